Background: an optimization exercise with open tools, aiming at small area and few clock cycles. Do not read the settings as production practice.
At most, simulation tests tie the RTL to the original design; equivalence was not proved.
Runs are listed by start time; runs that overlapped did not see each other's results, and the first one shown may already differ from the original design.
Some runs may be left out. An edit can pass the tests and still lose a function that they never use.
Only the layout flow was run in runs 2 to 4, 6, 8, 12, 19, 23 to 25, 27 to 31, 33, 34, 40 and 41; the RTL was not checked for function there.
Power figures rest on the tool's default switching activity, not on a simulated workload.

**config.mk**
```make
export PLATFORM = sky130hd
export DESIGN_NAME = F
export DESIGN_NICKNAME = F
export VERILOG_FILES = /design/flow/design.v
export SDC_FILE = /design/flow/constraint.sdc
export NUM_CORES = 4
export LEC_CHECK = 0
export CAP_MARGIN = 20
export CORE_MARGIN = 2
export CORE_UTILIZATION = 40
export SLEW_MARGIN = 20
```
**run.sh**
```bash
#!/bin/bash
# synth_recipe.tcl (not shown) runs the flow's synth.tcl, then flattens the netlist and writes it again
# the make line also repeats each setting of config.mk as NAME=value (left out here)
make -C /OpenROAD-flow-scripts/flow DESIGN_CONFIG=/design/flow/config.mk WORK_HOME=/design/flow/orfs CLKGATE_MAP_FILE= SYNTH_SCRIPT=/design/flow/synth_recipe.tcl finish
```
**constraint.sdc**
```tcl
create_clock -name core_clock -period 8.0 [get_ports {clk}]
set_input_delay 1.6000 -clock core_clock [delete_from_list [all_inputs] [get_ports {clk}]]
set_output_delay 1.6000 -clock core_clock [all_outputs]
set_load 0.01 [all_outputs]
```
**design.v**
```verilog
module BUFFER(input [DATA_WIDTH-1:0] data_in,
					input clk,
					input ce,
					input rst,
					output [DATA_WIDTH-1:0] data_out
);
parameter DATA_DEPTH = 4;
parameter DATA_WIDTH = 32;
reg [DATA_DEPTH-1:0] shift_reg [DATA_WIDTH-1:0];
genvar i;
generate
	for (i=0; i < DATA_WIDTH; i=i+1) begin: buffer
		always @(posedge clk) begin
			if (rst==1'b1) begin
				shift_reg[i] <= 0;
			end else begin
				if (ce) begin
					if (DATA_DEPTH<2) begin
						shift_reg[i] <= data_in[i];
					end else begin
						shift_reg[i] <= {shift_reg[i][DATA_DEPTH-2:0], data_in[i]};
					end
				end
			end
		end
		assign data_out[i] = shift_reg[i][DATA_DEPTH-1:DATA_DEPTH-1];
	end
endgenerate
endmodule
`timescale 1ns / 1ps
module F(
    input empty,
    input [15:0] iu,
    input [15:0] iv,
    input [15:0] offset,
    input [PRECISION-1:0] indatar,
    input [PRECISION-1:0] indatai,
    output read,
    output valid,
    output [15:0] gind,
    output [15:0] cind,
    output [PRECISION-1:0] outdatar,
    output [PRECISION-1:0] outdatai,
    input clk,
    input rst
    );
	parameter PRECISION = 32;
	parameter GSIZE = 32;
	parameter SUPPORT = 7;
	parameter SSIZE = 2*SUPPORT+1;
	reg [3:0] k;	 
	wire last = (k == SSIZE - 1);
	always @(posedge clk)
		if (rst)
			k <= 0;
		else if (!empty)
			k <= last ? 4'd0 : k + 4'd1;
	wire [34:0] prod = offset * 35'h8889;
	assign valid = !empty;
	assign read = !empty && last;
	assign gind = GSIZE * (iv + k) + iu - SUPPORT;
	assign cind = prod[34:19] + k;
	assign outdatar = indatar;
	assign outdatai = indatai;
endmodule
```
==> reports/qor.txt, run 1 <==
Worst EP arrival: 6520 ps
vias: 4,193
Area growth, synth to finish: 37.1%
Max VDD drop: 178 uV
Clock power frac: 5.1%
first-pass GRT wire length: 18,100 microns
DR iter-0 viols: 109
Req. time, crit path: 6400 ps
Setup-failing EPs final: 2
Pwr Density: 248 nW/um^2
Post-synth EDFFs: 0
Cell Int Power: 0.000874 W
Max Cap Viol: 0
GRT Util Overall: 17.2%
core area: 11,400 sq um
fraction of registers with async set/reset: 0%
die width: 112 microns
run status: complete, but fails checks
Unique masters post-synth: 57
pre-CTS worst setup slack: -1200 ps
grt ovf: 0
Tmin final: 8120 ps
CP Max Fanout: 6
critical path type: in2out
SO Faults: setup timing
clock sinks: 4
Fin. Hold Viols: 0
ant diodes: 0
Gate power share: 93.5%
clk slew on worst S/H paths: 30 ps
via-per-instance ratio: 5.15
Clock Skews: 4.11 ps
clock insertion delay at the later pin of the skew report: 230 ps
cell mode on critical path: ha_4
layout cells sized above 1: 29.7%
register bit total from synthesis: 4
Max Slew Vio Count: 0
Mapped Cells: 564
post-layout utilization of the core: 56.0%
H-tree depth: 1
largest net degree at the start of global routing: 10
Switching Fraction: 44.8%
post-synthesis sequential area ratio: 1.72%
Tcrit/Tclk final: 101%
yosys warns: 1
die span in y: 112 microns
Post-DP HPWL: 9520 microns
critical path endpoint category: output pin
Total Wirelength: 11,300 microns
CP delay by family, top: adder cells
Initial Utilization: 40.9%
slowest cell delay on critical path: 520 ps
Hold-fix buffers, CTS: 0
Final nets: 938
synthesized area: 4650 sq um
net load switching power: 0.000708 W
worst-case clock buffer depth: 2
top-level I/O count: 213
number of global-route vias before repair: 4,093
first-pass detailed-route iteration total: 4
post-synthesis area per instance: 8.24 sq um
Final ANT Viol Nets: 0
CP max-delay cell: fa_1
Worst Path Buf+Inv: 6
static leakage: 3.20 nW
root buffer cell: clkbuf_16
Achievable Freq: 123 MHz
max reg flops: 4
Seq pwr share: 1.5%
DRC Markers: 0
Synth Flop Type: dfxtp_1
Biggest register: k
die area: 12,500 sq um
CP Launch Type: input pin
Routed WL per cell: 13.9 microns
Cell Rows: 39
Fill cells: 1,013
CTS Buf Count: 3
RD Place Congestion: 0.837
RSZ-0062 raised after global routing: yes
TritonCTS clock tree: built
worst setup margin: -115 ps
PortBufs: 77
initial antenna violation count: 0
HP Class: reg2reg
-- worst register-to-register path, cell delays in order (launching register included) --
cell and delay [ps]:
dfxtp_1 460, inv_1 90, nor2_1 250, a31oi_1 130
a311oi_1 260
-- cell type report --
cell class,count,area (sq um),share of cell area (%)
Clock buffer,3,75.1,1.18
Timing Repair Buffer,175,1500,23.5
Tap cell,143,179,2.81
Inverter,84,315,4.95
Multi-Input combinational cell,405,4230,66.3
Sequential cell,4,80.1,1.26
-- placed cells by master, fill, tap and decap left out, types with 5 or more instances in the layout --
cell type / instances
ha_1: 102
xnor2_1: 22
a21oi_1: 28
nor3_2: 7
nand2_1: 14
fa_1: 20
inv_1: 77
buf_2: 8
a21oi_2: 6
nand3_1: 12
xor2_1: 18
inv_2: 7
clkdlybuf4s50_1: 54
nor3_1: 10
buf_4: 94
buf_6: 10
a21o_1: 12
ha_4: 25
nand4_1: 5
nor2_1: 24
o21ai_0: 19
-- cell families after synthesis --
kind of cell | count (synthesis) | synth area share, %
XOR/XNOR | 42 | 7.92
buffers and inverters | 156 | 18.1
other | 1 | 0.0807
AO/OA/AOI/OAI | 96 | 13.8
multiplexers | 5 | 1.10
AND/OR/NAND/NOR | 110 | 13.5
adder cells (fa/ha/maj) | 150 | 43.8
flip-flops | 4 | 1.72
-- through the flow --
stage	area [sq um]	setup TNS, ps	total power, W	hold slack, ps	instances
floorplan	4810	0	0.000833	538	565
global placement	5840	-9400	0.00130	584	793
detailed placement	5840	-10250	0.00133	603	793
CTS	6210	-221	0.00152	640	809
global route	6370	-1490	0.00172	675	814
finish	6370	-156	0.00158	641	814
-- final timing paths --
path | cells past startpoint | slack, ps | startpoint | to
hold reg to reg | 2 | 640 | k[0] | k[1]
setup / recovery | 26 | -120 | offset[1] | cind[9]
hold / removal | 2 | 640 | k[0] | k[1]
setup reg to reg | 4 | 6700 | k[1] | k[3]
-- Yosys cell counts, types with 3 or more instances --
library cell	count	area, sq um
buf_4	66	495
and3_1	4	25.0
buf_2	3	15.0
dfxtp_1	4	80.1
nand4_1	5	31.3
fa_1	21	420
nor3_1	17	85.1
a21o_1	12	90.1
mux2i_1	4	40.0
o21bai_1	4	30.0
nand2_1	15	56.3
inv_1	84	315
xnor2_1	22	193
a21oi_1	33	165
nand3_1	16	80.1
nor2b_1	5	31.3
nor4_1	3	18.8
xor2_1	20	175
a211oi_1	5	37.5
ha_1	129	1610
nor2_1	26	97.6
o21ai_0	22	110
-- layer usage --
layer | up-vias | wire length (microns) | part of all wire (%) | global-route usage (%)
li1 | 2095 | - | - | -
met1 | 1974 | 4710 | 42 | 21.0
met2 | 91 | 5760 | 51 | 31.8
met3 | 33 | 573 | 5.1 | 2.01
met4 | 0 | 250 | 2.2 | 4.53
met5 | - | 0 | 0 | 0
-- power by group through the flow --
stage | Combinational (W) | Clock [W] | Sequential (W)
final | 0.00148 | 0.0000800 | 0.0000234
after floorplan | 0.000811 | 0 | 0.0000225
after CTS | 0.00141 | 0.0000810 | 0.0000234
after global placement | 0.00128 | 0 | 0.0000236
after detailed placement | 0.00131 | 0 | 0.0000237
after global routing | 0.00162 | 0.0000818 | 0.0000237
-- timing repair --
action,4_1_cts,5_1_grt
setup endpoints to repair,13,10
cloned,0,0
setup buffers,13,6
pin swaps,52,16
resized for setup,105,36
Testbench counts, summed over its fixed seeds: cycles 21,630.
==> run 2: changes to the inputs <==
==> design.v (replaced) <==
`timescale 1ns / 1ps
module BUFFER(input [DATA_WIDTH-1:0] data_in,
					input clk,
					input ce,
					input rst,
					output [DATA_WIDTH-1:0] data_out
);
parameter DATA_DEPTH = 4;
parameter DATA_WIDTH = 32;
reg [DATA_DEPTH-1:0] shift_reg [DATA_WIDTH-1:0];
genvar i;
generate
	for (i=0; i < DATA_WIDTH; i=i+1) begin: buffer
		always @(posedge clk) begin
			if (rst==1'b1) begin
				shift_reg[i] <= 0;
			end else begin
				if (ce) begin
					if (DATA_DEPTH<2) begin
						shift_reg[i] <= data_in[i];
					end else begin
						shift_reg[i] <= {shift_reg[i][DATA_DEPTH-2:0], data_in[i]};
					end
				end
			end
		end
		assign data_out[i] = shift_reg[i][DATA_DEPTH-1:DATA_DEPTH-1];
	end
endgenerate
endmodule
`timescale 1ns / 1ps
module F(
    input empty,
    input [15:0] iu,
    input [15:0] iv,
    input [15:0] offset,
    input [PRECISION-1:0] indatar,
    input [PRECISION-1:0] indatai,
	 output read,	 
	 output valid,  
    output [15:0] gind,
    output [15:0] cind,
	 output [PRECISION-1:0] outdatar,
	 output [PRECISION-1:0] outdatai,
    input clk,
    input rst
    );
	parameter CELLSIZE= 5.0;
	parameter BASELINE = 2000;
	parameter WSIZE = 2; 
	parameter NCHAN = 1;
	parameter GSIZE = 32; 
	parameter COMPLEX = 2;
	parameter PRECISION = 32;
	parameter BRAM_PARALLELISM_BITS = 4;
	parameter BRAM_DEPTH_BITS = 10;
	parameter FREQ = (1.4e9 - 2.0e5) / 2.998e8;  
	parameter SUPPORT = 7; 
	parameter SSIZE = 2*SUPPORT+1;
	parameter WCELLSIZE = 2 * BASELINE * FREQ / WSIZE;
	parameter OVERSAMPLE = 2; 
	parameter CSIZE = SSIZE * SSIZE * OVERSAMPLE * OVERSAMPLE * WSIZE;
	reg [15:0] g_row,iu_support,prefetch_cind,gind_start,cind_start,cp,gp;
	reg prefetch_valid;
   parameter idle				= 2'b00;
   parameter prefetch		= 2'b01;
   parameter fetch			= 2'b10;
   parameter incremental	= 2'b11;
   (* FSM_ENCODING="SEQUENTIAL", SAFE_IMPLEMENTATION="NO", fsm_encoding="none" *) reg [1:0] state;
	wire [PRECISION-1:0] buf_datar_out,buf_datai_out;
	wire shift_en;
	BUFFER #(
		.DATA_WIDTH(PRECISION),
		.DATA_DEPTH(2)
	) buf_datar (
		.data_in(indatar), 
		.clk(clk), 
		.ce(shift_en), 
		.rst(rst), 
		.data_out(buf_datar_out)
	);
	BUFFER #(
		.DATA_WIDTH(PRECISION),
		.DATA_DEPTH(2)
	) buf_datai (
		.data_in(indatai), 
		.clk(clk), 
		.ce(shift_en), 
		.rst(rst), 
		.data_out(buf_datai_out)
	);
	assign gind = gind_start + gp;
	assign cind = cind_start + cp;
	assign read = empty == 0 && (state == idle ||
											state == prefetch ||
											(state == incremental && cp >= SSIZE - 1 && prefetch_valid == 1));
	assign valid = (state == fetch) || (state == incremental);
	assign outdatar = valid ? buf_datar_out : 0;
	assign outdatai = valid ? buf_datai_out : 0;
	assign shift_en = (state == idle && empty == 0) ||
							(state == prefetch) || 
							(state == incremental && cp >= SSIZE - 1 && prefetch_valid == 1);
   always@(posedge clk)
      if (rst) begin
			state <= idle;
			gind_start <= 0;
			cind_start <= 0;
			g_row <= g_row;
			iu_support <= 0;
			cp <= 0;
			gp <= 0;
			prefetch_valid <= 0;
			prefetch_cind <= 0;
      end else
         (* FULL_CASE, PARALLEL_CASE *) case (state)
            idle : begin
               if (empty==0)
                  state <= prefetch;
               else 
                  state <= idle;
               cp <= 0;
					gp <= 0;
					gind_start <= 0;
					cind_start <= 0;
					if (empty==0) begin
						g_row <= GSIZE * iv;
						iu_support <= iu - SUPPORT;
						prefetch_cind <= offset / SSIZE;
						prefetch_valid <= 1;
					end else begin
						g_row <= 0;
						iu_support <= 0;
						prefetch_valid <= 0;
						prefetch_cind <= 0;
					end
            end
            prefetch : begin
               state <= fetch;
               cp <= 0;
					gp <= 0;
					if (empty==0) begin
						g_row <= GSIZE * iv;
						iu_support <= iu - SUPPORT;
						prefetch_cind <= offset / SSIZE;
						prefetch_valid <= 1;
					end else begin
						g_row <= 0;
						iu_support <= 0;
						prefetch_cind <= 0;
						prefetch_valid <= 0;
					end
					gind_start <= g_row + iu_support;
					cind_start <= prefetch_cind;
				end
            fetch : begin
               state <= incremental;
					gind_start <= gind_start;
					cind_start <= cind_start;
					g_row <= g_row;
					iu_support <= iu_support;
               cp <= cp + 1;
					gp <= gp + GSIZE;
					prefetch_cind <= prefetch_cind;
					prefetch_valid <= prefetch_valid;
            end
            incremental : begin
               if (cp >= SSIZE - 1 && prefetch_valid == 1)
                  state <= fetch;
               else if (cp >= SSIZE - 1 && prefetch_valid == 0)
                  state <= idle;
               else
                  state <= incremental;
					if (cp >= SSIZE - 1) begin
						cp <= 0;
						gp <= 0;
					end else begin
						cp <= cp + 1;
						gp <= gp + GSIZE;
					end
					if (cp >= SSIZE - 1 && prefetch_valid == 1) begin  
						if (empty==0) begin
							g_row <= GSIZE * iv;
							iu_support <= iu - SUPPORT;
							prefetch_cind <= offset / SSIZE;
							prefetch_valid <= 1;
						end else begin
							g_row <= 0;
							iu_support <= 0;
							prefetch_cind <= 0;
							prefetch_valid <= 0;
						end
						gind_start <= g_row + iu_support;
						cind_start <= prefetch_cind;
					end else if (cp >= SSIZE - 1 && prefetch_valid == 0) begin  
						if (empty==0) begin
							g_row <= GSIZE * iv;
							iu_support <= iu - SUPPORT;
							prefetch_cind <= offset / SSIZE;
							prefetch_valid <= 1;
						end else begin
							g_row <= 0;
							iu_support <= 0;
							prefetch_cind <= 0;
							prefetch_valid <= 0;
						end
						gind_start <= 0;
						cind_start <= 0;
					end else begin	 
						gind_start <= gind_start;
						cind_start <= cind_start;
						g_row <= g_row;
						iu_support <= iu_support;
						prefetch_cind <= prefetch_cind;
						prefetch_valid <= prefetch_valid;
					end
            end
         endcase
endmodule
==> reports/qor.txt, run 2 <==
run status: finished clean
Post-synth EDFFs: 11
post-layout utilization of the core: 53.4%
synthesized area: 11,400 sq um
grt ovf: 0
Fin. Hold Viols: 0
CTS Buf Count: 26
critical path endpoint category: register
clock insertion delay at the later pin of the skew report: 530 ps
CP Launch Type: input pin
worst slew pin tran: 959 ps
RSZ-0062 raised after global routing: no
Worst EP arrival: 7860 ps
root buffer cell: clkbuf_16
ranking of synthesized cells by area: dfxtp_1 (38%), nand2_1 (11%), a21oi_1 (7.6%)
Pwr Density: 224 nW/um^2
die area: 29,800 sq um
post-CTS setup buffers: 0
layout cells sized above 1: 7.25%
static leakage: 5.83 nW
GRT Util Overall: 18.2%
Hold-fix buffers, CTS: 0
Setup-failing EPs final: 0
Yosys top cell area share: 38.0%
Max Slew Vio Count: 0
first-pass GRT wire length: 46,500 microns
commonest cells in the synthesized netlist: nand2_1 (322), dfxtp_1 (216), a21oi_1 (173), clkbuf_1 (78), and2_1 (75)
Resize count post-CTS: 0
top-level I/O count: 213
CP max-delay cell: or4_1
Clock Skews: 24.7 ps
clk slew on worst S/H paths: 60 ps
cell accounting for the most synthesized area: dfxtp_1
post-synthesis sequential area ratio: 40.9%
largest net degree at the start of global routing: 80
Total Wirelength: 28,200 microns
CP Max Fanout: 5
Area growth, synth to finish: 30.8%
DRC Markers: 0
CP delay by family, top: compound AO/OA/AOI/OAI gates
register bit total from synthesis: 227
Mapped Cells: 1,414
die width: 173 microns
Worst Path Buf+Inv: 1
H-tree depth: 1
Routed WL per cell: 14.0 microns
PortBufs: 207
clock sinks: 227
Synth Flop Type: dfxtp_1
slowest cell delay on critical path: 500 ps
initial antenna violation count: 0
Cell Rows: 61
RD Place Congestion: 0.823
TritonCTS clock tree: built
die span in y: 173 microns
HP Class: reg2reg
most common cell in the synthesized netlist: nand2_1
Initial Utilization: 40.8%
Final ANT Viol Nets: 0
most frequent cells in the layout: nand2_1 (322), dfxtp_1 (215), clkdlybuf4s50_1 (206)
post-synthesis area per instance: 8.06 sq um
hold slack: 443 ps
number of global-route vias before repair: 9,363
Achievable Freq: 134 MHz
DR iter-0 viols: 520
Post-DP HPWL: 19,500 microns
via-per-instance ratio: 4.97
fraction of registers with async set/reset: 0%
Req. time, crit path: 8380 ps
commonest non-fill, non-tap cell in the layout: nand2_1
worst-case clock buffer depth: 3
Unique masters post-synth: 80
slew margin rel.: 35.8%
Tmin final: 7480 ps
first-pass detailed-route iteration total: 5
Max VDD drop: 155 uV
critical path type: in2reg
Max Cap Viol: 0
Final nets: 1,764
vias: 9,975
core area: 27,900 sq um
Tcrit/Tclk final: 93.5%
yosys warns: 3
[run 2: cell count changes after synthesis, moves of 23 or more]
cell      before  now
dfxtp_1        4  216
ha_1         129   39
and2_1         1   75
buf_4         66    2
inv_1         84   26
xor2_1        20   43
a21oi_1       33  173
nand2_1       15  322
a22o_1         0   36
clkbuf_1       2   78
nor2_1        26   68
[run 2: area by class of cell]
type                    count  area [sq um]
fillers                  2723         13000
multi-input cells        1068          6300
flip-flops and latches    227          4660
repair buffers            259          2470
clock buffers              32           714
well taps                 378           473
clock inverters            15           190
inverters                  26          97.6
diodes                      1          2.50
[run 2: path summary, 6_finish.rpt]
kind	start	slack [ps]	cells past startpoint	end
hold reg to reg	buf_datai.shift_reg[25][0]	440	2	buf_datai.shift_reg[25][1]
hold / removal	buf_datai.shift_reg[25][0]	440	2	buf_datai.shift_reg[25][1]
setup / recovery	offset[13]	520	25	prefetch_cind[1]
setup reg to reg	cp[0]	4240	11	buf_datai.shift_reg[21][0]
[run 2: worst min-delay path, stage by stage, from the launching register on]
cell and delay (ps):
dfxtp_1 300, nand2_1 50, a21oi_1 50
[run 2: metal layers]
| layer | vias up | wire length, microns | part of all wire (%) | track usage (%) |
|---|---|---|---|---|
| li1 | 5223 | - | - | - |
| met1 | 4521 | 12800 | 45 | 23.4 |
| met2 | 192 | 12500 | 44 | 29.5 |
| met3 | 39 | 2220 | 7.9 | 6.24 |
| met4 | 0 | 664 | 2.4 | 4.52 |
| met5 | - | 0 | 0 | 0 |
[run 2: power breakdown]
part | internal (W) | switching, W
logic | 0.000365 | 0.000462
clock network | 0.000764 | 0.000466
registers | 0.00124 | 0.0000444
total | 0.00236 | 0.000973
[run 2: kinds of logic (layout without fill, tap and decap cells)]
kind of cell | after synthesis | after routing | synth area share, %
AND/OR/NAND/NOR | 589 | 589 | 23.7
AO/OA/AOI/OAI | 345 | 345 | 19.1
flip-flops | 227 | 227 | 40.9
buffers and inverters | 119 | 332 | 4.27
XOR/XNOR | 80 | 80 | 6.22
adder cells (fa/ha/maj) | 43 | 43 | 4.82
multiplexers | 11 | 11 | 1.04
other | 0 | 1 | 0
[run 2: per-stage QoR]
step	TNS [ps]	setup slack [ps]	cell area [sq um]	std cells	total power, W
after CTS	0	508	14900	2004	0.00337
after global routing	0	39.8	14900	2005	0.00352
after detailed placement	-43.0	-40.0	14000	1957	0.00213
after global placement	0	48.3	14000	1957	0.00212
final	0	519	14900	2006	0.00334
after floorplan	0	357	11400	1414	0.00185
==> run 3: changes to the inputs <==
==> design.v (replaced) <==
module BUFFER(input [DATA_WIDTH-1:0] data_in,
					input clk,
					input ce,
					input rst,
					output [DATA_WIDTH-1:0] data_out
);
parameter DATA_DEPTH = 4;
parameter DATA_WIDTH = 32;
reg [DATA_DEPTH-1:0] shift_reg [DATA_WIDTH-1:0];
genvar i;
generate
	for (i=0; i < DATA_WIDTH; i=i+1) begin: buffer
		always @(posedge clk) begin
			if (rst==1'b1) begin
				shift_reg[i] <= 0;
			end else begin
				if (ce) begin
					if (DATA_DEPTH<2) begin
						shift_reg[i] <= data_in[i];
					end else begin
						shift_reg[i] <= {shift_reg[i][DATA_DEPTH-2:0], data_in[i]};
					end
				end
			end
		end
		assign data_out[i] = shift_reg[i][DATA_DEPTH-1:DATA_DEPTH-1];
	end
endgenerate
endmodule
`timescale 1ns / 1ps
module F(
    input empty,
    input [15:0] iu,
    input [15:0] iv,
    input [15:0] offset,
    input [PRECISION-1:0] indatar,
    input [PRECISION-1:0] indatai,
    output read,
    output valid,
    output [15:0] gind,
    output [15:0] cind,
    output [PRECISION-1:0] outdatar,
    output [PRECISION-1:0] outdatai,
    input clk,
    input rst
    );
	parameter PRECISION = 32;
	parameter GSIZE = 32;
	parameter SUPPORT = 7;
	parameter SSIZE = 2*SUPPORT+1;
	reg [3:0] k;	 
	wire last = (k == SSIZE - 1);
	always @(posedge clk)
		if (rst)
			k <= 0;
		else if (!empty)
			k <= last ? 4'd0 : k + 4'd1;
	wire [3:0] n0 = offset[3:0], n1 = offset[7:4], n2 = offset[11:8], n3 = offset[15:12];
	wire [4:0] a = n2 + n3;
	wire [5:0] b = n1 + a;
	wire [5:0] s = n0 + b;		 
	wire [2:0] c = (s >= 15) + (s >= 30) + (s >= 45) + (s >= 60);
	wire [5:0] lo = b + c + k;	 
	assign valid = !empty;
	assign read = !empty && last;
	assign gind = GSIZE * (iv + k) + iu - SUPPORT;
	assign cind = {n3, 8'd0} + {a, 4'd0} + lo;
	assign outdatar = indatar;
	assign outdatai = indatai;
endmodule
==> reports/qor.txt, run 3 <==
Biggest register: k
Routed WL per cell: 13.9 microns
critical path type: in2out
final instance area: 3870 sq um
synthesized area: 2810 sq um
hold path cells: 2
Area growth, synth to finish: 38.0%
most common cell in the synthesized netlist: buf_4
DR iter-0 viols: 65
ant diodes: 0
Initial Utilization: 41.3%
R2R depth: 3
first-pass detailed-route iteration total: 4
CTS Buf Count: 3
critical path endpoint category: output pin
cell depth of the worst setup path: 30
via-per-instance ratio: 4.81
RSZ-0062 raised after global routing: yes
root buffer cell: clkbuf_8
GRT Util Overall: 17.7%
CP delay by family, top: adder cells
fin cells: 517
clock insertion delay at the later pin of the skew report: 220 ps
TritonCTS clock tree: built
most frequent cells in the layout: clkdlybuf4s50_1 (58), ha_1 (50), inv_1 (48), buf_4 (48), xor2_1 (19)
number of global-route vias before repair: 2,392
H-tree depth: 1
Synth Flop Type: dfxtp_1
Fin. Hold Viols: 0
clock sinks: 4
vias: 2,489
die width: 87.7 microns
run status: complete, but fails checks
layout cells sized above 1: 29.2%
top-level I/O count: 213
HP Class: reg2reg
Worst EP arrival: 7710 ps
initial antenna violation count: 0
Req. time, crit path: 6400 ps
die area: 7700 sq um
Cell Rows: 30
post-synthesis sequential area ratio: 2.85%
RD Place Congestion: 0.881
die span in y: 87.7 microns
Pwr Density: 289 nW/um^2
grt ovf: 0
Yosys top cell area share: 25.9%
Max Slew Vio Count: 0
Clock Skews: 2.75 ps
yosys warns: 1
PortBufs: 76
cell accounting for the most synthesized area: ha_1
CP Max Fanout: 4
Max Cap Viol: 0
ranking of synthesized cells by area: ha_1 (26%), buf_4 (18%), xnor2_1 (8.1%)
commonest cells in the synthesized netlist: buf_4 (67), ha_1 (58), inv_1 (54), xnor2_1 (26), a21oi_1 (21)
Unique masters post-synth: 44
register bit total from synthesis: 4
largest net degree at the start of global routing: 10
worst setup margin: -1310 ps
core area: 6790 sq um
static leakage: 1.90 nW
fraction of registers with async set/reset: 0%
placed cell count: 491
Post-synth EDFFs: 0
worst-case clock buffer depth: 2
Final ANT Viol Nets: 0
Final nets: 604
Tcrit/Tclk final: 116%
Worst Path Buf+Inv: 6
SO Faults: setup timing
Hold-fix buffers, CTS: 0
Mapped Cells: 356
Setup-failing EPs final: 11
first-pass GRT wire length: 10,800 microns
commonest non-fill, non-tap cell in the layout: clkdlybuf4s50_1
Total Wirelength: 7190 microns
post-synthesis area per instance: 7.88 sq um
CP Launch Type: input pin
Achievable Freq: 107 MHz
Tmin final: 9310 ps
CP max-delay cell: fa_2
DRC Markers: 0
Post-DP HPWL: 6090 microns
slowest cell delay on critical path: 590 ps
Max VDD drop: 372 uV
max reg flops: 4
Cell Area, Placed: 3510 sq um
clk slew on worst S/H paths: 30 ps
run 3: where the power goes:
part	switching, W	total, W	internal (W)
clock	0.0000125	0.0000448	0.0000323
sequential	0.00000246	0.0000235	0.0000211
combinational	0.000454	0.00105	0.000597
run 3: what timing repair did:
| action | CTS | global route |
|---|---|---|
| endpoints found under the setup margin | 13 | 12 |
| setup buffers | 18 | 5 |
| gates cloned | 0 | 0 |
| pin swaps | 36 | 24 |
| resized for setup | 80 | 18 |
run 3: final timing paths:
check,slack (ps),startpoint,to
worst max-delay path,-1310,offset[12],cind[10]
worst min-delay path,590,k[1],k[1]
worst max register to register,6760,k[1],k[3]
worst min register to register,590,k[1],k[1]
run 3: kinds of logic after synthesis:
family / Yosys count / synth area share [%]
fa+ha+maj: 66 / 31.6
simple gates: 51 / 9.50
compound gates: 65 / 15.8
flops: 4 / 2.85
xor+xnor: 45 / 14.1
other cells: 1 / 0.134
buf+inv: 122 / 25.3
mux: 2 / 0.758
run 3: through the flow:
stage / worst slack (ps) / hold WS [ps] / power [W] / utilization, % / setup TNS (ps)
floorplan: -833 / 517 / 0.000543 / - / -4950
global placement: -1960 / 562 / 0.000885 / 51.6 / -17860
detailed placement: -2140 / 582 / 0.000889 / 51.6 / -19550
CTS: -1460 / 587 / 0.00106 / 55.3 / -12190
global route: -1590 / 623 / 0.00122 / 57.0 / -13920
finish: -1310 / 592 / 0.00112 / 57.0 / -11150
run 3: final cells by class:
cell class / count / area, sq um
fill: 632 / 2920
multi-input combinational: 232 / 2300
timing repair buffer: 128 / 1120
inverter: 54 / 203
tap: 96 / 120
sequential: 4 / 80.1
clock buffer: 3 / 41.3
run 3: per-layer routing:
metal,wire length (microns),vias up,share of wire [%],global-route usage (%)
li1,-,1248,-,-
met1,2730,1137,38,19.7
met2,3680,75,51,32.9
met3,491,29,6.8,2.64
met4,280,0,3.9,8.11
met5,0,-,0,0
run 3: worst register-to-register path, delay by kind of cell (launching register included):
family / cells / cell delay [ps]
flops: 1 / 460
compound gates: 2 / 370
simple gates: 1 / 330
==> run 4: changes to the inputs <==
--- a/design.v
+++ b/design.v
@@ -57,13 +57,11 @@
 			k <= last ? 4'd0 : k + 4'd1;
 	wire [3:0] n0 = offset[3:0], n1 = offset[7:4], n2 = offset[11:8], n3 = offset[15:12];
-	wire [4:0] a = n2 + n3;
-	wire [5:0] b = n1 + a;
-	wire [5:0] s = n0 + b;		 
+	wire [5:0] s = n0 + n1 + n2 + n3;	 
 	wire [2:0] c = (s >= 15) + (s >= 30) + (s >= 45) + (s >= 60);
-	wire [5:0] lo = b + c + k;	 
+	wire [12:0] base = {n3, 8'd0} + {n3, 4'd0} + {n2, 4'd0} + n3 + n2 + n1 + k;
+	assign cind = {3'd0, base + c};
 	assign valid = !empty;
 	assign read = !empty && last;
 	assign gind = GSIZE * (iv + k) + iu - SUPPORT;
-	assign cind = {n3, 8'd0} + {a, 4'd0} + lo;
 	assign outdatar = indatar;
 	assign outdatai = indatai;
==> reports/qor.txt, run 4 <==
Tcrit/Tclk final: 107%
Max Slew Vio Count: 0
Cell Rows: 31
top-level I/O count: 213
grt ovf: 0
CTS Buf Count: 3
Cell Area, Placed: 3630 sq um
ant diodes: 0
Total Wirelength: 6630 microns
HP Class: reg2reg
initial antenna violation count: 0
Max VDD drop: 314 uV
vias: 2,485
critical path type: in2out
Final nets: 615
Mapped Cells: 375
run status: complete, but fails checks
multi-input gate area in the final layout: 2390 sq um
Post-DP HPWL: 5560 microns
die span in y: 90.9 microns
Area growth, synth to finish: 27.0%
most frequent cells in the layout: inv_1 (58), ha_1 (58), clkdlybuf4s50_1 (52)
hold path cells: 2
CP Launch Type: input pin
CP max-delay cell: fa_2
die width: 90.9 microns
fraction of registers with async set/reset: 0%
Max Cap Viol: 0
PortBufs: 76
static leakage: 1.91 nW
worst setup margin: -563 ps
RSZ-0062 raised after global routing: yes
Yosys top cell area share: 25.7%
via-per-instance ratio: 4.82
register area: 80.1 sq um
Req. time, crit path: 6400 ps
core area: 7290 sq um
Tmin final: 8560 ps
first-pass detailed-route iteration total: 4
Routed WL per cell: 12.8 microns
die area: 8270 sq um
Clock Skews: 0.154 ps
DR iter-0 viols: 39
cell mode on critical path: fa_1
clk slew on worst S/H paths: 30 ps
placed cell count: 505
most common cell in the synthesized netlist: buf_4
Hold-fix buffers, CTS: 0
register bit total from synthesis: 4
final instance area: 3840 sq um
critical path endpoint category: output pin
cell accounting for the most synthesized area: ha_1
CP Max Fanout: 3
first-pass GRT wire length: 10,700 microns
worst-case clock buffer depth: 2
ranking of synthesized cells by area: ha_1 (26%), buf_4 (17%), fa_1 (13%)
max reg flops: 4
root buffer cell: clkbuf_8
Pwr Density: 262 nW/um^2
post-synthesis sequential area ratio: 2.65%
Unique masters post-synth: 43
Fin. Hold Viols: 0
commonest cells in the synthesized netlist: buf_4 (67), inv_1 (66), ha_1 (62), xnor2_1 (26), a21oi_1 (20)
Biggest register: k
TritonCTS clock tree: built
synthesized area: 3020 sq um
Synth Flop Type: dfxtp_1
yosys warns: 1
Fill cells: 722
GRT Util Overall: 15.2%
Achievable Freq: 117 MHz
largest net degree at the start of global routing: 10
Final ANT Viol Nets: 0
SO Faults: setup timing
clock sinks: 4
slowest cell delay on critical path: 540 ps
number of global-route vias before repair: 2,359
fin cells: 516
worst path cell trace: buf_8 -> inv_4 -> fa_1 -> inv_1 -> fa_1 -> ha_2 -> inv_2 -> fa_2 -> nor3_4 -> buf_4 -> a311oi_4 -> fa_1 -> fa_1 -> fa_1 -> inv_2 -> ha_4 -> fa_2 -> a21o_1 -> a21oi_2 -> buf_4 -> o21bai_1 -> a21oi_1 -> xnor2_1 -> buf_2
Worst EP arrival: 6960 ps
H-tree depth: 1
R2R depth: 4
RD Place Congestion: 0.785
clock insertion delay at the later pin of the skew report: 220 ps
Initial Utilization: 41.4%
Setup-failing EPs final: 10
DRC Markers: 0
Post-synth EDFFs: 0
layout cells sized above 1: 21.8%
post-synthesis area per instance: 8.06 sq um
==> run 4: worst max-delay path, delay by kind of cell <==
kind | cells | cell delay, ps
adder cells (fa/ha/maj) | 9 | 3670
AND/OR/NAND/NOR | 1 | 50
XOR/XNOR | 1 | 130
AO/OA/AOI/OAI | 5 | 850
buffers and inverters | 8 | 670
==> run 4: final cells by class <==
cell class                      instances  share of cell area (%)
Clock buffer                            3                    1.08
Inverter                               66                    6.72
Sequential cell                         4                    2.09
Multi-Input combinational cell        239                    62.3
Timing Repair Buffer                  105                    24.6
Tap cell                               99                    3.23
==> run 4: routing by layer <==
layer | track usage [%] | share of wire, %
met1 | 18.8 | 44
met2 | 26.9 | 48
met3 | 3.76 | 6.6
met4 | 2.53 | 1.1
met5 | 0 | 0
==> run 4: logic make-up (layout without fill, tap and decap cells) <==
logic type               Yosys count  count (layout)  share of synthesized area [%]
AO/OA/AOI/OAI                     65              65                           14.4
buffers and inverters            134             174                           25.0
AND/OR/NAND/NOR                   55              55                           9.44
other                              1               3                          0.124
XOR/XNOR                          35              35                           10.1
flip-flops                         4               4                           2.65
adder cells (fa/ha/maj)           81              81                           38.3
==> run 4: power by group <==
part           internal (W)  total [W]  switching, W
logic              0.000501   0.000938      0.000437
registers         0.0000211  0.0000231    0.00000206
clock network     0.0000321  0.0000429     0.0000108
==> run 4: through the flow <==
stage                     worst slack [ps]  util, %  total power [W]  hold slack (ps)  TNS (ps)
after detailed placement             -1560     49.8         0.000854              531    -15510
final                                 -563     52.6          0.00100              530     -3520
after CTS                             -618     51.3         0.000907              534     -3640
after floorplan                       -309        -         0.000535              493      -855
after global placement               -1500     49.8         0.000852              524    -14830
after global routing                  -766     52.6          0.00109              572     -5880
==> run 4: path summary, 6_finish.rpt <==
| path | start | to | slack [ps] |
|---|---|---|---|
| hold / removal | k[1] | k[1] | 530 |
| setup / recovery | offset[5] | cind[6] | -560 |
| setup reg to reg | k[1] | k[3] | 6800 |
| hold reg to reg | k[1] | k[1] | 530 |
==> run 4: what timing repair did <==
action / 4_1_cts / 5_1_grt
pin swaps: 34 / 18
gates resized for setup: 99 / 14
endpoints found under the setup margin: 13 / 13
setup buffers: 5 / 4
==> run 5: changes to the inputs <==
--- a/design.v
+++ b/design.v
@@ -59,6 +59,6 @@
 	wire [5:0] s = n0 + n1 + n2 + n3;	 
 	wire [2:0] c = (s >= 15) + (s >= 30) + (s >= 45) + (s >= 60);
-	wire [12:0] base = {n3, 8'd0} + {n3, 4'd0} + {n2, 4'd0} + n3 + n2 + n1 + k;
-	assign cind = {3'd0, base + c};
+	wire [12:0] q = {n3, 8'd0} + {n3, 4'd0} + {n2, 4'd0} + n3 + n2 + n1 + k + c;
+	assign cind = {3'd0, q};
 	assign valid = !empty;
 	assign read = !empty && last;
==> reports/qor.txt, run 5 <==
run status: complete, but fails checks
SO Faults: setup timing
worst-case clock buffer depth: 2
placed cell count: 508
GRT Util Overall: 15.9%
Clock Skews: 1.28 ps
Area growth, synth to finish: 28.7%
Max Cap Viol: 0
H-tree depth: 1
worst setup margin: -685 ps
clock insertion delay at the later pin of the skew report: 210 ps
Tmin final: 8690 ps
Max Slew Vio Count: 0
Cell Rows: 31
fraction of registers with async set/reset: 0%
vias: 2,538
Fin. Hold Viols: 0
Pwr Density: 269 nW/um^2
Hold-fix buffers, CTS: 0
first-pass GRT wire length: 11,200 microns
initial antenna violation count: 0
worst setup path start: offset[1]
worst slew pin tran: 543 ps
post-synthesis sequential area ratio: 2.63%
most frequent cells in the layout: inv_1 (59), ha_1 (58), clkdlybuf4s50_1 (51)
clk slew on worst S/H paths: 30 ps
final instance area: 3930 sq um
commonest cells in the synthesized netlist: buf_4 (67), inv_1 (66), ha_1 (62), xnor2_1 (21), fa_1 (19)
overall power: 0.00106 W
TritonCTS clock tree: built
yosys warns: 1
Unique masters post-synth: 43
static leakage: 1.98 nW
commonest non-fill, non-tap cell in the layout: inv_1
core area: 7330 sq um
max reg flops: 4
clock sinks: 4
ant diodes: 0
critical path type: in2out
Final ANT Viol Nets: 0
Biggest register: k
Setup-failing EPs final: 11
die width: 91.3 microns
post-layout utilization of the core: 53.6%
register bit total from synthesis: 4
Cell Area, Placed: 3710 sq um
fin cells: 524
cell accounting for the most synthesized area: ha_1
largest net degree at the start of global routing: 10
Yosys top cell area share: 25.4%
most common cell in the synthesized netlist: buf_4
Req. time, crit path: 6400 ps
slew margin rel.: 63.5%
Max VDD drop: 375 uV
Worst EP arrival: 7090 ps
pre-CTS worst setup slack: -1570 ps
Initial Utilization: 41.6%
via-per-instance ratio: 4.84
die span in y: 91.3 microns
RSZ-0062 raised after global routing: yes
Routed WL per cell: 12.7 microns
die area: 8340 sq um
Post-DP HPWL: 5560 microns
critical path endpoint category: output pin
DRC Markers: 0
post-synthesis area per instance: 8.18 sq um
Achievable Freq: 115 MHz
first-pass detailed-route iteration total: 4
PortBufs: 76
synthesized area: 3050 sq um
number of global-route vias before repair: 2,550
HP Class: reg2reg
Post-synth EDFFs: 0
ranking of synthesized cells by area: ha_1 (25%), buf_4 (16%), fa_1 (12%)
top-level I/O count: 213
worst r2r src: k[1]
layout cells sized above 1: 25.9%
CP Max Fanout: 4
Tcrit/Tclk final: 109%
CTS Buf Count: 3
DR iter-0 viols: 21
root buffer cell: clkbuf_8
Mapped Cells: 373
Min-Delay Startpoint: k[1]
Final nets: 623
RD Place Congestion: 0.875
CP Launch Type: input pin
Total Wirelength: 6630 microns
Synth Flop Type: dfxtp_1
grt ovf: 0
-- run 5: where the power goes --
part           switching [W]  total [W]  internal [W]
clock network      0.0000103  0.0000423     0.0000321
registers         0.00000199  0.0000231     0.0000211
logic               0.000453   0.000992      0.000539
total               0.000465    0.00106      0.000592
-- run 5: path summary, 6_finish.rpt --
path / to / slack [ps] / cells after the start
setup / recovery: cind[12] / -690 / 25
hold / removal: k[1] / 540 / 2
setup reg to reg: k[3] / 6730 / 4
hold reg to reg: k[1] / 540 / 2
-- run 5: layer usage --
layer  track usage (%)  vias to the layer above  routed length (microns)
li1                  -                     1268                        -
met1              19.1                     1169                     2880
met2              28.9                       85                     3310
met3              2.82                       16                      362
met4              4.55                        0                       87
met5                 0                        -                        0
-- run 5: cell type report --
cell class                 instances  area (sq um)
inverter                          66           255
tap                               99           124
fill                             707          3400
multi-input combinational        237          2410
clock buffer                       3          41.3
timing repair buffer             115          1010
sequential                         4          80.1
-- run 5: critical path: stages --
cell and delay, ps:
buf_8 80, inv_8 20, fa_1 520, inv_1 50, fa_1 480, ha_2 180
inv_2 40, fa_2 360, nor2b_4 150, nor3_4 240, o21a_1 170, o21ai_2 70
fa_1 570, fa_1 450, fa_1 530, inv_2 40, ha_4 160, fa_2 360
a211oi_2 250, nor2_2 80, o221ai_2 160, o21a_1 230, buf_6 110, o21ai_2 40
buf_2 130
-- run 5: metrics by stage --
step | hold slack [ps] | TNS, ps
floorplan | 493 | -868
global placement | 519 | -15760
detailed placement | 534 | -16220
CTS | 539 | -5410
global route | 564 | -8430
finish | 539 | -6190
-- run 5: kinds of logic (layout without fill, tap and decap cells) --
logic type / count (synthesis) / after routing / synth area share (%)
DFF: 4 / 4 / 2.63
xor gates and xnor gates: 33 / 33 / 9.48
buffers and inverters: 134 / 184 / 24.7
and+or+nand+nor: 57 / 57 / 9.93
other: 1 / 3 / 0.123
AOI/OAI and AO/OA: 63 / 63 / 15.2
adders and majority gates: 81 / 81 / 37.9
-- run 5: timing repair --
| action | CTS | global route |
|---|---|---|
| setup endpoints to repair | 13 | 13 |
| resized for setup | 101 | 15 |
| setup buffers | 12 | 4 |
| pin swaps | 42 | 23 |
Testbench counts for the RTL of run 5, summed over its fixed seeds: cycles 21,630.
==> run 6: changes to the inputs <==
--- a/design.v
+++ b/design.v
@@ -57,11 +57,13 @@
 			k <= last ? 4'd0 : k + 4'd1;
 	wire [3:0] n0 = offset[3:0], n1 = offset[7:4], n2 = offset[11:8], n3 = offset[15:12];
-	wire [5:0] s = n0 + n1 + n2 + n3;	 
+	wire [4:0] a = n2 + n3;
+	wire [5:0] b = n1 + a;
+	wire [5:0] s = n0 + b;		 
 	wire [2:0] c = (s >= 15) + (s >= 30) + (s >= 45) + (s >= 60);
-	wire [12:0] q = {n3, 8'd0} + {n3, 4'd0} + {n2, 4'd0} + n3 + n2 + n1 + k + c;
-	assign cind = {3'd0, q};
+	wire [5:0] lo = b + c + k;	 
 	assign valid = !empty;
 	assign read = !empty && last;
 	assign gind = GSIZE * (iv + k) + iu - SUPPORT;
+	assign cind = {n3, 8'd0} + {a, 4'd0} + lo;
 	assign outdatar = indatar;
 	assign outdatai = indatai;
==> flow/run.sh (new file) <==
#!/bin/bash
bash standard.sh > standard.log 2>&1
==> standard.sh (new file) <==
#!/bin/bash
# synth_recipe.tcl (not shown) runs the flow's synth.tcl, then flattens the netlist and writes it again
# the make line also repeats each setting of config.mk as NAME=value (left out here)
make -C /OpenROAD-flow-scripts/flow DESIGN_CONFIG=/design/flow/config.mk WORK_HOME=/design/flow/orfs CLKGATE_MAP_FILE= SYNTH_SCRIPT=/design/flow/synth_recipe.tcl "${@:-finish}"
removed: run.sh
==> reports/qor.txt, run 6 <==
CP Max Fanout: 4
Post-DP HPWL: 6090 microns
DRC Markers: 0
first-pass detailed-route iteration total: 4
H-tree depth: 1
DR iter-0 viols: 65
Yosys top cell area share: 25.9%
Achievable Freq: 107 MHz
Area growth, synth to finish: 38.0%
critical path endpoint category: output pin
number of global-route vias before repair: 2,392
static leakage: 1.90 nW
Synth Flop Type: dfxtp_1
Setup-failing EPs final: 11
Initial Utilization: 41.3%
die width: 87.7 microns
post-synthesis area per instance: 7.88 sq um
cell accounting for the most synthesized area: ha_1
Total Wirelength: 7190 microns
clock insertion delay at the later pin of the skew report: 220 ps
post-synthesis sequential area ratio: 2.85%
run status: complete, but fails checks
TNS Setup: -11,150 ps
worst setup margin: -1310 ps
Biggest register: k
critical path type: in2out
placed cell count: 491
multi-input gate area in the final layout: 2300 sq um
RSZ-0062 raised after global routing: yes
die span in y: 87.7 microns
net load switching power: 0.000469 W
commonest non-fill, non-tap cell in the layout: clkdlybuf4s50_1
Max Slew Vio Count: 0
Tmin final: 9310 ps
Fill cells: 632
Cell Area, Placed: 3510 sq um
CTS Buf Count: 3
ant diodes: 0
Mapped Cells: 356
register area: 80.1 sq um
Clock Skews: 2.75 ps
uppermost layer routed: met4
max reg flops: 4
Max VDD drop: 372 uV
vias: 2,489
core area: 6790 sq um
wl on met1: 2730 microns
most common cell in the synthesized netlist: buf_4
Final ANT Viol Nets: 0
Worst EP arrival: 7710 ps
die area: 7700 sq um
RD Place Congestion: 0.881
initial antenna violation count: 0
Switching Fraction: 41.9%
Gate power share: 93.9%
first-pass GRT wire length: 10,800 microns
SO Faults: setup timing
overall power: 0.00112 W
routed wl met3: 491 microns
CP Launch Type: input pin
PortBufs: 76
Final nets: 604
ranking of synthesized cells by area: ha_1 (26%), buf_4 (18%), xnor2_1 (8.1%)
Seq pwr share: 2.1%
final instance area: 3870 sq um
HP Class: reg2reg
Cell Rows: 30
Unique masters post-synth: 44
synthesized area: 2810 sq um
yosys warns: 1
Fin. Hold Viols: 0
largest net degree at the start of global routing: 10
Clock power frac: 4.0%
most frequent cells in the layout: clkdlybuf4s50_1 (58), ha_1 (50), inv_1 (48), buf_4 (48), xor2_1 (19)
root buffer cell: clkbuf_8
slowest cell delay on critical path: 590 ps
Tcrit/Tclk final: 116%
Routed WL per cell: 13.9 microns
TritonCTS clock tree: built
CP max-delay cell: fa_2
fin cells: 517
grt ovf: 0
Pwr Density: 289 nW/um^2
GRT Util Overall: 17.7%
layout cells sized above 1: 29.2%
register bit total from synthesis: 4
via-per-instance ratio: 4.81
Req. time, crit path: 6400 ps
clock sinks: 4
commonest cells in the synthesized netlist: buf_4 (67), ha_1 (58), inv_1 (54), xnor2_1 (26), a21oi_1 (21)
Max Cap Viol: 0
top-level I/O count: 213
clk slew on worst S/H paths: 30 ps
worst-case clock buffer depth: 2
Cell Int Power: 0.000650 W
Post-synth EDFFs: 0
fraction of registers with async set/reset: 0%
met2 WL: 3680 microns
run 6: timing repair:
item	4_1_cts	5_1_grt
setup endpoints to repair	13	12
setup buffers	18	5
gates cloned	0	0
hold buffers	0	0
resized for setup	80	18
pin swaps	36	24
run 6: metrics by stage:
step,hold WS (ps),util [%],setup slack [ps]
final,592,57.0,-1310
after global routing,623,57.0,-1590
after CTS,587,55.3,-1460
after detailed placement,582,51.6,-2140
after global placement,562,51.6,-1960
after floorplan,517,-,-833
run 6: worst paths after layout:
kind / end / cells past startpoint / from / slack [ps]
setup / recovery: cind[10] / 30 / offset[12] / -1310
hold / removal: k[1] / 2 / k[1] / 590
hold reg to reg: k[1] / 2 / k[1] / 590
setup reg to reg: k[3] / 3 / k[1] / 6760
run 6: metal layers:
metal	vias to the layer above	track usage, %
li1	1248	-
met1	1137	19.7
met2	75	32.9
met3	29	2.64
met4	0	8.11
met5	-	0
run 6: area by class of cell:
| class | count | share of cell area (%) |
|---|---|---|
| sequential | 4 | 2.07 |
| multi-input combinational | 232 | 59.6 |
| tap | 96 | 3.10 |
| inverter | 54 | 5.24 |
| clock buffer | 3 | 1.07 |
| timing repair buffer | 128 | 29.0 |
run 6: power groups by stage:
stage	sequential, W	combinational, W	clock [W]
final	0.0000235	0.00105	0.0000448
after global routing	0.0000238	0.00115	0.0000461
after CTS	0.0000235	0.000994	0.0000455
after detailed placement	0.0000238	0.000865	0
after global placement	0.0000237	0.000861	0
after floorplan	0.0000225	0.000520	0
run 6: critical path, delay by kind of cell:
kind            cells  cell delay (ps)
fa+ha+maj           8             2780
compound gates      9             1510
buf+inv             6              740
simple gates        3              400
xor+xnor            3              340
mux                 1              320
run 6: logic make-up (layout without fill, tap and decap cells):
family          Yosys count  count (layout)  share of synthesized area (%)
compound gates           65              65                           15.8
buf+inv                 122             185                           25.3
simple gates             51              51                           9.50
mux                       2               2                          0.758
other cells               1               3                          0.134
xor+xnor                 45              45                           14.1
fa+ha+maj                66              66                           31.6
flops                     4               4                           2.85
==> run 7: changes to the inputs <==
--- a/design.v
+++ b/design.v
@@ -57,13 +57,11 @@
 			k <= last ? 4'd0 : k + 4'd1;
 	wire [3:0] n0 = offset[3:0], n1 = offset[7:4], n2 = offset[11:8], n3 = offset[15:12];
-	wire [4:0] a = n2 + n3;
-	wire [5:0] b = n1 + a;
-	wire [5:0] s = n0 + b;		 
+	wire [5:0] s = n0 + n1 + n2 + n3;	 
 	wire [2:0] c = (s >= 15) + (s >= 30) + (s >= 45) + (s >= 60);
-	wire [5:0] lo = b + c + k;	 
+	wire [12:0] q = {n3, 8'd0} + {n3, 4'd0} + {n2, 4'd0} + n3 + n2 + n1 + k + c;
+	assign cind = {3'd0, q};
 	assign valid = !empty;
 	assign read = !empty && last;
 	assign gind = GSIZE * (iv + k) + iu - SUPPORT;
-	assign cind = {n3, 8'd0} + {a, 4'd0} + lo;
 	assign outdatar = indatar;
 	assign outdatai = indatai;
==> run.sh (new file) <==
#!/bin/bash
# synth_recipe.tcl (not shown) runs the flow's synth.tcl, then flattens the netlist and writes it again
# the make line also repeats each setting of config.mk as NAME=value (left out here)
make -C /OpenROAD-flow-scripts/flow DESIGN_CONFIG=/design/flow/config.mk WORK_HOME=/design/flow/orfs CLKGATE_MAP_FILE= SYNTH_SCRIPT=/design/flow/synth_recipe.tcl finish
--- a/config.mk
+++ b/config.mk
@@ -6,4 +6,5 @@
 export NUM_CORES = 4
 export LEC_CHECK = 0
+export ABC_AREA = 1
 export CAP_MARGIN = 20
 export CORE_MARGIN = 2
removed: flow/run.sh
removed: standard.sh
==> reports/qor.txt, run 7 <==
most frequent cells in the layout: nand2_1 (112), inv_1 (101), ha_1 (59)
cell mode on critical path: fa_1
met3 GRT Util: 3.31%
most common cell in the synthesized netlist: nand2_1
H-tree depth: 1
Max VDD drop: 213 uV
Max Cap Viol: 0
yosys warns: 1
worst r2r src: k[1]
post-synthesis area per instance: 6.45 sq um
worst-case clock buffer depth: 2
Tcrit/Tclk final: 103%
TNS Setup: -1120 ps
DRC Markers: 0
Setup-failing EPs final: 8
synthesized area: 3470 sq um
Worst setup endpoint: cind[6]
ranking of synthesized cells by area: ha_1 (22%), buf_4 (14%), nand2_1 (13%)
FF-to-FF setup slack: 6730 ps
CTS Buf Count: 3
Cell Rows: 34
Cell Int Power: 0.000489 W
first-pass GRT wire length: 14,500 microns
largest net degree at the start of global routing: 8
die area: 9450 sq um
Switching Fraction: 50.5%
grt peak-use layer: met2
met1 Use GR: 21.5%
cell accounting for the most synthesized area: ha_1
grt ovf: 0
CP max-delay cell: fa_1
PortBufs: 76
critical path type: in2out
Synth Flop Type: dfxtp_1
top-level I/O count: 213
static leakage: 2.42 nW
via-per-instance ratio: 4.78
Achievable Freq: 122 MHz
die width: 97.2 microns
Initial Utilization: 40.6%
Final ANT Viol Nets: 0
worst setup path start: offset[5]
RD Place Congestion: 0.911
Post-DP HPWL: 7570 microns
vias: 3,315
Worst EP arrival: 6630 ps
GRT Util Overall: 18.1%
worst setup margin: -226 ps
die span in y: 97.2 microns
Mapped Cells: 539
Worst Path Buf+Inv: 6
CP Max Fanout: 3
root buffer cell: clkbuf_8
Biggest register: k
Fin. Hold Viols: 0
fraction of registers with async set/reset: 0%
Yosys top cell area share: 22.3%
r2r endpoint: k[0]
clk slew on worst S/H paths: 30 ps
core area: 8550 sq um
met2 GRT Util: 31.9%
Final nets: 784
clock sinks: 4
Routed WL per cell: 12.7 microns
slowest cell delay on critical path: 540 ps
initial antenna violation count: 0
Max Slew Vio Count: 0
commonest non-fill, non-tap cell in the layout: nand2_1
Hold-fix buffers, CTS: 0
RSZ-0062 raised after global routing: yes
layout cells sized above 1: 18.1%
first-pass detailed-route iteration total: 4
Pwr Density: 230 nW/um^2
net load switching power: 0.000499 W
Total Wirelength: 8800 microns
DR iter-0 viols: 83
run status: complete, but fails checks
ant diodes: 0
Seq pwr share: 2.3%
HP Class: reg2reg
cell depth of the worst setup path: 26
Clock Skews: 2.43 ps
Area growth, synth to finish: 23.6%
Unique masters post-synth: 29
pre-CTS worst setup slack: -1210 ps
hold slack: 593 ps
post-synthesis sequential area ratio: 2.30%
max reg flops: 4
TritonCTS clock tree: built
Fill cells: 866
register bit total from synthesis: 4
clock insertion delay at the later pin of the skew report: 220 ps
SO Faults: setup timing
Tmin final: 8230 ps
Gate power share: 93.4%
number of global-route vias before repair: 3,318
Clock power frac: 4.4%
R2R depth: 5
CP delay by family, top: adder cells
CP Launch Type: input pin
Req. time, crit path: 6400 ps
commonest cells in the synthesized netlist: nand2_1 (119), inv_1 (111), buf_4 (67), ha_1 (62), nor2_1 (44)
critical path endpoint category: output pin
Post-synth EDFFs: 0
## run 7: cell types whose count changed after synthesis, sizes merged, moves of 10 or more
cell   before  now
nand2      13  124
nand3       2   34
nor2       14   46
xnor2      26    4
fa          8   19
inv        54  112
nand4       1   11
## run 7: worst min path at each step
stage / from / end / slack, ps / cells after the start
6_report: k[0] / k[0] / 590 / 2
5_1_grt: k[0] / k[0] / 640 / 2
4_1_cts: k[0] / k[0] / 590 / 2
3_5_place_dp: k[0] / k[0] / 590 / 2
3_3_place_gp: k[0] / k[0] / 580 / 2
2_1_floorplan: k[3] / k[3] / 520 / 2
## run 7: metrics by stage
step	power, W	area, sq um	util [%]	cells
floorplan	0.000501	3490	-	541
global placement	0.000833	4060	47.4	681
detailed placement	0.000842	4060	47.4	681
CTS	0.000917	4180	48.9	692
global route	0.00109	4300	50.2	694
finish	0.000988	4300	50.2	694
## run 7: final cells by class
cell class,instances,area [sq um],area share (%)
timing repair buffer,109,966,22.5
tap,108,135,3.15
inverter,112,425,9.90
sequential,4,80.1,1.86
multi-input combinational,358,2650,61.6
clock buffer,3,41.3,0.961
## run 7: worst register-to-register path, cell delays in order, from the launching register on
cell	delay [ps]
dfxtp_1	390
inv_1	120
nor2_1	180
nand3_1	150
o21ai_0	240
nor3_1	70
## run 7: cells by family (layout without fill, tap and decap cells)
logic type / Yosys count / count (layout) / share of synthesized area, %
AOI/OAI and AO/OA: 34 / 34 / 5.55
xor gates and xnor gates: 18 / 18 / 4.54
adders and majority gates: 81 / 81 / 33.3
buffers and inverters: 179 / 224 / 26.6
DFF: 4 / 4 / 2.30
other: 1 / 3 / 0.108
and+or+nand+nor: 222 / 222 / 27.7
## run 7: power by group through the flow
| stage | clock, W | combinational (W) | sequential (W) |
|---|---|---|---|
| 2_1_floorplan | 0 | 0.000479 | 0.0000222 |
| 3_3_place_gp | 0 | 0.000810 | 0.0000226 |
| 3_5_place_dp | 0 | 0.000820 | 0.0000226 |
| 4_1_cts | 0.0000438 | 0.000851 | 0.0000224 |
| 5_1_grt | 0.0000457 | 0.00102 | 0.0000225 |
| 6_report | 0.0000432 | 0.000922 | 0.0000224 |
## run 7: metal layers
layer / routed length (microns) / up-vias
li1: - / 1700
met1: 3680 / 1466
met2: 4300 / 111
met3: 503 / 38
met4: 311 / 0
met5: 0 / -
## run 7: what timing repair did
item | CTS | global route
setup endpoints to repair | 13 | 13
setup buffers | 8 | 3
pin swaps | 24 | 23
resized for setup | 104 | 25
Testbench counts for the RTL of run 7, summed over its fixed seeds: cycles 21,630.
==> run 8: changes to the inputs <==
--- a/design.v
+++ b/design.v
@@ -57,11 +57,13 @@
 			k <= last ? 4'd0 : k + 4'd1;
 	wire [3:0] n0 = offset[3:0], n1 = offset[7:4], n2 = offset[11:8], n3 = offset[15:12];
-	wire [5:0] s = n0 + n1 + n2 + n3;	 
+	wire [4:0] a = n2 + n3;
+	wire [5:0] b = n1 + a;
+	wire [5:0] s = n0 + b;		 
 	wire [2:0] c = (s >= 15) + (s >= 30) + (s >= 45) + (s >= 60);
-	wire [12:0] q = {n3, 8'd0} + {n3, 4'd0} + {n2, 4'd0} + n3 + n2 + n1 + k + c;
-	assign cind = {3'd0, q};
+	wire [5:0] lo = b + c + k;	 
 	assign valid = !empty;
 	assign read = !empty && last;
 	assign gind = GSIZE * (iv + k) + iu - SUPPORT;
+	assign cind = {n3, 8'd0} + {a, 4'd0} + lo;
 	assign outdatar = indatar;
 	assign outdatai = indatai;
==> flow/run.sh (new file) <==
#!/bin/bash
# Standard layout, but synthesis keeps adders as plain gates for ABC (no
# full/half-adder cells) and uses ABC's area script.
bash standard.sh ADDER_MAP_FILE= ABC_AREA=1 finish > standard.log 2>&1
==> standard.sh (new file) <==
#!/bin/bash
# synth_recipe.tcl (not shown) runs the flow's synth.tcl, then flattens the netlist and writes it again
# the make line also repeats each setting of config.mk as NAME=value (left out here)
make -C /OpenROAD-flow-scripts/flow DESIGN_CONFIG=/design/flow/config.mk WORK_HOME=/design/flow/orfs CLKGATE_MAP_FILE= SYNTH_SCRIPT=/design/flow/synth_recipe.tcl "${@:-finish}"
--- a/config.mk
+++ b/config.mk
@@ -6,5 +6,4 @@
 export NUM_CORES = 4
 export LEC_CHECK = 0
-export ABC_AREA = 1
 export CAP_MARGIN = 20
 export CORE_MARGIN = 2
removed: run.sh
==> reports/qor.txt, run 8 <==
run status: finished clean
Tcrit/Tclk final: 93.1%
grt ovf: 0
clock insertion delay at the later pin of the skew report: 220 ps
RD Place Congestion: 0.829
post-synthesis area per instance: 5.55 sq um
core area: 6830 sq um
register bit total from synthesis: 4
Mapped Cells: 512
Initial Utilization: 41.6%
CTS Buf Count: 3
H-tree depth: 1
CP max-delay cell: clkdlybuf4s50_1
top-level I/O count: 213
Fin. Hold Viols: 0
slowest cell delay on critical path: 590 ps
Biggest register: k
Yosys top cell area share: 17.7%
Total Wirelength: 6140 microns
Gate power share: 86.6%
Clock power frac: 8.8%
CP Max Fanout: 6
Switching Fraction: 48.1%
most frequent cells in the layout: nand2_1 (127), inv_1 (83), clkdlybuf4s50_1 (76)
root buffer cell: clkbuf_8
cell mode on critical path: nand3_2
fraction of registers with async set/reset: 0%
via-per-instance ratio: 4.48
static leakage: 1.76 nW
CP Launch Type: input pin
critical path endpoint category: output pin
Resize count post-CTS: 0
final instance area: 3260 sq um
number of global-route vias before repair: 2,422
Worst Path Buf+Inv: 3
synthesized area: 2840 sq um
vias: 2,776
TritonCTS clock tree: built
DRC Markers: 0
ant diodes: 0
Req. time, crit path: 6400 ps
die width: 88.3 microns
multi-input gate area in the final layout: 1930 sq um
clock sinks: 4
Seq pwr share: 4.6%
Cell Rows: 30
RSZ-0062 raised after global routing: no
largest net degree at the start of global routing: 10
die area: 7790 sq um
Max Cap Viol: 0
HP Class: reg2reg
Synth Flop Type: dfxtp_1
clk slew on worst S/H paths: 30 ps
Setup-failing EPs final: 0
hold slack: 575 ps
Post-DP HPWL: 5540 microns
Post-synth EDFFs: 0
R2R depth: 5
Tmin final: 7450 ps
PortBufs: 76
CP delay by family, top: simple AND/OR/NAND/NOR gates
Clock Skews: 5.00 ps
Final nets: 641
Cell Int Power: 0.000251 W
Max Slew Vio Count: 0
initial antenna violation count: 0
Cell Area, Placed: 3220 sq um
most common cell in the synthesized netlist: nand2_1
Worst EP arrival: 5850 ps
worst-case clock buffer depth: 2
GRT Util Overall: 15.4%
Achievable Freq: 134 MHz
max reg flops: 4
die span in y: 88.3 microns
Hold-fix buffers, CTS: 0
cell accounting for the most synthesized area: buf_4
Fill cells: 766
critical path type: in2out
Area growth, synth to finish: 14.7%
Unique masters post-synth: 43
net load switching power: 0.000233 W
commonest cells in the synthesized netlist: nand2_1 (127), inv_1 (83), buf_4 (67), nor2_1 (59), xor2_1 (28)
TNS Setup: 0 ps
first-pass GRT wire length: 9970 microns
first-pass detailed-route iteration total: 4
commonest non-fill, non-tap cell in the layout: nand2_1
post-CTS setup buffers: 0
layout cells sized above 1: 13.5%
register area: 80.1 sq um
ranking of synthesized cells by area: buf_4 (18%), nand2_1 (17%), inv_1 (11%)
cell depth of the worst setup path: 31
Routed WL per cell: 9.91 microns
DR iter-0 viols: 66
hold path cells: 2
Final ANT Viol Nets: 0
Pwr Density: 149 nW/um^2
Max VDD drop: 53.2 uV
yosys warns: 1
post-synthesis sequential area ratio: 2.82%
[run 8: cell types whose count changed in the layout (fill, tap and decap cells not counted), moves of 10 or more]
cell / previous run / this run
buf_2: 11 / 0
buf_4: 30 / 0
clkdlybuf4s50_1: 51 / 76
fa_1: 16 / 0
ha_1: 59 / 0
inv_1: 101 / 83
nand2_1: 112 / 127
nand2_2: 11 / 27
nand4_1: 11 / 1
nor2_1: 40 / 59
xor2_1: 11 / 28
[run 8: cells by family after synthesis]
kind of cell,Yosys count,synth area share [%]
compound gates,37,8.59
fa+ha+maj,1,0.352
xor+xnor,35,11.1
flops,4,2.82
other cells,1,0.132
buf+inv,157,29.6
simple gates,277,47.4
[run 8: per-layer routing]
metal  up-vias  routed length, microns  track usage (%)
li1       1509                       -                -
met1      1147                    2550             17.8
met2        82                    2840             26.7
met3        38                     475             3.08
met4         0                     279             7.99
met5         -                       0                0
[run 8: path summary, 6_finish.rpt]
kind / endpoint / slack [ps] / startpoint
worst max-delay path: cind[12] / 550 / offset[13]
worst min-delay path: k[2] / 580 / k[2]
worst max register to register: k[2] / 6800 / k[1]
worst min register to register: k[2] / 580 / k[2]
[run 8: power by group through the flow]
stage	registers, W	clock network [W]	logic, W
after floorplan	0.0000216	0	0.000300
after global placement	0.0000226	0	0.000419
after detailed placement	0.0000226	0	0.000423
after CTS	0.0000223	0.0000446	0.000425
after global routing	0.0000225	0.0000466	0.000467
final	0.0000223	0.0000425	0.000420
[run 8: final cells by class]
| type | instances | area share, % |
|---|---|---|
| Multi-Input combinational cell | 353 | 59.1 |
| Timing Repair Buffer | 76 | 23.3 |
| Inverter | 88 | 10.1 |
| Tap cell | 96 | 3.69 |
| Sequential cell | 4 | 2.46 |
| Clock buffer | 3 | 1.27 |
[run 8: worst reg2reg max path: cells and delay by family (launching register included)]
kind | cells | cell delay [ps]
compound gates | 1 | 270
buf+inv | 1 | 80
flops | 1 | 360
simple gates | 3 | 360
[run 8: metrics by stage]
stage                     utilization, %  power, W  instances  setup slack (ps)
after floorplan                        -  0.000322        514              1920
after global placement              47.1  0.000442        617               571
after detailed placement            47.1  0.000446        617               504
after CTS                           47.7  0.000492        620               475
after global routing                47.7  0.000536        620              3.77
final                               47.7  0.000485        620               550
==> run 9: changes to the inputs <==
--- a/design.v
+++ b/design.v
@@ -57,13 +57,15 @@
 			k <= last ? 4'd0 : k + 4'd1;
 	wire [3:0] n0 = offset[3:0], n1 = offset[7:4], n2 = offset[11:8], n3 = offset[15:12];
-	wire [4:0] a = n2 + n3;
-	wire [5:0] b = n1 + a;
-	wire [5:0] s = n0 + b;		 
-	wire [2:0] c = (s >= 15) + (s >= 30) + (s >= 45) + (s >= 60);
-	wire [5:0] lo = b + c + k;	 
+	wire [5:0] t = n1 + n2 + n3;		 
+	wire [5:0] s = t + n0;			 
+	wire [1:0] sh = s[5:4];
+	wire [3:0] sl = s[3:0];
+	wire e = (sl + sh >= 15);
+	wire [5:0] l = t + k + sh + e;		 
+	wire [8:0] u = {n3, n3} + n2;		 
+	assign cind = {3'd0, u + l[5:4], l[3:0]};
 	assign valid = !empty;
 	assign read = !empty && last;
 	assign gind = GSIZE * (iv + k) + iu - SUPPORT;
-	assign cind = {n3, 8'd0} + {a, 4'd0} + lo;
 	assign outdatar = indatar;
 	assign outdatai = indatai;
==> reports/qor.txt, run 9 <==
hold path cells: 2
Setup-failing EPs final: 0
FF-to-FF setup slack: 6590 ps
Mapped Cells: 513
HP Class: reg2reg
Cell Area, Placed: 3130 sq um
slowest cell delay on critical path: 530 ps
first-pass GRT wire length: 10,100 microns
CP max-delay cell: clkdlybuf4s50_1
TNS Setup: 0 ps
DR iter-0 viols: 36
CTS Buf Count: 3
vias: 2,774
synthesized area: 2760 sq um
Yosys top cell area share: 19.3%
grt ovf: 0
commonest non-fill, non-tap cell in the layout: nand2_1
fraction of registers with async set/reset: 0%
commonest cells in the synthesized netlist: nand2_1 (142), inv_1 (86), buf_4 (67), nor2_1 (66)
most frequent cells in the layout: nand2_1 (142), inv_1 (86), clkdlybuf4s50_1 (76)
first-pass detailed-route iteration total: 4
top-level I/O count: 213
Fin. Hold Viols: 0
Final nets: 644
run status: finished clean
post-CTS setup buffers: 0
TritonCTS clock tree: built
die span in y: 87.1 microns
Pwr Density: 143 nW/um^2
Area growth, synth to finish: 14.7%
Initial Utilization: 40.9%
clock sinks: 4
RSZ-0062 raised after global routing: no
DRC Markers: 0
Biggest register: k
layout cells sized above 1: 12.1%
clock insertion delay at the later pin of the skew report: 230 ps
register bit total from synthesis: 4
R2R depth: 5
Tmin final: 7010 ps
ranking of synthesized cells by area: nand2_1 (19%), buf_4 (18%), inv_1 (12%)
CP Max Fanout: 4
cell accounting for the most synthesized area: nand2_1
slew margin rel.: 60.9%
Final ANT Viol Nets: 0
GRT Util Overall: 15.9%
Resize count post-CTS: 0
Cell Rows: 30
largest net degree at the start of global routing: 8
Fill cells: 753
Total Wirelength: 5900 microns
Max Slew Vio Count: 0
core area: 6760 sq um
root buffer cell: clkbuf_8
initial antenna violation count: 0
via-per-instance ratio: 4.57
Routed WL per cell: 9.72 microns
Unique masters post-synth: 36
most common cell in the synthesized netlist: nand2_1
RD Place Congestion: 0.808
ant diodes: 0
max reg flops: 4
yosys warns: 1
Post-synth EDFFs: 0
PortBufs: 76
Max VDD drop: 98.3 uV
WHS Endpoint: k[0]
critical path type: in2out
worst slew pin tran: 579 ps
Min-Delay Startpoint: k[0]
final instance area: 3170 sq um
Worst EP arrival: 5410 ps
CP Launch Type: input pin
Synth Flop Type: dfxtp_1
H-tree depth: 1
die width: 87.1 microns
Achievable Freq: 143 MHz
worst r2r src: k[3]
static leakage: 1.79 nW
number of global-route vias before repair: 2,544
Hold-fix buffers, CTS: 0
critical path endpoint category: output pin
clk slew on worst S/H paths: 30 ps
Post-DP HPWL: 5180 microns
worst-case clock buffer depth: 2
Max Cap Viol: 0
cell mode on critical path: nand2_2
die area: 7590 sq um
Tcrit/Tclk final: 87.6%
r2r endpoint: k[2]
post-synthesis sequential area ratio: 2.90%
post-synthesis area per instance: 5.39 sq um
Req. time, crit path: 6400 ps
Clock Skews: 6.12 ps
[run 9: changes by cell type after synthesis, moves of 4 or more]
| cell | change |
|---|---|
| nand2_2 | -4 |
| nand2_1 | +15 |
| nand3_1 | -9 |
| o21ai_0 | -5 |
| nor2_1 | +7 |
| xor2_1 | -5 |
[run 9: where the power goes]
group          internal [W]   total, W  switching [W]
Combinational      0.000182   0.000385       0.000203
Sequential        0.0000209  0.0000220     0.00000110
Clock             0.0000322  0.0000446      0.0000124
[run 9: kinds of logic after synthesis]
family | Yosys count | synth area share, %
simple gates | 285 | 48.0
other cells | 1 | 0.136
xor+xnor | 33 | 10.7
flops | 4 | 2.90
compound gates | 30 | 7.43
buf+inv | 160 | 30.8
[run 9: critical path: cells and delay by family]
kind            cells  cell delay (ps)
simple gates       21             1910
buf+inv             3             1160
compound gates      4              750
[run 9: layout make-up]
type | instances | area, sq um | area share, %
Tap cell | 80 | 100 | 3.16
Multi-Input combinational cell | 351 | 1840 | 58.0
Sequential cell | 4 | 80.1 | 2.53
Inverter | 93 | 349 | 11.0
Clock buffer | 3 | 41.3 | 1.30
Timing Repair Buffer | 76 | 761 | 24.0
[run 9: worst max path at each step]
stage	start	to	slack (ps)	cells past startpoint
3_3_place_gp	offset[12]	cind[11]	990	28
4_1_cts	offset[12]	cind[11]	940	28
6_report	offset[12]	cind[11]	990	28
2_1_floorplan	offset[5]	cind[12]	2340	27
5_1_grt	offset[12]	cind[8]	580	32
3_5_place_dp	offset[12]	cind[11]	950	28
[run 9: metal layers]
metal	up-vias	share of wire [%]	global-route usage (%)
met5	-	0	0
met4	0	1.4	4.20
met3	7	8.9	5.78
met2	106	44	27.8
met1	1162	45	18.3
li1	1499	-	-
[run 9: per-stage QoR]
step           setup WS, ps  std cells  total power [W]  utilization [%]  hold slack, ps
2_1_floorplan          2340        515         0.000298                -             498
3_3_place_gp            986        604         0.000406             46.3             521
3_5_place_dp            948        604         0.000410             46.3             526
4_1_cts                 940        607         0.000458             46.9             532
5_1_grt                 582        607         0.000501             46.9             544
6_report                992        607         0.000452             46.9             535
Testbench counts for the RTL of run 9, summed over its fixed seeds: cycles 21,630.
==> run 10: changes to the inputs <==
--- a/design.v
+++ b/design.v
@@ -56,16 +56,37 @@
 		else if (!empty)
 			k <= last ? 4'd0 : k + 4'd1;
+	function [16:0] radd(input [15:0] a, input [15:0] b, input ci);
+		integer i;
+		reg c;
+		begin
+			c = ci;
+			for (i = 0; i < 16; i = i + 1) begin
+				radd[i] = a[i] ^ b[i] ^ c;
+				c = (a[i] & b[i]) | (c & (a[i] ^ b[i]));
+			end
+			radd[16] = c;
+		end
+	endfunction
+	function [31:0] csa(input [15:0] a, input [15:0] b, input [15:0] c);
+		csa = {(a & b) | (a & c) | (b & c), a ^ b ^ c};
+	endfunction
 	wire [3:0] n0 = offset[3:0], n1 = offset[7:4], n2 = offset[11:8], n3 = offset[15:12];
-	wire [5:0] t = n1 + n2 + n3;		 
-	wire [5:0] s = t + n0;			 
+	wire [31:0] tc = csa(n1, n2, n3);
+	wire [16:0] t = radd(tc[15:0], {tc[30:16], 1'b0}, 1'b0);	 
+	wire [16:0] s = radd(t, n0, 1'b0);				 
 	wire [1:0] sh = s[5:4];
 	wire [3:0] sl = s[3:0];
-	wire e = (sl + sh >= 15);
-	wire [5:0] l = t + k + sh + e;		 
-	wire [8:0] u = {n3, n3} + n2;		 
-	assign cind = {3'd0, u + l[5:4], l[3:0]};
+	wire e = (sl == 15) || (sl >= 14 && sh != 0) || (sl >= 13 && sh[1]) || (sl >= 12 && sh == 3);
+	wire [31:0] lc = csa(t[5:0], k, sh);
+	wire [16:0] l = radd(lc[5:0], {lc[20:16], 1'b0}, e);		 
+	wire [16:0] u = radd({n3, n3}, n2, 1'b0);			 
+	wire [16:0] h = radd(u[8:0], l[5:4], 1'b0);
+	assign cind = {3'd0, h[8:0], l[3:0]};
 	assign valid = !empty;
 	assign read = !empty && last;
-	assign gind = GSIZE * (iv + k) + iu - SUPPORT;
+	wire [16:0] gl = radd(iu[4:0], 5'd25, 1'b0);
+	wire [31:0] gc = csa(iv[10:0], iu[15:5], k);
+	wire [16:0] gh = radd(gc[10:0], {gc[25:16], 1'b0}, gl[5]);
+	assign gind = {gh[10:0] - 11'd1, gl[4:0]};
 	assign outdatar = indatar;
 	assign outdatai = indatai;
==> flow/run.sh (replaced) <==
#!/bin/bash
# Standard layout with two changes to synthesis: adders stay plain gates
# (no full/half-adder cells) and ABC maps with flow/abc.script.
# Each tool's output goes to a log file in the work folder.
set -e
W=$(pwd)
cat flow/abc_proc.tcl synth_recipe.tcl > own_synth.tcl
export MY_ABC_SCRIPT=$W/flow/abc.script MY_ABC_D=4000
bash standard.sh ADDER_MAP_FILE= SYNTH_SCRIPT=$W/own_synth.tcl BUFFER_PORTS_ARGS="-buffer_cell sky130_fd_sc_hd__buf_1" finish > standard.log 2>&1
==> flow/abc.script (new file) <==
strash; dc2; dch; amap; topo; stime -c
==> flow/abc_proc.tcl (new file) <==
# Own ABC script for technology mapping: synth.tcl calls abc with its
# -script and -D; this replaces the script with flow/abc.script and the
# delay target with ABC_D_PS (in ps).
proc abc {args} {
  set out {}
  for {set i 0} {$i < [llength $args]} {incr i} {
    set a [lindex $args $i]
    if {$a eq "-script"} { incr i; lappend out -script $::env(MY_ABC_SCRIPT); continue }
    if {$a eq "-D"} { incr i; continue }
    lappend out $a
  }
  yosys abc -D $::env(MY_ABC_D) {*}$out
}
==> reports/qor.txt, run 10 <==
Max Slew Vio Count: 0
ranking of synthesized cells by area: buf_4 (26%), o21ai_0 (17%), nand2_1 (11%)
number of global-route vias before repair: 2,296
clock insertion delay at the later pin of the skew report: 220 ps
fraction of registers with async set/reset: 0%
first-pass GRT wire length: 9660 microns
Yosys top cell area share: 25.8%
cell mode on critical path: buf_4
slew margin rel.: 62.4%
cell accounting for the most synthesized area: buf_4
Final nets: 583
synthesized area: 1950 sq um
clk slew on worst S/H paths: 30 ps
Routed WL per cell: 14.5 microns
ant diodes: 0
Post-DP HPWL: 4530 microns
SO Faults: setup timing
worst slew pin tran: 558 ps
root buffer cell: clkbuf_8
post-synthesis sequential area ratio: 4.11%
pre-CTS worst setup slack: -695 ps
Biggest register: k
worst setup margin: -300 ps
H-tree depth: 1
most common cell in the synthesized netlist: buf_4
HP Class: reg2reg
post-synthesis area per instance: 5.32 sq um
yosys warns: 1
CTS Buf Count: 3
Synth Flop Type: dfxtp_1
Fill cells: 393
vias: 2,814
first-pass detailed-route iteration total: 5
Cell Rows: 25
critical path endpoint category: output pin
CP Max Fanout: 4
Setup-failing EPs final: 5
slowest cell delay on critical path: 240 ps
largest net degree at the start of global routing: 7
grt ovf: 0
Mapped Cells: 367
Area growth, synth to finish: 51.8%
die area: 5450 sq um
DR iter-0 viols: 116
Initial Utilization: 41.3%
top-level I/O count: 213
Achievable Freq: 120 MHz
Hold-fix buffers, CTS: 0
commonest non-fill, non-tap cell in the layout: buf_4
via-per-instance ratio: 5.28
run status: complete, but fails checks
worst-case clock buffer depth: 2
RSZ-0062 raised after global routing: yes
multi-input gate area in the final layout: 1640 sq um
initial antenna violation count: 0
most frequent cells in the layout: buf_4 (82), buf_1 (66), nor2_1 (46)
FF-to-FF setup slack: 6540 ps
Tmin final: 8300 ps
post-layout utilization of the core: 62.7%
Clock Skews: 1.65 ps
DRC Markers: 0
die span in y: 73.8 microns
Post-synth EDFFs: 0
Unique masters post-synth: 22
Final ANT Viol Nets: 0
PortBufs: 76
RD Place Congestion: 0.783
CP Launch Type: input pin
Worst EP arrival: 6700 ps
GRT Util Overall: 22.3%
Max VDD drop: 115 uV
commonest cells in the synthesized netlist: buf_4 (67), o21ai_0 (65), nand2_1 (59), nor2_1 (58), clkinv_1 (35)
static leakage: 1.24 nW
Tcrit/Tclk final: 104%
core area: 4720 sq um
register bit total from synthesis: 4
Total Wirelength: 7760 microns
max reg flops: 4
clock sinks: 4
Fin. Hold Viols: 0
register area: 80.1 sq um
die width: 73.8 microns
layout cells sized above 1: 36.9%
critical path type: in2out
CP max-delay cell: o22ai_2
TritonCTS clock tree: built
Max Cap Viol: 0
Pwr Density: 165 nW/um^2
Req. time, crit path: 6400 ps
run 10: where the power goes:
group	leakage [nW]	internal [W]	switching, W
registers	0.0327	0.0000209	0.00000127
logic	1.18	0.000204	0.000218
clock network	0.0216	0.0000321	0.0000105
run 10: stage by stage:
| step | hold slack, ps | total power (W) | cell area [sq um] | instances | setup TNS, ps |
|---|---|---|---|---|---|
| after floorplan | 511 | 0.000197 | 1960 | 369 | -40.5 |
| after global placement | 545 | 0.000274 | 2170 | 491 | -2750 |
| after detailed placement | 549 | 0.000279 | 2170 | 491 | -3460 |
| after CTS | 550 | 0.000402 | 2670 | 530 | 0 |
| after global routing | 623 | 0.000521 | 2960 | 533 | -2760 |
| final | 578 | 0.000488 | 2960 | 533 | -1100 |
run 10: critical path: cells and delay by family:
| kind | cells | cell delay, ps |
|---|---|---|
| and+or+nand+nor | 17 | 2020 |
| AOI/OAI and AO/OA | 10 | 1220 |
| buffers and inverters | 15 | 1850 |
run 10: area by class of cell:
class | instances | area share [%]
inverter | 35 | 4.78
clock buffer | 3 | 1.39
sequential | 4 | 2.70
multi-input combinational | 263 | 55.3
tap | 67 | 2.83
timing repair buffer | 161 | 33.0
run 10: worst paths after layout:
kind / cells past startpoint / from / endpoint
hold reg to reg: 2 / k[0] / k[0]
setup reg to reg: 4 / k[1] / k[2]
setup / recovery: 42 / offset[13] / cind[11]
hold / removal: 2 / k[0] / k[0]
run 10: cell families after synthesis:
| logic type | share of synthesized area (%) |
|---|---|
| DFF | 4.11 |
| and+or+nand+nor | 28.1 |
| buffers and inverters | 32.5 |
| AOI/OAI and AO/OA | 34.6 |
| xor gates and xnor gates | 0.449 |
| other | 0.192 |
run 10: per-layer routing:
layer | routed length (microns) | GRT usage, %
met1 | 2700 | 21.7
met4 | 284 | 9.09
met5 | 0 | 0
met2 | 4100 | 44.0
met3 | 666 | 5.35
run 10: timing repair:
action,CTS,global route
setup endpoints to repair,7,8
setup buffers,37,5
gates resized for setup,75,74
pin swaps,30,28
Testbench counts for the RTL of run 10, summed over its fixed seeds: cycles 21,630.
==> run 11: changes to the inputs <==
==> flow/abc.script (replaced) <==
strash; dch; amap; topo; stime -c; buffer -c; upsize -c; dnsize -c
--- a/config.mk
+++ b/config.mk
@@ -8,4 +8,5 @@
 export CAP_MARGIN = 20
 export CORE_MARGIN = 2
-export CORE_UTILIZATION = 40
+export CORE_UTILIZATION = 70
+export CTS_BUF_LIST = sky130_fd_sc_hd__clkbuf_1
 export SLEW_MARGIN = 20
==> reports/qor.txt, run 11 <==
run status: aborted with a tool error
Exit stage: I/O pin placement
Err: [ERROR PPL-0024] Number of IO pins (213) exceeds maximum number of available positions (202). Increase the die perimeter from 234.28um to 289.68um.
Synth Flop Type: dfxtp_1
post-synthesis area per instance: 5.74 sq um
commonest cells in the synthesized netlist: buf_4 (67), nand2_1 (54), o21ai_0 (50), nor2_1 (43), a21oi_1 (34)
synthesized area: 2080 sq um
Post-synth EDFFs: 0
Cell Rows: 19
Initial Utilization: 74.9%
ranking of synthesized cells by area: buf_4 (24%), o21ai_0 (12%), nand2_1 (9.7%)
most common cell in the synthesized netlist: buf_4
die span in y: 58.6 microns
register bit total from synthesis: 4
fraction of registers with async set/reset: 0%
die width: 58.6 microns
Yosys top cell area share: 24.1%
cell accounting for the most synthesized area: buf_4
yosys warns: 1
Mapped Cells: 363
Unique masters post-synth: 35
post-synthesis sequential area ratio: 3.84%
[run 11: changes by cell type after synthesis, moves of 6 or more]
cell,before,now
nand2_2,0,7
o21ai_2,0,8
inv_1,0,31
o22ai_1,11,5
nor2_1,58,43
clkinv_1,35,0
o21ai_0,65,50
[run 11: cell families after synthesis]
group / synth area share, %
AOI/OAI and AO/OA: 38.7
buffers and inverters: 30.8
DFF: 3.84
other: 0.180
and+or+nand+nor: 26.5
==> run 12: changes to the inputs <==
--- a/design.v
+++ b/design.v
@@ -71,22 +71,36 @@
 		csa = {(a & b) | (a & c) | (b & c), a ^ b ^ c};
 	endfunction
+	function [15:0] inc(input [15:0] a, input ci);
+		integer i;
+		reg p;
+		begin
+			p = 1'b1;
+			for (i = 0; i < 16; i = i + 1) begin
+				inc[i] = a[i] ^ (ci & p);
+				p = p & a[i];
+			end
+		end
+	endfunction
 	wire [3:0] n0 = offset[3:0], n1 = offset[7:4], n2 = offset[11:8], n3 = offset[15:12];
 	wire [31:0] tc = csa(n1, n2, n3);
-	wire [16:0] t = radd(tc[15:0], {tc[30:16], 1'b0}, 1'b0);	 
-	wire [16:0] s = radd(t, n0, 1'b0);				 
+	wire [31:0] sc = csa(tc[3:0], {tc[19:16], 1'b0}, n0);
+	wire [16:0] s = radd(sc[4:0], {sc[20:16], 1'b0}, 1'b0);	 
 	wire [1:0] sh = s[5:4];
 	wire [3:0] sl = s[3:0];
 	wire e = (sl == 15) || (sl >= 14 && sh != 0) || (sl >= 13 && sh[1]) || (sl >= 12 && sh == 3);
-	wire [31:0] lc = csa(t[5:0], k, sh);
-	wire [16:0] l = radd(lc[5:0], {lc[20:16], 1'b0}, e);		 
-	wire [16:0] u = radd({n3, n3}, n2, 1'b0);			 
-	wire [16:0] h = radd(u[8:0], l[5:4], 1'b0);
+	wire [31:0] mc = csa(tc[3:0], {tc[19:16], 1'b0}, k);
+	wire [16:0] m = radd(mc[4:0], {mc[20:16], 1'b0}, 1'b0);	 
+	wire [16:0] l2 = radd(m[1:0], sh, e);
+	wire [15:0] l = {inc(m[5:2], l2[2]), l2[1:0]};		 
+	wire [16:0] u = radd({n3, n3}, n2, 1'b0);		 
+	wire [16:0] h2 = radd(u[1:0], l[5:4], 1'b0);
+	wire [15:0] h = {inc(u[8:2], h2[2]), h2[1:0]};
 	assign cind = {3'd0, h[8:0], l[3:0]};
 	assign valid = !empty;
 	assign read = !empty && last;
-	wire [16:0] gl = radd(iu[4:0], 5'd25, 1'b0);
-	wire [31:0] gc = csa(iv[10:0], iu[15:5], k);
-	wire [16:0] gh = radd(gc[10:0], {gc[25:16], 1'b0}, gl[5]);
-	assign gind = {gh[10:0] - 11'd1, gl[4:0]};
+	wire [15:0] iu7 = iu - SUPPORT;
+	wire [31:0] gc = csa(iv[10:0], iu7[15:5], k);
+	wire [16:0] gh = radd(gc[10:0], {gc[25:16], 1'b0}, 1'b0);
+	assign gind = {gh[10:0], iu7[4:0]};
 	assign outdatar = indatar;
 	assign outdatai = indatai;
--- a/flow/run.sh
+++ b/flow/run.sh
@@ -5,5 +5,5 @@
 set -e
 W=$(pwd)
-cat flow/abc_proc.tcl synth_recipe.tcl > own_synth.tcl
+{ head -n 1 synth_recipe.tcl; cat flow/abc_proc.tcl; tail -n +2 synth_recipe.tcl; } > own_synth.tcl
 export MY_ABC_SCRIPT=$W/flow/abc.script MY_ABC_D=4000
 bash standard.sh ADDER_MAP_FILE= SYNTH_SCRIPT=$W/own_synth.tcl BUFFER_PORTS_ARGS="-buffer_cell sky130_fd_sc_hd__buf_1" finish > standard.log 2>&1
==> flow/abc.script (replaced) <==
strash; dch -f; amap -A 2; topo; stime -c
==> flow/abc_proc.tcl (replaced) <==
# Own ABC script for technology mapping: synth.tcl calls abc with its
# -script and -D; this replaces the script with $MY_ABC_SCRIPT, in which
# {D} stands for the delay target $MY_ABC_D (ps).
proc abc {args} {
  set f [open $::env(MY_ABC_SCRIPT) r]
  set s [string map [list "{D}" $::env(MY_ABC_D)] [read $f]]
  close $f
  set script $::env(OBJECTS_DIR)/own_abc.script
  set f [open $script w]
  puts $f $s
  close $f
  set out {}
  for {set i 0} {$i < [llength $args]} {incr i} {
    set a [lindex $args $i]
    if {$a eq "-script"} { incr i; lappend out -script $script; continue }
    if {$a eq "-D"} { incr i; continue }
    lappend out $a
  }
  yosys abc {*}$out
}
--- a/config.mk
+++ b/config.mk
@@ -8,5 +8,5 @@
 export CAP_MARGIN = 20
 export CORE_MARGIN = 2
-export CORE_UTILIZATION = 70
-export CTS_BUF_LIST = sky130_fd_sc_hd__clkbuf_1
+export CORE_UTILIZATION = 55
+export CTS_BUF_LIST = sky130_fd_sc_hd__clkbuf_2
 export SLEW_MARGIN = 20
==> reports/qor.txt, run 12 <==
run status: finished clean
via-per-instance ratio: 5.21
fraction of registers with async set/reset: 0%
Final nets: 572
Max Cap Viol: 0
clock insertion delay at the later pin of the skew report: 210 ps
die width: 64.8 microns
Fin. Hold Viols: 0
Initial Utilization: 56.5%
first-pass detailed-route iteration total: 4
register bit total from synthesis: 4
met3 GRT Util: 17.4%
number of global-route vias before repair: 1,984
critical path type: in2out
Biggest register: k
Post-synth EDFFs: 0
Area growth, synth to finish: 30.1%
root buffer cell: clkbuf_2
initial antenna violation count: 0
die area: 4200 sq um
Max Slew Vio Count: 0
Hold-fix buffers, CTS: 0
worst slew pin tran: 641 ps
Setup-failing EPs final: 0
Routed WL per cell: 13.5 microns
GRT Util Overall: 27.0%
hold path cells: 2
CP max-delay cell: or2_4
vias: 2,620
final instance area: 2650 sq um
hold slack: 602 ps
Achievable Freq: 128 MHz
largest net degree at the start of global routing: 9
commonest cells in the synthesized netlist: nor2_1 (82), buf_4 (67), o21ai_0 (51), nand2_1 (50), a21oi_1 (41)
HP Class: reg2reg
core area: 3610 sq um
Worst EP arrival: 6230 ps
RD Place Congestion: 0.880
slew margin rel.: 56.9%
critical path endpoint category: output pin
first-pass GRT wire length: 8810 microns
most common cell in the synthesized netlist: nor2_1
Pwr Density: 132 nW/um^2
synthesized area: 2040 sq um
CP Launch Type: input pin
post-synthesis area per instance: 5.30 sq um
net load switching power: 0.000176 W
Cell Rows: 22
CTS Buf Count: 3
top-level I/O count: 213
most frequent cells in the layout: nor2_1 (68), buf_1 (66), buf_4 (56)
met1 Use GR: 24.9%
slowest cell delay on critical path: 280 ps
PortBufs: 76
cell accounting for the most synthesized area: buf_4
Req. time, crit path: 6400 ps
grt ovf: 0
Clock Skews: 4.42 ps
TritonCTS clock tree: built
met2 GRT Util: 46.1%
Synth Flop Type: dfxtp_1
H-tree depth: 1
Mapped Cells: 384
max reg flops: 4
static leakage: 1.10 nW
yosys warns: 1
grt peak-use layer: met2
Total Wirelength: 6780 microns
worst-case clock buffer depth: 2
R2R depth: 4
clk slew on worst S/H paths: 50 ps
Gate power share: 88.0%
RSZ-0062 raised after global routing: yes
ant diodes: 0
Cell Int Power: 0.000173 W
Post-DP HPWL: 5260 microns
clock sinks: 4
Seq pwr share: 6.4%
Cell Area, Placed: 2200 sq um
DR iter-0 viols: 63
Clock power frac: 5.6%
post-synthesis sequential area ratio: 3.93%
commonest non-fill, non-tap cell in the layout: nor2_1
Switching Fraction: 50.5%
Tmin final: 7830 ps
Unique masters post-synth: 23
layout cells sized above 1: 29.9%
Max VDD drop: 108 uV
DRC Markers: 0
CP Max Fanout: 3
ranking of synthesized cells by area: buf_4 (25%), nor2_1 (15%), o21ai_0 (13%)
die span in y: 64.8 microns
Yosys top cell area share: 24.7%
Final ANT Viol Nets: 0
Tcrit/Tclk final: 97.9%
run 12: cell count changes after synthesis, moves of 4 or more:
cell	before	now
nor2_1	43	82
clkinv_1	0	32
inv_1	31	0
and2_0	0	14
or2_0	0	9
o21ai_2	8	0
a21oi_1	34	41
nand2_2	7	0
inv_2	5	0
o21ai_1	5	0
a21oi_2	4	0
nand2_1	54	50
o21a_1	9	5
run 12: cells by family (layout without fill, tap and decap cells):
group	count (synthesis)	after routing	share of synthesized area (%)
AND/OR/NAND/NOR	166	166	34.4
other	1	3	0.184
buffers and inverters	99	168	30.6
AO/OA/AOI/OAI	112	112	30.0
XOR/XNOR	2	2	0.861
flip-flops	4	4	3.93
run 12: through the flow:
stage	util, %	setup WS (ps)	setup TNS (ps)	cells	total power [W]
final	73.4	169	0	503	0.000349
after CTS	63.9	11.0	0	493	0.000291
after floorplan	-	245	0	386	0.000193
after global placement	61.0	-366	-2070	485	0.000250
after detailed placement	61.0	-442	-2610	485	0.000254
after global routing	73.4	-152	-782	503	0.000380
run 12: repair_timing:
item	in CTS	in global routing
setup endpoints to repair	8	10
gates cloned	0	0
resized for setup	27	91
setup buffers	5	10
pin swaps	5	23
run 12: worst paths after layout:
check,start,endpoint,slack (ps)
hold / removal,k[2],k[2],600
setup reg to reg,k[1],k[2],6460
hold reg to reg,k[2],k[2],600
setup / recovery,offset[9],cind[9],170
run 12: layout make-up:
cell class / instances / area [sq um]
repair buffers: 133 / 729
fillers: 322 / 958
clock buffers: 3 / 15.0
multi-input cells: 283 / 1640
flip-flops and latches: 4 / 80.1
inverters: 32 / 120
well taps: 48 / 60.1
run 12: worst max-delay path: cells and delay by family:
family          cells  cell delay, ps
compound gates     10            1030
simple gates       18            2540
buf+inv             8            1020
run 12: per-layer routing:
layer,part of all wire [%],up-vias
met2,49,108
met1,33,1125
li1,-,1357
met5,0,-
met4,4.0,0
met3,14,30
run 12: power by group through the flow:
stage | clock [W] | combinational [W] | sequential (W)
floorplan | 0 | 0.000170 | 0.0000223
global placement | 0 | 0.000227 | 0.0000227
detailed placement | 0 | 0.000231 | 0.0000228
CTS | 0.0000198 | 0.000249 | 0.0000223
global route | 0.0000210 | 0.000336 | 0.0000225
finish | 0.0000195 | 0.000307 | 0.0000224
==> run 13: changes to the inputs <==
--- a/design.v
+++ b/design.v
@@ -71,36 +71,22 @@
 		csa = {(a & b) | (a & c) | (b & c), a ^ b ^ c};
 	endfunction
-	function [15:0] inc(input [15:0] a, input ci);
-		integer i;
-		reg p;
-		begin
-			p = 1'b1;
-			for (i = 0; i < 16; i = i + 1) begin
-				inc[i] = a[i] ^ (ci & p);
-				p = p & a[i];
-			end
-		end
-	endfunction
 	wire [3:0] n0 = offset[3:0], n1 = offset[7:4], n2 = offset[11:8], n3 = offset[15:12];
 	wire [31:0] tc = csa(n1, n2, n3);
-	wire [31:0] sc = csa(tc[3:0], {tc[19:16], 1'b0}, n0);
-	wire [16:0] s = radd(sc[4:0], {sc[20:16], 1'b0}, 1'b0);	 
+	wire [16:0] t = radd(tc[15:0], {tc[30:16], 1'b0}, 1'b0);	 
+	wire [16:0] s = radd(t, n0, 1'b0);				 
 	wire [1:0] sh = s[5:4];
 	wire [3:0] sl = s[3:0];
 	wire e = (sl == 15) || (sl >= 14 && sh != 0) || (sl >= 13 && sh[1]) || (sl >= 12 && sh == 3);
-	wire [31:0] mc = csa(tc[3:0], {tc[19:16], 1'b0}, k);
-	wire [16:0] m = radd(mc[4:0], {mc[20:16], 1'b0}, 1'b0);	 
-	wire [16:0] l2 = radd(m[1:0], sh, e);
-	wire [15:0] l = {inc(m[5:2], l2[2]), l2[1:0]};		 
-	wire [16:0] u = radd({n3, n3}, n2, 1'b0);		 
-	wire [16:0] h2 = radd(u[1:0], l[5:4], 1'b0);
-	wire [15:0] h = {inc(u[8:2], h2[2]), h2[1:0]};
+	wire [31:0] lc = csa(t[5:0], k, sh);
+	wire [16:0] l = radd(lc[5:0], {lc[20:16], 1'b0}, e);		 
+	wire [16:0] u = radd({n3, n3}, n2, 1'b0);			 
+	wire [16:0] h = radd(u[8:0], l[5:4], 1'b0);
 	assign cind = {3'd0, h[8:0], l[3:0]};
 	assign valid = !empty;
 	assign read = !empty && last;
-	wire [15:0] iu7 = iu - SUPPORT;
-	wire [31:0] gc = csa(iv[10:0], iu7[15:5], k);
-	wire [16:0] gh = radd(gc[10:0], {gc[25:16], 1'b0}, 1'b0);
-	assign gind = {gh[10:0], iu7[4:0]};
+	wire [16:0] gl = radd(iu[4:0], 5'd25, 1'b0);
+	wire [31:0] gc = csa(iv[10:0], iu[15:5], k);
+	wire [16:0] gh = radd(gc[10:0], {gc[25:16], 1'b0}, gl[5]);
+	assign gind = {gh[10:0] - 11'd1, gl[4:0]};
 	assign outdatar = indatar;
 	assign outdatai = indatai;
--- a/flow/run.sh
+++ b/flow/run.sh
@@ -5,5 +5,5 @@
 set -e
 W=$(pwd)
-{ head -n 1 synth_recipe.tcl; cat flow/abc_proc.tcl; tail -n +2 synth_recipe.tcl; } > own_synth.tcl
+cat flow/abc_proc.tcl synth_recipe.tcl > own_synth.tcl
 export MY_ABC_SCRIPT=$W/flow/abc.script MY_ABC_D=4000
 bash standard.sh ADDER_MAP_FILE= SYNTH_SCRIPT=$W/own_synth.tcl BUFFER_PORTS_ARGS="-buffer_cell sky130_fd_sc_hd__buf_1" finish > standard.log 2>&1
==> flow/abc.script (replaced) <==
strash; dch; amap; topo; stime -c; buffer -c; upsize -c; dnsize -c
==> flow/abc_proc.tcl (replaced) <==
# Own ABC script for technology mapping: synth.tcl calls abc with its
# -script and -D; this replaces the script with flow/abc.script and the
# delay target with ABC_D_PS (in ps).
proc abc {args} {
  set out {}
  for {set i 0} {$i < [llength $args]} {incr i} {
    set a [lindex $args $i]
    if {$a eq "-script"} { incr i; lappend out -script $::env(MY_ABC_SCRIPT); continue }
    if {$a eq "-D"} { incr i; continue }
    lappend out $a
  }
  yosys abc -D $::env(MY_ABC_D) {*}$out
}
--- a/config.mk
+++ b/config.mk
@@ -8,5 +8,4 @@
 export CAP_MARGIN = 20
 export CORE_MARGIN = 2
-export CORE_UTILIZATION = 55
-export CTS_BUF_LIST = sky130_fd_sc_hd__clkbuf_2
+export CORE_UTILIZATION = 40
 export SLEW_MARGIN = 20
==> reports/qor.txt, run 13 <==
run status: finished clean
overall power: 0.000335 W
core area: 5070 sq um
static leakage: 0.986 nW
TNS Setup: 0 ps
Cell Int Power: 0.000164 W
first-pass detailed-route iteration total: 5
clk slew on worst S/H paths: 30 ps
ant diodes: 0
CP delay by family, top: compound AO/OA/AOI/OAI gates
Switching Fraction: 51.1%
proportion of synthesized area in mux cells: 0%
Biggest register: k
Pwr Density: 147 nW/um^2
simple-gate area share of the yosys netlist: 26.5%
clock sinks: 4
CTS Buf Count: 3
largest family of logic cells by synthesized area: compound AO/OA/AOI/OAI gates
Post-Synth XOR/XNOR Area: 0%
PortBufs: 76
cell accounting for the most synthesized area: buf_4
CP Launch Type: input pin
die span in y: 76.2 microns
die area: 5800 sq um
Cell Rows: 26
TritonCTS clock tree: built
Worst EP arrival: 6140 ps
critical path type: in2out
Gate power share: 80.6%
Max Cap Viol: 0
placed cell count: 443
Cell Area, Placed: 1960 sq um
root buffer cell: clkbuf_8
Yosys top cell area share: 24.1%
Req. time, crit path: 6400 ps
grt ovf: 0
slew margin rel.: 65.2%
register bit total from synthesis: 4
CP Max Fanout: 4
commonest non-fill, non-tap cell in the layout: buf_1
Synth Flop Type: dfxtp_1
layout cells sized above 1: 20.5%
Clock power frac: 12.9%
die width: 76.2 microns
Seq pwr share: 6.5%
Setup-failing EPs final: 0
Final ANT Viol Nets: 0
yosys warns: 1
Hold-fix buffers, CTS: 0
synthesized area: 2080 sq um
pre-CTS worst setup slack: 126 ps
cell mode on critical path: nand2_2
GRT Util Overall: 17.3%
number of global-route vias before repair: 1,917
Worst Path Buf+Inv: 7
worst setup path start: offset[14]
first-pass GRT wire length: 8380 microns
Total Wirelength: 5500 microns
Tcrit/Tclk final: 96.8%
Post-DP HPWL: 4590 microns
slowest cell delay on critical path: 310 ps
largest net degree at the start of global routing: 9
clock insertion delay at the later pin of the skew report: 220 ps
worst-case clock buffer depth: 2
vias: 2,292
fin cells: 466
Final nets: 513
Min-Delay Startpoint: k[1]
worst slew pin tran: 517 ps
post-synthesis sequential area ratio: 3.84%
Clock Skews: 1.67 ps
Fin. Hold Viols: 0
Achievable Freq: 129 MHz
Unique masters post-synth: 35
initial antenna violation count: 0
Post-synth EDFFs: 0
Mapped Cells: 363
DR iter-0 viols: 32
commonest cells in the synthesized netlist: buf_4 (67), nand2_1 (54), o21ai_0 (50), nor2_1 (43), a21oi_1 (34)
top-level I/O count: 213
final instance area: 2290 sq um
post-synthesis area per instance: 5.74 sq um
critical path endpoint category: output pin
H-tree depth: 1
CP max-delay cell: a2111oi_4
hold path cells: 2
R2R depth: 4
via-per-instance ratio: 4.92
cell depth of the worst setup path: 40
DRC Markers: 0
max reg flops: 4
most frequent cells in the layout: buf_1 (70), nand2_1 (52), o21ai_0 (47)
Max VDD drop: 128 uV
worst r2r src: k[0]
RD Place Congestion: 0.795
most common cell in the synthesized netlist: buf_4
HP Class: reg2reg
Synth Area in Compound Gates: 38.7%
net load switching power: 0.000172 W
Initial Utilization: 41.1%
worst setup margin: 259 ps
Routed WL per cell: 11.8 microns
post-synthesis adder-cell area fraction: 0%
Area growth, synth to finish: 9.66%
fraction of registers with async set/reset: 0%
Max Slew Vio Count: 0
ranking of synthesized cells by area: buf_4 (24%), o21ai_0 (12%), nand2_1 (9.7%)
Tmin final: 7740 ps
run 13: logic make-up after synthesis:
logic type,Yosys count
other cells,1
simple gates,123
buf+inv,104
compound gates,131
flops,4
run 13: area by class of cell:
class                      instances  area (sq um)
clock buffer                       3          41.3
fill                             559          2790
inverter                          36           135
multi-input combinational        257          1480
sequential                         4          80.1
tap                               70          87.6
timing repair buffer              96           460
run 13: path summary, 6_finish.rpt:
check                                end  slack [ps]
worst max register to register      k[2]        6620
worst min-delay path                k[1]         550
worst max-delay path            cind[12]         260
worst min register to register      k[1]         550
run 13: tightest hold or removal path, stage by stage (launching register included):
cell and delay (ps):
dfxtp_1 320, a21oi_1 120, nor4_1 60
run 13: power by group through the flow:
| stage | Combinational (W) | Clock [W] | Sequential, W |
|---|---|---|---|
| 3_5_place_dp | 0.000234 | 0 | 0.0000221 |
| 6_report | 0.000270 | 0.0000432 | 0.0000219 |
| 4_1_cts | 0.000235 | 0.0000439 | 0.0000218 |
| 5_1_grt | 0.000303 | 0.0000461 | 0.0000221 |
| 2_1_floorplan | 0.000209 | 0 | 0.0000219 |
| 3_3_place_gp | 0.000230 | 0 | 0.0000221 |
run 13: timing repair:
| action | CTS | global route |
|---|---|---|
| endpoints found under the setup margin | 0 | 6 |
| buffers inserted | 0 | 20 |
| gates resized for setup | 0 | 39 |
run 13: routing by layer:
metal	GRT usage, %	routed length, microns	up-vias
met1	15.9	1890	924
met2	30.5	2630	111
li1	-	-	1242
met3	12.1	860	15
met5	0	0	-
met4	5.45	110	0
run 13: per-stage QoR:
stage	hold WS (ps)	util [%]
after floorplan	509	-
after global placement	543	38.6
after detailed placement	536	38.6
after CTS	545	39.4
after global routing	617	45.0
final	551	45.0
Testbench counts for the RTL of run 13, summed over its fixed seeds: cycles 21,630.
==> run 14: changes to the inputs <==
--- a/flow/run.sh
+++ b/flow/run.sh
@@ -5,5 +5,5 @@
 set -e
 W=$(pwd)
-cat flow/abc_proc.tcl synth_recipe.tcl > own_synth.tcl
-export MY_ABC_SCRIPT=$W/flow/abc.script MY_ABC_D=4000
+{ head -n 1 synth_recipe.tcl; cat flow/abc_proc.tcl; tail -n +2 synth_recipe.tcl; } > own_synth.tcl
+export MY_ABC_SCRIPT=$W/flow/abc.script MY_ABC_D=4500
 bash standard.sh ADDER_MAP_FILE= SYNTH_SCRIPT=$W/own_synth.tcl BUFFER_PORTS_ARGS="-buffer_cell sky130_fd_sc_hd__buf_1" finish > standard.log 2>&1
==> flow/abc.script (replaced) <==
strash; dch; amap; topo; stime -c; upsize -c -D {D}; dnsize -c -D {D}
==> flow/abc_proc.tcl (replaced) <==
# Own ABC script for technology mapping: synth.tcl calls abc with its
# -script and -D; this replaces the script with $MY_ABC_SCRIPT, in which
# {D} stands for the delay target $MY_ABC_D (ps).
proc abc {args} {
  set f [open $::env(MY_ABC_SCRIPT) r]
  set s [string map [list "{D}" $::env(MY_ABC_D)] [read $f]]
  close $f
  set script $::env(OBJECTS_DIR)/own_abc.script
  set f [open $script w]
  puts $f $s
  close $f
  set out {}
  for {set i 0} {$i < [llength $args]} {incr i} {
    set a [lindex $args $i]
    if {$a eq "-script"} { incr i; lappend out -script $script; continue }
    if {$a eq "-D"} { incr i; continue }
    lappend out $a
  }
  yosys abc {*}$out
}
--- a/config.mk
+++ b/config.mk
@@ -8,4 +8,5 @@
 export CAP_MARGIN = 20
 export CORE_MARGIN = 2
-export CORE_UTILIZATION = 40
+export CORE_UTILIZATION = 55
+export CTS_BUF_LIST = sky130_fd_sc_hd__clkbuf_2
 export SLEW_MARGIN = 20
==> reports/qor.txt, run 14 <==
critical path type: in2out
max reg flops: 4
H-tree depth: 1
worst setup path start: offset[5]
Hold-fix buffers, CTS: 0
Seq pwr share: 6.9%
die span in y: 64.2 microns
Cell Area, Placed: 1970 sq um
yosys warns: 1
CP Launch Type: input pin
Yosys top cell area share: 25.2%
clock insertion delay at the later pin of the skew report: 210 ps
static leakage: 0.849 nW
fraction of registers with async set/reset: 0%
Biggest register: k
Fin. Hold Viols: 0
Clock power frac: 5.8%
largest net degree at the start of global routing: 9
ant diodes: 0
Total Wirelength: 5210 microns
Unique masters post-synth: 32
CP Max Fanout: 4
core area: 3420 sq um
Max Slew Vio Count: 0
Achievable Freq: 129 MHz
Post-DP HPWL: 4340 microns
CP max-delay cell: a222oi_1
Area growth, synth to finish: 10.2%
Synth Flop Type: dfxtp_1
run status: finished clean
Tcrit/Tclk final: 96.6%
Post-synth EDFFs: 0
worst r2r src: k[0]
RD Place Congestion: 0.844
placed cell count: 436
root buffer cell: clkbuf_2
first-pass GRT wire length: 7760 microns
Switching Fraction: 53.1%
cell mode on critical path: o21ai_2
net load switching power: 0.000168 W
Min-Delay Startpoint: k[1]
number of global-route vias before repair: 1,855
commonest cells in the synthesized netlist: buf_4 (67), nand2_1 (61), o21ai_0 (54), nor2_1 (44), a21oi_1 (36)
Req. time, crit path: 6400 ps
most frequent cells in the layout: buf_1 (69), nand2_1 (56), o21ai_0 (47)
DRC Markers: 0
top-level I/O count: 213
TritonCTS clock tree: built
slowest cell delay on critical path: 330 ps
register bit total from synthesis: 4
Mapped Cells: 362
ranking of synthesized cells by area: buf_4 (25%), o21ai_0 (14%), nand2_1 (11%)
Pwr Density: 144 nW/um^2
Tmin final: 7730 ps
clk slew on worst S/H paths: 40 ps
worst slew pin tran: 505 ps
Clock Skews: 0.537 ps
die width: 64.2 microns
Final nets: 517
clock sinks: 4
Setup-failing EPs final: 0
slew margin rel.: 66.3%
grt ovf: 0
cell accounting for the most synthesized area: buf_4
via-per-instance ratio: 5.26
commonest non-fill, non-tap cell in the layout: buf_1
PortBufs: 76
GRT Util Overall: 23.1%
Max VDD drop: 84.2 uV
Final ANT Viol Nets: 0
synthesized area: 1990 sq um
first-pass detailed-route iteration total: 6
Max Cap Viol: 0
fin cells: 446
critical path endpoint category: output pin
post-synthesis sequential area ratio: 4.02%
final instance area: 2200 sq um
Cell Rows: 21
Cell Int Power: 0.000148 W
most common cell in the synthesized netlist: buf_4
Initial Utilization: 58.4%
die area: 4120 sq um
CTS Buf Count: 3
Worst EP arrival: 6130 ps
Routed WL per cell: 11.7 microns
layout cells sized above 1: 20.5%
vias: 2,346
initial antenna violation count: 0
post-synthesis area per instance: 5.51 sq um
worst-case clock buffer depth: 2
DR iter-0 viols: 73
Gate power share: 87.3%
HP Class: reg2reg
TNS Setup: 0 ps
==> run 14: cell types whose count changed after synthesis, sizes merged <==
cell / change
clkbuf: -1
clkinv: +30
inv: -30
==> run 14: per-layer routing <==
| metal | vias up | part of all wire, % | global-route usage [%] |
|---|---|---|---|
| li1 | 1258 | - | - |
| met3 | 8 | 15 | 14.8 |
| met4 | 2 | 0.46 | 2.66 |
| met5 | - | 1.2 | 11.1 |
| met2 | 119 | 43 | 37.0 |
| met1 | 959 | 40 | 25.8 |
==> run 14: logic make-up (layout without fill, tap and decap cells) <==
family	after synthesis	in the layout	share of synthesized area (%)
AO/OA/AOI/OAI	131	131	38.4
other	1	3	0.188
flip-flops	4	4	4.02
buffers and inverters	103	139	32.0
AND/OR/NAND/NOR	123	123	25.4
==> run 14: cell type report <==
class                   count  area, sq um
inverters                  36          138
flip-flops and latches      4         80.1
multi-input cells         257         1420
fillers                   363         1220
well taps                  46         57.6
clock buffers               3         15.0
repair buffers            100          485
==> run 14: through the flow <==
stage          hold WS [ps]  util (%)  setup WS, ps  power [W]
2_1_floorplan           513         -           513   0.000212
3_3_place_gp            540      57.6          94.9   0.000260
3_5_place_dp            562      57.6          46.9   0.000263
4_1_cts                 581      58.1          12.6   0.000283
5_1_grt                 641      64.3          -109   0.000351
6_report                578      64.3           274   0.000316
==> run 14: repair_timing <==
| action | 4_1_cts | 5_1_grt |
|---|---|---|
| endpoints found under the setup margin | 0 | 8 |
| setup buffers | 0 | 7 |
| resized for setup | 0 | 63 |
==> run 14: worst max-delay path: cells and delay by family <==
family / cells / cell delay [ps]
buf+inv: 7 / 950
simple gates: 16 / 1510
compound gates: 14 / 2080
==> run 14: worst paths after layout <==
check,to,slack [ps],cells past startpoint
min reg2reg,k[1],580,2
min,k[1],580,2
max,cind[10],270,37
max reg2reg,k[2],6390,4
==> run 14: power by group through the flow <==
stage | Sequential (W) | Combinational, W | Clock (W)
CTS | 0.0000218 | 0.000242 | 0.0000189
global route | 0.0000219 | 0.000309 | 0.0000200
global placement | 0.0000221 | 0.000238 | 0
finish | 0.0000219 | 0.000276 | 0.0000183
detailed placement | 0.0000222 | 0.000241 | 0
floorplan | 0.0000220 | 0.000190 | 0
==> run 15: changes to the inputs <==
--- a/flow/run.sh
+++ b/flow/run.sh
@@ -6,4 +6,4 @@
 W=$(pwd)
 { head -n 1 synth_recipe.tcl; cat flow/abc_proc.tcl; tail -n +2 synth_recipe.tcl; } > own_synth.tcl
-export MY_ABC_SCRIPT=$W/flow/abc.script MY_ABC_D=4500
+export MY_ABC_SCRIPT=$W/flow/abc.script MY_ABC_D=4300
 bash standard.sh ADDER_MAP_FILE= SYNTH_SCRIPT=$W/own_synth.tcl BUFFER_PORTS_ARGS="-buffer_cell sky130_fd_sc_hd__buf_1" finish > standard.log 2>&1
==> reports/qor.txt, run 15 <==
run status: finished clean
Mapped Cells: 362
CP delay by family, top: compound AO/OA/AOI/OAI gates
PortBufs: 76
pre-CTS worst setup slack: -7.13 ps
first-pass detailed-route iteration total: 5
largest net degree at the start of global routing: 9
Final nets: 513
FF-to-FF setup slack: 6390 ps
DR iter-0 viols: 111
die width: 64.6 microns
Clock power frac: 6.0%
CP Max Fanout: 6
post-synthesis area per instance: 5.58 sq um
fraction of registers with async set/reset: 0%
Cell Int Power: 0.000145 W
GRT Util Overall: 29.4%
synthesized area: 2020 sq um
CTS Buf Count: 3
Routed WL per cell: 15.3 microns
layout cells sized above 1: 21.7%
Seq pwr share: 6.8%
Fin. Hold Viols: 0
Max Cap Viol: 0
via-per-instance ratio: 5.30
Tcrit/Tclk final: 98.4%
clk slew on worst S/H paths: 50 ps
worst setup margin: 126 ps
initial antenna violation count: 0
net load switching power: 0.000176 W
Worst Path Buf+Inv: 6
Cell Rows: 22
post-synthesis sequential area ratio: 3.96%
Unique masters post-synth: 33
Req. time, crit path: 6400 ps
Gate power share: 87.2%
worst-case clock buffer depth: 2
Achievable Freq: 127 MHz
die area: 4180 sq um
Tmin final: 7870 ps
Post-synth EDFFs: 0
Post-DP HPWL: 5660 microns
root buffer cell: clkbuf_2
commonest cells in the synthesized netlist: buf_4 (67), nand2_1 (59), o21ai_0 (53), nor2_1 (43), a21oi_1 (34)
ranking of synthesized cells by area: buf_4 (25%), o21ai_0 (13%), nand2_1 (11%)
first-pass GRT wire length: 9230 microns
CP max-delay cell: a2111oi_4
TNS Setup: 0 ps
register bit total from synthesis: 4
Clock Skews: 2.94 ps
TritonCTS clock tree: built
ant diodes: 0
vias: 2,354
RD Place Congestion: 0.866
Area growth, synth to finish: 11.2%
Fill cells: 361
Total Wirelength: 6810 microns
Worst EP arrival: 6270 ps
CP Launch Type: input pin
commonest non-fill, non-tap cell in the layout: buf_1
Hold-fix buffers, CTS: 0
die span in y: 64.6 microns
critical path type: in2out
H-tree depth: 1
most frequent cells in the layout: buf_1 (67), nand2_1 (54), o21ai_0 (46)
number of global-route vias before repair: 1,820
static leakage: 0.867 nW
top-level I/O count: 213
Switching Fraction: 54.8%
Max VDD drop: 99.3 uV
core area: 3610 sq um
grt ovf: 0
DRC Markers: 0
slowest cell delay on critical path: 330 ps
Initial Utilization: 56.0%
worst slew pin tran: 528 ps
Pwr Density: 143 nW/um^2
clock insertion delay at the later pin of the skew report: 210 ps
cell accounting for the most synthesized area: buf_4
Synth Flop Type: dfxtp_1
critical path endpoint category: output pin
most common cell in the synthesized netlist: buf_4
overall power: 0.000322 W
Setup-failing EPs final: 0
Yosys top cell area share: 24.9%
Max Slew Vio Count: 0
max reg flops: 4
yosys warns: 1
clock sinks: 4
slew margin rel.: 64.8%
Final ANT Viol Nets: 0
Biggest register: k
HP Class: reg2reg
[run 15: worst paths after layout]
check | to | depth (start not counted) | from
hold / removal | k[1] | 2 | k[1]
setup reg to reg | k[2] | 4 | k[0]
setup / recovery | cind[12] | 38 | offset[13]
hold reg to reg | k[1] | 2 | k[1]
[run 15: logic make-up after synthesis]
family          count (synthesis)  share of synthesized area (%)
buf+inv                       103                           31.6
other cells                     1                          0.186
compound gates                131                           38.8
simple gates                  123                           25.5
flops                           4                           3.96
[run 15: layout make-up]
type                    instances  area (sq um)  share of cell area (%)
well taps                      48          60.1                    2.67
clock buffers                   3          15.0                   0.668
flip-flops and latches          4          80.1                    3.56
multi-input cells             257          1480                    66.0
inverters                      36           135                    6.01
repair buffers                 96           474                    21.1
[run 15: per-stage QoR]
| stage | cells | cell area [sq um] | hold WS (ps) | utilization (%) |
|---|---|---|---|---|
| finish | 444 | 2250 | 563 | 62.3 |
| global route | 444 | 2250 | 589 | 62.3 |
| CTS | 427 | 1920 | 562 | 53.1 |
| detailed placement | 424 | 1890 | 540 | 52.5 |
| global placement | 424 | 1890 | 536 | 52.5 |
| floorplan | 364 | 2030 | 513 | - |
[run 15: timing repair]
| action | CTS | global route |
|---|---|---|
| cloned | 0 | 0 |
| buffers inserted | 0 | 17 |
| setup endpoints to repair | 2 | 7 |
| gates resized for setup | 2 | 71 |
| pin swaps | 0 | 27 |
[run 15: power by group through the flow]
stage                      clock, W  combinational [W]  sequential (W)
after floorplan                   0           0.000197       0.0000220
after global placement            0           0.000222       0.0000222
after detailed placement          0           0.000224       0.0000221
after CTS                 0.0000194           0.000226       0.0000218
after global routing      0.0000208           0.000312       0.0000219
final                     0.0000193           0.000281       0.0000218
[run 15: per-layer routing]
metal	track usage [%]	vias up	routed length, microns
met5	0	-	0
met4	15.2	0	312
met3	22.0	26	1170
met2	48.6	124	3280
met1	26.3	954	2040
li1	-	1250	-
[run 15: worst min-delay path: stages, from the launching register on]
cell and delay, ps:
dfxtp_1 330, a21oi_1 130, nor4_1 60
==> run 16: changes to the inputs <==
--- a/flow/run.sh
+++ b/flow/run.sh
@@ -6,4 +6,4 @@
 W=$(pwd)
 { head -n 1 synth_recipe.tcl; cat flow/abc_proc.tcl; tail -n +2 synth_recipe.tcl; } > own_synth.tcl
-export MY_ABC_SCRIPT=$W/flow/abc.script MY_ABC_D=4300
+export MY_ABC_SCRIPT=$W/flow/abc.script MY_ABC_D=4500
 bash standard.sh ADDER_MAP_FILE= SYNTH_SCRIPT=$W/own_synth.tcl BUFFER_PORTS_ARGS="-buffer_cell sky130_fd_sc_hd__buf_1" finish > standard.log 2>&1
--- a/config.mk
+++ b/config.mk
@@ -10,3 +10,4 @@
 export CORE_UTILIZATION = 55
 export CTS_BUF_LIST = sky130_fd_sc_hd__clkbuf_2
+export PLACE_DENSITY = 0.9
 export SLEW_MARGIN = 20
==> reports/qor.txt, run 16 <==
run status: complete, but fails checks
SO Faults: setup timing
Final ANT Viol Nets: 0
initial antenna violation count: 0
synthesized area: 1990 sq um
Fill cells: 278
layout cells sized above 1: 21.0%
Gate power share: 87.8%
Min-Delay Startpoint: k[1]
first-pass detailed-route iteration total: 5
r2r endpoint: k[2]
Max Cap Viol: 0
post-synthesis sequential area ratio: 4.02%
commonest cells in the synthesized netlist: buf_4 (67), nand2_1 (61), o21ai_0 (54), nor2_1 (44), a21oi_1 (36)
die area: 4120 sq um
ant diodes: 0
register bit total from synthesis: 4
DR iter-0 viols: 206
HP Class: reg2reg
Clock Skews: 0.344 ps
CP max-delay cell: a222oi_1
worst setup margin: -113 ps
clock sinks: 4
root buffer cell: clkbuf_2
via-per-instance ratio: 5.86
Hold-fix buffers, CTS: 0
Achievable Freq: 123 MHz
largest net degree at the start of global routing: 9
Mapped Cells: 362
Routed WL per cell: 15.8 microns
net load switching power: 0.000190 W
core area: 3420 sq um
grt ovf: 0
Seq pwr share: 6.5%
register area: 80.1 sq um
Cell Rows: 21
cell mode on critical path: o21ai_2
cell accounting for the most synthesized area: buf_4
Biggest register: k
DRC Markers: 0
Max Slew Vio Count: 0
commonest non-fill, non-tap cell in the layout: buf_1
clk slew on worst S/H paths: 50 ps
CP delay by family, top: compound AO/OA/AOI/OAI gates
fraction of registers with async set/reset: 0%
CP Max Fanout: 5
slowest cell delay on critical path: 550 ps
RSZ-0062 raised after global routing: yes
Post-synth EDFFs: 0
Req. time, crit path: 6400 ps
R2R depth: 4
slew margin rel.: 62.1%
top-level I/O count: 213
die width: 64.2 microns
Max VDD drop: 136 uV
Initial Utilization: 58.4%
Synth Flop Type: dfxtp_1
Yosys top cell area share: 25.2%
post-synthesis area per instance: 5.51 sq um
Worst Path Buf+Inv: 5
Tcrit/Tclk final: 101%
die span in y: 64.2 microns
Tmin final: 8110 ps
FF-to-FF setup slack: 6330 ps
clock insertion delay at the later pin of the skew report: 210 ps
number of global-route vias before repair: 1,979
Post-DP HPWL: 4580 microns
critical path endpoint category: output pin
Clock power frac: 5.7%
Fin. Hold Viols: 0
ranking of synthesized cells by area: buf_4 (25%), o21ai_0 (14%), nand2_1 (11%)
most common cell in the synthesized netlist: buf_4
Setup-failing EPs final: 4
most frequent cells in the layout: buf_1 (69), nand2_1 (57), o21ai_0 (47)
Unique masters post-synth: 32
CP Launch Type: input pin
CTS Buf Count: 3
TritonCTS clock tree: built
Pwr Density: 151 nW/um^2
yosys warns: 1
worst-case clock buffer depth: 2
Final nets: 517
Switching Fraction: 56.1%
H-tree depth: 1
Area growth, synth to finish: 12.4%
vias: 2,612
Total Wirelength: 7050 microns
PortBufs: 76
pre-CTS worst setup slack: -232 ps
post-layout utilization of the core: 65.6%
worst slew pin tran: 569 ps
first-pass GRT wire length: 8510 microns
hold path cells: 2
multi-input gate area in the final layout: 1450 sq um
static leakage: 0.870 nW
Worst EP arrival: 6510 ps
WHS Endpoint: k[1]
GRT Util Overall: 25.2%
critical path type: in2out
Cell Int Power: 0.000149 W
worst r2r src: k[1]
RD Place Congestion: 0.918
max reg flops: 4
==> run 16: cell types whose count changed after synthesis, sizes merged <==
cell,before,now
clkinv,27,30
inv,9,6
==> run 16: repair_timing <==
item,CTS,global route
setup buffers,10,10
pin swaps,8,26
resized for setup,16,54
endpoints found under the setup margin,4,7
==> run 16: metal layers <==
metal | part of all wire [%] | wire length (microns) | vias to the layer above | GRT usage [%]
met2 | 44 | 3110 | 262 | 42.7
met1 | 33 | 2350 | 1063 | 25.3
met3 | 19 | 1340 | 45 | 18.7
met5 | 0 | 0 | - | 0
li1 | - | - | 1242 | -
met4 | 3.5 | 246 | 0 | 3.72
==> run 16: metrics by stage <==
| stage | power (W) | TNS, ps | area [sq um] | std cells | hold slack, ps |
|---|---|---|---|---|---|
| floorplan | 0.000212 | 0 | 2000 | 364 | 513 |
| global placement | 0.000233 | 0 | 1870 | 423 | 538 |
| detailed placement | 0.000239 | -568 | 1870 | 423 | 539 |
| CTS | 0.000282 | 0 | 2010 | 436 | 572 |
| global route | 0.000362 | -1430 | 2240 | 446 | 606 |
| finish | 0.000339 | -365 | 2240 | 446 | 581 |
==> run 16: worst min-delay path, cell delays in order, from the launching register on <==
cell and delay [ps]:
dfxtp_1 350, a21oi_1 140, nor4_1 50
==> run 16: cell type report <==
type	instances	share of cell area (%)
multi-input combinational	257	64.9
tap	46	2.57
sequential	4	3.58
inverter	36	6.09
clock buffer	3	0.670
timing repair buffer	100	22.2
==> run 16: worst max-delay path by stage <==
stage	to	from	cells past startpoint
5_1_grt	cind[12]	offset[9]	36
3_3_place_gp	cind[12]	offset[14]	39
6_report	cind[10]	offset[9]	36
2_1_floorplan	cind[11]	offset[14]	37
4_1_cts	cind[11]	offset[14]	41
3_5_place_dp	cind[11]	offset[14]	41
==> run 16: power by group through the flow <==
stage                     logic, W  clock network (W)  registers [W]
final                     0.000298          0.0000195      0.0000220
after global routing      0.000319          0.0000208      0.0000221
after CTS                 0.000241          0.0000191      0.0000218
after detailed placement  0.000217                  0      0.0000222
after global placement    0.000210                  0      0.0000222
after floorplan           0.000190                  0      0.0000220
==> run 16: cell families after synthesis <==
| kind of cell | synth area share (%) |
|---|---|
| buf+inv | 32.0 |
| other cells | 0.188 |
| compound gates | 38.4 |
| simple gates | 25.4 |
| flops | 4.02 |
==> run 17: changes to the inputs <==
--- a/design.v
+++ b/design.v
@@ -56,37 +56,51 @@
 		else if (!empty)
 			k <= last ? 4'd0 : k + 4'd1;
-	function [16:0] radd(input [15:0] a, input [15:0] b, input ci);
-		integer i;
-		reg c;
-		begin
-			c = ci;
-			for (i = 0; i < 16; i = i + 1) begin
-				radd[i] = a[i] ^ b[i] ^ c;
-				c = (a[i] & b[i]) | (c & (a[i] ^ b[i]));
-			end
-			radd[16] = c;
-		end
-	endfunction
 	function [31:0] csa(input [15:0] a, input [15:0] b, input [15:0] c);
 		csa = {(a & b) | (a & c) | (b & c), a ^ b ^ c};
 	endfunction
+	function [16:0] padd(input [15:0] a, input [15:0] b, input ci);
+		reg [15:0] g, p, gg, pp;
+		integer i, j, l;
+		begin
+			g = a & b;
+			p = a ^ b;
+			gg = g;
+			pp = p;
+			gg[0] = g[0] | (p[0] & ci);
+			for (l = 0; l < 4; l = l + 1)
+				for (i = 0; i < 16; i = i + 1)
+					if ((i >> l) & 1) begin
+						j = ((i >> (l + 1)) << (l + 1)) + (1 << l) - 1;
+						gg[i] = gg[i] | (pp[i] & gg[j]);
+						pp[i] = pp[i] & pp[j];
+					end
+			padd = {gg[15], p ^ {gg[14:0], ci}};
+		end
+	endfunction
 	wire [3:0] n0 = offset[3:0], n1 = offset[7:4], n2 = offset[11:8], n3 = offset[15:12];
-	wire [31:0] tc = csa(n1, n2, n3);
-	wire [16:0] t = radd(tc[15:0], {tc[30:16], 1'b0}, 1'b0);	 
-	wire [16:0] s = radd(t, n0, 1'b0);				 
-	wire [1:0] sh = s[5:4];
-	wire [3:0] sl = s[3:0];
-	wire e = (sl == 15) || (sl >= 14 && sh != 0) || (sl >= 13 && sh[1]) || (sl >= 12 && sh == 3);
-	wire [31:0] lc = csa(t[5:0], k, sh);
-	wire [16:0] l = radd(lc[5:0], {lc[20:16], 1'b0}, e);		 
-	wire [16:0] u = radd({n3, n3}, n2, 1'b0);			 
-	wire [16:0] h = radd(u[8:0], l[5:4], 1'b0);
-	assign cind = {3'd0, h[8:0], l[3:0]};
+	wire [31:0] t = csa(n1, n2, n3);			 
+	wire [31:0] sc = csa(t[3:0], {t[19:16], 1'b0}, n0);
+	wire [16:0] s = padd(sc[4:0], {sc[20:16], 1'b0}, 1'b0);	 
+	reg [2:0] c;
+	always @(*)
+		case (s[5:0])
+			0, 1, 2, 3, 4, 5, 6, 7, 8, 9, 10, 11, 12, 13, 14: c = 3'd0;
+			15, 16, 17, 18, 19, 20, 21, 22, 23, 24, 25, 26, 27, 28, 29: c = 3'd1;
+			30, 31, 32, 33, 34, 35, 36, 37, 38, 39, 40, 41, 42, 43, 44: c = 3'd2;
+			45, 46, 47, 48, 49, 50, 51, 52, 53, 54, 55, 56, 57, 58, 59: c = 3'd3;
+			default: c = 3'd4;
+		endcase
+	wire [31:0] dc = csa(t[3:0], {t[19:16], 1'b0}, k);
+	wire [16:0] d = padd(dc[4:0], {dc[20:16], 1'b0}, 1'b0);	 
+	wire [16:0] u = padd({n3, n3}, n2, 1'b0);		 
+	wire [16:0] bh = padd(u[8:0], d[5:4], 1'b0);
+	wire [16:0] q = padd({bh[8:0], d[3:0]}, c, 1'b0);
+	assign cind = {3'd0, q[12:0]};
 	assign valid = !empty;
 	assign read = !empty && last;
-	wire [16:0] gl = radd(iu[4:0], 5'd25, 1'b0);
-	wire [31:0] gc = csa(iv[10:0], iu[15:5], k);
-	wire [16:0] gh = radd(gc[10:0], {gc[25:16], 1'b0}, gl[5]);
-	assign gind = {gh[10:0] - 11'd1, gl[4:0]};
+	wire [16:0] iu7 = padd(iu, 16'hfff9, 1'b0);
+	wire [31:0] gc = csa(iv[10:0], iu7[15:5], k);
+	wire [16:0] gh = padd(gc[10:0], {gc[25:16], 1'b0}, 1'b0);
+	assign gind = {gh[10:0], iu7[4:0]};
 	assign outdatar = indatar;
 	assign outdatai = indatai;
==> flow/abc.script (replaced) <==
strash; dch; amap; topo; stime -c
--- a/config.mk
+++ b/config.mk
@@ -10,4 +10,3 @@
 export CORE_UTILIZATION = 55
 export CTS_BUF_LIST = sky130_fd_sc_hd__clkbuf_2
-export PLACE_DENSITY = 0.9
 export SLEW_MARGIN = 20
==> reports/qor.txt, run 17 <==
run status: finished clean
CP Max Fanout: 5
clock insertion delay at the later pin of the skew report: 210 ps
largest family of logic cells by synthesized area: simple AND/OR/NAND/NOR gates
Post-DP HPWL: 6660 microns
clk slew on worst S/H paths: 40 ps
ranking of synthesized cells by area: buf_4 (23%), nand2_1 (13%), nor2_1 (13%)
most frequent cells in the layout: nand2_1 (76), buf_1 (75), nor2_1 (73)
cell accounting for the most synthesized area: buf_4
fraction of registers with async set/reset: 0%
simple-gate area share of the yosys netlist: 33.9%
Max Cap Viol: 0
PortBufs: 76
initial antenna violation count: 0
RD Place Congestion: 0.853
Routed WL per cell: 15.7 microns
register bit total from synthesis: 4
CTS Buf Count: 3
most common cell in the synthesized netlist: nand2_1
GRT Util Overall: 33.3%
hold slack: 584 ps
CP delay by family, top: simple AND/OR/NAND/NOR gates
top-level I/O count: 213
largest net degree at the start of global routing: 10
die area: 4470 sq um
DR iter-0 viols: 100
Pwr Density: 125 nW/um^2
Synth Area in Compound Gates: 33.5%
Post-synth EDFFs: 0
Fill cells: 448
H-tree depth: 1
yosys warns: 1
slowest cell delay on critical path: 400 ps
layout cells sized above 1: 2.12%
critical path type: in2out
Worst EP arrival: 5840 ps
die span in y: 66.9 microns
Post-Synth XOR/XNOR Area: 0.403%
clock sinks: 4
first-pass detailed-route iteration total: 4
CP max-delay cell: or3_1
overall power: 0.000258 W
die width: 66.9 microns
net load switching power: 0.000149 W
Initial Utilization: 58.1%
Unique masters post-synth: 28
Worst Path Buf+Inv: 4
Area growth, synth to finish: -5.06%
Fin. Hold Viols: 0
post-synthesis sequential area ratio: 3.68%
Setup-failing EPs final: 0
Total Wirelength: 7420 microns
Resize count post-CTS: 0
DRC Markers: 0
Final ANT Viol Nets: 0
Cell Int Power: 0.000109 W
cell mode on critical path: nand2_1
grt ovf: 0
worst slew pin tran: 628 ps
Seq pwr share: 8.3%
Synth Flop Type: dfxtp_1
number of global-route vias before repair: 2,120
Gate power share: 84.6%
Hold-fix buffers, CTS: 0
Tmin final: 7440 ps
slew margin rel.: 58.1%
vias: 2,494
critical path endpoint category: output pin
commonest non-fill, non-tap cell in the layout: nand2_1
max reg flops: 4
CP Launch Type: input pin
post-synthesis area per instance: 5.30 sq um
Cell Rows: 22
HP Class: reg2reg
Switching Fraction: 57.8%
worst setup margin: 555 ps
Mapped Cells: 410
Yosys top cell area share: 23.1%
post-layout utilization of the core: 55.1%
Final nets: 541
Achievable Freq: 134 MHz
Clock power frac: 7.1%
post-CTS setup buffers: 0
synthesized area: 2170 sq um
via-per-instance ratio: 5.28
Req. time, crit path: 6400 ps
Biggest register: k
Clock Skews: 4.88 ps
commonest cells in the synthesized netlist: nand2_1 (76), nor2_1 (74), buf_4 (67), o21ai_0 (54), a21oi_1 (43)
core area: 3740 sq um
TritonCTS clock tree: built
Max VDD drop: 116 uV
static leakage: 0.786 nW
Max Slew Vio Count: 0
ant diodes: 0
post-synthesis adder-cell area fraction: 0%
worst-case clock buffer depth: 2
first-pass GRT wire length: 10,700 microns
proportion of synthesized area in mux cells: 0%
Tcrit/Tclk final: 93.1%
pre-CTS worst setup slack: 373 ps
root buffer cell: clkbuf_2
==> run 17: final cells by class <==
cell class	instances	area [sq um]	area share [%]
repair buffers	76	287	13.9
flip-flops and latches	4	80.1	3.88
clock buffers	3	15.0	0.727
inverters	30	113	5.45
multi-input cells	311	1510	73.2
well taps	48	60.1	2.91
==> run 17: worst min-delay path: stages, from the launching register on <==
cell     delay [ps]
dfxtp_1         360
nor2_1          130
nor3_1           50
==> run 17: worst paths after layout <==
check	slack [ps]	start	end	cells past startpoint
min	580	k[3]	k[3]	2
max reg2reg	6510	k[0]	k[2]	6
max	560	offset[13]	cind[9]	27
min reg2reg	580	k[3]	k[3]	2
==> run 17: power by group through the flow <==
stage	logic (W)	clock network [W]	registers (W)
after floorplan	0.000188	0	0.0000217
after global placement	0.000207	0	0.0000218
after detailed placement	0.000210	0	0.0000218
after CTS	0.000211	0.0000194	0.0000215
after global routing	0.000252	0.0000212	0.0000216
final	0.000218	0.0000183	0.0000215
==> run 17: metrics by stage <==
stage / TNS, ps / area, sq um / instances
after global routing: -61.8 / 2060 / 472
after floorplan: 0 / 2180 / 412
after CTS: 0 / 2040 / 472
after detailed placement: 0 / 2020 / 469
after global placement: 0 / 2020 / 469
final: 0 / 2060 / 472
==> run 17: kinds of logic (layout without fill, tap and decap cells) <==
| group | after synthesis | count (layout) |
|---|---|---|
| AOI/OAI and AO/OA | 128 | 128 |
| other | 1 | 3 |
| and+or+nand+nor | 179 | 179 |
| buffers and inverters | 97 | 109 |
| xor gates and xnor gates | 1 | 1 |
| DFF | 4 | 4 |
==> run 17: routing by layer <==
metal  up-vias  part of all wire, %  routed length [microns]  GRT usage (%)
met4         2                   10                      741           31.6
met3        38                   20                     1450           29.2
li1       1360                    -                        -              -
met2       121                   42                     3110           49.6
met5         -                 0.73                       54           9.72
met1       973                   28                     2060           24.9
Testbench counts for the RTL of run 17, summed over its fixed seeds: cycles 21,630.
==> run 18: changes to the inputs <==
==> flow/abc.script (replaced) <==
strash; dc2; dc2; dch -f; amap; topo; stime -c
==> reports/qor.txt, run 18 <==
RD Place Congestion: 0.831
Tmin final: 7470 ps
die area: 4310 sq um
slew margin rel.: 52.4%
worst-case clock buffer depth: 2
final instance area: 2120 sq um
Final ANT Viol Nets: 0
r2r endpoint: k[0]
Max VDD drop: 95.9 uV
first-pass detailed-route iteration total: 4
CP delay by family, top: simple AND/OR/NAND/NOR gates
via-per-instance ratio: 5.03
Worst Path Buf+Inv: 3
Cell Area, Placed: 1990 sq um
critical path type: in2out
simple-gate area share of the yosys netlist: 31.7%
most frequent cells in the layout: buf_1 (75), nand2_1 (73), nor2_1 (67)
clock sinks: 4
Final nets: 531
Worst EP arrival: 5870 ps
first-pass GRT wire length: 8420 microns
Routed WL per cell: 11.6 microns
WHS Endpoint: k[3]
commonest non-fill, non-tap cell in the layout: buf_1
worst slew pin tran: 707 ps
largest net degree at the start of global routing: 8
Clock Skews: 5.52 ps
Tcrit/Tclk final: 93.4%
CP Max Fanout: 5
synthesized area: 2090 sq um
Max Cap Viol: 0
TritonCTS clock tree: built
R2R depth: 4
worst r2r src: k[1]
Biggest register: k
Post-DP HPWL: 4690 microns
Req. time, crit path: 6400 ps
Post-Synth XOR/XNOR Area: 0.838%
root buffer cell: clkbuf_2
Area growth, synth to finish: 1.50%
Unique masters post-synth: 25
run status: finished clean
ranking of synthesized cells by area: buf_4 (24%), o21ai_0 (14%), nand2_1 (13%)
Max Slew Vio Count: 0
CP Launch Type: input pin
HP Class: reg2reg
PortBufs: 76
Post-synth EDFFs: 0
Initial Utilization: 57.1%
yosys warns: 1
Fill cells: 414
Yosys top cell area share: 24.1%
number of global-route vias before repair: 1,951
layout cells sized above 1: 9.18%
cell mode on critical path: nand2_1
critical path endpoint category: output pin
Achievable Freq: 134 MHz
post-synthesis sequential area ratio: 3.83%
H-tree depth: 1
hold path cells: 2
core area: 3660 sq um
GRT Util Overall: 24.8%
FF-to-FF setup slack: 6640 ps
post-layout utilization of the core: 57.9%
slowest cell delay on critical path: 240 ps
largest family of logic cells by synthesized area: compound AO/OA/AOI/OAI gates
Synth Flop Type: dfxtp_1
clk slew on worst S/H paths: 40 ps
register bit total from synthesis: 4
grt ovf: 0
CP max-delay cell: or2_0
Cell Rows: 22
die span in y: 65.6 microns
Synth Area in Compound Gates: 35.4%
DRC Markers: 0
fraction of registers with async set/reset: 0%
max reg flops: 4
ant diodes: 0
top-level I/O count: 213
worst setup path start: offset[14]
overall power: 0.000269 W
initial antenna violation count: 0
commonest cells in the synthesized netlist: nand2_1 (73), nor2_1 (72), buf_4 (67), o21ai_0 (59), a21oi_1 (35)
hold slack: 534 ps
cell accounting for the most synthesized area: buf_4
post-synthesis adder-cell area fraction: 0%
Total Wirelength: 5380 microns
DR iter-0 viols: 85
Fin. Hold Viols: 0
Mapped Cells: 391
Pwr Density: 127 nW/um^2
clock insertion delay at the later pin of the skew report: 220 ps
Setup-failing EPs final: 0
post-synthesis area per instance: 5.34 sq um
static leakage: 0.813 nW
CTS Buf Count: 3
worst setup margin: 529 ps
die width: 65.6 microns
Min-Delay Startpoint: k[3]
proportion of synthesized area in mux cells: 0%
vias: 2,323
most common cell in the synthesized netlist: nand2_1
pre-CTS worst setup slack: 152 ps
-- run 18: metal layers --
| layer | GRT usage [%] | share of wire (%) |
|---|---|---|
| met4 | 5.21 | 1.2 |
| met5 | 0 | 0 |
| met2 | 45.1 | 48 |
| met3 | 9.76 | 9.7 |
| met1 | 26.8 | 41 |
-- run 18: worst max path at each step --
stage / end / cells past startpoint
after floorplan: cind[12] / 30
after global placement: cind[12] / 32
after detailed placement: cind[12] / 32
after CTS: cind[12] / 32
after global routing: cind[12] / 34
final: cind[12] / 34
-- run 18: timing repair --
item / 4_1_cts / 5_1_grt
setup buffers: 0 / 2
endpoints found under the setup margin: 0 / 7
hold buffers: 0 / 0
gates resized for setup: 0 / 37
-- run 18: metrics by stage --
stage | std cells | setup TNS, ps
finish | 462 | 0
global route | 462 | -41.6
CTS | 460 | 0
detailed placement | 457 | 0
global placement | 457 | 0
floorplan | 393 | 0
-- run 18: final cells by class --
class | instances | area [sq um] | share of cell area (%)
Multi-Input combinational cell | 300 | 1530 | 72.1
Tap cell | 48 | 60.1 | 2.83
Clock buffer | 3 | 15.0 | 0.708
Inverter | 22 | 82.6 | 3.89
Timing Repair Buffer | 85 | 354 | 16.7
Sequential cell | 4 | 80.1 | 3.78
-- run 18: logic make-up (layout without fill, tap and decap cells) --
family                 count (synthesis)  in the layout
AND/OR/NAND/NOR                      164            164
AO/OA/AOI/OAI                        131            131
buffers and inverters                 89            110
XOR/XNOR                               2              2
flip-flops                             4              4
other                                  1              3
-- run 18: tightest hold or removal path, cell delays in order, from the launching register on --
cell	delay, ps
dfxtp_1	340
nor2_1	110
nor2_1	40
-- run 18: report_power, final --
part / internal (W) / leakage (nW) / switching (W) / total (W)
registers: 0.0000208 / 0.0327 / 0.00000141 / 0.0000222
logic: 0.0000906 / 0.767 / 0.000137 / 0.000227
clock network: 0.0000101 / 0.0125 / 0.00000935 / 0.0000195
total: 0.000122 / 0.813 / 0.000147 / 0.000269
==> run 19: changes to the inputs <==
--- a/design.v
+++ b/design.v
@@ -56,4 +56,16 @@
 		else if (!empty)
 			k <= last ? 4'd0 : k + 4'd1;
+	function [16:0] radd(input [15:0] a, input [15:0] b, input ci);
+		integer i;
+		reg c;
+		begin
+			c = ci;
+			for (i = 0; i < 16; i = i + 1) begin
+				radd[i] = a[i] ^ b[i] ^ c;
+				c = (a[i] & b[i]) | (c & (a[i] ^ b[i]));
+			end
+			radd[16] = c;
+		end
+	endfunction
 	function [31:0] csa(input [15:0] a, input [15:0] b, input [15:0] c);
 		csa = {(a & b) | (a & c) | (b & c), a ^ b ^ c};
@@ -93,5 +105,5 @@
 	wire [31:0] dc = csa(t[3:0], {t[19:16], 1'b0}, k);
 	wire [16:0] d = padd(dc[4:0], {dc[20:16], 1'b0}, 1'b0);	 
-	wire [16:0] u = padd({n3, n3}, n2, 1'b0);		 
+	wire [16:0] u = radd({n3, n3}, n2, 1'b0);		 
 	wire [16:0] bh = padd(u[8:0], d[5:4], 1'b0);
 	wire [16:0] q = padd({bh[8:0], d[3:0]}, c, 1'b0);
@@ -99,7 +111,7 @@
 	assign valid = !empty;
 	assign read = !empty && last;
-	wire [16:0] iu7 = padd(iu, 16'hfff9, 1'b0);
+	wire [16:0] iu7 = radd(iu, 16'hfff9, 1'b0);
 	wire [31:0] gc = csa(iv[10:0], iu7[15:5], k);
-	wire [16:0] gh = padd(gc[10:0], {gc[25:16], 1'b0}, 1'b0);
+	wire [16:0] gh = radd(gc[10:0], {gc[25:16], 1'b0}, 1'b0);
 	assign gind = {gh[10:0], iu7[4:0]};
 	assign outdatar = indatar;
==> flow/abc.script (replaced) <==
strash; dch; amap; topo; stime -c
==> reports/qor.txt, run 19 <==
fin cells: 470
Area growth, synth to finish: 0.709%
ranking of synthesized cells by area: buf_4 (24%), nor2_1 (13%), o21ai_0 (13%)
worst-case clock buffer depth: 2
pre-CTS worst setup slack: 38.9 ps
Tcrit/Tclk final: 92.9%
Cell Area, Placed: 2060 sq um
fraction of registers with async set/reset: 0%
top-level I/O count: 213
die area: 4360 sq um
post-synthesis sequential area ratio: 3.78%
Routed WL per cell: 11.3 microns
Req. time, crit path: 6400 ps
hold path cells: 2
Mapped Cells: 396
layout cells sized above 1: 6.87%
cell accounting for the most synthesized area: buf_4
number of global-route vias before repair: 1,760
Clock Skews: 4.80 ps
Pwr Density: 129 nW/um^2
critical path type: in2out
slew margin rel.: 50.7%
Final nets: 539
slowest cell delay on critical path: 230 ps
clk slew on worst S/H paths: 40 ps
HP Class: reg2reg
synthesized area: 2120 sq um
CP delay by family, top: simple AND/OR/NAND/NOR gates
first-pass detailed-route iteration total: 4
CP max-delay cell: or2_0
DR iter-0 viols: 72
post-CTS setup buffers: 0
Total Wirelength: 5310 microns
max reg flops: 4
placed cell count: 467
Max Cap Viol: 0
Fin. Hold Viols: 0
Unique masters post-synth: 23
cell depth of the worst setup path: 31
yosys warns: 1
register bit total from synthesis: 4
CP Max Fanout: 4
Max Slew Vio Count: 0
Final ANT Viol Nets: 0
Achievable Freq: 135 MHz
PortBufs: 76
R2R depth: 4
DRC Markers: 0
Hold-fix buffers, CTS: 0
register area: 80.1 sq um
Setup-failing EPs final: 0
CTS Buf Count: 3
clock sinks: 4
Post-DP HPWL: 4710 microns
Initial Utilization: 57.4%
Worst EP arrival: 5830 ps
root buffer cell: clkbuf_2
Post-synth EDFFs: 0
commonest non-fill, non-tap cell in the layout: buf_1
Worst Path Buf+Inv: 5
core area: 3690 sq um
CP Launch Type: input pin
initial antenna violation count: 0
die width: 66.0 microns
die span in y: 66.0 microns
via-per-instance ratio: 5.07
most frequent cells in the layout: buf_1 (75), nor2_1 (73), nand2_1 (60)
final instance area: 2130 sq um
RD Place Congestion: 0.801
worst slew pin tran: 740 ps
Cell Rows: 22
cell mode on critical path: nand2_1
TritonCTS clock tree: built
critical path endpoint category: output pin
clock insertion delay at the later pin of the skew report: 210 ps
Biggest register: k
overall power: 0.000275 W
grt ovf: 0
Fill cells: 398
commonest cells in the synthesized netlist: nor2_1 (74), buf_4 (67), nand2_1 (60), o21ai_0 (55), a21oi_1 (45)
run status: finished clean
Synth Flop Type: dfxtp_1
post-synthesis area per instance: 5.34 sq um
hold slack: 554 ps
largest net degree at the start of global routing: 8
most common cell in the synthesized netlist: nor2_1
static leakage: 0.815 nW
worst setup margin: 568 ps
vias: 2,385
first-pass GRT wire length: 7370 microns
H-tree depth: 1
Yosys top cell area share: 23.8%
Tmin final: 7430 ps
multi-input gate area in the final layout: 1490 sq um
Max VDD drop: 143 uV
GRT Util Overall: 21.5%
ant diodes: 0
## run 19: cell count changes after synthesis, moves of 2 or more
cell      previous run  this run
a21oi_1             35        45
and2_0               5         8
nor2_1              72        74
o21ai_0             59        55
or2_0                7         5
o21a_1              20        16
clkinv_1            22        29
a211oi_1             3         0
a21o_1               4         6
nor3_1               1         6
nand2_1             73        60
o22ai_1              5         7
## run 19: power by group
part           switching (W)  internal (W)  leakage [nW]
clock network     0.00000828     0.0000101        0.0125
registers         0.00000106     0.0000209        0.0327
logic               0.000139     0.0000961         0.770
total               0.000148      0.000127         0.815
## run 19: per-stage QoR
stage	setup TNS, ps	utilization, %
finish	0	57.8
global route	-77.0	57.8
CTS	0	56.1
detailed placement	0	55.7
global placement	0	55.7
floorplan	0	-
## run 19: timing repair
| item | 4_1_cts | 5_1_grt |
|---|---|---|
| setup endpoints to repair | 1 | 8 |
| gates cloned | 0 | 0 |
| pin swaps | 0 | 0 |
| hold endpoints to repair | 0 | 0 |
| resized for setup | 1 | 23 |
## run 19: logic make-up (layout without fill, tap and decap cells)
group / after synthesis / in the layout / synth area share (%)
compound gates: 136 / 136 / 36.3
buf+inv: 96 / 120 / 28.9
flops: 4 / 4 / 3.78
other cells: 1 / 3 / 0.177
simple gates: 159 / 159 / 30.8
## run 19: worst paths after layout
path	slack, ps	startpoint	end
min	550	k[1]	k[1]
max reg2reg	6480	k[0]	k[2]
min reg2reg	550	k[1]	k[1]
max	570	offset[5]	cind[11]
## run 19: routing by layer
layer	GRT usage [%]	up-vias	wire length, microns
li1	-	1336	-
met1	22.4	944	2020
met2	42.8	98	2720
met3	6.81	7	544
met4	2.30	0	23
met5	0	-	0
## run 19: area by class of cell
type / instances / area share [%]
clock buffers: 3 / 0.705
well taps: 48 / 2.82
flip-flops and latches: 4 / 3.76
multi-input cells: 298 / 69.9
repair buffers: 88 / 17.7
inverters: 29 / 5.11
## run 19: worst reg2reg max path, stage by stage, from the launching register on
cell and delay (ps):
dfxtp_1 410, clkinv_1 170, nor3_1 270, clkinv_1 120, a2111oi_0 410
==> run 20: changes to the inputs <==
--- a/design.v
+++ b/design.v
@@ -56,16 +56,4 @@
 		else if (!empty)
 			k <= last ? 4'd0 : k + 4'd1;
-	function [16:0] radd(input [15:0] a, input [15:0] b, input ci);
-		integer i;
-		reg c;
-		begin
-			c = ci;
-			for (i = 0; i < 16; i = i + 1) begin
-				radd[i] = a[i] ^ b[i] ^ c;
-				c = (a[i] & b[i]) | (c & (a[i] ^ b[i]));
-			end
-			radd[16] = c;
-		end
-	endfunction
 	function [31:0] csa(input [15:0] a, input [15:0] b, input [15:0] c);
 		csa = {(a & b) | (a & c) | (b & c), a ^ b ^ c};
@@ -105,5 +93,5 @@
 	wire [31:0] dc = csa(t[3:0], {t[19:16], 1'b0}, k);
 	wire [16:0] d = padd(dc[4:0], {dc[20:16], 1'b0}, 1'b0);	 
-	wire [16:0] u = radd({n3, n3}, n2, 1'b0);		 
+	wire [16:0] u = padd({n3, n3}, n2, 1'b0);		 
 	wire [16:0] bh = padd(u[8:0], d[5:4], 1'b0);
 	wire [16:0] q = padd({bh[8:0], d[3:0]}, c, 1'b0);
@@ -111,7 +99,7 @@
 	assign valid = !empty;
 	assign read = !empty && last;
-	wire [16:0] iu7 = radd(iu, 16'hfff9, 1'b0);
+	wire [16:0] iu7 = padd(iu, 16'hfff9, 1'b0);
 	wire [31:0] gc = csa(iv[10:0], iu7[15:5], k);
-	wire [16:0] gh = radd(gc[10:0], {gc[25:16], 1'b0}, 1'b0);
+	wire [16:0] gh = padd(gc[10:0], {gc[25:16], 1'b0}, 1'b0);
 	assign gind = {gh[10:0], iu7[4:0]};
 	assign outdatar = indatar;
--- a/config.mk
+++ b/config.mk
@@ -8,5 +8,5 @@
 export CAP_MARGIN = 20
 export CORE_MARGIN = 2
-export CORE_UTILIZATION = 55
-export CTS_BUF_LIST = sky130_fd_sc_hd__clkbuf_2
+export CORE_UTILIZATION = 60
+export CTS_BUF_LIST = sky130_fd_sc_hd__clkbuf_1
 export SLEW_MARGIN = 20
==> reports/qor.txt, run 20 <==
CP max-delay cell: or3_1
number of global-route vias before repair: 2,142
net load switching power: 0.000149 W
Final ANT Viol Nets: 0
RSZ-0062 raised after global routing: no
Routed WL per cell: 15.0 microns
most common cell in the synthesized netlist: nand2_1
DR iter-0 viols: 125
worst-case clock buffer depth: 2
Pwr Density: 123 nW/um^2
Unique masters post-synth: 28
worst setup path start: offset[13]
CTS Buf Count: 3
clock sinks: 4
first-pass GRT wire length: 10,500 microns
critical path endpoint category: output pin
post-synthesis area per instance: 5.30 sq um
Achievable Freq: 136 MHz
RD Place Congestion: 0.892
H-tree depth: 1
worst slew pin tran: 578 ps
Gate power share: 85.6%
Max Slew Vio Count: 0
cell depth of the worst setup path: 25
Cell Rows: 21
DRC Markers: 0
Req. time, crit path: 6400 ps
commonest non-fill, non-tap cell in the layout: nand2_1
ant diodes: 0
worst r2r src: k[0]
Switching Fraction: 58.6%
Post-DP HPWL: 6500 microns
Cell Area, Placed: 2030 sq um
slowest cell delay on critical path: 400 ps
Min-Delay Startpoint: k[0]
Synth Flop Type: dfxtp_1
fraction of registers with async set/reset: 0%
Fill cells: 387
die span in y: 64.2 microns
final instance area: 2060 sq um
Yosys top cell area share: 23.1%
die width: 64.2 microns
cell accounting for the most synthesized area: buf_4
max reg flops: 4
TritonCTS clock tree: built
root buffer cell: clkbuf_1
Setup-failing EPs final: 0
top-level I/O count: 213
r2r endpoint: k[2]
static leakage: 0.782 nW
CP delay by family, top: simple AND/OR/NAND/NOR gates
Post-synth EDFFs: 0
Mapped Cells: 410
via-per-instance ratio: 5.27
Total Wirelength: 7070 microns
post-CTS setup buffers: 0
Max VDD drop: 98.2 uV
cell mode on critical path: nand2_1
post-synthesis sequential area ratio: 3.68%
Initial Utilization: 63.7%
Clock power frac: 6.0%
CP Launch Type: input pin
Tmin final: 7360 ps
layout cells sized above 1: 1.41%
Fin. Hold Viols: 0
synthesized area: 2170 sq um
CP Max Fanout: 5
TNS Setup: 0 ps
Worst EP arrival: 5760 ps
FF-to-FF setup slack: 6530 ps
GRT Util Overall: 33.7%
PortBufs: 76
most frequent cells in the layout: nand2_1 (76), buf_1 (75), nor2_1 (74)
Clock Skews: 7.00 ps
Cell Int Power: 0.000105 W
Biggest register: k
Resize count post-CTS: 0
HP Class: reg2reg
yosys warns: 1
core area: 3420 sq um
initial antenna violation count: 0
first-pass detailed-route iteration total: 5
Hold-fix buffers, CTS: 0
Worst Path Buf+Inv: 5
R2R depth: 6
Max Cap Viol: 0
largest net degree at the start of global routing: 10
hold path cells: 2
grt ovf: 0
critical path type: in2out
vias: 2,480
Seq pwr share: 8.4%
slew margin rel.: 61.1%
Final nets: 542
WHS Endpoint: k[0]
Area growth, synth to finish: -5.12%
clock insertion delay at the later pin of the skew report: 250 ps
Tcrit/Tclk final: 92.0%
ranking of synthesized cells by area: buf_4 (23%), nand2_1 (13%), nor2_1 (13%)
run status: finished clean
commonest cells in the synthesized netlist: nand2_1 (76), nor2_1 (74), buf_4 (67), o21ai_0 (54), a21oi_1 (43)
die area: 4120 sq um
clk slew on worst S/H paths: 90 ps
register bit total from synthesis: 4
==> run 20: through the flow <==
stage	hold slack, ps	setup WS, ps	std cells	total power (W)	util (%)
final	589	641	471	0.000255	60.4
after floorplan	517	1050	412	0.000210	-
after global routing	632	20.4	471	0.000292	60.4
after global placement	578	415	468	0.000231	59.4
after CTS	591	282	471	0.000250	59.7
after detailed placement	582	300	468	0.000233	59.4
==> run 20: worst min-delay path, cell delays in order (launching register included) <==
cell and delay (ps):
dfxtp_1 330, clkinv_1 110, a2111oi_0 100
==> run 20: area by class of cell <==
| class | count | area (sq um) | area share [%] |
|---|---|---|---|
| clock buffers | 3 | 11.3 | 0.546 |
| multi-input cells | 311 | 1510 | 73.1 |
| well taps | 46 | 57.6 | 2.79 |
| inverters | 30 | 113 | 5.46 |
| repair buffers | 77 | 294 | 14.3 |
| flip-flops and latches | 4 | 80.1 | 3.88 |
==> run 20: per-layer routing <==
layer	wire length [microns]	global-route usage, %	up-vias	part of all wire [%]
met5	0	0	-	0
met4	512	25.0	0	7.2
met3	1240	24.1	40	18
met2	3250	56.9	118	46
met1	2070	26.6	962	29
li1	-	-	1360	-
==> run 20: logic make-up after synthesis <==
family / synth area share (%)
other: 0.172
AND/OR/NAND/NOR: 33.9
flip-flops: 3.68
XOR/XNOR: 0.403
buffers and inverters: 28.3
AO/OA/AOI/OAI: 33.5
==> run 20: power groups by stage <==
stage	registers (W)	clock network, W	logic, W
finish	0.0000214	0.0000152	0.000218
global placement	0.0000218	0	0.000209
detailed placement	0.0000218	0	0.000211
floorplan	0.0000217	0	0.000188
global route	0.0000215	0.0000191	0.000251
CTS	0.0000214	0.0000160	0.000212
==> run 20: how the worst max path moves through the flow <==
stage / endpoint
2_1_floorplan: cind[12]
4_1_cts: cind[12]
5_1_grt: cind[10]
3_5_place_dp: cind[12]
6_report: cind[12]
3_3_place_gp: cind[12]
Testbench counts for the RTL of run 20, summed over its fixed seeds: cycles 21,630.
==> run 21: changes to the inputs <==
--- a/config.mk
+++ b/config.mk
@@ -8,5 +8,7 @@
 export CAP_MARGIN = 20
 export CORE_MARGIN = 2
-export CORE_UTILIZATION = 60
+export CORE_UTILIZATION = 55
 export CTS_BUF_LIST = sky130_fd_sc_hd__clkbuf_1
+export CTS_CLUSTER_DIAMETER = 200
+export CTS_CLUSTER_SIZE = 20
 export SLEW_MARGIN = 20
==> reports/qor.txt, run 21 <==
Max Cap Viol: 0
Biggest register: k
H-tree depth: 1
first-pass detailed-route iteration total: 4
Total Wirelength: 7430 microns
die area: 4470 sq um
core area: 3740 sq um
Post-DP HPWL: 6660 microns
Synth Flop Type: dfxtp_1
Min-Delay Startpoint: k[3]
ranking of synthesized cells by area: buf_4 (23%), nand2_1 (13%), nor2_1 (13%)
met2 GRT Util: 49.6%
largest net degree at the start of global routing: 10
yosys warns: 1
clk slew on worst S/H paths: 70 ps
layout cells sized above 1: 1.42%
Mapped Cells: 410
net load switching power: 0.000150 W
CP Launch Type: input pin
DRC Markers: 0
most common cell in the synthesized netlist: nand2_1
via-per-instance ratio: 5.29
ant diodes: 0
Pwr Density: 124 nW/um^2
run status: finished clean
Final ANT Viol Nets: 0
post-synthesis sequential area ratio: 3.68%
most frequent cells in the layout: nand2_1 (76), buf_1 (75), nor2_1 (73)
static leakage: 0.777 nW
Worst EP arrival: 5840 ps
Setup-failing EPs final: 0
fraction of registers with async set/reset: 0%
Max Slew Vio Count: 0
first-pass GRT wire length: 10,700 microns
Routed WL per cell: 15.7 microns
Gate power share: 85.8%
Initial Utilization: 58.1%
RD Place Congestion: 0.853
met1 Use GR: 24.9%
Tcrit/Tclk final: 93.0%
Cell Int Power: 0.000105 W
Cell Rows: 22
Final nets: 541
CP Max Fanout: 5
Hold-fix buffers, CTS: 0
Area growth, synth to finish: -5.24%
synthesized area: 2170 sq um
WHS Endpoint: k[3]
vias: 2,496
GRT Util Overall: 33.3%
PortBufs: 76
worst-case clock buffer depth: 2
die span in y: 66.9 microns
HP Class: reg2reg
overall power: 0.000255 W
Seq pwr share: 8.4%
post-layout utilization of the core: 55.0%
slew margin rel.: 58.0%
Clock power frac: 5.8%
fin cells: 472
initial antenna violation count: 0
Post-synth EDFFs: 0
number of global-route vias before repair: 2,120
FF-to-FF setup slack: 6470 ps
R2R depth: 6
worst slew pin tran: 631 ps
met3 GRT Util: 29.2%
Max VDD drop: 112 uV
Tmin final: 7440 ps
grt peak-use layer: met2
Yosys top cell area share: 23.1%
critical path endpoint category: output pin
TritonCTS clock tree: built
commonest cells in the synthesized netlist: nand2_1 (76), nor2_1 (74), buf_4 (67), o21ai_0 (54), a21oi_1 (43)
commonest non-fill, non-tap cell in the layout: nand2_1
Fin. Hold Viols: 0
Switching Fraction: 58.8%
top-level I/O count: 213
Clock Skews: 15.2 ps
Unique masters post-synth: 28
post-synthesis area per instance: 5.30 sq um
CTS Buf Count: 3
Req. time, crit path: 6400 ps
placed cell count: 469
die width: 66.9 microns
clock sinks: 4
worst r2r src: k[0]
Achievable Freq: 134 MHz
critical path type: in2out
cell accounting for the most synthesized area: buf_4
r2r endpoint: k[2]
clock insertion delay at the later pin of the skew report: 250 ps
grt ovf: 0
max reg flops: 4
root buffer cell: clkbuf_1
register bit total from synthesis: 4
TNS Setup: 0 ps
hold path cells: 2
DR iter-0 viols: 98
run 21: changes by cell type in the layout (fill, tap and decap cells not counted), sizes merged:
cell  change
buf       -1
run 21: metrics by stage:
stage,instance area [sq um],worst slack (ps),hold WS [ps]
6_report,2060,557,588
5_1_grt,2060,-31.9,624
4_1_cts,2040,353,582
3_5_place_dp,2020,373,569
3_3_place_gp,2020,537,577
2_1_floorplan,2180,1050,517
run 21: layer usage:
layer	wire length (microns)	up-vias
met5	54	-
met4	742	2
met3	1470	40
met2	3100	121
met1	2060	971
li1	-	1362
run 21: how the worst max path moves through the flow:
stage / from / end / slack, ps
2_1_floorplan: offset[9] / cind[12] / 1050
3_3_place_gp: offset[13] / cind[9] / 540
3_5_place_dp: offset[13] / cind[9] / 370
4_1_cts: offset[13] / cind[9] / 350
5_1_grt: offset[13] / cind[9] / -30
6_report: offset[13] / cind[9] / 560
run 21: power groups by stage:
| stage | clock network, W | logic [W] | registers (W) |
|---|---|---|---|
| finish | 0.0000148 | 0.000218 | 0.0000214 |
| global placement | 0 | 0.000207 | 0.0000218 |
| detailed placement | 0 | 0.000210 | 0.0000218 |
| global route | 0.0000171 | 0.000252 | 0.0000215 |
| CTS | 0.0000154 | 0.000211 | 0.0000214 |
| floorplan | 0 | 0.000188 | 0.0000217 |
run 21: cell type report:
type | count | area (sq um)
flip-flops and latches | 4 | 80.1
multi-input cells | 311 | 1510
fillers | 448 | 1680
clock buffers | 3 | 11.3
inverters | 30 | 113
repair buffers | 76 | 287
well taps | 48 | 60.1
run 21: logic make-up after synthesis:
family,Yosys count,synth area share (%)
xor gates and xnor gates,1,0.403
buffers and inverters,97,28.3
AOI/OAI and AO/OA,128,33.5
DFF,4,3.68
other,1,0.172
and+or+nand+nor,179,33.9
run 21: worst max-delay path, stage by stage:
cell      delay (ps)
buf_1            160
nand2_1          100
o21ai_1          190
clkinv_1         160
o22ai_2          220
nand2_1          110
o21ai_0          160
o22ai_1          150
nor2_1           150
clkinv_1         100
nor2_1           180
nor2_1            80
nor2_1            90
a21oi_1           50
or3b_1           380
o21ai_1          230
nand2_1          100
a21oi_1          230
a21o_1           170
nand2_1           70
o21ai_0          100
nand2_1          140
or3_1            400
nor2_1           190
nand2_1           70
o21ai_0           80
buf_1            170
run 21: what timing repair did:
item	4_1_cts	5_1_grt
setup buffers	0	0
setup endpoints to repair	0	7
gates resized for setup	0	11
==> run 22: changes to the inputs <==
==> flow/abc.script (replaced) <==
strash; &get -n; &deepsyn -I 4 -J 50; &put; dch; amap; topo; stime -c
==> reports/qor.txt, run 22 <==
Hold-fix buffers, CTS: 0
post-synthesis area per instance: 5.45 sq um
Area growth, synth to finish: 1.91%
largest net degree at the start of global routing: 8
static leakage: 0.803 nW
ant diodes: 0
clock insertion delay at the later pin of the skew report: 230 ps
DR iter-0 viols: 55
first-pass detailed-route iteration total: 4
fraction of registers with async set/reset: 0%
H-tree depth: 1
Cell Int Power: 0.000121 W
layout cells sized above 1: 7.46%
RD Place Congestion: 0.815
run status: finished clean
most frequent cells in the layout: buf_1 (74), nand2_1 (61), nor2_1 (57)
CP Launch Type: input pin
commonest cells in the synthesized netlist: buf_4 (67), nand2_1 (61), nor2_1 (57), o21ai_0 (55), a21oi_1 (40)
Final nets: 519
number of global-route vias before repair: 1,790
Tmin final: 7560 ps
critical path type: in2out
Max VDD drop: 82.6 uV
post-synthesis sequential area ratio: 3.94%
HP Class: reg2reg
Achievable Freq: 132 MHz
TritonCTS clock tree: built
Switching Fraction: 55.8%
PortBufs: 76
Yosys top cell area share: 24.7%
synthesized area: 2030 sq um
via-per-instance ratio: 5.23
top-level I/O count: 213
met3 GRT Util: 9.55%
root buffer cell: clkbuf_1
Fill cells: 412
CP max-delay cell: a211o_1
Routed WL per cell: 11.9 microns
GRT Util Overall: 24.1%
Post-DP HPWL: 4710 microns
commonest non-fill, non-tap cell in the layout: buf_1
yosys warns: 1
vias: 2,355
Tcrit/Tclk final: 94.6%
Worst EP arrival: 5960 ps
die span in y: 64.8 microns
Setup-failing EPs final: 0
max reg flops: 4
Clock Skews: 11.0 ps
worst-case clock buffer depth: 2
core area: 3610 sq um
Seq pwr share: 8.0%
Max Slew Vio Count: 0
ranking of synthesized cells by area: buf_4 (25%), o21ai_0 (14%), nand2_1 (11%)
met1 Use GR: 25.2%
die area: 4200 sq um
first-pass GRT wire length: 7970 microns
cell mode on critical path: nor2_1
die width: 64.8 microns
Gate power share: 86.9%
Pwr Density: 133 nW/um^2
overall power: 0.000275 W
Biggest register: k
register bit total from synthesis: 4
met2 GRT Util: 44.2%
cell accounting for the most synthesized area: buf_4
Cell Rows: 22
Max Cap Viol: 0
Req. time, crit path: 6400 ps
CP Max Fanout: 5
Post-synth EDFFs: 0
Mapped Cells: 373
grt ovf: 0
Synth Flop Type: dfxtp_1
DRC Markers: 0
clk slew on worst S/H paths: 80 ps
Initial Utilization: 56.4%
CTS Buf Count: 3
Fin. Hold Viols: 0
net load switching power: 0.000153 W
Unique masters post-synth: 25
slowest cell delay on critical path: 290 ps
most common cell in the synthesized netlist: buf_4
Clock power frac: 5.1%
Final ANT Viol Nets: 0
critical path endpoint category: output pin
initial antenna violation count: 0
Total Wirelength: 5370 microns
TNS Setup: 0 ps
clock sinks: 4
grt peak-use layer: met2
==> run 22: cell count changes after synthesis, moves of 4 or more <==
cell | previous run | this run
a22oi_1 | 0 | 5
nor2_1 | 74 | 57
and2_0 | 6 | 2
o21a_1 | 9 | 16
nor3_1 | 5 | 1
a211oi_1 | 0 | 4
nand2_1 | 76 | 61
==> run 22: path summary, 6_finish.rpt <==
path | cells after the start | start | slack (ps) | endpoint
worst max-delay path | 32 | offset[13] | 440 | cind[9]
worst min-delay path | 1 | k[1] | 550 | k[1]
worst max register to register | 5 | k[1] | 6460 | k[2]
worst min register to register | 1 | k[1] | 550 | k[1]
==> run 22: final cells by class <==
class                   instances  area [sq um]  share of cell area, %
flip-flops and latches          4          80.1                   3.86
multi-input cells             276          1420                   68.3
repair buffers                 91           400                   19.3
clock buffers                   3          11.3                  0.543
inverters                      28           105                   5.07
well taps                      48          60.1                   2.90
==> run 22: metal layers <==
metal / share of wire [%] / routed length [microns]
met4: 1.7 / 90
met1: 39 / 2090
met2: 50 / 2690
met3: 9.4 / 507
met5: 0 / 0
==> run 22: timing repair <==
action,CTS,global route
gates resized for setup,0,24
endpoints found under the setup margin,0,6
setup buffers,0,1
==> run 22: kinds of logic after synthesis <==
| kind of cell | synth area share, % |
|---|---|
| compound gates | 38.3 |
| simple gates | 27.3 |
| buf+inv | 29.9 |
| flops | 3.94 |
| xor+xnor | 0.431 |
| other cells | 0.184 |
==> run 22: through the flow <==
stage / util [%] / hold slack [ps] / area, sq um / setup slack, ps / cells
6_report: 57.5 / 548 / 2070 / 436 / 450
2_1_floorplan: - / 483 / 2040 / 673 / 375
3_3_place_gp: 55.1 / 522 / 1990 / 219 / 446
3_5_place_dp: 55.1 / 531 / 1990 / 156 / 446
4_1_cts: 55.4 / 550 / 2000 / 136 / 449
5_1_grt: 57.5 / 595 / 2070 / -38.4 / 450
==> run 22: power groups by stage <==
stage / clock [W] / sequential (W) / combinational, W
global route: 0.0000166 / 0.0000221 / 0.000269
floorplan: 0 / 0.0000221 / 0.000188
global placement: 0 / 0.0000224 / 0.000225
finish: 0.0000140 / 0.0000220 / 0.000239
detailed placement: 0 / 0.0000224 / 0.000227
CTS: 0.0000149 / 0.0000220 / 0.000228
==> run 22: critical path: cells and delay by family <==
| kind | cells | cell delay [ps] |
|---|---|---|
| AO/OA/AOI/OAI | 14 | 2160 |
| AND/OR/NAND/NOR | 13 | 1520 |
| buffers and inverters | 5 | 670 |
==> run 23: changes to the inputs <==
--- a/design.v
+++ b/design.v
@@ -56,4 +56,16 @@
 		else if (!empty)
 			k <= last ? 4'd0 : k + 4'd1;
+	function [16:0] radd(input [15:0] a, input [15:0] b, input ci);
+		integer i;
+		reg c;
+		begin
+			c = ci;
+			for (i = 0; i < 16; i = i + 1) begin
+				radd[i] = a[i] ^ b[i] ^ c;
+				c = (a[i] & b[i]) | (c & (a[i] ^ b[i]));
+			end
+			radd[16] = c;
+		end
+	endfunction
 	function [31:0] csa(input [15:0] a, input [15:0] b, input [15:0] c);
 		csa = {(a & b) | (a & c) | (b & c), a ^ b ^ c};
@@ -99,8 +111,9 @@
 	assign valid = !empty;
 	assign read = !empty && last;
-	wire [16:0] iu7 = padd(iu, 16'hfff9, 1'b0);
-	wire [31:0] gc = csa(iv[10:0], iu7[15:5], k);
-	wire [16:0] gh = padd(gc[10:0], {gc[25:16], 1'b0}, 1'b0);
-	assign gind = {gh[10:0], iu7[4:0]};
+	wire [16:0] gl = radd(iu[4:0], 5'd25, 1'b0);
+	wire [31:0] g1 = csa(iv[10:0], iu[15:5], 11'h7ff);
+	wire [31:0] g2 = csa(g1[10:0], {g1[25:16], 1'b0}, k);
+	wire [16:0] gh = radd(g2[10:0], {g2[25:16], 1'b0}, gl[5]);
+	assign gind = {gh[10:0], gl[4:0]};
 	assign outdatar = indatar;
 	assign outdatai = indatai;
==> flow/abc.script (replaced) <==
strash; dc2; dc2; dch -f; amap; topo; stime -c
==> reports/qor.txt, run 23 <==
run status: finished clean
die area: 4260 sq um
GRT Util Overall: 23.3%
yosys warns: 1
layout cells sized above 1: 8.31%
clock insertion delay at the later pin of the skew report: 250 ps
Unique masters post-synth: 24
CTS Buf Count: 3
post-synthesis sequential area ratio: 3.87%
Total Wirelength: 5040 microns
overall power: 0.000278 W
die width: 65.3 microns
Max Slew Vio Count: 0
worst-case clock buffer depth: 2
slowest cell delay on critical path: 510 ps
H-tree depth: 1
commonest cells in the synthesized netlist: nor2_1 (86), buf_4 (67), a21oi_1 (61), nand2_1 (48), o21ai_0 (39)
commonest non-fill, non-tap cell in the layout: nor2_1
static leakage: 0.771 nW
Area growth, synth to finish: 0.968%
Tmin final: 7540 ps
post-synthesis area per instance: 5.33 sq um
HP Class: reg2reg
net load switching power: 0.000159 W
Cell Int Power: 0.000119 W
worst slew pin tran: 609 ps
Worst EP arrival: 5940 ps
Final nets: 526
Routed WL per cell: 11.0 microns
die span in y: 65.3 microns
most common cell in the synthesized netlist: nor2_1
via-per-instance ratio: 5.27
DR iter-0 viols: 49
register bit total from synthesis: 4
Synth Flop Type: dfxtp_1
Mapped Cells: 388
CP Max Fanout: 4
fraction of registers with async set/reset: 0%
clk slew on worst S/H paths: 70 ps
most frequent cells in the layout: nor2_1 (82), buf_1 (72), a21oi_1 (57)
CP delay by family, top: compound AO/OA/AOI/OAI gates
synthesized area: 2070 sq um
Fin. Hold Viols: 0
Pwr Density: 133 nW/um^2
Gate power share: 86.7%
critical path type: in2out
largest net degree at the start of global routing: 8
Hold-fix buffers, CTS: 0
number of global-route vias before repair: 1,934
cell accounting for the most synthesized area: buf_4
RD Place Congestion: 0.786
DRC Markers: 0
Worst Path Buf+Inv: 6
Post-DP HPWL: 4190 microns
Req. time, crit path: 6400 ps
Fill cells: 422
ranking of synthesized cells by area: buf_4 (24%), nor2_1 (16%), a21oi_1 (15%)
Max VDD drop: 55.1 uV
Clock power frac: 5.4%
root buffer cell: clkbuf_1
top-level I/O count: 213
final instance area: 2090 sq um
core area: 3630 sq um
Setup-failing EPs final: 0
CP max-delay cell: o21ai_0
Yosys top cell area share: 24.3%
cell mode on critical path: nand2_1
fin cells: 457
clock sinks: 4
Seq pwr share: 7.9%
Final ANT Viol Nets: 0
ant diodes: 0
TNS Setup: 0 ps
Initial Utilization: 56.9%
Cell Rows: 22
placed cell count: 453
vias: 2,409
first-pass GRT wire length: 8080 microns
first-pass detailed-route iteration total: 4
Cell Area, Placed: 1960 sq um
CP Launch Type: input pin
initial antenna violation count: 0
PortBufs: 76
grt ovf: 0
critical path endpoint category: output pin
hold slack: 517 ps
Clock Skews: 23.6 ps
Switching Fraction: 57.2%
Max Cap Viol: 0
Tcrit/Tclk final: 94.2%
slew margin rel.: 59.0%
Achievable Freq: 133 MHz
max reg flops: 4
Biggest register: k
Post-synth EDFFs: 0
TritonCTS clock tree: built
## run 23: cell count changes after synthesis, sizes merged, moves of 3 or more
cell	previous run	this run
a21oi	40	61
and2	2	6
or3	3	0
a22oi	5	1
nor2	57	86
or2	6	1
and3	0	4
o21ai	55	39
nand2	61	48
o22ai	5	10
a21o	5	1
## run 23: logic make-up (layout without fill, tap and decap cells)
family                 after synthesis  in the layout  share of synthesized area, %
AO/OA/AOI/OAI                      134            134                          36.0
buffers and inverters               94            113                          29.2
flip-flops                           4              4                          3.87
XOR/XNOR                             2              2                         0.848
other                                1              3                         0.181
AND/OR/NAND/NOR                    153            153                          29.9
## run 23: power by group through the flow
stage | combinational (W) | clock (W) | sequential [W]
CTS | 0.000225 | 0.0000158 | 0.0000220
global placement | 0.000222 | 0 | 0.0000224
floorplan | 0.000194 | 0 | 0.0000220
detailed placement | 0.000224 | 0 | 0.0000224
finish | 0.000241 | 0.0000151 | 0.0000220
global route | 0.000276 | 0.0000186 | 0.0000222
## run 23: final cells by class
| class | count | area (sq um) | share of cell area [%] |
|---|---|---|---|
| multi-input combinational | 292 | 1490 | 71.5 |
| timing repair buffer | 83 | 343 | 16.4 |
| inverter | 27 | 101 | 4.86 |
| sequential | 4 | 80.1 | 3.84 |
| tap | 48 | 60.1 | 2.88 |
| clock buffer | 3 | 11.3 | 0.540 |
## run 23: final timing paths
path	slack, ps	cells past startpoint	endpoint	startpoint
worst max-delay path	460	31	cind[10]	offset[13]
worst min-delay path	520	2	k[3]	k[3]
worst max register to register	6530	4	k[1]	k[2]
worst min register to register	520	2	k[3]	k[3]
## run 23: stage by stage
step | utilization [%] | worst slack [ps]
floorplan | - | 676
global placement | 54.0 | 189
detailed placement | 54.0 | 151
CTS | 54.3 | 129
global route | 57.4 | -77.6
finish | 57.4 | 465
## run 23: worst reg2reg max path, cell delays in order (launching register included)
cell and delay, ps:
dfxtp_1 480, clkinv_1 190, nor4_1 360, or2_0 240
nor2_1 70
## run 23: per-layer routing
layer / routed length, microns / global-route usage [%] / share of wire (%) / vias up
met5: 0 / 0 / 0 / -
met4: 68 / 8.85 / 1.3 / 0
met3: 608 / 9.42 / 12 / 12
met2: 2150 / 35.2 / 43 / 106
met1: 2210 / 29.6 / 44 / 992
li1: - / - / - / 1299
## run 23: timing repair
action                     in CTS  in global routing
setup endpoints to repair       0                  6
setup buffers                   0                  1
gates resized for setup         0                 38
==> run 24: changes to the inputs <==
==> flow/abc.script (replaced) <==
strash; dch; amap; topo; stime -c
==> reports/qor.txt, run 24 <==
Worst EP arrival: 5660 ps
synthesized area: 2120 sq um
Biggest register: k
critical path type: in2out
run status: finished clean
clock insertion delay at the later pin of the skew report: 250 ps
number of global-route vias before repair: 1,980
Fill cells: 432
cell depth of the worst setup path: 24
register bit total from synthesis: 4
Fin. Hold Viols: 0
yosys warns: 1
die area: 4370 sq um
Mapped Cells: 399
Max Slew Vio Count: 0
worst path cell trace: buf_1 -> nand2_1 -> o21ai_1 -> clkinv_1 -> o22ai_1 -> and2_0 -> nor2_1 -> clkinv_1 -> o22ai_1 -> nor2_1 -> clkinv_1 -> nor2_1 -> clkinv_1 -> a31oi_1 -> a21oi_1 -> a21oi_1 -> a21oi_1 -> nor2_1 -> nand2_1 -> nor3_1 -> o21ai_0 -> or3b_1 -> o311ai_0 -> buf_1
Tmin final: 7260 ps
Worst Path Buf+Inv: 6
post-synthesis sequential area ratio: 3.78%
RD Place Congestion: 0.772
commonest cells in the synthesized netlist: nor2_1 (90), buf_4 (67), a21oi_1 (65), nand2_1 (42), o21ai_0 (42)
Routed WL per cell: 10.3 microns
Max VDD drop: 59.4 uV
Cell Area, Placed: 1980 sq um
HP Class: reg2reg
worst-case clock buffer depth: 2
grt ovf: 0
Final nets: 532
first-pass detailed-route iteration total: 6
Yosys top cell area share: 23.7%
RSZ-0062 raised after global routing: no
Total Wirelength: 4760 microns
cell accounting for the most synthesized area: buf_4
Pwr Density: 134 nW/um^2
Clock Skews: 33.2 ps
ant diodes: 0
hold path cells: 2
multi-input gate area in the final layout: 1460 sq um
die span in y: 66.1 microns
Req. time, crit path: 6400 ps
root buffer cell: clkbuf_1
grt peak-use layer: met2
Cell Rows: 22
core area: 3690 sq um
static leakage: 0.725 nW
final instance area: 2020 sq um
post-synthesis area per instance: 5.32 sq um
most common cell in the synthesized netlist: nor2_1
CP delay by family, top: compound AO/OA/AOI/OAI gates
Initial Utilization: 57.5%
Setup-failing EPs final: 0
ranking of synthesized cells by area: buf_4 (24%), nor2_1 (16%), a21oi_1 (15%)
CP max-delay cell: or3b_1
layout cells sized above 1: 1.93%
CP Max Fanout: 5
critical path endpoint category: output pin
clk slew on worst S/H paths: 60 ps
R2R depth: 5
Unique masters post-synth: 26
GRT Util Overall: 22.0%
clock sinks: 4
TritonCTS clock tree: built
Final ANT Viol Nets: 0
initial antenna violation count: 0
largest net degree at the start of global routing: 9
DRC Markers: 0
fraction of registers with async set/reset: 0%
die width: 66.1 microns
CTS Buf Count: 3
met1 Use GR: 26.0%
via-per-instance ratio: 5.10
PortBufs: 76
max reg flops: 4
Area growth, synth to finish: -4.84%
Synth Flop Type: dfxtp_1
first-pass GRT wire length: 7850 microns
CP Launch Type: input pin
worst r2r src: k[1]
vias: 2,363
Min-Delay Startpoint: k[1]
most frequent cells in the layout: nor2_1 (90), buf_1 (75), a21oi_1 (65)
worst setup path start: offset[13]
commonest non-fill, non-tap cell in the layout: nor2_1
slowest cell delay on critical path: 400 ps
register area: 80.1 sq um
Post-DP HPWL: 4140 microns
top-level I/O count: 213
Achievable Freq: 138 MHz
met3 GRT Util: 5.96%
Max Cap Viol: 0
Post-synth EDFFs: 0
DR iter-0 viols: 58
met2 GRT Util: 37.8%
H-tree depth: 1
TNS Setup: 0 ps
Tcrit/Tclk final: 90.8%
-- run 24: worst paths after layout --
check | endpoint | slack (ps)
max reg2reg | k[2] | 6680
min reg2reg | k[1] | 570
max | cind[12] | 740
min | k[1] | 570
-- run 24: logic make-up after synthesis --
family	count (synthesis)	synth area share (%)
compound gates	141	36.8
buf+inv	96	28.8
flops	4	3.78
other cells	1	0.177
simple gates	157	30.4
-- run 24: final cells by class --
type	instances	share of cell area [%]
Multi-Input combinational cell	301	72.2
Timing Repair Buffer	78	14.9
Inverter	29	5.39
Sequential cell	4	3.97
Tap cell	48	2.98
Clock buffer	3	0.558
-- run 24: worst reg2reg max path, stage by stage (launching register included) --
cell and delay [ps]:
dfxtp_1 420, clkinv_1 220, nor3_1 330, nand2_1 110, o21ai_0 90, nor3_1 70
-- run 24: power breakdown --
group	internal, W	switching [W]	total [W]
Combinational	0.0000864	0.000146	0.000233
Clock	0.00000614	0.00000865	0.0000148
Sequential	0.0000208	0.00000139	0.0000222
Total	0.000113	0.000156	0.000270
-- run 24: per-stage QoR --
step	hold WS [ps]	utilization [%]	setup slack, ps	power [W]	cells
after floorplan	505	-	1010	0.000222	401
after global placement	559	53.6	457	0.000246	459
after detailed placement	559	53.6	420	0.000247	459
after CTS	569	53.9	380	0.000264	462
after global routing	618	54.7	21.2	0.000310	463
final	574	54.7	737	0.000270	463
-- run 24: routing by layer --
metal | routed length (microns) | vias to the layer above
met2 | 2070 | 99
met4 | 89 | 0
li1 | - | 1350
met3 | 418 | 18
met5 | 0 | -
met1 | 2180 | 896
-- run 24: repair_timing --
item                       in CTS  in global routing
gates resized for setup         0                  9
buffers inserted                0                  1
hold buffers                    0                  0
setup endpoints to repair       0                  9
==> run 25: changes to the inputs <==
--- a/design.v
+++ b/design.v
@@ -104,6 +104,6 @@
 		endcase
 	wire [31:0] dc = csa(t[3:0], {t[19:16], 1'b0}, k);
-	wire [16:0] d = padd(dc[4:0], {dc[20:16], 1'b0}, 1'b0);	 
-	wire [16:0] u = padd({n3, n3}, n2, 1'b0);		 
+	wire [16:0] d = radd(dc[4:0], {dc[20:16], 1'b0}, 1'b0);	 
+	wire [16:0] u = radd({n3, n3}, n2, 1'b0);		 
 	wire [16:0] bh = padd(u[8:0], d[5:4], 1'b0);
 	wire [16:0] q = padd({bh[8:0], d[3:0]}, c, 1'b0);
--- a/config.mk
+++ b/config.mk
@@ -9,5 +9,5 @@
 export CORE_MARGIN = 2
 export CORE_UTILIZATION = 55
-export CTS_BUF_LIST = sky130_fd_sc_hd__clkbuf_1
+export CTS_BUF_LIST = sky130_fd_sc_hd__clkbuf_2
 export CTS_CLUSTER_DIAMETER = 200
 export CTS_CLUSTER_SIZE = 20
==> reports/qor.txt, run 25 <==
Post-synth EDFFs: 0
Tmin final: 7430 ps
r2r endpoint: k[2]
Final ANT Viol Nets: 0
worst setup margin: 568 ps
cell accounting for the most synthesized area: buf_4
most frequent cells in the layout: nor2_1 (80), buf_1 (76), a21oi_1 (67)
Final nets: 535
placed cell count: 460
Worst EP arrival: 5830 ps
fin cells: 466
Max Cap Viol: 0
clk slew on worst S/H paths: 40 ps
Fin. Hold Viols: 0
Total Wirelength: 4760 microns
CP Launch Type: input pin
Setup-failing EPs final: 0
clock insertion delay at the later pin of the skew report: 210 ps
run status: finished clean
HP Class: reg2reg
TNS Setup: 0 ps
number of global-route vias before repair: 1,999
initial antenna violation count: 0
critical path type: in2out
hold path cells: 2
most common cell in the synthesized netlist: nor2_1
clock sinks: 4
Biggest register: k
grt ovf: 0
commonest non-fill, non-tap cell in the layout: nor2_1
CP delay by family, top: compound AO/OA/AOI/OAI gates
via-per-instance ratio: 5.24
worst r2r src: k[1]
vias: 2,442
Clock Skews: 1.01 ps
Unique masters post-synth: 28
overall power: 0.000290 W
Area growth, synth to finish: -0.418%
cell mode on critical path: nand2_1
commonest cells in the synthesized netlist: nor2_1 (83), a21oi_1 (71), buf_4 (67), nand2_1 (46), o21ai_0 (44)
RSZ-0062 raised after global routing: no
static leakage: 0.744 nW
yosys warns: 1
RD Place Congestion: 0.758
Worst Path Buf+Inv: 6
synthesized area: 2090 sq um
Yosys top cell area share: 24.0%
Max VDD drop: 55.1 uV
Tcrit/Tclk final: 92.9%
CP max-delay cell: o311ai_1
DR iter-0 viols: 84
layout cells sized above 1: 6.46%
core area: 3660 sq um
WHS Endpoint: k[3]
ranking of synthesized cells by area: buf_4 (24%), a21oi_1 (17%), nor2_1 (15%)
H-tree depth: 1
R2R depth: 5
worst-case clock buffer depth: 2
post-layout utilization of the core: 56.9%
largest net degree at the start of global routing: 9
Pwr Density: 139 nW/um^2
GRT Util Overall: 21.8%
pre-CTS worst setup slack: 122 ps
fraction of registers with async set/reset: 0%
die width: 65.7 microns
first-pass detailed-route iteration total: 4
Synth Flop Type: dfxtp_1
max reg flops: 4
Cell Rows: 22
slowest cell delay on critical path: 270 ps
TritonCTS clock tree: built
CTS Buf Count: 3
Routed WL per cell: 10.2 microns
die span in y: 65.7 microns
root buffer cell: clkbuf_2
CP Max Fanout: 4
critical path endpoint category: output pin
register bit total from synthesis: 4
top-level I/O count: 213
Max Slew Vio Count: 0
die area: 4320 sq um
Min-Delay Startpoint: k[2]
Post-DP HPWL: 4060 microns
post-synthesis area per instance: 5.30 sq um
ant diodes: 0
Req. time, crit path: 6400 ps
post-synthesis sequential area ratio: 3.83%
DRC Markers: 0
FF-to-FF setup slack: 6680 ps
Hold-fix buffers, CTS: 0
first-pass GRT wire length: 7600 microns
PortBufs: 76
Initial Utilization: 57.2%
Achievable Freq: 135 MHz
Mapped Cells: 395
-- run 25: changes by cell type after synthesis, moves of 3 or more --
cell | before | now
a21o_1 | 5 | 2
nor2_1 | 90 | 83
nor2b_1 | 6 | 3
a22oi_1 | 0 | 4
o22ai_1 | 13 | 7
a21oi_1 | 65 | 71
nand2_1 | 42 | 46
-- run 25: metrics by stage --
stage | hold WS [ps] | area [sq um]
floorplan | 492 | 2100
global placement | 521 | 1990
detailed placement | 521 | 1990
CTS | 527 | 2000
global route | 555 | 2080
finish | 528 | 2080
-- run 25: where the power goes --
group	switching (W)	internal (W)	total, W
logic	0.000156	0.0000925	0.000248
registers	0.00000117	0.0000209	0.0000220
clock network	0.00000901	0.0000101	0.0000191
total	0.000166	0.000123	0.000290
-- run 25: final cells by class --
type | instances | area, sq um
Sequential cell | 4 | 80.1
Clock buffer | 3 | 15.0
Fill cell | 418 | 1580
Timing Repair Buffer | 85 | 353
Inverter | 30 | 113
Tap cell | 48 | 60.1
Multi-Input combinational cell | 296 | 1460
-- run 25: repair_timing --
action | 4_1_cts | 5_1_grt
buffers inserted | 0 | 3
endpoints found under the setup margin | 0 | 7
resized for setup | 0 | 23
-- run 25: cell families (layout without fill, tap and decap cells) --
logic type	Yosys count	after routing	share of synthesized area, %
buffers and inverters	97	118	29.4
AND/OR/NAND/NOR	148	148	28.5
XOR/XNOR	1	1	0.418
flip-flops	4	4	3.83
other	1	3	0.179
AO/OA/AOI/OAI	144	144	37.7
-- run 25: worst max path at each step --
stage                           from  endpoint  depth (start not counted)
after floorplan           offset[13]  cind[12]                         26
after detailed placement   offset[9]  cind[12]                         27
final                      offset[9]  cind[12]                         28
after global routing       offset[9]  cind[11]                         30
after CTS                  offset[9]  cind[12]                         27
after global placement     offset[9]  cind[11]                         29
-- run 25: routing by layer --
| layer | GRT usage [%] | wire length [microns] | up-vias |
|---|---|---|---|
| li1 | - | - | 1332 |
| met1 | 24.6 | 2100 | 990 |
| met2 | 37.4 | 2130 | 105 |
| met3 | 7.19 | 432 | 15 |
| met4 | 8.59 | 93 | 0 |
| met5 | 0 | 0 | - |
-- run 25: worst register-to-register path: cells and delay by family (launching register included) --
family / cells / cell delay, ps
flip-flops: 1 / 400
AND/OR/NAND/NOR: 3 / 520
AO/OA/AOI/OAI: 1 / 90
buffers and inverters: 1 / 200
==> run 26: changes to the inputs <==
--- a/design.v
+++ b/design.v
@@ -104,5 +104,5 @@
 		endcase
 	wire [31:0] dc = csa(t[3:0], {t[19:16], 1'b0}, k);
-	wire [16:0] d = radd(dc[4:0], {dc[20:16], 1'b0}, 1'b0);	 
+	wire [16:0] d = padd(dc[4:0], {dc[20:16], 1'b0}, 1'b0);	 
 	wire [16:0] u = radd({n3, n3}, n2, 1'b0);		 
 	wire [16:0] bh = padd(u[8:0], d[5:4], 1'b0);
==> reports/qor.txt, run 26 <==
TNS Setup: 0 ps
DR iter-0 viols: 49
Tmin final: 7360 ps
Post-DP HPWL: 4370 microns
top-level I/O count: 213
via-per-instance ratio: 5.21
overall power: 0.000269 W
CTS Buf Count: 3
ranking of synthesized cells by area: buf_4 (24%), a21oi_1 (15%), nor2_1 (15%)
Total Wirelength: 4940 microns
RD Place Congestion: 0.830
Initial Utilization: 57.4%
Final ANT Viol Nets: 0
HP Class: reg2reg
die area: 4360 sq um
Cell Int Power: 0.000112 W
Switching Fraction: 58.2%
routed wl met3: 449 microns
max reg flops: 4
post-synthesis sequential area ratio: 3.78%
final instance area: 1980 sq um
CP Launch Type: input pin
Clock Skews: 8.78 ps
Max Cap Viol: 0
critical path endpoint category: output pin
number of global-route vias before repair: 1,959
H-tree depth: 1
Worst EP arrival: 5760 ps
Post-Synth XOR/XNOR Area: 0%
PortBufs: 76
run status: finished clean
die span in y: 66.0 microns
post-layout utilization of the core: 53.8%
DRC Markers: 0
largest family of logic cells by synthesized area: compound AO/OA/AOI/OAI gates
worst-case clock buffer depth: 2
post-synthesis adder-cell area fraction: 0%
clock insertion delay at the later pin of the skew report: 230 ps
met2 WL: 2170 microns
Hold-fix buffers, CTS: 0
yosys warns: 1
Worst Path Buf+Inv: 7
uppermost layer routed: met4
Yosys top cell area share: 23.8%
Setup-failing EPs final: 0
Pwr Density: 136 nW/um^2
Mapped Cells: 399
clock sinks: 4
Req. time, crit path: 6400 ps
largest net degree at the start of global routing: 9
CP Max Fanout: 5
static leakage: 0.702 nW
GRT Util Overall: 22.4%
grt ovf: 0
Cell Rows: 22
TritonCTS clock tree: built
CP max-delay cell: or3b_1
critical path type: in2out
Synth Area in Compound Gates: 37.3%
Biggest register: k
Seq pwr share: 8.2%
Achievable Freq: 136 MHz
layout cells sized above 1: 0.969%
Fill cells: 433
die width: 66.0 microns
most frequent cells in the layout: nor2_1 (82), buf_1 (76), a21oi_1 (64)
RSZ-0062 raised after global routing: no
Max Slew Vio Count: 0
most common cell in the synthesized netlist: nor2_1
commonest non-fill, non-tap cell in the layout: nor2_1
Tcrit/Tclk final: 92.0%
Gate power share: 84.2%
simple-gate area share of the yosys netlist: 29.7%
slowest cell delay on critical path: 380 ps
Routed WL per cell: 10.7 microns
commonest cells in the synthesized netlist: nor2_1 (82), buf_4 (67), a21oi_1 (64), o21ai_0 (48), nand2_1 (47)
post-synthesis area per instance: 5.31 sq um
synthesized area: 2120 sq um
CP delay by family, top: simple AND/OR/NAND/NOR gates
proportion of synthesized area in mux cells: 0%
root buffer cell: clkbuf_2
register bit total from synthesis: 4
Area growth, synth to finish: -6.26%
ant diodes: 0
Unique masters post-synth: 28
vias: 2,402
Cell Area, Placed: 1970 sq um
core area: 3690 sq um
Clock power frac: 7.6%
initial antenna violation count: 0
net load switching power: 0.000157 W
clk slew on worst S/H paths: 40 ps
Synth Flop Type: dfxtp_1
Final nets: 530
cell accounting for the most synthesized area: buf_4
first-pass GRT wire length: 7930 microns
Post-synth EDFFs: 0
Max VDD drop: 53.2 uV
wl on met1: 2190 microns
Fin. Hold Viols: 0
first-pass detailed-route iteration total: 4
fraction of registers with async set/reset: 0%
## run 26: cell types whose count changed in the layout (fill, tap and decap cells not counted), moves of 4 or more
cell / delta
buf_4: -9
o21ai_0: +7
o22ai_1: +6
a21oi_2: -4
## run 26: routing by layer
metal | vias to the layer above | global-route usage, %
li1 | 1343 | -
met1 | 938 | 25.9
met2 | 102 | 39.8
met3 | 19 | 5.62
met4 | 0 | 7.65
met5 | - | 0
## run 26: through the flow
step	instances	worst slack [ps]	hold WS, ps
2_1_floorplan	401	1170	505
3_3_place_gp	458	641	568
3_5_place_dp	458	581	555
4_1_cts	461	566	581
5_1_grt	461	16.8	619
6_report	461	640	579
## run 26: worst register-to-register path, cell delays in order, from the launching register on
cell	delay [ps]
dfxtp_1	410
clkinv_1	230
nor3_1	340
nand2_1	110
o21ai_0	80
nor3_1	60
## run 26: final cells by class
cell class | instances | area, sq um | area share (%)
Inverter | 30 | 113 | 5.67
Clock buffer | 3 | 15.0 | 0.757
Sequential cell | 4 | 80.1 | 4.04
Multi-Input combinational cell | 300 | 1430 | 72.1
Timing Repair Buffer | 76 | 285 | 14.4
Tap cell | 48 | 60.1 | 3.03
## run 26: worst paths after layout
kind                            slack (ps)       end        from  depth (start not counted)
worst max-delay path                   640  cind[10]  offset[13]                         28
worst min-delay path                   580      k[1]        k[1]                          2
worst max register to register        6660      k[2]        k[1]                          5
worst min register to register         580      k[1]        k[1]                          2
## run 26: cell families after synthesis
family / Yosys count
AOI/OAI and AO/OA: 144
DFF: 4
buffers and inverters: 97
and+or+nand+nor: 153
other: 1
## run 26: power groups by stage
stage	Clock (W)	Sequential (W)	Combinational, W
after CTS	0.0000199	0.0000221	0.000227
after global placement	0	0.0000225	0.000223
final	0.0000206	0.0000221	0.000227
after floorplan	0	0.0000220	0.000200
after detailed placement	0	0.0000225	0.000225
after global routing	0.0000207	0.0000222	0.000260
## run 26: what timing repair did
| action | 4_1_cts | 5_1_grt |
|---|---|---|
| buffers inserted | 0 | 0 |
| gates resized for setup | 0 | 5 |
| endpoints found under the setup margin | 0 | 6 |
Testbench counts for the RTL of run 26, summed over its fixed seeds: cycles 21,630.
==> run 27: changes to the inputs <==
--- a/design.v
+++ b/design.v
@@ -91,6 +91,6 @@
 	endfunction
 	wire [3:0] n0 = offset[3:0], n1 = offset[7:4], n2 = offset[11:8], n3 = offset[15:12];
-	wire [31:0] t = csa(n1, n2, n3);			 
-	wire [31:0] sc = csa(t[3:0], {t[19:16], 1'b0}, n0);
+	wire [16:0] a = padd(n2, n3, 1'b0);			 
+	wire [31:0] sc = csa(n0, n1, a[4:0]);
 	wire [16:0] s = padd(sc[4:0], {sc[20:16], 1'b0}, 1'b0);	 
 	reg [2:0] c;
@@ -103,8 +103,8 @@
 			default: c = 3'd4;
 		endcase
-	wire [31:0] dc = csa(t[3:0], {t[19:16], 1'b0}, k);
+	wire [31:0] dc = csa(n1, a[4:0], k);
 	wire [16:0] d = padd(dc[4:0], {dc[20:16], 1'b0}, 1'b0);	 
-	wire [16:0] u = radd({n3, n3}, n2, 1'b0);		 
-	wire [16:0] bh = padd(u[8:0], d[5:4], 1'b0);
+	wire [16:0] u = radd(n3, a[4], 1'b0);			 
+	wire [16:0] bh = padd({u[4:0], a[3:0]}, d[5:4], 1'b0);
 	wire [16:0] q = padd({bh[8:0], d[3:0]}, c, 1'b0);
 	assign cind = {3'd0, q[12:0]};
==> reports/qor.txt, run 27 <==
ant diodes: 0
worst slew pin tran: 633 ps
critical path endpoint category: output pin
WHS Endpoint: k[3]
placed cell count: 458
worst-case clock buffer depth: 2
Fin. Hold Viols: 0
clk slew on worst S/H paths: 50 ps
static leakage: 0.752 nW
fraction of registers with async set/reset: 0%
Worst EP arrival: 5880 ps
FF-to-FF setup slack: 6420 ps
most common cell in the synthesized netlist: nor2_1
fin cells: 462
max reg flops: 4
via-per-instance ratio: 5.06
Mapped Cells: 386
grt ovf: 0
HP Class: reg2reg
Final ANT Viol Nets: 0
Biggest register: k
Final nets: 531
CP Launch Type: input pin
number of global-route vias before repair: 1,829
commonest non-fill, non-tap cell in the layout: nor2_1
cell mode on critical path: nor2_1
Post-DP HPWL: 5140 microns
critical path type: in2out
r2r endpoint: k[2]
CP max-delay cell: a22oi_2
R2R depth: 6
Max Cap Viol: 0
DRC Markers: 0
first-pass detailed-route iteration total: 5
slowest cell delay on critical path: 200 ps
layout cells sized above 1: 7.25%
die area: 4250 sq um
yosys warns: 1
Yosys top cell area share: 24.4%
core area: 3630 sq um
overall power: 0.000301 W
run status: finished clean
Req. time, crit path: 6400 ps
vias: 2,336
Worst Path Buf+Inv: 6
post-synthesis sequential area ratio: 3.89%
commonest cells in the synthesized netlist: nor2_1 (81), buf_4 (67), a21oi_1 (61), nand2_1 (43), o21ai_0 (43)
Achievable Freq: 134 MHz
Routed WL per cell: 12.4 microns
Tmin final: 7480 ps
Max Slew Vio Count: 0
Setup-failing EPs final: 0
Area growth, synth to finish: 0.425%
synthesized area: 2060 sq um
Cell Rows: 22
post-synthesis area per instance: 5.34 sq um
PortBufs: 76
CTS Buf Count: 3
Max VDD drop: 136 uV
GRT Util Overall: 25.1%
slew margin rel.: 57.4%
Clock Skews: 6.42 ps
Initial Utilization: 56.7%
DR iter-0 viols: 55
die width: 65.2 microns
largest net degree at the start of global routing: 8
H-tree depth: 1
top-level I/O count: 213
clock insertion delay at the later pin of the skew report: 210 ps
clock sinks: 4
worst r2r src: k[0]
most frequent cells in the layout: nor2_1 (79), buf_1 (74), a21oi_1 (56)
RD Place Congestion: 0.770
Unique masters post-synth: 27
ranking of synthesized cells by area: buf_4 (24%), a21oi_1 (15%), nor2_1 (15%)
TritonCTS clock tree: built
register bit total from synthesis: 4
Min-Delay Startpoint: k[3]
Synth Flop Type: dfxtp_1
Tcrit/Tclk final: 93.5%
die span in y: 65.2 microns
hold path cells: 2
first-pass GRT wire length: 8250 microns
Total Wirelength: 5750 microns
root buffer cell: clkbuf_2
CP Max Fanout: 6
CP delay by family, top: simple AND/OR/NAND/NOR gates
Pwr Density: 145 nW/um^2
initial antenna violation count: 0
Post-synth EDFFs: 0
cell accounting for the most synthesized area: buf_4
[run 27: how the worst max path moves through the flow]
stage / from / to / slack, ps / depth (start not counted)
floorplan: offset[13] / cind[12] / 570 / 29
global placement: offset[13] / cind[11] / 160 / 33
detailed placement: offset[13] / cind[11] / 70 / 32
CTS: offset[13] / cind[11] / 30 / 33
global route: offset[13] / cind[11] / -30 / 35
finish: offset[13] / cind[11] / 520 / 34
[run 27: through the flow]
stage	setup WS (ps)	TNS (ps)	util, %	hold WS, ps	cell area [sq um]
6_report	516	0	57.0	576	2070
3_5_place_dp	70.5	0	55.3	567	2010
5_1_grt	-32.5	-111	57.0	603	2070
2_1_floorplan	569	0	-	520	2070
3_3_place_gp	161	0	55.3	567	2010
4_1_cts	28.9	0	55.7	577	2020
[run 27: cell families (layout without fill, tap and decap cells)]
family,after synthesis,after routing,share of synthesized area [%]
other,1,3,0.182
buffers and inverters,99,125,30.2
and+or+nand+nor,146,146,29.0
DFF,4,4,3.89
AOI/OAI and AO/OA,136,136,36.7
[run 27: area by class of cell]
class                      count  area, sq um
timing repair buffer          90          393
clock buffer                   3         15.0
inverter                      32          120
multi-input combinational    285         1400
fill                         438         1560
sequential                     4         80.1
tap                           48         60.1
[run 27: tightest hold or removal path, cell delays in order, from the launching register on]
cell and delay (ps):
dfxtp_1 360, nor2_1 120, nor3_1 50
[run 27: per-layer routing]
metal  GRT usage, %  vias to the layer above  wire (microns)
met5              0                        -               0
met4           8.59                        0             188
met3           18.7                       18             989
met2           42.9                       96            2530
met1           23.0                      910            2040
li1               -                     1312               -
[run 27: report_power, final]
part / switching, W / internal [W] / total [W]
Clock: 0.00000795 / 0.0000101 / 0.0000180
Sequential: 0.000000887 / 0.0000209 / 0.0000218
Combinational: 0.000155 / 0.000106 / 0.000261
Total: 0.000164 / 0.000137 / 0.000301
[run 27: repair_timing]
| action | CTS | global route |
|---|---|---|
| setup buffers | 0 | 1 |
| setup endpoints to repair | 0 | 10 |
| hold buffers | 0 | 0 |
| resized for setup | 0 | 19 |
==> run 28: changes to the inputs <==
--- a/design.v
+++ b/design.v
@@ -105,5 +105,5 @@
 	wire [31:0] dc = csa(n1, a[4:0], k);
 	wire [16:0] d = padd(dc[4:0], {dc[20:16], 1'b0}, 1'b0);	 
-	wire [16:0] u = radd(n3, a[4], 1'b0);			 
+	wire [16:0] u = padd(n3, a[4], 1'b0);			 
 	wire [16:0] bh = padd({u[4:0], a[3:0]}, d[5:4], 1'b0);
 	wire [16:0] q = padd({bh[8:0], d[3:0]}, c, 1'b0);
==> reports/qor.txt, run 28 <==
CP Launch Type: input pin
Area growth, synth to finish: 3.71%
cell accounting for the most synthesized area: buf_4
cell mode on critical path: nor2_1
CP max-delay cell: o21ai_1
hold slack: 551 ps
H-tree depth: 1
worst setup margin: 548 ps
Tcrit/Tclk final: 93.1%
Tmin final: 7450 ps
Worst Path Buf+Inv: 7
DRC Markers: 0
Unique masters post-synth: 27
via-per-instance ratio: 5.17
fraction of registers with async set/reset: 0%
core area: 3630 sq um
run status: finished clean
most common cell in the synthesized netlist: nor2_1
pre-CTS worst setup slack: 121 ps
Synth Flop Type: dfxtp_1
Total Wirelength: 5010 microns
TNS Setup: 0 ps
clock insertion delay at the later pin of the skew report: 210 ps
worst r2r src: k[1]
PortBufs: 76
Post-synth EDFFs: 0
worst slew pin tran: 551 ps
HP Class: reg2reg
top-level I/O count: 213
die area: 4240 sq um
Clock Skews: 1.37 ps
critical path type: in2out
Achievable Freq: 134 MHz
Post-DP HPWL: 4300 microns
Fill cells: 387
initial antenna violation count: 0
number of global-route vias before repair: 2,022
worst-case clock buffer depth: 2
register bit total from synthesis: 4
met1 Use GR: 27.8%
RD Place Congestion: 0.778
Setup-failing EPs final: 0
post-synthesis sequential area ratio: 3.90%
Fin. Hold Viols: 0
Pwr Density: 147 nW/um^2
vias: 2,430
met3 GRT Util: 6.85%
CTS Buf Count: 3
Max Slew Vio Count: 0
static leakage: 0.774 nW
clock sinks: 4
ant diodes: 0
met2 GRT Util: 41.6%
DR iter-0 viols: 86
commonest cells in the synthesized netlist: nor2_1 (81), a21oi_1 (67), buf_4 (67), o21ai_0 (43), nand2_1 (40)
slowest cell delay on critical path: 220 ps
GRT Util Overall: 23.4%
die width: 65.1 microns
yosys warns: 1
register area: 80.1 sq um
layout cells sized above 1: 9.24%
clk slew on worst S/H paths: 40 ps
Biggest register: k
overall power: 0.000313 W
Initial Utilization: 56.6%
Mapped Cells: 387
Max Cap Viol: 0
Req. time, crit path: 6400 ps
root buffer cell: clkbuf_2
largest net degree at the start of global routing: 10
first-pass GRT wire length: 8100 microns
CP delay by family, top: compound AO/OA/AOI/OAI gates
commonest non-fill, non-tap cell in the layout: nor2_1
synthesized area: 2060 sq um
post-synthesis area per instance: 5.31 sq um
Max VDD drop: 54.4 uV
most frequent cells in the layout: nor2_1 (77), buf_1 (75), a21oi_1 (63)
worst setup path start: offset[13]
max reg flops: 4
Final ANT Viol Nets: 0
CP Max Fanout: 4
die span in y: 65.1 microns
post-layout utilization of the core: 58.7%
grt ovf: 0
multi-input gate area in the final layout: 1410 sq um
Worst EP arrival: 5850 ps
critical path endpoint category: output pin
first-pass detailed-route iteration total: 4
Yosys top cell area share: 24.5%
ranking of synthesized cells by area: buf_4 (24%), a21oi_1 (16%), nor2_1 (15%)
Cell Rows: 22
Min-Delay Startpoint: k[2]
Final nets: 539
Routed WL per cell: 10.7 microns
grt peak-use layer: met2
TritonCTS clock tree: built
slew margin rel.: 62.9%
Hold-fix buffers, CTS: 0
## run 28: cell types whose count changed in the layout (fill, tap and decap cells not counted), sizes merged, moves of 2 or more
cell / before / now
and2: 5 / 3
nand2: 43 / 40
clkinv: 32 / 34
a21oi: 61 / 67
o21a: 10 / 7
buf: 88 / 96
## run 28: cells by family after synthesis
kind of cell | count (synthesis) | share of synthesized area [%]
flip-flops | 4 | 3.90
AND/OR/NAND/NOR | 142 | 28.2
other | 1 | 0.182
buffers and inverters | 101 | 30.7
AO/OA/AOI/OAI | 139 | 37.0
## run 28: metal layers
metal / vias to the layer above / wire length (microns)
met2: 105 / 2400
met3: 8 / 497
li1: 1331 / -
met4: 0 / 29
met5: - / 0
met1: 986 / 2090
## run 28: path summary, 6_finish.rpt
path / to / slack [ps] / depth (start not counted)
worst min register to register: k[2] / 550 / 2
worst max-delay path: cind[10] / 550 / 33
worst min-delay path: k[2] / 550 / 2
worst max register to register: k[0] / 6600 / 3
## run 28: power by group
group | switching (W) | total [W] | leakage, nW | internal (W)
sequential | 0.000000779 | 0.0000216 | 0.0327 | 0.0000209
clock | 0.00000879 | 0.0000189 | 0.0125 | 0.0000101
combinational | 0.000162 | 0.000272 | 0.729 | 0.000110
total | 0.000172 | 0.000313 | 0.774 | 0.000141
## run 28: worst min-delay path, delay by kind of cell (launching register included)
kind	cells	cell delay (ps)
simple gates	2	170
flops	1	330
## run 28: timing repair
action / in CTS / in global routing
setup buffers: 0 / 3
gates resized for setup: 0 / 19
setup endpoints to repair: 0 / 9
## run 28: through the flow
step           std cells  cell area, sq um
4_1_cts              467              2060
3_3_place_gp         464              2040
2_1_floorplan        389              2060
5_1_grt              470              2130
6_report             470              2130
3_5_place_dp         464              2040
## run 28: area by class of cell
type	count	area share (%)
Sequential cell	4	3.76
Timing Repair Buffer	97	20.8
Tap cell	48	2.82
Clock buffer	3	0.704
Inverter	34	5.99
Multi-Input combinational cell	284	65.9
==> run 29: changes to the inputs <==
--- a/design.v
+++ b/design.v
@@ -92,6 +92,6 @@
 	wire [3:0] n0 = offset[3:0], n1 = offset[7:4], n2 = offset[11:8], n3 = offset[15:12];
 	wire [16:0] a = padd(n2, n3, 1'b0);			 
-	wire [31:0] sc = csa(n0, n1, a[4:0]);
-	wire [16:0] s = padd(sc[4:0], {sc[20:16], 1'b0}, 1'b0);	 
+	wire [16:0] p = padd(n0, n1, 1'b0);			 
+	wire [16:0] s = padd(p[4:0], a[4:0], 1'b0);		 
 	reg [2:0] c;
 	always @(*)
@@ -105,5 +105,5 @@
 	wire [31:0] dc = csa(n1, a[4:0], k);
 	wire [16:0] d = padd(dc[4:0], {dc[20:16], 1'b0}, 1'b0);	 
-	wire [16:0] u = padd(n3, a[4], 1'b0);			 
+	wire [16:0] u = radd(n3, a[4], 1'b0);			 
 	wire [16:0] bh = padd({u[4:0], a[3:0]}, d[5:4], 1'b0);
 	wire [16:0] q = padd({bh[8:0], d[3:0]}, c, 1'b0);
==> reports/qor.txt, run 29 <==
clock sinks: 4
Post-synth EDFFs: 0
Clock Skews: 6.35 ps
most common cell in the synthesized netlist: nor2_1
CP Max Fanout: 4
CP max-delay cell: nor4_2
DRC Markers: 0
multi-input gate area in the final layout: 1430 sq um
Yosys top cell area share: 24.2%
slowest cell delay on critical path: 200 ps
die area: 4290 sq um
critical path endpoint category: output pin
vias: 2,312
Req. time, crit path: 6400 ps
Achievable Freq: 136 MHz
Fill cells: 460
worst slew pin tran: 517 ps
Setup-failing EPs final: 0
Area growth, synth to finish: -3.73%
FF-to-FF setup slack: 6660 ps
register bit total from synthesis: 4
grt ovf: 0
H-tree depth: 1
hold slack: 571 ps
layout cells sized above 1: 3.70%
Tmin final: 7370 ps
worst-case clock buffer depth: 2
Post-DP HPWL: 4900 microns
Synth Flop Type: dfxtp_1
Unique masters post-synth: 25
Initial Utilization: 56.8%
die span in y: 65.5 microns
slew margin rel.: 65.2%
clock insertion delay at the later pin of the skew report: 230 ps
root buffer cell: clkbuf_2
yosys warns: 1
number of global-route vias before repair: 1,870
overall power: 0.000285 W
Tcrit/Tclk final: 92.1%
TritonCTS clock tree: built
CTS Buf Count: 3
Cell Rows: 22
Total Wirelength: 5560 microns
critical path type: in2out
Final nets: 522
initial antenna violation count: 0
post-synthesis sequential area ratio: 3.85%
cell mode on critical path: nand2_1
Final ANT Viol Nets: 0
Biggest register: k
RSZ-0062 raised after global routing: no
GRT Util Overall: 24.9%
Worst EP arrival: 5770 ps
Max Slew Vio Count: 0
Max VDD drop: 53.3 uV
register area: 80.1 sq um
ant diodes: 0
clk slew on worst S/H paths: 60 ps
post-CTS setup buffers: 0
CP Launch Type: input pin
Pwr Density: 142 nW/um^2
synthesized area: 2080 sq um
commonest cells in the synthesized netlist: nor2_1 (77), buf_4 (67), nand2_1 (55), a21oi_1 (54), o21ai_0 (33)
largest net degree at the start of global routing: 11
post-synthesis area per instance: 5.38 sq um
first-pass GRT wire length: 8270 microns
Routed WL per cell: 12.3 microns
max reg flops: 4
Hold-fix buffers, CTS: 0
most frequent cells in the layout: nor2_1 (76), buf_1 (76), nand2_1 (55)
fraction of registers with async set/reset: 0%
TNS Setup: 0 ps
Mapped Cells: 387
run status: finished clean
DR iter-0 viols: 90
Max Cap Viol: 0
static leakage: 0.770 nW
RD Place Congestion: 0.811
PortBufs: 76
ranking of synthesized cells by area: buf_4 (24%), nor2_1 (14%), a21oi_1 (13%)
die width: 65.5 microns
Fin. Hold Viols: 0
first-pass detailed-route iteration total: 4
post-layout utilization of the core: 54.7%
top-level I/O count: 213
cell accounting for the most synthesized area: buf_4
via-per-instance ratio: 5.10
HP Class: reg2reg
core area: 3660 sq um
[run 29: cell types whose count changed in the layout (fill, tap and decap cells not counted), moves of 3 or more]
| cell | before | now |
|---|---|---|
| buf_4 | 21 | 4 |
| nand2_1 | 40 | 55 |
| o21a_1 | 7 | 19 |
| o21ai_0 | 39 | 28 |
| a21oi_1 | 63 | 54 |
| clkinv_1 | 34 | 26 |
| o22ai_1 | 2 | 7 |
| a21o_1 | 1 | 5 |
| a21oi_2 | 4 | 0 |
| nor2_2 | 4 | 1 |
[run 29: metal layers]
| metal | up-vias | part of all wire [%] | routed length, microns | track usage, % |
|---|---|---|---|---|
| li1 | 1299 | - | - | - |
| met1 | 905 | 38 | 2090 | 25.2 |
| met5 | - | 0 | 0 | 0 |
| met4 | 0 | 0.86 | 48 | 5.73 |
| met3 | 7 | 13 | 727 | 13.2 |
| met2 | 101 | 49 | 2700 | 44.9 |
[run 29: worst max-delay path: cells and delay by family]
family | cells | cell delay (ps)
AO/OA/AOI/OAI | 10 | 1650
AND/OR/NAND/NOR | 17 | 1990
buffers and inverters | 4 | 530
[run 29: path summary, 6_finish.rpt]
kind | endpoint | from | depth (start not counted)
hold reg to reg | k[0] | k[0] | 2
hold / removal | k[0] | k[0] | 2
setup reg to reg | k[2] | k[1] | 3
setup / recovery | cind[12] | offset[13] | 31
[run 29: layout make-up]
class                           instances  area share, %
Clock buffer                            3          0.750
Tap cell                               48           3.00
Multi-Input combinational cell        290           71.3
Sequential cell                         4           4.00
Timing Repair Buffer                   80           15.7
Inverter                               28           5.25
[run 29: repair_timing]
action | 4_1_cts | 5_1_grt
endpoints found under the hold margin | 0 | 0
setup endpoints to repair | 0 | 6
gates resized for setup | 0 | 13
[run 29: cell families after synthesis]
group / after synthesis / share of synthesized area (%)
flops: 4 / 3.85
simple gates: 156 / 30.5
compound gates: 131 / 36.2
other cells: 1 / 0.180
buf+inv: 95 / 29.2
[run 29: where the power goes]
| group | switching, W | internal (W) | leakage [nW] |
|---|---|---|---|
| Clock | 0.0000105 | 0.0000101 | 0.0125 |
| Combinational | 0.000152 | 0.0000903 | 0.725 |
| Sequential | 0.00000124 | 0.0000208 | 0.0327 |
[run 29: per-stage QoR]
stage	cells	setup slack, ps	cell area, sq um
floorplan	389	1060	2090
global placement	450	413	1960
detailed placement	450	349	1960
CTS	453	322	1980
global route	453	12.7	2000
finish	453	629	2000
==> run 30: changes to the inputs <==
--- a/config.mk
+++ b/config.mk
@@ -12,3 +12,4 @@
 export CTS_CLUSTER_DIAMETER = 200
 export CTS_CLUSTER_SIZE = 20
+export GPL_TIMING_DRIVEN = 0
 export SLEW_MARGIN = 20
==> reports/qor.txt, run 30 <==
final instance area: 2730 sq um
clock insertion delay at the later pin of the skew report: 230 ps
post-CTS setup buffers: 0
PortBufs: 140
Setup-failing EPs final: 0
layout cells sized above 1: 14.8%
Final nets: 649
cell mode on critical path: nand2_1
Biggest register: k
grt ovf: 0
Cell Rows: 22
post-synthesis sequential area ratio: 3.85%
Unique masters post-synth: 25
Max Slew Vio Count: 0
H-tree depth: 1
largest net degree at the start of global routing: 11
slew margin rel.: 48.5%
Hold-fix buffers, CTS: 0
commonest non-fill, non-tap cell in the layout: buf_1
Tcrit/Tclk final: 93.2%
Routed WL per cell: 10.6 microns
first-pass GRT wire length: 9140 microns
static leakage: 1.15 nW
Achievable Freq: 134 MHz
max reg flops: 4
Mapped Cells: 387
CP delay by family, top: simple AND/OR/NAND/NOR gates
cell accounting for the most synthesized area: buf_4
register bit total from synthesis: 4
Area growth, synth to finish: 31.2%
Worst EP arrival: 5860 ps
Synth Flop Type: dfxtp_1
DRC Markers: 0
ranking of synthesized cells by area: buf_4 (24%), nor2_1 (14%), a21oi_1 (13%)
CTS Buf Count: 3
first-pass detailed-route iteration total: 4
core area: 3660 sq um
post-synthesis area per instance: 5.38 sq um
die span in y: 65.5 microns
RSZ-0062 raised after global routing: no
most frequent cells in the layout: buf_1 (140), nor2_1 (76), buf_4 (67)
worst slew pin tran: 765 ps
via-per-instance ratio: 5.04
overall power: 0.000331 W
slowest cell delay on critical path: 210 ps
HP Class: reg2reg
yosys warns: 1
Total Wirelength: 6170 microns
CP Launch Type: input pin
die width: 65.5 microns
initial antenna violation count: 0
Max Cap Viol: 0
Yosys top cell area share: 24.2%
vias: 2,926
Fin. Hold Viols: 0
Max VDD drop: 57.2 uV
ant diodes: 0
CP max-delay cell: buf_1
RD Place Congestion: 0.827
Worst Path Buf+Inv: 4
die area: 4290 sq um
post-layout utilization of the core: 74.6%
commonest cells in the synthesized netlist: nor2_1 (77), buf_4 (67), nand2_1 (55), a21oi_1 (54), o21ai_0 (33)
critical path type: in2out
worst-case clock buffer depth: 2
Req. time, crit path: 6400 ps
Pwr Density: 121 nW/um^2
CP Max Fanout: 4
GRT Util Overall: 26.3%
Resize count post-CTS: 0
clk slew on worst S/H paths: 50 ps
synthesized area: 2080 sq um
TritonCTS clock tree: built
TNS Setup: 0 ps
Tmin final: 7460 ps
DR iter-0 viols: 126
number of global-route vias before repair: 2,282
Initial Utilization: 56.8%
top-level I/O count: 213
critical path endpoint category: output pin
Post-DP HPWL: 5470 microns
most common cell in the synthesized netlist: nor2_1
root buffer cell: clkbuf_2
run status: finished clean
Clock Skews: 7.71 ps
Final ANT Viol Nets: 0
Post-synth EDFFs: 0
fraction of registers with async set/reset: 0%
Cell Area, Placed: 2670 sq um
clock sinks: 4
-- run 30: cell counts after synthesis --
Identical to the previous run, type by type.
-- run 30: final timing paths --
kind / start / end / slack [ps] / cells past startpoint
hold / removal: k[0] / k[0] / 580 / 2
setup / recovery: offset[5] / cind[12] / 540 / 29
hold reg to reg: k[0] / k[0] / 580 / 2
setup reg to reg: k[1] / k[2] / 6640 / 3
-- run 30: routing by layer --
| metal | vias to the layer above | routed length (microns) | GRT usage, % |
|---|---|---|---|
| li1 | 1554 | - | - |
| met2 | 110 | 3170 | 49.2 |
| met4 | 0 | 105 | 7.81 |
| met3 | 9 | 393 | 3.25 |
| met5 | - | 0 | 0 |
| met1 | 1253 | 2490 | 30.9 |
-- run 30: metrics by stage --
step / hold WS, ps / cells / setup WS [ps]
global route: 591 / 580 / 0.589
global placement: 552 / 577 / 271
finish: 577 / 580 / 541
CTS: 571 / 580 / 139
detailed placement: 561 / 577 / 160
floorplan: 521 / 389 / 1060
-- run 30: cell type report --
| class | instances | area, sq um |
|---|---|---|
| multi-input combinational | 290 | 1440 |
| fill | 361 | 931 |
| timing repair buffer | 140 | 526 |
| buffer | 67 | 503 |
| inverter | 28 | 105 |
| sequential | 4 | 80.1 |
| tap | 48 | 60.1 |
| clock buffer | 3 | 15.0 |
-- run 30: logic make-up (layout without fill, tap and decap cells) --
logic type      after synthesis  count (layout)  share of synthesized area, %
compound gates              131             131                          36.2
flops                         4               4                          3.85
buf+inv                      95             238                          29.2
simple gates                156             156                          30.5
other cells                   1               3                         0.180
-- run 30: worst reg2reg max path: stages, from the launching register on --
cell and delay, ps:
dfxtp_1 410, clkinv_1 190, nor4_1 530, nor4_1 110
-- run 30: power by group --
group          total (W)  internal (W)  switching [W]  leakage [nW]
clock          0.0000203     0.0000101      0.0000102        0.0125
sequential     0.0000221     0.0000208     0.00000126        0.0327
combinational   0.000289      0.000115       0.000174          1.11
total           0.000331      0.000146       0.000185          1.15
==> run 31: changes to the inputs <==
--- a/config.mk
+++ b/config.mk
@@ -6,5 +6,5 @@
 export NUM_CORES = 4
 export LEC_CHECK = 0
-export CAP_MARGIN = 20
+export CAP_MARGIN = 0
 export CORE_MARGIN = 2
 export CORE_UTILIZATION = 55
@@ -12,4 +12,3 @@
 export CTS_CLUSTER_DIAMETER = 200
 export CTS_CLUSTER_SIZE = 20
-export GPL_TIMING_DRIVEN = 0
-export SLEW_MARGIN = 20
+export SLEW_MARGIN = 0
==> reports/qor.txt, run 31 <==
Setup-failing EPs final: 0
first-pass GRT wire length: 8270 microns
HP Class: reg2reg
Req. time, crit path: 6400 ps
slowest cell delay on critical path: 200 ps
Clock Skews: 6.35 ps
synthesized area: 2080 sq um
Resize count post-CTS: 0
Yosys top cell area share: 24.2%
PortBufs: 76
RD Place Congestion: 0.811
initial antenna violation count: 0
Cell Area, Placed: 1960 sq um
layout cells sized above 1: 3.70%
GRT Util Overall: 24.9%
TritonCTS clock tree: built
cell mode on critical path: nand2_1
Mapped Cells: 387
DR iter-0 viols: 90
largest net degree at the start of global routing: 11
Max VDD drop: 53.3 uV
die area: 4290 sq um
Fin. Hold Viols: 0
die width: 65.5 microns
grt ovf: 0
Final ANT Viol Nets: 0
H-tree depth: 1
Unique masters post-synth: 25
post-synthesis area per instance: 5.38 sq um
cell accounting for the most synthesized area: buf_4
Cell Rows: 22
Synth Flop Type: dfxtp_1
run status: finished clean
hold slack: 571 ps
post-layout utilization of the core: 54.7%
ranking of synthesized cells by area: buf_4 (24%), nor2_1 (14%), a21oi_1 (13%)
static leakage: 0.770 nW
Worst EP arrival: 5770 ps
fraction of registers with async set/reset: 0%
RSZ-0062 raised after global routing: no
CP max-delay cell: nor4_2
FF-to-FF setup slack: 6660 ps
number of global-route vias before repair: 1,870
Final nets: 522
critical path endpoint category: output pin
first-pass detailed-route iteration total: 4
most common cell in the synthesized netlist: nor2_1
root buffer cell: clkbuf_2
worst-case clock buffer depth: 2
CP Launch Type: input pin
Area growth, synth to finish: -3.73%
max reg flops: 4
ant diodes: 0
clock insertion delay at the later pin of the skew report: 230 ps
slew margin rel.: 65.2%
Initial Utilization: 56.8%
DRC Markers: 0
Post-synth EDFFs: 0
Hold-fix buffers, CTS: 0
Achievable Freq: 136 MHz
register bit total from synthesis: 4
clk slew on worst S/H paths: 60 ps
Tcrit/Tclk final: 92.1%
Biggest register: k
most frequent cells in the layout: nor2_1 (76), buf_1 (76), nand2_1 (55)
via-per-instance ratio: 5.10
Max Cap Viol: 0
Total Wirelength: 5560 microns
core area: 3660 sq um
CTS Buf Count: 3
Max Slew Vio Count: 0
Tmin final: 7370 ps
worst slew pin tran: 517 ps
Pwr Density: 142 nW/um^2
Post-DP HPWL: 4900 microns
final instance area: 2000 sq um
clock sinks: 4
Routed WL per cell: 12.3 microns
post-synthesis sequential area ratio: 3.85%
TNS Setup: 0 ps
CP Max Fanout: 4
post-CTS setup buffers: 0
yosys warns: 1
top-level I/O count: 213
commonest cells in the synthesized netlist: nor2_1 (77), buf_4 (67), nand2_1 (55), a21oi_1 (54), o21ai_0 (33)
die span in y: 65.5 microns
critical path type: in2out
vias: 2,312
[run 31: cell types whose count changed in the layout (fill, tap and decap cells not counted), sizes merged]
cell	change
buf	-127
[run 31: final timing paths]
path | start | endpoint | cells after the start
setup / recovery | offset[13] | cind[12] | 31
hold / removal | k[0] | k[0] | 2
setup reg to reg | k[1] | k[2] | 3
hold reg to reg | k[0] | k[0] | 2
[run 31: cell families (layout without fill, tap and decap cells)]
kind of cell    after synthesis  in the layout  synth area share, %
simple gates                156            156                 30.5
compound gates              131            131                 36.2
buf+inv                      95            111                 29.2
flops                         4              4                 3.85
other cells                   1              3                0.180
[run 31: stage by stage]
stage               power (W)  instances  setup WS, ps
floorplan            0.000225        389          1060
global placement     0.000253        450           413
detailed placement   0.000255        450           349
CTS                  0.000277        453           322
global route         0.000319        453          12.7
finish               0.000285        453           629
[run 31: final cells by class]
class	count	area, sq um
Fill cell	460	1660
Multi-Input combinational cell	290	1430
Timing Repair Buffer	80	315
Inverter	28	105
Sequential cell	4	80.1
Tap cell	48	60.1
Clock buffer	3	15.0
[run 31: routing by layer]
layer | vias up | wire [microns] | track usage [%]
met5 | - | 0 | 0
met4 | 0 | 48 | 5.73
met3 | 7 | 727 | 13.2
met2 | 101 | 2700 | 44.9
met1 | 905 | 2090 | 25.2
li1 | 1299 | - | -
[run 31: worst max-delay path: cells and delay by family]
kind                   cells  cell delay, ps
buffers and inverters      4             530
AND/OR/NAND/NOR           17            1990
AO/OA/AOI/OAI             10            1650
[run 31: power by group]
part / internal, W / switching, W
registers: 0.0000208 / 0.00000124
logic: 0.0000903 / 0.000152
clock network: 0.0000101 / 0.0000105
total: 0.000121 / 0.000164
==> run 32: changes to the inputs <==
--- a/design.v
+++ b/design.v
@@ -91,7 +91,7 @@
 	endfunction
 	wire [3:0] n0 = offset[3:0], n1 = offset[7:4], n2 = offset[11:8], n3 = offset[15:12];
-	wire [16:0] a = padd(n2, n3, 1'b0);			 
-	wire [16:0] p = padd(n0, n1, 1'b0);			 
-	wire [16:0] s = padd(p[4:0], a[4:0], 1'b0);		 
+	wire [31:0] t = csa(n1, n2, n3);			 
+	wire [31:0] sc = csa(t[3:0], {t[19:16], 1'b0}, n0);
+	wire [16:0] s = padd(sc[4:0], {sc[20:16], 1'b0}, 1'b0);	 
 	reg [2:0] c;
 	always @(*)
@@ -103,8 +103,8 @@
 			default: c = 3'd4;
 		endcase
-	wire [31:0] dc = csa(n1, a[4:0], k);
+	wire [31:0] dc = csa(t[3:0], {t[19:16], 1'b0}, k);
 	wire [16:0] d = padd(dc[4:0], {dc[20:16], 1'b0}, 1'b0);	 
-	wire [16:0] u = radd(n3, a[4], 1'b0);			 
-	wire [16:0] bh = padd({u[4:0], a[3:0]}, d[5:4], 1'b0);
+	wire [16:0] u = radd({n3, n3}, n2, 1'b0);		 
+	wire [16:0] bh = padd(u[8:0], d[5:4], 1'b0);
 	wire [16:0] q = padd({bh[8:0], d[3:0]}, c, 1'b0);
 	assign cind = {3'd0, q[12:0]};
==> reports/qor.txt, run 32 <==
TNS Setup: 0 ps
Final nets: 530
TritonCTS clock tree: built
Max Cap Viol: 0
cell accounting for the most synthesized area: buf_4
die width: 66.0 microns
clk slew on worst S/H paths: 40 ps
first-pass GRT wire length: 7930 microns
H-tree depth: 1
DR iter-0 viols: 49
Post-DP HPWL: 4370 microns
Mapped Cells: 399
run status: finished clean
Area growth, synth to finish: -6.26%
commonest cells in the synthesized netlist: nor2_1 (82), buf_4 (67), a21oi_1 (64), o21ai_0 (48), nand2_1 (47)
Cell Rows: 22
grt ovf: 0
core area: 3690 sq um
via-per-instance ratio: 5.21
static leakage: 0.702 nW
Worst EP arrival: 5760 ps
layout cells sized above 1: 0.969%
Resize count post-CTS: 0
Unique masters post-synth: 28
worst setup margin: 640 ps
CP Launch Type: input pin
Routed WL per cell: 10.7 microns
Tcrit/Tclk final: 92.0%
DRC Markers: 0
ant diodes: 0
root buffer cell: clkbuf_2
fin cells: 461
number of global-route vias before repair: 1,959
Initial Utilization: 57.4%
die area: 4360 sq um
pre-CTS worst setup slack: 581 ps
CP max-delay cell: or3b_1
synthesized area: 2120 sq um
largest net degree at the start of global routing: 9
critical path endpoint category: output pin
Fill cells: 433
top-level I/O count: 213
most common cell in the synthesized netlist: nor2_1
Biggest register: k
yosys warns: 1
Hold-fix buffers, CTS: 0
fraction of registers with async set/reset: 0%
overall power: 0.000269 W
Pwr Density: 136 nW/um^2
Worst Path Buf+Inv: 7
placed cell count: 458
Synth Flop Type: dfxtp_1
commonest non-fill, non-tap cell in the layout: nor2_1
vias: 2,402
Post-synth EDFFs: 0
HP Class: reg2reg
first-pass detailed-route iteration total: 4
Max VDD drop: 53.2 uV
Fin. Hold Viols: 0
clock sinks: 4
initial antenna violation count: 0
die span in y: 66.0 microns
post-synthesis sequential area ratio: 3.78%
Tmin final: 7360 ps
Setup-failing EPs final: 0
ranking of synthesized cells by area: buf_4 (24%), a21oi_1 (15%), nor2_1 (15%)
Max Slew Vio Count: 0
slowest cell delay on critical path: 380 ps
post-synthesis area per instance: 5.31 sq um
CTS Buf Count: 3
RSZ-0062 raised after global routing: no
Total Wirelength: 4940 microns
Req. time, crit path: 6400 ps
critical path type: in2out
Final ANT Viol Nets: 0
worst-case clock buffer depth: 2
post-layout utilization of the core: 53.8%
CP Max Fanout: 5
most frequent cells in the layout: nor2_1 (82), buf_1 (76), a21oi_1 (64)
clock insertion delay at the later pin of the skew report: 230 ps
GRT Util Overall: 22.4%
RD Place Congestion: 0.830
post-CTS setup buffers: 0
max reg flops: 4
Yosys top cell area share: 23.8%
CP delay by family, top: simple AND/OR/NAND/NOR gates
register bit total from synthesis: 4
PortBufs: 76
Clock Skews: 8.78 ps
Achievable Freq: 136 MHz
-- run 32: cell count changes after synthesis, sizes merged, moves of 5 or more --
cell / delta
a21oi: +10
a31oi: -6
o22ai: +6
o21a: -10
nand2: -8
o21ai: +15
nor2: +5
-- run 32: cells by family (layout without fill, tap and decap cells) --
| group | after synthesis | in the layout | synth area share (%) |
|---|---|---|---|
| buffers and inverters | 97 | 109 | 29.1 |
| and+or+nand+nor | 153 | 153 | 29.7 |
| DFF | 4 | 4 | 3.78 |
| other | 1 | 3 | 0.177 |
| AOI/OAI and AO/OA | 144 | 144 | 37.3 |
-- run 32: layer usage --
layer  global-route usage [%]  wire, microns  vias to the layer above
met5                        0              0                        -
met4                     7.65            135                        0
met3                     5.62            449                       19
met2                     39.8           2170                      102
met1                     25.9           2190                      938
li1                         -              -                     1343
-- run 32: report_power, final --
part | switching, W | internal, W | leakage [nW]
Sequential | 0.00000124 | 0.0000208 | 0.0327
Combinational | 0.000145 | 0.0000815 | 0.657
Clock | 0.0000105 | 0.0000101 | 0.0125
Total | 0.000157 | 0.000112 | 0.702
-- run 32: final timing paths --
kind / end / cells past startpoint / slack (ps) / from
max reg2reg: k[2] / 5 / 6660 / k[1]
min: k[1] / 2 / 580 / k[1]
min reg2reg: k[1] / 2 / 580 / k[1]
max: cind[10] / 28 / 640 / offset[13]
-- run 32: worst reg2reg max path, delay by kind of cell (launching register included) --
kind,cells,cell delay (ps)
buffers and inverters,1,230
AOI/OAI and AO/OA,1,80
DFF,1,410
and+or+nand+nor,3,510
-- run 32: stage by stage --
stage	cell area, sq um	hold slack, ps
floorplan	2120	505
global placement	1970	568
detailed placement	1970	555
CTS	1980	581
global route	1980	619
finish	1980	579
-- run 32: area by class of cell --
cell class / count / area (sq um) / area share (%)
multi-input combinational: 300 / 1430 / 72.1
timing repair buffer: 76 / 285 / 14.4
inverter: 30 / 113 / 5.67
sequential: 4 / 80.1 / 4.04
tap: 48 / 60.1 / 3.03
clock buffer: 3 / 15.0 / 0.757
Testbench counts for the RTL of run 32, summed over its fixed seeds: cycles 21,630.
==> run 33: changes to the inputs <==
--- a/design.v
+++ b/design.v
@@ -91,7 +91,7 @@
 	endfunction
 	wire [3:0] n0 = offset[3:0], n1 = offset[7:4], n2 = offset[11:8], n3 = offset[15:12];
-	wire [31:0] t = csa(n1, n2, n3);			 
-	wire [31:0] sc = csa(t[3:0], {t[19:16], 1'b0}, n0);
-	wire [16:0] s = padd(sc[4:0], {sc[20:16], 1'b0}, 1'b0);	 
+	wire [16:0] a = padd(n2, n3, 1'b0);			 
+	wire [16:0] p = padd(n0, n1, 1'b0);			 
+	wire [16:0] s = padd(p[4:0], a[4:0], 1'b0);		 
 	reg [2:0] c;
 	always @(*)
@@ -103,10 +103,10 @@
 			default: c = 3'd4;
 		endcase
-	wire [31:0] dc = csa(t[3:0], {t[19:16], 1'b0}, k);
+	wire [31:0] dc = csa(n1, a[4:0], k);
 	wire [16:0] d = padd(dc[4:0], {dc[20:16], 1'b0}, 1'b0);	 
-	wire [16:0] u = radd({n3, n3}, n2, 1'b0);		 
-	wire [16:0] bh = padd(u[8:0], d[5:4], 1'b0);
-	wire [16:0] q = padd({bh[8:0], d[3:0]}, c, 1'b0);
-	assign cind = {3'd0, q[12:0]};
+	wire [16:0] u = radd(n3, a[4], 1'b0);			 
+	wire [16:0] w = padd(d[5:0], c, 1'b0);			 
+	wire [16:0] bh = padd({u[4:0], a[3:0]}, w[5:4], 1'b0);
+	assign cind = {3'd0, bh[8:0], w[3:0]};
 	assign valid = !empty;
 	assign read = !empty && last;
--- a/config.mk
+++ b/config.mk
@@ -6,5 +6,5 @@
 export NUM_CORES = 4
 export LEC_CHECK = 0
-export CAP_MARGIN = 0
+export CAP_MARGIN = 20
 export CORE_MARGIN = 2
 export CORE_UTILIZATION = 55
@@ -12,3 +12,3 @@
 export CTS_CLUSTER_DIAMETER = 200
 export CTS_CLUSTER_SIZE = 20
-export SLEW_MARGIN = 0
+export SLEW_MARGIN = 20
==> reports/qor.txt, run 33 <==
run status: finished clean
Max Slew Vio Count: 0
die width: 64.2 microns
CP Launch Type: input pin
first-pass detailed-route iteration total: 5
number of global-route vias before repair: 1,810
RD Place Congestion: 0.858
Biggest register: k
fin cells: 458
Fill cells: 363
H-tree depth: 1
Req. time, crit path: 6400 ps
ant diodes: 0
worst slew pin tran: 489 ps
Synth Flop Type: dfxtp_1
Post-synth EDFFs: 0
ranking of synthesized cells by area: buf_4 (25%), a21oi_1 (13%), nor2_1 (13%)
grt ovf: 0
DR iter-0 viols: 74
Worst Path Buf+Inv: 5
Initial Utilization: 58.3%
register area: 80.1 sq um
critical path endpoint category: output pin
TritonCTS clock tree: built
Area growth, synth to finish: 9.49%
register bit total from synthesis: 4
DRC Markers: 0
CP delay by family, top: compound AO/OA/AOI/OAI gates
worst setup margin: 268 ps
Worst EP arrival: 6130 ps
Unique masters post-synth: 23
Routed WL per cell: 11.8 microns
via-per-instance ratio: 5.17
clock insertion delay at the later pin of the skew report: 210 ps
cell mode on critical path: nand2_1
cell accounting for the most synthesized area: buf_4
placed cell count: 453
pre-CTS worst setup slack: -242 ps
fraction of registers with async set/reset: 0%
Cell Rows: 21
Mapped Cells: 369
CP Max Fanout: 3
Achievable Freq: 129 MHz
commonest non-fill, non-tap cell in the layout: buf_1
first-pass GRT wire length: 7730 microns
yosys warns: 1
PortBufs: 76
post-synthesis sequential area ratio: 4.02%
Post-DP HPWL: 4560 microns
Cell Area, Placed: 2040 sq um
max reg flops: 4
most frequent cells in the layout: buf_1 (71), nor2_1 (63), a21oi_1 (51)
Clock Skews: 2.29 ps
HP Class: reg2reg
static leakage: 0.869 nW
Max VDD drop: 121 uV
commonest cells in the synthesized netlist: nor2_1 (69), buf_4 (67), a21oi_1 (53), nand2_1 (51), o21ai_0 (34)
vias: 2,366
largest net degree at the start of global routing: 8
GRT Util Overall: 22.9%
final instance area: 2180 sq um
Final ANT Viol Nets: 0
die area: 4120 sq um
worst-case clock buffer depth: 2
Total Wirelength: 5380 microns
clk slew on worst S/H paths: 40 ps
layout cells sized above 1: 16.3%
die span in y: 64.2 microns
clock sinks: 4
initial antenna violation count: 0
Tcrit/Tclk final: 96.6%
slowest cell delay on critical path: 260 ps
Yosys top cell area share: 25.3%
synthesized area: 1990 sq um
most common cell in the synthesized netlist: nor2_1
top-level I/O count: 213
multi-input gate area in the final layout: 1410 sq um
post-synthesis area per instance: 5.39 sq um
Final nets: 529
Tmin final: 7730 ps
Pwr Density: 151 nW/um^2
critical path type: in2out
core area: 3420 sq um
CP max-delay cell: a211oi_2
Setup-failing EPs final: 0
root buffer cell: clkbuf_2
slew margin rel.: 67.1%
Fin. Hold Viols: 0
Max Cap Viol: 0
CTS Buf Count: 3
==> run 33: changes by cell type after synthesis, moves of 3 or more <==
cell	delta
o22ai_1	-6
nand2_1	+4
o21ai_0	-14
or2_0	+3
nor2_1	-13
and2_0	-3
o21a_1	+6
a31oi_1	+6
a21oi_1	-11
==> run 33: metrics by stage <==
step	setup TNS, ps	total power (W)	utilization (%)	hold slack (ps)
floorplan	0	0.000218	-	499
global placement	-584	0.000279	59.7	545
detailed placement	-709	0.000281	59.7	536
CTS	0	0.000306	60.7	552
global route	-777	0.000364	63.8	591
finish	0	0.000328	63.8	551
==> run 33: area by class of cell <==
cell class | instances | area share [%]
clock buffers | 3 | 0.689
well taps | 46 | 2.64
multi-input cells | 272 | 64.8
flip-flops and latches | 4 | 3.67
inverters | 28 | 4.82
repair buffers | 105 | 23.4
==> run 33: routing by layer <==
metal	share of wire (%)	wire (microns)	vias up	GRT usage (%)
li1	-	-	1287	-
met4	0.50	27	0	3.46
met2	49	2620	129	41.3
met5	0	0	-	0
met3	12	653	6	10.4
met1	39	2080	944	25.0
==> run 33: repair_timing <==
item,CTS,global route
pin swaps,0,16
setup buffers,0,2
setup endpoints to repair,4,7
hold buffers,0,0
resized for setup,5,41
hold endpoints to repair,0,0
==> run 33: path summary, 6_finish.rpt <==
check                           depth (start not counted)       from        to  slack (ps)
worst max-delay path                                   37  offset[9]  cind[11]         270
worst min-delay path                                    2       k[3]      k[3]         550
worst min register to register                          2       k[3]      k[3]         550
worst max register to register                          4       k[2]      k[0]        6670
==> run 33: tightest hold or removal path: stages, from the launching register on <==
cell and delay [ps]:
dfxtp_1 370, clkinv_1 80, a21oi_1 50
==> run 33: kinds of logic after synthesis <==
kind of cell,count (synthesis),share of synthesized area [%]
other cells,1,0.188
simple gates,142,29.1
buf+inv,95,30.5
flops,4,4.02
compound gates,127,36.1
==> run 33: where the power goes <==
group	switching [W]	total (W)	leakage, nW	internal, W
sequential	0.00000117	0.0000220	0.0327	0.0000209
clock	0.00000880	0.0000189	0.0125	0.0000101
combinational	0.000164	0.000287	0.824	0.000123
total	0.000174	0.000328	0.869	0.000154
==> run 34: changes to the inputs <==
==> flow/abc.script (replaced) <==
strash; dc2; dc2; dch -f; amap; topo; stime -c
==> reports/qor.txt, run 34 <==
first-pass detailed-route iteration total: 7
clock insertion delay at the later pin of the skew report: 220 ps
Tcrit/Tclk final: 95.7%
Final ANT Viol Nets: 0
Req. time, crit path: 6400 ps
grt ovf: 0
Clock power frac: 5.3%
static leakage: 0.872 nW
simple-gate area share of the yosys netlist: 26.6%
commonest non-fill, non-tap cell in the layout: buf_1
run status: finished clean
post-synthesis adder-cell area fraction: 0%
fraction of registers with async set/reset: 0%
first-pass GRT wire length: 8030 microns
GRT Util Overall: 23.9%
Area growth, synth to finish: 12.5%
layout cells sized above 1: 19.6%
ranking of synthesized cells by area: buf_4 (25%), a21oi_1 (17%), nor2_1 (15%)
max reg flops: 4
DR iter-0 viols: 99
Gate power share: 88.4%
Clock Skews: 3.53 ps
TritonCTS clock tree: built
worst-case clock buffer depth: 2
fin cells: 465
Synth Area in Compound Gates: 37.5%
largest net degree at the start of global routing: 8
Yosys top cell area share: 25.3%
slowest cell delay on critical path: 190 ps
critical path endpoint category: output pin
Setup-failing EPs final: 0
Synth Flop Type: dfxtp_1
HP Class: reg2reg
cell mode on critical path: nor2_2
net load switching power: 0.000189 W
initial antenna violation count: 0
post-synthesis area per instance: 5.31 sq um
overall power: 0.000356 W
worst setup path start: offset[13]
Min-Delay Startpoint: k[0]
Max VDD drop: 67.8 uV
Achievable Freq: 131 MHz
clk slew on worst S/H paths: 40 ps
largest family of logic cells by synthesized area: compound AO/OA/AOI/OAI gates
Final nets: 536
Total Wirelength: 5310 microns
hold slack: 579 ps
Biggest register: k
die width: 64.1 microns
cell accounting for the most synthesized area: buf_4
Initial Utilization: 58.5%
die span in y: 64.1 microns
Cell Rows: 21
worst r2r src: k[0]
FF-to-FF setup slack: 6640 ps
Worst EP arrival: 6050 ps
Switching Fraction: 53.0%
core area: 3390 sq um
Unique masters post-synth: 23
DRC Markers: 0
Fin. Hold Viols: 0
post-synthesis sequential area ratio: 4.04%
Post-Synth XOR/XNOR Area: 0.883%
yosys warns: 1
CP Launch Type: input pin
Post-DP HPWL: 4310 microns
commonest cells in the synthesized netlist: nor2_1 (80), buf_4 (67), a21oi_1 (66), o21ai_0 (48), nand2_1 (41)
most frequent cells in the layout: buf_1 (72), nor2_1 (71), a21oi_1 (61)
top-level I/O count: 213
Mapped Cells: 374
Max Cap Viol: 0
Tmin final: 7650 ps
critical path type: in2out
number of global-route vias before repair: 1,967
CTS Buf Count: 3
register bit total from synthesis: 4
proportion of synthesized area in mux cells: 0%
die area: 4100 sq um
via-per-instance ratio: 5.19
CP max-delay cell: a22oi_2
placed cell count: 458
synthesized area: 1980 sq um
root buffer cell: clkbuf_2
Max Slew Vio Count: 0
H-tree depth: 1
CP Max Fanout: 5
Seq pwr share: 6.2%
ant diodes: 0
most common cell in the synthesized netlist: nor2_1
Routed WL per cell: 11.4 microns
Pwr Density: 160 nW/um^2
RD Place Congestion: 0.786
vias: 2,415
PortBufs: 76
clock sinks: 4
Cell Int Power: 0.000167 W
Post-synth EDFFs: 0
## run 34: cell count changes after synthesis, moves of 3 or more
cell     change
a31oi_1      -5
nand2_1     -10
a21oi_1     +13
a22oi_1      +5
o21ai_0     +14
o21a_1       -9
nor2b_1      -3
nor3_1       -6
nor2_1      +11
## run 34: critical path, delay by kind of cell
kind,cells,cell delay [ps]
and+or+nand+nor,19,1990
buffers and inverters,8,910
AOI/OAI and AO/OA,12,1510
## run 34: worst paths after layout
| kind | end | depth (start not counted) |
|---|---|---|
| max | cind[12] | 39 |
| max reg2reg | k[2] | 4 |
| min reg2reg | k[0] | 2 |
| min | k[0] | 2 |
## run 34: per-layer routing
layer | track usage [%] | wire (microns)
met1 | 26.4 | 2130
met2 | 40.8 | 2520
met3 | 9.51 | 531
met4 | 9.51 | 132
met5 | 0 | 0
## run 34: final cells by class
class                   instances  area, sq um
clock buffers                   3         15.0
fillers                       362         1160
inverters                      29          109
multi-input cells             276         1450
flip-flops and latches          4         80.1
well taps                      46         57.6
repair buffers                107          523
## run 34: power groups by stage
stage	clock (W)	combinational [W]	sequential [W]
2_1_floorplan	0	0.000199	0.0000221
3_3_place_gp	0	0.000273	0.0000224
3_5_place_dp	0	0.000276	0.0000225
4_1_cts	0.0000193	0.000278	0.0000221
5_1_grt	0.0000214	0.000350	0.0000222
6_report	0.0000190	0.000315	0.0000221
## run 34: what timing repair did
| action | CTS | global route |
|---|---|---|
| resized for setup | 3 | 67 |
| hold buffers | 0 | 0 |
| setup buffers | 0 | 4 |
| endpoints found under the setup margin | 4 | 6 |
| pin swaps | 0 | 11 |
## run 34: per-stage QoR
stage | setup slack [ps] | setup TNS [ps] | utilization (%) | area, sq um
after floorplan | 372 | 0 | - | 1990
after global placement | -57.2 | -97.7 | 60.0 | 2030
after detailed placement | -182 | -427 | 60.0 | 2030
after CTS | 10.0 | 0 | 60.5 | 2050
after global routing | -98.6 | -192 | 65.9 | 2230
final | 347 | 0 | 65.9 | 2230
## run 34: kinds of logic after synthesis
logic type             count (synthesis)
buffers and inverters                 96
AND/OR/NAND/NOR                      133
XOR/XNOR                               2
flip-flops                             4
other                                  1
AO/OA/AOI/OAI                        138
==> run 35: changes to the inputs <==
--- a/design.v
+++ b/design.v
@@ -91,7 +91,7 @@
 	endfunction
 	wire [3:0] n0 = offset[3:0], n1 = offset[7:4], n2 = offset[11:8], n3 = offset[15:12];
-	wire [16:0] a = padd(n2, n3, 1'b0);			 
-	wire [16:0] p = padd(n0, n1, 1'b0);			 
-	wire [16:0] s = padd(p[4:0], a[4:0], 1'b0);		 
+	wire [31:0] t = csa(n1, n2, n3);			 
+	wire [31:0] sc = csa(t[3:0], {t[19:16], 1'b0}, n0);
+	wire [16:0] s = padd(sc[4:0], {sc[20:16], 1'b0}, 1'b0);	 
 	reg [2:0] c;
 	always @(*)
@@ -103,10 +103,10 @@
 			default: c = 3'd4;
 		endcase
-	wire [31:0] dc = csa(n1, a[4:0], k);
+	wire [31:0] dc = csa(t[3:0], {t[19:16], 1'b0}, k);
 	wire [16:0] d = padd(dc[4:0], {dc[20:16], 1'b0}, 1'b0);	 
-	wire [16:0] u = radd(n3, a[4], 1'b0);			 
-	wire [16:0] w = padd(d[5:0], c, 1'b0);			 
-	wire [16:0] bh = padd({u[4:0], a[3:0]}, w[5:4], 1'b0);
-	assign cind = {3'd0, bh[8:0], w[3:0]};
+	wire [16:0] u = radd({n3, n3}, n2, 1'b0);		 
+	wire [16:0] bh = padd(u[8:0], d[5:4], 1'b0);
+	wire [16:0] q = padd({bh[8:0], d[3:0]}, c, 1'b0);
+	assign cind = {3'd0, q[12:0]};
 	assign valid = !empty;
 	assign read = !empty && last;
==> flow/abc.script (replaced) <==
strash; dch; amap; topo; stime -c
--- a/config.mk
+++ b/config.mk
@@ -12,3 +12,4 @@
 export CTS_CLUSTER_DIAMETER = 200
 export CTS_CLUSTER_SIZE = 20
+export PLACE_DENSITY = 0.5
 export SLEW_MARGIN = 20
==> reports/qor.txt, run 35 <==
run status: finished clean
CP Max Fanout: 5
Tcrit/Tclk final: 91.2%
post-CTS setup buffers: 0
first-pass GRT wire length: 8170 microns
Gate power share: 84.9%
first-pass detailed-route iteration total: 6
TNS Setup: 0 ps
post-synthesis area per instance: 5.31 sq um
Yosys top cell area share: 23.8%
RSZ-0062 raised after global routing: no
H-tree depth: 1
root buffer cell: clkbuf_2
layout cells sized above 1: 1.45%
Final ANT Viol Nets: 0
DRC Markers: 0
core area: 3690 sq um
Fill cells: 428
die span in y: 66.0 microns
grt ovf: 0
Hold-fix buffers, CTS: 0
DR iter-0 viols: 60
CP Launch Type: input pin
worst r2r src: k[1]
Post-synth EDFFs: 0
GRT Util Overall: 23.4%
worst-case clock buffer depth: 2
slowest cell delay on critical path: 260 ps
fraction of registers with async set/reset: 0%
critical path type: in2out
Switching Fraction: 58.2%
CP max-delay cell: a211o_1
clock insertion delay at the later pin of the skew report: 210 ps
ant diodes: 0
Resize count post-CTS: 0
ranking of synthesized cells by area: buf_4 (24%), a21oi_1 (15%), nor2_1 (15%)
number of global-route vias before repair: 1,978
Setup-failing EPs final: 0
Initial Utilization: 57.4%
register area: 80.1 sq um
Cell Rows: 22
Mapped Cells: 399
Max Slew Vio Count: 0
Fin. Hold Viols: 0
Clock Skews: 9.56 ps
net load switching power: 0.000157 W
CP delay by family, top: simple AND/OR/NAND/NOR gates
register bit total from synthesis: 4
max reg flops: 4
initial antenna violation count: 0
Synth Flop Type: dfxtp_1
Max VDD drop: 64.8 uV
Seq pwr share: 8.2%
Req. time, crit path: 6400 ps
TritonCTS clock tree: built
Worst EP arrival: 5700 ps
worst setup path start: offset[13]
Post-DP HPWL: 4500 microns
die area: 4360 sq um
largest net degree at the start of global routing: 9
clock sinks: 4
Final nets: 530
most common cell in the synthesized netlist: nor2_1
Achievable Freq: 137 MHz
multi-input gate area in the final layout: 1430 sq um
PortBufs: 76
Routed WL per cell: 11.1 microns
critical path endpoint category: output pin
via-per-instance ratio: 5.19
Area growth, synth to finish: -6.09%
hold slack: 584 ps
commonest non-fill, non-tap cell in the layout: nor2_1
Tmin final: 7300 ps
vias: 2,394
top-level I/O count: 213
die width: 66.0 microns
RD Place Congestion: 0.821
commonest cells in the synthesized netlist: nor2_1 (82), buf_4 (67), a21oi_1 (64), o21ai_0 (48), nand2_1 (47)
static leakage: 0.705 nW
clk slew on worst S/H paths: 50 ps
Biggest register: k
Min-Delay Startpoint: k[2]
CTS Buf Count: 3
HP Class: reg2reg
Total Wirelength: 5100 microns
Max Cap Viol: 0
cell accounting for the most synthesized area: buf_4
Cell Int Power: 0.000113 W
yosys warns: 1
Pwr Density: 136 nW/um^2
synthesized area: 2120 sq um
most frequent cells in the layout: nor2_1 (81), buf_1 (75), a21oi_1 (64)
post-synthesis sequential area ratio: 3.78%
Worst Path Buf+Inv: 7
Unique masters post-synth: 28
Clock power frac: 6.9%
-- run 35: cells by family (layout without fill, tap and decap cells) --
kind of cell / Yosys count / count (layout) / synth area share, %
buf+inv: 97 / 109 / 29.1
simple gates: 153 / 153 / 29.7
flops: 4 / 4 / 3.78
compound gates: 144 / 144 / 37.3
other cells: 1 / 3 / 0.177
-- run 35: stage by stage --
step	setup WS [ps]	std cells	power (W)	util, %	instance area (sq um)
after global routing	39.8	461	0.000308	53.9	1990
final	702	461	0.000270	53.9	1990
after CTS	515	461	0.000270	53.7	1980
after floorplan	1170	401	0.000222	-	2120
after global placement	628	458	0.000246	53.3	1970
after detailed placement	523	458	0.000249	53.3	1970
-- run 35: worst paths after layout --
check,end,slack [ps],cells past startpoint
setup / recovery,cind[9],700,31
hold / removal,k[3],580,2
setup reg to reg,k[2],6640,5
hold reg to reg,k[3],580,2
-- run 35: power by group through the flow --
stage	clock network, W	registers [W]	logic, W
after floorplan	0	0.0000220	0.000200
after global placement	0	0.0000226	0.000224
after detailed placement	0	0.0000226	0.000226
after CTS	0.0000199	0.0000222	0.000228
after global routing	0.0000222	0.0000223	0.000264
final	0.0000186	0.0000222	0.000229
-- run 35: worst reg2reg max path: stages (launching register included) --
cell and delay, ps:
dfxtp_1 420, clkinv_1 230, nor3_1 330, nand2_1 110
o21ai_0 80, nor3_1 60
-- run 35: area by class of cell --
class	instances	share of cell area [%]
inverters	30	5.66
flip-flops and latches	4	4.03
well taps	48	3.02
multi-input cells	300	72.1
repair buffers	76	14.4
clock buffers	3	0.755
-- run 35: routing by layer --
layer	track usage, %	part of all wire (%)	vias to the layer above
met1	27.0	43	936
li1	-	-	1338
met2	41.0	45	100
met3	6.47	8.6	20
met4	8.16	2.8	0
met5	0	0	-
Testbench counts for the RTL of run 35, summed over its fixed seeds: cycles 21,630.
==> run 36: changes to the inputs <==
--- a/config.mk
+++ b/config.mk
@@ -12,4 +12,4 @@
 export CTS_CLUSTER_DIAMETER = 200
 export CTS_CLUSTER_SIZE = 20
-export PLACE_DENSITY = 0.5
+export PLACE_DENSITY = 0.75
 export SLEW_MARGIN = 20
==> reports/qor.txt, run 36 <==
post-synthesis area per instance: 5.31 sq um
die span in y: 66.0 microns
RSZ-0062 raised after global routing: no
post-synthesis adder-cell area fraction: 0%
largest family of logic cells by synthesized area: compound AO/OA/AOI/OAI gates
via-per-instance ratio: 5.33
DRC Markers: 0
root buffer cell: clkbuf_2
TNS Setup: 0 ps
first-pass GRT wire length: 7660 microns
ant diodes: 0
critical path type: in2out
Cell Rows: 22
vias: 2,456
Total Wirelength: 4850 microns
PortBufs: 76
Final nets: 530
CP Launch Type: input pin
layout cells sized above 1: 1.21%
Achievable Freq: 136 MHz
r2r endpoint: k[2]
post-synthesis sequential area ratio: 3.78%
Synth Area in Compound Gates: 37.3%
Area growth, synth to finish: -5.97%
Post-DP HPWL: 4220 microns
yosys warns: 1
most frequent cells in the layout: nor2_1 (82), buf_1 (76), a21oi_1 (64)
CP delay by family, top: simple AND/OR/NAND/NOR gates
Routed WL per cell: 10.5 microns
proportion of synthesized area in mux cells: 0%
clock sinks: 4
commonest cells in the synthesized netlist: nor2_1 (82), buf_4 (67), a21oi_1 (64), o21ai_0 (48), nand2_1 (47)
hold path cells: 2
die area: 4360 sq um
static leakage: 0.705 nW
Tmin final: 7350 ps
Post-Synth XOR/XNOR Area: 0%
WHS Endpoint: k[1]
clock insertion delay at the later pin of the skew report: 210 ps
critical path endpoint category: output pin
FF-to-FF setup slack: 6660 ps
register bit total from synthesis: 4
H-tree depth: 1
Max VDD drop: 46.3 uV
clk slew on worst S/H paths: 40 ps
most common cell in the synthesized netlist: nor2_1
Fill cells: 386
die width: 66.0 microns
Yosys top cell area share: 23.8%
worst r2r src: k[1]
Hold-fix buffers, CTS: 0
Max Cap Viol: 0
CTS Buf Count: 3
Unique masters post-synth: 28
Post-synth EDFFs: 0
Synth Flop Type: dfxtp_1
slowest cell delay on critical path: 370 ps
Worst EP arrival: 5750 ps
core area: 3690 sq um
Biggest register: k
synthesized area: 2120 sq um
max reg flops: 4
GRT Util Overall: 21.4%
Max Slew Vio Count: 0
top-level I/O count: 213
simple-gate area share of the yosys netlist: 29.7%
Req. time, crit path: 6400 ps
largest net degree at the start of global routing: 9
DR iter-0 viols: 75
Mapped Cells: 399
Tcrit/Tclk final: 91.9%
Initial Utilization: 57.4%
ranking of synthesized cells by area: buf_4 (24%), a21oi_1 (15%), nor2_1 (15%)
Min-Delay Startpoint: k[1]
post-CTS setup buffers: 0
worst-case clock buffer depth: 2
initial antenna violation count: 0
Pwr Density: 134 nW/um^2
commonest non-fill, non-tap cell in the layout: nor2_1
Fin. Hold Viols: 0
HP Class: reg2reg
R2R depth: 5
first-pass detailed-route iteration total: 4
CP max-delay cell: or3b_1
Final ANT Viol Nets: 0
hold slack: 579 ps
Clock Skews: 5.85 ps
Setup-failing EPs final: 0
cell mode on critical path: nand2_1
run status: finished clean
grt ovf: 0
fraction of registers with async set/reset: 0%
number of global-route vias before repair: 1,948
RD Place Congestion: 0.822
TritonCTS clock tree: built
CP Max Fanout: 5
Resize count post-CTS: 0
Worst Path Buf+Inv: 7
cell accounting for the most synthesized area: buf_4
==> run 36: cell count changes in the layout (fill, tap and decap cells not counted), sizes merged <==
cell | before | now
buf | 75 | 76
clkbuf | 4 | 3
==> run 36: worst max path at each step <==
stage,startpoint,endpoint,cells past startpoint
floorplan,offset[9],cind[12],24
finish,offset[13],cind[9],31
global placement,offset[14],cind[10],29
CTS,offset[13],cind[9],30
global route,offset[13],cind[9],31
detailed placement,offset[13],cind[9],30
==> run 36: report_power, final <==
| group | internal [W] | switching [W] |
|---|---|---|
| Sequential | 0.0000209 | 0.00000127 |
| Clock | 0.0000101 | 0.00000802 |
| Combinational | 0.0000816 | 0.000144 |
| Total | 0.000113 | 0.000153 |
==> run 36: stage by stage <==
stage | utilization [%] | power (W) | setup WS, ps | instances | cell area [sq um]
after detailed placement | 53.3 | 0.000247 | 537 | 458 | 1970
after global placement | 53.3 | 0.000242 | 684 | 458 | 1970
final | 54.0 | 0.000266 | 648 | 461 | 1990
after floorplan | - | 0.000222 | 1170 | 401 | 2120
after CTS | 53.7 | 0.000266 | 522 | 461 | 1980
after global routing | 54.0 | 0.000302 | 11.2 | 461 | 1990
==> run 36: tightest hold or removal path, cell delays in order (launching register included) <==
cell     delay, ps
dfxtp_1        350
nor2_1         130
nor3_1          60
==> run 36: cell families (layout without fill, tap and decap cells) <==
| group | after synthesis | count (layout) |
|---|---|---|
| other | 1 | 3 |
| buffers and inverters | 97 | 109 |
| and+or+nand+nor | 153 | 153 |
| DFF | 4 | 4 |
| AOI/OAI and AO/OA | 144 | 144 |
==> run 36: final cells by class <==
cell class / instances / area, sq um / area share, %
timing repair buffer: 76 / 285 / 14.3
tap: 48 / 60.1 / 3.02
sequential: 4 / 80.1 / 4.02
multi-input combinational: 300 / 1440 / 72.2
clock buffer: 3 / 15.0 / 0.754
inverter: 30 / 113 / 5.66
==> run 36: per-layer routing <==
metal / GRT usage, % / share of wire, %
met1: 22.3 / 40
met2: 41.0 / 48
met3: 5.11 / 9.6
met4: 7.65 / 2.1
met5: 0 / 0
==> run 37: changes to the inputs <==
--- a/design.v
+++ b/design.v
@@ -91,21 +91,15 @@
 	endfunction
 	wire [3:0] n0 = offset[3:0], n1 = offset[7:4], n2 = offset[11:8], n3 = offset[15:12];
-	wire [31:0] t = csa(n1, n2, n3);			 
-	wire [31:0] sc = csa(t[3:0], {t[19:16], 1'b0}, n0);
-	wire [16:0] s = padd(sc[4:0], {sc[20:16], 1'b0}, 1'b0);	 
-	reg [2:0] c;
-	always @(*)
-		case (s[5:0])
-			0, 1, 2, 3, 4, 5, 6, 7, 8, 9, 10, 11, 12, 13, 14: c = 3'd0;
-			15, 16, 17, 18, 19, 20, 21, 22, 23, 24, 25, 26, 27, 28, 29: c = 3'd1;
-			30, 31, 32, 33, 34, 35, 36, 37, 38, 39, 40, 41, 42, 43, 44: c = 3'd2;
-			45, 46, 47, 48, 49, 50, 51, 52, 53, 54, 55, 56, 57, 58, 59: c = 3'd3;
-			default: c = 3'd4;
-		endcase
-	wire [31:0] dc = csa(t[3:0], {t[19:16], 1'b0}, k);
+	wire [16:0] a = padd(n2, n3, 1'b0);			 
+	wire [16:0] p = padd(n0, n1, 1'b0);			 
+	wire [16:0] s = padd(p[4:0], a[4:0], 1'b0);		 
+	wire [1:0] sh = s[5:4];
+	wire [3:0] sl = s[3:0];
+	wire e = (sl == 15) || (sl >= 14 && sh != 0) || (sl >= 13 && sh[1]) || (sl >= 12 && sh == 3);
+	wire [31:0] dc = csa(n1, a[4:0], k);
 	wire [16:0] d = padd(dc[4:0], {dc[20:16], 1'b0}, 1'b0);	 
-	wire [16:0] u = radd({n3, n3}, n2, 1'b0);		 
-	wire [16:0] bh = padd(u[8:0], d[5:4], 1'b0);
-	wire [16:0] q = padd({bh[8:0], d[3:0]}, c, 1'b0);
+	wire [16:0] u = radd(n3, a[4], 1'b0);			 
+	wire [16:0] bh = padd({u[4:0], a[3:0]}, d[5:4], 1'b0);
+	wire [16:0] q = padd({bh[8:0], d[3:0]}, sh, e);
 	assign cind = {3'd0, q[12:0]};
 	assign valid = !empty;
--- a/config.mk
+++ b/config.mk
@@ -12,4 +12,3 @@
 export CTS_CLUSTER_DIAMETER = 200
 export CTS_CLUSTER_SIZE = 20
-export PLACE_DENSITY = 0.75
 export SLEW_MARGIN = 20
==> reports/qor.txt, run 37 <==
run status: finished clean
Total Wirelength: 4460 microns
vias: 2,305
Tcrit/Tclk final: 93.3%
RD Place Congestion: 0.782
commonest non-fill, non-tap cell in the layout: buf_1
grt peak-use layer: met2
initial antenna violation count: 0
register bit total from synthesis: 4
clock insertion delay at the later pin of the skew report: 200 ps
commonest cells in the synthesized netlist: nor2_1 (75), buf_4 (67), a21oi_1 (60), nand2_1 (56), o21ai_0 (38)
DRC Markers: 0
Min-Delay Startpoint: k[0]
via-per-instance ratio: 5.10
critical path type: in2out
top-level I/O count: 213
H-tree depth: 1
synthesized area: 2040 sq um
met2 GRT Util: 33.0%
ranking of synthesized cells by area: buf_4 (25%), a21oi_1 (15%), nor2_1 (14%)
max reg flops: 4
worst setup margin: 538 ps
worst r2r src: k[1]
first-pass detailed-route iteration total: 4
clock sinks: 4
Mapped Cells: 385
hold path cells: 2
Tmin final: 7460 ps
Routed WL per cell: 9.86 microns
core area: 3610 sq um
clk slew on worst S/H paths: 40 ps
fraction of registers with async set/reset: 0%
static leakage: 0.747 nW
Initial Utilization: 56.7%
pre-CTS worst setup slack: 221 ps
slowest cell delay on critical path: 310 ps
PortBufs: 76
Fill cells: 431
Max Cap Viol: 0
Area growth, synth to finish: -2.75%
Cell Rows: 22
Req. time, crit path: 6400 ps
grt ovf: 0
met3 GRT Util: 6.08%
die width: 65.0 microns
ant diodes: 0
Post-DP HPWL: 3870 microns
yosys warns: 1
Final nets: 521
Synth Flop Type: dfxtp_1
Max Slew Vio Count: 0
TNS Setup: 0 ps
Resize count post-CTS: 0
post-CTS setup buffers: 0
number of global-route vias before repair: 1,812
Clock Skews: 4.32 ps
WHS Endpoint: k[0]
Pwr Density: 133 nW/um^2
Achievable Freq: 134 MHz
Biggest register: k
CP Max Fanout: 4
cell accounting for the most synthesized area: buf_4
met1 Use GR: 26.4%
worst-case clock buffer depth: 2
Post-synth EDFFs: 0
first-pass GRT wire length: 7210 microns
root buffer cell: clkbuf_2
TritonCTS clock tree: built
cell mode on critical path: nand2_1
largest net degree at the start of global routing: 10
Yosys top cell area share: 24.6%
Final ANT Viol Nets: 0
post-synthesis area per instance: 5.31 sq um
most common cell in the synthesized netlist: nor2_1
CP max-delay cell: a311oi_2
Setup-failing EPs final: 0
most frequent cells in the layout: buf_1 (76), nor2_1 (72), a21oi_1 (59)
Max VDD drop: 60.5 uV
HP Class: reg2reg
die area: 4220 sq um
CTS Buf Count: 3
Hold-fix buffers, CTS: 0
Worst EP arrival: 5860 ps
post-synthesis sequential area ratio: 3.92%
Unique masters post-synth: 26
GRT Util Overall: 20.6%
R2R depth: 3
layout cells sized above 1: 4.70%
CP Launch Type: input pin
die span in y: 65.0 microns
critical path endpoint category: output pin
DR iter-0 viols: 52
Fin. Hold Viols: 0
r2r endpoint: k[0]
FF-to-FF setup slack: 6670 ps
==> run 37: cell count changes after synthesis, sizes merged, moves of 2 or more <==
cell    previous run  this run
a31oi              1         8
o21a               9        15
nor2              82        75
o22ai             13         3
a22oi              0         2
nor2b              4         1
nand3              2         0
clkinv            30        34
nand2             47        56
nor3               6         3
or2                0         2
and2               6         3
o21ai             48        38
a21oi             64        60
==> run 37: per-layer routing <==
| metal | part of all wire [%] | vias to the layer above | wire length [microns] |
|---|---|---|---|
| li1 | - | 1277 | - |
| met1 | 45 | 930 | 2010 |
| met2 | 44 | 82 | 1970 |
| met3 | 9.1 | 16 | 405 |
| met4 | 1.4 | 0 | 63 |
| met5 | 0 | - | 0 |
==> run 37: final cells by class <==
class	count	area [sq um]	share of cell area [%]
clock buffer	3	15.0	0.755
tap	48	60.1	3.02
sequential	4	80.1	4.03
inverter	34	128	6.42
timing repair buffer	81	323	16.2
multi-input combinational	282	1380	69.5
==> run 37: report_power, final <==
group / internal [W] / total [W] / switching, W
Clock: 0.0000101 / 0.0000177 / 0.00000762
Sequential: 0.0000209 / 0.0000220 / 0.00000113
Combinational: 0.0000832 / 0.000224 / 0.000141
Total: 0.000114 / 0.000264 / 0.000150
==> run 37: critical path, delay by kind of cell <==
kind                   cells  cell delay (ps)
AO/OA/AOI/OAI              8             1200
buffers and inverters      4              590
AND/OR/NAND/NOR           20             2470
==> run 37: cells by family after synthesis <==
family,Yosys count,synth area share (%)
simple gates,145,28.2
other cells,1,0.183
compound gates,134,36.8
flops,4,3.92
buf+inv,101,30.8
==> run 37: worst max-delay path by stage <==
stage / start / end / cells past startpoint / slack (ps)
CTS: offset[13] / cind[12] / 32 / 190
finish: offset[5] / cind[12] / 32 / 540
global route: offset[5] / cind[12] / 32 / -60
floorplan: offset[13] / cind[12] / 29 / 920
global placement: offset[13] / cind[12] / 32 / 320
detailed placement: offset[13] / cind[12] / 32 / 220
==> run 37: through the flow <==
stage          hold slack, ps  instance area, sq um  total power [W]  cells  utilization, %
4_1_cts                   582                  1950         0.000259    452            54.0
6_report                  582                  1990         0.000264    452            55.1
3_5_place_dp              574                  1930         0.000239    449            53.6
2_1_floorplan             519                  2050         0.000211    387               -
5_1_grt                   620                  1990         0.000300    452            55.1
3_3_place_gp              578                  1930         0.000237    449            53.6
Testbench counts for the RTL of run 37, summed over its fixed seeds: cycles 21,630.
==> run 38: changes to the inputs <==
==> flow/abc.script (replaced) <==
strash; dc2; dc2; dch -f; amap; topo; stime -c
==> reports/qor.txt, run 38 <==
most common cell in the synthesized netlist: nor2_1
worst setup margin: 689 ps
Final nets: 509
Yosys top cell area share: 25.0%
TritonCTS clock tree: built
core area: 3420 sq um
ant diodes: 0
DR iter-0 viols: 73
grt ovf: 0
largest net degree at the start of global routing: 8
Routed WL per cell: 11.6 microns
Max Cap Viol: 0
static leakage: 0.705 nW
Req. time, crit path: 6400 ps
run status: finished clean
Final ANT Viol Nets: 0
Unique masters post-synth: 26
CP max-delay cell: o21ai_0
post-synthesis area per instance: 5.37 sq um
Setup-failing EPs final: 0
Tmin final: 7310 ps
post-synthesis sequential area ratio: 3.98%
hold slack: 561 ps
slowest cell delay on critical path: 240 ps
synthesized area: 2010 sq um
commonest non-fill, non-tap cell in the layout: buf_1
first-pass GRT wire length: 8250 microns
Cell Rows: 21
CTS Buf Count: 3
CP Launch Type: input pin
clk slew on worst S/H paths: 40 ps
die width: 64.5 microns
Worst Path Buf+Inv: 3
worst-case clock buffer depth: 2
root buffer cell: clkbuf_2
clock insertion delay at the later pin of the skew report: 200 ps
slew margin rel.: 62.7%
Synth Flop Type: dfxtp_1
commonest cells in the synthesized netlist: nor2_1 (76), buf_4 (67), a21oi_1 (60), nand2_1 (46), o21ai_0 (43)
HP Class: reg2reg
Mapped Cells: 375
worst slew pin tran: 554 ps
Achievable Freq: 137 MHz
Fin. Hold Viols: 0
via-per-instance ratio: 5.25
critical path type: in2out
number of global-route vias before repair: 1,926
Pwr Density: 134 nW/um^2
initial antenna violation count: 0
register bit total from synthesis: 4
layout cells sized above 1: 4.34%
yosys warns: 1
die span in y: 64.5 microns
Clock Skews: 4.34 ps
fin cells: 438
Max VDD drop: 61.1 uV
vias: 2,301
first-pass detailed-route iteration total: 5
placed cell count: 434
critical path endpoint category: output pin
CP Max Fanout: 5
cell accounting for the most synthesized area: buf_4
Post-DP HPWL: 4530 microns
H-tree depth: 1
Post-synth EDFFs: 0
fraction of registers with async set/reset: 0%
Tcrit/Tclk final: 91.4%
RD Place Congestion: 0.818
max reg flops: 4
Initial Utilization: 58.9%
TNS Setup: 0 ps
Fill cells: 400
pre-CTS worst setup slack: 359 ps
CP delay by family, top: simple AND/OR/NAND/NOR gates
DRC Markers: 0
ranking of synthesized cells by area: buf_4 (25%), a21oi_1 (15%), nor2_1 (14%)
GRT Util Overall: 24.3%
Max Slew Vio Count: 0
die area: 4160 sq um
Total Wirelength: 5080 microns
Biggest register: k
Area growth, synth to finish: -3.92%
cell mode on critical path: nand2_1
top-level I/O count: 213
clock sinks: 4
PortBufs: 76
Worst EP arrival: 5710 ps
most frequent cells in the layout: buf_1 (76), nor2_1 (74), a21oi_1 (59)
RSZ-0062 raised after global routing: no
run 38: changes by cell type after synthesis, moves of 2 or more:
cell      change
nand2_1      -10
a31oi_1       -6
o21ai_0       +5
a21o_1        -2
xor2_1        +2
and2_0        +2
o22ai_1       +3
a22oi_1       +5
clkinv_1      -4
o21a_1        -4
run 38: routing by layer:
layer  part of all wire, %  global-route usage, %  wire [microns]  up-vias
met5                     0                      0               0        -
met4                   1.4                   7.71              71        0
met3                    14                   11.8             720        8
met2                    46                   41.9            2310      112
met1                    39                   26.0            1970      930
li1                      -                      -               -     1251
run 38: power by group:
part | switching [W] | internal (W)
Combinational | 0.000140 | 0.0000795
Sequential | 0.00000110 | 0.0000209
Clock | 0.00000766 | 0.0000101
run 38: tightest hold or removal path: cells and delay by family, from the launching register on:
kind | cells | cell delay (ps)
flip-flops | 1 | 340
AO/OA/AOI/OAI | 1 | 70
buffers and inverters | 1 | 100
run 38: worst paths after layout:
path                   from  endpoint  slack, ps  cells past startpoint
setup / recovery  offset[9]  cind[12]        690                     30
hold / removal         k[0]      k[0]        560                      2
setup reg to reg       k[0]      k[2]       6620                      4
hold reg to reg        k[0]      k[0]        560                      2
run 38: cell type report:
| cell class | count | area, sq um | share of cell area [%] |
|---|---|---|---|
| Multi-Input combinational cell | 276 | 1360 | 70.4 |
| Clock buffer | 3 | 15.0 | 0.776 |
| Inverter | 30 | 113 | 5.82 |
| Timing Repair Buffer | 79 | 308 | 15.9 |
| Tap cell | 46 | 57.6 | 2.98 |
| Sequential cell | 4 | 80.1 | 4.14 |
run 38: cells by family after synthesis:
family | share of synthesized area [%]
AO/OA/AOI/OAI | 37.8
AND/OR/NAND/NOR | 26.6
buffers and inverters | 30.6
flip-flops | 3.98
XOR/XNOR | 0.870
other | 0.186
run 38: through the flow:
stage / util [%] / total power [W] / cell area [sq um]
finish: 56.6 / 0.000260 / 1930
global route: 56.6 / 0.000295 / 1930
CTS: 55.3 / 0.000256 / 1890
detailed placement: 54.9 / 0.000236 / 1880
global placement: 54.9 / 0.000234 / 1880
floorplan: - / 0.000209 / 2020
run 38: what timing repair did:
item | CTS | global route
buffers inserted | 0 | 1
hold buffers | 0 | 0
endpoints found under the setup margin | 0 | 5
gates resized for setup | 0 | 18
==> run 39: changes to the inputs <==
==> flow/abc.script (replaced) <==
strash; dc2; resub -K 8; dc2; dch -f; amap; topo; stime -c
==> reports/qor.txt, run 39 <==
run status: finished clean
H-tree depth: 1
most common cell in the synthesized netlist: nor2_1
Resize count post-CTS: 0
Fin. Hold Viols: 0
CP Launch Type: input pin
Post-synth EDFFs: 0
GRT Util Overall: 22.0%
Mapped Cells: 375
cell mode on critical path: nand2_1
commonest cells in the synthesized netlist: nor2_1 (81), buf_4 (67), a21oi_1 (61), o21ai_0 (46), nand2_1 (45)
CP Max Fanout: 5
Clock Skews: 1.29 ps
critical path endpoint category: output pin
die area: 4130 sq um
post-synthesis area per instance: 5.33 sq um
clock insertion delay at the later pin of the skew report: 200 ps
TritonCTS clock tree: built
Tmin final: 7290 ps
Synth Flop Type: dfxtp_1
Setup-failing EPs final: 0
Req. time, crit path: 6400 ps
ranking of synthesized cells by area: buf_4 (25%), a21oi_1 (15%), nor2_1 (15%)
via-per-instance ratio: 5.16
worst slew pin tran: 529 ps
Routed WL per cell: 11.2 microns
max reg flops: 4
FF-to-FF setup slack: 6630 ps
fraction of registers with async set/reset: 0%
commonest non-fill, non-tap cell in the layout: nor2_1
Post-DP HPWL: 4260 microns
DRC Markers: 0
most frequent cells in the layout: nor2_1 (78), buf_1 (76), a21oi_1 (59)
clk slew on worst S/H paths: 40 ps
Cell Rows: 21
PortBufs: 76
yosys warns: 1
Unique masters post-synth: 25
ant diodes: 0
Final ANT Viol Nets: 0
final instance area: 1920 sq um
uppermost layer routed: met4
overall power: 0.000260 W
first-pass GRT wire length: 7440 microns
clock sinks: 4
Cell Area, Placed: 1860 sq um
number of global-route vias before repair: 1,752
slowest cell delay on critical path: 210 ps
core area: 3420 sq um
Worst Path Buf+Inv: 3
Max VDD drop: 58.0 uV
post-CTS setup buffers: 0
worst-case clock buffer depth: 2
CP delay by family, top: simple AND/OR/NAND/NOR gates
HP Class: reg2reg
routed wl met3: 539 microns
first-pass detailed-route iteration total: 4
Achievable Freq: 137 MHz
Initial Utilization: 58.5%
vias: 2,257
Yosys top cell area share: 25.2%
root buffer cell: clkbuf_2
Final nets: 508
static leakage: 0.696 nW
Max Cap Viol: 0
grt ovf: 0
register bit total from synthesis: 4
Area growth, synth to finish: -4.19%
DR iter-0 viols: 50
top-level I/O count: 213
critical path type: in2out
Biggest register: k
Worst EP arrival: 5690 ps
CP max-delay cell: a22oi_1
RD Place Congestion: 0.822
Tcrit/Tclk final: 91.2%
met2 WL: 2290 microns
Max Slew Vio Count: 0
cell accounting for the most synthesized area: buf_4
synthesized area: 2000 sq um
Total Wirelength: 4910 microns
Pwr Density: 136 nW/um^2
Hold-fix buffers, CTS: 0
CTS Buf Count: 3
post-synthesis sequential area ratio: 4.01%
die width: 64.3 microns
layout cells sized above 1: 4.35%
initial antenna violation count: 0
slew margin rel.: 64.3%
die span in y: 64.3 microns
largest net degree at the start of global routing: 8
wl on met1: 1960 microns
-- run 39: changes by cell type after synthesis, moves of 2 or more --
cell	previous run	this run
o21ai_0	43	46
clkinv_1	30	27
o21a_1	11	9
nor2_1	76	81
-- run 39: stage by stage --
| step | worst slack (ps) | hold slack (ps) | setup TNS (ps) | util [%] | std cells |
|---|---|---|---|---|---|
| after floorplan | 1120 | 516 | 0 | - | 377 |
| after global placement | 478 | 554 | 0 | 54.5 | 434 |
| after detailed placement | 404 | 557 | 0 | 54.5 | 434 |
| after CTS | 377 | 566 | 0 | 54.9 | 437 |
| after global routing | -11.2 | 583 | -11.7 | 56.1 | 437 |
| final | 706 | 567 | 0 | 56.1 | 437 |
-- run 39: area by class of cell --
cell class | count | area [sq um]
repair buffers | 78 | 300
inverters | 27 | 101
well taps | 46 | 57.6
flip-flops and latches | 4 | 80.1
fillers | 411 | 1500
multi-input cells | 279 | 1360
clock buffers | 3 | 15.0
-- run 39: metal layers --
metal | vias to the layer above | GRT usage (%)
met5 | - | 0
met4 | 0 | 8.24
met3 | 14 | 8.27
li1 | 1250 | -
met2 | 112 | 38.0
met1 | 881 | 24.4
-- run 39: cells by family after synthesis --
logic type	Yosys count	synth area share, %
compound gates	136	37.4
other cells	1	0.188
xor+xnor	2	0.876
flops	4	4.01
buf+inv	94	30.2
simple gates	138	27.3
-- run 39: path summary, 6_finish.rpt --
check                   from  endpoint  cells past startpoint
setup / recovery  offset[13]  cind[12]                     32
hold / removal          k[3]      k[3]                      2
setup reg to reg        k[0]      k[2]                      4
hold reg to reg         k[3]      k[3]                      2
-- run 39: where the power goes --
part           internal [W]  switching (W)   total, W
Combinational     0.0000784       0.000142   0.000220
Sequential        0.0000209    0.000000901  0.0000218
Clock             0.0000101     0.00000788  0.0000179
Total              0.000109       0.000150   0.000260
-- run 39: tightest hold or removal path, cell delays in order (launching register included) --
cell	delay (ps)
dfxtp_1	350
nor2_1	120
nor2_1	50
==> run 40: changes to the inputs <==
--- a/design.v
+++ b/design.v
@@ -100,7 +100,7 @@
 	wire [16:0] d = padd(dc[4:0], {dc[20:16], 1'b0}, 1'b0);	 
 	wire [16:0] u = radd(n3, a[4], 1'b0);			 
-	wire [16:0] bh = padd({u[4:0], a[3:0]}, d[5:4], 1'b0);
-	wire [16:0] q = padd({bh[8:0], d[3:0]}, sh, e);
-	assign cind = {3'd0, q[12:0]};
+	wire [16:0] lo = padd(d[3:0], sh, e);
+	wire [16:0] hi = padd({u[4:0], a[3:0]}, d[5:4], lo[4]);
+	assign cind = {3'd0, hi[8:0], lo[3:0]};
 	assign valid = !empty;
 	assign read = !empty && last;
==> reports/qor.txt, run 40 <==
run status: finished clean
ranking of synthesized cells by area: buf_4 (26%), a21oi_1 (12%), nor2_1 (12%)
via-per-instance ratio: 5.28
Post-Synth XOR/XNOR Area: 0.904%
Initial Utilization: 57.6%
Clock power frac: 6.9%
Cell Area, Placed: 1800 sq um
Min-Delay Startpoint: k[3]
clock insertion delay at the later pin of the skew report: 200 ps
Routed WL per cell: 13.3 microns
DR iter-0 viols: 77
fraction of registers with async set/reset: 0%
number of global-route vias before repair: 1,808
Worst Path Buf+Inv: 4
clock sinks: 4
slowest cell delay on critical path: 270 ps
Tmin final: 7410 ps
most frequent cells in the layout: buf_1 (75), nor2_1 (56), nand2_1 (45), a21oi_1 (45), o21ai_0 (35)
FF-to-FF setup slack: 6640 ps
CTS Buf Count: 3
r2r endpoint: k[2]
first-pass GRT wire length: 8450 microns
commonest non-fill, non-tap cell in the layout: buf_1
layout cells sized above 1: 7.01%
synthesized area: 1940 sq um
CP max-delay cell: o31ai_1
grt ovf: 0
Worst EP arrival: 5810 ps
Gate power share: 84.8%
WHS Endpoint: k[3]
Seq pwr share: 8.3%
post-synthesis sequential area ratio: 4.13%
HP Class: reg2reg
first-pass detailed-route iteration total: 4
hold path cells: 2
die width: 63.4 microns
static leakage: 0.682 nW
proportion of synthesized area in mux cells: 0%
slew margin rel.: 65.8%
clk slew on worst S/H paths: 40 ps
Biggest register: k
Synth Flop Type: dfxtp_1
net load switching power: 0.000146 W
cell accounting for the most synthesized area: buf_4
Fin. Hold Viols: 0
post-synthesis area per instance: 5.46 sq um
ant diodes: 0
Max Slew Vio Count: 0
most common cell in the synthesized netlist: buf_4
Total Wirelength: 5560 microns
CP Launch Type: input pin
critical path type: in2out
worst-case clock buffer depth: 2
Cell Int Power: 0.000111 W
PortBufs: 76
max reg flops: 4
root buffer cell: clkbuf_2
R2R depth: 4
worst r2r src: k[0]
die area: 4010 sq um
RD Place Congestion: 0.876
core area: 3360 sq um
yosys warns: 1
Post-synth EDFFs: 0
Req. time, crit path: 6400 ps
TritonCTS clock tree: built
DRC Markers: 0
post-layout utilization of the core: 56.6%
Mapped Cells: 355
post-synthesis adder-cell area fraction: 0%
initial antenna violation count: 0
die span in y: 63.4 microns
Post-DP HPWL: 5060 microns
final instance area: 1900 sq um
Clock Skews: 0.0273 ps
Final nets: 488
critical path endpoint category: output pin
GRT Util Overall: 26.7%
Cell Rows: 21
post-CTS setup buffers: 0
largest net degree at the start of global routing: 9
worst slew pin tran: 507 ps
simple-gate area share of the yosys netlist: 24.3%
register bit total from synthesis: 4
Yosys top cell area share: 26.0%
Pwr Density: 135 nW/um^2
top-level I/O count: 213
commonest cells in the synthesized netlist: buf_4 (67), nor2_1 (60), a21oi_1 (48), nand2_1 (46), o21ai_0 (42)
Setup-failing EPs final: 0
Max VDD drop: 73.4 uV
pre-CTS worst setup slack: 302 ps
CP delay by family, top: simple AND/OR/NAND/NOR gates
Hold-fix buffers, CTS: 0
TNS Setup: 0 ps
Area growth, synth to finish: -1.81%
cell mode on critical path: nand2_1
Max Cap Viol: 0
vias: 2,201
H-tree depth: 1
Final ANT Viol Nets: 0
Tcrit/Tclk final: 92.6%
Unique masters post-synth: 24
worst setup margin: 595 ps
CP Max Fanout: 5
Achievable Freq: 135 MHz
Synth Area in Compound Gates: 38.3%
Switching Fraction: 56.8%
largest family of logic cells by synthesized area: compound AO/OA/AOI/OAI gates
overall power: 0.000258 W
run 40: worst register-to-register path, delay by kind of cell, from the launching register on:
| family | cells | cell delay [ps] |
|---|---|---|
| AO/OA/AOI/OAI | 1 | 390 |
| buffers and inverters | 1 | 190 |
| flip-flops | 1 | 330 |
| AND/OR/NAND/NOR | 2 | 340 |
run 40: layer usage:
metal  track usage (%)  routed length, microns
met5              8.33                      40
met4              5.43                     152
met3              17.0                     889
met2              43.2                    2490
met1              29.0                    1980
run 40: area by class of cell:
| cell class | count | area (sq um) |
|---|---|---|
| Multi-Input combinational cell | 254 | 1330 |
| Timing Repair Buffer | 78 | 302 |
| Tap cell | 46 | 57.6 |
| Inverter | 32 | 120 |
| Sequential cell | 4 | 80.1 |
| Fill cell | 379 | 1460 |
| Clock buffer | 3 | 15.0 |
run 40: worst max path at each step:
| stage | to | cells after the start | start |
|---|---|---|---|
| 6_report | cind[11] | 33 | offset[9] |
| 5_1_grt | cind[11] | 35 | offset[9] |
| 4_1_cts | cind[11] | 32 | offset[13] |
| 3_5_place_dp | cind[11] | 32 | offset[13] |
| 3_3_place_gp | cind[11] | 32 | offset[13] |
| 2_1_floorplan | cind[11] | 32 | offset[13] |
run 40: cells by family after synthesis:
kind of cell    Yosys count
other cells               1
flops                     4
xor+xnor                  2
simple gates            118
buf+inv                  99
compound gates          131
run 40: power by group through the flow:
stage | registers (W) | logic (W) | clock network (W)
floorplan | 0.0000217 | 0.000181 | 0
global placement | 0.0000218 | 0.000204 | 0
detailed placement | 0.0000218 | 0.000206 | 0
CTS | 0.0000215 | 0.000207 | 0.0000187
global route | 0.0000216 | 0.000249 | 0.0000205
finish | 0.0000215 | 0.000219 | 0.0000177
run 40: metrics by stage:
stage,cells,hold WS (ps)
2_1_floorplan,357,492
3_3_place_gp,414,509
3_5_place_dp,414,517
4_1_cts,417,521
5_1_grt,417,562
6_report,417,519
run 40: timing repair:
item	in CTS	in global routing
setup endpoints to repair	0	5
endpoints found under the hold margin	0	0
gates resized for setup	0	31
==> run 41: changes to the inputs <==
--- a/config.mk
+++ b/config.mk
@@ -12,3 +12,4 @@
 export CTS_CLUSTER_DIAMETER = 200
 export CTS_CLUSTER_SIZE = 20
+export MIN_ROUTING_LAYER = met2
 export SLEW_MARGIN = 20
==> reports/qor.txt, run 41 <==
run status: finished clean
via-per-instance ratio: 7.51
Initial Utilization: 57.6%
Synth Area in Compound Gates: 38.3%
register bit total from synthesis: 4
Mapped Cells: 355
die width: 63.4 microns
Routed WL per cell: 14.1 microns
critical path type: in2out
Worst EP arrival: 5830 ps
post-synthesis sequential area ratio: 4.13%
synthesized area: 1940 sq um
RD Place Congestion: 1.04
Total Wirelength: 5900 microns
Fin. Hold Viols: 0
DR iter-0 viols: 444
Cell Rows: 21
multi-input gate area in the final layout: 1340 sq um
post-synthesis area per instance: 5.46 sq um
number of global-route vias before repair: 2,764
slowest cell delay on critical path: 180 ps
static leakage: 0.689 nW
Post-synth EDFFs: 0
ant diodes: 0
slew margin rel.: 55.0%
most common cell in the synthesized netlist: buf_4
TritonCTS clock tree: built
yosys warns: 1
Achievable Freq: 135 MHz
clk slew on worst S/H paths: 50 ps
commonest cells in the synthesized netlist: buf_4 (67), nor2_1 (60), a21oi_1 (48), nand2_1 (46), o21ai_0 (42)
Max Slew Vio Count: 0
pre-CTS worst setup slack: 300 ps
die area: 4010 sq um
Yosys top cell area share: 26.0%
H-tree depth: 1
Pwr Density: 142 nW/um^2
CP max-delay cell: o21a_1
post-synthesis adder-cell area fraction: 0%
largest net degree at the start of global routing: 9
Hold-fix buffers, CTS: 0
cell accounting for the most synthesized area: buf_4
layout cells sized above 1: 8.04%
Seq pwr share: 7.9%
CP Launch Type: input pin
Cell Int Power: 0.000116 W
initial antenna violation count: 0
Post-Synth XOR/XNOR Area: 0.904%
first-pass GRT wire length: 8600 microns
CTS Buf Count: 3
cell mode on critical path: nand2_1
PortBufs: 76
HP Class: reg2reg
commonest non-fill, non-tap cell in the layout: buf_1
first-pass detailed-route iteration total: 7
CP Max Fanout: 5
Gate power share: 85.1%
Max Cap Viol: 0
Fill cells: 381
core area: 3360 sq um
Max VDD drop: 88.6 uV
vias: 3,147
worst setup margin: 565 ps
Final nets: 490
critical path endpoint category: output pin
DRC Markers: 0
clock insertion delay at the later pin of the skew report: 220 ps
grt ovf: 0
largest family of logic cells by synthesized area: compound AO/OA/AOI/OAI gates
Switching Fraction: 57.7%
Tcrit/Tclk final: 92.9%
ranking of synthesized cells by area: buf_4 (26%), a21oi_1 (12%), nor2_1 (12%)
worst slew pin tran: 668 ps
worst-case clock buffer depth: 2
Synth Flop Type: dfxtp_1
register area: 80.1 sq um
Clock Skews: 7.13 ps
Clock power frac: 7.0%
Post-DP HPWL: 5040 microns
Setup-failing EPs final: 0
proportion of synthesized area in mux cells: 0%
most frequent cells in the layout: buf_1 (75), nor2_1 (54), nand2_1 (45)
root buffer cell: clkbuf_2
Final ANT Viol Nets: 0
simple-gate area share of the yosys netlist: 24.3%
GRT Util Overall: 41.4%
clock sinks: 4
Req. time, crit path: 6400 ps
fraction of registers with async set/reset: 0%
max reg flops: 4
post-layout utilization of the core: 57.3%
Unique masters post-synth: 24
Biggest register: k
Area growth, synth to finish: -0.581%
die span in y: 63.4 microns
Tmin final: 7430 ps
top-level I/O count: 213
net load switching power: 0.000157 W
==> run 41: cell counts after synthesis <==
Identical to the previous run, type by type.
==> run 41: per-stage QoR <==
step	TNS (ps)	cells	power [W]	hold slack (ps)	area (sq um)
final	0	419	0.000273	524	1930
after global routing	-21.2	419	0.000305	563	1930
after CTS	0	418	0.000249	518	1820
after detailed placement	0	415	0.000229	509	1810
after global placement	0	415	0.000227	509	1810
after floorplan	0	357	0.000203	492	1950
==> run 41: power groups by stage <==
stage / Combinational [W] / Sequential [W] / Clock, W
after floorplan: 0.000181 / 0.0000217 / 0
after CTS: 0.000208 / 0.0000215 / 0.0000192
after global placement: 0.000205 / 0.0000218 / 0
after global routing: 0.000261 / 0.0000216 / 0.0000224
after detailed placement: 0.000207 / 0.0000218 / 0
final: 0.000232 / 0.0000215 / 0.0000192
==> run 41: cells by family (layout without fill, tap and decap cells) <==
group | Yosys count | count (layout)
buffers and inverters | 99 | 115
and+or+nand+nor | 118 | 118
xor gates and xnor gates | 2 | 2
AOI/OAI and AO/OA | 131 | 131
other | 1 | 3
DFF | 4 | 4
==> run 41: cell type report <==
| class | instances | share of cell area [%] |
|---|---|---|
| clock buffers | 3 | 0.779 |
| inverters | 32 | 6.23 |
| multi-input cells | 254 | 69.4 |
| flip-flops and latches | 4 | 4.16 |
| well taps | 46 | 2.99 |
| repair buffers | 80 | 16.4 |
==> run 41: path summary, 6_finish.rpt <==
check	start	endpoint	slack, ps	cells after the start
max	offset[9]	cind[11]	570	35
min	k[3]	k[3]	520	2
max reg2reg	k[0]	k[2]	6660	4
min reg2reg	k[3]	k[3]	520	2
==> run 41: repair_timing <==
action,in CTS,in global routing
resized for setup,0,33
buffers inserted,0,1
setup endpoints to repair,0,6
==> run 41: layer usage <==
metal	share of wire, %	vias up	global-route usage (%)
li1	-	1170	-
met1	0	1170	-
met2	51	738	46.6
met3	39	65	61.4
met4	8.8	4	4.35
met5	1.3	-	20.8
==> run 41: critical path: cells and delay by family <==
family | cells | cell delay, ps
and+or+nand+nor | 18 | 2070
buffers and inverters | 4 | 440
AOI/OAI and AO/OA | 13 | 1710
==> run 42: changes to the inputs <==
--- a/design.v
+++ b/design.v
@@ -99,7 +99,6 @@
 	wire [31:0] dc = csa(n1, a[4:0], k);
 	wire [16:0] d = padd(dc[4:0], {dc[20:16], 1'b0}, 1'b0);	 
-	wire [16:0] u = radd(n3, a[4], 1'b0);			 
 	wire [16:0] lo = padd(d[3:0], sh, e);
-	wire [16:0] hi = padd({u[4:0], a[3:0]}, d[5:4], lo[4]);
+	wire [16:0] hi = padd({n3, a[3:0]}, {a[4], 2'b00, d[5:4]}, lo[4]);
 	assign cind = {3'd0, hi[8:0], lo[3:0]};
 	assign valid = !empty;
--- a/config.mk
+++ b/config.mk
@@ -12,4 +12,3 @@
 export CTS_CLUSTER_DIAMETER = 200
 export CTS_CLUSTER_SIZE = 20
-export MIN_ROUTING_LAYER = met2
 export SLEW_MARGIN = 20
==> reports/qor.txt, run 42 <==
run status: finished clean
Tmin final: 7330 ps
CP max-delay cell: a31o_1
Cell Rows: 21
Routed WL per cell: 13.5 microns
Fill cells: 386
clock insertion delay at the later pin of the skew report: 220 ps
Unique masters post-synth: 24
Fin. Hold Viols: 0
met3 GRT Util: 16.6%
Cell Int Power: 0.000112 W
die width: 63.3 microns
synthesized area: 1930 sq um
most common cell in the synthesized netlist: buf_4
HP Class: reg2reg
Worst EP arrival: 5730 ps
clk slew on worst S/H paths: 40 ps
RSZ-0062 raised after global routing: no
Setup-failing EPs final: 0
critical path type: in2out
register bit total from synthesis: 4
ant diodes: 0
worst-case clock buffer depth: 2
die span in y: 63.3 microns
post-synthesis sequential area ratio: 4.15%
clock sinks: 4
Max Slew Vio Count: 0
Switching Fraction: 56.8%
worst slew pin tran: 640 ps
Initial Utilization: 57.4%
net load switching power: 0.000147 W
Post-DP HPWL: 5060 microns
overall power: 0.000259 W
TritonCTS clock tree: built
max reg flops: 4
placed cell count: 416
Seq pwr share: 8.4%
vias: 2,157
die area: 4000 sq um
Pwr Density: 138 nW/um^2
root buffer cell: clkbuf_2
ranking of synthesized cells by area: buf_4 (26%), a21oi_1 (11%), o21ai_0 (11%)
Tcrit/Tclk final: 91.6%
commonest non-fill, non-tap cell in the layout: buf_1
commonest cells in the synthesized netlist: buf_4 (67), nor2_1 (58), nand2_1 (47), a21oi_1 (44), o21ai_0 (44)
TNS Setup: 0 ps
CP Max Fanout: 4
static leakage: 0.696 nW
RD Place Congestion: 0.819
GRT Util Overall: 28.1%
pre-CTS worst setup slack: 329 ps
worst setup margin: 673 ps
Cell Area, Placed: 1820 sq um
Total Wirelength: 5650 microns
number of global-route vias before repair: 1,827
core area: 3360 sq um
final instance area: 1870 sq um
fin cells: 419
critical path endpoint category: output pin
Gate power share: 84.0%
grt ovf: 0
Post-synth EDFFs: 0
Max Cap Viol: 0
post-synthesis area per instance: 5.46 sq um
cell mode on critical path: nand2_1
Yosys top cell area share: 26.0%
PortBufs: 76
Clock power frac: 7.6%
Synth Flop Type: dfxtp_1
met2 GRT Util: 47.2%
Biggest register: k
Req. time, crit path: 6400 ps
DRC Markers: 0
via-per-instance ratio: 5.15
initial antenna violation count: 0
yosys warns: 1
Final nets: 490
slowest cell delay on critical path: 210 ps
Final ANT Viol Nets: 0
Hold-fix buffers, CTS: 0
DR iter-0 viols: 61
Clock Skews: 10.9 ps
layout cells sized above 1: 5.63%
slew margin rel.: 56.9%
Mapped Cells: 354
most frequent cells in the layout: buf_1 (75), nor2_1 (56), nand2_1 (47)
fraction of registers with async set/reset: 0%
CTS Buf Count: 3
cell accounting for the most synthesized area: buf_4
H-tree depth: 1
Area growth, synth to finish: -3.04%
largest net degree at the start of global routing: 9
top-level I/O count: 213
first-pass GRT wire length: 8750 microns
Max VDD drop: 63.2 uV
CP Launch Type: input pin
Achievable Freq: 136 MHz
met1 Use GR: 27.2%
first-pass detailed-route iteration total: 4
grt peak-use layer: met2
## run 42: final timing paths
path | to | slack, ps | start | depth (start not counted)
max reg2reg | k[2] | 6620 | k[2] | 4
min | k[3] | 530 | k[3] | 2
max | cind[11] | 670 | offset[9] | 35
min reg2reg | k[3] | 530 | k[3] | 2
## run 42: metrics by stage
| stage | hold WS, ps | util (%) |
|---|---|---|
| floorplan | 487 | - |
| global placement | 520 | 54.0 |
| detailed placement | 520 | 54.0 |
| CTS | 530 | 54.5 |
| global route | 577 | 55.7 |
| finish | 534 | 55.7 |
## run 42: layout make-up
| cell class | count | area (sq um) | share of cell area [%] |
|---|---|---|---|
| repair buffers | 81 | 324 | 17.3 |
| multi-input cells | 250 | 1260 | 67.5 |
| flip-flops and latches | 4 | 80.1 | 4.28 |
| inverters | 35 | 131 | 7.01 |
| clock buffers | 3 | 15.0 | 0.802 |
| well taps | 46 | 57.6 | 3.07 |
## run 42: power by group through the flow
stage	clock network [W]	registers, W	logic [W]
detailed placement	0	0.0000222	0.000211
global placement	0	0.0000222	0.000209
global route	0.0000217	0.0000220	0.000248
floorplan	0	0.0000219	0.000181
CTS	0.0000199	0.0000218	0.000212
finish	0.0000196	0.0000218	0.000218
## run 42: timing repair
action	CTS	global route
resized for setup	0	19
buffers inserted	0	0
setup endpoints to repair	0	4
endpoints found under the hold margin	0	0
## run 42: critical path: cells and delay by family
kind / cells / cell delay [ps]
AOI/OAI and AO/OA: 14 / 1860
and+or+nand+nor: 16 / 1740
buffers and inverters: 5 / 510
## run 42: routing by layer
metal	wire (microns)	part of all wire, %
met4	268	4.7
met5	0	0
met3	816	14
met1	1980	35
met2	2580	46
## run 42: kinds of logic after synthesis
| family | share of synthesized area, % |
|---|---|
| simple gates | 24.0 |
| compound gates | 38.0 |
| flops | 4.15 |
| other cells | 0.194 |
| buf+inv | 32.8 |
| xor+xnor | 0.907 |
Testbench counts for the RTL of run 42, summed over its fixed seeds: cycles 21,630.
==> run 43: changes to the inputs <==
==> flow/abc.script (replaced) <==
strash; dc2; resub -K 8; dc2; resub -K 8; dch -f; amap; topo; stime -c
==> reports/qor.txt, run 43 <==
ant diodes: 0
first-pass GRT wire length: 8300 microns
commonest cells in the synthesized netlist: buf_4 (67), nor2_1 (58), nand2_1 (47), a21oi_1 (44), o21ai_0 (44)
die area: 4000 sq um
Req. time, crit path: 6400 ps
clock sinks: 4
Yosys top cell area share: 26.1%
Hold-fix buffers, CTS: 0
largest family of logic cells by synthesized area: compound AO/OA/AOI/OAI gates
DR iter-0 viols: 82
post-synthesis area per instance: 5.45 sq um
die span in y: 63.2 microns
TNS Setup: 0 ps
Worst EP arrival: 5790 ps
TritonCTS clock tree: built
Total Wirelength: 5710 microns
Unique masters post-synth: 23
top-level I/O count: 213
multi-input gate area in the final layout: 1260 sq um
overall power: 0.000260 W
Fin. Hold Viols: 0
Tcrit/Tclk final: 92.4%
CP delay by family, top: simple AND/OR/NAND/NOR gates
Fill cells: 390
proportion of synthesized area in mux cells: 0%
Initial Utilization: 57.4%
slew margin rel.: 57.6%
Final nets: 492
cell accounting for the most synthesized area: buf_4
Routed WL per cell: 13.6 microns
cell mode on critical path: nand2_1
Pwr Density: 138 nW/um^2
CTS Buf Count: 3
register bit total from synthesis: 4
run status: finished clean
post-synthesis adder-cell area fraction: 0%
Cell Rows: 21
initial antenna violation count: 0
Max Slew Vio Count: 0
final instance area: 1890 sq um
commonest non-fill, non-tap cell in the layout: buf_1
largest net degree at the start of global routing: 9
core area: 3360 sq um
Post-DP HPWL: 5150 microns
via-per-instance ratio: 5.11
HP Class: reg2reg
GRT Util Overall: 27.2%
fraction of registers with async set/reset: 0%
Synth Area in Compound Gates: 37.9%
register area: 80.1 sq um
post-synthesis sequential area ratio: 4.15%
vias: 2,153
yosys warns: 1
Biggest register: k
most common cell in the synthesized netlist: buf_4
placed cell count: 418
Mapped Cells: 354
Clock Skews: 8.08 ps
Cell Area, Placed: 1830 sq um
number of global-route vias before repair: 1,698
worst slew pin tran: 630 ps
Setup-failing EPs final: 0
RSZ-0062 raised after global routing: no
RD Place Congestion: 0.810
root buffer cell: clkbuf_2
Achievable Freq: 135 MHz
grt ovf: 0
H-tree depth: 1
static leakage: 0.703 nW
Tmin final: 7390 ps
fin cells: 421
max reg flops: 4
synthesized area: 1930 sq um
Area growth, synth to finish: -2.27%
CP max-delay cell: a31o_1
clock insertion delay at the later pin of the skew report: 210 ps
CP Launch Type: input pin
post-CTS setup buffers: 0
Post-Synth XOR/XNOR Area: 0.907%
die width: 63.2 microns
CP Max Fanout: 4
Synth Flop Type: dfxtp_1
slowest cell delay on critical path: 220 ps
most frequent cells in the layout: buf_1 (75), nor2_1 (56), nand2_1 (47)
PortBufs: 76
worst-case clock buffer depth: 2
critical path type: in2out
clk slew on worst S/H paths: 40 ps
Worst Path Buf+Inv: 5
DRC Markers: 0
ranking of synthesized cells by area: buf_4 (26%), a21oi_1 (11%), o21ai_0 (11%)
simple-gate area share of the yosys netlist: 24.0%
layout cells sized above 1: 5.87%
first-pass detailed-route iteration total: 4
Post-synth EDFFs: 0
critical path endpoint category: output pin
Max VDD drop: 60.7 uV
Final ANT Viol Nets: 0
Max Cap Viol: 0
-- run 43: cell types whose count changed in the layout (fill, tap and decap cells not counted), sizes merged --
cell / previous run / this run
a2111oi: 1 / 0
a211oi: 1 / 2
buf: 80 / 82
clkinv: 32 / 33
inv: 3 / 2
-- run 43: cell families (layout without fill, tap and decap cells) --
logic type | after synthesis | in the layout
xor+xnor | 2 | 2
flops | 4 | 4
buf+inv | 102 | 121
compound gates | 129 | 129
other cells | 1 | 3
simple gates | 116 | 116
-- run 43: path summary, 6_finish.rpt --
| path | start | to | slack (ps) | depth (start not counted) |
|---|---|---|---|---|
| max | offset[13] | cind[11] | 610 | 36 |
| min | k[3] | k[3] | 540 | 2 |
| max reg2reg | k[2] | k[2] | 6570 | 4 |
| min reg2reg | k[3] | k[3] | 540 | 2 |
-- run 43: repair_timing --
item | CTS | global route
resized for setup | 0 | 17
endpoints found under the setup margin | 0 | 4
hold endpoints to repair | 0 | 0
-- run 43: layout make-up --
type / count / share of cell area, %
inverter: 35 / 6.96
sequential: 4 / 4.24
multi-input combinational: 250 / 67.0
tap: 46 / 3.05
timing repair buffer: 83 / 18.0
clock buffer: 3 / 0.796
-- run 43: routing by layer --
layer,wire length (microns),GRT usage (%),vias to the layer above,part of all wire (%)
met5,0,0,-,0
met4,206,11.4,0,3.6
met3,1020,20.2,22,18
met2,2570,45.3,98,45
met1,1920,25.1,834,34
li1,-,-,1199,-
-- run 43: power breakdown --
group | switching, W | total [W] | internal, W
sequential | 0.000000989 | 0.0000218 | 0.0000209
combinational | 0.000136 | 0.000220 | 0.0000837
clock | 0.00000818 | 0.0000183 | 0.0000101
total | 0.000146 | 0.000260 | 0.000115
-- run 43: worst register-to-register path, cell delays in order, from the launching register on --
cell	delay, ps
dfxtp_1	360
clkinv_1	200
nor4_1	380
or2_0	290
a211oi_1	70
-- run 43: stage by stage --
stage                     utilization, %  setup WS, ps  hold slack [ps]
after floorplan                        -           915              488
after detailed placement            54.4           341              528
after global routing                56.1          25.6              580
after global placement              54.4           401              522
final                               56.1           606              536
after CTS                           54.9           303              532
==> run 44: changes to the inputs <==
==> flow/abc.script (replaced) <==
strash; dc2; resub -K 8; dc2; dch -f; amap; topo; stime -c
--- a/config.mk
+++ b/config.mk
@@ -12,3 +12,4 @@
 export CTS_CLUSTER_DIAMETER = 200
 export CTS_CLUSTER_SIZE = 20
+export GPL_ROUTABILITY_DRIVEN = 0
 export SLEW_MARGIN = 20
==> reports/qor.txt, run 44 <==
run status: finished clean
root buffer cell: clkbuf_2
Synth Area in Compound Gates: 38.0%
Synth Flop Type: dfxtp_1
FF-to-FF setup slack: 6620 ps
top-level I/O count: 213
slowest cell delay on critical path: 210 ps
Mapped Cells: 354
clock sinks: 4
commonest cells in the synthesized netlist: buf_4 (67), nor2_1 (58), nand2_1 (47), a21oi_1 (44), o21ai_0 (44)
Area growth, synth to finish: -3.04%
Tmin final: 7330 ps
grt ovf: 0
max reg flops: 4
largest family of logic cells by synthesized area: compound AO/OA/AOI/OAI gates
via-per-instance ratio: 5.15
ant diodes: 0
hold path cells: 2
H-tree depth: 1
worst-case clock buffer depth: 2
R2R depth: 4
slew margin rel.: 56.9%
DRC Markers: 0
layout cells sized above 1: 5.63%
Tcrit/Tclk final: 91.6%
number of global-route vias before repair: 1,827
first-pass detailed-route iteration total: 4
Fill cells: 386
Max VDD drop: 63.2 uV
TritonCTS clock tree: built
Biggest register: k
RSZ-0062 raised after global routing: no
Resize count post-CTS: 0
die area: 4000 sq um
post-synthesis adder-cell area fraction: 0%
post-synthesis sequential area ratio: 4.15%
vias: 2,157
worst slew pin tran: 640 ps
most frequent cells in the layout: buf_1 (75), nor2_1 (56), nand2_1 (47)
Max Slew Vio Count: 0
Post-synth EDFFs: 0
Worst setup endpoint: cind[11]
placed cell count: 416
Unique masters post-synth: 24
first-pass GRT wire length: 8750 microns
largest net degree at the start of global routing: 9
Initial Utilization: 57.4%
r2r endpoint: k[2]
die width: 63.3 microns
Yosys top cell area share: 26.0%
cell accounting for the most synthesized area: buf_4
initial antenna violation count: 0
clock insertion delay at the later pin of the skew report: 220 ps
post-CTS setup buffers: 0
critical path type: in2out
proportion of synthesized area in mux cells: 0%
Hold-fix buffers, CTS: 0
yosys warns: 1
PortBufs: 76
Total Wirelength: 5650 microns
cell mode on critical path: nand2_1
synthesized area: 1930 sq um
simple-gate area share of the yosys netlist: 24.0%
Final nets: 490
GRT Util Overall: 28.1%
fraction of registers with async set/reset: 0%
Setup-failing EPs final: 0
Cell Area, Placed: 1820 sq um
most common cell in the synthesized netlist: buf_4
Pwr Density: 138 nW/um^2
core area: 3360 sq um
Req. time, crit path: 6400 ps
CP max-delay cell: a31o_1
static leakage: 0.696 nW
commonest non-fill, non-tap cell in the layout: buf_1
Routed WL per cell: 13.5 microns
Achievable Freq: 136 MHz
HP Class: reg2reg
post-synthesis area per instance: 5.46 sq um
DR iter-0 viols: 61
die span in y: 63.3 microns
Worst EP arrival: 5730 ps
clk slew on worst S/H paths: 40 ps
final instance area: 1870 sq um
ranking of synthesized cells by area: buf_4 (26%), a21oi_1 (11%), o21ai_0 (11%)
CP Launch Type: input pin
register bit total from synthesis: 4
Post-Synth XOR/XNOR Area: 0.907%
worst setup path start: offset[9]
Fin. Hold Viols: 0
Final ANT Viol Nets: 0
worst r2r src: k[2]
fin cells: 419
Post-DP HPWL: 5060 microns
Cell Rows: 21
critical path endpoint category: output pin
CTS Buf Count: 3
Clock Skews: 10.9 ps
CP Max Fanout: 4
Max Cap Viol: 0
TNS Setup: 0 ps
-- run 44: worst max-delay path, delay by kind of cell --
family | cells | cell delay, ps
buffers and inverters | 5 | 510
and+or+nand+nor | 16 | 1740
AOI/OAI and AO/OA | 14 | 1860
-- run 44: per-layer routing --
layer | vias up | wire length (microns) | global-route usage [%]
li1 | 1189 | - | -
met4 | 0 | 268 | 14.1
met5 | - | 0 | 0
met3 | 23 | 816 | 16.6
met1 | 836 | 1980 | 27.2
met2 | 109 | 2580 | 47.2
-- run 44: metrics by stage --
step	util [%]	total power (W)	setup WS, ps	hold WS [ps]
global placement	54.0	0.000231	403	520
global route	55.7	0.000292	42.1	577
finish	55.7	0.000259	673	534
floorplan	-	0.000203	915	487
CTS	54.5	0.000254	290	530
detailed placement	54.0	0.000233	329	520
-- run 44: area by class of cell --
cell class	count	area [sq um]	area share (%)
flip-flops and latches	4	80.1	4.28
inverters	35	131	7.01
clock buffers	3	15.0	0.802
well taps	46	57.6	3.07
repair buffers	81	324	17.3
multi-input cells	250	1260	67.5
-- run 44: how the worst min path moves through the flow --
stage	start	end
2_1_floorplan	k[3]	k[3]
3_3_place_gp	k[3]	k[3]
3_5_place_dp	k[3]	k[3]
4_1_cts	k[3]	k[3]
5_1_grt	k[3]	k[3]
6_report	k[3]	k[3]
-- run 44: kinds of logic after synthesis --
| kind of cell | count (synthesis) |
|---|---|
| AOI/OAI and AO/OA | 129 |
| buffers and inverters | 102 |
| and+or+nand+nor | 116 |
| other | 1 |
| xor gates and xnor gates | 2 |
| DFF | 4 |
-- run 44: power by group --
part / internal (W) / switching [W] / leakage, nW
Sequential: 0.0000208 / 0.000000976 / 0.0327
Clock: 0.0000101 / 0.00000952 / 0.0125
Combinational: 0.0000811 / 0.000137 / 0.651

[re-timing with driven ports]
No port has a modelled driver above. Below, the same layouts with a new extraction and two added sets of constraints.
Step 1, drivers: a clkbuf_16 drives clk and a buf_2 each remaining input, both assumed.
Step 2 times the ports against the registers' clock, not the clock port: input delays grow and output delays shrink by t, the midpoint of the rising clock arrivals with the driver on.
Three values: no drivers, after step 1, after step 2; two values: the first two.
run	shift t [ns]	slack for setup (ns)	worst register clock-pin slew, ns
run 1	0.256	-0.115 / -0.154 / -0.154	0.03 / 0.03
run 2	0.561	0.519 / 0.543 / -0.018	0.06 / 0.06
run 3	0.240	-1.306 / -1.345 / -1.345	0.03 / 0.03
run 4	0.236	-0.563 / -0.621 / -0.621	0.03 / 0.03
run 5	0.233	-0.685 / -0.737 / -0.737	0.03 / 0.03
run 6	0.240	-1.306 / -1.345 / -1.345	0.03 / 0.03
run 7	0.237	-0.226 / -0.281 / -0.281	0.03 / 0.03
run 8	0.239	0.550 / 0.529 / 0.529	0.03 / 0.03
run 9	0.248	0.992 / 0.967 / 0.967	0.03 / 0.03
run 10	0.238	-0.300 / -0.332 / -0.332	0.03 / 0.03
run 12	0.229	0.169 / 0.146 / 0.146	0.05 / 0.05
run 13	0.239	0.259 / 0.238 / 0.238	0.03 / 0.03
run 14	0.225	0.274 / 0.251 / 0.251	0.04 / 0.04
run 15	0.226	0.126 / 0.100 / 0.100	0.05 / 0.05
run 16	0.234	-0.113 / -0.164 / -0.164	0.05 / 0.05
run 17	0.225	0.555 / 0.531 / 0.531	0.04 / 0.04
run 18	0.233	0.529 / 0.505 / 0.505	0.05 / 0.05
run 19	0.226	0.568 / 0.547 / 0.547	0.04 / 0.04
run 20	0.260	0.641 / 0.615 / 0.615	0.09 / 0.09
run 21	0.261	0.557 / 0.533 / 0.533	0.09 / 0.09
run 22	0.244	0.436 / 0.412 / 0.412	0.08 / 0.08
run 23	0.260	0.465 / 0.442 / 0.442	0.11 / 0.11
run 24	0.255	0.737 / 0.704 / 0.704	0.11 / 0.11
run 25	0.235	0.568 / 0.545 / 0.545	0.05 / 0.05
run 26	0.247	0.640 / 0.612 / 0.612	0.05 / 0.05
run 27	0.222	0.516 / 0.495 / 0.495	0.05 / 0.05
run 28	0.230	0.548 / 0.528 / 0.528	0.05 / 0.05
run 29	0.242	0.629 / 0.605 / 0.605	0.06 / 0.06
run 30	0.243	0.541 / 0.515 / 0.515	0.05 / 0.05
run 31	0.242	0.629 / 0.605 / 0.605	0.06 / 0.06
run 32	0.247	0.640 / 0.612 / 0.612	0.05 / 0.05
run 33	0.231	0.268 / 0.245 / 0.245	0.04 / 0.04
run 34	0.233	0.347 / 0.323 / 0.323	0.05 / 0.05
run 35	0.229	0.702 / 0.673 / 0.673	0.05 / 0.05
run 36	0.220	0.648 / 0.625 / 0.625	0.05 / 0.05
run 37	0.213	0.538 / 0.516 / 0.516	0.04 / 0.04
run 38	0.217	0.689 / 0.665 / 0.665	0.04 / 0.04
run 39	0.223	0.706 / 0.683 / 0.683	0.04 / 0.04
run 40	0.215	0.595 / 0.570 / 0.570	0.04 / 0.04
run 41	0.230	0.565 / 0.532 / 0.532	0.05 / 0.05
run 42	0.237	0.673 / 0.651 / 0.651	0.05 / 0.05
run 43	0.220	0.606 / 0.584 / 0.584	0.05 / 0.05
run 44	0.237	0.673 / 0.651 / 0.651	0.05 / 0.05
With both steps, setup timing fails in run 2, where it was met with ideal ports. For run 2, which loses most, drivers alone change the setup slack by +0.024 ns; drivers and shift together by -0.537 ns.
